From an optimization exercise on the open Yosys and OpenROAD flow, aimed at small area and a short achievable clock period; shortcuts taken in it are not production practice.
At most, simulation tests tie the RTL to the original design; equivalence was not proved.
Order is by start time. A run may have started before the one above it ended, and the first run may already hold edits.
Some runs may be left out. An edit can pass the tests and still lose a function that they never use.
No functional check of the RTL was part of runs 5 to 9, 27 and 28.

**design/flow/config.mk**
```make
export PLATFORM = sky130hd
export DESIGN_NAME = proc
export DESIGN_NICKNAME = proc
export VERILOG_FILES = /design/flow/design.v
export SDC_FILE = /design/flow/constraint.sdc
export NUM_CORES = 4
export LEC_CHECK = 0
export CAP_MARGIN = 20
export CORE_MARGIN = 2
export CORE_UTILIZATION = 40
export SLEW_MARGIN = 20
```
**design/flow/constraint.sdc**
```tcl
create_clock -name core_clock -period 9.0 [get_ports {clk}]
set_input_delay 1.8000 -clock core_clock [delete_from_list [all_inputs] [get_ports {clk}]]
set_output_delay 1.8000 -clock core_clock [all_outputs]
set_load 0.01 [all_outputs]
```
**design/flow/design.v**
```verilog
module adder16 (A, B, Cin, sign, Out, Ofl);
  input [15:0] A;
  input [15:0] B;
  input Cin;
  input sign;
  output [15:0] Out;
  output Ofl;
  wire [15:0] cout, G, P;
  wire [3:0] outP, outG;
  wire top_outP, top_outG;
  wire [3:0] top_cout;
  wire signed_overflow;
  adder1b ZERO  (.A(A[0]),  .B(B[0]),  .Cin(Cin),        .Sum(Out[0]),  .P(P[0]),  .G(G[0]));
  adder1b ONE   (.A(A[1]),  .B(B[1]),  .Cin(cout[0]),    .Sum(Out[1]),  .P(P[1]),  .G(G[1]));
  adder1b TWO   (.A(A[2]),  .B(B[2]),  .Cin(cout[1]),    .Sum(Out[2]),  .P(P[2]),  .G(G[2]));
  adder1b THREE (.A(A[3]),  .B(B[3]),  .Cin(cout[2]),    .Sum(Out[3]),  .P(P[3]),  .G(G[3]));
  cla4    CLA1  (.G(G[3:0]), .P(P[3:0]), .Cin(Cin), .Cout(cout[3:0]), .outP(outP[0]), .outG(outG[0]));  
  adder1b FOUR  (.A(A[4]),  .B(B[4]),  .Cin(top_cout[0]),.Sum(Out[4]),  .P(P[4]),  .G(G[4]));
  adder1b FIVE  (.A(A[5]),  .B(B[5]),  .Cin(cout[4]),    .Sum(Out[5]),  .P(P[5]),  .G(G[5]));
  adder1b SIX   (.A(A[6]),  .B(B[6]),  .Cin(cout[5]),    .Sum(Out[6]),  .P(P[6]),  .G(G[6]));
  adder1b SEVEN (.A(A[7]),  .B(B[7]),  .Cin(cout[6]),    .Sum(Out[7]),  .P(P[7]),  .G(G[7]));
  cla4    CLA2  (.G(G[7:4]), .P(P[7:4]), .Cin(cout[3]),.Cout(cout[7:4]), .outP(outP[1]), .outG(outG[1])); 
  adder1b EIGHT (.A(A[8]),  .B(B[8]),  .Cin(top_cout[1]),.Sum(Out[8]),  .P(P[8]),  .G(G[8]));
  adder1b NINE  (.A(A[9]),  .B(B[9]),  .Cin(cout[8]),    .Sum(Out[9]),  .P(P[9]),  .G(G[9]));
  adder1b TEN   (.A(A[10]), .B(B[10]), .Cin(cout[9]),    .Sum(Out[10]), .P(P[10]), .G(G[10]));
  adder1b ELEVE (.A(A[11]), .B(B[11]), .Cin(cout[10]),   .Sum(Out[11]), .P(P[11]), .G(G[11]));
  cla4    CLA3  (.G(G[11:8]), .P(P[11:8]), .Cin(cout[7]), .Cout(cout[11:8]), .outP(outP[2]), .outG(outG[2])); 
  adder1b TWELV (.A(A[12]), .B(B[12]), .Cin(top_cout[2]),.Sum(Out[12]), .P(P[12]), .G(G[12]));
  adder1b THIRT (.A(A[13]), .B(B[13]), .Cin(cout[12]),   .Sum(Out[13]), .P(P[13]), .G(G[13]));
  adder1b FOURT (.A(A[14]), .B(B[14]), .Cin(cout[13]),   .Sum(Out[14]), .P(P[14]), .G(G[14]));
  adder1b FIFTE (.A(A[15]), .B(B[15]), .Cin(cout[14]),   .Sum(Out[15]), .P(P[15]), .G(G[15]));
  cla4    CLA4  (.G(G[15:12]), .P(P[15:12]), .Cin(cout[11]), .Cout(cout[15:12]), .outP(outP[3]), .outG(outG[3])); 
  cla4    CLATOP(.G(outG[3:0]), .P(outP[3:0]), .Cin(Cin), .Cout(top_cout[3:0]), .outP(top_outP), .outG(top_outG));
  assign signed_overflow = (((A[15] & B[15]) & (~Out[15])) | (((~A[15]) & (~B[15])) & Out[15]));
  mux2_1 OFL (.InB(signed_overflow), .InA(cout[15]), .S(sign), .Out(Ofl ));      
endmodule
module adder1b(A, B, Cin, P, G, Sum);
	input A, B, Cin;
	output P, G, Sum;
	assign G = A & B;
	assign P = A | B;
	assign Sum = ((A ^ B) ^ Cin);
endmodule
module alu(A, B, Cin, Op, invA, invB, sign, Out, Ofl, Z, ltz);
  input [15:0] A;
  input [15:0] B;
  input Cin;
  input [2:0] Op;
  input invA;
  input invB;
  input sign;
  output [15:0] Out;
  output Ofl;
  output Z;
  output ltz;
  wire [15:0] a_inv, b_inv, muxed_A, muxed_B;
  wire [15:0] add_out, or_out, xor_out, and_out, logical_out, shift_out;
  wire add_Ofl, Ofl_temp, ltz_temp;
  inverter A_INV(.In(A[15:0]), .sign(sign), .Out(a_inv[15:0]));
  inverter B_INV(.In(B[15:0]), .sign(sign), .Out(b_inv[15:0]));
  mux2_1_16bit A_OR_AINV (.InB(a_inv[15:0]), .InA(A[15:0]), .S(invA), .Out(muxed_A[15:0]));
  mux2_1_16bit B_OR_BINV (.InB(b_inv[15:0]), .InA(B[15:0]), .S(invB), .Out(muxed_B[15:0]));
  adder16 A0(.Out(add_out[15:0]), .Ofl(add_Ofl),
    .A(muxed_A[15:0]), .B(muxed_B[15:0]), .Cin(Cin), .sign(sign));
  or16          OR0   (.A(muxed_A[15:0]), .B(muxed_B[15:0]), .Out(or_out[15:0]));
  xor16         XOR0  (.A(muxed_A[15:0]), .B(muxed_B[15:0]), .Out(xor_out[15:0]));
  and16         AND0  (.A(muxed_A[15:0]), .B(muxed_B[15:0]), .Out(and_out[15:0]));
  shifter SHIFT0(.In(muxed_A[15:0]), .Cnt(muxed_B[3:0]), .Op(Op[1:0]), .Out(shift_out[15:0]));
  mux4_1_16bit LOGICAL_MUX (.InD(and_out[15:0]), .InC(xor_out[15:0]), .InB(or_out[15:0]), .InA(add_out[15:0]), .S(Op[1:0]), .Out(logical_out[15:0]));
  mux2_1_16bit SHIFT_OR_ALU(.InB(logical_out[15:0]), .InA(shift_out[15:0]), .S(Op[2]), .Out(Out[15:0])); 
  mux2_1 OFLMUX1(.InB(add_Ofl), .InA(1'b0), .S(Op[2]), .Out(Ofl_temp));
  mux4_1 OFLMUX2(.InD(1'b0), .InC(1'b0), .InB(1'b0), .InA(Ofl_temp), .S(Op[1:0]), .Out(Ofl));
  zero_detector ZERO(.In(Out[15:0]), .Z(Z), .ltz(ltz_temp));
  assign ltz = ((Ofl & (Out[15] ^ muxed_A[15])) == 1'b1)  ? ~ltz_temp : ltz_temp;
endmodule
module alu_control(ALU_op, ALU_funct, invA, invB, sign, op_to_alu, cin, passA, passB);
  input [4:0] ALU_op;
  input [1:0] ALU_funct;
  output reg invA;
  output reg invB;
  output reg sign;
  output reg [2:0] op_to_alu; 
  output reg cin;
  output reg passA, passB;
  always @(*)
  begin
    invA = 1'b0;
    invB = 1'b0;
    sign = 1'b0;
    op_to_alu = 3'b000;
    cin = 1'b0;
    passA = 1'b0;
    passB = 1'b0;
    casex({ALU_op, ALU_funct})
      7'b00000_xx:  
        begin
        end
      7'b11000_xx:  
        begin
          op_to_alu = 3'b000;
          passB = 1'b1;
        end
      7'b11011_00:  
        begin
          op_to_alu = 3'b100;
        end
      7'b11011_11:  
        begin
          invB = 1'b1;
          op_to_alu = 3'b111;
         end
      7'b11011_01:  
        begin
          invA = 1'b1;
          cin = 1'b1;
          op_to_alu = 3'b100;
         end
      7'b11011_10:  
        begin
          op_to_alu = 3'b110;
         end
      7'b11100_xx:  
        begin
          invA = 1'b1;
          cin = 1'b1;
          op_to_alu = 3'b100;
         end
      7'b11101_xx:  
        begin
          sign = 1'b1;
          invB = 1'b1;
          cin = 1'b1;
          op_to_alu = 3'b100;
         end
      7'b11110_xx:  
        begin
          sign = 1'b1;
          invB = 1'b1;
          cin = 1'b1;
          op_to_alu = 3'b100;
         end
      7'b11111_xx:  
        begin
          op_to_alu = 3'b100;
         end
      7'b10010_xx:  
        begin
          op_to_alu = 3'b101;  
         end
      7'b01000_xx:  
        begin
          sign = 1'b1;
          op_to_alu = 3'b100;
        end
      7'b01001_xx:  
        begin
          invA = 1'b1;
          cin = 1'b1;
          op_to_alu = 3'b100;
         end
      7'b01010_xx:  
        begin
          op_to_alu = 3'b110;
         end
      7'b01011_xx:  
        begin
          invB = 1'b1;
          op_to_alu = 3'b111;
         end
      7'b11010_00:  
        begin
          op_to_alu = 3'b000;
         end
      7'b10100_xx:  
        begin
          op_to_alu = 3'b000;
         end
      7'b11010_01:  
        begin
          op_to_alu = 3'b001;
         end
      7'b10101_xx:  
        begin
          op_to_alu = 3'b001;
         end
      7'b11010_10:  
        begin
          op_to_alu = 3'b010;
         end
      7'b10110_xx:  
        begin
          op_to_alu = 3'b010;
         end
      7'b11010_11:  
        begin
          op_to_alu = 3'b011;
         end
      7'b10111_xx:  
        begin
          op_to_alu = 3'b011;
         end
      7'b10000_xx:  
        begin
          op_to_alu = 3'b100;
         end
      7'b10001_xx:  
        begin
          op_to_alu = 3'b100;
         end
      7'b10011_xx:  
        begin
          op_to_alu = 3'b100;
         end
      7'b11001_xx:  
        begin
          op_to_alu = 3'b100;
        end
      7'b01110_xx:  
        begin
          sign = 1'b1;
          invB = 1'b1;
          cin = 1'b1;
          op_to_alu = 3'b100;
        end
      7'b01111_xx:  
        begin
          sign = 1'b1;
          invB = 1'b1;
          cin = 1'b1;
          op_to_alu = 3'b100;
        end
      default:
        begin
        end
    endcase
  end
endmodule
module and16(A,B,Out);
	input [15:0] A;
	input [15:0] B;
	output [15:0] Out;
	assign Out[15] = A[15] & B[15];
	assign Out[14] = A[14] & B[14];
	assign Out[13] = A[13] & B[13];
	assign Out[12] = A[12] & B[12];
	assign Out[11] = A[11] & B[11];
	assign Out[10] = A[10] & B[10];
	assign Out[9]  = A[9]  & B[9];
	assign Out[8]  = A[8]  & B[8];
	assign Out[7]  = A[7]  & B[7];
	assign Out[6]  = A[6]  & B[6];
	assign Out[5]  = A[5]  & B[5];
	assign Out[4]  = A[4]  & B[4];
	assign Out[3]  = A[3]  & B[3];
	assign Out[2]  = A[2]  & B[2];
	assign Out[1]  = A[1]  & B[1];
	assign Out[0]  = A[0]  & B[0];
endmodule
module cla4(G, P, Cin, Cout, outP, outG);
  input [3:0] G, P;
  input Cin;
  output [3:0] Cout;
  output outP, outG;
  assign Cout[0] = G[0] | (P[0] & Cin);
  assign Cout[1] = G[1] | (P[1] & G[0]) | (P[1] & P[0] & Cin);
  assign Cout[2] = G[2] | (G[1] & P[2]) | (G[0] & P[1] & P[2]) | (Cin & P[0] & P[1] & P[2]);  
  assign Cout[3] = G[3] | (G[2] & P[3]) | (G[1] & P[3] & P[2]) | (G[0] & P[3] & P[2] & P[1] & P[0]) | (P[3] & P[2] & P[1] & P[0] & Cin); 
  assign outP = P[3] & P[2] & P[1] & P[0];
  assign outG = G[3] | (P[3] & G[2]) | (P[3] & P[2] & G[1]) | (P[3] & P[2] & P[1] & G[0]);
endmodule
module control(instruction_op, instr_valid, five_bit_imm,
               RegDst, Jump, Branch, MemRead, MemToReg, ALU_op, MemWrite,
               ALUSrc, RegWrite, err, halt, ZeroExtend);
  input [4:0] instruction_op;     
  input instr_valid;
  output reg halt;
  output reg err;
  output reg RegDst;           
  output reg Jump;             
  output reg Branch;           
  output reg MemRead;          
  output reg MemToReg;         
  output [4:0] ALU_op;     
  output reg MemWrite;         
  output reg ALUSrc;          
  output reg RegWrite;         
  output reg five_bit_imm;
  output reg ZeroExtend;
  wire [4:0] instr;
  mux2_1 INSTR [4:0] (.InB(instruction_op), .InA(5'b00001), .S(instr_valid), .Out(instr));
  assign ALU_op = instr;
  always @(instr, instruction_op, instr_valid)
  begin
    RegDst   = 1'b0;
    Jump     = 1'b0;
    Branch   = 1'b0;
    MemRead  = 1'b0;
    MemToReg = 1'b0;
    MemWrite = 1'b0;
    ALUSrc   = 1'b0;
    RegWrite = 1'b0;
    halt     = 1'b0;
    err      = 1'b0;
    five_bit_imm = 1'b0;
    ZeroExtend = 1'b0;
    casex(instr)
      5'b0_0000:  
        begin
          halt = 1'b1;
        end
      5'b0_0001:  
        begin
        end
      5'b0_1000:  
        begin
          five_bit_imm = 1'b1;
          ALUSrc = 1'b1;
          RegWrite = 1'b1;
        end
      5'b0_1001:  
        begin
          five_bit_imm = 1'b1;
          ALUSrc = 1'b1;
          RegWrite = 1'b1;
        end
      5'b0_1010:  
        begin
          five_bit_imm = 1'b1;
          ALUSrc = 1'b1;
          RegWrite = 1'b1;
          ZeroExtend = 1'b1;
        end
      5'b0_1011:  
        begin
          five_bit_imm = 1'b1;
          ALUSrc = 1'b1;
          RegWrite = 1'b1;
          ZeroExtend = 1'b1;
        end
      5'b1_0100:  
        begin
          ALUSrc = 1'b1;
          five_bit_imm = 1'b1;
          RegWrite = 1'b1;
        end
      5'b1_0101:  
        begin
          five_bit_imm = 1'b1;
          ALUSrc = 1'b1;
          RegWrite = 1'b1;
        end
      5'b1_0110:  
        begin
          five_bit_imm = 1'b1;
          RegWrite = 1'b1;
        end
      5'b1_0111:  
        begin
          five_bit_imm = 1'b1;
          ALUSrc = 1'b1;
          RegWrite = 1'b1;
        end
      5'b1_0000:  
        begin
          ALUSrc = 1'b1;
          five_bit_imm = 1'b1;
          MemWrite = 1'b1;
          MemRead = 1'b1;
          MemToReg = 1'b1;
        end
      5'b1_0001:  
        begin
          MemRead = 1'b1;
          MemToReg = 1'b1;
          five_bit_imm = 1'b1;
          ALUSrc = 1'b1;
          RegWrite = 1'b1;
        end
      5'b1_0011:  
        begin
          RegWrite = 1'b1;
          five_bit_imm = 1'b1;
          MemWrite = 1'b1;
          MemRead = 1'b1;
          ALUSrc = 1'b1;
        end
      5'b1_1001:  
        begin
          RegWrite = 1'b1;
          RegDst = 1'b1;
        end
      5'b1_1011:  
        begin
          RegDst = 1'b1;
          RegWrite = 1'b1;
        end
      5'b1_1010:  
        begin
          RegDst = 1'b1;
          RegWrite = 1'b1;
        end
      5'b1_1100:  
        begin
          RegDst = 1'b1;
          RegWrite = 1'b1;
        end
      5'b1_1101:  
        begin
          RegDst = 1'b1;
          RegWrite = 1'b1;
        end
      5'b1_1110:  
        begin
          RegDst = 1'b1;
          RegWrite = 1'b1;
        end
      5'b1_1111:  
        begin
          RegDst = 1'b1;
          RegWrite = 1'b1;
        end
      5'b0_1100:  
        begin
          ALUSrc = 1'b1;
          Branch = 1'b1;
        end
      5'b0_1101:  
        begin
          ALUSrc = 1'b1;
          Branch = 1'b1;
        end
      5'b0_1110:  
        begin
          ALUSrc = 1'b1;
          Branch = 1'b1;
        end
      5'b0_1111:  
        begin
          ALUSrc = 1'b1;
          Branch = 1'b1;
        end
      5'b1_1000:  
        begin
          RegWrite = 1'b1;
          ALUSrc = 1'b1;
        end
      5'b1_0010:  
        begin
          RegWrite = 1'b1;
          ALUSrc = 1'b1;
          ZeroExtend = 1'b1;
        end
      5'b0_0100:  
        begin
          Jump = 1'b1;
        end
      5'b0_0101:  
        begin
          Jump = 1'b1;
          ALUSrc = 1'b1;
        end
      5'b0_0110:  
        begin
          Jump = 1'b1;
          RegWrite = 1'b1;
        end
      5'b0_0111:  
        begin
          Jump = 1'b1;
          RegWrite = 1'b1;
          ALUSrc = 1'b1;
        end
      5'b0_0010:  
        begin
        end
      5'b0_0011:  
        begin
        end
      default:
        begin
          err = 1'b1;  
        end
    endcase
  end
endmodule
module data_forward_unit(
                        WriteReg_ex_mem,  WriteReg_mem_wb,
                        MemRead_ex_mem,
                        Rs_id_ex, Rs_valid_id_ex, 
                        Rt_id_ex, Rt_valid_id_ex, 
                        Rd_ex_mem, Rd_valid_ex_mem, 
                        Rd_mem_wb, Rd_valid_mem_wb,
                        Rs_ex_mem, Rs_valid_ex_mem,
                        forwardA, forwardB 
                        );
  input [2:0] Rd_ex_mem, Rd_mem_wb, Rs_id_ex, Rt_id_ex, Rs_ex_mem;
  input WriteReg_ex_mem, WriteReg_mem_wb, MemRead_ex_mem;
  input Rs_valid_id_ex, Rt_valid_id_ex, Rd_valid_ex_mem, Rd_valid_mem_wb, Rs_valid_ex_mem; 
  output [1:0] forwardA, forwardB;
  wire Rs_ex_hazard, Rt_ex_hazard;
  assign Rs_ex_hazard = (WriteReg_ex_mem & (Rs_id_ex == Rd_ex_mem) & Rs_valid_id_ex & Rd_valid_ex_mem) ? 1 : 0;
  assign Rt_ex_hazard = (WriteReg_ex_mem & (Rt_id_ex == Rd_ex_mem) & Rt_valid_id_ex & Rd_valid_ex_mem) ? 1 : 0;
  wire Rs_mem_hazard, Rt_mem_hazard;
  assign Rs_mem_hazard = (WriteReg_mem_wb & (Rs_id_ex == Rd_mem_wb) & Rs_valid_id_ex & Rd_valid_mem_wb) ? 1 : 0;
  assign Rt_mem_hazard = (WriteReg_mem_wb & (Rt_id_ex == Rd_mem_wb) & Rt_valid_id_ex & Rd_valid_mem_wb) ? 1 : 0;
  assign load_ex_mem = (MemRead_ex_mem & WriteReg_ex_mem & Rs_valid_ex_mem & (Rs_id_ex == Rs_ex_mem)) ? 1 : 0;
  assign forwardA = (load_ex_mem)? 2'b11 : (Rs_ex_hazard) ? 2'b10 : (Rs_mem_hazard) ? 2'b01 : 2'b00;
  assign forwardB = (Rt_ex_hazard) ? 2'b10 : (Rt_mem_hazard) ? 2'b01 : 2'b00;
endmodule
module data_mem(zero, Branch, branchAddr, MemWrite, MemRead, ALU_result, writedata, clk, rst, halt,
           jumpaddr, branch_or_jump, readData, ltz, branch_op,
           dmem_addr, dmem_wdata, dmem_re, dmem_we, dmem_rdata);
  input zero;              
  input Branch;            
  input [15:0] branchAddr; 
  input MemWrite;          
  input [15:0] ALU_result; 
  input [15:0] writedata;  
  input MemRead;           
  input clk, rst;
  input halt;
  input ltz;
  input [1:0] branch_op;
  input [15:0] jumpaddr;
  output [15:0] branch_or_jump; 
  output [15:0] readData;     
  output [15:0] dmem_addr, dmem_wdata;
  output dmem_re, dmem_we;
  input [15:0] dmem_rdata;
  wire nZero;
  wire enable;
  wire isThereABranch, toBranch;
  wire lessThan_or_greatOrEqual, equalZ_or_notEqualZ;
  wire gez;  
  wire [15:0] addr, in;
  assign nZero = ~zero;
  assign enable = (~halt) & MemRead;
  assign gez = ~ltz; 
  mux2_1 LOW1(.InB(nZero), .InA(zero), .S(branch_op[0]), .Out(equalZ_or_notEqualZ));
  mux2_1 LOW2(.InB(gez), .InA(ltz), .S(branch_op[0]), .Out(lessThan_or_greatOrEqual));
  mux2_1 HIGH(.InB(lessThan_or_greatOrEqual), .InA(equalZ_or_notEqualZ), .S(branch_op[1]), .Out(isThereABranch));
  assign toBranch = Branch & isThereABranch;
  mux2_1_16bit BMUX(.InB(branchAddr), .InA(jumpaddr), .S(toBranch), .Out(branch_or_jump));
  mux2_1_16bit STADDR(.InA(writedata), .InB(ALU_result), .S(MemRead), .Out(addr));
  mux2_1_16bit STIN(.InA(ALU_result), .InB(writedata), .S(MemRead), .Out(in));
  assign dmem_addr = addr;
  assign dmem_wdata = in;
  assign dmem_re = enable & (~MemWrite);
  assign dmem_we = enable & MemWrite & (~rst);
  assign readData = dmem_re ? dmem_rdata : 16'h0000;
endmodule
module decode3_8(in, out);
	input [2:0] in;
	output [7:0] out;
	wire[2:0] not_in;
	assign not_in[0] = ~in[0];
	assign not_in[1] = ~in[1];
	assign not_in[2] = ~in[2];
	assign out[0] = not_in[2] & not_in[1] & not_in[0];
	assign out[1] = not_in[2] & not_in[1] & in[0];
	assign out[2] = not_in[2] & in[1] 		& not_in[0];
	assign out[3] = not_in[2] & in[1] 		& in[0];
	assign out[4] = in[2]			& not_in[1] & not_in[0];
	assign out[5] = in[2] 		& not_in[1] & in[0];
	assign out[6] = in[2]			& in[1] 		& not_in[0];
	assign out[7] = in[2] 		& in[1] 		& in[0];
endmodule
module dff (q, d, clk, rst);
    output         q;
    input          d;
    input          clk;
    input          rst;
    reg            state;
    assign q = state;
    always @(posedge clk) begin
      state <= rst? 0 : d;
    end
endmodule
module eight_registers(clk, rst, write, writedata, read0, read1, read2, read3, read4, read5, read6, read7);
  input clk;
  input rst;
  input [7:0] write;
  input [15:0] writedata;
  output[15:0] read0, read1, read2, read3, read4, read5, read6, read7;
  wire [7:0] write_reg;
  reg16bit ZERO (.clk(clk), .rst(rst), .write(write[0]),  .writedata(writedata[15:0]), .readdata(read0[15:0]));
  reg16bit ONE  (.clk(clk), .rst(rst), .write(write[1]),  .writedata(writedata[15:0]), .readdata(read1[15:0]));
  reg16bit TWO  (.clk(clk), .rst(rst), .write(write[2]),  .writedata(writedata[15:0]), .readdata(read2[15:0]));
  reg16bit THREE(.clk(clk), .rst(rst), .write(write[3]),  .writedata(writedata[15:0]), .readdata(read3[15:0]));
  reg16bit FOUR (.clk(clk), .rst(rst), .write(write[4]),  .writedata(writedata[15:0]), .readdata(read4[15:0]));
  reg16bit FIVE (.clk(clk), .rst(rst), .write(write[5]),  .writedata(writedata[15:0]), .readdata(read5[15:0]));
  reg16bit SIX  (.clk(clk), .rst(rst), .write(write[6]),  .writedata(writedata[15:0]), .readdata(read6[15:0]));
  reg16bit SEVEN(.clk(clk), .rst(rst), .write(write[7]),  .writedata(writedata[15:0]), .readdata(read7[15:0]));
endmodule
module ex_mem_ff (clk, rst, alu_result_in, branch_result_in, zero_in, ltz_in,
                  jumpaddr_in, next_pc_in, read2data_in, alu_op_in, write_reg_in,
                  branch_in, mem_read_in, mem_write_in, halt_in, mem_to_reg_in, 
                  reg_write_in, jump_in, 
                  Rs_in, Rd_in, Rt_in, Rs_valid_in, Rt_valid_in, Rd_valid_in,
                  alu_result_out, branch_result_out, zero_out, ltz_out, 
                  jumpaddr_out, next_pc_out, read2data_out, alu_op_out,
                  write_reg_out, branch_out, mem_read_out, mem_write_out, halt_out,
                  mem_to_reg_out, reg_write_out, jump_out,
                  Rs_out, Rd_out, Rt_out, Rs_valid_out, Rt_valid_out, Rd_valid_out);
  input clk, rst;
  input [15:0] alu_result_in, branch_result_in, jumpaddr_in, next_pc_in, read2data_in;
  input zero_in, ltz_in, branch_in, mem_read_in, mem_write_in, halt_in, mem_to_reg_in, reg_write_in, jump_in;
  input [4:0] alu_op_in;
  input [2:0] write_reg_in;
  input [2:0] Rs_in, Rd_in, Rt_in;
  input Rs_valid_in, Rt_valid_in, Rd_valid_in;
  output [15:0] alu_result_out, branch_result_out, jumpaddr_out, next_pc_out, read2data_out;
  output zero_out, ltz_out, branch_out, mem_read_out, mem_write_out, halt_out, mem_to_reg_out, reg_write_out, jump_out;
  output [4:0] alu_op_out;
  output [2:0] write_reg_out;
  output [2:0] Rs_out, Rd_out, Rt_out;
  output Rs_valid_out, Rt_valid_out, Rd_valid_out;
  dff ALU  [15:0] (.q(alu_result_out),    .d(alu_result_in),    .clk(clk), .rst(rst));
  dff BR   [15:0] (.q(branch_result_out), .d(branch_result_in), .clk(clk), .rst(rst));
  dff JUMPA[15:0] (.q(jumpaddr_out),      .d(jumpaddr_in),      .clk(clk), .rst(rst));
  dff PC   [15:0] (.q(next_pc_out),       .d(next_pc_in),       .clk(clk), .rst(rst));
  dff READ2[15:0] (.q(read2data_out),     .d(read2data_in),     .clk(clk), .rst(rst));
  dff ALU_OP [4:0] (.q(alu_op_out), .d(alu_op_in), .clk(clk), .rst(rst));
  dff WRITE_REG [2:0] (.q(write_reg_out), .d(write_reg_in), .clk(clk), .rst(rst));
  dff ZERO (.q(zero_out),       .d(zero_in),       .clk(clk), .rst(rst));
  dff LTZ  (.q(ltz_out),        .d(ltz_in),        .clk(clk), .rst(rst));
  dff BRO  (.q(branch_out),     .d(branch_in),     .clk(clk), .rst(rst));
  dff MEMR (.q(mem_read_out),   .d(mem_read_in),   .clk(clk), .rst(rst));
  dff MEMW (.q(mem_write_out),  .d(mem_write_in),  .clk(clk), .rst(rst));
  dff HALT (.q(halt_out),       .d(halt_in),       .clk(clk), .rst(rst));
  dff MTR  (.q(mem_to_reg_out), .d(mem_to_reg_in), .clk(clk), .rst(rst));
  dff RWO  (.q(reg_write_out),  .d(reg_write_in),  .clk(clk), .rst(rst));
  dff JUMP (.q(jump_out),       .d(jump_in),       .clk(clk), .rst(rst));
  dff RS [2:0] (.q(Rs_out),       .d(Rs_in),       .clk(clk), .rst(rst));
  dff RT [2:0] (.q(Rt_out),       .d(Rt_in),       .clk(clk), .rst(rst));
  dff RD [2:0] (.q(Rd_out),       .d(Rd_in),       .clk(clk), .rst(rst));
  dff RS_V     (.q(Rs_valid_out), .d(Rs_valid_in), .clk(clk), .rst(rst));
  dff RT_V     (.q(Rt_valid_out), .d(Rt_valid_in), .clk(clk), .rst(rst));
  dff RD_V     (.q(Rd_valid_out), .d(Rd_valid_in), .clk(clk), .rst(rst));
endmodule
module execute(alu_op, ALUSrc, read1data, read2data, immediate, pc, invA, invB, cin, sign,
    passThroughA, passThroughB, instr_op, MemWrite, jump_in, jump_out,
    ALU_result, branch_result, zero, ltz, err,
    forwardA, forwardB, data_mem_from_mem_wb, ALU_result_from_ex_mem,
    read2out);
  input [1:0] forwardA, forwardB;
  input [15:0] data_mem_from_mem_wb, ALU_result_from_ex_mem;
  input [2:0] alu_op;    
  input ALUSrc;          
  input [15:0] read1data;
  input [15:0] read2data;
  input [15:0] immediate;
  input [15:0] pc;        
  input invA, invB;       
  input cin;
  input sign;
  input passThroughA;
  input passThroughB;
  input [4:0] instr_op;
  input MemWrite;
  input [15:0] jump_in;
  output [15:0] jump_out;
  output [15:0] ALU_result;  
  output [15:0] branch_result;  
  output zero;
  output err;
  output ltz;
  output [15:0] read2out;
  wire [15:0] alu_in1, alu_in2;
  wire [1:0] sll;          
  wire toShift;            
  wire cin_for_branch;
  wire sign_branch;
  wire branch_ofl;         
  wire alu_ofl, jump_ofl;
  wire [15:0] result, temp_result;
  wire isSetOP;            
  wire seq, slt, sle, sco;
  wire [15:0] set_condition_result; 
  assign sll = 2'b01;
  assign toShift = 1'b1;
  assign cin_for_branch = 1'b0;  
  assign sign_branch = 1'b0;  
  wire isSLBI;
  wire [15:0] shiftBits_SLBI;
  wire isBTR;
  wire [15:0] btr_result, ALU_result_temp;
  wire [15:0] nRead1data, newRead1data;
  wire isRotateRight;
  wire [2:0] ror_or_alu_op;
  wire [15:0] nRead1, rotateVal;
  wire isRORI;
  wire [15:0] fwd_alu_in1, fwd_alu_in2;
  mux4_1 FWDA [15:0] (.InD(read2data), .InC(ALU_result_from_ex_mem), .InB(data_mem_from_mem_wb), .InA(read1data), .S(forwardB), .Out(fwd_alu_in1));
  mux4_1 FWDB [15:0] (.InD(read1data), .InC(ALU_result_from_ex_mem), .InB(data_mem_from_mem_wb), .InA(read2data), .S(forwardA), .Out(fwd_alu_in2));
  assign isRORI = ((~instr_op[0]) & instr_op[1] & instr_op[2] & (~instr_op[3]) & instr_op[4]);
  mux2_1_16bit RORI(.InB(immediate), .InA(fwd_alu_in1), .S(isRORI), .Out(rotateVal));
  inverter NREAD1(.In(rotateVal), .sign(1'b1), .Out(nRead1data));
  assign nRead1 = nRead1data + 1;
  assign isRotateRight = ((~alu_op[0]) & alu_op[1] & (~alu_op[2]));    
  assign ror_or_alu_op = (isRotateRight) ? 3'b000 : alu_op;  
  mux2_1_16bit ROTATERIGHT(.InB(nRead1), .InA(fwd_alu_in1), .S(isRotateRight), .Out(newRead1data));
  assign isBTR = (instr_op[0] & (~instr_op[1]) & (~instr_op[2]) & instr_op[3] & instr_op[4]);
  assign btr_result = {fwd_alu_in2[0],fwd_alu_in2[1],fwd_alu_in2[2],fwd_alu_in2[3],fwd_alu_in2[4],fwd_alu_in2[5],fwd_alu_in2[6],
  fwd_alu_in2[7], fwd_alu_in2[8],fwd_alu_in2[9],fwd_alu_in2[10],fwd_alu_in2[11],fwd_alu_in2[12],
  fwd_alu_in2[13],fwd_alu_in2[14],fwd_alu_in2[15]}; 
  assign isSLBI = ((~instr_op[0]) & instr_op[1] & (~instr_op[2]) & (~instr_op[3]) & instr_op[4]);
  assign shiftBits_SLBI = fwd_alu_in2 << 8;
  mux4_1_16bit ALU_IN1(.InD(fwd_alu_in2), .InC(shiftBits_SLBI), .InB(fwd_alu_in1), .InA(fwd_alu_in2), .S({isSLBI, MemWrite}), .Out(alu_in1));
  wire [15:0] alu_in2_temp;
  mux4_1_16bit ALU_IN2(.InD(immediate), .InC(immediate), .InB(fwd_alu_in2), .InA(newRead1data), .S({ALUSrc,MemWrite}), .Out(alu_in2_temp));
  wire isBranch;
  assign isBranch = ((~instr_op[4]) & instr_op[3] & instr_op[2]);
  mux2_1_16bit ALU2_BRANCH (.InB(16'h0000), .InA(alu_in2_temp), .S(isBranch), .Out(alu_in2));
  alu ALU( 
    .A(alu_in1), .B(alu_in2), .Cin(cin), .Op(ror_or_alu_op), .invA(invA), .invB(invB), .sign(sign), 
    .Out(result), .Ofl(alu_ofl), .Z(zero), .ltz(ltz));
  mux4_1_16bit RESULT(.InD(result), .InC(alu_in2), .InB(read1data), .InA(result), .S({passThroughB, passThroughA}), .Out(temp_result));
  assign seq = ((~instr_op[1]) & (~instr_op[0])) & zero;
  assign slt = ((~instr_op[1]) & instr_op[0]) & ltz;
  assign sle = (instr_op[1] & (~instr_op[0])) & (zero | ltz);
  assign sco = (instr_op[1] & instr_op[0]) & alu_ofl;
  assign isSetOP = ((instr_op[2] & instr_op[3]) & instr_op[4]);
  assign set_condition_result = (seq | slt | sle | sco) ? 16'h0001 : 16'h0000;
  mux2_1_16bit SETRESULT(.InB(set_condition_result), .InA(temp_result), .S(isSetOP), .Out(ALU_result_temp));
  mux2_1_16bit BTRresult(.InB(btr_result), .InA(ALU_result_temp), .S(isBTR), .Out(ALU_result));
    assign read2out = fwd_alu_in1;
  adder16 ADD( 
      .A(pc), .B(immediate), .Cin(cin_for_branch), .sign(sign_branch), 
              .Out(branch_result), .Ofl(branch_ofl));
  wire [15:0] a_in;
  wire jalr, jr, any_jump;
  assign jalr = (~instr_op[4]) & (~instr_op[3]) & instr_op[2] & instr_op[1] & instr_op[0];
  assign jr = (~instr_op[4]) & (~instr_op[3]) & instr_op[2] & (~instr_op[1]) & (instr_op[0]);
  assign any_jump = jalr | jr;
  mux2_1_16bit AIN(.InB(read2data), .InA(pc), .S(jr|jalr), .Out(a_in));
  adder16 JUMP(.A(a_in), .B(jump_in), .Cin(1'b0), .sign(1'b1), .Out(jump_out), .Ofl(jump_ofl));
  assign err = (branch_ofl | alu_ofl) & (~(passThroughA | passThroughB));  
endmodule
module hazard_detection_unit(
                            MemRead_id_ex, 
                            Rt_id_ex, Rs_if_id, Rt_if_id,
                            Rt_valid_id_ex, Rs_valid_if_id, Rt_valid_if_id,
                            PCWrite, IF_ID_Write, zero_control_signals
                            );
  input MemRead_id_ex;
  input [2:0] Rt_id_ex, Rs_if_id, Rt_if_id;
  input Rt_valid_id_ex, Rs_valid_if_id, Rt_valid_if_id;
  output PCWrite;  
  output IF_ID_Write;  
  output zero_control_signals;  
  assign loadUse = MemRead_id_ex && 
                   (((Rt_id_ex == Rs_if_id) & Rt_valid_id_ex & Rs_valid_if_id) || 
                    ((Rt_id_ex == Rt_if_id) & Rt_valid_id_ex & Rt_valid_if_id));
  assign PCWrite              = (loadUse) ? 1'b0 : 1'b1;
  assign IF_ID_Write          = (loadUse) ? 1'b0 : 1'b1;
  assign zero_control_signals = (loadUse) ? 1'b1 : 1'b0;
endmodule
module id_ex_ff(clk, rst, pc_in, read1_in, read2_in, imm_in, jumpaddr_in,
                instr_in, write_reg_in,
                alu_op_in, alu_src_in, branch_in, mem_read_in, mem_write_in,
                mem_to_reg_in, reg_write_in, jump_in, halt_in,
                Rs_in, Rd_in, Rt_in, Rs_valid_in, Rt_valid_in, Rd_valid_in,
                zero_control_signals,
                read1_out, read2_out, pc_out, imm_out, jumpaddr_out, instr_out,
                write_reg_out,
                alu_op_out, alu_src_out, branch_out, mem_read_out, mem_write_out,
                mem_to_reg_out, reg_write_out, jump_out, halt_out,
                Rs_out, Rd_out, Rt_out, Rs_valid_out, Rt_valid_out, Rd_valid_out);
  input clk, rst;
  input [15:0] pc_in, read1_in, read2_in, imm_in, jumpaddr_in;
  input [4:0] alu_op_in;
  input [2:0] write_reg_in;
  input [1:0] instr_in;
  input alu_src_in, branch_in, mem_read_in, mem_write_in, mem_to_reg_in;
  input reg_write_in, jump_in, halt_in;
  input [2:0] Rs_in, Rd_in, Rt_in;
  input Rs_valid_in, Rt_valid_in, Rd_valid_in;
  input zero_control_signals;
  output [4:0] alu_op_out;
  output [2:0] write_reg_out;
  output [1:0] instr_out;
  output alu_src_out, branch_out, mem_read_out, mem_write_out, mem_to_reg_out;
  output reg_write_out, jump_out, halt_out;
  output [15:0] read1_out, read2_out, pc_out, imm_out, jumpaddr_out;
  output [2:0] Rs_out, Rd_out, Rt_out;
  output Rs_valid_out, Rt_valid_out, Rd_valid_out;
  wire mem_write_in_actual, reg_write_in_actual;
  dff PC_FF    [15:0] (.q(pc_out),        .d(pc_in),        .clk(clk), .rst(rst));
  dff READ1_FF [15:0] (.q(read1_out),     .d(read1_in),     .clk(clk), .rst(rst));
  dff READ2_FF [15:0] (.q(read2_out),     .d(read2_in),     .clk(clk), .rst(rst));
  dff IMM_FF   [15:0] (.q(imm_out),       .d(imm_in),       .clk(clk), .rst(rst));
  dff JUMPA_FF [15:0] (.q(jumpaddr_out),  .d(jumpaddr_in),  .clk(clk), .rst(rst));
  dff OP_FF [4:0] (.q(alu_op_out),     .d(alu_op_in),     .clk(clk), .rst(rst));
  dff WRITE_REG [2:0] (.q(write_reg_out), .d(write_reg_in), .clk(clk), .rst(rst));
  dff INSTR [1:0] (.q(instr_out), .d(instr_in), .clk(clk), .rst(rst));
  dff SRC_FF      (.q(alu_src_out),    .d(alu_src_in),    .clk(clk), .rst(rst));
  dff BR_FF       (.q(branch_out),     .d(branch_in),     .clk(clk), .rst(rst));
  dff MEMR_FF     (.q(mem_read_out),   .d(mem_read_in),   .clk(clk), .rst(rst));
  assign mem_write_in_actual = (zero_control_signals) ? 1'b0 : mem_write_in;
  assign reg_write_in_actual = (zero_control_signals) ? 1'b0 : reg_write_in;
  dff MEMW_FF     (.q(mem_write_out),  .d(mem_write_in_actual),  .clk(clk), .rst(rst));
  dff RW_FF       (.q(reg_write_out),  .d(reg_write_in_actual),  .clk(clk), .rst(rst));
  dff MEMTR_FF    (.q(mem_to_reg_out), .d(mem_to_reg_in), .clk(clk), .rst(rst));
  dff JUMP_FF     (.q(jump_out),       .d(jump_in),       .clk(clk), .rst(rst));
  dff HALT_FF     (.q(halt_out),       .d(halt_in),       .clk(clk), .rst(rst));
  dff RS [2:0] (.q(Rs_out),       .d(Rs_in),       .clk(clk), .rst(rst));
  dff RT [2:0] (.q(Rt_out),       .d(Rt_in),       .clk(clk), .rst(rst));
  dff RD [2:0] (.q(Rd_out),       .d(Rd_in),       .clk(clk), .rst(rst));
  dff RS_V     (.q(Rs_valid_out), .d(Rs_valid_in), .clk(clk), .rst(rst));
  dff RT_V     (.q(Rt_valid_out), .d(Rt_valid_in), .clk(clk), .rst(rst));
  dff RD_V     (.q(Rd_valid_out), .d(Rd_valid_in), .clk(clk), .rst(rst));
endmodule
module if_id_ff(pc_in, instr_in, clk, rst, instr_valid, IF_ID_Write,
                pc_out, instr_out, instr_valid_out);
  input clk, rst;
  input instr_valid;
  input [15:0] pc_in;
  input [15:0] instr_in;
  input IF_ID_Write;
  output instr_valid_out;
  output [15:0] pc_out;
  output [15:0] instr_out;
  wire [15:0] instr;
  dff VALID          (.q(instr_valid_out), .d(instr_valid), .clk(clk), .rst(rst));
  dff PC_FF [15:0]   (.q(pc_out),          .d(pc_in),       .clk(clk), .rst(rst));
  dff INSTR_FF [15:0](.q(instr_out),       .d(instr_in),    .clk(clk), .rst(rst));
endmodule
module instr_decode(instruction, writeData, RegWrite, RegDst, clk, rst, pc,
                    jumpAddr, read1data, read2data, immediate, err, five_bit_imm,
                    ZeroExtend, MemWrite, write_reg, write_reg_in);
  input [15:0] instruction;  
  input RegWrite;            
  input RegDst;              
  input [15:0] writeData;    
  input clk, rst;
  input [15:0] pc;            
  input five_bit_imm;
  input ZeroExtend;
  input MemWrite;
  input [2:0] write_reg_in;
  output err;
  output [15:0] jumpAddr;    
  output [15:0] read1data;
  output [15:0] read2data;
  output [15:0] immediate;
  output [2:0] write_reg;
  wire [15:0] imm1, imm2, temp_immediate, zero_imm1, zero_imm2, temp_zero_imm;
  wire [2:0] write_reg_temp;
  wire [2:0] read1reg, read2reg, write1_reg;
  wire [1:0] sll;            
  wire toShift;              
  wire [15:0] read1data_temp, read2data_temp;
  wire [2:0] stuReg, write_regtemp, write_regtemp2;
  wire isSTU;
  wire jal, jalr, jal_or_jalr;
  wire [15:0]writeData1;
  assign read2reg = instruction[7:5];
  assign read1reg = instruction[10:8];
  assign write1_reg = instruction[4:2];
  assign sll = 2'b01;
  assign toShift = 1'b1;
  assign isSTU = instruction[15] & (~instruction[14]) & (~instruction[13]) & instruction[12] & instruction[11]; 
  assign stuReg = read1reg;
  assign jal = (~instruction[15]) & (~instruction[14]) & instruction[13] & instruction[12] & (~instruction[11]);
  assign jalr = (~instruction[15]) & (~instruction[14]) & instruction[13] & instruction[12] & (instruction[11]);
  assign jal_or_jalr = jal | jalr;
  assign write_reg_temp = (RegDst == 1'b0) ? read1reg : write1_reg;
  assign write_regtemp = (five_bit_imm) ? read2reg : write_reg_temp;
  assign write_regtemp2 = (isSTU) ? stuReg : write_regtemp;
  assign write_reg = (jal_or_jalr) ? 3'b111 : write_regtemp2;  
  assign writeData1 = (jal_or_jalr) ? pc : writeData;
  rf_bypass REGS( 
          .read1data(read1data_temp), .read2data(read2data_temp), .err(err),
          .clk(clk), .rst(rst), .read1regsel(read2reg), .read2regsel(read1reg), 
          .writeregsel(write_reg_in), .writedata(writeData1), .write(RegWrite));
  mux2_1_16bit MEM1(.InB(read2data_temp), .InA(read1data_temp), .S(MemWrite), .Out(read1data));
  mux2_1_16bit MEM2(.InB(read1data_temp), .InA(read2data_temp), .S(MemWrite), .Out(read2data));
  wire jr;
  wire [15:0] jumpAddr1, jumpAddr2;
  sign_extend11bit SJUMP(.in(instruction[10:0]), .out(jumpAddr1));
  sign_extend8bit SJUMP8(.in(instruction[7:0]), .out(jumpAddr2));
  assign jr = (~instruction[15]) & (~instruction[14]) & instruction[13] & (~instruction[12]) & instruction[11];
  mux2_1_16bit JADDR(.InB(jumpAddr2), .InA(jumpAddr1), .S(jr|jalr), .Out(jumpAddr));
  sign_extend8bit EXT8 (.in(instruction[7:0]), .out(imm1));
  sign_extend5bit EXT5   (.in(instruction[4:0]), .out(imm2));
  zero_extend8bit Z8EXT(.in(instruction[7:0]), .out(zero_imm1));
  zero_extend5bit Z5EXT(.in(instruction[4:0]), .out(zero_imm2));
  mux2_1_16bit  IMM(.InB(imm2), .InA(imm1), .S(five_bit_imm), .Out(temp_immediate));
  mux2_1_16bit Z5IM(.InB(zero_imm2), .InA(zero_imm1), .S(five_bit_imm), .Out(temp_zero_imm));
  mux2_1_16bit ZIMM(.InB(temp_zero_imm), .InA(temp_immediate), .S(ZeroExtend), .Out(immediate));
endmodule
module instr_fetch(pc, clk, rst, branch_or_jump, toJump, toBranch, PCWrite,
                   instruction, next_pc, instr_valid, err, imem_addr, imem_data);
  input [15:0] pc, branch_or_jump; 
  input clk, rst;
  input toBranch, toJump;
  input PCWrite;
  output [15:0] next_pc;
  output [15:0] instruction;
  output instr_valid;
  output err;
  output [15:0] imem_addr;
  input [15:0] imem_data;
  wire [15:0] next, next_pc_temp;  
  wire cin;
  wire [15:0] increment_pc;
  wire sign;
  wire dump, wr, enable;
  wire [15:0] data_in;
  wire [15:0] jump_or_pc_or_branch;
  assign increment_pc = 16'b0000_0000_0000_0010;
  assign sign = 1'b0;  
  assign cin = 1'b0;   
  assign data_in = 16'b0000_0000_0000_0000;
  assign dump = 1'b0;
  assign wr = 1'b0;
  assign enable = ~rst;   
  assign instr_valid = 1'b1;
  mux4_1_16bit NEXTPC (.InD(branch_or_jump), .InC(pc), .InB(pc), .InA(pc), .S({PCWrite,(toJump | toBranch)}), .Out(jump_or_pc_or_branch));
  dff PC [15:0] (.q(next),  .d(jump_or_pc_or_branch),  .clk(clk), .rst(rst));
  adder16 ADD(.A(next), .B(increment_pc), .Cin(cin), .sign(sign), .Out(next_pc_temp), .Ofl(err));
  assign next_pc = (PCWrite) ? next_pc_temp : next;
  assign imem_addr = next;
  assign instruction = (enable & (~wr)) ? imem_data : 16'h0000;
endmodule
module inverter(In, sign, Out);
	input [15:0] In;
	input sign;
	output [15:0] Out;
	wire sign, Ofl, Z;
	assign Out[15] = ~In[15];	
	assign Out[14] = ~In[14];	
	assign Out[13] = ~In[13];	
	assign Out[12] = ~In[12];	
	assign Out[11] = ~In[11];	
	assign Out[10] = ~In[10];	
	assign Out[9]  = ~In[9];	
	assign Out[8]  = ~In[8];	
	assign Out[7]  = ~In[7];	
	assign Out[6]  = ~In[6];	
	assign Out[5]  = ~In[5];	
	assign Out[4]  = ~In[4];	
	assign Out[3]  = ~In[3];	
	assign Out[2]  = ~In[2];	
	assign Out[1]  = ~In[1];	
	assign Out[0]  = ~In[0];
endmodule
module mem_wb_ff(clk, rst, data_mem_in,  
                 alu_result_in, write_reg_in, mem_to_reg_in, reg_write_in,
                 Rs_in, Rd_in, Rt_in, Rs_valid_in, Rt_valid_in, Rd_valid_in,
                 data_mem_out, alu_result_out, 
                 write_reg_out, mem_to_reg_out, reg_write_out,
                 Rs_out, Rd_out, Rt_out, Rs_valid_out, Rt_valid_out, Rd_valid_out);
  input clk, rst;
  input [15:0]data_mem_in, alu_result_in;
  input [2:0] write_reg_in;
  input mem_to_reg_in, reg_write_in;
  input [2:0] Rs_in, Rd_in, Rt_in;
  input Rs_valid_in, Rt_valid_in, Rd_valid_in;
  output [15:0] data_mem_out, alu_result_out;
  output [2:0] write_reg_out;
  output mem_to_reg_out, reg_write_out;
  output [2:0] Rs_out, Rd_out, Rt_out;
  output Rs_valid_out, Rt_valid_out, Rd_valid_out;
  dff DMEM [15:0](.q(data_mem_out),     .d(data_mem_in),     .clk(clk), .rst(rst));
  dff ALUR [15:0](.q(alu_result_out),   .d(alu_result_in),   .clk(clk), .rst(rst));
  dff WREG [2:0] (.q(write_reg_out), .d(write_reg_in), .clk(clk), .rst(rst));
  dff MTR  (.q(mem_to_reg_out), .d(mem_to_reg_in), .clk(clk), .rst(rst));
  dff REGW (.q(reg_write_out),  .d(reg_write_in),  .clk(clk), .rst(rst));
  dff RS [2:0] (.q(Rs_out),       .d(Rs_in),       .clk(clk), .rst(rst));
  dff RT [2:0] (.q(Rt_out),       .d(Rt_in),       .clk(clk), .rst(rst));
  dff RD [2:0] (.q(Rd_out),       .d(Rd_in),       .clk(clk), .rst(rst));
  dff RS_V     (.q(Rs_valid_out), .d(Rs_valid_in), .clk(clk), .rst(rst));
  dff RT_V     (.q(Rt_valid_out), .d(Rt_valid_in), .clk(clk), .rst(rst));
  dff RD_V     (.q(Rd_valid_out), .d(Rd_valid_in), .clk(clk), .rst(rst));
endmodule
module mux2_1(InA, InB, S, Out);
	input InA;
	input InB;
	input S;
	output Out;
	wire notS;
	wire nandAS, nandBS;
	not1 N1(.in1(S), .out(notS));
	nand2 NA1(.in1(InB), .in2(S), .out(nandBS));
	nand2 NA2(.in1(InA), .in2(notS), .out(nandAS));
	nand2 NA3(.in1(nandBS), .in2(nandAS), .out(Out));
endmodule
module mux2_1_16bit(InB, InA, S, Out);
	input [15:0] InA, InB;
	input S;
	output [15:0] Out;
	mux2_1_4bit FIRST (.InB(InB[3:0]),   .InA(InA[3:0]),   .S(S), .Out(Out[3:0]));
	mux2_1_4bit SECOND(.InB(InB[7:4]),   .InA(InA[7:4]),   .S(S), .Out(Out[7:4]));
	mux2_1_4bit THIRD (.InB(InB[11:8]),  .InA(InA[11:8]),  .S(S), .Out(Out[11:8]));
	mux2_1_4bit LAST  (.InB(InB[15:12]), .InA(InA[15:12]), .S(S), .Out(Out[15:12]));
endmodule
module mux2_1_4bit(InB, InA, S, Out);
	input [3:0] InA, InB;
	input S;
	output [3:0] Out;
	mux2_1 FIRST (.InB(InB[0]), .InA(InA[0]), .S(S), .Out(Out[0]));
	mux2_1 SECOND(.InB(InB[1]), .InA(InA[1]), .S(S), .Out(Out[1]));
	mux2_1 THIRD (.InB(InB[2]), .InA(InA[2]), .S(S), .Out(Out[2]));
	mux2_1 LAST  (.InB(InB[3]), .InA(InA[3]), .S(S), .Out(Out[3]));
endmodule
module mux4_1(InA, InB, InC, InD, S, Out);
	input InA;
	input InB;
	input InC;
	input InD;
	input [1:0] S;
	output Out;
	wire low, high;
	mux2_1 LOW(.InA(InA), .InB(InB), .S(S[0]), .Out(low));
	mux2_1 HIGH(.InA(InC), .InB(InD), .S(S[0]), .Out(high));
	mux2_1 TOP(.InA(low), .InB(high), .S(S[1]), .Out(Out));
endmodule
module mux4_1_16bit(InD, InC, InB, InA, S, Out);
	input [15:0] InD, InC, InB, InA;
	input [1:0] S;
	output [15:0] Out;
	wire [15:0] low, high;
	mux2_1_16bit LOW (.InB(InB[15:0]), .InA(InA[15:0]), .S(S[0]), .Out(low[15:0]));
	mux2_1_16bit HIGH(.InB(InD[15:0]), .InA(InC[15:0]), .S(S[0]), .Out(high[15:0]));
	mux2_1_16bit TOP (.InB(high[15:0]), .InA(low[15:0]), .S(S[1]), .Out(Out[15:0]));
endmodule
module mux8_1_16bit(InH, InG, InF, InE, InD, InC, InB, InA, S, Out);
	input  [15:0] InH, InG, InF, InE, InD, InC, InB, InA;
	input  [2:0] S;
	output [15:0] Out;
	wire [15:0] low, high;
	mux4_1_16bit LOW (.InD(InD[15:0]), .InC(InC[15:0]), .InB(InB[15:0]), .InA(InA[15:0]), .S(S[1:0]), .Out(low[15:0]));
	mux4_1_16bit HIGH(.InD(InH[15:0]), .InC(InG[15:0]), .InB(InF[15:0]), .InA(InE[15:0]), .S(S[1:0]), .Out(high[15:0]));
	mux2_1_16bit TOP (.InB(high[15:0]), .InA(low[15:0]), .S(S[2]), .Out(Out[15:0]));
endmodule
module nand2 (in1,in2,out);
input in1,in2;
output out;
assign out = ~(in1 & in2);
endmodule
module not1 (in1,out);
input in1;
output out;
assign out = ~in1;
endmodule
module or16(A, B, Out);
	input [15:0] A;
	input [15:0] B;
	output [15:0] Out;
	assign Out[15] = A[15] | B[15];
	assign Out[14] = A[14] | B[14];
	assign Out[13] = A[13] | B[13];
	assign Out[12] = A[12] | B[12];
	assign Out[11] = A[11] | B[11];
	assign Out[10] = A[10] | B[10];
	assign Out[9]  = A[9]  | B[9];
	assign Out[8]  = A[8]  | B[8];
	assign Out[7]  = A[7]  | B[7];
	assign Out[6]  = A[6]  | B[6];
	assign Out[5]  = A[5]  | B[5];
	assign Out[4]  = A[4]  | B[4];
	assign Out[3]  = A[3]  | B[3];
  assign Out[2]  = A[2]  | B[2];
	assign Out[1]  = A[1]  | B[1];
	assign Out[0]  = A[0]  | B[0];
endmodule
module reg16bit(clk, rst, write, writedata, readdata);
  input clk;
  input rst;
  input write;
  input [15:0] writedata;
  output [15:0] readdata;
  wire [15:0] read;
  assign read = write ? writedata : readdata;   
  dff REGS[15:0](.q(readdata),  .d(read),  .clk(clk), .rst(rst));
endmodule
module register_control(instruction, Rs, Rt, Rd, Rs_valid, Rt_valid, Rd_valid);
  input [15:0] instruction;
  output reg [2:0] Rs, Rt, Rd;
  output reg Rs_valid, Rt_valid, Rd_valid;
  always @(instruction)
  begin
    Rs = 3'b000;
    Rs_valid = 1'b0;
    Rt = 3'b000;
    Rt_valid = 1'b0;
    Rd = 3'b000;
    Rd_valid = 1'b0;
    casex(instruction[15:11])
      5'b0_00xx:  
        begin
        end
      5'b0_10xx:  
        begin
          Rs = instruction[10:8];
          Rs_valid = 1'b1;
          Rd = instruction[7:5]; 
          Rd_valid = 1'b1;
        end
      5'b1_01xx:  
        begin
          Rs = instruction[10:8];
          Rs_valid = 1'b1;
          Rd = instruction[7:5];
          Rd_valid = 1'b1;
        end
      5'b1_101x:  
        begin
          Rs = instruction[10:8];
          Rs_valid = 1'b1;
          Rt = instruction[7:5];
          Rt_valid = 1'b1;
          Rd = instruction[4:2];
          Rd_valid = 1'b1;
        end
      5'b1_11xx:  
        begin
          Rs = instruction[10:8];
          Rs_valid = 1'b1;
          Rt = instruction[7:5];
          Rt_valid = 1'b1;
          Rd = instruction[4:2];
          Rd_valid = 1'b1;
        end
      5'b1_1001:  
        begin
          Rs = instruction[10:8];
          Rd = instruction[4:2];
          Rs_valid = 1'b1;
          Rd_valid = 1'b1;
        end
      5'b0_1100:  
        begin
          Rs = instruction[10:8];
          Rs_valid = 1'b1;
        end
      5'b1_1000:  
        begin
          Rd = instruction[10:8];
          Rd_valid = 1'b1;
        end
      5'b1_0010:  
        begin
          Rs = instruction[10:8];
          Rs_valid = 1'b1;
          Rd = instruction[10:8];
          Rd_valid = 1'b1;
        end
      5'b1_0000:  
        begin
          Rs = instruction[10:8];
          Rs_valid = 1'b1;
          Rt = instruction[7:5];
          Rt_valid = 1'b1;
          Rd = instruction[7:5];
          Rd_valid = 1'b1;
        end
      5'b1_0001:  
        begin
          Rs = instruction[10:8];
          Rs_valid = 1'b1;
          Rt = instruction[7:5];
          Rt_valid = 1'b1;
          Rd = instruction[7:5];
          Rd_valid = 1'b1;
        end
      5'b1_0011:  
        begin
          Rs = instruction[10:8];
          Rs_valid = 1'b1;
          Rt = instruction[7:5];
          Rt_valid = 1'b1;
          Rd = instruction[10:8];
          Rd_valid = 1'b1;
        end
      5'b0_0100:  
        begin
        end
      5'b0_0101:  
        begin
          Rs = instruction[10:8];
          Rs_valid = 1'b1;
        end
      5'b0_0110:  
        begin
          Rd = 3'b111;
          Rd_valid = 1'b1;
          Rt = 3'b111;
          Rt_valid = 1'b1;
        end
      5'b0_0111:  
        begin
          Rs = instruction[10:8];
          Rs_valid = 1'b1;
          Rd = 3'b111;
          Rd_valid = 1'b1;
          Rt = 3'b111;
          Rt_valid = 1'b1;
        end
      default:
        begin
        end
    endcase
  end
endmodule
module rf (read1data, read2data, err, clk, rst, read1regsel, read2regsel, writeregsel, writedata, write);
  input 			 clk;
	input 			 rst;
  input [2:0]  read1regsel;
  input [2:0]  read2regsel;
  input [2:0]  writeregsel;
  input [15:0] writedata;
  input        write;
	output [15:0] read1data;
  output [15:0] read2data;
  output        err;
	wire [15:0] read0, read1, read2, read3, read4, read5, read6, read7;
	wire [7:0] write_sel, write_logic;
	decode3_8 WRITE(.in(writeregsel[2:0]), .out(write_sel[7:0]));	
	assign write_logic[0] = write_sel[0] & write;
	assign write_logic[1] = write_sel[1] & write;
	assign write_logic[2] = write_sel[2] & write;
	assign write_logic[3] = write_sel[3] & write;
	assign write_logic[4] = write_sel[4] & write;
	assign write_logic[5] = write_sel[5] & write;
	assign write_logic[6] = write_sel[6] & write;
	assign write_logic[7] = write_sel[7] & write;
	eight_registers REGS(	.clk(clk), .rst(rst), .write(write_logic[7:0]), .writedata(writedata[15:0]),
												.read0(read0), .read1(read1), .read2(read2), .read3(read3), .read4(read4), .read5(read5), .read6(read6), .read7(read7));	
	mux8_1_16bit READ1(.InH(read7), .InG(read6), .InF(read5), .InE(read4), .InD(read3), .InC(read2), .InB(read1), .InA(read0), .S(read1regsel[2:0]), .Out(read1data[15:0]));
	mux8_1_16bit READ2(.InH(read7), .InG(read6), .InF(read5), .InE(read4), .InD(read3), .InC(read2), .InB(read1), .InA(read0), .S(read2regsel[2:0]), .Out(read2data[15:0]));
	assign err = 0;
endmodule
module rf_bypass (
           read1data, read2data, err,
           clk, rst, read1regsel, read2regsel, writeregsel, writedata, write
           );
  input clk, rst;
  input [2:0] read1regsel;
  input [2:0] read2regsel;
  input [2:0] writeregsel;
  input [15:0] writedata;
  input        write;
  output [15:0] read1data;
  output [15:0] read2data;
  output        err;
	wire [15:0] read1datainit, read2datainit;
	assign read1data = write && (read1regsel == writeregsel) ? writedata : read1datainit;
	assign read2data = write && (read2regsel == writeregsel) ? writedata : read2datainit;
	rf REG(.read1data(read1datainit), .read2data(read2datainit), .err(err), .clk(clk), .rst(rst), .read1regsel(read1regsel), .read2regsel(read2regsel), .writeregsel(writeregsel), .writedata(writedata), .write(write));
endmodule
module shifter(In, Cnt, Op, Out);
   input [15:0] In;
   input [3:0]  Cnt;
   input [1:0]  Op;
   output [15:0] Out;
  wire [15:0] eight_to_four;
  wire [15:0] four_to_two;
  wire [15:0] two_to_one;
  shifter_eight_bit s3(.Out(eight_to_four),.In(In),           .Cnt(Cnt[3]), .Op(Op));
  shifter_four_bit s2 (.Out(four_to_two),  .In(eight_to_four),.Cnt(Cnt[2]), .Op(Op));
  shifter_two_bit s1  (.Out(two_to_one),   .In(four_to_two),  .Cnt(Cnt[1]), .Op(Op));
  shifter_one_bit s0  (.Out(Out),          .In(two_to_one),   .Cnt(Cnt[0]), .Op(Op));
endmodule  
module shifter_eight_bit (In, Cnt, Op, Out);
  input [15:0] In;
  input Cnt;
  input [1:0]  Op;
  output [15:0] Out;
	wire [15:0] cmdLogic;
	mux4_1 CMD15(.InD(1'b0), .InC(In[15]), .InB(In[7]), .InA(In[7]), .S(Op), .Out(cmdLogic[15]));
	mux2_1 BIT15(.InB(cmdLogic[15]), .InA(In[15]), .S(Cnt), .Out(Out[15]));
	mux4_1 CMD14(.InD(1'b0), .InC(In[15]), .InB(In[6]), .InA(In[6]), .S(Op), .Out(cmdLogic[14]));
	mux2_1 BIT14(.InB(cmdLogic[14]), .InA(In[14]), .S(Cnt), .Out(Out[14]));
	mux4_1 CMD13(.InD(1'b0), .InC(In[15]), .InB(In[5]), .InA(In[5]), .S(Op), .Out(cmdLogic[13]));
	mux2_1 BIT13(.InB(cmdLogic[13]), .InA(In[13]), .S(Cnt), .Out(Out[13]));
	mux4_1 CMD12(.InD(1'b0), .InC(In[15]), .InB(In[4]), .InA(In[4]), .S(Op), .Out(cmdLogic[12]));
	mux2_1 BIT12(.InB(cmdLogic[12]), .InA(In[12]), .S(Cnt), .Out(Out[12]));
	mux4_1 CMD11(.InD(1'b0), .InC(In[15]), .InB(In[3]), .InA(In[3]), .S(Op), .Out(cmdLogic[11]));
	mux2_1 BIT11(.InB(cmdLogic[11]), .InA(In[11]), .S(Cnt), .Out(Out[11]));
	mux4_1 CMD10(.InD(1'b0), .InC(In[15]), .InB(In[2]), .InA(In[2]), .S(Op), .Out(cmdLogic[10]));
	mux2_1 BIT10(.InB(cmdLogic[10]), .InA(In[10]), .S(Cnt), .Out(Out[10]));
	mux4_1 CMD9 (.InD(1'b0), .InC(In[15]), .InB(In[1]), .InA(In[1]), .S(Op), .Out(cmdLogic[9]));
	mux2_1 BIT9 (.InB(cmdLogic[9]), .InA(In[9]),  .S(Cnt), .Out(Out[9]));
	mux4_1 CMD8 (.InD(1'b0), .InC(In[15]), .InB(In[0]), .InA(In[0]), .S(Op), .Out(cmdLogic[8]));
	mux2_1 BIT8 (.InB(cmdLogic[8]), .InA(In[8]),  .S(Cnt), .Out(Out[8]));
	mux4_1 CMD7 (.InD(In[15]), .InC(In[15]), .InB(1'b0), .InA(In[15]), .S(Op), .Out(cmdLogic[7]));
	mux2_1 BIT7 (.InB(cmdLogic[7]), .InA(In[7]),  .S(Cnt), .Out(Out[7]));
	mux4_1 CMD6 (.InD(In[14]), .InC(In[14]), .InB(1'b0), .InA(In[14]), .S(Op), .Out(cmdLogic[6]));
	mux2_1 BIT6 (.InB(cmdLogic[6]), .InA(In[6]),  .S(Cnt), .Out(Out[6]));
	mux4_1 CMD5 (.InD(In[13]), .InC(In[13]), .InB(1'b0), .InA(In[13]), .S(Op), .Out(cmdLogic[5]));
	mux2_1 BIT5 (.InB(cmdLogic[5]), .InA(In[5]),  .S(Cnt), .Out(Out[5]));
	mux4_1 CMD4 (.InD(In[12]), .InC(In[12]), .InB(1'b0), .InA(In[12]), .S(Op), .Out(cmdLogic[4]));
	mux2_1 BIT4 (.InB(cmdLogic[4]), .InA(In[4]),  .S(Cnt), .Out(Out[4]));
	mux4_1 CMD3 (.InD(In[11]), .InC(In[11]), .InB(1'b0), .InA(In[11]), .S(Op), .Out(cmdLogic[3]));
	mux2_1 BIT3 (.InB(cmdLogic[3]), .InA(In[3]),  .S(Cnt), .Out(Out[3]));
	mux4_1 CMD2 (.InD(In[10]), .InC(In[10]), .InB(1'b0), .InA(In[10]), .S(Op), .Out(cmdLogic[2]));
	mux2_1 BIT2 (.InB(cmdLogic[2]), .InA(In[2]),  .S(Cnt), .Out(Out[2]));
	mux4_1 CMD1 (.InD(In[9]), .InC(In[9]), .InB(1'b0), .InA(In[9]), .S(Op), .Out(cmdLogic[1]));
	mux2_1 BIT1 (.InB(cmdLogic[1]),  .InA(In[1]),  .S(Cnt), .Out(Out[1]));
	mux4_1 CMD0 (.InD(In[8]), .InC(In[8]), .InB(1'b0), .InA(In[8]), .S(Op), .Out(cmdLogic[0]));
	mux2_1 BIT0 (.InB(cmdLogic[0]),  .InA(In[0]),  .S(Cnt), .Out(Out[0]));
endmodule
module shifter_four_bit (In, Cnt, Op, Out);
  input [15:0] In;
  input Cnt;
  input [1:0]  Op;
  output [15:0] Out;
	wire [15:0]  cmdLogic;
	mux4_1 CMD15(.InD(1'b0), .InC(In[15]), .InB(In[11]), .InA(In[11]), .S(Op), .Out(cmdLogic[15]));
	mux2_1 BIT15(.InB(cmdLogic[15]), .InA(In[15]), .S(Cnt), .Out(Out[15]));
	mux4_1 CMD14(.InD(1'b0), .InC(In[15]), .InB(In[10]), .InA(In[10]), .S(Op), .Out(cmdLogic[14]));
	mux2_1 BIT14(.InB(cmdLogic[14]), .InA(In[14]), .S(Cnt), .Out(Out[14]));
	mux4_1 CMD13(.InD(1'b0), .InC(In[15]), .InB(In[9]), .InA(In[9]), .S(Op), .Out(cmdLogic[13]));
	mux2_1 BIT13(.InB(cmdLogic[13]), .InA(In[13]), .S(Cnt), .Out(Out[13]));
	mux4_1 CMD12(.InD(1'b0), .InC(In[15]), .InB(In[8]), .InA(In[8]), .S(Op), .Out(cmdLogic[12]));
	mux2_1 BIT12(.InB(cmdLogic[12]), .InA(In[12]), .S(Cnt), .Out(Out[12]));
	mux2_1 CMD11(.InB(In[15]), .InA(In[7]), .S(Op[1]), .Out(cmdLogic[11]));
	mux2_1 BIT11(.InB(cmdLogic[11]), .InA(In[11]), .S(Cnt), .Out(Out[11]));
	mux2_1 CMD10(.InB(In[14]), .InA(In[6]), .S(Op[1]), .Out(cmdLogic[10]));
	mux2_1 BIT10(.InB(cmdLogic[10]), .InA(In[10]), .S(Cnt), .Out(Out[10]));
	mux2_1 CMD9 (.InB(In[13]), .InA(In[5]), .S(Op[1]), .Out(cmdLogic[9]));
	mux2_1 BIT9 (.InB(cmdLogic[9]), .InA(In[9]),  .S(Cnt), .Out(Out[9]));
	mux2_1 CMD8 (.InB(In[12]), .InA(In[4]), .S(Op[1]), .Out(cmdLogic[8]));
	mux2_1 BIT8 (.InB(cmdLogic[8]), .InA(In[8]),  .S(Cnt), .Out(Out[8]));
	mux2_1 CMD7 (.InB(In[11]), .InA(In[3]), .S(Op[1]), .Out(cmdLogic[7]));
	mux2_1 BIT7 (.InB(cmdLogic[7]), .InA(In[7]),  .S(Cnt), .Out(Out[7]));
	mux2_1 CMD6 (.InB(In[10]), .InA(In[2]), .S(Op[1]), .Out(cmdLogic[6]));
	mux2_1 BIT6 (.InB(cmdLogic[6]), .InA(In[6]),  .S(Cnt), .Out(Out[6]));
	mux2_1 CMD5 (.InB(In[9]), .InA(In[1]), .S(Op[1]), .Out(cmdLogic[5]));
	mux2_1 BIT5 (.InB(cmdLogic[5]), .InA(In[5]),  .S(Cnt), .Out(Out[5]));
	mux2_1 CMD4 (.InB(In[8]), .InA(In[0]), .S(Op[1]), .Out(cmdLogic[4]));
	mux2_1 BIT4 (.InB(cmdLogic[4]), .InA(In[4]),  .S(Cnt), .Out(Out[4]));
	mux4_1 CMD3 (.InD(In[7]), .InC(In[7]), .InB(1'b0), .InA(In[15]), .S(Op), .Out(cmdLogic[3]));
	mux2_1 BIT3 (.InB(cmdLogic[3]), .InA(In[3]),  .S(Cnt), .Out(Out[3]));
	mux4_1 CMD2 (.InD(In[6]), .InC(In[6]), .InB(1'b0), .InA(In[14]), .S(Op), .Out(cmdLogic[2]));
	mux2_1 BIT2 (.InB(cmdLogic[2]), .InA(In[2]),  .S(Cnt), .Out(Out[2]));
	mux4_1 CMD1 (.InD(In[5]), .InC(In[5]), .InB(1'b0), .InA(In[13]), .S(Op), .Out(cmdLogic[1]));
	mux2_1 BIT1 (.InB(cmdLogic[1]), .InA(In[1]),  .S(Cnt), .Out(Out[1]));
	mux4_1 CMD0 (.InD(In[4]), .InC(In[4]), .InB(1'b0), .InA(In[12]), .S(Op), .Out(cmdLogic[0]));
	mux2_1 BIT0 (.InB(cmdLogic[0]), .InA(In[0]), .S(Cnt), .Out(Out[0]));
endmodule
module shifter_one_bit (In, Cnt, Op, Out);
  input [15:0] In;
  input Cnt;
  input [1:0]  Op;
  output [15:0] Out;
	wire [15:0] cmdLogic;
	mux4_1 CMD15(.InD(1'b0), .InC(In[15]), .InB(In[14]), .InA(In[14]), .S(Op), .Out(cmdLogic[15]));
	mux2_1 BIT15(.InB(cmdLogic[15]),  .InA(In[15]), .S(Cnt), .Out(Out[15]));
	mux2_1 CMD14(.InB(In[15]), .InA(In[13]), .S(Op[1]), .Out(cmdLogic[14]));
	mux2_1 BIT14(.InB(cmdLogic[14]), .InA(In[14]), .S(Cnt), .Out(Out[14]));
	mux2_1 CMD13(.InB(In[14]), .InA(In[12]), .S(Op[1]), .Out(cmdLogic[13]));
	mux2_1 BIT13(.InB(cmdLogic[13]), .InA(In[13]), .S(Cnt), .Out(Out[13]));
	mux2_1 CMD12(.InB(In[13]), .InA(In[11]), .S(Op[1]), .Out(cmdLogic[12]));
	mux2_1 BIT12(.InB(cmdLogic[12]), .InA(In[12]), .S(Cnt), .Out(Out[12]));
	mux2_1 CMD11(.InB(In[12]), .InA(In[10]), .S(Op[1]), .Out(cmdLogic[11]));
	mux2_1 BIT11(.InB(cmdLogic[11]), .InA(In[11]), .S(Cnt), .Out(Out[11]));
	mux2_1 CMD10(.InB(In[11]), .InA(In[9]), .S(Op[1]), .Out(cmdLogic[10]));
	mux2_1 BIT10(.InB(cmdLogic[10]), .InA(In[10]), .S(Cnt), .Out(Out[10]));
	mux2_1 CMD9 (.InB(In[10]), .InA(In[8]), .S(Op[1]), .Out(cmdLogic[9]));
	mux2_1 BIT9 (.InB(cmdLogic[9]), .InA(In[9]),  .S(Cnt), .Out(Out[9]));
	mux2_1 CMD8 (.InB(In[9]), .InA(In[7]), .S(Op[1]), .Out(cmdLogic[8]));
	mux2_1 BIT8 (.InB(cmdLogic[8]),  .InA(In[8]),  .S(Cnt), .Out(Out[8]));
	mux2_1 CMD7 (.InB(In[8]), .InA(In[6]), .S(Op[1]), .Out(cmdLogic[7]));
	mux2_1 BIT7 (.InB(cmdLogic[7]),  .InA(In[7]),  .S(Cnt), .Out(Out[7]));
	mux2_1 CMD6 (.InB(In[7]), .InA(In[5]), .S(Op[1]), .Out(cmdLogic[6]));
	mux2_1 BIT6 (.InB(cmdLogic[6]),  .InA(In[6]),  .S(Cnt), .Out(Out[6]));
	mux2_1 CMD5 (.InB(In[6]), .InA(In[4]), .S(Op[1]), .Out(cmdLogic[5]));
	mux2_1 BIT5 (.InB(cmdLogic[5]),  .InA(In[5]),  .S(Cnt), .Out(Out[5]));
	mux2_1 CMD4 (.InB(In[5]), .InA(In[3]), .S(Op[1]), .Out(cmdLogic[4]));
	mux2_1 BIT4 (.InB(cmdLogic[4]),  .InA(In[4]),  .S(Cnt), .Out(Out[4]));
	mux2_1 CMD3 (.InB(In[4]), .InA(In[2]), .S(Op[1]), .Out(cmdLogic[3]));
	mux2_1 BIT3 (.InB(cmdLogic[3]),  .InA(In[3]),  .S(Cnt), .Out(Out[3]));
	mux2_1 CMD2 (.InB(In[3]), .InA(In[1]), .S(Op[1]), .Out(cmdLogic[2]));
	mux2_1 BIT2 (.InB(cmdLogic[2]),  .InA(In[2]),  .S(Cnt), .Out(Out[2]));
	mux2_1 CMD1 (.InB(In[2]), .InA(In[0]), .S(Op[1]), .Out(cmdLogic[1]));
	mux2_1 BIT1 (.InB(cmdLogic[1]),  .InA(In[1]),  .S(Cnt), .Out(Out[1]));
	mux4_1 CMD0 (.InD(In[1]), .InC(In[1]), .InB(1'b0), .InA(In[15]), .S(Op), .Out(cmdLogic[0]));
	mux2_1 BIT0 (.InB(cmdLogic[0]),  .InA(In[0]),  .S(Cnt), .Out(Out[0]));
endmodule
module shifter_two_bit (In, Cnt, Op, Out);
  input [15:0] In;
  input Cnt;
  input [1:0]  Op;
  output [15:0] Out;
	wire [15:0] cmdLogic;
	mux4_1 CMD15(.InD(1'b0), .InC(In[15]), .InB(In[13]), .InA(In[13]), .S(Op), .Out(cmdLogic[15]));
	mux2_1 BIT15(.InB(cmdLogic[15]),      .InA(In[15]), .S(Cnt), .Out(Out[15]));
	mux4_1 CMD14(.InD(1'b0), .InC(In[15]), .InB(In[12]), .InA(In[12]), .S(Op), .Out(cmdLogic[14]));
	mux2_1 BIT14(.InB(cmdLogic[14]),      .InA(In[14]), .S(Cnt), .Out(Out[14]));
	mux2_1 CMD13(.InB(In[15]), .InA(In[11]), .S(Op[1]), .Out(cmdLogic[13]));
	mux2_1 BIT13(.InB(cmdLogic[13]), .InA(In[13]), .S(Cnt), .Out(Out[13]));
	mux2_1 CMD12(.InB(In[14]), .InA(In[10]), .S(Op[1]), .Out(cmdLogic[12]));
	mux2_1 BIT12(.InB(cmdLogic[12]), .InA(In[12]), .S(Cnt), .Out(Out[12]));
	mux2_1 CMD11(.InB(In[13]), .InA(In[9]), .S(Op[1]), .Out(cmdLogic[11]));
	mux2_1 BIT11(.InB(cmdLogic[11]), .InA(In[11]), .S(Cnt), .Out(Out[11]));
	mux2_1 CMD10(.InB(In[12]), .InA(In[8]), .S(Op[1]), .Out(cmdLogic[10]));
	mux2_1 BIT10(.InB(cmdLogic[10]), .InA(In[10]), .S(Cnt), .Out(Out[10]));
	mux2_1 CMD9 (.InB(In[11]), .InA(In[7]), .S(Op[1]), .Out(cmdLogic[9]));
	mux2_1 BIT9 (.InB(cmdLogic[9]), .InA(In[9]),  .S(Cnt), .Out(Out[9]));
	mux2_1 CMD8 (.InB(In[10]), .InA(In[6]), .S(Op[1]), .Out(cmdLogic[8]));
	mux2_1 BIT8 (.InB(cmdLogic[8]), .InA(In[8]),  .S(Cnt), .Out(Out[8]));
	mux2_1 CMD7 (.InB(In[9]), .InA(In[5]), .S(Op[1]), .Out(cmdLogic[7]));
	mux2_1 BIT7 (.InB(cmdLogic[7]),  .InA(In[7]),  .S(Cnt), .Out(Out[7]));
	mux2_1 CMD6 (.InB(In[8]), .InA(In[4]), .S(Op[1]), .Out(cmdLogic[6]));
	mux2_1 BIT6 (.InB(cmdLogic[6]),  .InA(In[6]),  .S(Cnt), .Out(Out[6]));
	mux2_1 CMD5(.InB(In[7]), .InA(In[3]), .S(Op[1]), .Out(cmdLogic[5]));
	mux2_1 BIT5 (.InB(cmdLogic[5]),  .InA(In[5]),  .S(Cnt), .Out(Out[5]));
	mux2_1 CMD4 (.InB(In[6]), .InA(In[2]), .S(Op[1]), .Out(cmdLogic[4]));
	mux2_1 BIT4 (.InB(cmdLogic[4]),  .InA(In[4]),  .S(Cnt), .Out(Out[4]));
	mux2_1 CMD3 (.InB(In[5]), .InA(In[1]), .S(Op[1]), .Out(cmdLogic[3]));
	mux2_1 BIT3 (.InB(cmdLogic[3]),  .InA(In[3]),  .S(Cnt), .Out(Out[3]));
	mux2_1 CMD2 (.InB(In[4]), .InA(In[0]), .S(Op[1]), .Out(cmdLogic[2]));
	mux2_1 BIT2 (.InB(cmdLogic[2]),  .InA(In[2]),  .S(Cnt), .Out(Out[2]));
	mux4_1 CMD1 (.InD(In[3]), .InC(In[3]), .InB(1'b0), .InA(In[15]), .S(Op), .Out(cmdLogic[1]));
	mux2_1 BIT1 (.InB(cmdLogic[1]),  .InA(In[1]),  .S(Cnt), .Out(Out[1]));
	mux4_1 CMD0 (.InD(In[2]), .InC(In[2]), .InB(1'b0), .InA(In[14]), .S(Op), .Out(cmdLogic[0]));
	mux2_1 BIT0 (.InB(cmdLogic[0]),  .InA(In[0]),  .S(Cnt), .Out(Out[0]));
endmodule
module sign_extend11bit(in, out);
  input [10:0] in;
  output [15:0] out;
  assign out = {{5{in[10]}},in};
endmodule
module sign_extend5bit(in, out);
  input [4:0] in;
  output [15:0] out;
  assign out = {{11{in[4]}},in};
endmodule
module sign_extend8bit(in, out);
  input [7:0] in;
  output [15:0] out;
  assign out = {{8{in[7]}},in};
endmodule
module write_back(mem_data, ALU_result, MemToReg, 
                  out_data);
  input [15:0] mem_data;
  input [15:0] ALU_result;
  input MemToReg;             
  output [15:0] out_data;     
  mux2_1_16bit DATA_MUX(.InB(mem_data), .InA(ALU_result), .S(MemToReg), .Out(out_data));
endmodule
module xor16(A,B,Out);
	input [15:0] A;
	input [15:0] B;
	output [15:0] Out;
	assign Out[15] = A[15] ^ B[15];
	assign Out[14] = A[14] ^ B[14];
	assign Out[13] = A[13] ^ B[13];
	assign Out[12] = A[12] ^ B[12];
	assign Out[11] = A[11] ^ B[11];
	assign Out[10] = A[10] ^ B[10];
	assign Out[9]  = A[9]  ^ B[9];
	assign Out[8]  = A[8]  ^ B[8];
	assign Out[7]  = A[7]  ^ B[7];
	assign Out[6]  = A[6]  ^ B[6];
	assign Out[5]  = A[5]  ^ B[5];
	assign Out[4]  = A[4]  ^ B[4];
	assign Out[3]  = A[3]  ^ B[3];
	assign Out[2]  = A[2]  ^ B[2];
	assign Out[1]  = A[1]  ^ B[1];
	assign Out[0]  = A[0]  ^ B[0];
endmodule
module zero_detector(In, Z, ltz);
	input [15:0] In;
  output ltz;  
	output Z;
	assign Z = ~|In; 
  assign ltz = (In[15] == 1) ? 1'b1 : 1'b0;
endmodule
module zero_extend5bit(in, out);
  input [4:0] in;
  output [15:0] out;
  wire zero;
  assign zero = 1'b0;
  assign out = {{11{zero}},in};
endmodule
module zero_extend8bit(in, out);
  input [7:0] in;
  output [15:0] out;
  wire zero;
  assign zero = 1'b0;
  assign out = {{8{zero}},in};
endmodule
module proc ( 
  imem_addr, dmem_addr, dmem_wdata, dmem_re, dmem_we, halt_out,
  clk, rst, imem_data, dmem_rdata
  );
  input clk;
  input rst;
  output [15:0] imem_addr;
  input  [15:0] imem_data;
  output [15:0] dmem_addr;
  output [15:0] dmem_wdata;
  output        dmem_re;
  output        dmem_we;
  input  [15:0] dmem_rdata;
  output        halt_out;
  wire RegDst, Jump, Branch, MemRead, MemToReg, MemWrite, ALU_Src, RegWrite; 
  wire [4:0] ALU_op;
  wire control_err;
  wire halt;
  wire five_bit_imm;
  wire ZeroExtend;
  wire alu_ofl;
  wire [15:0] wb_out; 
  wire [15:0] data_mem_from_mem_wb, ALU_result_from_mem_wb;
  wire [2:0] write_reg_from_mem_wb;
  wire MemToReg_from_mem_wb, RegWrite_from_mem_wb;
  wire [2:0] Rs_mem_wb, Rt_mem_wb, Rd_mem_wb;
  wire Rs_valid_mem_wb, Rt_valid_mem_wb, Rd_valid_mem_wb;
  wire [15:0] branch_or_jump;
  wire [15:0] data_mem_out;
  wire [15:0] ALU_result_from_ex_mem, branch_result_from_ex_mem, jumpaddr_from_ex_mem, read2_from_ex_mem, next_pc_from_ex_mem;
  wire [4:0] ALU_op_from_ex_mem;
  wire [2:0] write_reg_from_ex_mem;
  wire zero_from_ex_mem, ltz_from_ex_mem, Branch_from_ex_mem, MemRead_from_ex_mem, MemWrite_from_ex_mem, halt_from_ex_mem, MemToReg_from_ex_mem, RegWrite_from_ex_mem, Jump_from_ex_mem;
  wire [2:0] Rs_ex_mem, Rt_ex_mem, Rd_ex_mem;
  wire Rs_valid_ex_mem, Rt_valid_ex_mem, Rd_valid_ex_mem;
  wire [15:0] read2out_ex;
  wire [15:0] ALU_result;
  wire zero;
  wire [15:0] branch_result;
  wire alu_err;
  wire ltz;
  wire [15:0] jump_out;
  wire [15:0] read1_from_id_ex, read2_from_id_ex, imm_from_id_ex, jumpAddr_from_id_ex, next_pc_from_id_ex;
  wire [4:0] ALU_op_from_id_ex;
  wire [2:0] write_reg_from_id_ex;
  wire [1:0] instruction_from_id_ex;
  wire ALU_Src_from_id_ex, Branch_from_id_ex, MemRead_from_id_ex, MemWrite_from_id_ex, MemToReg_from_id_ex, RegWrite_from_id_ex, Jump_from_id_ex, halt_from_id_ex;
  wire [2:0] Rs_id_ex, Rt_id_ex, Rd_id_ex;
  wire Rs_valid_id_ex, Rt_valid_id_ex, Rd_valid_id_ex;
  wire [15:0] jumpAddr;
  wire [15:0] read1data;
  wire [15:0] read2data;
  wire [15:0] immediate;
  wire decode_err;
  wire [2:0] write_reg;
  wire [15:0] next_pc_from_if_id;
  wire[15:0] instruction_from_if_id;
  wire instr_valid_out;
  wire [15:0] next_pc;
  wire [15:0] instruction;
  wire fetch_err;
  wire instr_valid;
  wire [2:0] op_to_alu;
  wire invA, invB;
  wire sign;
  wire cin;
  wire passA;
  wire passB;
  wire [2:0] Rs, Rt, Rd;
  wire Rs_valid, Rt_valid, Rd_valid;
  wire [1:0] forwardA,forwardB;
  wire PCWrite, IF_ID_Write, zero_control_signals;
  instr_fetch FETCH( 
                    .pc(next_pc), .branch_or_jump(branch_or_jump), .toJump(Jump_from_ex_mem), .toBranch(Branch_from_ex_mem), .clk(clk), .rst(rst),
                    .PCWrite(PCWrite),
                    .next_pc(next_pc), .instruction(instruction), .err(fetch_err), .instr_valid(instr_valid),
                    .imem_addr(imem_addr), .imem_data(imem_data));
  if_id_ff IF_ID(.clk(clk), .rst(rst), .pc_in(next_pc), .instr_in(instruction), .instr_valid(instr_valid), .IF_ID_Write(IF_ID_Write),
                 .pc_out(next_pc_from_if_id), .instr_out(instruction_from_if_id), .instr_valid_out(instr_valid_out));
  instr_decode DECODE( 
                      .instruction(instruction_from_if_id), .RegWrite(RegWrite_from_mem_wb), .RegDst(RegDst), .writeData(wb_out),
                      .clk(clk), .rst(rst), .pc(next_pc_from_if_id), .five_bit_imm(five_bit_imm), .ZeroExtend(ZeroExtend),
                      .MemWrite(MemWrite), .write_reg_in(write_reg_from_mem_wb),
                      .jumpAddr(jumpAddr), .read1data(read1data), .read2data(read2data), .immediate(immediate),
                      .err(decode_err), .write_reg(write_reg));  
 id_ex_ff ID_EX ( 
                 .clk(clk), .rst(rst), .pc_in(next_pc_from_if_id), .read1_in(read1data), .read2_in(read2data), 
                 .imm_in(immediate), .jumpaddr_in(jumpAddr), .instr_in(instruction_from_if_id[1:0]), 
                 .write_reg_in(write_reg),
                 .alu_op_in(ALU_op), .alu_src_in(ALU_Src),
                 .branch_in(Branch), .mem_read_in(MemRead), .mem_write_in(MemWrite), .halt_in(halt), 
                 .mem_to_reg_in(MemToReg), .reg_write_in(RegWrite), .jump_in(Jump),
                 .Rs_in(Rs), .Rs_valid_in(Rs_valid), .Rt_in(Rt), .Rt_valid_in(Rt_valid), .Rd_in(Rd), .Rd_valid_in(Rd_valid),
                 .zero_control_signals(zero_control_signals),
                 .pc_out(next_pc_from_id_ex), .read1_out(read1_from_id_ex), .read2_out(read2_from_id_ex), 
                 .imm_out(imm_from_id_ex), .jumpaddr_out(jumpAddr_from_id_ex), .instr_out(instruction_from_id_ex[1:0]), 
                 .write_reg_out(write_reg_from_id_ex),
                 .alu_op_out(ALU_op_from_id_ex), .alu_src_out(ALU_Src_from_id_ex), 
                 .branch_out(Branch_from_id_ex), .mem_read_out(MemRead_from_id_ex), .mem_write_out(MemWrite_from_id_ex),
                 .halt_out(halt_from_id_ex),
                 .mem_to_reg_out(MemToReg_from_id_ex), .reg_write_out(RegWrite_from_id_ex), .jump_out(Jump_from_id_ex),
                 .Rs_out(Rs_id_ex), .Rs_valid_out(Rs_valid_id_ex), .Rt_out(Rt_id_ex), .Rt_valid_out(Rt_valid_id_ex), 
                 .Rd_out(Rd_id_ex), .Rd_valid_out(Rd_valid_id_ex)
                 ); 
  execute EXECUTE (  
                    .alu_op(op_to_alu), .ALUSrc(ALU_Src_from_id_ex), .read1data(read1_from_id_ex), .read2data(read2_from_id_ex), 
                    .immediate(imm_from_id_ex), .pc(next_pc_from_id_ex), .invA(invA), .invB(invB), .cin(cin), .sign(sign),  
                    .passThroughA(passA), .passThroughB(passB), .instr_op(ALU_op_from_id_ex), .MemWrite(MemWrite_from_id_ex),
                    .jump_in(jumpAddr_from_id_ex),
                    .ALU_result_from_ex_mem(ALU_result_from_ex_mem), .data_mem_from_mem_wb(wb_out),
                    .forwardA(forwardA), .forwardB(forwardB),
                    .ALU_result(ALU_result), .branch_result(branch_result), .zero(zero), .err(alu_err),
                    .ltz(ltz), .jump_out(jump_out), .read2out(read2out_ex));  
  ex_mem_ff EX_MEM ( 
                    .clk(clk), .rst(rst), .alu_result_in(ALU_result), .branch_result_in(branch_result), 
                    .zero_in(zero), .ltz_in(ltz), .jumpaddr_in(jump_out), .next_pc_in(next_pc_from_id_ex),
                    .read2data_in(read2out_ex), .alu_op_in(ALU_op_from_id_ex), .write_reg_in(write_reg_from_id_ex),
                    .branch_in(Branch_from_id_ex), .mem_read_in(MemRead_from_id_ex), .mem_write_in(MemWrite_from_id_ex),
                    .halt_in(halt_from_id_ex),
                    .mem_to_reg_in(MemToReg_from_id_ex), .reg_write_in(RegWrite_from_id_ex), .jump_in(Jump_from_id_ex),
                    .Rs_in(Rs_id_ex), .Rs_valid_in(Rs_valid_id_ex), .Rt_in(Rt_id_ex), .Rt_valid_in(Rt_valid_id_ex), 
                    .Rd_in(Rd_id_ex), .Rd_valid_in(Rd_valid_id_ex),
                    .alu_result_out(ALU_result_from_ex_mem), .branch_result_out(branch_result_from_ex_mem), .zero_out(zero_from_ex_mem),
                    .ltz_out(ltz_from_ex_mem), .jumpaddr_out(jumpaddr_from_ex_mem), .next_pc_out(next_pc_from_ex_mem),
                    .read2data_out(read2_from_ex_mem), .alu_op_out(ALU_op_from_ex_mem), .write_reg_out(write_reg_from_ex_mem),
                    .branch_out(Branch_from_ex_mem), .mem_read_out(MemRead_from_ex_mem), .mem_write_out(MemWrite_from_ex_mem),
                    .halt_out(halt_from_ex_mem),
                    .mem_to_reg_out(MemToReg_from_ex_mem), .reg_write_out(RegWrite_from_ex_mem), .jump_out(Jump_from_ex_mem),
                    .Rs_out(Rs_ex_mem), .Rs_valid_out(Rs_valid_ex_mem), .Rt_out(Rt_ex_mem), .Rt_valid_out(Rt_valid_ex_mem), 
                    .Rd_out(Rd_ex_mem), .Rd_valid_out(Rd_valid_ex_mem)
                   );
  data_mem MEM    (  
                    .zero(zero_from_ex_mem), .Branch(Branch_from_ex_mem), .branchAddr(branch_result_from_ex_mem),  
                    .MemWrite(MemWrite_from_ex_mem), .MemRead(MemRead_from_ex_mem), .ALU_result(ALU_result_from_ex_mem), 
                    .writedata(read2_from_ex_mem), .clk(clk), .rst(rst), .halt(halt_from_ex_mem), .ltz(ltz_from_ex_mem), 
                    .branch_op(ALU_op_from_ex_mem[1:0]), .jumpaddr(jumpaddr_from_ex_mem), 
                    .branch_or_jump(branch_or_jump), .readData(data_mem_out),
                    .dmem_addr(dmem_addr), .dmem_wdata(dmem_wdata), .dmem_re(dmem_re), .dmem_we(dmem_we),
                    .dmem_rdata(dmem_rdata));
  assign halt_out = halt_from_ex_mem;  
  mem_wb_ff MEM_WB( 
                   .data_mem_in(data_mem_out), .alu_result_in(ALU_result_from_ex_mem), .write_reg_in(write_reg_from_ex_mem),
                   .mem_to_reg_in(MemToReg_from_ex_mem), .reg_write_in(RegWrite_from_ex_mem), 
                   .clk(clk), .rst(rst),
                   .Rs_in(Rs_ex_mem), .Rs_valid_in(Rs_valid_ex_mem), .Rt_in(Rt_ex_mem), .Rt_valid_in(Rt_valid_ex_mem), 
                   .Rd_in(Rd_ex_mem), .Rd_valid_in(Rd_valid_ex_mem),
                   .data_mem_out(data_mem_from_mem_wb), .alu_result_out(ALU_result_from_mem_wb), .write_reg_out(write_reg_from_mem_wb),
                   .mem_to_reg_out(MemToReg_from_mem_wb), .reg_write_out(RegWrite_from_mem_wb),
                   .Rs_out(Rs_mem_wb), .Rs_valid_out(Rs_valid_mem_wb), .Rt_out(Rt_mem_wb), .Rt_valid_out(Rt_valid_mem_wb), 
                   .Rd_out(Rd_mem_wb), .Rd_valid_out(Rd_valid_mem_wb)
                  );
  write_back WB   (  
                    .mem_data(data_mem_from_mem_wb), .ALU_result(ALU_result_from_mem_wb), .MemToReg(MemToReg_from_mem_wb), 
                    .out_data(wb_out)); 
  control CONTROL (  
                    .instruction_op(instruction_from_if_id[15:11]), .instr_valid(instr_valid_out),
                    .RegDst(RegDst), .Jump(Jump), .Branch(Branch), .MemRead(MemRead), .MemToReg(MemToReg), .halt(halt),
                    .ALU_op(ALU_op), .MemWrite(MemWrite), .ALUSrc(ALU_Src), .RegWrite(RegWrite), .err(control_err),
                    .five_bit_imm(five_bit_imm), .ZeroExtend(ZeroExtend));
  alu_control ALU_CTL( 
                      .ALU_op(ALU_op_from_id_ex), .ALU_funct(instruction_from_id_ex[1:0]),
                      .invA(invA), .invB(invB), .op_to_alu(op_to_alu), .cin(cin), .sign(sign), .passA(passA), .passB(passB));
  register_control REG_CTL(.instruction(instruction_from_if_id), 
                           .Rs(Rs), .Rt(Rt), .Rd(Rd), 
                           .Rs_valid(Rs_valid), .Rt_valid(Rt_valid), .Rd_valid(Rd_valid));
  data_forward_unit FWD(
                    .Rs_id_ex(Rs_id_ex), .Rs_valid_id_ex(Rs_valid_id_ex), .Rt_id_ex(Rt_id_ex), .Rt_valid_id_ex(Rt_valid_id_ex), 
                    .Rs_ex_mem(Rs_ex_mem), .Rs_valid_ex_mem(Rs_valid_ex_mem),  
                    .Rd_ex_mem(Rd_ex_mem), .Rd_valid_ex_mem(Rd_valid_ex_mem), .Rd_mem_wb(Rd_mem_wb), .Rd_valid_mem_wb(Rd_valid_mem_wb),
                    .WriteReg_ex_mem(RegWrite_from_ex_mem), .WriteReg_mem_wb(RegWrite_from_mem_wb),
                    .MemRead_ex_mem(MemRead_from_ex_mem),
                    .forwardA(forwardA), .forwardB(forwardB));
  hazard_detection_unit HZD( 
                            .MemRead_id_ex(MemRead_from_id_ex), 
                            .Rt_id_ex(Rt_id_ex), .Rs_if_id(Rs), .Rt_if_id(Rt),
                            .Rt_valid_id_ex(Rt_valid_id_ex), .Rs_valid_if_id(Rs_valid), .Rt_valid_if_id(Rt_valid),
                            .PCWrite(PCWrite), .IF_ID_Write(IF_ID_Write), .zero_control_signals(zero_control_signals)
                           );
endmodule 
```
**design/flow/run.sh**
```bash
#!/bin/bash
# synth_recipe.tcl (not shown) runs the flow's synth.tcl, then flattens the netlist and writes it again
# the make line also repeats each setting of config.mk as NAME=value (left out here)
make -C /OpenROAD-flow-scripts/flow DESIGN_CONFIG=/design/flow/config.mk WORK_HOME=/design/flow/orfs CLKGATE_MAP_FILE= SYNTH_SCRIPT=/design/flow/synth_recipe.tcl finish
```
==> results of run 1 <==
worst max-delay path: cells and delay by family (launching register included):
family / cells / cell delay (ns)
mux: 1 / 0.31
flops: 1 / 0.57
fa+ha+maj: 3 / 0.87
xor+xnor: 3 / 0.54
compound gates: 18 / 3.51
simple gates: 7 / 1.79
buf+inv: 3 / 0.47
layer usage:
metal	global-route usage	routed length, µm	vias to the layer above
li1	-	-	11300
met1	0.365	39700	11500
met2	0.464	45200	1202
met3	0.0490	8460	253
met4	0.125	4570	0
met5	0	0	-
cell type report:
class                           instances  share of cell area
Timing Repair Buffer                  154              0.0473
Antenna cell                            4            0.000345
Multi-Input combinational cell       2497               0.566
Clock buffer                           65              0.0449
Sequential cell                       402               0.278
Inverter                              123              0.0160
Tap cell                              855              0.0369
Clock inverter                         20              0.0110
stage by stage:
| step | area, µm² | utilization | worst slack [ns] | instances |
|---|---|---|---|---|
| CTS | 29000 | 0.449 | 1.07 | 4116 |
| global route | 29000 | 0.450 | 0.105 | 4116 |
| detailed placement | 27400 | 0.424 | 1.16 | 4031 |
| floorplan | 26100 | - | 2.27 | 3293 |
| finish | 29000 | 0.450 | 0.874 | 4120 |
| global placement | 27400 | 0.424 | 1.24 | 4031 |
logic make-up (layout without fill, tap and decap cells):
kind of cell | count (synthesis) | in the layout | share of synthesized area
xor gates and xnor gates | 127 | 127 | 0.0437
muxes | 222 | 222 | 0.120
adders and majority gates | 106 | 106 | 0.0516
buffers and inverters | 394 | 362 | 0.0660
and+or+nand+nor | 1240 | 1240 | 0.213
other | 0 | 4 | 0
AOI/OAI and AO/OA | 802 | 802 | 0.197
DFF | 402 | 402 | 0.309
cells in the mapped netlist, drive strengths merged (10+ instances only):
| cell | number |
|---|---|
| mux2i | 97 |
| nor3 | 43 |
| ha | 102 |
| o21ai | 100 |
| nand4 | 15 |
| a31oi | 25 |
| dfxtp | 402 |
| mux4 | 66 |
| nand2 | 513 |
| or3 | 10 |
| a21oi | 353 |
| nor2b | 108 |
| a211oi | 53 |
| and2 | 42 |
| a21boi | 10 |
| o211ai | 45 |
| nand2b | 19 |
| buf | 94 |
| o31ai | 22 |
| or2 | 14 |
| nor4 | 15 |
| nand3 | 68 |
| xor2 | 51 |
| o21a | 17 |
| a41oi | 12 |
| xnor2 | 76 |
| inv | 122 |
| o221ai | 11 |
| clkbuf | 177 |
| mux2 | 59 |
| and3 | 13 |
| o22ai | 14 |
| a211o | 17 |
| nor2 | 348 |
final timing paths:
| kind | end | from | cells past startpoint |
|---|---|---|---|
| min | EX_MEM.HALT.state | ID_EX.HALT_FF.state | 1 |
| max | EX_MEM.ALU[0].state | MEM_WB.REGW.state | 35 |
| max reg2reg | EX_MEM.ALU[0].state | MEM_WB.REGW.state | 35 |
| min reg2reg | EX_MEM.HALT.state | ID_EX.HALT_FF.state | 1 |
==> impl_metrics.prom, run 1 <==
# TYPE chip_impl_metric gauge
chip_impl_metric{name="io-pin-count",unit=""} 85
chip_impl_metric{name="drive_above_1_share",unit=""} 0.103
chip_impl_metric{name="yosys.area.top_type_share",unit=""} 0.309
chip_impl_metric{name="clkLatencyLatePin",unit="ns"} 0.61
chip_impl_metric{name="timing.reg2reg.setup_slack",unit="ns"} 0.87
chip_impl_metric{name="fin_crit_sh",unit=""} 0.903
chip_impl_info{name="tritoncts",value="done"} 1
chip_impl_metric{name="routed-via-count",unit=""} 24300
chip_impl_info{name="most_common_cell_after_layout_fill_and_taps_aside",value="sky130_fd_sc_hd__nand2_1"} 1
chip_impl_metric{name="clk_pin_slew_worst_setup_hold_paths",unit="ns"} 0.07
chip_impl_metric{name="fin_setup_tns",unit="ns"} 0
chip_impl_metric{name="tritoncts_num_sinks",unit=""} 402
chip_impl_metric{name="finalWeightedCongestion",unit=""} 1.03
chip_impl_metric{name="fp-row-count",unit=""} 93
chip_impl_metric{name="grt_antenna_before_repair",unit=""} 2
chip_impl_info{name="kind_of_capture_point_of_the_worst_setup_path",value="flop"} 1
chip_impl_metric{name="antenna_left",unit=""} 0
chip_impl_metric{name="cts-hold-fix-buffers",unit=""} 0
chip_impl_metric{name="clockBufferDepth",unit=""} 3
chip_impl_info{name="unrepaired_setup_endpoints_after_global_routing",value="no"} 1
chip_impl_metric{name="finalWorstPathRequiredPeriod",unit="ns"} 8.13
chip_impl_metric{name="grt_start_max_net_pins",unit=""} 98
chip_impl_info{name="mostFrequentLayoutCells",value="sky130_fd_sc_hd__nand2_1 (513), sky130_fd_sc_hd__dfxtp_1 (397), sky130_fd_sc_hd__a21oi_1 (352)"} 1
chip_impl_metric{name="post_cts.repair.setup_buffers",unit=""} 0
chip_impl_metric{name="route.final.wire_length",unit="µm"} 97900
chip_impl_metric{name="synth_seq_area_share",unit=""} 0.309
chip_impl_metric{name="drt_iter0_markers",unit=""} 2761
chip_impl_info{name="tightest_hold_check_type",value="reg -> reg"} 1
chip_impl_metric{name="port-buffer-count",unit=""} 84
chip_impl_metric{name="timing.fmax",unit="GHz"} 0.123
chip_impl_metric{name="initial_core_util",unit=""} 0.404
chip_impl_metric{name="register_area",unit="µm²"} 8050
chip_impl_metric{name="vias_per_cell",unit=""} 5.90
chip_impl_metric{name="finalHoldViolCount",unit=""} 0
chip_impl_info{name="path_class",value="reg -> reg"} 1
chip_impl_metric{name="die-height",unit="µm"} 259
chip_impl_metric{name="design.core.area",unit="µm²"} 64500
chip_impl_metric{name="ys_seq_elements",unit=""} 402
chip_impl_metric{name="final-max-slew-violation-count",unit=""} 0
chip_impl_metric{name="drc_violations",unit=""} 0
chip_impl_info{name="master_of_the_slowest_instance_on_the_critical_path",value="sky130_fd_sc_hd__nor3_1"} 1
chip_impl_metric{name="timing.clock.skew",unit="ns"} 0.0439
chip_impl_info{name="yosys_top_cell_by_area",value="sky130_fd_sc_hd__dfxtp_1"} 1
chip_impl_metric{name="post-dp-hpwl",unit="µm"} 70400
chip_impl_metric{name="design.final.nets",unit=""} 3363
chip_impl_metric{name="synth_area",unit="µm²"} 26100
chip_impl_metric{name="post_synthesis_mean_instance_area",unit="µm²"} 7.92
chip_impl_metric{name="drt_first_pass_iters",unit=""} 7
chip_impl_metric{name="synthDistinctLibCells",unit=""} 98
chip_impl_metric{name="synth_edf_count",unit=""} 0
chip_impl_metric{name="ys_async_sr_fraction",unit=""} 0
chip_impl_info{name="cts-root-buf",value="sky130_fd_sc_hd__clkbuf_16"} 1
chip_impl_info{name="outcome",value="complete, no violations"} 1
chip_impl_metric{name="global_route.usage.total",unit=""} 0.283
chip_impl_info{name="worst_setup_path_start_kind",value="flop"} 1
chip_impl_metric{name="final-setup-viol-count",unit=""} 0
chip_impl_metric{name="synth_warnings",unit=""} 6
chip_impl_metric{name="area_of_the_multi_input_gates",unit="µm²"} 16400
chip_impl_metric{name="timing.critical_path.required",unit="ns"} 9.54
chip_impl_metric{name="die_area",unit="µm²"} 67200
chip_impl_metric{name="grt_first_pass_wirelength",unit="µm"} 145000
chip_impl_metric{name="postCtsResizedCells",unit=""} 0
chip_impl_info{name="synth_ff_type",value="sky130_fd_sc_hd__dfxtp_1"} 1
chip_impl_metric{name="area_growth",unit="%"} 11.2
chip_impl_metric{name="synthCells",unit=""} 3293
chip_impl_metric{name="first_global_vias",unit=""} 22500
chip_impl_info{name="synth.top_cells.by_area",value="sky130_fd_sc_hd__dfxtp_1 (31%), sky130_fd_sc_hd__nand2_1 (7.4%), sky130_fd_sc_hd__a21oi_1 (6.8%), sky130_fd_sc_hd__mux4_2 (5.7%), sky130_fd_sc_hd__nor2_1 (5.0%)"} 1
chip_impl_metric{name="maximum_fanout_along_the_worst_path",unit=""} 14
chip_impl_metric{name="timing.hold.ws",unit="ns"} 0.439
chip_impl_metric{name="wire_per_inst",unit="µm"} 23.8
chip_impl_metric{name="filler_cell_count",unit=""} 6499
chip_impl_metric{name="total_number_of_h_tree_levels",unit=""} 2
chip_impl_metric{name="max_slew_margin",unit=""} 0.227
chip_impl_metric{name="fp.dieW",unit="µm"} 259
chip_impl_metric{name="cp_slowest_stage_delay",unit="ns"} 0.67
chip_impl_metric{name="grt-ovfl-total",unit=""} 0
chip_impl_metric{name="worstPathArrival",unit="ns"} 8.66
chip_impl_metric{name="worstMarginPinSlew",unit="ns"} 1.14
chip_impl_metric{name="number_of_max_capacitance_violations_reported",unit=""} 0
chip_impl_metric{name="cts_buffers",unit=""} 46
Power of run 1 is not shown: the default activity estimate is doubtful for this run.
==> inputs of run 2 (changes only) <==
==> design/flow/design.v (replaced) <==
module proc (
  imem_addr, dmem_addr, dmem_wdata, dmem_re, dmem_we, halt_out,
  clk, rst, imem_data, dmem_rdata
  );
  input clk;
  input rst;
  output [15:0] imem_addr;
  input  [15:0] imem_data;
  output [15:0] dmem_addr;
  output [15:0] dmem_wdata;
  output        dmem_re;
  output        dmem_we;
  input  [15:0] dmem_rdata;
  output        halt_out;
  reg [15:0] pc;                   
  reg [15:0] ir_d, pc_d;           
  reg [15:0] pc_e, r1_e, r2_e;     
  reg [10:0] ir_e;
  reg [4:0]  op_e;
  reg        five_e, zx_e;
  reg [2:0]  wreg_e;
  reg        regw_e, memr_e, memw_e, br_e, jmp_e, halt_e;
  reg        fa_ld, fa_ex, fa_mem, fb_ex, fb_mem;
  reg [15:0] alu_m, wdata_m, tgt_m;  
  reg [2:0]  wreg_m;
  reg        regw_m, re_m, we_m, redir_m, halt_m;
  reg [15:0] wb_w;                 
  reg [2:0]  wreg_w;
  reg        regw_w;
  reg [15:0] rf [0:7];
  wire [4:0] op = ir_d[15:11];
  wire [2:0] fs = ir_d[10:8];
  wire [2:0] ft = ir_d[7:5];
  wire d_st    = (op == 5'b10000);
  wire d_ld    = (op == 5'b10001);
  wire d_stu   = (op == 5'b10011);
  wire d_jl    = (op[4:1] == 4'b0011);           
  wire d_memw  = d_st | d_stu;
  wire d_memr  = d_st | d_ld | d_stu;
  wire d_five  = (op[4:2] == 3'b010) | (op[4:2] == 3'b101) | d_memr;
  wire d_zx    = (op == 5'b01010) | (op == 5'b01011) | (op == 5'b10010);
  wire d_regdst = (op[4:2] == 3'b111) | (op[4:1] == 4'b1101) | (op == 5'b11001);
  wire d_regw  = (op[4:2] == 3'b010) | (op[4:2] == 3'b101) | d_ld | d_stu |
                 (op[4:3] == 2'b11) | (op == 5'b10010) | d_jl;
  wire d_rsv = (op[4:2] == 3'b010) | (op[4:2] == 3'b101) | (op[4:3] == 2'b11 && op != 5'b11000) |
               (op == 5'b01100) | (op == 5'b10010) | d_memr | (op == 5'b00101) | (op == 5'b00111);
  wire d_rtv = (op[4:2] == 3'b111) | (op[4:1] == 4'b1101) | d_memr | d_jl;
  wire [2:0] d_rt  = d_jl ? 3'b111 : ft;
  wire [2:0] d_rsf = d_rsv ? fs : 3'b000;
  wire [2:0] d_wreg = d_jl ? 3'b111 : d_stu ? fs : d_five ? ft : d_regdst ? ir_d[4:2] : fs;
  wire stall = memr_e & ((ir_e[7:5] == fs) & d_rsv | (ir_e[7:5] == d_rt) & d_rtv);
  wire [15:0] wd = d_jl ? pc_d : wb_w;
  wire [15:0] rd_t = (regw_w && ft == wreg_w) ? wd : rf[ft];
  wire [15:0] rd_s = (regw_w && fs == wreg_w) ? wd : rf[fs];
  integer i;
  always @(posedge clk) begin
    for (i = 0; i < 8; i = i + 1)
      if (rst | (regw_w & (wreg_w == i)))
        rf[i] <= rst ? 16'h0000 : wd;
  end
  wire [15:0] pc2 = pc + 16'd2;
  assign imem_addr = pc;
  always @(posedge clk) begin
    if (rst) pc <= 16'h0000;
    else if (!stall) pc <= redir_m ? tgt_m : pc2;
    ir_d <= rst ? 16'h0800 : imem_data;
    pc_d <= stall ? pc : pc2;
  end
  always @(posedge clk) begin
    pc_e   <= pc_d;
    r1_e   <= d_memw ? rd_s : rd_t;
    r2_e   <= d_memw ? rd_t : rd_s;
    ir_e   <= ir_d[10:0];
    op_e   <= op;
    five_e <= d_five;
    zx_e   <= d_zx;
    wreg_e <= d_wreg;
    fa_ld  <= memr_e & regw_e & (d_rsf == ir_e[10:8]);
    fa_ex  <= regw_e & d_rsv & (fs == wreg_e);
    fa_mem <= regw_m & d_rsv & (fs == wreg_m);
    fb_ex  <= regw_e & d_rtv & (d_rt == wreg_e);
    fb_mem <= regw_m & d_rtv & (d_rt == wreg_m);
    if (rst) begin
      regw_e <= 1'b0; memr_e <= 1'b0; memw_e <= 1'b0;
      br_e <= 1'b0; jmp_e <= 1'b0; halt_e <= 1'b0;
    end else begin
      regw_e <= d_regw & ~stall;
      memr_e <= d_memr;
      memw_e <= d_memw & ~stall;
      br_e   <= (op[4:2] == 3'b011);
      jmp_e  <= (op[4:2] == 3'b001);
      halt_e <= (op == 5'b00000);
    end
  end
  wire [15:0] x = fb_ex ? alu_m : fb_mem ? wb_w : r1_e;
  wire [15:0] y = fa_ld ? r1_e : fa_ex ? alu_m : fa_mem ? wb_w : r2_e;
  wire [15:0] imm = five_e ? (zx_e ? {11'b0, ir_e[4:0]} : {{11{ir_e[4]}}, ir_e[4:0]})
                           : (zx_e ? {8'b0, ir_e[7:0]}  : {{8{ir_e[7]}}, ir_e[7:0]});
  wire [1:0] fn = ir_e[1:0];
  wire e_rtype = (op_e == 5'b11011);
  wire e_sub   = (e_rtype & fn == 2'b01) | (op_e == 5'b01001);
  wire e_imm   = (op_e[4:2] == 3'b010) | (op_e[4:2] == 3'b100) | (op_e[4:2] == 3'b101) | (op_e == 5'b00111);
  wire [15:0] add_a0 = memw_e ? x : y;
  wire [15:0] add_a  = e_sub ? ~add_a0 : add_a0;
  wire [15:0] add_b  = e_imm ? imm : x;
  wire [16:0] sum    = {1'b0, add_a} + {1'b0, add_b} + {16'b0, e_sub};
  wire [3:0] sh_src = e_imm ? ir_e[3:0] : x[3:0];
  wire [1:0] sh_op  = (op_e[4:2] == 3'b101) ? op_e[1:0] : (op_e == 5'b11010) ? fn : 2'b00;
  wire [3:0] sh_rot = sh_op[1] ? (4'd0 - sh_src) : sh_src;
  wire [31:0] sh_dbl = {y, y} << sh_rot;
  wire [15:0] rot = sh_dbl[31:16];
  wire [15:0] sh_res = (sh_op == 2'b01) ? (y << sh_src) :
                       (sh_op == 2'b11) ? (y >> sh_src) : rot;
  wire eq  = (x == y);
  wire lt  = ({~y[15], y[14:0]} < {~x[15], x[14:0]});
  wire set_bit = (op_e[1:0] == 2'b00) ? eq : (op_e[1:0] == 2'b01) ? lt : (op_e[1:0] == 2'b10) ? (lt | eq) : sum[16];
  wire [15:0] btr;
  genvar g;
  generate for (g = 0; g < 16; g = g + 1) begin : BTRG
    assign btr[g] = y[15 - g];
  end endgenerate
  reg [15:0] res;
  always @(*) begin
    case (op_e)
      5'b01000, 5'b01001, 5'b10000, 5'b10001, 5'b10011: res = sum[15:0];
      5'b01010: res = y ^ imm;
      5'b01011: res = y & ~imm;
      5'b10010: res = {y[7:0], 8'h00} | imm;
      5'b11000: res = imm;
      5'b11001: res = btr;
      5'b11011: case (fn)
                  2'b00, 2'b01: res = sum[15:0];
                  2'b10: res = y ^ x;
                  default: res = y & ~x;
                endcase
      5'b11100, 5'b11101, 5'b11110, 5'b11111: res = {15'b0, set_bit};
      default: res = sh_res;    
    endcase
  end
  wire yz = (y == 16'h0000);
  wire cond = op_e[1] ? (op_e[0] ? ~y[15] : y[15]) : (op_e[0] ? ~yz : yz);
  wire e_jr = (op_e == 5'b00101) | (op_e == 5'b00111);
  wire [15:0] sext8  = {{8{ir_e[7]}}, ir_e[7:0]};
  wire [15:0] sext11 = {{5{ir_e[10]}}, ir_e[10:0]};
  wire [15:0] t_br = pc_e + sext8;
  wire [15:0] t_j  = (e_jr ? r2_e : pc_e) + (e_jr ? sext8 : sext11);
  always @(posedge clk) begin
    alu_m   <= res;
    wdata_m <= x;
    tgt_m   <= (br_e & cond) ? t_br : t_j;
    wreg_m  <= wreg_e;
    if (rst) begin
      regw_m <= 1'b0; re_m <= 1'b0; we_m <= 1'b0; redir_m <= 1'b0; halt_m <= 1'b0;
    end else begin
      regw_m  <= regw_e;
      re_m    <= memr_e & ~memw_e;
      we_m    <= memw_e;
      redir_m <= br_e | jmp_e;
      halt_m  <= halt_e;
    end
  end
  assign dmem_addr  = alu_m;
  assign dmem_wdata = wdata_m;
  assign dmem_re    = re_m;
  assign dmem_we    = we_m & ~rst;
  assign halt_out   = halt_m;
  always @(posedge clk) begin
    wb_w   <= re_m ? dmem_rdata : alu_m;
    wreg_w <= wreg_m;
    regw_w <= rst ? 1'b0 : regw_m;
  end
endmodule
==> run 2 against run 1 <==
- routed wire length down 22%
- register-to-register slack better by 2.9 ns
- count of clock-buffer cells in the layout shrank 9
- worst setup slack better by 2.9 ns
- clock skew fell by 0.020 ns
- design area down 20%
- sequential cell count is 70 lower
- synthesized cell count fell by 31%
- worst hold slack lost 0.12 ns
- critical path depth is 18 lower
- area after synthesis is 21% lower
- via count is 26% lower
- critical path type unchanged
- largest cell class unchanged
==> impl_metrics.prom, run 2 <==
# TYPE chip_impl_metric gauge
chip_impl_info{name="critical_path_launch_point",value="op_e[3]"} 1
chip_impl_info{name="kind_of_capture_point_of_the_worst_setup_path",value="flop"} 1
chip_impl_metric{name="cts-hold-fix-buffers",unit=""} 0
chip_impl_metric{name="timing.reg2reg.setup_slack",unit="ns"} 3.78
chip_impl_info{name="yosys_top_cell_by_area",value="sky130_fd_sc_hd__dfxtp_1"} 1
chip_impl_info{name="hold_path.startpoint",value="ir_d[1]"} 1
chip_impl_metric{name="total_number_of_h_tree_levels",unit=""} 2
chip_impl_info{name="registers.top_by_ff_count",value="rf"} 1
chip_impl_metric{name="drt_iter0_markers",unit=""} 1755
chip_impl_metric{name="clk_pin_slew_worst_setup_hold_paths",unit="ns"} 0.06
chip_impl_metric{name="area_of_the_multi_input_gates",unit="µm²"} 11800
chip_impl_info{name="tritoncts",value="done"} 1
chip_impl_info{name="most_common_cell_after_layout_fill_and_taps_aside",value="sky130_fd_sc_hd__nor2_1"} 1
chip_impl_metric{name="port-buffer-count",unit=""} 84
chip_impl_metric{name="timing.critical_path.required",unit="ns"} 9.43
chip_impl_metric{name="antenna_left",unit=""} 0
chip_impl_metric{name="ys_async_sr_fraction",unit=""} 0
chip_impl_metric{name="die-height",unit="µm"} 231
chip_impl_metric{name="finalWeightedCongestion",unit=""} 1.03
chip_impl_info{name="outcome",value="complete, no violations"} 1
chip_impl_metric{name="postLayoutCoreUtil",unit=""} 0.455
chip_impl_metric{name="timing.fmax",unit="GHz"} 0.192
chip_impl_metric{name="io-pin-count",unit=""} 85
chip_impl_metric{name="filler_cell_count",unit=""} 4970
chip_impl_metric{name="worstPathArrival",unit="ns"} 5.64
chip_impl_metric{name="final-max-slew-violation-count",unit=""} 0
chip_impl_metric{name="global_route.usage.total",unit=""} 0.280
chip_impl_metric{name="ys_seq_elements",unit=""} 332
chip_impl_metric{name="postCtsResizedCells",unit=""} 0
chip_impl_metric{name="cts_buffers",unit=""} 39
chip_impl_metric{name="drive_above_1_share",unit=""} 0.0962
chip_impl_metric{name="vias_per_cell",unit=""} 6.07
chip_impl_metric{name="finalHoldViolCount",unit=""} 0
chip_impl_info{name="yosys-top-cells-count",value="sky130_fd_sc_hd__nor2_1 (229), sky130_fd_sc_hd__a21oi_1 (208), sky130_fd_sc_hd__dfxtp_1 (204)"} 1
chip_impl_metric{name="reg2regPathDepth",unit=""} 17
chip_impl_info{name="synth_most_common_cell",value="sky130_fd_sc_hd__nor2_1"} 1
chip_impl_metric{name="drc_violations",unit=""} 0
chip_impl_metric{name="area_growth",unit="%"} 13.1
chip_impl_metric{name="fin_setup_tns",unit="ns"} 0
chip_impl_metric{name="num_antenna_cells",unit=""} 0
chip_impl_metric{name="register_area",unit="µm²"} 7930
chip_impl_metric{name="flip_flop_count_of_the_largest_register_all_copies_and_words_added",unit=""} 128
chip_impl_metric{name="maximum_fanout_along_the_worst_path",unit=""} 26
chip_impl_info{name="synth_ff_type",value="sky130_fd_sc_hd__dfxtp_1"} 1
chip_impl_metric{name="first_global_vias",unit=""} 17400
chip_impl_info{name="rr_endpoint",value="alu_m[14]"} 1
chip_impl_metric{name="number_of_max_capacitance_violations_reported",unit=""} 0
chip_impl_metric{name="final-setup-viol-count",unit=""} 0
chip_impl_metric{name="design.final.nets",unit=""} 2402
chip_impl_info{name="worst_hold_path.endpoint",value="ir_e[1]"} 1
chip_impl_metric{name="synth_warnings",unit=""} 2
chip_impl_metric{name="worstMarginPinSlew",unit="ns"} 1.10
chip_impl_metric{name="routed-via-count",unit=""} 18100
chip_impl_metric{name="wire_per_inst",unit="µm"} 25.5
chip_impl_metric{name="die_area",unit="µm²"} 53300
chip_impl_info{name="worst_setup_path_start_kind",value="flop"} 1
chip_impl_metric{name="post_cts.repair.setup_buffers",unit=""} 0
chip_impl_metric{name="post_synthesis_mean_instance_area",unit="µm²"} 9.11
chip_impl_metric{name="grt-ovfl-total",unit=""} 0
chip_impl_metric{name="design.core.area",unit="µm²"} 51100
chip_impl_info{name="mostFrequentLayoutCells",value="sky130_fd_sc_hd__nor2_1 (229), sky130_fd_sc_hd__a21oi_1 (208), sky130_fd_sc_hd__dfxtp_1 (199)"} 1
chip_impl_metric{name="synth_edf_count",unit=""} 128
chip_impl_metric{name="synthCells",unit=""} 2258
chip_impl_info{name="path_class",value="reg -> reg"} 1
chip_impl_metric{name="grt_antenna_before_repair",unit=""} 2
chip_impl_info{name="cts-root-buf",value="sky130_fd_sc_hd__clkbuf_16"} 1
chip_impl_info{name="unrepaired_setup_endpoints_after_global_routing",value="no"} 1
chip_impl_metric{name="timing.hold.ws",unit="ns"} 0.324
chip_impl_metric{name="synth_seq_area_share",unit=""} 0.385
chip_impl_metric{name="grt_first_pass_wirelength",unit="µm"} 112000
chip_impl_info{name="tightest_hold_check_type",value="reg -> reg"} 1
chip_impl_metric{name="synthDistinctLibCells",unit=""} 90
chip_impl_metric{name="route.final.wire_length",unit="µm"} 76000
chip_impl_metric{name="fp.dieW",unit="µm"} 231
chip_impl_info{name="timing.rr.start",value="op_e[3]"} 1
chip_impl_metric{name="tritoncts_num_sinks",unit=""} 332
chip_impl_metric{name="clockBufferDepth",unit=""} 3
chip_impl_metric{name="synth_area",unit="µm²"} 20600
chip_impl_metric{name="yosys.area.top_type_share",unit=""} 0.198
chip_impl_metric{name="min_path_cells",unit=""} 0
chip_impl_metric{name="post-dp-hpwl",unit="µm"} 55700
chip_impl_metric{name="grt_start_max_net_pins",unit=""} 70
chip_impl_metric{name="fin_crit_sh",unit=""} 0.579
chip_impl_metric{name="initial_core_util",unit=""} 0.403
chip_impl_metric{name="finalWorstPathRequiredPeriod",unit="ns"} 5.22
chip_impl_metric{name="clkLatencyLatePin",unit="ns"} 0.57
chip_impl_metric{name="fp-row-count",unit=""} 83
chip_impl_metric{name="timing.clock.skew",unit="ns"} 0.0235
chip_impl_metric{name="drt_first_pass_iters",unit=""} 6
chip_impl_info{name="synth.top_cells.by_area",value="sky130_fd_sc_hd__dfxtp_1 (20%), sky130_fd_sc_hd__edfxtp_1 (19%), sky130_fd_sc_hd__mux2i_1 (7.3%), sky130_fd_sc_hd__ha_1 (5.2%), sky130_fd_sc_hd__a21oi_1 (5.1%)"} 1
chip_impl_metric{name="max_slew_margin",unit=""} 0.267
[run 2: cell count changes after synthesis, moves of 47 or more]
cell / delta
sky130_fd_sc_hd__o21ai_0: +68
sky130_fd_sc_hd__edfxtp_1: +128
sky130_fd_sc_hd__a21oi_1: -145
sky130_fd_sc_hd__nor2_1: -119
sky130_fd_sc_hd__buf_4: -47
sky130_fd_sc_hd__nor2b_1: -56
sky130_fd_sc_hd__dfxtp_1: -198
sky130_fd_sc_hd__mux2i_1: +54
sky130_fd_sc_hd__clkbuf_1: -77
sky130_fd_sc_hd__inv_1: -47
sky130_fd_sc_hd__nand2_1: -334
[run 2: cell type report]
class	instances	share of cell area
sequential	332	0.341
multi-input combinational	1703	0.506
clock buffer	56	0.0487
timing repair buffer	122	0.0485
inverter	82	0.0133
tap	680	0.0366
clock inverter	12	0.00635
[run 2: cell families (layout without fill, tap and decap cells)]
| group | Yosys count | after routing | synth area share |
|---|---|---|---|
| compound gates | 646 | 646 | 0.195 |
| simple gates | 629 | 629 | 0.140 |
| flops | 332 | 332 | 0.385 |
| mux | 245 | 245 | 0.140 |
| buf+inv | 223 | 272 | 0.0437 |
| xor+xnor | 95 | 95 | 0.0418 |
| fa+ha+maj | 88 | 88 | 0.0546 |
[run 2: worst max path at each step]
stage                      endpoint  cells after the start
final                     alu_m[14]                     17
after global placement    alu_m[14]                     17
after CTS                 alu_m[14]                     17
after floorplan           alu_m[14]                     16
after detailed placement  alu_m[14]                     17
after global routing      alu_m[14]                     17
[run 2: layer usage]
layer  global-route usage  routed length [µm]  share of wire
met1                0.352               31200           0.41
met5                    0                   0              0
met4                0.138                3900          0.051
met3               0.0459                4860          0.064
met2                0.467               36100           0.47
[run 2: critical path: stages, from the launching register on]
cell                        delay [ns]
sky130_fd_sc_hd__dfxtp_1          0.66
sky130_fd_sc_hd__nand2b_1         0.23
sky130_fd_sc_hd__o22ai_2          0.19
sky130_fd_sc_hd__buf_4            0.31
sky130_fd_sc_hd__mux2_4           0.48
sky130_fd_sc_hd__inv_4            0.30
sky130_fd_sc_hd__a21oi_1          0.18
sky130_fd_sc_hd__fa_1             0.48
sky130_fd_sc_hd__a21o_1           0.20
sky130_fd_sc_hd__a211oi_1         0.24
sky130_fd_sc_hd__nor2_1           0.10
sky130_fd_sc_hd__or4b_1           0.50
sky130_fd_sc_hd__nand3_1          0.16
sky130_fd_sc_hd__a21oi_1          0.10
sky130_fd_sc_hd__or2_2            0.30
sky130_fd_sc_hd__mux2i_1          0.12
sky130_fd_sc_hd__a2111oi_0        0.40
sky130_fd_sc_hd__nor3_1           0.11
[run 2: stage by stage]
step	cell area (µm²)	instances	worst slack [ns]
finish	23300	2987	3.78
global route	23300	2987	3.40
CTS	23300	2987	3.87
detailed placement	22000	2919	3.90
global placement	22000	2918	3.92
floorplan	20600	2258	4.46
Power of run 2 is not shown: the default activity estimate is doubtful for this run.
==> inputs of run 3 (changes only) <==
--- a/design/flow/config.mk
+++ b/design/flow/config.mk
@@ -8,4 +8,5 @@
 export CAP_MARGIN = 20
 export CORE_MARGIN = 2
 export CORE_UTILIZATION = 40
+export SETUP_SLACK_MARGIN = 5
 export SLEW_MARGIN = 20
==> run 3 against run 2 <==
- still clean
- via count grew 2.7%
- routed wire length grew 5.1%
- utilization grew 2.7 points
- count of clock-buffer cells in the layout shrank 5
- sequential share of layout area shrank 1.8 points
- design area grew 5.9%
- non-clock buffer count grew 68
- die area is the same
- maximum frequency grew 30%
- worst hold slack gained 0.00097 ns
- highest routed layer unchanged
==> impl_metrics.prom, run 3 <==
# TYPE chip_impl_metric gauge
chip_impl_info{name="yosys-top-cells-count",value="sky130_fd_sc_hd__nor2_1 (229), sky130_fd_sc_hd__a21oi_1 (208), sky130_fd_sc_hd__dfxtp_1 (204)"} 1
chip_impl_info{name="outcome",value="complete, no violations"} 1
chip_impl_info{name="worst_setup_path_start_kind",value="input pin"} 1
chip_impl_metric{name="clockBufferDepth",unit=""} 3
chip_impl_metric{name="post-dp-hpwl",unit="µm"} 55200
chip_impl_info{name="master_of_the_slowest_instance_on_the_critical_path",value="sky130_fd_sc_hd__buf_12"} 1
chip_impl_metric{name="grt_first_pass_wirelength",unit="µm"} 117000
chip_impl_metric{name="fp-row-count",unit=""} 83
chip_impl_info{name="tightest_hold_check_type",value="reg -> reg"} 1
chip_impl_metric{name="final-max-slew-violation-count",unit=""} 0
chip_impl_metric{name="finalHoldViolCount",unit=""} 0
chip_impl_metric{name="route.final.wire_length",unit="µm"} 79900
chip_impl_metric{name="finalWorstPathRequiredPeriod",unit="ns"} 4.01
chip_impl_metric{name="synth_edf_count",unit=""} 128
chip_impl_metric{name="yosys.area.top_type_share",unit=""} 0.198
chip_impl_metric{name="die-height",unit="µm"} 231
chip_impl_metric{name="worstPathArrival",unit="ns"} 2.21
chip_impl_metric{name="number_of_max_capacitance_violations_reported",unit=""} 0
chip_impl_metric{name="clk_pin_slew_worst_setup_hold_paths",unit="ns"} 0.06
chip_impl_metric{name="grt_start_max_net_pins",unit=""} 58
chip_impl_metric{name="wire_per_inst",unit="µm"} 26.1
chip_impl_metric{name="drive_above_1_share",unit=""} 0.154
chip_impl_metric{name="initial_core_util",unit=""} 0.403
chip_impl_metric{name="global_route.usage.total",unit=""} 0.294
chip_impl_info{name="tritoncts",value="done"} 1
chip_impl_metric{name="synth_area",unit="µm²"} 20600
chip_impl_metric{name="routed-via-count",unit=""} 18600
chip_impl_info{name="cell_breakdown_of_the_critical_path",value="buf_12, buf_12, nor2b_4, buf_6"} 1
chip_impl_info{name="synth.top_cells.by_area",value="sky130_fd_sc_hd__dfxtp_1 (20%), sky130_fd_sc_hd__edfxtp_1 (19%), sky130_fd_sc_hd__mux2i_1 (7.3%), sky130_fd_sc_hd__ha_1 (5.2%), sky130_fd_sc_hd__a21oi_1 (5.1%)"} 1
chip_impl_info{name="unrepaired_setup_endpoints_after_global_routing",value="yes"} 1
chip_impl_metric{name="crit_buf_inv",unit=""} 3
chip_impl_metric{name="final-setup-viol-count",unit=""} 0
chip_impl_info{name="synth_most_common_cell",value="sky130_fd_sc_hd__nor2_1"} 1
chip_impl_metric{name="timing.clock.skew",unit="ns"} 0.0331
chip_impl_metric{name="first_global_vias",unit=""} 18100
chip_impl_metric{name="post_synthesis_mean_instance_area",unit="µm²"} 9.11
chip_impl_metric{name="ys_async_sr_fraction",unit=""} 0
chip_impl_info{name="yosys_top_cell_by_area",value="sky130_fd_sc_hd__dfxtp_1"} 1
chip_impl_metric{name="total_number_of_h_tree_levels",unit=""} 2
chip_impl_metric{name="cts_buffers",unit=""} 39
chip_impl_metric{name="timing.critical_path.required",unit="ns"} 7.20
chip_impl_info{name="most_common_cell_after_layout_fill_and_taps_aside",value="sky130_fd_sc_hd__nor2_1"} 1
chip_impl_metric{name="synthCells",unit=""} 2258
chip_impl_info{name="registers.top_by_ff_count",value="rf"} 1
chip_impl_info{name="path_class",value="in -> out"} 1
chip_impl_info{name="critical_path.most_common_cell",value="sky130_fd_sc_hd__buf_12"} 1
chip_impl_metric{name="area_growth",unit="%"} 19.8
chip_impl_metric{name="vias_per_cell",unit=""} 6.09
chip_impl_metric{name="max_slew_margin",unit=""} 0.272
chip_impl_info{name="mostFrequentLayoutCells",value="sky130_fd_sc_hd__nor2_1 (225), sky130_fd_sc_hd__a21oi_1 (198), sky130_fd_sc_hd__dfxtp_1 (188)"} 1
chip_impl_metric{name="tritoncts_num_sinks",unit=""} 332
chip_impl_metric{name="grt_antenna_before_repair",unit=""} 1
chip_impl_metric{name="port-buffer-count",unit=""} 84
chip_impl_metric{name="drt_iter0_markers",unit=""} 1836
chip_impl_metric{name="timing.fmax",unit="GHz"} 0.249
chip_impl_info{name="kind_of_capture_point_of_the_worst_setup_path",value="output port"} 1
chip_impl_metric{name="die_area",unit="µm²"} 53300
chip_impl_metric{name="synthDistinctLibCells",unit=""} 90
chip_impl_metric{name="worstMarginPinSlew",unit="ns"} 1.09
chip_impl_metric{name="clkLatencyLatePin",unit="ns"} 0.57
chip_impl_info{name="crit_path_leading_delay_family",value="buffers and inverters"} 1
chip_impl_info{name="synth_ff_type",value="sky130_fd_sc_hd__dfxtp_1"} 1
chip_impl_metric{name="drt_first_pass_iters",unit=""} 6
chip_impl_metric{name="synth_seq_area_share",unit=""} 0.385
chip_impl_metric{name="cts-hold-fix-buffers",unit=""} 0
chip_impl_metric{name="drc_violations",unit=""} 0
chip_impl_metric{name="design.core.area",unit="µm²"} 51100
chip_impl_metric{name="design.final.nets",unit=""} 2473
chip_impl_metric{name="io-pin-count",unit=""} 85
chip_impl_metric{name="synth_warnings",unit=""} 2
chip_impl_metric{name="grt-ovfl-total",unit=""} 0
chip_impl_metric{name="fp.dieW",unit="µm"} 231
chip_impl_info{name="cts-root-buf",value="sky130_fd_sc_hd__clkbuf_16"} 1
chip_impl_metric{name="finalWeightedCongestion",unit=""} 1.01
chip_impl_metric{name="cp_slowest_stage_delay",unit="ns"} 0.11
chip_impl_metric{name="antenna_left",unit=""} 0
chip_impl_metric{name="ys_seq_elements",unit=""} 332
chip_impl_metric{name="flip_flop_count_of_the_largest_register_all_copies_and_words_added",unit=""} 128
chip_impl_metric{name="fin_crit_sh",unit=""} 0.446
chip_impl_metric{name="maximum_fanout_along_the_worst_path",unit=""} 2
chip_impl_metric{name="fin_setup_tns",unit="ns"} 0
## run 3: cell count changes in the layout (fill, tap and decap cells not counted), moves of 7 or more
cell | previous run | this run
sky130_fd_sc_hd__dfxtp_1 | 199 | 188
sky130_fd_sc_hd__buf_12 | 0 | 13
sky130_fd_sc_hd__buf_4 | 37 | 80
sky130_fd_sc_hd__a21oi_1 | 208 | 198
sky130_fd_sc_hd__bufbuf_16 | 0 | 7
sky130_fd_sc_hd__dfxtp_4 | 0 | 7
sky130_fd_sc_hd__o21ai_0 | 164 | 156
sky130_fd_sc_hd__a21oi_2 | 1 | 9
## run 3: kinds of logic (layout without fill, tap and decap cells)
kind of cell,count (synthesis),after routing,synth area share
other,0,1,0
AOI/OAI and AO/OA,646,647,0.195
and+or+nand+nor,629,629,0.140
xor gates and xnor gates,95,95,0.0418
DFF,332,332,0.385
muxes,245,246,0.140
adders and majority gates,88,88,0.0546
buffers and inverters,223,341,0.0437
## run 3: layout make-up
| cell class | count | area, µm² |
|---|---|---|
| antenna | 1 | 2.50 |
| multi-input combinational | 1705 | 12200 |
| timing repair inverter | 1 | 8.76 |
| fill | 4934 | 26500 |
| timing repair buffer | 190 | 1990 |
| tap | 680 | 851 |
| clock inverter | 17 | 195 |
| sequential | 332 | 7970 |
| inverter | 82 | 335 |
| clock buffer | 51 | 1090 |
## run 3: what timing repair did
item                       4_1_cts  5_1_grt
gates cloned                    12        0
setup buffers                   44       15
gates resized for setup        116       39
pin swaps                       20       12
setup endpoints to repair       24       12
## run 3: worst paths after layout
path | from | end | slack [ns] | cells after the start
setup / recovery | rst | dmem_we | 4.99 | 4
setup reg to reg | r2_e[1] | alu_m[14] | 5.09 | 17
hold / removal | ir_d[1] | ir_e[1] | 0.32 | 0
hold reg to reg | ir_d[1] | ir_e[1] | 0.32 | 0
## run 3: layer usage
metal	vias up	global-route usage	share of wire
li1	8487	-	-
met1	9104	0.361	0.40
met2	806	0.486	0.47
met3	221	0.0552	0.072
met4	0	0.164	0.059
met5	-	0	0
## run 3: per-stage QoR
stage	util	worst slack (ns)	instance area, µm²	cells	hold WS [ns]
floorplan	-	4.92	20700	2258	0.310
global placement	0.431	3.66	22000	2919	0.313
detailed placement	0.431	3.63	22000	2919	0.315
CTS	0.477	4.99	24400	3043	0.326
global route	0.482	4.88	24600	3058	0.329
finish	0.482	4.99	24600	3059	0.325
Power of run 3 is not shown: the default activity estimate is doubtful for this run.
==> inputs of run 4 (changes only) <==
--- a/design/flow/config.mk
+++ b/design/flow/config.mk
@@ -5,6 +5,7 @@
 export SDC_FILE = /design/flow/constraint.sdc
 export NUM_CORES = 4
 export LEC_CHECK = 0
+export ABC_CLOCK_PERIOD_IN_PS = 3500
 export CAP_MARGIN = 20
 export CORE_MARGIN = 2
 export CORE_UTILIZATION = 40
==> run 4 against run 3 <==
- via count is the same
- critical endpoint unchanged
- worst setup slack is the same
- first-iteration DRC count is the same
- sequential share of layout area is the same
- largest cell class unchanged
- still clean
- worst hold slack is the same
- sequential cell count is the same
- maximum frequency is the same
==> impl_metrics.prom, run 4 <==
# TYPE chip_impl_metric gauge
chip_impl_info{name="outcome",value="complete, no violations"} 1
chip_impl_metric{name="filler_cell_count",unit=""} 4934
chip_impl_metric{name="drt_first_pass_iters",unit=""} 6
chip_impl_metric{name="ys_async_sr_fraction",unit=""} 0
chip_impl_metric{name="final-max-slew-violation-count",unit=""} 0
chip_impl_info{name="path_class",value="in -> out"} 1
chip_impl_info{name="unrepaired_setup_endpoints_after_global_routing",value="yes"} 1
chip_impl_metric{name="critical_path_depth",unit=""} 4
chip_impl_metric{name="fp-row-count",unit=""} 83
chip_impl_info{name="synth_ff_type",value="sky130_fd_sc_hd__dfxtp_1"} 1
chip_impl_metric{name="timing.clock.skew",unit="ns"} 0.0331
chip_impl_metric{name="timing.reg2reg.setup_slack",unit="ns"} 5.09
chip_impl_metric{name="fin_setup_tns",unit="ns"} 0
chip_impl_info{name="tritoncts",value="done"} 1
chip_impl_metric{name="crit_buf_inv",unit=""} 3
chip_impl_metric{name="maximum_fanout_along_the_worst_path",unit=""} 2
chip_impl_metric{name="design.final.nets",unit=""} 2473
chip_impl_info{name="cts-root-buf",value="sky130_fd_sc_hd__clkbuf_16"} 1
chip_impl_info{name="registers.top_by_ff_count",value="rf"} 1
chip_impl_metric{name="routed-via-count",unit=""} 18600
chip_impl_metric{name="route.final.wire_length",unit="µm"} 79900
chip_impl_metric{name="final-setup-viol-count",unit=""} 0
chip_impl_metric{name="worstPathArrival",unit="ns"} 2.21
chip_impl_metric{name="grt_first_pass_wirelength",unit="µm"} 117000
chip_impl_info{name="rr_endpoint",value="alu_m[14]"} 1
chip_impl_metric{name="post-place-ws",unit="ns"} 3.63
chip_impl_metric{name="synth_area",unit="µm²"} 20600
chip_impl_info{name="worst_setup_path_start_kind",value="input pin"} 1
chip_impl_info{name="worst_setup_path_endpoint",value="dmem_we"} 1
chip_impl_info{name="master_of_the_slowest_instance_on_the_critical_path",value="sky130_fd_sc_hd__buf_12"} 1
chip_impl_info{name="yosys_top_cell_by_area",value="sky130_fd_sc_hd__dfxtp_1"} 1
chip_impl_metric{name="wire_per_inst",unit="µm"} 26.1
chip_impl_metric{name="vias_per_cell",unit=""} 6.09
chip_impl_metric{name="cts-hold-fix-buffers",unit=""} 0
chip_impl_metric{name="flip_flop_count_of_the_largest_register_all_copies_and_words_added",unit=""} 128
chip_impl_info{name="hold_path.startpoint",value="ir_d[1]"} 1
chip_impl_metric{name="design.core.area",unit="µm²"} 51100
chip_impl_info{name="yosys-top-cells-count",value="sky130_fd_sc_hd__nor2_1 (229), sky130_fd_sc_hd__a21oi_1 (208), sky130_fd_sc_hd__dfxtp_1 (204)"} 1
chip_impl_metric{name="drt_iter0_markers",unit=""} 1836
chip_impl_metric{name="fin_crit_sh",unit=""} 0.446
chip_impl_metric{name="ys_seq_elements",unit=""} 332
chip_impl_metric{name="clockBufferDepth",unit=""} 3
chip_impl_info{name="mostFrequentLayoutCells",value="sky130_fd_sc_hd__nor2_1 (225), sky130_fd_sc_hd__a21oi_1 (198), sky130_fd_sc_hd__dfxtp_1 (188)"} 1
chip_impl_metric{name="tritoncts_num_sinks",unit=""} 332
chip_impl_metric{name="global_route.usage.total",unit=""} 0.294
chip_impl_metric{name="fp.dieW",unit="µm"} 231
chip_impl_metric{name="worstMarginPinSlew",unit="ns"} 1.09
chip_impl_metric{name="number_of_max_capacitance_violations_reported",unit=""} 0
chip_impl_info{name="tightest_hold_check_type",value="reg -> reg"} 1
chip_impl_metric{name="yosys.area_share.adder",unit=""} 0.0546
chip_impl_metric{name="first_global_vias",unit=""} 18100
chip_impl_metric{name="max_slew_margin",unit=""} 0.272
chip_impl_metric{name="io-pin-count",unit=""} 85
chip_impl_metric{name="drive_above_1_share",unit=""} 0.154
chip_impl_metric{name="grt-ovfl-total",unit=""} 0
chip_impl_metric{name="clk_pin_slew_worst_setup_hold_paths",unit="ns"} 0.06
chip_impl_info{name="synth_most_common_cell",value="sky130_fd_sc_hd__nor2_1"} 1
chip_impl_metric{name="grt_antenna_before_repair",unit=""} 1
chip_impl_metric{name="antenna_left",unit=""} 0
chip_impl_metric{name="yosys.area.top_type_share",unit=""} 0.198
chip_impl_metric{name="drc_violations",unit=""} 0
chip_impl_metric{name="synth_simple_gate_area_frac",unit=""} 0.140
chip_impl_metric{name="finalHoldViolCount",unit=""} 0
chip_impl_metric{name="cp_slowest_stage_delay",unit="ns"} 0.11
chip_impl_info{name="timing.rr.start",value="r2_e[1]"} 1
chip_impl_info{name="crit_path_leading_delay_family",value="buffers and inverters"} 1
chip_impl_metric{name="final.setup.worst_slack",unit="ns"} 4.99
chip_impl_metric{name="post-dp-hpwl",unit="µm"} 55200
chip_impl_metric{name="cts_buffers",unit=""} 39
chip_impl_metric{name="clkLatencyLatePin",unit="ns"} 0.57
chip_impl_metric{name="post_synthesis_mean_instance_area",unit="µm²"} 9.11
chip_impl_metric{name="finalWorstPathRequiredPeriod",unit="ns"} 4.01
chip_impl_info{name="critical_path_launch_point",value="rst"} 1
chip_impl_metric{name="synth_warnings",unit=""} 2
chip_impl_metric{name="grt_start_max_net_pins",unit=""} 58
chip_impl_info{name="critical_path.most_common_cell",value="sky130_fd_sc_hd__buf_12"} 1
chip_impl_info{name="cell_breakdown_of_the_critical_path",value="buf_12, buf_12, nor2b_4, buf_6"} 1
chip_impl_metric{name="finalWeightedCongestion",unit=""} 1.01
chip_impl_info{name="most_common_cell_after_layout_fill_and_taps_aside",value="sky130_fd_sc_hd__nor2_1"} 1
chip_impl_metric{name="port-buffer-count",unit=""} 84
chip_impl_info{name="kind_of_capture_point_of_the_worst_setup_path",value="output port"} 1
chip_impl_metric{name="synth_seq_area_share",unit=""} 0.385
chip_impl_metric{name="area_growth",unit="%"} 19.8
chip_impl_metric{name="reg2regPathDepth",unit=""} 17
chip_impl_metric{name="die-height",unit="µm"} 231
chip_impl_metric{name="total_number_of_h_tree_levels",unit=""} 2
chip_impl_metric{name="yosys-mux-area-fraction",unit=""} 0.140
chip_impl_info{name="synth.top_cells.by_area",value="sky130_fd_sc_hd__dfxtp_1 (20%), sky130_fd_sc_hd__edfxtp_1 (19%), sky130_fd_sc_hd__mux2i_1 (7.3%), sky130_fd_sc_hd__ha_1 (5.2%), sky130_fd_sc_hd__a21oi_1 (5.1%)"} 1
chip_impl_info{name="largest_family_of_logic_cells_by_synthesized_area",value="compound AO/OA/AOI/OAI gates"} 1
chip_impl_metric{name="die_area",unit="µm²"} 53300
chip_impl_metric{name="timing.fmax",unit="GHz"} 0.249
chip_impl_metric{name="timing.critical_path.required",unit="ns"} 7.20
chip_impl_metric{name="synthCells",unit=""} 2258
chip_impl_metric{name="synth_compound_area_frac",unit=""} 0.195
chip_impl_metric{name="yosys.area_share.xor_xnor",unit=""} 0.0418
chip_impl_metric{name="initial_core_util",unit=""} 0.403
chip_impl_metric{name="synthDistinctLibCells",unit=""} 90
chip_impl_metric{name="synth_edf_count",unit=""} 128
## run 4: cell type report
class | instances | area (µm²) | share of cell area
Antenna cell | 1 | 2.50 | 0.000102
Clock buffer | 51 | 1090 | 0.0444
Clock inverter | 17 | 195 | 0.00792
Inverter | 82 | 335 | 0.0136
Multi-Input combinational cell | 1705 | 12200 | 0.495
Sequential cell | 332 | 7970 | 0.323
Tap cell | 680 | 851 | 0.0345
Timing Repair Buffer | 190 | 1990 | 0.0807
Timing Repair inverter | 1 | 8.76 | 0.000355
## run 4: worst min path at each step
stage	cells past startpoint	end
2_1_floorplan	0	ir_e[0]
3_3_place_gp	0	ir_e[0]
3_5_place_dp	0	ir_e[1]
4_1_cts	0	ir_e[1]
5_1_grt	0	ir_e[1]
6_report	0	ir_e[1]
## run 4: through the flow
step,hold slack (ns),util,std cells,area (µm²)
after floorplan,0.310,-,2258,20700
after CTS,0.326,0.477,3043,24400
after global placement,0.313,0.431,2919,22000
after detailed placement,0.315,0.431,2919,22000
final,0.325,0.482,3059,24600
after global routing,0.329,0.482,3058,24600
## run 4: what timing repair did
item                       4_1_cts  5_1_grt
setup endpoints to repair       24       12
gates resized for setup        116       39
buffers inserted                44       15
gates cloned                    12        0
pin swaps                       20       12
## run 4: cell families after synthesis
family	after synthesis
AO/OA/AOI/OAI	646
AND/OR/NAND/NOR	629
flip-flops	332
multiplexers	245
buffers and inverters	223
XOR/XNOR	95
adder cells (fa/ha/maj)	88
## run 4: layer usage
| metal | track usage | wire length [µm] | vias to the layer above |
|---|---|---|---|
| li1 | - | - | 8487 |
| met1 | 0.361 | 31800 | 9104 |
| met2 | 0.486 | 37700 | 806 |
| met3 | 0.0552 | 5720 | 221 |
| met4 | 0.164 | 4730 | 0 |
| met5 | 0 | 0 | - |
Power of run 4 is not shown: the default activity estimate is doubtful for this run.
==> inputs of run 5 (changes only) <==
==> design/flow/design.v (replaced) <==
module proc (
  imem_addr, dmem_addr, dmem_wdata, dmem_re, dmem_we, halt_out,
  clk, rst, imem_data, dmem_rdata
  );
  input clk;
  input rst;
  output [15:0] imem_addr;
  input  [15:0] imem_data;
  output [15:0] dmem_addr;
  output [15:0] dmem_wdata;
  output        dmem_re;
  output        dmem_we;
  input  [15:0] dmem_rdata;
  output        halt_out;
  reg [15:0] pc;                   
  reg [15:0] ir_d, pc_d;           
  reg [15:0] pc_e, r1_e, r2_e;     
  reg [15:0] imm_e;
  reg [10:0] ir_e;
  reg [1:0]  opl_e;                
  reg        sub_e, bimm_e, jr_e;
  reg        r_add_e, r_xor_e, r_andn_e, r_slbi_e, r_imm_e, r_btr_e, r_set_e, r_sh_e;
  reg [1:0]  shop_e;               
  reg        shx_e;                
  reg [3:0]  shamt_e, shrot_e;     
  reg [2:0]  wreg_e;
  reg        regw_e, memr_e, memw_e, br_e, jmp_e, halt_e;
  reg        fa_ld, fa_ex, fa_mem, fb_ex, fb_mem;
  reg [15:0] alu_m, wdata_m, tgt_m;  
  reg [2:0]  wreg_m;
  reg        regw_m, re_m, we_m, redir_m, halt_m;
  reg [15:0] wb_w;                 
  reg [15:0] rf [0:7];
  wire [15:0] wd;
  wire [4:0] op = ir_d[15:11];
  wire [2:0] fs = ir_d[10:8];
  wire [2:0] ft = ir_d[7:5];
  wire d_st    = (op == 5'b10000);
  wire d_ld    = (op == 5'b10001);
  wire d_stu   = (op == 5'b10011);
  wire d_jl    = (op[4:1] == 4'b0011);           
  wire d_memw  = d_st | d_stu;
  wire d_memr  = d_st | d_ld | d_stu;
  wire d_five  = (op[4:2] == 3'b010) | (op[4:2] == 3'b101) | d_memr;
  wire d_zx    = (op == 5'b01010) | (op == 5'b01011) | (op == 5'b10010);
  wire d_regdst = (op[4:2] == 3'b111) | (op[4:1] == 4'b1101) | (op == 5'b11001);
  wire d_regw  = (op[4:2] == 3'b010) | (op[4:2] == 3'b101) | d_ld | d_stu |
                 (op[4:3] == 2'b11) | (op == 5'b10010) | d_jl;
  wire d_rsv = (op[4:2] == 3'b010) | (op[4:2] == 3'b101) | (op[4:3] == 2'b11 && op != 5'b11000) |
               (op == 5'b01100) | (op == 5'b10010) | d_memr | (op == 5'b00101) | (op == 5'b00111);
  wire d_rtv = (op[4:2] == 3'b111) | (op[4:1] == 4'b1101) | d_memr | d_jl;
  wire [2:0] d_rt  = d_jl ? 3'b111 : ft;
  wire [2:0] d_rsf = d_rsv ? fs : 3'b000;
  wire [2:0] d_wreg = d_jl ? 3'b111 : d_stu ? fs : d_five ? ft : d_regdst ? ir_d[4:2] : fs;
  wire [1:0] d_fn = ir_d[1:0];
  wire d_rr   = (op == 5'b11011);
  wire d_sub  = (d_rr & d_fn == 2'b01) | (op == 5'b01001);
  wire d_bimm = (op[4:2] == 3'b010) | (op[4:2] == 3'b100) | (op[4:2] == 3'b101) | (op == 5'b00111);
  wire [15:0] d_imm = d_five ? (d_zx ? {11'b0, ir_d[4:0]} : {{11{ir_d[4]}}, ir_d[4:0]})
                             : (d_zx ? {8'b0, ir_d[7:0]}  : {{8{ir_d[7]}}, ir_d[7:0]});
  wire d_r_add  = (op == 5'b01000) | (op == 5'b01001) | d_memr | (d_rr & ~d_fn[1]);
  wire d_r_xor  = (op == 5'b01010) | (d_rr & d_fn == 2'b10);
  wire d_r_andn = (op == 5'b01011) | (d_rr & d_fn == 2'b11);
  wire d_r_slbi = (op == 5'b10010);
  wire d_r_lbi  = (op == 5'b11000);
  wire d_r_btr  = (op == 5'b11001);
  wire d_r_set  = (op[4:2] == 3'b111);
  wire d_r_sh   = ~(d_r_add | d_r_xor | d_r_andn | d_r_slbi | d_r_lbi | d_r_btr | d_r_set);
  wire [1:0] d_shop = (op[4:2] == 3'b101) ? op[1:0] : (op == 5'b11010) ? d_fn : 2'b00;
  wire [3:0] d_shamt = ir_d[3:0];
  wire [3:0] d_shrot = d_shop[1] ? (4'd0 - ir_d[3:0]) : ir_d[3:0];
  wire stall = memr_e & ((ir_e[7:5] == fs) & d_rsv | (ir_e[7:5] == d_rt) & d_rtv);
  wire [2:0] sel1 = d_memw ? fs : ft;
  wire [2:0] sel2 = d_memw ? ft : fs;
  wire [7:0] oh1 = 8'b1 << sel1;
  wire [7:0] oh2 = 8'b1 << sel2;
  reg [15:0] rf_1, rf_2;
  integer j;
  always @(*) begin
    rf_1 = 16'h0; rf_2 = 16'h0;
    for (j = 0; j < 8; j = j + 1) begin
      rf_1 = rf_1 | ({16{oh1[j]}} & rf[j]);
      rf_2 = rf_2 | ({16{oh2[j]}} & rf[j]);
    end
  end
  wire [15:0] rd_1 = rf_1;
  wire [15:0] rd_2 = rf_2;
  integer i;
  always @(posedge clk) begin
    for (i = 0; i < 8; i = i + 1)
      if (rst | (regw_m & (wreg_m == i)))
        rf[i] <= rst ? 16'h0000 : wd;
  end
  wire [15:0] pc2 = pc + 16'd2;
  assign imem_addr = pc;
  wire [15:0] pc_d_nx = stall ? pc : pc2;
  always @(posedge clk) begin
    if (rst) pc <= 16'h0000;
    else if (!stall) pc <= redir_m ? tgt_m : pc2;
    ir_d <= rst ? 16'h0800 : imem_data;
    pc_d <= pc_d_nx;
  end
  always @(posedge clk) begin
    pc_e   <= pc_d;
    r1_e   <= rd_1;
    r2_e   <= rd_2;
    ir_e   <= ir_d[10:0];
    imm_e  <= d_imm;
    opl_e  <= op[1:0];
    sub_e  <= d_sub;
    bimm_e <= d_bimm;
    jr_e   <= (op == 5'b00101) | (op == 5'b00111);
    r_add_e <= d_r_add; r_xor_e <= d_r_xor; r_andn_e <= d_r_andn; r_slbi_e <= d_r_slbi;
    r_imm_e <= d_r_slbi | d_r_lbi; r_btr_e <= d_r_btr; r_set_e <= d_r_set; r_sh_e <= d_r_sh;
    shop_e  <= d_shop;
    shx_e   <= ~d_bimm;
    shamt_e <= d_shamt;
    shrot_e <= d_shrot;
    wreg_e <= d_wreg;
    fa_ld  <= memr_e & regw_e & (d_rsf == ir_e[10:8]);
    fa_ex  <= regw_e & d_rsv & (fs == wreg_e);
    fa_mem <= regw_m & d_rsv & (fs == wreg_m);
    fb_ex  <= regw_e & d_rtv & (d_rt == wreg_e);
    fb_mem <= regw_m & d_rtv & (d_rt == wreg_m);
    if (rst) begin
      regw_e <= 1'b0; memr_e <= 1'b0; memw_e <= 1'b0;
      br_e <= 1'b0; jmp_e <= 1'b0; halt_e <= 1'b0;
    end else begin
      regw_e <= d_regw & ~stall;
      memr_e <= d_memr;
      memw_e <= d_memw & ~stall;
      br_e   <= (op[4:2] == 3'b011);
      jmp_e  <= (op[4:2] == 3'b001);
      halt_e <= (op == 5'b00000);
    end
  end
  wire [15:0] x = fb_ex ? alu_m : fb_mem ? wb_w : r1_e;
  wire [15:0] y = fa_ld ? r1_e : fa_ex ? alu_m : fa_mem ? wb_w : r2_e;
  wire [15:0] imm = imm_e;
  wire [15:0] opb    = bimm_e ? imm : x;
  wire [15:0] add_a0 = memw_e ? x : y;
  wire [15:0] add_a  = sub_e ? ~add_a0 : add_a0;
  wire [16:0] sum    = {1'b0, add_a} + {1'b0, opb} + {16'b0, sub_e};
  wire [3:0] sh_amt = shx_e ? x[3:0] : shamt_e;
  wire [3:0] sh_rot = shx_e ? (shop_e[1] ? (4'd0 - x[3:0]) : x[3:0]) : shrot_e;
  wire [15:0] rt1 = sh_rot[0] ? {y[14:0],   y[15]}      : y;
  wire [15:0] rt2 = sh_rot[1] ? {rt1[13:0], rt1[15:14]} : rt1;
  wire [15:0] rt4 = sh_rot[2] ? {rt2[11:0], rt2[15:12]} : rt2;
  wire [15:0] rot = sh_rot[3] ? {rt4[7:0],  rt4[15:8]}  : rt4;
  reg  [15:0] sh_mask;
  integer k;
  always @(*) begin
    for (k = 0; k < 16; k = k + 1)
      case (shop_e)
        2'b01:   sh_mask[k] = (k >= sh_amt);         
        2'b11:   sh_mask[k] = ((15 - k) >= sh_amt);  
        default: sh_mask[k] = 1'b1;                  
      endcase
  end
  wire [15:0] sh_res = rot & sh_mask;
  wire eq  = (x == y);
  wire lt  = ({~y[15], y[14:0]} < {~x[15], x[14:0]});
  wire set_bit = (opl_e == 2'b00) ? eq : (opl_e == 2'b01) ? lt : (opl_e == 2'b10) ? (lt | eq) : sum[16];
  wire [15:0] btr;
  genvar g;
  generate for (g = 0; g < 16; g = g + 1) begin : BTRG
    assign btr[g] = y[15 - g];
  end endgenerate
  wire [15:0] res = ({16{r_add_e}}  & sum[15:0]) |
                    ({16{r_xor_e}}  & (y ^ opb)) |
                    ({16{r_andn_e}} & (y & ~opb)) |
                    ({16{r_slbi_e}} & {y[7:0], 8'h00}) |
                    ({16{r_imm_e}}  & imm) |
                    ({16{r_btr_e}}  & btr) |
                    ({16{r_set_e}}  & {15'b0, set_bit}) |
                    ({16{r_sh_e}}   & sh_res);
  wire yz = (y == 16'h0000);
  wire cond = opl_e[1] ? (opl_e[0] ? ~y[15] : y[15]) : (opl_e[0] ? ~yz : yz);
  wire [15:0] t_base = jr_e ? r2_e : pc_e;
  wire [8:0]  t_lo   = {1'b0, t_base[7:0]} + {1'b0, ir_e[7:0]};
  wire [7:0]  t_hi8  = t_base[15:8] + {8{ir_e[7]}} + {7'b0, t_lo[8]};
  wire [7:0]  t_hi11 = t_base[15:8] + {{5{ir_e[10]}}, ir_e[10:8]} + {7'b0, t_lo[8]};
  wire [7:0]  t_hi   = (jr_e | (br_e & cond)) ? t_hi8 : t_hi11;
  always @(posedge clk) begin
    alu_m   <= res;
    wdata_m <= x;
    tgt_m   <= {t_hi, t_lo[7:0]};
    wreg_m  <= wreg_e;
    if (rst) begin
      regw_m <= 1'b0; re_m <= 1'b0; we_m <= 1'b0; redir_m <= 1'b0; halt_m <= 1'b0;
    end else begin
      regw_m  <= regw_e;
      re_m    <= memr_e & ~memw_e;
      we_m    <= memw_e;
      redir_m <= br_e | jmp_e;
      halt_m  <= halt_e;
    end
  end
  assign dmem_addr  = alu_m;
  assign dmem_wdata = wdata_m;
  assign dmem_re    = re_m;
  assign dmem_we    = we_m & ~rst;
  assign halt_out   = halt_m;
  wire [15:0] wbv = re_m ? dmem_rdata : alu_m;
  wire jl_next = (imem_data[15:12] == 4'b0011);
  assign wd = jl_next ? pc_d_nx : wbv;
  always @(posedge clk) begin
    wb_w <= wbv;
  end
endmodule
--- a/design/flow/config.mk
+++ b/design/flow/config.mk
@@ -5,7 +5,6 @@
 export SDC_FILE = /design/flow/constraint.sdc
 export NUM_CORES = 4
 export LEC_CHECK = 0
-export ABC_CLOCK_PERIOD_IN_PS = 3500
 export CAP_MARGIN = 20
 export CORE_MARGIN = 2
 export CORE_UTILIZATION = 40
==> run 5 against run 4 <==
- still clean on timing, DRC and antenna
- first-iteration DRC count decreased by 20%
- routed wire length is 23% lower
- global-route usage fell by 3.9 points
- via count decreased by 20%
==> impl_metrics.prom, run 5 <==
# TYPE chip_impl_metric gauge
chip_impl_info{name="outcome",value="complete, no violations"} 1
chip_impl_metric{name="route.final.wire_length",unit="µm"} 61300
chip_impl_metric{name="area_growth",unit="%"} 17.5
chip_impl_metric{name="worstPathArrival",unit="ns"} 2.22
chip_impl_metric{name="maximum_fanout_along_the_worst_path",unit=""} 2
chip_impl_metric{name="worstMarginPinSlew",unit="ns"} 1.14
chip_impl_metric{name="post-dp-hpwl",unit="µm"} 43200
chip_impl_info{name="mostFrequentLayoutCells",value="sky130_fd_sc_hd__dfxtp_1 (210), sky130_fd_sc_hd__edfxtp_1 (128), sky130_fd_sc_hd__nor2_1 (116)"} 1
chip_impl_metric{name="timing.clock.skew",unit="ns"} 0.0138
chip_impl_metric{name="drt_first_pass_iters",unit=""} 5
chip_impl_info{name="synth_ff_type",value="sky130_fd_sc_hd__dfxtp_1"} 1
chip_impl_metric{name="drt_iter0_markers",unit=""} 1477
chip_impl_info{name="most_common_cell_after_layout_fill_and_taps_aside",value="sky130_fd_sc_hd__dfxtp_1"} 1
chip_impl_metric{name="clockBufferDepth",unit=""} 3
chip_impl_metric{name="design.final.nets",unit=""} 1999
chip_impl_metric{name="io-pin-count",unit=""} 85
chip_impl_metric{name="number_of_max_capacitance_violations_reported",unit=""} 0
chip_impl_metric{name="grt_start_max_net_pins",unit=""} 44
chip_impl_metric{name="ys_seq_elements",unit=""} 344
chip_impl_metric{name="fp.dieW",unit="µm"} 218
chip_impl_metric{name="finalWorstPathRequiredPeriod",unit="ns"} 4.02
chip_impl_metric{name="drc_violations",unit=""} 0
chip_impl_metric{name="clkLatencyLatePin",unit="ns"} 0.57
chip_impl_metric{name="synthDistinctLibCells",unit=""} 86
chip_impl_metric{name="synth_warnings",unit=""} 2
chip_impl_metric{name="synth_seq_area_share",unit=""} 0.447
chip_impl_metric{name="timing.reg2reg.setup_slack",unit="ns"} 5.00
chip_impl_metric{name="initial_core_util",unit=""} 0.404
chip_impl_metric{name="synth_area",unit="µm²"} 18300
chip_impl_info{name="synth_most_common_cell",value="sky130_fd_sc_hd__dfxtp_1"} 1
chip_impl_info{name="tightest_hold_check_type",value="reg -> reg"} 1
chip_impl_metric{name="finalWeightedCongestion",unit=""} 0.981
chip_impl_metric{name="timing.fmax",unit="GHz"} 0.249
chip_impl_metric{name="finalHoldViolCount",unit=""} 0
chip_impl_metric{name="wire_per_inst",unit="µm"} 24.4
chip_impl_metric{name="drive_above_1_share",unit=""} 0.128
chip_impl_metric{name="grt-ovfl-total",unit=""} 0
chip_impl_metric{name="max_slew_margin",unit=""} 0.237
chip_impl_metric{name="timing.critical_path.required",unit="ns"} 7.20
chip_impl_metric{name="flip_flop_count_of_the_largest_register_all_copies_and_words_added",unit=""} 128
chip_impl_info{name="tritoncts",value="done"} 1
chip_impl_info{name="registers.top_by_ff_count",value="rf"} 1
chip_impl_metric{name="final-max-slew-violation-count",unit=""} 0
chip_impl_info{name="path_class",value="in -> out"} 1
chip_impl_info{name="kind_of_capture_point_of_the_worst_setup_path",value="output port"} 1
chip_impl_metric{name="routed-via-count",unit=""} 15000
chip_impl_info{name="yosys_top_cell_by_area",value="sky130_fd_sc_hd__dfxtp_1"} 1
chip_impl_metric{name="num_antenna_cells",unit=""} 0
chip_impl_metric{name="port-buffer-count",unit=""} 84
chip_impl_metric{name="clk_pin_slew_worst_setup_hold_paths",unit="ns"} 0.06
chip_impl_metric{name="yosys.area.top_type_share",unit=""} 0.236
chip_impl_metric{name="fin_crit_sh",unit=""} 0.447
chip_impl_metric{name="synthCells",unit=""} 1819
chip_impl_metric{name="synth_edf_count",unit=""} 128
chip_impl_metric{name="die_area",unit="µm²"} 47400
chip_impl_metric{name="ys_async_sr_fraction",unit=""} 0
chip_impl_info{name="unrepaired_setup_endpoints_after_global_routing",value="yes"} 1
chip_impl_metric{name="global_route.usage.total",unit=""} 0.255
chip_impl_info{name="worst_setup_path_start_kind",value="input pin"} 1
chip_impl_metric{name="cts_buffers",unit=""} 40
chip_impl_info{name="yosys-top-cells-count",value="sky130_fd_sc_hd__dfxtp_1 (216), sky130_fd_sc_hd__edfxtp_1 (128), sky130_fd_sc_hd__nor2_1 (123)"} 1
chip_impl_metric{name="final-setup-viol-count",unit=""} 0
chip_impl_metric{name="die-height",unit="µm"} 218
chip_impl_info{name="synth.top_cells.by_area",value="sky130_fd_sc_hd__dfxtp_1 (24%), sky130_fd_sc_hd__edfxtp_1 (21%), sky130_fd_sc_hd__mux2i_1 (6.1%), sky130_fd_sc_hd__ha_1 (5.1%), sky130_fd_sc_hd__a22oi_1 (3.2%)"} 1
chip_impl_metric{name="antenna_left",unit=""} 0
chip_impl_metric{name="post_synthesis_mean_instance_area",unit="µm²"} 10.1
chip_impl_metric{name="vias_per_cell",unit=""} 5.96
chip_impl_metric{name="fin_setup_tns",unit="ns"} 0
chip_impl_metric{name="tritoncts_num_sinks",unit=""} 344
chip_impl_metric{name="fp-row-count",unit=""} 78
chip_impl_metric{name="filler_cell_count",unit=""} 4187
chip_impl_metric{name="grt_antenna_before_repair",unit=""} 0
chip_impl_info{name="cts-root-buf",value="sky130_fd_sc_hd__clkbuf_16"} 1
chip_impl_metric{name="design.core.area",unit="µm²"} 45300
chip_impl_metric{name="total_number_of_h_tree_levels",unit=""} 2
chip_impl_metric{name="grt_first_pass_wirelength",unit="µm"} 90800
chip_impl_metric{name="first_global_vias",unit=""} 14500
## run 5: cell count changes after synthesis, moves of 20 or more
cell,previous run,this run
sky130_fd_sc_hd__o21ai_0,164,66
sky130_fd_sc_hd__a21oi_1,208,99
sky130_fd_sc_hd__mux2i_1,151,111
sky130_fd_sc_hd__mux4_2,27,0
sky130_fd_sc_hd__xor2_1,30,54
sky130_fd_sc_hd__a211oi_1,40,20
sky130_fd_sc_hd__nor2_1,229,123
sky130_fd_sc_hd__inv_1,73,94
sky130_fd_sc_hd__nand2_1,179,106
sky130_fd_sc_hd__a22oi_1,16,79
sky130_fd_sc_hd__a221oi_1,17,39
sky130_fd_sc_hd__clkbuf_1,98,72
sky130_fd_sc_hd__xnor2_1,62,24
## run 5: final cells by class
cell class,count,area [µm²],area share
inverter,95,357,0.0166
sequential,344,8180,0.381
clock inverter,12,133,0.00617
clock buffer,57,1220,0.0568
timing repair buffer,137,1340,0.0624
multi-input combinational,1266,9500,0.442
tap,600,751,0.0349
## run 5: layer usage
metal | vias up | GRT usage | share of wire
met1 | 7303 | 0.319 | 0.41
met3 | 159 | 0.0377 | 0.061
met4 | 0 | 0.131 | 0.055
li1 | 6898 | - | -
met5 | - | 0 | 0
met2 | 605 | 0.429 | 0.47
## run 5: kinds of logic (layout without fill, tap and decap cells)
family                     Yosys count  in the layout  synth area share
buffers and inverters              209            301            0.0476
xor gates and xnor gates            78             78            0.0374
and+or+nand+nor                    441            441             0.119
DFF                                344            344             0.447
muxes                              163            163            0.0936
AOI/OAI and AO/OA                  503            503             0.198
adders and majority gates           81             81            0.0579
## run 5: path summary, 6_finish.rpt
kind | startpoint | end | depth (start not counted)
max | rst | dmem_we | 4
min | pc_d[7] | pc_e[7] | 0
max reg2reg | fa_ld | alu_m[0] | 16
min reg2reg | pc_d[7] | pc_e[7] | 0
## run 5: through the flow
stage               worst slack [ns]  cell area (µm²)  hold WS (ns)   util  instances
finish                          4.98            21500         0.322  0.475       2511
detailed placement              4.08            19700         0.312  0.434       2424
global route                    4.76            21500         0.330  0.475       2511
floorplan                       5.02            18300         0.310      -       1819
global placement                4.12            19700         0.311  0.434       2423
CTS                             4.81            21200         0.323  0.469       2500
## run 5: timing repair
action / in CTS / in global routing
gates cloned: 2 / 0
resized for setup: 33 / 37
endpoints found under the setup margin: 112 / 114
setup buffers: 5 / 11
hold buffers: 0 / 0
pin swaps: 1 / 15
## run 5: worst max-delay path, cell delays in order
cell and delay (ns):
sky130_fd_sc_hd__buf_12 0.10, sky130_fd_sc_hd__buf_12 0.11, sky130_fd_sc_hd__nor2b_4 0.10, sky130_fd_sc_hd__buf_6 0.10
Power of run 5 is not shown: the default activity estimate is doubtful for this run.
==> inputs of run 6 (changes only) <==
--- a/design/flow/config.mk
+++ b/design/flow/config.mk
@@ -8,5 +8,4 @@
 export CAP_MARGIN = 20
 export CORE_MARGIN = 2
 export CORE_UTILIZATION = 40
-export SETUP_SLACK_MARGIN = 5
 export SLEW_MARGIN = 20
==> run 6 against run 5 <==
- still clean on timing, DRC and antenna
- global-route usage shrank 0.59 points
- worst setup slack lost 1.1 ns
- utilization shrank 1.2 points
- first-iteration DRC count shrank 0.74%
- maximum frequency shrank 22%
- register-to-register slack lost 1.2 ns
- design area shrank 2.5%
- clock skew grew 0.019 ns
- sequential cell count is the same
- critical path depth grew 10
- die area is the same
- highest routed layer unchanged
==> impl_metrics.prom, run 6 <==
# TYPE chip_impl_metric gauge
chip_impl_info{name="outcome",value="complete, no violations"} 1
chip_impl_info{name="yosys_top_cell_by_area",value="sky130_fd_sc_hd__dfxtp_1"} 1
chip_impl_metric{name="port-buffer-count",unit=""} 84
chip_impl_metric{name="final-max-slew-violation-count",unit=""} 0
chip_impl_metric{name="first_global_vias",unit=""} 14300
chip_impl_info{name="synth_ff_type",value="sky130_fd_sc_hd__dfxtp_1"} 1
chip_impl_metric{name="timing.clock.skew",unit="ns"} 0.0332
chip_impl_metric{name="clkLatencyLatePin",unit="ns"} 0.58
chip_impl_info{name="kind_of_capture_point_of_the_worst_setup_path",value="flop"} 1
chip_impl_metric{name="post_cts.repair.setup_buffers",unit=""} 0
chip_impl_metric{name="postLayoutCoreUtil",unit=""} 0.463
chip_impl_metric{name="finalWeightedCongestion",unit=""} 0.958
chip_impl_metric{name="synth_edf_count",unit=""} 128
chip_impl_metric{name="flip_flop_count_of_the_largest_register_all_copies_and_words_added",unit=""} 128
chip_impl_metric{name="grt_antenna_before_repair",unit=""} 1
chip_impl_metric{name="max_slew_margin",unit=""} 0.179
chip_impl_metric{name="yosys.area.top_type_share",unit=""} 0.236
chip_impl_info{name="unrepaired_setup_endpoints_after_global_routing",value="no"} 1
chip_impl_metric{name="vias_per_cell",unit=""} 5.91
chip_impl_metric{name="number_of_max_capacitance_violations_reported",unit=""} 0
chip_impl_metric{name="io-pin-count",unit=""} 85
chip_impl_metric{name="timing.reg2reg.setup_slack",unit="ns"} 3.84
chip_impl_metric{name="design.final.nets",unit=""} 1982
chip_impl_metric{name="routedLengthMet1",unit="µm"} 24600
chip_impl_metric{name="finalHoldViolCount",unit=""} 0
chip_impl_metric{name="clockBufferDepth",unit=""} 3
chip_impl_metric{name="drt_iter0_markers",unit=""} 1466
chip_impl_metric{name="ys_seq_elements",unit=""} 344
chip_impl_info{name="worst_setup_path_start_kind",value="flop"} 1
chip_impl_metric{name="global_route.usage.total",unit=""} 0.249
chip_impl_metric{name="design.core.area",unit="µm²"} 45300
chip_impl_metric{name="worstMarginPinSlew",unit="ns"} 1.23
chip_impl_metric{name="worstPathArrival",unit="ns"} 5.58
chip_impl_info{name="registers.top_by_ff_count",value="rf"} 1
chip_impl_metric{name="fp.dieW",unit="µm"} 218
chip_impl_metric{name="synth_area",unit="µm²"} 18300
chip_impl_metric{name="tritoncts_num_sinks",unit=""} 344
chip_impl_metric{name="die_area",unit="µm²"} 47400
chip_impl_info{name="rr_endpoint",value="alu_m[0]"} 1
chip_impl_metric{name="ys_async_sr_fraction",unit=""} 0
chip_impl_info{name="tightest_hold_check_type",value="reg -> reg"} 1
chip_impl_metric{name="fp-row-count",unit=""} 78
chip_impl_metric{name="route.met3.wl",unit="µm"} 3800
chip_impl_metric{name="synthDistinctLibCells",unit=""} 86
chip_impl_metric{name="filler_cell_count",unit=""} 4187
chip_impl_info{name="synth_most_common_cell",value="sky130_fd_sc_hd__dfxtp_1"} 1
chip_impl_info{name="path_class",value="reg -> reg"} 1
chip_impl_metric{name="total_number_of_h_tree_levels",unit=""} 2
chip_impl_metric{name="cts-hold-fix-buffers",unit=""} 0
chip_impl_metric{name="reg2regPathDepth",unit=""} 14
chip_impl_info{name="timing.rr.start",value="fa_ex"} 1
chip_impl_metric{name="post_synthesis_mean_instance_area",unit="µm²"} 10.1
chip_impl_info{name="synth.top_cells.by_area",value="sky130_fd_sc_hd__dfxtp_1 (24%), sky130_fd_sc_hd__edfxtp_1 (21%), sky130_fd_sc_hd__mux2i_1 (6.1%), sky130_fd_sc_hd__ha_1 (5.1%), sky130_fd_sc_hd__a22oi_1 (3.2%)"} 1
chip_impl_metric{name="clk_pin_slew_worst_setup_hold_paths",unit="ns"} 0.06
chip_impl_metric{name="antenna_left",unit=""} 0
chip_impl_metric{name="routed-via-count",unit=""} 14800
chip_impl_metric{name="detailroute.wirelength.met2",unit="µm"} 28100
chip_impl_info{name="highest_layer",value="met4"} 1
chip_impl_metric{name="postCtsResizedCells",unit=""} 0
chip_impl_info{name="yosys-top-cells-count",value="sky130_fd_sc_hd__dfxtp_1 (216), sky130_fd_sc_hd__edfxtp_1 (128), sky130_fd_sc_hd__nor2_1 (123)"} 1
chip_impl_metric{name="synthCells",unit=""} 1819
chip_impl_metric{name="timing.critical_path.required",unit="ns"} 9.41
chip_impl_metric{name="synth_seq_area_share",unit=""} 0.447
chip_impl_metric{name="timing.fmax",unit="GHz"} 0.194
chip_impl_metric{name="grt-ovfl-total",unit=""} 0
chip_impl_info{name="worst_hold_path.endpoint",value="pc_e[7]"} 1
chip_impl_metric{name="wire_per_inst",unit="µm"} 23.8
chip_impl_info{name="tritoncts",value="done"} 1
chip_impl_metric{name="fin_setup_tns",unit="ns"} 0
chip_impl_metric{name="finalWorstPathRequiredPeriod",unit="ns"} 5.16
chip_impl_metric{name="drc_violations",unit=""} 0
chip_impl_metric{name="initial_core_util",unit=""} 0.404
chip_impl_metric{name="fin_crit_sh",unit=""} 0.574
chip_impl_metric{name="cts_buffers",unit=""} 39
chip_impl_metric{name="drt_first_pass_iters",unit=""} 5
chip_impl_info{name="most_common_cell_after_layout_fill_and_taps_aside",value="sky130_fd_sc_hd__dfxtp_1"} 1
chip_impl_metric{name="synth_warnings",unit=""} 2
chip_impl_metric{name="maximum_fanout_along_the_worst_path",unit=""} 27
chip_impl_info{name="hold_path.startpoint",value="pc_d[7]"} 1
chip_impl_metric{name="post-dp-hpwl",unit="µm"} 43300
chip_impl_metric{name="min_path_cells",unit=""} 0
chip_impl_metric{name="grt_start_max_net_pins",unit=""} 68
chip_impl_metric{name="route.final.wire_length",unit="µm"} 59500
chip_impl_metric{name="final-setup-viol-count",unit=""} 0
chip_impl_info{name="mostFrequentLayoutCells",value="sky130_fd_sc_hd__dfxtp_1 (216), sky130_fd_sc_hd__edfxtp_1 (128), sky130_fd_sc_hd__nor2_1 (119)"} 1
chip_impl_metric{name="die-height",unit="µm"} 218
chip_impl_metric{name="num_antenna_cells",unit=""} 0
chip_impl_metric{name="drive_above_1_share",unit=""} 0.0980
chip_impl_info{name="cts-root-buf",value="sky130_fd_sc_hd__clkbuf_16"} 1
chip_impl_metric{name="area_growth",unit="%"} 14.6
chip_impl_metric{name="grt_first_pass_wirelength",unit="µm"} 89400
-- run 6: cell counts after synthesis --
No cell type changed its count.
-- run 6: layout make-up --
class | count | area (µm²) | area share
multi-input cells | 1266 | 9310 | 0.444
repair buffers | 121 | 1110 | 0.0531
well taps | 600 | 751 | 0.0358
flip-flops and latches | 344 | 8170 | 0.390
clock buffers | 58 | 1120 | 0.0535
clock inverters | 13 | 134 | 0.00639
inverters | 95 | 357 | 0.0170
-- run 6: cell families after synthesis --
group / share of synthesized area
compound gates: 0.198
xor+xnor: 0.0374
fa+ha+maj: 0.0579
buf+inv: 0.0476
flops: 0.447
mux: 0.0936
simple gates: 0.119
-- run 6: how the worst max path moves through the flow --
stage          slack (ns)   from  cells after the start   endpoint
2_1_floorplan        4.98   jr_e                     20  tgt_m[15]
3_3_place_gp         4.13    rst                      4    dmem_we
3_5_place_dp         3.94  fa_ex                     14   alu_m[0]
4_1_cts              3.93  fa_ex                     14   alu_m[0]
5_1_grt              3.59  fa_ex                     14   alu_m[0]
6_report             3.84  fa_ex                     14   alu_m[0]
-- run 6: worst max-delay path, stage by stage, from the launching register on --
cell	delay (ns)
sky130_fd_sc_hd__dfxtp_1	0.84
sky130_fd_sc_hd__nor2_2	0.34
sky130_fd_sc_hd__a221oi_2	0.80
sky130_fd_sc_hd__nor2_1	0.08
sky130_fd_sc_hd__a21oi_1	0.17
sky130_fd_sc_hd__xor2_1	0.13
sky130_fd_sc_hd__fa_1	0.49
sky130_fd_sc_hd__a21o_1	0.19
sky130_fd_sc_hd__a21oi_1	0.24
sky130_fd_sc_hd__o21ai_0	0.22
sky130_fd_sc_hd__a31oi_1	0.37
sky130_fd_sc_hd__o221ai_1	0.27
sky130_fd_sc_hd__a221o_1	0.40
sky130_fd_sc_hd__a211oi_1	0.33
sky130_fd_sc_hd__o41ai_1	0.13
-- run 6: per-stage QoR --
stage | setup WS, ns | instance area [µm²] | hold slack [ns] | std cells
after floorplan | 4.98 | 18300 | 0.310 | 1819
after global placement | 4.13 | 19700 | 0.311 | 2426
after detailed placement | 3.94 | 19700 | 0.312 | 2426
after CTS | 3.93 | 20900 | 0.311 | 2497
after global routing | 3.59 | 21000 | 0.320 | 2497
final | 3.84 | 21000 | 0.314 | 2497
-- run 6: metal layers --
| metal | vias up | track usage |
|---|---|---|
| met3 | 157 | 0.0339 |
| met2 | 626 | 0.417 |
| met1 | 7112 | 0.315 |
| met5 | - | 0 |
| li1 | 6858 | - |
| met4 | 0 | 0.126 |
Power of run 6 is not shown: the default activity estimate is doubtful for this run.
==> inputs of run 7 (changes only) <==
==> design/flow/design.v (replaced) <==
module proc (
  imem_addr, dmem_addr, dmem_wdata, dmem_re, dmem_we, halt_out,
  clk, rst, imem_data, dmem_rdata
  );
  input clk;
  input rst;
  output [15:0] imem_addr;
  input  [15:0] imem_data;
  output [15:0] dmem_addr;
  output [15:0] dmem_wdata;
  output        dmem_re;
  output        dmem_we;
  input  [15:0] dmem_rdata;
  output        halt_out;
  reg [15:0] pc;                   
  reg [15:0] ir_d, pc_d;           
  reg [15:0] x_e, y_e;             
  reg [15:0] imm_e;
  reg [2:0]  rs_e, rt_e;           
  reg [1:0]  opl_e;                
  reg        sub_e, jr_e;
  reg        r_add_e, r_xor_e, r_andn_e, r_slbi_e, r_imm_e, r_btr_e, r_set_e, r_sh_e;
  reg [1:0]  shop_e;               
  reg [3:0]  shamt_e;              
  reg [2:0]  wreg_e;
  reg        regw_e, memr_e, memw_e, br_e, jmp_e, halt_e;
  reg [15:0] alu_m, wdata_m, tgt_m;  
  reg [2:0]  wreg_m;
  reg        regw_m, re_m, we_m, redir_m, halt_m;
  reg [15:0] rf [0:7];
  wire [4:0] op = ir_d[15:11];
  wire [2:0] fs = ir_d[10:8];
  wire [2:0] ft = ir_d[7:5];
  wire [1:0] d_fn = ir_d[1:0];
  wire d_st    = (op == 5'b10000);
  wire d_ld    = (op == 5'b10001);
  wire d_stu   = (op == 5'b10011);
  wire d_jl    = (op[4:1] == 4'b0011);           
  wire d_jr    = (op == 5'b00101) | (op == 5'b00111);
  wire d_br    = (op[4:2] == 3'b011);
  wire d_jmp   = (op[4:2] == 3'b001);
  wire d_memw  = d_st | d_stu;
  wire d_memr  = d_st | d_ld | d_stu;
  wire d_five  = (op[4:2] == 3'b010) | (op[4:2] == 3'b101) | d_memr;
  wire d_zx    = (op == 5'b01010) | (op == 5'b01011) | (op == 5'b10010);
  wire d_regdst = (op[4:2] == 3'b111) | (op[4:1] == 4'b1101) | (op == 5'b11001);
  wire d_regw  = (op[4:2] == 3'b010) | (op[4:2] == 3'b101) | d_ld | d_stu |
                 (op[4:3] == 2'b11) | (op == 5'b10010) | d_jl;
  wire d_rsv = (op[4:2] == 3'b010) | (op[4:2] == 3'b101) | (op[4:3] == 2'b11 && op != 5'b11000) |
               (op == 5'b01100) | (op == 5'b10010) | d_memr | d_jr;
  wire d_rtv = (op[4:2] == 3'b111) | (op[4:1] == 4'b1101) | d_memr | d_jl;
  wire [2:0] d_rt  = d_jl ? 3'b111 : ft;
  wire [2:0] d_rsf = d_rsv ? fs : 3'b000;
  wire [2:0] d_wreg = d_jl ? 3'b111 : d_stu ? fs : d_five ? ft : d_regdst ? ir_d[4:2] : fs;
  wire d_rr   = (op == 5'b11011);
  wire d_sub  = (d_rr & d_fn == 2'b01) | (op == 5'b01001);
  wire d_bimm = (op[4:2] == 3'b010) | (op[4:2] == 3'b100) | (op[4:2] == 3'b101) | (op == 5'b00111);
  wire [15:0] d_imm = d_five ? (d_zx ? {11'b0, ir_d[4:0]} : {{11{ir_d[4]}}, ir_d[4:0]})
                             : (d_zx ? {8'b0, ir_d[7:0]}  : {{8{ir_d[7]}}, ir_d[7:0]});
  wire d_r_add  = (op == 5'b01000) | (op == 5'b01001) | d_memr | (d_rr & ~d_fn[1]);
  wire d_r_xor  = (op == 5'b01010) | (d_rr & d_fn == 2'b10);
  wire d_r_andn = (op == 5'b01011) | (d_rr & d_fn == 2'b11);
  wire d_r_slbi = (op == 5'b10010);
  wire d_r_lbi  = (op == 5'b11000);
  wire d_r_btr  = (op == 5'b11001);
  wire d_r_set  = (op[4:2] == 3'b111);
  wire d_r_sh   = ~(d_r_add | d_r_xor | d_r_andn | d_r_slbi | d_r_lbi | d_r_btr | d_r_set);
  wire [1:0] d_shop = (op[4:2] == 3'b101) ? op[1:0] : (op == 5'b11010) ? d_fn : 2'b00;
  wire stall = memr_e & ((rt_e == fs) & d_rsv | (rt_e == d_rt) & d_rtv);
  wire [15:0] wd;
  integer i;
  always @(posedge clk) begin
    for (i = 0; i < 8; i = i + 1)
      if (rst | (regw_m & (wreg_m == i)))
        rf[i] <= rst ? 16'h0000 : wd;
  end
  wire [2:0] sel1 = d_memw ? fs : ft;
  wire [2:0] sel2 = d_memw ? ft : fs;
  wire [7:0] oh1 = 8'b1 << sel1;
  wire [7:0] oh2 = 8'b1 << sel2;
  reg [15:0] rd_1, rd_2;
  integer j;
  always @(*) begin
    rd_1 = 16'h0; rd_2 = 16'h0;
    for (j = 0; j < 8; j = j + 1) begin
      rd_1 = rd_1 | ({16{oh1[j]}} & rf[j]);
      rd_2 = rd_2 | ({16{oh2[j]}} & rf[j]);
    end
  end
  wire [15:0] res, wbv;
  wire fa_ld  = memr_e & regw_e & (d_rsf == rs_e);
  wire fa_ex  = regw_e & d_rsv & (fs == wreg_e);
  wire fa_mem = regw_m & d_rsv & (fs == wreg_m);
  wire fb_ex  = regw_e & d_rtv & (d_rt == wreg_e);
  wire fb_mem = regw_m & d_rtv & (d_rt == wreg_m);
  wire [15:0] x_n = fb_ex ? res : fb_mem ? wbv : rd_1;
  wire [15:0] y_n = fa_ld ? rd_1 : fa_ex ? res : fa_mem ? wbv : rd_2;
  wire [15:0] pc2 = pc + 16'd2;
  wire [15:0] pc_d_nx = stall ? pc : pc2;
  assign imem_addr = pc;
  always @(posedge clk) begin
    if (rst) pc <= 16'h0000;
    else if (!stall) pc <= redir_m ? tgt_m : pc2;
    ir_d[15:11] <= rst ? 5'b00001 : imem_data[15:11];    
    ir_d[10:0]  <= imem_data[10:0];
    pc_d <= pc_d_nx;
  end
  always @(posedge clk) begin
    x_e    <= d_jr ? rd_2 : (d_br | op == 5'b00100 | op == 5'b00110) ? pc_d :
              (d_bimm | d_r_lbi) ? d_imm : x_n;
    y_e    <= (d_memw & ~stall) ? x_n : y_n;
    imm_e  <= d_imm;
    rs_e   <= fs;
    rt_e   <= ft;
    opl_e  <= op[1:0];
    sub_e  <= d_sub;
    jr_e   <= d_jr;
    r_add_e <= d_r_add; r_xor_e <= d_r_xor; r_andn_e <= d_r_andn; r_slbi_e <= d_r_slbi;
    r_imm_e <= d_r_slbi | d_r_lbi; r_btr_e <= d_r_btr; r_set_e <= d_r_set; r_sh_e <= d_r_sh;
    shop_e  <= d_shop;
    shamt_e <= d_bimm ? ir_d[3:0] : x_n[3:0];
    wreg_e <= d_wreg;
    if (rst) begin
      regw_e <= 1'b0; memr_e <= 1'b0; memw_e <= 1'b0;
      br_e <= 1'b0; jmp_e <= 1'b0; halt_e <= 1'b0;
    end else begin
      regw_e <= d_regw & ~stall;
      memr_e <= d_memr;
      memw_e <= d_memw & ~stall;
      br_e   <= d_br;
      jmp_e  <= d_jmp;
      halt_e <= (op == 5'b00000);
    end
  end
  wire [15:0] x = x_e;
  wire [15:0] y = y_e;
  wire [15:0] imm = imm_e;
  wire [15:0] opb    = x;
  wire [15:0] add_a  = sub_e ? ~y : y;
  wire [16:0] sum    = {1'b0, add_a} + {1'b0, opb} + {16'b0, sub_e};
  wire [3:0] sh_rot = shop_e[1] ? (4'd0 - shamt_e) : shamt_e;
  wire [15:0] rt1 = sh_rot[0] ? {y[14:0],   y[15]}      : y;
  wire [15:0] rt2 = sh_rot[1] ? {rt1[13:0], rt1[15:14]} : rt1;
  wire [15:0] rt4 = sh_rot[2] ? {rt2[11:0], rt2[15:12]} : rt2;
  wire [15:0] rot = sh_rot[3] ? {rt4[7:0],  rt4[15:8]}  : rt4;
  reg  [15:0] sh_mask;
  integer k;
  always @(*) begin
    for (k = 0; k < 16; k = k + 1)
      case (shop_e)
        2'b01:   sh_mask[k] = (k >= shamt_e);         
        2'b11:   sh_mask[k] = ((15 - k) >= shamt_e);  
        default: sh_mask[k] = 1'b1;                   
      endcase
  end
  wire [15:0] sh_res = rot & sh_mask;
  wire eq  = (x == y);
  wire lt  = ({~y[15], y[14:0]} < {~x[15], x[14:0]});
  wire set_bit = (opl_e == 2'b00) ? eq : (opl_e == 2'b01) ? lt : (opl_e == 2'b10) ? (lt | eq) : sum[16];
  wire [15:0] btr;
  genvar g;
  generate for (g = 0; g < 16; g = g + 1) begin : BTRG
    assign btr[g] = y[15 - g];
  end endgenerate
  assign res = ({16{r_add_e}}  & sum[15:0]) |
               ({16{r_xor_e}}  & (y ^ opb)) |
               ({16{r_andn_e}} & (y & ~opb)) |
               ({16{r_slbi_e}} & {y[7:0], 8'h00}) |
               ({16{r_imm_e}}  & x) |
               ({16{r_btr_e}}  & btr) |
               ({16{r_set_e}}  & {15'b0, set_bit}) |
               ({16{r_sh_e}}   & sh_res);
  wire yz = (y == 16'h0000);
  wire cond = opl_e[1] ? (opl_e[0] ? ~y[15] : y[15]) : (opl_e[0] ? ~yz : yz);
  wire [8:0]  t_lo   = {1'b0, x[7:0]} + {1'b0, imm[7:0]};
  wire [7:0]  t_hi8  = x[15:8] + {8{imm[7]}} + {7'b0, t_lo[8]};
  wire [7:0]  t_hi11 = x[15:8] + {{5{rs_e[2]}}, rs_e} + {7'b0, t_lo[8]};
  wire [7:0]  t_hi   = (jr_e | (br_e & cond)) ? t_hi8 : t_hi11;
  always @(posedge clk) begin
    alu_m   <= res;
    wdata_m <= y;
    tgt_m   <= {t_hi, t_lo[7:0]};
    wreg_m  <= wreg_e;
    if (rst) begin
      regw_m <= 1'b0; re_m <= 1'b0; we_m <= 1'b0; redir_m <= 1'b0; halt_m <= 1'b0;
    end else begin
      regw_m  <= regw_e;
      re_m    <= memr_e & ~memw_e;
      we_m    <= memw_e;
      redir_m <= br_e | jmp_e;
      halt_m  <= halt_e;
    end
  end
  assign dmem_addr  = alu_m;
  assign dmem_wdata = wdata_m;
  assign dmem_re    = re_m;
  assign dmem_we    = we_m & ~rst;
  assign halt_out   = halt_m;
  assign wbv = re_m ? dmem_rdata : alu_m;
  wire jl_next = (imem_data[15:12] == 4'b0011);
  assign wd = jl_next ? pc_d_nx : wbv;
endmodule
--- a/design/flow/config.mk
+++ b/design/flow/config.mk
@@ -7,5 +7,6 @@
 export LEC_CHECK = 0
 export CAP_MARGIN = 20
 export CORE_MARGIN = 2
-export CORE_UTILIZATION = 40
+export CORE_UTILIZATION = 70
+export SETUP_SLACK_MARGIN = 5
 export SLEW_MARGIN = 20
==> run 7 against run 6 <==
- clock skew shrank 0.0057 ns
- routed wire length up 15%
- non-clock buffer count grew 4
- global-route usage is 24 points higher
- utilization grew 34 points
- sequential share of layout area down 2.6 points
- die area shrank 43%
- maximum frequency grew 28%
- critical path depth is 10 lower
- critical path type is now in -> out
- critical endpoint is now dmem_we
==> impl_metrics.prom, run 7 <==
# TYPE chip_impl_metric gauge
chip_impl_info{name="yosys-top-cells-count",value="sky130_fd_sc_hd__dfxtp_1 (177), sky130_fd_sc_hd__o21ai_0 (129), sky130_fd_sc_hd__edfxtp_1 (128)"} 1
chip_impl_metric{name="die-height",unit="µm"} 165
chip_impl_metric{name="synthDistinctLibCells",unit=""} 98
chip_impl_metric{name="finalHoldViolCount",unit=""} 0
chip_impl_metric{name="register_area",unit="µm²"} 7400
chip_impl_metric{name="fp-row-count",unit=""} 58
chip_impl_info{name="tritoncts",value="done"} 1
chip_impl_metric{name="finalWorstPathRequiredPeriod",unit="ns"} 4.02
chip_impl_metric{name="port-buffer-count",unit=""} 84
chip_impl_metric{name="cp_slowest_stage_delay",unit="ns"} 0.12
chip_impl_metric{name="clkLatencyLatePin",unit="ns"} 0.59
chip_impl_metric{name="vias_per_cell",unit=""} 7.69
chip_impl_metric{name="max_slew_margin",unit=""} 0.210
chip_impl_info{name="worst_setup_path_start_kind",value="input pin"} 1
chip_impl_metric{name="synth_compound_area_frac",unit=""} 0.234
chip_impl_metric{name="flip_flop_count_of_the_largest_register_all_copies_and_words_added",unit=""} 128
chip_impl_metric{name="worstMarginPinSlew",unit="ns"} 1.18
chip_impl_metric{name="initial_core_util",unit=""} 0.716
chip_impl_metric{name="timing.critical_path.required",unit="ns"} 7.20
chip_impl_metric{name="grt_first_pass_wirelength",unit="µm"} 99300
chip_impl_metric{name="routed-via-count",unit=""} 17500
chip_impl_metric{name="design.final.nets",unit=""} 2024
chip_impl_metric{name="synth_edf_count",unit=""} 128
chip_impl_metric{name="global_route.usage.total",unit=""} 0.492
chip_impl_metric{name="ys_async_sr_fraction",unit=""} 0
chip_impl_metric{name="yosys.area_share.xor_xnor",unit=""} 0.0401
chip_impl_metric{name="drt_iter0_markers",unit=""} 3296
chip_impl_metric{name="route.final.wire_length",unit="µm"} 68200
chip_impl_metric{name="final.setup.worst_slack",unit="ns"} 4.98
chip_impl_info{name="synth_ff_type",value="sky130_fd_sc_hd__dfxtp_1"} 1
chip_impl_metric{name="fp.dieW",unit="µm"} 165
chip_impl_metric{name="antenna_left",unit=""} 0
chip_impl_metric{name="first_global_vias",unit=""} 16600
chip_impl_metric{name="crit_buf_inv",unit=""} 3
chip_impl_metric{name="filler_cell_count",unit=""} 1553
chip_impl_metric{name="post-dp-hpwl",unit="µm"} 46000
chip_impl_info{name="master_of_the_slowest_instance_on_the_critical_path",value="sky130_fd_sc_hd__buf_12"} 1
chip_impl_metric{name="synthCells",unit=""} 1900
chip_impl_info{name="mostFrequentLayoutCells",value="sky130_fd_sc_hd__dfxtp_1 (169), sky130_fd_sc_hd__edfxtp_1 (128), sky130_fd_sc_hd__o21ai_0 (124)"} 1
chip_impl_metric{name="yosys-mux-area-fraction",unit=""} 0.0736
chip_impl_info{name="outcome",value="complete, no violations"} 1
chip_impl_metric{name="ys_seq_elements",unit=""} 305
chip_impl_metric{name="clockBufferDepth",unit=""} 3
chip_impl_metric{name="timing.fmax",unit="GHz"} 0.249
chip_impl_metric{name="design.core.area",unit="µm²"} 25300
chip_impl_metric{name="drc_violations",unit=""} 0
chip_impl_metric{name="final-setup-viol-count",unit=""} 0
chip_impl_info{name="path_class",value="in -> out"} 1
chip_impl_info{name="unrepaired_setup_endpoints_after_global_routing",value="yes"} 1
chip_impl_metric{name="finalWeightedCongestion",unit=""} 1.06
chip_impl_metric{name="fin_crit_sh",unit=""} 0.446
chip_impl_info{name="critical_path.most_common_cell",value="sky130_fd_sc_hd__buf_12"} 1
chip_impl_metric{name="fin_setup_tns",unit="ns"} 0
chip_impl_metric{name="wire_per_inst",unit="µm"} 29.9
chip_impl_info{name="registers.top_by_ff_count",value="rf"} 1
chip_impl_metric{name="final-max-slew-violation-count",unit=""} 0
chip_impl_metric{name="total_number_of_h_tree_levels",unit=""} 1
chip_impl_metric{name="area_growth",unit="%"} 12.5
chip_impl_info{name="synth_most_common_cell",value="sky130_fd_sc_hd__dfxtp_1"} 1
chip_impl_metric{name="grt_start_max_net_pins",unit=""} 43
chip_impl_metric{name="die_area",unit="µm²"} 27100
chip_impl_metric{name="number_of_max_capacitance_violations_reported",unit=""} 0
chip_impl_metric{name="drive_above_1_share",unit=""} 0.118
chip_impl_metric{name="cts_buffers",unit=""} 30
chip_impl_metric{name="synth_warnings",unit=""} 2
chip_impl_metric{name="synth_seq_area_share",unit=""} 0.409
chip_impl_info{name="yosys_top_cell_by_area",value="sky130_fd_sc_hd__edfxtp_1"} 1
chip_impl_metric{name="post-place-ws",unit="ns"} 4.20
chip_impl_info{name="cell_breakdown_of_the_critical_path",value="buf_12, buf_12, nor2b_4, buf_6"} 1
chip_impl_info{name="tightest_hold_check_type",value="reg -> reg"} 1
chip_impl_metric{name="grt_antenna_before_repair",unit=""} 3
chip_impl_metric{name="tritoncts_num_sinks",unit=""} 305
chip_impl_info{name="kind_of_capture_point_of_the_worst_setup_path",value="output port"} 1
chip_impl_metric{name="worstPathArrival",unit="ns"} 2.22
chip_impl_metric{name="synth_simple_gate_area_frac",unit=""} 0.144
chip_impl_metric{name="yosys.area.top_type_share",unit=""} 0.213
chip_impl_info{name="largest_family_of_logic_cells_by_synthesized_area",value="compound AO/OA/AOI/OAI gates"} 1
chip_impl_metric{name="area_of_the_multi_input_gates",unit="µm²"} 9930
chip_impl_metric{name="synth_area",unit="µm²"} 18100
chip_impl_info{name="cts-root-buf",value="sky130_fd_sc_hd__clkbuf_16"} 1
chip_impl_metric{name="grt-ovfl-total",unit=""} 0
chip_impl_info{name="crit_path_leading_delay_family",value="buffers and inverters"} 1
chip_impl_metric{name="maximum_fanout_along_the_worst_path",unit=""} 3
chip_impl_info{name="most_common_cell_after_layout_fill_and_taps_aside",value="sky130_fd_sc_hd__dfxtp_1"} 1
chip_impl_metric{name="yosys.area_share.adder",unit=""} 0.0482
chip_impl_metric{name="io-pin-count",unit=""} 85
chip_impl_metric{name="post_synthesis_mean_instance_area",unit="µm²"} 9.52
chip_impl_info{name="synth.top_cells.by_area",value="sky130_fd_sc_hd__edfxtp_1 (21%), sky130_fd_sc_hd__dfxtp_1 (20%), sky130_fd_sc_hd__ha_1 (4.2%), sky130_fd_sc_hd__o21ai_0 (3.6%), sky130_fd_sc_hd__mux2i_1 (3.2%)"} 1
chip_impl_metric{name="clk_pin_slew_worst_setup_hold_paths",unit="ns"} 0.07
chip_impl_metric{name="timing.clock.skew",unit="ns"} 0.0275
chip_impl_metric{name="drt_first_pass_iters",unit=""} 9
-- run 7: cell types whose count changed in the layout (fill, tap and decap cells not counted), sizes merged, moves of 21 or more --
| cell | delta |
|---|---|
| o21ai | +72 |
| a22oi | -23 |
| mux2i | -53 |
| nor4 | +21 |
| dfxtp | -39 |
| a221oi | -31 |
-- run 7: logic make-up after synthesis --
family	count (synthesis)
AO/OA/AOI/OAI	607
XOR/XNOR	78
adder cells (fa/ha/maj)	66
buffers and inverters	218
flip-flops	305
multiplexers	109
AND/OR/NAND/NOR	517
-- run 7: worst paths after layout --
| check | startpoint | end | slack (ns) | cells past startpoint |
|---|---|---|---|---|
| setup / recovery | rst | dmem_we | 4.98 | 4 |
| hold / removal | wreg_e[2] | wreg_m[2] | 0.40 | 0 |
| setup reg to reg | ir_d[15] | rf[2][1] | 4.99 | 8 |
| hold reg to reg | wreg_e[2] | wreg_m[2] | 0.40 | 0 |
-- run 7: cell type report --
| type | count | share of cell area |
|---|---|---|
| diodes | 3 | 0.000369 |
| clock buffers | 40 | 0.0402 |
| clock inverters | 16 | 0.0112 |
| inverters | 85 | 0.0157 |
| multi-input cells | 1377 | 0.488 |
| flip-flops and latches | 305 | 0.364 |
| well taps | 330 | 0.0203 |
| repair buffers | 125 | 0.0601 |
-- run 7: layer usage --
metal  up-vias  GRT usage  routed length, µm
met5         -          0                 13
met4         2      0.363               6630
met3       509      0.149              10200
met2      1750      0.745              28900
met1      8026      0.594              22500
li1       7248          -                  -
-- run 7: what timing repair did --
item / 4_1_cts / 5_1_grt
gates resized for setup: 11 / 47
cloned: 1 / 1
buffers inserted: 0 / 9
hold buffers: 0 / 0
endpoints found under the setup margin: 126 / 144
pin swaps: 0 / 5
-- run 7: metrics by stage --
step / util / instances / area, µm² / hold slack (ns)
after floorplan: - / 1900 / 18100 / 0.326
after global placement: 0.750 / 2209 / 18900 / 0.392
after CTS: 0.794 / 2266 / 20100 / 0.400
after detailed placement: 0.750 / 2209 / 18900 / 0.394
after global routing: 0.805 / 2278 / 20300 / 0.406
final: 0.805 / 2281 / 20300 / 0.402
Power of run 7 is not shown: the default activity estimate is doubtful for this run.
==> inputs of run 8 (changes only) <==
--- a/design/flow/design.v
+++ b/design/flow/design.v
@@ -15,7 +15,7 @@
   reg [15:0] pc;                   
   reg [15:0] ir_d, pc_d;           
   reg [15:0] x_e, y_e;             
-  reg [15:0] imm_e;
+  reg [7:0]  imm_e;                 
   reg [2:0]  rs_e, rt_e;           
   reg [1:0]  opl_e;                
   reg        sub_e, jr_e;
@@ -109,7 +109,7 @@
     x_e    <= d_jr ? rd_2 : (d_br | op == 5'b00100 | op == 5'b00110) ? pc_d :
               (d_bimm | d_r_lbi) ? d_imm : x_n;
     y_e    <= (d_memw & ~stall) ? x_n : y_n;
-    imm_e  <= d_imm;
+    imm_e  <= ir_d[7:0];
     rs_e   <= fs;
     rt_e   <= ft;
     opl_e  <= op[1:0];
@@ -134,7 +134,7 @@
   end
   wire [15:0] x = x_e;
   wire [15:0] y = y_e;
-  wire [15:0] imm = imm_e;
+  wire [7:0]  imm = imm_e;
   wire [15:0] opb    = x;
   wire [15:0] add_a  = sub_e ? ~y : y;
   wire [16:0] sum    = {1'b0, add_a} + {1'b0, opb} + {16'b0, sub_e};
==> design/flow/flow/run.sh (new file) <==
#!/bin/bash
# The standard ORFS layout (standard.sh), with two changes to how it
# sizes cells: port buffers use the smallest buffer (buf_1) instead of the
# resizer's default pick, and gates off the critical paths are downsized after
# global routing (RECOVER_POWER). Everything else is the standard flow.
set -euo pipefail
export BUFFER_PORTS_ARGS="-buffer_cell sky130_fd_sc_hd__buf_1"
export RECOVER_POWER=100
bash standard.sh > standard_flow.log 2>&1
==> design/flow/standard.sh (new file) <==
#!/bin/bash
# synth_recipe.tcl (not shown) runs the flow's synth.tcl, then flattens the netlist and writes it again
# the make line also repeats each setting of config.mk as NAME=value (left out here)
make -C /OpenROAD-flow-scripts/flow DESIGN_CONFIG=/design/flow/config.mk WORK_HOME=/design/flow/orfs CLKGATE_MAP_FILE= SYNTH_SCRIPT=/design/flow/synth_recipe.tcl "${@:-finish}"
--- a/design/flow/config.mk
+++ b/design/flow/config.mk
@@ -7,6 +7,6 @@
 export LEC_CHECK = 0
 export CAP_MARGIN = 20
 export CORE_MARGIN = 2
-export CORE_UTILIZATION = 70
+export CORE_UTILIZATION = 55
 export SETUP_SLACK_MARGIN = 5
 export SLEW_MARGIN = 20
removed: design/flow/run.sh
==> run 8 against run 7 <==
- the layout now fails its checks (capacitance limit, slew limit)
- sequential cell count fell by 3
- sequential share of layout area rose by 1.2 points
- non-clock buffer count rose by 1
- final cell count rose by 2.3%
- routed wire length fell by 2.7%
- worst setup slack got worse by 1.9 ns
- synthesized cell count fell by 1.9%
- global-route usage fell by 11 points
- design area fell by 4.2%
- first-iteration DRC count fell by 27%
- area after synthesis fell by 1.3%
- critical path depth rose by 7
- critical path type is now reg -> reg
==> impl_metrics.prom, run 8 <==
# TYPE chip_impl_metric gauge
chip_impl_metric{name="filler_cell_count",unit=""} 2746
chip_impl_metric{name="synthCells",unit=""} 1864
chip_impl_metric{name="timing.fmax",unit="GHz"} 0.170
chip_impl_metric{name="finalWorstPathRequiredPeriod",unit="ns"} 5.89
chip_impl_info{name="synth.top_cells.by_area",value="sky130_fd_sc_hd__edfxtp_1 (22%), sky130_fd_sc_hd__dfxtp_1 (20%), sky130_fd_sc_hd__ha_1 (4.2%), sky130_fd_sc_hd__o21ai_0 (3.3%), sky130_fd_sc_hd__a21oi_1 (3.1%)"} 1
chip_impl_info{name="yosys_top_cell_by_area",value="sky130_fd_sc_hd__edfxtp_1"} 1
chip_impl_metric{name="drive_above_1_share",unit=""} 0.0906
chip_impl_info{name="synth_most_common_cell",value="sky130_fd_sc_hd__dfxtp_1"} 1
chip_impl_metric{name="synth_seq_area_share",unit=""} 0.411
chip_impl_metric{name="antenna_left",unit=""} 0
chip_impl_metric{name="design.final.nets",unit=""} 2005
chip_impl_metric{name="grt.met2_usage",unit=""} 0.622
chip_impl_info{name="tritoncts",value="done"} 1
chip_impl_metric{name="fp.dieW",unit="µm"} 184
chip_impl_metric{name="globalRouteMet3Util",unit=""} 0.0686
chip_impl_metric{name="final-max-slew-violation-count",unit=""} 20
chip_impl_metric{name="grt_start_max_net_pins",unit=""} 39
chip_impl_info{name="most_common_cell_after_layout_fill_and_taps_aside",value="sky130_fd_sc_hd__dfxtp_1"} 1
chip_impl_info{name="mostFrequentLayoutCells",value="sky130_fd_sc_hd__dfxtp_1 (173), sky130_fd_sc_hd__edfxtp_1 (128), sky130_fd_sc_hd__nor2_1 (126)"} 1
chip_impl_metric{name="initial_core_util",unit=""} 0.563
chip_impl_metric{name="ys_seq_elements",unit=""} 302
chip_impl_metric{name="post-place-ws",unit="ns"} 4.55
chip_impl_metric{name="fin_setup_tns",unit="ns"} 0
chip_impl_metric{name="area_growth",unit="%"} 9.21
chip_impl_metric{name="routed-via-count",unit=""} 16300
chip_impl_metric{name="flip_flop_count_of_the_largest_register_all_copies_and_words_added",unit=""} 128
chip_impl_metric{name="first_global_vias",unit=""} 15300
chip_impl_metric{name="worstMarginPinSlew",unit="ns"} 1.75
chip_impl_metric{name="drt_iter0_markers",unit=""} 2422
chip_impl_metric{name="cts_buffers",unit=""} 35
chip_impl_info{name="yosys-top-cells-count",value="sky130_fd_sc_hd__dfxtp_1 (174), sky130_fd_sc_hd__edfxtp_1 (128), sky130_fd_sc_hd__nand2_1 (124), sky130_fd_sc_hd__nor2_1 (124), sky130_fd_sc_hd__o21ai_0 (118)"} 1
chip_impl_metric{name="fin_area",unit="µm²"} 19500
chip_impl_info{name="tightest_hold_check_type",value="reg -> reg"} 1
chip_impl_metric{name="post-dp-hpwl",unit="µm"} 46600
chip_impl_metric{name="grtUsageMet1",unit=""} 0.499
chip_impl_info{name="outcome",value="complete, but fails checks"} 1
chip_impl_metric{name="design.core.area",unit="µm²"} 31700
chip_impl_metric{name="detailed_place.area",unit="µm²"} 18300
chip_impl_metric{name="drt_first_pass_iters",unit=""} 7
chip_impl_metric{name="fin_crit_sh",unit=""} 0.654
chip_impl_metric{name="synth_area",unit="µm²"} 17800
chip_impl_metric{name="yosys.area.top_type_share",unit=""} 0.215
chip_impl_metric{name="die_area",unit="µm²"} 33900
chip_impl_metric{name="total_number_of_h_tree_levels",unit=""} 2
chip_impl_metric{name="global_route.usage.total",unit=""} 0.387
chip_impl_metric{name="clkLatencyLatePin",unit="ns"} 0.55
chip_impl_metric{name="port-buffer-count",unit=""} 84
chip_impl_metric{name="register_area",unit="µm²"} 7330
chip_impl_metric{name="drc_violations",unit=""} 0
chip_impl_metric{name="synth_edf_count",unit=""} 128
chip_impl_metric{name="max_slew_margin",unit=""} -0.202
chip_impl_metric{name="vias_per_cell",unit=""} 6.98
chip_impl_metric{name="finalHoldViolCount",unit=""} 0
chip_impl_metric{name="clk_pin_slew_worst_setup_hold_paths",unit="ns"} 0.06
chip_impl_metric{name="number_of_max_capacitance_violations_reported",unit=""} 2
chip_impl_metric{name="synth_warnings",unit=""} 2
chip_impl_metric{name="worstPathArrival",unit="ns"} 6.29
chip_impl_info{name="grt.busiest_layer",value="met2"} 1
chip_impl_metric{name="clockBufferDepth",unit=""} 3
chip_impl_info{name="violatedChecks",value="capacitance limit, slew limit"} 1
chip_impl_metric{name="area_of_the_multi_input_gates",unit="µm²"} 9680
chip_impl_metric{name="synthDistinctLibCells",unit=""} 98
chip_impl_metric{name="maximum_fanout_along_the_worst_path",unit=""} 37
chip_impl_metric{name="tritoncts_num_sinks",unit=""} 302
chip_impl_metric{name="grt_antenna_before_repair",unit=""} 0
chip_impl_metric{name="route.final.wire_length",unit="µm"} 66300
chip_impl_metric{name="wire_per_inst",unit="µm"} 28.4
chip_impl_info{name="path_class",value="reg -> reg"} 1
chip_impl_metric{name="grt_first_pass_wirelength",unit="µm"} 97200
chip_impl_metric{name="die-height",unit="µm"} 184
chip_impl_metric{name="grt-ovfl-total",unit=""} 0
chip_impl_info{name="synth_ff_type",value="sky130_fd_sc_hd__dfxtp_1"} 1
chip_impl_metric{name="final.setup.worst_slack",unit="ns"} 3.11
chip_impl_metric{name="finalWeightedCongestion",unit=""} 0.979
chip_impl_metric{name="num_antenna_cells",unit=""} 0
chip_impl_metric{name="post_synthesis_mean_instance_area",unit="µm²"} 9.57
chip_impl_metric{name="timing.critical_path.required",unit="ns"} 9.40
chip_impl_info{name="registers.top_by_ff_count",value="rf"} 1
chip_impl_info{name="unrepaired_setup_endpoints_after_global_routing",value="yes"} 1
chip_impl_metric{name="final-setup-viol-count",unit=""} 0
chip_impl_metric{name="fp-row-count",unit=""} 65
chip_impl_metric{name="ys_async_sr_fraction",unit=""} 0
chip_impl_info{name="kind_of_capture_point_of_the_worst_setup_path",value="flop"} 1
chip_impl_info{name="cts-root-buf",value="sky130_fd_sc_hd__clkbuf_16"} 1
chip_impl_metric{name="timing.clock.skew",unit="ns"} 0.0244
chip_impl_metric{name="io-pin-count",unit=""} 85
chip_impl_metric{name="cts-hold-fix-buffers",unit=""} 0
chip_impl_info{name="worst_setup_path_start_kind",value="flop"} 1
## run 8: changes by cell type in the layout (fill, tap and decap cells not counted), sizes merged, moves of 9 or more
cell           before  now
a22oi              56   70
a31oi              13   26
buf                41  103
clkbuf             41   66
clkdlybuf4s50      82    0
inv                85   69
mux2i              59   50
nor4               28   19
o21ai             139  126
xnor2              31   43
xor2               47   37
## run 8: worst paths after layout
check,start,slack [ns],to,cells past startpoint
worst max-delay path,ir_d[15],3.11,y_e[8],11
worst min-delay path,memw_e,0.41,re_m,1
worst max register to register,ir_d[15],3.11,y_e[8],11
worst min register to register,memw_e,0.41,re_m,1
## run 8: worst max-delay path, stage by stage, from the launching register on
cell	delay, ns
sky130_fd_sc_hd__dfxtp_1	0.31
sky130_fd_sc_hd__clkbuf_1	1.05
sky130_fd_sc_hd__or3b_1	0.87
sky130_fd_sc_hd__nor2_1	0.56
sky130_fd_sc_hd__clkbuf_4	0.25
sky130_fd_sc_hd__mux2i_1	0.17
sky130_fd_sc_hd__clkbuf_1	0.42
sky130_fd_sc_hd__a22o_1	0.35
sky130_fd_sc_hd__a2111oi_0	1.26
sky130_fd_sc_hd__a211oi_1	0.19
sky130_fd_sc_hd__a21oi_1	0.17
sky130_fd_sc_hd__o221ai_1	0.12
## run 8: logic make-up after synthesis
logic type,share of synthesized area
AND/OR/NAND/NOR,0.147
AO/OA/AOI/OAI,0.238
adder cells (fa/ha/maj),0.0488
buffers and inverters,0.0469
multiplexers,0.0679
XOR/XNOR,0.0407
flip-flops,0.411
## run 8: layout make-up
class,instances,area share
clock buffers,44,0.0488
flip-flops and latches,302,0.376
clock inverters,20,0.0106
inverters,67,0.0129
repair buffers,126,0.0288
multi-input cells,1373,0.497
well taps,402,0.0258
## run 8: through the flow
| step | util | instances | hold WS, ns |
|---|---|---|---|
| final | 0.614 | 2334 | 0.411 |
| after global routing | 0.614 | 2334 | 0.427 |
| after CTS | 0.620 | 2332 | 0.408 |
| after detailed placement | 0.578 | 2260 | 0.400 |
| after global placement | 0.578 | 2260 | 0.396 |
| after floorplan | - | 1864 | 0.326 |
## run 8: metal layers
metal	routed length (µm)	vias up	share of wire
li1	-	7171	-
met1	25800	7849	0.39
met2	29900	1018	0.45
met3	6300	246	0.095
met4	4270	0	0.064
met5	0	-	0
## run 8: timing repair
| action | in CTS | in global routing |
|---|---|---|
| pin swaps | 1 | 2 |
| cloned | 2 | 1 |
| setup endpoints to repair | 57 | 100 |
| resized for setup | 14 | 24 |
| buffers inserted | 6 | 1 |
Power of run 8 is not shown: the default activity estimate is doubtful for this run.
==> inputs of run 9 (changes only) <==
==> design/flow/flow/run.sh (replaced) <==
#!/bin/bash
# The standard ORFS layout (standard.sh) with one change to how it
# sizes cells: the port buffers that the standard flow inserts use the
# smallest buffer (buf_1) instead of the resizer's default pick.
set -euo pipefail
export BUFFER_PORTS_ARGS="-buffer_cell sky130_fd_sc_hd__buf_1"
bash standard.sh > standard_flow.log 2>&1
==> run 9 against run 8 <==
- the run now finishes clean
- area after synthesis unchanged
- utilization grew 0.89 points
- first-iteration DRC count fell by 3.4%
- die area did not move
- non-clock buffer count did not move
- critical path depth fell by 7
- global-route usage stayed put
- design area increased by 1.5%
- worst setup slack improved by 1.9 ns
- synthesized cell count stayed put
- final cell count did not move
- critical endpoint is now dmem_we
- largest cell class unchanged
- highest routed layer unchanged
==> impl_metrics.prom, run 9 <==
# TYPE chip_impl_metric gauge
chip_impl_metric{name="final-max-slew-violation-count",unit=""} 0
chip_impl_metric{name="drc_violations",unit=""} 0
chip_impl_metric{name="synth_warnings",unit=""} 2
chip_impl_metric{name="finalWeightedCongestion",unit=""} 0.979
chip_impl_metric{name="synth_seq_area_share",unit=""} 0.411
chip_impl_metric{name="clockBufferDepth",unit=""} 3
chip_impl_metric{name="cts_buffers",unit=""} 35
chip_impl_metric{name="ys_seq_elements",unit=""} 302
chip_impl_metric{name="clk_pin_slew_worst_setup_hold_paths",unit="ns"} 0.06
chip_impl_metric{name="cp_slowest_stage_delay",unit="ns"} 0.13
chip_impl_metric{name="num_antenna_cells",unit=""} 0
chip_impl_metric{name="finalHoldViolCount",unit=""} 0
chip_impl_metric{name="fin_setup_tns",unit="ns"} 0
chip_impl_metric{name="worstPathArrival",unit="ns"} 2.24
chip_impl_metric{name="drive_above_1_share",unit=""} 0.121
chip_impl_metric{name="timing.reg2reg.setup_slack",unit="ns"} 5.19
chip_impl_metric{name="synthCells",unit=""} 1864
chip_impl_metric{name="grt_antenna_before_repair",unit=""} 0
chip_impl_metric{name="register_area",unit="µm²"} 7330
chip_impl_info{name="tritoncts",value="done"} 1
chip_impl_metric{name="total_number_of_h_tree_levels",unit=""} 2
chip_impl_info{name="worst_setup_path_start_kind",value="input pin"} 1
chip_impl_info{name="critical_path.most_common_cell",value="sky130_fd_sc_hd__buf_12"} 1
chip_impl_metric{name="route.final.wire_length",unit="µm"} 66300
chip_impl_metric{name="cts-hold-fix-buffers",unit=""} 0
chip_impl_metric{name="drt_first_pass_iters",unit=""} 8
chip_impl_info{name="outcome",value="complete, no violations"} 1
chip_impl_metric{name="initial_core_util",unit=""} 0.563
chip_impl_metric{name="area_of_the_multi_input_gates",unit="µm²"} 9810
chip_impl_info{name="cts-root-buf",value="sky130_fd_sc_hd__clkbuf_16"} 1
chip_impl_metric{name="grt_first_pass_wirelength",unit="µm"} 97200
chip_impl_metric{name="filler_cell_count",unit=""} 2703
chip_impl_metric{name="fp.dieW",unit="µm"} 184
chip_impl_info{name="yosys_top_cell_by_area",value="sky130_fd_sc_hd__edfxtp_1"} 1
chip_impl_metric{name="antenna_left",unit=""} 0
chip_impl_metric{name="post-dp-hpwl",unit="µm"} 46600
chip_impl_metric{name="routed-via-count",unit=""} 16200
chip_impl_metric{name="die-height",unit="µm"} 184
chip_impl_metric{name="wire_per_inst",unit="µm"} 28.4
chip_impl_metric{name="grt-ovfl-total",unit=""} 0
chip_impl_info{name="unrepaired_setup_endpoints_after_global_routing",value="yes"} 1
chip_impl_metric{name="timing.hold.ws",unit="ns"} 0.410
chip_impl_metric{name="synth_area",unit="µm²"} 17800
chip_impl_info{name="path_class",value="in -> out"} 1
chip_impl_metric{name="fin_crit_sh",unit=""} 0.448
chip_impl_metric{name="yosys.area.top_type_share",unit=""} 0.215
chip_impl_metric{name="synthDistinctLibCells",unit=""} 98
chip_impl_metric{name="port-buffer-count",unit=""} 84
chip_impl_info{name="kind_of_capture_point_of_the_worst_setup_path",value="output port"} 1
chip_impl_metric{name="final-setup-viol-count",unit=""} 0
chip_impl_metric{name="design.core.area",unit="µm²"} 31700
chip_impl_info{name="master_of_the_slowest_instance_on_the_critical_path",value="sky130_fd_sc_hd__buf_2"} 1
chip_impl_metric{name="design.final.nets",unit=""} 2005
chip_impl_metric{name="clkLatencyLatePin",unit="ns"} 0.55
chip_impl_metric{name="fp-row-count",unit=""} 65
chip_impl_metric{name="tritoncts_num_sinks",unit=""} 302
chip_impl_info{name="synth.top_cells.by_area",value="sky130_fd_sc_hd__edfxtp_1 (22%), sky130_fd_sc_hd__dfxtp_1 (20%), sky130_fd_sc_hd__ha_1 (4.2%), sky130_fd_sc_hd__o21ai_0 (3.3%), sky130_fd_sc_hd__a21oi_1 (3.1%)"} 1
chip_impl_metric{name="worstMarginPinSlew",unit="ns"} 1.14
chip_impl_metric{name="place_inst",unit=""} 2260
chip_impl_metric{name="max_slew_margin",unit=""} 0.242
chip_impl_metric{name="timing.critical_path.required",unit="ns"} 7.20
chip_impl_metric{name="flip_flop_count_of_the_largest_register_all_copies_and_words_added",unit=""} 128
chip_impl_metric{name="ys_async_sr_fraction",unit=""} 0
chip_impl_metric{name="area_growth",unit="%"} 10.8
chip_impl_metric{name="timing.clock.skew",unit="ns"} 0.0210
chip_impl_metric{name="vias_per_cell",unit=""} 6.95
chip_impl_metric{name="global_route.usage.total",unit=""} 0.387
chip_impl_metric{name="post_synthesis_mean_instance_area",unit="µm²"} 9.57
chip_impl_info{name="synth_most_common_cell",value="sky130_fd_sc_hd__dfxtp_1"} 1
chip_impl_metric{name="number_of_max_capacitance_violations_reported",unit=""} 0
chip_impl_metric{name="io-pin-count",unit=""} 85
chip_impl_metric{name="maximum_fanout_along_the_worst_path",unit=""} 2
chip_impl_info{name="mostFrequentLayoutCells",value="sky130_fd_sc_hd__dfxtp_1 (168), sky130_fd_sc_hd__edfxtp_1 (128), sky130_fd_sc_hd__nand2_1 (124)"} 1
chip_impl_info{name="yosys-top-cells-count",value="sky130_fd_sc_hd__dfxtp_1 (174), sky130_fd_sc_hd__edfxtp_1 (128), sky130_fd_sc_hd__nand2_1 (124), sky130_fd_sc_hd__nor2_1 (124), sky130_fd_sc_hd__o21ai_0 (118)"} 1
chip_impl_metric{name="drt_iter0_markers",unit=""} 2339
chip_impl_metric{name="post_layout_nonfiller_instances",unit=""} 2334
chip_impl_info{name="cell_breakdown_of_the_critical_path",value="buf_12, buf_12, nor2b_1, buf_2"} 1
chip_impl_info{name="registers.top_by_ff_count",value="rf"} 1
chip_impl_metric{name="synth_edf_count",unit=""} 128
chip_impl_metric{name="timing.fmax",unit="GHz"} 0.248
chip_impl_metric{name="detailed_place.area",unit="µm²"} 18300
chip_impl_info{name="tightest_hold_check_type",value="reg -> reg"} 1
chip_impl_metric{name="grt_start_max_net_pins",unit=""} 39
chip_impl_info{name="most_common_cell_after_layout_fill_and_taps_aside",value="sky130_fd_sc_hd__dfxtp_1"} 1
chip_impl_info{name="synth_ff_type",value="sky130_fd_sc_hd__dfxtp_1"} 1
chip_impl_metric{name="finalWorstPathRequiredPeriod",unit="ns"} 4.04
chip_impl_metric{name="fin_area",unit="µm²"} 19800
chip_impl_metric{name="first_global_vias",unit=""} 15300
chip_impl_metric{name="die_area",unit="µm²"} 33900
## run 9: cell counts after synthesis
Identical to the previous run, type by type.
## run 9: final cells by class
| class | instances | share of cell area |
|---|---|---|
| clock inverter | 20 | 0.0104 |
| tap | 402 | 0.0254 |
| clock buffer | 44 | 0.0481 |
| multi-input combinational | 1373 | 0.496 |
| timing repair buffer | 126 | 0.0360 |
| inverter | 67 | 0.0127 |
| sequential | 302 | 0.371 |
## run 9: logic make-up (layout without fill, tap and decap cells)
kind of cell / after synthesis / in the layout / synth area share
AO/OA/AOI/OAI: 612 / 612 / 0.238
XOR/XNOR: 79 / 80 / 0.0407
adder cells (fa/ha/maj): 66 / 66 / 0.0488
buffers and inverters: 190 / 257 / 0.0469
flip-flops: 302 / 302 / 0.411
multiplexers: 101 / 101 / 0.0679
AND/OR/NAND/NOR: 514 / 514 / 0.147
## run 9: path summary, 6_finish.rpt
path / from / endpoint / cells past startpoint
max: rst / dmem_we / 4
min: memw_e / re_m / 1
max reg2reg: shamt_e[0] / x_e[5] / 10
min reg2reg: memw_e / re_m / 1
## run 9: worst max-delay path: cells and delay by family
family	cells	cell delay [ns]
buf+inv	3	0.34
simple gates	1	0.09
## run 9: layer usage
| metal | wire length (µm) | vias to the layer above | GRT usage |
|---|---|---|---|
| li1 | - | 7169 | - |
| met1 | 26000 | 7812 | 0.499 |
| met2 | 29900 | 989 | 0.622 |
| met3 | 6170 | 255 | 0.0686 |
| met4 | 4280 | 0 | 0.206 |
| met5 | 0 | - | 0 |
## run 9: repair_timing
item                       4_1_cts  5_1_grt
gates resized for setup         14       24
buffers inserted                 6        1
pin swaps                        1        2
cloned                           2        1
setup endpoints to repair       57      100
## run 9: metrics by stage
stage	setup slack, ns	utilization
floorplan	5.02	-
finish	4.96	0.623
global placement	4.55	0.578
detailed placement	4.55	0.578
global route	4.93	0.623
CTS	4.86	0.620
Power of run 9 is not shown: the default activity estimate is doubtful for this run.
==> inputs of run 10 (changes only) <==
--- a/design/flow/design.v
+++ b/design/flow/design.v
@@ -19,7 +19,7 @@
   reg [2:0]  rs_e, rt_e;           
   reg [1:0]  opl_e;                
   reg        sub_e, jr_e;
-  reg        r_add_e, r_xor_e, r_andn_e, r_slbi_e, r_imm_e, r_btr_e, r_set_e, r_sh_e;
+  reg        r_add_e, r_xor_e, r_andn_e, r_imm_e, r_btr_e, r_set_e, r_sh_e;
   reg [1:0]  shop_e;               
   reg [3:0]  shamt_e;              
   reg [2:0]  wreg_e;
@@ -53,7 +53,7 @@
   wire [2:0] d_rsf = d_rsv ? fs : 3'b000;
   wire [2:0] d_wreg = d_jl ? 3'b111 : d_stu ? fs : d_five ? ft : d_regdst ? ir_d[4:2] : fs;
   wire d_rr   = (op == 5'b11011);
-  wire d_sub  = (d_rr & d_fn == 2'b01) | (op == 5'b01001);
+  wire d_sub  = (d_rr & d_fn == 2'b01) | (op == 5'b01001) | (op[4:2] == 3'b111 && op[1:0] != 2'b11);
   wire d_bimm = (op[4:2] == 3'b010) | (op[4:2] == 3'b100) | (op[4:2] == 3'b101) | (op == 5'b00111);
   wire [15:0] d_imm = d_five ? (d_zx ? {11'b0, ir_d[4:0]} : {{11{ir_d[4]}}, ir_d[4:0]})
                              : (d_zx ? {8'b0, ir_d[7:0]}  : {{8{ir_d[7]}}, ir_d[7:0]});
@@ -64,8 +64,8 @@
   wire d_r_lbi  = (op == 5'b11000);
   wire d_r_btr  = (op == 5'b11001);
   wire d_r_set  = (op[4:2] == 3'b111);
-  wire d_r_sh   = ~(d_r_add | d_r_xor | d_r_andn | d_r_slbi | d_r_lbi | d_r_btr | d_r_set);
-  wire [1:0] d_shop = (op[4:2] == 3'b101) ? op[1:0] : (op == 5'b11010) ? d_fn : 2'b00;
+  wire d_r_sh   = ~(d_r_add | d_r_xor | d_r_andn | d_r_lbi | d_r_btr | d_r_set);    
+  wire [1:0] d_shop = (op[4:2] == 3'b101) ? op[1:0] : (op == 5'b11010) ? d_fn : d_r_slbi ? 2'b01 : 2'b00;
   wire stall = memr_e & ((rt_e == fs) & d_rsv | (rt_e == d_rt) & d_rtv);
   wire [15:0] wd;
   integer i;
@@ -115,10 +115,10 @@
     opl_e  <= op[1:0];
     sub_e  <= d_sub;
     jr_e   <= d_jr;
-    r_add_e <= d_r_add; r_xor_e <= d_r_xor; r_andn_e <= d_r_andn; r_slbi_e <= d_r_slbi;
+    r_add_e <= d_r_add; r_xor_e <= d_r_xor; r_andn_e <= d_r_andn;
     r_imm_e <= d_r_slbi | d_r_lbi; r_btr_e <= d_r_btr; r_set_e <= d_r_set; r_sh_e <= d_r_sh;
     shop_e  <= d_shop;
-    shamt_e <= d_bimm ? ir_d[3:0] : x_n[3:0];
+    shamt_e <= d_r_slbi ? 4'd8 : d_bimm ? ir_d[3:0] : x_n[3:0];
     wreg_e <= d_wreg;
     if (rst) begin
       regw_e <= 1'b0; memr_e <= 1'b0; memw_e <= 1'b0;
@@ -154,9 +154,10 @@
       endcase
   end
   wire [15:0] sh_res = rot & sh_mask;
-  wire eq  = (x == y);
-  wire lt  = ({~y[15], y[14:0]} < {~x[15], x[14:0]});
-  wire set_bit = (opl_e == 2'b00) ? eq : (opl_e == 2'b01) ? lt : (opl_e == 2'b10) ? (lt | eq) : sum[16];
+  wire eq  = (sum[15:0] == 16'h0000);
+  wire c15 = sum[15] ^ ~y[15] ^ x[15];
+  wire le  = (~x[15] & y[15]) | (~x[15] & c15) | (y[15] & c15);    
+  wire set_bit = (opl_e == 2'b00) ? eq : (opl_e == 2'b01) ? (le & ~eq) : (opl_e == 2'b10) ? le : sum[16];
   wire [15:0] btr;
   genvar g;
   generate for (g = 0; g < 16; g = g + 1) begin : BTRG
@@ -165,7 +166,6 @@
   assign res = ({16{r_add_e}}  & sum[15:0]) |
                ({16{r_xor_e}}  & (y ^ opb)) |
                ({16{r_andn_e}} & (y & ~opb)) |
-               ({16{r_slbi_e}} & {y[7:0], 8'h00}) |
                ({16{r_imm_e}}  & x) |
                ({16{r_btr_e}}  & btr) |
                ({16{r_set_e}}  & {15'b0, set_bit}) |
==> run 10 against run 9 <==
- clock skew is essentially flat
- worst setup slack worse by 0.018 ns
- utilization decreased by 0.91 points
- area after synthesis shrank 2.4%
- via count down 6.4%
- die area fell by 2.4%
- synthesized cell count fell by 2.6%
- critical path depth unchanged
- highest routed layer unchanged
==> impl_metrics.prom, run 10 <==
# TYPE chip_impl_metric gauge
chip_impl_info{name="outcome",value="complete, no violations"} 1
chip_impl_metric{name="finalHoldViolCount",unit=""} 0
chip_impl_metric{name="synth_edf_count",unit=""} 128
chip_impl_metric{name="worstPathArrival",unit="ns"} 2.25
chip_impl_metric{name="place_inst",unit=""} 2196
chip_impl_info{name="path_class",value="in -> out"} 1
chip_impl_metric{name="reg2regPathDepth",unit=""} 11
chip_impl_metric{name="max_slew_margin",unit=""} 0.264
chip_impl_metric{name="fin_setup_tns",unit="ns"} 0
chip_impl_metric{name="routed-via-count",unit=""} 15200
chip_impl_metric{name="design.final.nets",unit=""} 1936
chip_impl_metric{name="initial_core_util",unit=""} 0.555
chip_impl_metric{name="synth_seq_area_share",unit=""} 0.420
chip_impl_metric{name="global_route.usage.total",unit=""} 0.358
chip_impl_info{name="cts-root-buf",value="sky130_fd_sc_hd__clkbuf_16"} 1
chip_impl_metric{name="tritoncts_num_sinks",unit=""} 301
chip_impl_metric{name="flip_flop_count_of_the_largest_register_all_copies_and_words_added",unit=""} 128
chip_impl_metric{name="grt-ovfl-total",unit=""} 0
chip_impl_metric{name="drt_iter0_markers",unit=""} 1827
chip_impl_info{name="yosys_top_cell_by_area",value="sky130_fd_sc_hd__edfxtp_1"} 1
chip_impl_metric{name="final-max-slew-violation-count",unit=""} 0
chip_impl_metric{name="timing.clock.skew",unit="ns"} 0.0213
chip_impl_metric{name="clk_pin_slew_worst_setup_hold_paths",unit="ns"} 0.06
chip_impl_metric{name="postLayoutCoreUtil",unit=""} 0.614
chip_impl_metric{name="die_area",unit="µm²"} 33100
chip_impl_metric{name="finalWorstPathRequiredPeriod",unit="ns"} 4.05
chip_impl_metric{name="ys_seq_elements",unit=""} 301
chip_impl_metric{name="timing.fmax",unit="GHz"} 0.247
chip_impl_metric{name="finalWeightedCongestion",unit=""} 0.959
chip_impl_info{name="most_common_cell_after_layout_fill_and_taps_aside",value="sky130_fd_sc_hd__dfxtp_1"} 1
chip_impl_metric{name="yosys.area.top_type_share",unit=""} 0.221
chip_impl_metric{name="timing.critical_path.required",unit="ns"} 7.20
chip_impl_metric{name="post_layout_nonfiller_instances",unit=""} 2266
chip_impl_metric{name="timing.hold.ws",unit="ns"} 0.399
chip_impl_metric{name="post_synthesis_mean_instance_area",unit="µm²"} 9.59
chip_impl_metric{name="port-buffer-count",unit=""} 84
chip_impl_info{name="unrepaired_setup_endpoints_after_global_routing",value="yes"} 1
chip_impl_metric{name="drt_first_pass_iters",unit=""} 5
chip_impl_metric{name="clockBufferDepth",unit=""} 3
chip_impl_info{name="mostFrequentLayoutCells",value="sky130_fd_sc_hd__dfxtp_1 (169), sky130_fd_sc_hd__nand2_1 (153), sky130_fd_sc_hd__edfxtp_1 (128)"} 1
chip_impl_info{name="kind_of_capture_point_of_the_worst_setup_path",value="output port"} 1
chip_impl_metric{name="worstMarginPinSlew",unit="ns"} 1.10
chip_impl_metric{name="fp.dieW",unit="µm"} 182
chip_impl_info{name="synth_ff_type",value="sky130_fd_sc_hd__dfxtp_1"} 1
chip_impl_metric{name="synth_warnings",unit=""} 2
chip_impl_info{name="yosys-top-cells-count",value="sky130_fd_sc_hd__dfxtp_1 (173), sky130_fd_sc_hd__nand2_1 (153), sky130_fd_sc_hd__edfxtp_1 (128)"} 1
chip_impl_metric{name="clkLatencyLatePin",unit="ns"} 0.53
chip_impl_metric{name="synth_area",unit="µm²"} 17400
chip_impl_info{name="synth.top_cells.by_area",value="sky130_fd_sc_hd__edfxtp_1 (22%), sky130_fd_sc_hd__dfxtp_1 (20%), sky130_fd_sc_hd__mux2i_1 (5.0%), sky130_fd_sc_hd__ha_1 (4.0%), sky130_fd_sc_hd__a22oi_1 (3.4%)"} 1
chip_impl_metric{name="fp-row-count",unit=""} 65
chip_impl_metric{name="register_area",unit="µm²"} 7310
chip_impl_metric{name="area_growth",unit="%"} 10.7
chip_impl_metric{name="cts_buffers",unit=""} 34
chip_impl_metric{name="grt_antenna_before_repair",unit=""} 0
chip_impl_info{name="worst_setup_path_start_kind",value="input pin"} 1
chip_impl_metric{name="filler_cell_count",unit=""} 2705
chip_impl_metric{name="area_of_the_multi_input_gates",unit="µm²"} 9480
chip_impl_metric{name="num_antenna_cells",unit=""} 0
chip_impl_metric{name="io-pin-count",unit=""} 85
chip_impl_metric{name="final-setup-viol-count",unit=""} 0
chip_impl_metric{name="antenna_left",unit=""} 0
chip_impl_metric{name="die-height",unit="µm"} 182
chip_impl_metric{name="drc_violations",unit=""} 0
chip_impl_metric{name="grt_first_pass_wirelength",unit="µm"} 89100
chip_impl_metric{name="number_of_max_capacitance_violations_reported",unit=""} 0
chip_impl_metric{name="grt_start_max_net_pins",unit=""} 47
chip_impl_metric{name="total_number_of_h_tree_levels",unit=""} 2
chip_impl_info{name="tritoncts",value="done"} 1
chip_impl_info{name="registers.top_by_ff_count",value="rf"} 1
chip_impl_info{name="tightest_hold_check_type",value="reg -> reg"} 1
chip_impl_metric{name="post-dp-hpwl",unit="µm"} 42200
chip_impl_metric{name="drive_above_1_share",unit=""} 0.101
chip_impl_metric{name="route.final.wire_length",unit="µm"} 60600
chip_impl_metric{name="wire_per_inst",unit="µm"} 26.7
chip_impl_metric{name="maximum_fanout_along_the_worst_path",unit=""} 2
chip_impl_metric{name="ys_async_sr_fraction",unit=""} 0
chip_impl_metric{name="min_path_cells",unit=""} 0
chip_impl_metric{name="first_global_vias",unit=""} 14200
chip_impl_metric{name="vias_per_cell",unit=""} 6.70
chip_impl_metric{name="fin_crit_sh",unit=""} 0.450
chip_impl_info{name="synth_most_common_cell",value="sky130_fd_sc_hd__dfxtp_1"} 1
chip_impl_metric{name="synthCells",unit=""} 1815
chip_impl_metric{name="design.core.area",unit="µm²"} 31400
chip_impl_metric{name="synthDistinctLibCells",unit=""} 99
## run 10: cell count changes after synthesis, sizes merged, moves of 10 or more
cell    before  now
a22o        35   10
a22oi       70   81
nand2      124  154
mux2        41   22
o211ai      14   26
a21oi      112   96
inv         67   57
a222oi      15    1
o21ai      126   96
mux2i       50   89
## run 10: stage by stage
stage	cell area, µm²	setup slack (ns)
final	19300	4.95
after floorplan	17400	5.02
after global placement	17900	4.49
after detailed placement	17900	4.49
after CTS	19100	4.95
after global routing	19300	4.94
## run 10: worst max-delay path, stage by stage
cell                        delay, ns
sky130_fd_sc_hd__clkbuf_16       0.12
sky130_fd_sc_hd__buf_12          0.11
sky130_fd_sc_hd__nor2b_1         0.09
sky130_fd_sc_hd__buf_2           0.13
## run 10: cells by family (layout without fill, tap and decap cells)
logic type,count (synthesis),after routing,synth area share
compound gates,542,542,0.217
xor+xnor,82,82,0.0425
fa+ha+maj,62,62,0.0471
buf+inv,188,236,0.0464
flops,301,301,0.420
mux,123,123,0.0818
simple gates,517,518,0.145
## run 10: worst paths after layout
| path | startpoint | to | slack [ns] |
|---|---|---|---|
| worst min register to register | wreg_e[2] | wreg_m[2] | 0.40 |
| worst min-delay path | wreg_e[2] | wreg_m[2] | 0.40 |
| worst max register to register | ir_d[13] | rf[1][4] | 5.17 |
| worst max-delay path | rst | dmem_we | 4.95 |
## run 10: final cells by class
type	instances	share of cell area
flip-flops and latches	301	0.379
inverters	59	0.0117
clock inverters	19	0.00798
multi-input cells	1327	0.492
well taps	402	0.0261
repair buffers	117	0.0349
clock buffers	41	0.0482
## run 10: metal layers
layer / part of all wire / GRT usage
met1: 0.40 / 0.460
met2: 0.47 / 0.589
met3: 0.082 / 0.0634
met4: 0.052 / 0.169
met5: 0 / 0
## run 10: repair_timing
item                                    in CTS  in global routing
endpoints found under the setup margin      66                143
pin swaps                                    0                  3
buffers inserted                             5                  2
gates cloned                                 2                  1
hold buffers                                 0                  0
gates resized for setup                     15                 25
Power of run 10 is not shown: the default activity estimate is doubtful for this run.
==> inputs of run 11 (changes only) <==
--- a/design/flow/config.mk
+++ b/design/flow/config.mk
@@ -8,5 +8,8 @@
 export CAP_MARGIN = 20
 export CORE_MARGIN = 2
 export CORE_UTILIZATION = 55
+export CTS_BUF_LIST = sky130_fd_sc_hd__clkbuf_8
+export CTS_CLUSTER_DIAMETER = 50
+export CTS_CLUSTER_SIZE = 20
 export SETUP_SLACK_MARGIN = 5
 export SLEW_MARGIN = 20
==> run 11 against run 10 <==
- clock skew increased by 0.0083 ns
- first-iteration DRC count decreased by 15%
- final cell count increased by 0.22%
- design area decreased by 2.0%
- worst setup slack improved by 0.0014 ns
- register-to-register slack improved by 0.02 ns
- still clean on timing, DRC and antenna
==> impl_metrics.prom, run 11 <==
# TYPE chip_impl_metric gauge
chip_impl_metric{name="timing.clock.skew",unit="ns"} 0.0296
chip_impl_info{name="unrepaired_setup_endpoints_after_global_routing",value="yes"} 1
chip_impl_metric{name="min_path_cells",unit=""} 0
chip_impl_info{name="kind_of_capture_point_of_the_worst_setup_path",value="output port"} 1
chip_impl_info{name="synth_most_common_cell",value="sky130_fd_sc_hd__dfxtp_1"} 1
chip_impl_metric{name="wire_per_inst",unit="µm"} 26.5
chip_impl_info{name="registers.top_by_ff_count",value="rf"} 1
chip_impl_metric{name="synth_seq_area_share",unit=""} 0.420
chip_impl_metric{name="global_route.usage.total",unit=""} 0.355
chip_impl_metric{name="synth_edf_count",unit=""} 128
chip_impl_metric{name="vias_per_cell",unit=""} 6.69
chip_impl_metric{name="routed-via-count",unit=""} 15200
chip_impl_metric{name="final-max-slew-violation-count",unit=""} 0
chip_impl_metric{name="die-height",unit="µm"} 182
chip_impl_metric{name="post_synthesis_mean_instance_area",unit="µm²"} 9.59
chip_impl_metric{name="grt_antenna_before_repair",unit=""} 0
chip_impl_metric{name="design.core.area",unit="µm²"} 31400
chip_impl_metric{name="flip_flop_count_of_the_largest_register_all_copies_and_words_added",unit=""} 128
chip_impl_metric{name="clockBufferDepth",unit=""} 3
chip_impl_info{name="tritoncts",value="done"} 1
chip_impl_metric{name="die_area",unit="µm²"} 33100
chip_impl_metric{name="grt-ovfl-total",unit=""} 0
chip_impl_metric{name="maximum_fanout_along_the_worst_path",unit=""} 2
chip_impl_metric{name="total_number_of_h_tree_levels",unit=""} 2
chip_impl_info{name="mostFrequentLayoutCells",value="sky130_fd_sc_hd__dfxtp_1 (168), sky130_fd_sc_hd__nand2_1 (153), sky130_fd_sc_hd__edfxtp_1 (128)"} 1
chip_impl_metric{name="drt_first_pass_iters",unit=""} 6
chip_impl_metric{name="synthDistinctLibCells",unit=""} 99
chip_impl_metric{name="drc_violations",unit=""} 0
chip_impl_metric{name="clk_pin_slew_worst_setup_hold_paths",unit="ns"} 0.09
chip_impl_metric{name="reg2regPathDepth",unit=""} 11
chip_impl_metric{name="worstPathArrival",unit="ns"} 2.25
chip_impl_metric{name="finalWeightedCongestion",unit=""} 0.959
chip_impl_metric{name="tritoncts_num_sinks",unit=""} 301
chip_impl_metric{name="io-pin-count",unit=""} 85
chip_impl_metric{name="cts_buffers",unit=""} 35
chip_impl_info{name="cell_breakdown_of_the_critical_path",value="clkbuf_16, buf_12, nor2b_1, buf_2"} 1
chip_impl_metric{name="drt_iter0_markers",unit=""} 1554
chip_impl_metric{name="cp_slowest_stage_delay",unit="ns"} 0.13
chip_impl_metric{name="fp-row-count",unit=""} 65
chip_impl_metric{name="finalWorstPathRequiredPeriod",unit="ns"} 4.05
chip_impl_info{name="path_class",value="in -> out"} 1
chip_impl_metric{name="drive_above_1_share",unit=""} 0.105
chip_impl_metric{name="area_growth",unit="%"} 8.54
chip_impl_metric{name="timing.fmax",unit="GHz"} 0.247
chip_impl_metric{name="finalHoldViolCount",unit=""} 0
chip_impl_metric{name="timing.hold.ws",unit="ns"} 0.410
chip_impl_metric{name="ys_seq_elements",unit=""} 301
chip_impl_metric{name="number_of_max_capacitance_violations_reported",unit=""} 0
chip_impl_metric{name="ys_async_sr_fraction",unit=""} 0
chip_impl_info{name="synth.top_cells.by_area",value="sky130_fd_sc_hd__edfxtp_1 (22%), sky130_fd_sc_hd__dfxtp_1 (20%), sky130_fd_sc_hd__mux2i_1 (5.0%), sky130_fd_sc_hd__ha_1 (4.0%), sky130_fd_sc_hd__a22oi_1 (3.4%)"} 1
chip_impl_metric{name="post-dp-hpwl",unit="µm"} 42200
chip_impl_metric{name="crit_buf_inv",unit=""} 3
chip_impl_metric{name="critical_path_depth",unit=""} 4
chip_impl_info{name="crit_path_leading_delay_family",value="buffers and inverters"} 1
chip_impl_info{name="yosys_top_cell_by_area",value="sky130_fd_sc_hd__edfxtp_1"} 1
chip_impl_metric{name="yosys.area.top_type_share",unit=""} 0.221
chip_impl_metric{name="num_antenna_cells",unit=""} 0
chip_impl_info{name="tightest_hold_check_type",value="reg -> reg"} 1
chip_impl_metric{name="first_global_vias",unit=""} 14200
chip_impl_metric{name="port-buffer-count",unit=""} 84
chip_impl_metric{name="fp.dieW",unit="µm"} 182
chip_impl_metric{name="filler_cell_count",unit=""} 2755
chip_impl_metric{name="synthCells",unit=""} 1815
chip_impl_info{name="cts-root-buf",value="sky130_fd_sc_hd__clkbuf_8"} 1
chip_impl_metric{name="antenna_left",unit=""} 0
chip_impl_metric{name="synth_area",unit="µm²"} 17400
chip_impl_info{name="yosys-top-cells-count",value="sky130_fd_sc_hd__dfxtp_1 (173), sky130_fd_sc_hd__nand2_1 (153), sky130_fd_sc_hd__edfxtp_1 (128)"} 1
chip_impl_metric{name="clkLatencyLatePin",unit="ns"} 0.59
chip_impl_metric{name="grt_first_pass_wirelength",unit="µm"} 88600
chip_impl_metric{name="max_slew_margin",unit=""} 0.253
chip_impl_metric{name="worstMarginPinSlew",unit="ns"} 1.11
chip_impl_metric{name="timing.critical_path.required",unit="ns"} 7.20
chip_impl_metric{name="synth_warnings",unit=""} 2
chip_impl_metric{name="design.final.nets",unit=""} 1938
chip_impl_metric{name="route.final.wire_length",unit="µm"} 60200
chip_impl_info{name="master_of_the_slowest_instance_on_the_critical_path",value="sky130_fd_sc_hd__buf_2"} 1
chip_impl_metric{name="grt_start_max_net_pins",unit=""} 47
chip_impl_info{name="worst_setup_path_start_kind",value="input pin"} 1
chip_impl_metric{name="fin_setup_tns",unit="ns"} 0
chip_impl_info{name="outcome",value="complete, no violations"} 1
chip_impl_metric{name="initial_core_util",unit=""} 0.555
chip_impl_info{name="synth_ff_type",value="sky130_fd_sc_hd__dfxtp_1"} 1
chip_impl_metric{name="final-setup-viol-count",unit=""} 0
chip_impl_info{name="most_common_cell_after_layout_fill_and_taps_aside",value="sky130_fd_sc_hd__dfxtp_1"} 1
chip_impl_metric{name="fin_crit_sh",unit=""} 0.450
[run 11: worst reg2reg max path, cell delays in order, from the launching register on]
cell                       delay, ns
sky130_fd_sc_hd__dfxtp_2        0.68
sky130_fd_sc_hd__xor2_1         0.21
sky130_fd_sc_hd__fa_1           0.47
sky130_fd_sc_hd__a21oi_1        0.23
sky130_fd_sc_hd__o21bai_1       0.11
sky130_fd_sc_hd__xor2_1         0.19
sky130_fd_sc_hd__or4b_2         0.66
sky130_fd_sc_hd__nor4_1         0.29
sky130_fd_sc_hd__and4b_1        0.32
sky130_fd_sc_hd__a21oi_1        0.12
sky130_fd_sc_hd__o21a_1         0.23
sky130_fd_sc_hd__o221a_1        0.22
[run 11: area by class of cell]
| type | count | area, µm² | area share |
|---|---|---|---|
| clock buffer | 35 | 482 | 0.0255 |
| clock inverter | 29 | 243 | 0.0128 |
| inverter | 59 | 225 | 0.0119 |
| multi-input combinational | 1327 | 9460 | 0.501 |
| sequential | 301 | 7320 | 0.387 |
| tap | 402 | 503 | 0.0266 |
| timing repair buffer | 118 | 668 | 0.0354 |
[run 11: cell families (layout without fill, tap and decap cells)]
group           Yosys count  count (layout)  synth area share
compound gates          542             542             0.217
buf+inv                 188             241            0.0464
simple gates            517             518             0.145
mux                     123             123            0.0818
flops                   301             301             0.420
xor+xnor                 82              82            0.0425
fa+ha+maj                62              62            0.0471
[run 11: timing repair]
action / 4_1_cts / 5_1_grt
gates cloned: 2 / 1
resized for setup: 16 / 24
setup buffers: 7 / 1
hold buffers: 0 / 0
pin swaps: 1 / 1
setup endpoints to repair: 75 / 139
[run 11: final timing paths]
kind / startpoint / endpoint / slack (ns)
worst max-delay path: rst / dmem_we / 4.95
worst min-delay path: wreg_e[2] / wreg_m[2] / 0.41
worst max register to register: sub_e / y_e[0] / 5.19
worst min register to register: wreg_e[2] / wreg_m[2] / 0.41
[run 11: per-stage QoR]
step	cell area [µm²]	setup WS, ns	util	std cells
after floorplan	17400	5.02	-	1815
after global placement	17900	4.49	0.569	2196
after detailed placement	17900	4.49	0.569	2196
after CTS	18800	4.95	0.599	2269
after global routing	18900	4.94	0.602	2271
final	18900	4.95	0.602	2271
[run 11: layer usage]
layer | vias to the layer above | GRT usage | share of wire
met5 | - | 0 | 0
li1 | 6875 | - | -
met4 | 0 | 0.173 | 0.053
met3 | 179 | 0.0622 | 0.079
met2 | 786 | 0.586 | 0.47
met1 | 7353 | 0.455 | 0.40
Power of run 11 is not shown: the default activity estimate is doubtful for this run.
==> inputs of run 12 (changes only) <==
--- a/design/flow/config.mk
+++ b/design/flow/config.mk
@@ -8,8 +8,8 @@
 export CAP_MARGIN = 20
 export CORE_MARGIN = 2
 export CORE_UTILIZATION = 55
-export CTS_BUF_LIST = sky130_fd_sc_hd__clkbuf_8
-export CTS_CLUSTER_DIAMETER = 50
-export CTS_CLUSTER_SIZE = 20
+export CTS_BUF_LIST = sky130_fd_sc_hd__clkbuf_4 sky130_fd_sc_hd__clkbuf_8
+export CTS_CLUSTER_DIAMETER = 40
+export CTS_CLUSTER_SIZE = 16
 export SETUP_SLACK_MARGIN = 5
 export SLEW_MARGIN = 20
==> run 12 against run 11 <==
- first-iteration DRC count is 1.4% higher
- still clean
- area after synthesis is the same
- sequential share of layout area is 0.53 points lower
- count of clock-buffer cells in the layout is 9 higher
- largest cell class unchanged
- global-route usage up 0.42 points
- critical path type unchanged
==> impl_metrics.prom, run 12 <==
# TYPE chip_impl_metric gauge
chip_impl_metric{name="synth_warnings",unit=""} 2
chip_impl_metric{name="final-setup-viol-count",unit=""} 0
chip_impl_metric{name="ys_async_sr_fraction",unit=""} 0
chip_impl_info{name="master_of_the_slowest_instance_on_the_critical_path",value="sky130_fd_sc_hd__buf_2"} 1
chip_impl_info{name="unrepaired_setup_endpoints_after_global_routing",value="yes"} 1
chip_impl_metric{name="max_slew_margin",unit=""} 0.275
chip_impl_metric{name="finalHoldViolCount",unit=""} 0
chip_impl_metric{name="cts-hold-fix-buffers",unit=""} 0
chip_impl_metric{name="yosys-mux-area-fraction",unit=""} 0.0818
chip_impl_metric{name="fp.dieW",unit="µm"} 182
chip_impl_metric{name="die-height",unit="µm"} 182
chip_impl_metric{name="critical_path_depth",unit=""} 4
chip_impl_metric{name="antenna_left",unit=""} 0
chip_impl_metric{name="design.core.area",unit="µm²"} 31400
chip_impl_metric{name="initial_core_util",unit=""} 0.555
chip_impl_metric{name="reg2regPathDepth",unit=""} 11
chip_impl_metric{name="yosys.area_share.adder",unit=""} 0.0471
chip_impl_info{name="crit_path_leading_delay_family",value="buffers and inverters"} 1
chip_impl_metric{name="route.final.wire_length",unit="µm"} 59900
chip_impl_info{name="worst_setup_path_start_kind",value="input pin"} 1
chip_impl_metric{name="drt_iter0_markers",unit=""} 1575
chip_impl_info{name="tightest_hold_check_type",value="reg -> reg"} 1
chip_impl_info{name="cell_breakdown_of_the_critical_path",value="clkbuf_16, buf_12, nor2b_1, buf_2"} 1
chip_impl_metric{name="post_synthesis_mean_instance_area",unit="µm²"} 9.59
chip_impl_metric{name="synth_compound_area_frac",unit=""} 0.217
chip_impl_metric{name="maximum_fanout_along_the_worst_path",unit=""} 2
chip_impl_metric{name="clockBufferDepth",unit=""} 3
chip_impl_metric{name="grt_antenna_before_repair",unit=""} 1
chip_impl_info{name="kind_of_capture_point_of_the_worst_setup_path",value="output port"} 1
chip_impl_info{name="synth.top_cells.by_area",value="sky130_fd_sc_hd__edfxtp_1 (22%), sky130_fd_sc_hd__dfxtp_1 (20%), sky130_fd_sc_hd__mux2i_1 (5.0%), sky130_fd_sc_hd__ha_1 (4.0%), sky130_fd_sc_hd__a22oi_1 (3.4%)"} 1
chip_impl_metric{name="number_of_max_capacitance_violations_reported",unit=""} 0
chip_impl_metric{name="flip_flop_count_of_the_largest_register_all_copies_and_words_added",unit=""} 128
chip_impl_metric{name="total_number_of_h_tree_levels",unit=""} 2
chip_impl_metric{name="grt_start_max_net_pins",unit=""} 47
chip_impl_metric{name="finalWorstPathRequiredPeriod",unit="ns"} 4.06
chip_impl_info{name="synth_most_common_cell",value="sky130_fd_sc_hd__dfxtp_1"} 1
chip_impl_metric{name="crit_buf_inv",unit=""} 3
chip_impl_info{name="most_common_cell_after_layout_fill_and_taps_aside",value="sky130_fd_sc_hd__dfxtp_1"} 1
chip_impl_metric{name="filler_cell_count",unit=""} 2748
chip_impl_info{name="registers.top_by_ff_count",value="rf"} 1
chip_impl_info{name="path_class",value="in -> out"} 1
chip_impl_info{name="mostFrequentLayoutCells",value="sky130_fd_sc_hd__dfxtp_1 (168), sky130_fd_sc_hd__nand2_1 (153), sky130_fd_sc_hd__edfxtp_1 (128)"} 1
chip_impl_metric{name="tritoncts_num_sinks",unit=""} 301
chip_impl_metric{name="clkLatencyLatePin",unit="ns"} 0.65
chip_impl_metric{name="timing.fmax",unit="GHz"} 0.246
chip_impl_metric{name="timing.critical_path.required",unit="ns"} 7.20
chip_impl_metric{name="vias_per_cell",unit=""} 6.65
chip_impl_metric{name="yosys.area_share.xor_xnor",unit=""} 0.0425
chip_impl_info{name="yosys-top-cells-count",value="sky130_fd_sc_hd__dfxtp_1 (173), sky130_fd_sc_hd__nand2_1 (153), sky130_fd_sc_hd__edfxtp_1 (128)"} 1
chip_impl_metric{name="port-buffer-count",unit=""} 84
chip_impl_metric{name="drt_first_pass_iters",unit=""} 5
chip_impl_metric{name="drc_violations",unit=""} 0
chip_impl_metric{name="global_route.usage.total",unit=""} 0.360
chip_impl_metric{name="fp-row-count",unit=""} 65
chip_impl_metric{name="timing.clock.skew",unit="ns"} 0.0252
chip_impl_metric{name="grt_first_pass_wirelength",unit="µm"} 89000
chip_impl_metric{name="design.final.nets",unit=""} 1946
chip_impl_metric{name="yosys.area.top_type_share",unit=""} 0.221
chip_impl_metric{name="ys_seq_elements",unit=""} 301
chip_impl_metric{name="synth_simple_gate_area_frac",unit=""} 0.145
chip_impl_metric{name="synthCells",unit=""} 1815
chip_impl_metric{name="wire_per_inst",unit="µm"} 26.2
chip_impl_metric{name="worstPathArrival",unit="ns"} 2.26
chip_impl_metric{name="num_antenna_cells",unit=""} 0
chip_impl_metric{name="synth_seq_area_share",unit=""} 0.420
chip_impl_metric{name="synthDistinctLibCells",unit=""} 99
chip_impl_info{name="largest_family_of_logic_cells_by_synthesized_area",value="compound AO/OA/AOI/OAI gates"} 1
chip_impl_metric{name="post-dp-hpwl",unit="µm"} 42200
chip_impl_metric{name="cp_slowest_stage_delay",unit="ns"} 0.13
chip_impl_info{name="cts-root-buf",value="sky130_fd_sc_hd__clkbuf_8"} 1
chip_impl_metric{name="fin_setup_tns",unit="ns"} 0
chip_impl_info{name="outcome",value="complete, no violations"} 1
chip_impl_metric{name="first_global_vias",unit=""} 14300
chip_impl_metric{name="drive_above_1_share",unit=""} 0.114
chip_impl_metric{name="worstMarginPinSlew",unit="ns"} 1.09
chip_impl_metric{name="synth_edf_count",unit=""} 128
chip_impl_info{name="synth_ff_type",value="sky130_fd_sc_hd__dfxtp_1"} 1
chip_impl_metric{name="finalWeightedCongestion",unit=""} 0.959
chip_impl_metric{name="synth_area",unit="µm²"} 17400
chip_impl_metric{name="die_area",unit="µm²"} 33100
chip_impl_metric{name="area_growth",unit="%"} 10.0
chip_impl_info{name="tritoncts",value="done"} 1
chip_impl_metric{name="fin_crit_sh",unit=""} 0.451
chip_impl_info{name="yosys_top_cell_by_area",value="sky130_fd_sc_hd__edfxtp_1"} 1
chip_impl_metric{name="cts_buffers",unit=""} 43
chip_impl_metric{name="clk_pin_slew_worst_setup_hold_paths",unit="ns"} 0.09
chip_impl_metric{name="routed-via-count",unit=""} 15200
chip_impl_metric{name="final-max-slew-violation-count",unit=""} 0
chip_impl_metric{name="grt-ovfl-total",unit=""} 0
chip_impl_metric{name="io-pin-count",unit=""} 85
chip_impl_metric{name="min_path_cells",unit=""} 1
==> run 12: changes by cell type in the layout (fill, tap and decap cells not counted), sizes merged <==
cell,change
clkbuf,+9
clkinv,+6
inv,-1
bufinv,+2
nor2,-1
clkinvlp,-1
buf,+1
==> run 12: layout make-up <==
cell class / count / area, µm² / share of cell area
Sequential cell: 301 / 7310 / 0.382
Tap cell: 402 / 503 / 0.0263
Clock inverter: 35 / 363 / 0.0189
Timing Repair Buffer: 119 / 676 / 0.0353
Inverter: 59 / 225 / 0.0118
Clock buffer: 44 / 599 / 0.0313
Multi-Input combinational cell: 1326 / 9480 / 0.495
==> run 12: layer usage <==
| metal | up-vias | GRT usage | part of all wire |
|---|---|---|---|
| met5 | - | 0 | 0.00027 |
| met4 | 2 | 0.172 | 0.052 |
| met3 | 188 | 0.0644 | 0.079 |
| met2 | 757 | 0.594 | 0.47 |
| met1 | 7354 | 0.459 | 0.40 |
| li1 | 6899 | - | - |
==> run 12: repair_timing <==
item / 4_1_cts / 5_1_grt
endpoints found under the hold margin: 0 / 0
setup buffers: 9 / 0
cloned: 2 / 0
pin swaps: 1 / 0
endpoints found under the setup margin: 75 / 139
gates resized for setup: 17 / 24
==> run 12: cells by family after synthesis <==
| family | count (synthesis) |
|---|---|
| mux | 123 |
| xor+xnor | 82 |
| flops | 301 |
| compound gates | 542 |
| simple gates | 517 |
| fa+ha+maj | 62 |
| buf+inv | 188 |
==> run 12: final timing paths <==
kind | start | slack (ns) | endpoint
worst min-delay path | memw_e | 0.41 | re_m
worst min register to register | memw_e | 0.41 | re_m
worst max register to register | sub_e | 5.17 | y_e[0]
worst max-delay path | rst | 4.94 | dmem_we
==> run 12: through the flow <==
step	utilization	setup WS [ns]	instance area [µm²]	instances	hold WS, ns
after detailed placement	0.569	4.49	17900	2196	0.389
after CTS	0.607	4.95	19000	2286	0.415
final	0.610	4.94	19200	2286	0.413
after global routing	0.610	4.93	19200	2286	0.434
after global placement	0.569	4.49	17900	2196	0.392
after floorplan	-	5.02	17400	1815	0.326
==> run 12: worst reg2reg max path, cell delays in order (launching register included) <==
cell                       delay [ns]
sky130_fd_sc_hd__dfxtp_2         0.67
sky130_fd_sc_hd__xor2_1          0.21
sky130_fd_sc_hd__fa_1            0.47
sky130_fd_sc_hd__a21oi_1         0.23
sky130_fd_sc_hd__o21bai_1        0.10
sky130_fd_sc_hd__xor2_1          0.19
sky130_fd_sc_hd__or4b_2          0.66
sky130_fd_sc_hd__nor4_1          0.28
sky130_fd_sc_hd__and4b_1         0.33
sky130_fd_sc_hd__a21oi_1         0.13
sky130_fd_sc_hd__o21a_1          0.24
sky130_fd_sc_hd__o221a_1         0.22
Power of run 12 is not shown: the default activity estimate is doubtful for this run.
==> inputs of run 13 (changes only) <==
==> design/flow/flow/run.sh (replaced) <==
#!/bin/bash
# The standard ORFS layout (standard.sh) with changes to how it sizes
# cells only: the port buffers that the standard flow inserts use the smallest
# buffer (buf_1), and clock tree synthesis uses clkbuf_8 clusters of at most
# 20 sinks and no dummy loads. Everything else is the standard flow.
set -euo pipefail
export BUFFER_PORTS_ARGS="-buffer_cell sky130_fd_sc_hd__buf_1"
export CTS_ARGS="-sink_clustering_enable -repair_clock_nets -sink_clustering_size 20 -sink_clustering_max_diameter 50 -buf_list sky130_fd_sc_hd__clkbuf_8 -dont_use_dummy_load"
bash standard.sh > standard_flow.log 2>&1
==> design/flow/config.mk (replaced) <==
export PLATFORM = sky130hd
export DESIGN_NAME = proc
export DESIGN_NICKNAME = proc
export VERILOG_FILES = /design/flow/design.v
export SDC_FILE = /design/flow/constraint.sdc
export NUM_CORES = 4
export LEC_CHECK = 0
export CAP_MARGIN = 20
export CORE_MARGIN = 2
export CORE_UTILIZATION = 55
export CTS_BUF_LIST = sky130_fd_sc_hd__clkbuf_8
export CTS_CLUSTER_DIAMETER = 50
export CTS_CLUSTER_SIZE = 20
export SETUP_SLACK_MARGIN = 5
export SLEW_MARGIN = 20
==> run 13 against run 12 <==
- still clean
- design area down 2.6%
- global-route usage down 0.44 points
- maximum frequency up 0.16%
- critical path type unchanged
- critical endpoint unchanged
==> impl_metrics.prom, run 13 <==
# TYPE chip_impl_metric gauge
chip_impl_info{name="worst_setup_path_start_kind",value="input pin"} 1
chip_impl_info{name="tritoncts",value="done"} 1
chip_impl_metric{name="drt_first_pass_iters",unit=""} 6
chip_impl_metric{name="port-buffer-count",unit=""} 84
chip_impl_metric{name="finalHoldViolCount",unit=""} 0
chip_impl_metric{name="route.final.wire_length",unit="µm"} 59800
chip_impl_metric{name="synth_seq_area_share",unit=""} 0.420
chip_impl_metric{name="maximum_fanout_along_the_worst_path",unit=""} 2
chip_impl_metric{name="die_area",unit="µm²"} 33100
chip_impl_metric{name="antenna_left",unit=""} 0
chip_impl_metric{name="number_of_max_capacitance_violations_reported",unit=""} 0
chip_impl_metric{name="design.final.nets",unit=""} 1939
chip_impl_info{name="yosys_top_cell_by_area",value="sky130_fd_sc_hd__edfxtp_1"} 1
chip_impl_info{name="cts-root-buf",value="sky130_fd_sc_hd__clkbuf_8"} 1
chip_impl_metric{name="grt-ovfl-total",unit=""} 0
chip_impl_info{name="mostFrequentLayoutCells",value="sky130_fd_sc_hd__dfxtp_1 (170), sky130_fd_sc_hd__nand2_1 (153), sky130_fd_sc_hd__edfxtp_1 (128)"} 1
chip_impl_metric{name="post-dp-hpwl",unit="µm"} 42200
chip_impl_info{name="path_class",value="in -> out"} 1
chip_impl_metric{name="synthCells",unit=""} 1815
chip_impl_info{name="synth.top_cells.by_area",value="sky130_fd_sc_hd__edfxtp_1 (22%), sky130_fd_sc_hd__dfxtp_1 (20%), sky130_fd_sc_hd__mux2i_1 (5.0%), sky130_fd_sc_hd__ha_1 (4.0%), sky130_fd_sc_hd__a22oi_1 (3.4%)"} 1
chip_impl_metric{name="grt_antenna_before_repair",unit=""} 0
chip_impl_metric{name="cts_buffers",unit=""} 35
chip_impl_info{name="critical_path_launch_point",value="rst"} 1
chip_impl_metric{name="yosys.area_share.xor_xnor",unit=""} 0.0425
chip_impl_metric{name="synth_warnings",unit=""} 2
chip_impl_metric{name="global_route.usage.total",unit=""} 0.355
chip_impl_metric{name="total_number_of_h_tree_levels",unit=""} 2
chip_impl_metric{name="fin_crit_sh",unit=""} 0.450
chip_impl_metric{name="final-setup-viol-count",unit=""} 0
chip_impl_info{name="largest_family_of_logic_cells_by_synthesized_area",value="compound AO/OA/AOI/OAI gates"} 1
chip_impl_info{name="rr_endpoint",value="y_e[0]"} 1
chip_impl_metric{name="drc_violations",unit=""} 0
chip_impl_info{name="unrepaired_setup_endpoints_after_global_routing",value="yes"} 1
chip_impl_metric{name="clk_pin_slew_worst_setup_hold_paths",unit="ns"} 0.08
chip_impl_metric{name="final-max-slew-violation-count",unit=""} 0
chip_impl_metric{name="clockBufferDepth",unit=""} 3
chip_impl_metric{name="die-height",unit="µm"} 182
chip_impl_metric{name="timing.critical_path.required",unit="ns"} 7.20
chip_impl_info{name="timing.rr.start",value="y_e[0]"} 1
chip_impl_metric{name="yosys.area.top_type_share",unit=""} 0.221
chip_impl_metric{name="fp.dieW",unit="µm"} 182
chip_impl_info{name="worst_setup_path_endpoint",value="dmem_we"} 1
chip_impl_metric{name="ys_seq_elements",unit=""} 301
chip_impl_metric{name="wire_per_inst",unit="µm"} 26.7
chip_impl_metric{name="synth_simple_gate_area_frac",unit=""} 0.145
chip_impl_metric{name="finalWorstPathRequiredPeriod",unit="ns"} 4.05
chip_impl_metric{name="yosys-mux-area-fraction",unit=""} 0.0818
chip_impl_info{name="yosys-top-cells-count",value="sky130_fd_sc_hd__dfxtp_1 (173), sky130_fd_sc_hd__nand2_1 (153), sky130_fd_sc_hd__edfxtp_1 (128)"} 1
chip_impl_metric{name="grt_first_pass_wirelength",unit="µm"} 88500
chip_impl_metric{name="finalWeightedCongestion",unit=""} 0.959
chip_impl_info{name="hold_path.startpoint",value="wreg_e[2]"} 1
chip_impl_info{name="most_common_cell_after_layout_fill_and_taps_aside",value="sky130_fd_sc_hd__dfxtp_1"} 1
chip_impl_metric{name="drt_iter0_markers",unit=""} 1751
chip_impl_metric{name="flip_flop_count_of_the_largest_register_all_copies_and_words_added",unit=""} 128
chip_impl_metric{name="reg2regPathDepth",unit=""} 12
chip_impl_metric{name="fp-row-count",unit=""} 65
chip_impl_metric{name="num_antenna_cells",unit=""} 0
chip_impl_metric{name="max_slew_margin",unit=""} 0.259
chip_impl_metric{name="ys_async_sr_fraction",unit=""} 0
chip_impl_metric{name="timing.fmax",unit="GHz"} 0.247
chip_impl_metric{name="area_growth",unit="%"} 7.16
chip_impl_metric{name="io-pin-count",unit=""} 85
chip_impl_info{name="outcome",value="complete, no violations"} 1
chip_impl_info{name="synth_most_common_cell",value="sky130_fd_sc_hd__dfxtp_1"} 1
chip_impl_metric{name="yosys.area_share.adder",unit=""} 0.0471
chip_impl_metric{name="tritoncts_num_sinks",unit=""} 301
chip_impl_info{name="registers.top_by_ff_count",value="rf"} 1
chip_impl_metric{name="synth_edf_count",unit=""} 128
chip_impl_info{name="kind_of_capture_point_of_the_worst_setup_path",value="output port"} 1
chip_impl_metric{name="timing.reg2reg.setup_slack",unit="ns"} 5.06
chip_impl_metric{name="grt_start_max_net_pins",unit=""} 47
chip_impl_metric{name="vias_per_cell",unit=""} 6.68
chip_impl_metric{name="post_synthesis_mean_instance_area",unit="µm²"} 9.59
chip_impl_metric{name="synth_compound_area_frac",unit=""} 0.217
chip_impl_metric{name="clkLatencyLatePin",unit="ns"} 0.58
chip_impl_metric{name="fin_setup_tns",unit="ns"} 0
chip_impl_info{name="synth_ff_type",value="sky130_fd_sc_hd__dfxtp_1"} 1
chip_impl_metric{name="synthDistinctLibCells",unit=""} 99
chip_impl_metric{name="worstPathArrival",unit="ns"} 2.25
chip_impl_info{name="tightest_hold_check_type",value="reg -> reg"} 1
chip_impl_metric{name="first_global_vias",unit=""} 14100
chip_impl_metric{name="drive_above_1_share",unit=""} 0.0929
chip_impl_metric{name="synth_area",unit="µm²"} 17400
chip_impl_metric{name="design.core.area",unit="µm²"} 31400
chip_impl_metric{name="worstMarginPinSlew",unit="ns"} 1.10
chip_impl_metric{name="routed-via-count",unit=""} 15000
chip_impl_metric{name="timing.clock.skew",unit="ns"} 0.0601
chip_impl_metric{name="initial_core_util",unit=""} 0.555
[run 13: worst min path at each step]
stage / to / slack, ns / cells after the start
3_5_place_dp: wreg_m[2] / 0.39 / 0
6_report: wreg_m[2] / 0.41 / 0
5_1_grt: wreg_m[2] / 0.41 / 0
3_3_place_gp: re_m / 0.39 / 1
4_1_cts: wreg_m[2] / 0.41 / 0
2_1_floorplan: opl_e[1] / 0.33 / 0
[run 13: worst max-delay path, cell delays in order]
cell and delay [ns]:
sky130_fd_sc_hd__clkbuf_16 0.12, sky130_fd_sc_hd__buf_12 0.11, sky130_fd_sc_hd__nor2b_1 0.09, sky130_fd_sc_hd__buf_2 0.13
[run 13: cells by family (layout without fill, tap and decap cells)]
| family | after synthesis | after routing |
|---|---|---|
| xor+xnor | 82 | 82 |
| buf+inv | 188 | 213 |
| fa+ha+maj | 62 | 62 |
| compound gates | 542 | 542 |
| simple gates | 517 | 518 |
| flops | 301 | 301 |
| mux | 123 | 123 |
[run 13: metal layers]
metal  wire [µm]  vias to the layer above  GRT usage
met5           0                        -          0
met1       24200                     7272      0.460
li1            -                     6848          -
met4        2880                        0      0.152
met2       28300                      716      0.594
met3        4520                      154     0.0552
[run 13: timing repair]
item | 4_1_cts | 5_1_grt
resized for setup | 16 | 21
setup endpoints to repair | 68 | 139
hold buffers | 0 | 0
pin swaps | 1 | 2
cloned | 2 | 1
setup buffers | 8 | 1
[run 13: cell type report]
type	count	area, µm²
Fill cell	2774	12700
Multi-Input combinational cell	1327	9460
Sequential cell	301	7310
Timing Repair Buffer	119	676
Tap cell	402	503
Clock buffer	35	482
Inverter	59	225
[run 13: stage by stage]
stage | setup slack (ns) | hold slack [ns] | area [µm²] | cells | util
6_report | 4.95 | 0.408 | 18700 | 2243 | 0.594
4_1_cts | 4.95 | 0.405 | 18600 | 2241 | 0.591
2_1_floorplan | 5.02 | 0.326 | 17400 | 1815 | -
5_1_grt | 4.81 | 0.410 | 18700 | 2243 | 0.594
3_3_place_gp | 4.49 | 0.392 | 17900 | 2196 | 0.569
3_5_place_dp | 4.49 | 0.389 | 17900 | 2196 | 0.569
Power of run 13 is not shown: the default activity estimate is doubtful for this run.
==> inputs of run 14 (changes only) <==
--- a/design/flow/design.v
+++ b/design/flow/design.v
@@ -24,7 +24,7 @@
   reg [3:0]  shamt_e;              
   reg [2:0]  wreg_e;
   reg        regw_e, memr_e, memw_e, br_e, jmp_e, halt_e;
-  reg [15:0] alu_m, wdata_m, tgt_m;  
+  reg [15:0] alu_m, wdata_m;       
   reg [2:0]  wreg_m;
   reg        regw_m, re_m, we_m, redir_m, halt_m;
   reg [15:0] rf [0:7];
@@ -72,7 +72,7 @@
   always @(posedge clk) begin
     for (i = 0; i < 8; i = i + 1)
       if (rst | (regw_m & (wreg_m == i)))
-        rf[i] <= rst ? 16'h0000 : wd;
+        rf[i] <= wd;
   end
   wire [2:0] sel1 = d_memw ? fs : ft;
   wire [2:0] sel2 = d_memw ? ft : fs;
@@ -99,8 +99,9 @@
   wire [15:0] pc_d_nx = stall ? pc : pc2;
   assign imem_addr = pc;
   always @(posedge clk) begin
-    if (rst) pc <= 16'h0000;
-    else if (!stall) pc <= redir_m ? tgt_m : pc2;
+    pc <= ({16{~rst & ~stall &  redir_m}} & wdata_m) |
+          ({16{~rst & ~stall & ~redir_m}} & pc2) |
+          ({16{~rst &  stall}} & pc);
     ir_d[15:11] <= rst ? 5'b00001 : imem_data[15:11];    
     ir_d[10:0]  <= imem_data[10:0];
     pc_d <= pc_d_nx;
@@ -178,8 +179,7 @@
   wire [7:0]  t_hi   = (jr_e | (br_e & cond)) ? t_hi8 : t_hi11;
   always @(posedge clk) begin
     alu_m   <= res;
-    wdata_m <= y;
-    tgt_m   <= {t_hi, t_lo[7:0]};
+    wdata_m <= (br_e | jmp_e) ? {t_hi, t_lo[7:0]} : y;
     wreg_m  <= wreg_e;
     if (rst) begin
       regw_m <= 1'b0; re_m <= 1'b0; we_m <= 1'b0; redir_m <= 1'b0; halt_m <= 1'b0;
@@ -198,5 +198,8 @@
   assign halt_out   = halt_m;
   assign wbv = re_m ? dmem_rdata : alu_m;
   wire jl_next = (imem_data[15:12] == 4'b0011);
-  assign wd = jl_next ? pc_d_nx : wbv;
+  wire w_pc  = ~rst & jl_next;
+  wire w_rd  = ~rst & ~jl_next & re_m;
+  wire w_alu = ~rst & ~jl_next & ~re_m;
+  assign wd = ({16{w_pc}} & pc_d_nx) | ({16{w_rd}} & dmem_rdata) | ({16{w_alu}} & alu_m);
 endmodule
==> design/flow/flow/run.sh (replaced) <==
#!/bin/bash
# The standard ORFS layout (standard.sh) with one change to how it
# sizes cells: the port buffers that the standard flow inserts use the
# smallest buffer (buf_1) instead of the resizer's default pick.
set -euo pipefail
export BUFFER_PORTS_ARGS="-buffer_cell sky130_fd_sc_hd__buf_1"
bash standard.sh > standard_flow.log 2>&1
==> run 14 against run 13 <==
- routed wire length rose by 2.8%
- design area rose by 0.35%
- count of clock-buffer cells in the layout fell by 6
- critical path depth did not move
- non-clock buffer count rose by 10
- worst setup slack got worse by 0.00089 ns
- still clean
- synthesized cell count rose by 1.2%
- highest routed layer unchanged
==> impl_metrics.prom, run 14 <==
# TYPE chip_impl_metric gauge
chip_impl_metric{name="port-buffer-count",unit=""} 84
chip_impl_metric{name="drive_above_1_share",unit=""} 0.120
chip_impl_metric{name="timing.fmax",unit="GHz"} 0.247
chip_impl_metric{name="post_layout_nonfiller_instances",unit=""} 2281
chip_impl_metric{name="yosys.area_share.adder",unit=""} 0.0480
chip_impl_info{name="largest_family_of_logic_cells_by_synthesized_area",value="compound AO/OA/AOI/OAI gates"} 1
chip_impl_metric{name="total_number_of_h_tree_levels",unit=""} 1
chip_impl_metric{name="fin_area",unit="µm²"} 18700
chip_impl_metric{name="final-setup-viol-count",unit=""} 0
chip_impl_metric{name="worstMarginPinSlew",unit="ns"} 1.22
chip_impl_metric{name="synth_seq_area_share",unit=""} 0.409
chip_impl_metric{name="timing.critical_path.required",unit="ns"} 7.20
chip_impl_metric{name="clkLatencyLatePin",unit="ns"} 0.63
chip_impl_metric{name="grt.met2_usage",unit=""} 0.575
chip_impl_metric{name="fp.dieW",unit="µm"} 180
chip_impl_info{name="path_class",value="in -> out"} 1
chip_impl_metric{name="timing.clock.skew",unit="ns"} 0.0195
chip_impl_metric{name="antenna_left",unit=""} 0
chip_impl_info{name="most_common_cell_after_layout_fill_and_taps_aside",value="sky130_fd_sc_hd__nand2_1"} 1
chip_impl_metric{name="max_slew_margin",unit=""} 0.179
chip_impl_metric{name="io-pin-count",unit=""} 85
chip_impl_metric{name="timing.reg2reg.setup_slack",unit="ns"} 5.08
chip_impl_info{name="synth_ff_type",value="sky130_fd_sc_hd__dfxtp_1"} 1
chip_impl_info{name="mostFrequentLayoutCells",value="sky130_fd_sc_hd__nand2_1 (156), sky130_fd_sc_hd__nor2_1 (148), sky130_fd_sc_hd__dfxtp_1 (143)"} 1
chip_impl_metric{name="num_antenna_cells",unit=""} 0
chip_impl_metric{name="clk_pin_slew_worst_setup_hold_paths",unit="ns"} 0.09
chip_impl_metric{name="first_global_vias",unit=""} 14600
chip_impl_metric{name="maximum_fanout_along_the_worst_path",unit=""} 2
chip_impl_metric{name="synthDistinctLibCells",unit=""} 94
chip_impl_metric{name="grtUsageMet1",unit=""} 0.478
chip_impl_metric{name="wire_per_inst",unit="µm"} 27.0
chip_impl_metric{name="synth_edf_count",unit=""} 128
chip_impl_info{name="worst_hold_path.endpoint",value="re_m"} 1
chip_impl_metric{name="global_route.usage.total",unit=""} 0.363
chip_impl_metric{name="grt-ovfl-total",unit=""} 0
chip_impl_metric{name="route.final.wire_length",unit="µm"} 61500
chip_impl_metric{name="place_inst",unit=""} 2206
chip_impl_metric{name="drc_violations",unit=""} 0
chip_impl_metric{name="yosys-mux-area-fraction",unit=""} 0.0762
chip_impl_metric{name="die_area",unit="µm²"} 32500
chip_impl_metric{name="detailed_place.area",unit="µm²"} 17600
chip_impl_info{name="yosys_top_cell_by_area",value="sky130_fd_sc_hd__edfxtp_1"} 1
chip_impl_metric{name="synthCells",unit=""} 1836
chip_impl_info{name="cts-root-buf",value="sky130_fd_sc_hd__clkbuf_8"} 1
chip_impl_metric{name="flip_flop_count_of_the_largest_register_all_copies_and_words_added",unit=""} 128
chip_impl_metric{name="area_growth",unit="%"} 9.58
chip_impl_info{name="grt.busiest_layer",value="met2"} 1
chip_impl_metric{name="min_path_cells",unit=""} 1
chip_impl_metric{name="grt_start_max_net_pins",unit=""} 44
chip_impl_metric{name="post_synthesis_mean_instance_area",unit="µm²"} 9.31
chip_impl_metric{name="area_of_the_multi_input_gates",unit="µm²"} 9570
chip_impl_info{name="kind_of_capture_point_of_the_worst_setup_path",value="output port"} 1
chip_impl_info{name="timing.rr.start",value="x_e[0]"} 1
chip_impl_metric{name="fp-row-count",unit=""} 64
chip_impl_metric{name="initial_core_util",unit=""} 0.559
chip_impl_metric{name="worstPathArrival",unit="ns"} 2.25
chip_impl_info{name="unrepaired_setup_endpoints_after_global_routing",value="yes"} 1
chip_impl_metric{name="tritoncts_num_sinks",unit=""} 285
chip_impl_metric{name="filler_cell_count",unit=""} 2680
chip_impl_metric{name="grt_first_pass_wirelength",unit="µm"} 90700
chip_impl_info{name="outcome",value="complete, no violations"} 1
chip_impl_metric{name="register_area",unit="µm²"} 7010
chip_impl_metric{name="drt_iter0_markers",unit=""} 2076
chip_impl_metric{name="synth_area",unit="µm²"} 17100
chip_impl_info{name="tritoncts",value="done"} 1
chip_impl_metric{name="yosys.area.top_type_share",unit=""} 0.225
chip_impl_metric{name="fin_crit_sh",unit=""} 0.450
chip_impl_metric{name="vias_per_cell",unit=""} 6.86
chip_impl_metric{name="routed-via-count",unit=""} 15700
chip_impl_metric{name="ys_seq_elements",unit=""} 285
chip_impl_metric{name="fin_setup_tns",unit="ns"} 0
chip_impl_metric{name="grt_antenna_before_repair",unit=""} 0
chip_impl_metric{name="die-height",unit="µm"} 180
chip_impl_metric{name="clockBufferDepth",unit=""} 3
chip_impl_metric{name="design.core.area",unit="µm²"} 30600
chip_impl_info{name="hold_path.startpoint",value="memw_e"} 1
chip_impl_metric{name="number_of_max_capacitance_violations_reported",unit=""} 0
chip_impl_metric{name="reg2regPathDepth",unit=""} 12
chip_impl_metric{name="synth_compound_area_frac",unit=""} 0.234
chip_impl_info{name="tightest_hold_check_type",value="reg -> reg"} 1
chip_impl_metric{name="post-dp-hpwl",unit="µm"} 43300
chip_impl_metric{name="synth_warnings",unit=""} 2
chip_impl_metric{name="finalWeightedCongestion",unit=""} 0.980
chip_impl_metric{name="cts_buffers",unit=""} 29
chip_impl_metric{name="synth_simple_gate_area_frac",unit=""} 0.150
chip_impl_metric{name="finalHoldViolCount",unit=""} 0
chip_impl_info{name="synth.top_cells.by_area",value="sky130_fd_sc_hd__edfxtp_1 (22%), sky130_fd_sc_hd__dfxtp_1 (18%), sky130_fd_sc_hd__a22oi_1 (4.6%), sky130_fd_sc_hd__ha_1 (4.1%), sky130_fd_sc_hd__a21oi_1 (3.9%)"} 1
chip_impl_metric{name="final-max-slew-violation-count",unit=""} 0
chip_impl_info{name="rr_endpoint",value="y_e[0]"} 1
chip_impl_metric{name="globalRouteMet3Util",unit=""} 0.0467
chip_impl_metric{name="drt_first_pass_iters",unit=""} 9
chip_impl_metric{name="yosys.area_share.xor_xnor",unit=""} 0.0399
chip_impl_metric{name="ys_async_sr_fraction",unit=""} 0
chip_impl_info{name="worst_setup_path_start_kind",value="input pin"} 1
chip_impl_metric{name="finalWorstPathRequiredPeriod",unit="ns"} 4.05
chip_impl_info{name="registers.top_by_ff_count",value="rf"} 1
chip_impl_info{name="yosys-top-cells-count",value="sky130_fd_sc_hd__dfxtp_1 (157), sky130_fd_sc_hd__nand2_1 (157), sky130_fd_sc_hd__nor2_1 (150)"} 1
chip_impl_metric{name="design.final.nets",unit=""} 1959
-- run 14: cell count changes in the layout (fill, tap and decap cells not counted), moves of 10 or more --
cell / delta
sky130_fd_sc_hd__a21oi_1: +37
sky130_fd_sc_hd__a22oi_1: +24
sky130_fd_sc_hd__dfxtp_1: -27
sky130_fd_sc_hd__o21ai_0: +33
sky130_fd_sc_hd__a221oi_1: -10
sky130_fd_sc_hd__mux2i_1: -28
sky130_fd_sc_hd__nor2_1: +22
sky130_fd_sc_hd__buf_4: +10
sky130_fd_sc_hd__o21ai_1: -12
-- run 14: worst max-delay path by stage --
stage	from	endpoint	slack, ns	depth (start not counted)
3_5_place_dp	sub_e	y_e[0]	4.50	10
6_report	rst	dmem_we	4.95	4
2_1_floorplan	rst	dmem_we	5.02	2
3_3_place_gp	rst	dmem_we	4.53	4
5_1_grt	x_e[0]	wdata_m[14]	4.88	21
4_1_cts	rst	dmem_we	4.95	4
-- run 14: kinds of logic (layout without fill, tap and decap cells) --
kind of cell / after synthesis / after routing
flops: 285 / 285
simple gates: 531 / 531
buf+inv: 184 / 233
compound gates: 591 / 591
mux: 106 / 106
xor+xnor: 77 / 77
fa+ha+maj: 62 / 62
-- run 14: repair_timing --
action | 4_1_cts | 5_1_grt
setup endpoints to repair | 89 | 116
gates cloned | 2 | 0
hold buffers | 0 | 0
pin swaps | 2 | 15
resized for setup | 29 | 37
setup buffers | 2 | 18
-- run 14: worst max-delay path: stages --
cell	delay (ns)
sky130_fd_sc_hd__clkbuf_16	0.12
sky130_fd_sc_hd__buf_12	0.12
sky130_fd_sc_hd__nor2b_4	0.10
sky130_fd_sc_hd__buf_6	0.11
-- run 14: through the flow --
step | worst slack, ns | util | hold slack, ns
finish | 4.95 | 0.612 | 0.423
global route | 4.88 | 0.612 | 0.440
CTS | 4.95 | 0.603 | 0.424
detailed placement | 4.50 | 0.574 | 0.400
global placement | 4.53 | 0.574 | 0.399
floorplan | 5.02 | - | 0.326
-- run 14: routing by layer --
| metal | share of wire | vias to the layer above |
|---|---|---|
| li1 | - | 6979 |
| met1 | 0.39 | 7528 |
| met2 | 0.45 | 917 |
| met3 | 0.087 | 235 |
| met4 | 0.069 | 0 |
| met5 | 0 | - |
-- run 14: area by class of cell --
type / instances / area share
multi-input combinational: 1367 / 0.511
sequential: 285 / 0.375
timing repair buffer: 129 / 0.0404
tap: 396 / 0.0265
clock buffer: 29 / 0.0213
clock inverter: 24 / 0.0160
inverter: 51 / 0.0102
Power of run 14 is not shown: the default activity estimate is doubtful for this run.
==> inputs of run 15 (changes only) <==
==> design/flow/flow/run.sh (replaced) <==
#!/bin/bash
# The standard ORFS layout (standard.sh) with changes to how it sizes
# cells only: the port buffers that the standard flow inserts use the smallest
# buffer (buf_1), and clock tree synthesis uses clkbuf_8 clusters of at most
# 20 sinks and no dummy loads; the buffers that ABC inserted are removed at
# floorplan and the resizer buffers again where needed. Everything else is
# the standard flow.
set -euo pipefail
export BUFFER_PORTS_ARGS="-buffer_cell sky130_fd_sc_hd__buf_1"
export CTS_ARGS="-sink_clustering_enable -repair_clock_nets -sink_clustering_size 20 -sink_clustering_max_diameter 50 -buf_list sky130_fd_sc_hd__clkbuf_8 -dont_use_dummy_load"
export REMOVE_ABC_BUFFERS=1
bash standard.sh > standard_flow.log 2>&1
==> run 15 against run 14 <==
- register-to-register slack about the same
- first-iteration DRC count decreased by 10%
- synthesized cell count did not move
- area after synthesis is the same
- die area is the same
- still clean
- maximum frequency is essentially flat
- critical path depth stayed put
- clock skew grew 0.11 ns
- sequential share of layout area rose by 0.64 points
- utilization fell by 0.92 points
- final cell count decreased by 1.3%
==> impl_metrics.prom, run 15 <==
# TYPE chip_impl_metric gauge
chip_impl_info{name="outcome",value="complete, no violations"} 1
chip_impl_info{name="unrepaired_setup_endpoints_after_global_routing",value="yes"} 1
chip_impl_info{name="tritoncts",value="done"} 1
chip_impl_metric{name="post-dp-hpwl",unit="µm"} 42300
chip_impl_metric{name="finalWeightedCongestion",unit=""} 0.997
chip_impl_metric{name="fp-row-count",unit=""} 64
chip_impl_metric{name="grt_antenna_before_repair",unit=""} 0
chip_impl_info{name="tightest_hold_check_type",value="reg -> reg"} 1
chip_impl_metric{name="route.final.wire_length",unit="µm"} 59500
chip_impl_metric{name="synthCells",unit=""} 1836
chip_impl_metric{name="wire_per_inst",unit="µm"} 26.4
chip_impl_metric{name="synth_warnings",unit=""} 2
chip_impl_metric{name="fp.dieW",unit="µm"} 180
chip_impl_metric{name="maximum_fanout_along_the_worst_path",unit=""} 2
chip_impl_info{name="registers.top_by_ff_count",value="rf"} 1
chip_impl_metric{name="total_number_of_h_tree_levels",unit=""} 1
chip_impl_info{name="kind_of_capture_point_of_the_worst_setup_path",value="output port"} 1
chip_impl_metric{name="final-setup-viol-count",unit=""} 0
chip_impl_metric{name="grt_first_pass_wirelength",unit="µm"} 88700
chip_impl_metric{name="grt-ovfl-total",unit=""} 0
chip_impl_metric{name="die_area",unit="µm²"} 32500
chip_impl_metric{name="grt_start_max_net_pins",unit=""} 44
chip_impl_metric{name="ys_seq_elements",unit=""} 285
chip_impl_info{name="synth.top_cells.by_area",value="sky130_fd_sc_hd__edfxtp_1 (22%), sky130_fd_sc_hd__dfxtp_1 (18%), sky130_fd_sc_hd__a22oi_1 (4.6%), sky130_fd_sc_hd__ha_1 (4.1%), sky130_fd_sc_hd__a21oi_1 (3.9%)"} 1
chip_impl_metric{name="drive_above_1_share",unit=""} 0.115
chip_impl_info{name="most_common_cell_after_layout_fill_and_taps_aside",value="sky130_fd_sc_hd__nand2_1"} 1
chip_impl_metric{name="final-max-slew-violation-count",unit=""} 0
chip_impl_info{name="yosys_top_cell_by_area",value="sky130_fd_sc_hd__edfxtp_1"} 1
chip_impl_metric{name="io-pin-count",unit=""} 85
chip_impl_metric{name="die-height",unit="µm"} 180
chip_impl_metric{name="routed-via-count",unit=""} 15300
chip_impl_metric{name="global_route.usage.total",unit=""} 0.354
chip_impl_metric{name="synth_area",unit="µm²"} 17100
chip_impl_info{name="synth_ff_type",value="sky130_fd_sc_hd__dfxtp_1"} 1
chip_impl_metric{name="ys_async_sr_fraction",unit=""} 0
chip_impl_metric{name="clockBufferDepth",unit=""} 3
chip_impl_metric{name="number_of_max_capacitance_violations_reported",unit=""} 0
chip_impl_info{name="path_class",value="in -> out"} 1
chip_impl_metric{name="max_slew_margin",unit=""} 0.233
chip_impl_metric{name="synth_seq_area_share",unit=""} 0.409
chip_impl_metric{name="design.core.area",unit="µm²"} 30600
chip_impl_metric{name="num_antenna_cells",unit=""} 0
chip_impl_metric{name="yosys.area.top_type_share",unit=""} 0.225
chip_impl_metric{name="synthDistinctLibCells",unit=""} 94
chip_impl_metric{name="vias_per_cell",unit=""} 6.78
chip_impl_metric{name="drt_first_pass_iters",unit=""} 5
chip_impl_metric{name="clk_pin_slew_worst_setup_hold_paths",unit="ns"} 0.06
chip_impl_metric{name="timing.critical_path.required",unit="ns"} 7.20
chip_impl_metric{name="fin_crit_sh",unit=""} 0.450
chip_impl_metric{name="worstPathArrival",unit="ns"} 2.25
chip_impl_metric{name="fin_setup_tns",unit="ns"} 0
chip_impl_metric{name="worstMarginPinSlew",unit="ns"} 1.13
chip_impl_metric{name="initial_core_util",unit=""} 0.559
chip_impl_metric{name="first_global_vias",unit=""} 14200
chip_impl_metric{name="design.final.nets",unit=""} 1954
chip_impl_metric{name="timing.fmax",unit="GHz"} 0.247
chip_impl_metric{name="area_growth",unit="%"} 7.93
chip_impl_info{name="mostFrequentLayoutCells",value="sky130_fd_sc_hd__nand2_1 (154), sky130_fd_sc_hd__nor2_1 (146), sky130_fd_sc_hd__dfxtp_1 (135)"} 1
chip_impl_info{name="yosys-top-cells-count",value="sky130_fd_sc_hd__dfxtp_1 (157), sky130_fd_sc_hd__nand2_1 (157), sky130_fd_sc_hd__nor2_1 (150)"} 1
chip_impl_metric{name="port-buffer-count",unit=""} 84
chip_impl_metric{name="drt_iter0_markers",unit=""} 1861
chip_impl_metric{name="tritoncts_num_sinks",unit=""} 285
chip_impl_metric{name="filler_cell_count",unit=""} 2710
chip_impl_metric{name="synth_edf_count",unit=""} 128
chip_impl_metric{name="flip_flop_count_of_the_largest_register_all_copies_and_words_added",unit=""} 128
chip_impl_metric{name="antenna_left",unit=""} 0
chip_impl_metric{name="cts_buffers",unit=""} 31
chip_impl_info{name="cts-root-buf",value="sky130_fd_sc_hd__clkbuf_8"} 1
chip_impl_metric{name="clkLatencyLatePin",unit="ns"} 0.66
chip_impl_info{name="worst_setup_path_start_kind",value="input pin"} 1
chip_impl_metric{name="finalHoldViolCount",unit=""} 0
chip_impl_metric{name="drc_violations",unit=""} 0
chip_impl_metric{name="post_synthesis_mean_instance_area",unit="µm²"} 9.31
chip_impl_metric{name="finalWorstPathRequiredPeriod",unit="ns"} 4.05
chip_impl_metric{name="timing.clock.skew",unit="ns"} 0.132
## run 15: changes by cell type in the layout (fill, tap and decap cells not counted), sizes merged
cell	change
clkbuf	+2
bufinv	-2
clkinv	-6
inv	-12
clkinvlp	-4
buf	-7
## run 15: routing by layer
metal | wire length (µm) | part of all wire | vias up | track usage
met1 | 23900 | 0.40 | 7330 | 0.472
met3 | 5140 | 0.086 | 167 | 0.0525
li1 | - | - | 6923 | -
met2 | 27600 | 0.46 | 852 | 0.574
met4 | 2870 | 0.048 | 0 | 0.157
met5 | 0 | 0 | - | 0
## run 15: final cells by class
class	instances	area [µm²]	share of cell area
multi-input combinational	1367	9600	0.521
sequential	285	7030	0.381
timing repair buffer	122	698	0.0379
tap	396	495	0.0269
clock buffer	31	427	0.0231
inverter	51	191	0.0104
## run 15: final timing paths
kind / from / endpoint / slack [ns] / cells after the start
worst max register to register: x_e[0] / wdata_m[14] / 5.08 / 22
worst min-delay path: pc[0] / pc_d[0] / 0.38 / 0
worst min register to register: pc[0] / pc_d[0] / 0.38 / 0
worst max-delay path: rst / dmem_we / 4.95 / 4
## run 15: kinds of logic after synthesis
| kind of cell | share of synthesized area |
|---|---|
| AO/OA/AOI/OAI | 0.234 |
| XOR/XNOR | 0.0399 |
| adder cells (fa/ha/maj) | 0.0480 |
| buffers and inverters | 0.0432 |
| flip-flops | 0.409 |
| multiplexers | 0.0762 |
| AND/OR/NAND/NOR | 0.150 |
## run 15: per-stage QoR
stage                     area, µm²  setup slack (ns)  instances   util  hold WS [ns]
final                         18400              4.95       2252  0.603         0.376
after global routing          18400              4.85       2252  0.603         0.391
after CTS                     18200              4.95       2243  0.595         0.379
after detailed placement      17600              4.46       2207  0.575         0.394
after global placement        17600              4.53       2207  0.575         0.403
after floorplan               16500              4.82       1703      -         0.361
## run 15: timing repair
item	4_1_cts	5_1_grt
pin swaps	1	11
hold buffers	0	0
buffers inserted	3	9
gates resized for setup	28	50
gates cloned	2	0
endpoints found under the setup margin	55	95
## run 15: worst max-delay path, stage by stage
cell and delay, ns:
sky130_fd_sc_hd__clkbuf_16 0.12, sky130_fd_sc_hd__buf_12 0.12, sky130_fd_sc_hd__nor2b_1 0.08, sky130_fd_sc_hd__buf_2 0.13
Power of run 15 is not shown: the default activity estimate is doubtful for this run.
==> inputs of run 16 (changes only) <==
==> design/flow/flow/run.sh (replaced) <==
#!/bin/bash
# The standard ORFS layout (standard.sh) with changes to how it sizes
# cells only: the port buffers that the standard flow inserts use the smallest
# buffer (buf_1), and clock tree synthesis uses clkbuf_8 clusters of at most
# 20 sinks and no dummy loads. Everything else is the standard flow.
set -euo pipefail
export BUFFER_PORTS_ARGS="-buffer_cell sky130_fd_sc_hd__buf_1"
export CTS_ARGS="-sink_clustering_enable -repair_clock_nets -sink_clustering_size 20 -sink_clustering_max_diameter 50 -buf_list sky130_fd_sc_hd__clkbuf_8 -dont_use_dummy_load"
bash standard.sh > standard_flow.log 2>&1
==> run 16 against run 15 <==
- die area unchanged
- synthesized cell count unchanged
- non-clock buffer count up 5
- register-to-register slack better by 0.04 ns
- maximum frequency about the same
- worst setup slack about the same
- design area down 0.18%
- critical path type unchanged
- still clean
- final cell count up 0.13%
- largest cell class unchanged
- first-iteration DRC count up 4.1%
==> impl_metrics.prom, run 16 <==
# TYPE chip_impl_metric gauge
chip_impl_info{name="outcome",value="complete, no violations"} 1
chip_impl_info{name="kind_of_capture_point_of_the_worst_setup_path",value="output port"} 1
chip_impl_metric{name="clkLatencyLatePin",unit="ns"} 0.62
chip_impl_metric{name="total_number_of_h_tree_levels",unit=""} 1
chip_impl_metric{name="cts-hold-fix-buffers",unit=""} 0
chip_impl_metric{name="synth_area",unit="µm²"} 17100
chip_impl_metric{name="finalHoldViolCount",unit=""} 0
chip_impl_metric{name="maximum_fanout_along_the_worst_path",unit=""} 2
chip_impl_metric{name="timing.fmax",unit="GHz"} 0.247
chip_impl_metric{name="cts_buffers",unit=""} 29
chip_impl_info{name="mostFrequentLayoutCells",value="sky130_fd_sc_hd__nand2_1 (155), sky130_fd_sc_hd__nor2_1 (148), sky130_fd_sc_hd__dfxtp_1 (143)"} 1
chip_impl_metric{name="flip_flop_count_of_the_largest_register_all_copies_and_words_added",unit=""} 128
chip_impl_metric{name="number_of_max_capacitance_violations_reported",unit=""} 0
chip_impl_info{name="master_of_the_slowest_instance_on_the_critical_path",value="sky130_fd_sc_hd__clkbuf_16"} 1
chip_impl_metric{name="drt_iter0_markers",unit=""} 1937
chip_impl_metric{name="num_antenna_cells",unit=""} 0
chip_impl_metric{name="die_area",unit="µm²"} 32500
chip_impl_metric{name="synth_warnings",unit=""} 2
chip_impl_metric{name="global_route.usage.total",unit=""} 0.363
chip_impl_metric{name="antenna_left",unit=""} 0
chip_impl_metric{name="wire_per_inst",unit="µm"} 27.1
chip_impl_metric{name="finalWeightedCongestion",unit=""} 0.980
chip_impl_metric{name="fp.dieW",unit="µm"} 180
chip_impl_info{name="tritoncts",value="done"} 1
chip_impl_metric{name="drive_above_1_share",unit=""} 0.107
chip_impl_metric{name="port-buffer-count",unit=""} 84
chip_impl_metric{name="filler_cell_count",unit=""} 2709
chip_impl_metric{name="max_slew_margin",unit=""} 0.202
chip_impl_metric{name="vias_per_cell",unit=""} 6.87
chip_impl_metric{name="initial_core_util",unit=""} 0.559
chip_impl_metric{name="cp_slowest_stage_delay",unit="ns"} 0.12
chip_impl_info{name="most_common_cell_after_layout_fill_and_taps_aside",value="sky130_fd_sc_hd__nand2_1"} 1
chip_impl_metric{name="route.final.wire_length",unit="µm"} 61200
chip_impl_metric{name="die-height",unit="µm"} 180
chip_impl_metric{name="design.core.area",unit="µm²"} 30600
chip_impl_metric{name="register_area",unit="µm²"} 7010
chip_impl_metric{name="fp-row-count",unit=""} 64
chip_impl_info{name="cts-root-buf",value="sky130_fd_sc_hd__clkbuf_8"} 1
chip_impl_metric{name="post_synthesis_mean_instance_area",unit="µm²"} 9.31
chip_impl_metric{name="synth_seq_area_share",unit=""} 0.409
chip_impl_metric{name="clockBufferDepth",unit=""} 3
chip_impl_info{name="registers.top_by_ff_count",value="rf"} 1
chip_impl_metric{name="grt_start_max_net_pins",unit=""} 44
chip_impl_metric{name="timing.clock.skew",unit="ns"} 0.0645
chip_impl_info{name="cell_breakdown_of_the_critical_path",value="clkbuf_16, buf_12, nor2b_4, buf_6"} 1
chip_impl_metric{name="grt-ovfl-total",unit=""} 0
chip_impl_metric{name="area_of_the_multi_input_gates",unit="µm²"} 9560
chip_impl_metric{name="final-max-slew-violation-count",unit=""} 0
chip_impl_info{name="synth.top_cells.by_area",value="sky130_fd_sc_hd__edfxtp_1 (22%), sky130_fd_sc_hd__dfxtp_1 (18%), sky130_fd_sc_hd__a22oi_1 (4.6%), sky130_fd_sc_hd__ha_1 (4.1%), sky130_fd_sc_hd__a21oi_1 (3.9%)"} 1
chip_impl_info{name="synth_ff_type",value="sky130_fd_sc_hd__dfxtp_1"} 1
chip_impl_metric{name="final-setup-viol-count",unit=""} 0
chip_impl_metric{name="first_global_vias",unit=""} 14500
chip_impl_metric{name="synthDistinctLibCells",unit=""} 94
chip_impl_info{name="tightest_hold_check_type",value="reg -> reg"} 1
chip_impl_info{name="worst_setup_path_start_kind",value="input pin"} 1
chip_impl_metric{name="io-pin-count",unit=""} 85
chip_impl_info{name="path_class",value="in -> out"} 1
chip_impl_metric{name="post-dp-hpwl",unit="µm"} 43300
chip_impl_metric{name="design.final.nets",unit=""} 1957
chip_impl_metric{name="routed-via-count",unit=""} 15500
chip_impl_metric{name="area_growth",unit="%"} 7.74
chip_impl_metric{name="worstMarginPinSlew",unit="ns"} 1.19
chip_impl_info{name="unrepaired_setup_endpoints_after_global_routing",value="yes"} 1
chip_impl_metric{name="synthCells",unit=""} 1836
chip_impl_metric{name="drt_first_pass_iters",unit=""} 8
chip_impl_metric{name="clk_pin_slew_worst_setup_hold_paths",unit="ns"} 0.05
chip_impl_info{name="highest_layer",value="met4"} 1
chip_impl_metric{name="fin_crit_sh",unit=""} 0.450
chip_impl_info{name="yosys-top-cells-count",value="sky130_fd_sc_hd__dfxtp_1 (157), sky130_fd_sc_hd__nand2_1 (157), sky130_fd_sc_hd__nor2_1 (150)"} 1
chip_impl_info{name="yosys_top_cell_by_area",value="sky130_fd_sc_hd__edfxtp_1"} 1
chip_impl_metric{name="yosys.area.top_type_share",unit=""} 0.225
chip_impl_metric{name="ys_seq_elements",unit=""} 285
chip_impl_metric{name="finalWorstPathRequiredPeriod",unit="ns"} 4.05
chip_impl_metric{name="tritoncts_num_sinks",unit=""} 285
chip_impl_metric{name="synth_edf_count",unit=""} 128
chip_impl_metric{name="crit_buf_inv",unit=""} 3
chip_impl_metric{name="worstPathArrival",unit="ns"} 2.25
chip_impl_metric{name="routedLengthMet1",unit="µm"} 24000
chip_impl_metric{name="ys_async_sr_fraction",unit=""} 0
chip_impl_metric{name="timing.critical_path.required",unit="ns"} 7.20
chip_impl_metric{name="fin_setup_tns",unit="ns"} 0
chip_impl_metric{name="route.met3.wl",unit="µm"} 5400
chip_impl_metric{name="detailroute.wirelength.met2",unit="µm"} 27700
chip_impl_metric{name="drc_violations",unit=""} 0
chip_impl_metric{name="grt_antenna_before_repair",unit=""} 0
chip_impl_info{name="crit_path_leading_delay_family",value="buffers and inverters"} 1
chip_impl_metric{name="grt_first_pass_wirelength",unit="µm"} 90400
==> run 16: cell types whose count changed in the layout (fill, tap and decap cells not counted), sizes merged <==
cell | before | now
clkbuf | 32 | 30
buf | 119 | 124
==> run 16: kinds of logic (layout without fill, tap and decap cells) <==
group | Yosys count | in the layout | share of synthesized area
compound gates | 591 | 591 | 0.234
simple gates | 531 | 531 | 0.150
flops | 285 | 285 | 0.409
buf+inv | 184 | 207 | 0.0432
mux | 106 | 106 | 0.0762
xor+xnor | 77 | 77 | 0.0399
fa+ha+maj | 62 | 62 | 0.0480
==> run 16: area by class of cell <==
| cell class | count | share of cell area |
|---|---|---|
| timing repair buffer | 127 | 0.0410 |
| tap | 396 | 0.0269 |
| clock buffer | 29 | 0.0217 |
| sequential | 285 | 0.381 |
| inverter | 51 | 0.0104 |
| multi-input combinational | 1367 | 0.519 |
==> run 16: worst paths after layout <==
kind	endpoint	slack [ns]	startpoint	cells after the start
max	dmem_we	4.95	rst	4
min	re_m	0.42	memw_e	1
max reg2reg	y_e[0]	5.12	y_e[0]	11
min reg2reg	re_m	0.42	memw_e	1
==> run 16: worst reg2reg max path: cells and delay by family, from the launching register on <==
kind | cells | cell delay (ns)
flip-flops | 1 | 0.38
XOR/XNOR | 1 | 0.19
adder cells (fa/ha/maj) | 1 | 0.42
AO/OA/AOI/OAI | 3 | 0.92
AND/OR/NAND/NOR | 4 | 1.50
multiplexers | 1 | 0.27
buffers and inverters | 1 | 0.08
==> run 16: what timing repair did <==
action / 4_1_cts / 5_1_grt
gates resized for setup: 27 / 39
setup endpoints to repair: 89 / 108
setup buffers: 2 / 16
gates cloned: 2 / 0
pin swaps: 1 / 15
==> run 16: per-layer routing <==
layer	up-vias	track usage
li1	6934	-
met1	7430	0.478
met2	917	0.572
met3	212	0.0495
met4	0	0.214
met5	-	0
==> run 16: per-stage QoR <==
step | instances | util | setup WS, ns | cell area, µm² | hold WS [ns]
after floorplan | 1836 | - | 5.02 | 17100 | 0.326
after global placement | 2206 | 0.574 | 4.53 | 17600 | 0.399
after detailed placement | 2206 | 0.574 | 4.50 | 17600 | 0.400
after CTS | 2239 | 0.593 | 4.95 | 18100 | 0.418
after global routing | 2255 | 0.602 | 4.91 | 18400 | 0.421
final | 2255 | 0.602 | 4.95 | 18400 | 0.417
Power of run 16 is not shown: the default activity estimate is doubtful for this run.
==> inputs of run 17 (changes only) <==
==> design/flow/config.mk (replaced) <==
export PLATFORM = sky130hd
export DESIGN_NAME = proc
export DESIGN_NICKNAME = proc
export VERILOG_FILES = /design/flow/design.v
export SDC_FILE = /design/flow/constraint.sdc
export NUM_CORES = 4
export LEC_CHECK = 0
export CAP_MARGIN = 20
export CORE_MARGIN = 2
export CORE_UTILIZATION = 65
export SETUP_SLACK_MARGIN = 5
export SLEW_MARGIN = 20
==> run 17 against run 16 <==
- still clean
- synthesized cell count stayed put
- register-to-register slack about the same
- routed wire length fell by 6.0%
- final cell count is 3.2% lower
- utilization grew 10 points
- worst hold slack gained 0.011 ns
- clock skew decreased by 0.0063 ns
- count of clock-buffer cells in the layout decreased by 4
==> impl_metrics.prom, run 17 <==
# TYPE chip_impl_metric gauge
chip_impl_info{name="outcome",value="complete, no violations"} 1
chip_impl_metric{name="first_global_vias",unit=""} 14700
chip_impl_info{name="cell_breakdown_of_the_critical_path",value="buf_12, buf_12, nor2b_4, buf_6"} 1
chip_impl_metric{name="worstPathArrival",unit="ns"} 2.26
chip_impl_info{name="master_of_the_slowest_instance_on_the_critical_path",value="sky130_fd_sc_hd__buf_12"} 1
chip_impl_metric{name="drc_violations",unit=""} 0
chip_impl_metric{name="global_route.usage.total",unit=""} 0.401
chip_impl_metric{name="grt_first_pass_wirelength",unit="µm"} 85800
chip_impl_metric{name="clk_pin_slew_worst_setup_hold_paths",unit="ns"} 0.08
chip_impl_metric{name="final-setup-viol-count",unit=""} 0
chip_impl_metric{name="area_growth",unit="%"} 6.46
chip_impl_metric{name="fp-row-count",unit=""} 59
chip_impl_info{name="yosys_top_cell_by_area",value="sky130_fd_sc_hd__edfxtp_1"} 1
chip_impl_metric{name="finalWorstPathRequiredPeriod",unit="ns"} 4.06
chip_impl_metric{name="timing.reg2reg.setup_slack",unit="ns"} 5.13
chip_impl_metric{name="synth_edf_count",unit=""} 128
chip_impl_metric{name="clkLatencyLatePin",unit="ns"} 0.61
chip_impl_metric{name="grt_start_max_net_pins",unit=""} 57
chip_impl_metric{name="initial_core_util",unit=""} 0.659
chip_impl_info{name="most_common_cell_after_layout_fill_and_taps_aside",value="sky130_fd_sc_hd__nand2_1"} 1
chip_impl_metric{name="io-pin-count",unit=""} 85
chip_impl_metric{name="timing.fmax",unit="GHz"} 0.247
chip_impl_info{name="registers.top_by_ff_count",value="rf"} 1
chip_impl_metric{name="yosys.area.top_type_share",unit=""} 0.225
chip_impl_info{name="cts-root-buf",value="sky130_fd_sc_hd__clkbuf_8"} 1
chip_impl_metric{name="worstMarginPinSlew",unit="ns"} 1.09
chip_impl_metric{name="drive_above_1_share",unit=""} 0.0979
chip_impl_info{name="unrepaired_setup_endpoints_after_global_routing",value="yes"} 1
chip_impl_metric{name="fp.dieW",unit="µm"} 166
chip_impl_metric{name="reg2regPathDepth",unit=""} 11
chip_impl_metric{name="timing.critical_path.required",unit="ns"} 7.20
chip_impl_metric{name="cts_buffers",unit=""} 25
chip_impl_metric{name="synth_warnings",unit=""} 2
chip_impl_info{name="mostFrequentLayoutCells",value="sky130_fd_sc_hd__nand2_1 (153), sky130_fd_sc_hd__nor2_1 (148), sky130_fd_sc_hd__dfxtp_1 (142)"} 1
chip_impl_metric{name="max_slew_margin",unit=""} 0.272
chip_impl_metric{name="num_antenna_cells",unit=""} 0
chip_impl_metric{name="wire_per_inst",unit="µm"} 26.4
chip_impl_metric{name="filler_cell_count",unit=""} 2057
chip_impl_info{name="hold_path.startpoint",value="wreg_e[0]"} 1
chip_impl_info{name="critical_path.most_common_cell",value="sky130_fd_sc_hd__buf_12"} 1
chip_impl_info{name="synth.top_cells.by_area",value="sky130_fd_sc_hd__edfxtp_1 (22%), sky130_fd_sc_hd__dfxtp_1 (18%), sky130_fd_sc_hd__a22oi_1 (4.6%), sky130_fd_sc_hd__ha_1 (4.1%), sky130_fd_sc_hd__a21oi_1 (3.9%)"} 1
chip_impl_metric{name="cp_slowest_stage_delay",unit="ns"} 0.12
chip_impl_metric{name="vias_per_cell",unit=""} 7.17
chip_impl_metric{name="drt_first_pass_iters",unit=""} 6
chip_impl_metric{name="routed-via-count",unit=""} 15600
chip_impl_metric{name="finalHoldViolCount",unit=""} 0
chip_impl_metric{name="min_path_cells",unit=""} 0
chip_impl_metric{name="die-height",unit="µm"} 166
chip_impl_metric{name="grt_antenna_before_repair",unit=""} 0
chip_impl_metric{name="synth_area",unit="µm²"} 17100
chip_impl_info{name="yosys-top-cells-count",value="sky130_fd_sc_hd__dfxtp_1 (157), sky130_fd_sc_hd__nand2_1 (157), sky130_fd_sc_hd__nor2_1 (150)"} 1
chip_impl_metric{name="design.final.nets",unit=""} 1946
chip_impl_metric{name="timing.clock.skew",unit="ns"} 0.0582
chip_impl_metric{name="maximum_fanout_along_the_worst_path",unit=""} 3
chip_impl_metric{name="antenna_left",unit=""} 0
chip_impl_metric{name="final-max-slew-violation-count",unit=""} 0
chip_impl_metric{name="route.final.wire_length",unit="µm"} 57500
chip_impl_metric{name="total_number_of_h_tree_levels",unit=""} 1
chip_impl_info{name="synth_ff_type",value="sky130_fd_sc_hd__dfxtp_1"} 1
chip_impl_metric{name="fin_area",unit="µm²"} 18200
chip_impl_metric{name="synthCells",unit=""} 1836
chip_impl_metric{name="finalWeightedCongestion",unit=""} 1.00
chip_impl_metric{name="grt-ovfl-total",unit=""} 0
chip_impl_metric{name="ys_seq_elements",unit=""} 285
chip_impl_info{name="critical_path_launch_point",value="rst"} 1
chip_impl_metric{name="port-buffer-count",unit=""} 84
chip_impl_metric{name="post-dp-hpwl",unit="µm"} 40300
chip_impl_metric{name="ys_async_sr_fraction",unit=""} 0
chip_impl_info{name="kind_of_capture_point_of_the_worst_setup_path",value="output port"} 1
chip_impl_info{name="worst_setup_path_start_kind",value="input pin"} 1
chip_impl_metric{name="design.core.area",unit="µm²"} 25900
chip_impl_metric{name="post_synthesis_mean_instance_area",unit="µm²"} 9.31
chip_impl_metric{name="fin_crit_sh",unit=""} 0.451
chip_impl_metric{name="clockBufferDepth",unit=""} 3
chip_impl_metric{name="tritoncts_num_sinks",unit=""} 285
chip_impl_metric{name="die_area",unit="µm²"} 27600
chip_impl_info{name="worst_hold_path.endpoint",value="wreg_m[0]"} 1
chip_impl_metric{name="synthDistinctLibCells",unit=""} 94
chip_impl_info{name="rr_endpoint",value="y_e[0]"} 1
chip_impl_info{name="tightest_hold_check_type",value="reg -> reg"} 1
chip_impl_metric{name="number_of_max_capacitance_violations_reported",unit=""} 0
chip_impl_info{name="timing.rr.start",value="y_e[0]"} 1
chip_impl_metric{name="postLayoutCoreUtil",unit=""} 0.702
chip_impl_metric{name="detailed_place.area",unit="µm²"} 17500
chip_impl_metric{name="synth_seq_area_share",unit=""} 0.409
chip_impl_metric{name="fin_setup_tns",unit="ns"} 0
chip_impl_info{name="tritoncts",value="done"} 1
chip_impl_info{name="path_class",value="in -> out"} 1
chip_impl_metric{name="flip_flop_count_of_the_largest_register_all_copies_and_words_added",unit=""} 128
chip_impl_metric{name="drt_iter0_markers",unit=""} 2398
run 17: layout make-up:
| type | count | area, µm² | area share |
|---|---|---|---|
| repair buffers | 120 | 673 | 0.0370 |
| inverters | 51 | 191 | 0.0105 |
| well taps | 335 | 419 | 0.0230 |
| flip-flops and latches | 285 | 7010 | 0.385 |
| multi-input cells | 1367 | 9550 | 0.525 |
| clock buffers | 25 | 344 | 0.0189 |
run 17: worst max path at each step:
| stage | to | slack, ns | depth (start not counted) |
|---|---|---|---|
| after floorplan | dmem_we | 5.02 | 2 |
| after global placement | dmem_we | 4.55 | 4 |
| after detailed placement | y_e[0] | 4.53 | 10 |
| after CTS | dmem_we | 4.80 | 4 |
| after global routing | wdata_m[14] | 4.82 | 22 |
| final | dmem_we | 4.94 | 4 |
run 17: repair_timing:
action | in CTS | in global routing
hold buffers | 0 | 0
buffers inserted | 0 | 12
pin swaps | 1 | 6
setup endpoints to repair | 36 | 80
resized for setup | 21 | 40
cloned | 0 | 2
run 17: layer usage:
layer | GRT usage | part of all wire | vias up
li1 | - | - | 6910
met3 | 0.0589 | 0.11 | 259
met5 | 0 | 0 | -
met2 | 0.637 | 0.45 | 1137
met4 | 0.242 | 0.073 | 0
met1 | 0.524 | 0.37 | 7342
run 17: through the flow:
step                hold WS, ns  instances  worst slack, ns
finish                    0.428       2183             4.94
global route              0.437       2183             4.82
CTS                       0.422       2168             4.80
detailed placement        0.398       2143             4.53
global placement          0.397       2143             4.55
floorplan                 0.326       1836             5.02
run 17: worst max-delay path, delay by kind of cell:
family | cells | cell delay [ns]
AND/OR/NAND/NOR | 1 | 0.12
buffers and inverters | 3 | 0.33
run 17: cells by family after synthesis:
logic type | after synthesis | synth area share
DFF | 285 | 0.409
buffers and inverters | 184 | 0.0432
AOI/OAI and AO/OA | 591 | 0.234
adders and majority gates | 62 | 0.0480
xor gates and xnor gates | 77 | 0.0399
and+or+nand+nor | 531 | 0.150
muxes | 106 | 0.0762
Power of run 17 is not shown: the default activity estimate is doubtful for this run.
==> inputs of run 18 (changes only) <==
--- a/design/flow/design.v
+++ b/design/flow/design.v
@@ -78,15 +78,11 @@
   wire [2:0] sel2 = d_memw ? ft : fs;
   wire [7:0] oh1 = 8'b1 << sel1;
   wire [7:0] oh2 = 8'b1 << sel2;
-  reg [15:0] rd_1, rd_2;
-  integer j;
-  always @(*) begin
-    rd_1 = 16'h0; rd_2 = 16'h0;
-    for (j = 0; j < 8; j = j + 1) begin
-      rd_1 = rd_1 | ({16{oh1[j]}} & rf[j]);
-      rd_2 = rd_2 | ({16{oh2[j]}} & rf[j]);
-    end
-  end
+  wire [15:0] rd_1, rd_2;
+  sel8 RD1(.s(oh1), .d0(rf[0]), .d1(rf[1]), .d2(rf[2]), .d3(rf[3]),
+           .d4(rf[4]), .d5(rf[5]), .d6(rf[6]), .d7(rf[7]), .q(rd_1));
+  sel8 RD2(.s(oh2), .d0(rf[0]), .d1(rf[1]), .d2(rf[2]), .d3(rf[3]),
+           .d4(rf[4]), .d5(rf[5]), .d6(rf[6]), .d7(rf[7]), .q(rd_2));
   wire [15:0] res, wbv;
   wire fa_ld  = memr_e & regw_e & (d_rsf == rs_e);
   wire fa_ex  = regw_e & d_rsv & (fs == wreg_e);
@@ -94,7 +90,25 @@
   wire fb_ex  = regw_e & d_rtv & (d_rt == wreg_e);
   wire fb_mem = regw_m & d_rtv & (d_rt == wreg_m);
   wire [15:0] x_n = fb_ex ? res : fb_mem ? wbv : rd_1;
-  wire [15:0] y_n = fa_ld ? rd_1 : fa_ex ? res : fa_mem ? wbv : rd_2;
+  wire d_pcb = d_br | (op == 5'b00100) | (op == 5'b00110);    
+  wire d_ximm = d_bimm | d_r_lbi;
+  wire xs_rd2 = d_jr;
+  wire xs_pc  = ~d_jr & d_pcb;
+  wire xs_imm = ~d_jr & ~d_pcb & d_ximm;
+  wire xs_fwd = ~d_jr & ~d_pcb & ~d_ximm;
+  wire xs_res = xs_fwd & fb_ex;
+  wire xs_wbv = xs_fwd & ~fb_ex & fb_mem;
+  wire xs_rd1 = xs_fwd & ~fb_ex & ~fb_mem;
+  wire st_go  = d_memw & ~stall;
+  wire ys_rd1 = st_go ? (~fb_ex & ~fb_mem) : fa_ld;
+  wire ys_res = st_go ? fb_ex : (~fa_ld & fa_ex);
+  wire ys_wbv = st_go ? (~fb_ex & fb_mem) : (~fa_ld & ~fa_ex & fa_mem);
+  wire ys_rd2 = ~st_go & ~fa_ld & ~fa_ex & ~fa_mem;
+  wire [15:0] x_sel, y_sel;
+  sel6 XS(.s({xs_res, xs_wbv, xs_rd1, xs_rd2, xs_pc, xs_imm}),
+          .d0(d_imm), .d1(pc_d), .d2(rd_2), .d3(rd_1), .d4(wbv), .d5(res), .q(x_sel));
+  sel4 YS(.s({ys_res, ys_wbv, ys_rd1, ys_rd2}),
+          .d0(rd_2), .d1(rd_1), .d2(wbv), .d3(res), .q(y_sel));
   wire [15:0] pc2 = pc + 16'd2;
   wire [15:0] pc_d_nx = stall ? pc : pc2;
   assign imem_addr = pc;
@@ -107,9 +121,8 @@
     pc_d <= pc_d_nx;
   end
   always @(posedge clk) begin
-    x_e    <= d_jr ? rd_2 : (d_br | op == 5'b00100 | op == 5'b00110) ? pc_d :
-              (d_bimm | d_r_lbi) ? d_imm : x_n;
-    y_e    <= (d_memw & ~stall) ? x_n : y_n;
+    x_e    <= x_sel;
+    y_e    <= y_sel;
     imm_e  <= ir_d[7:0];
     rs_e   <= fs;
     rt_e   <= ft;
@@ -203,3 +216,23 @@
   wire w_alu = ~rst & ~jl_next & ~re_m;
   assign wd = ({16{w_pc}} & pc_d_nx) | ({16{w_rd}} & dmem_rdata) | ({16{w_alu}} & alu_m);
 endmodule
+module sel8(s, d0, d1, d2, d3, d4, d5, d6, d7, q);
+  input  [7:0]  s;
+  input  [15:0] d0, d1, d2, d3, d4, d5, d6, d7;
+  output [15:0] q;
+  assign q = ({16{s[0]}} & d0) | ({16{s[1]}} & d1) | ({16{s[2]}} & d2) | ({16{s[3]}} & d3) |
+             ({16{s[4]}} & d4) | ({16{s[5]}} & d5) | ({16{s[6]}} & d6) | ({16{s[7]}} & d7);
+endmodule
+module sel6(s, d0, d1, d2, d3, d4, d5, q);
+  input  [5:0]  s;
+  input  [15:0] d0, d1, d2, d3, d4, d5;
+  output [15:0] q;
+  assign q = ({16{s[0]}} & d0) | ({16{s[1]}} & d1) | ({16{s[2]}} & d2) | ({16{s[3]}} & d3) |
+             ({16{s[4]}} & d4) | ({16{s[5]}} & d5);
+endmodule
+module sel4(s, d0, d1, d2, d3, q);
+  input  [3:0]  s;
+  input  [15:0] d0, d1, d2, d3;
+  output [15:0] q;
+  assign q = ({16{s[0]}} & d0) | ({16{s[1]}} & d1) | ({16{s[2]}} & d2) | ({16{s[3]}} & d3);
+endmodule
--- a/design/flow/config.mk
+++ b/design/flow/config.mk
@@ -7,6 +7,7 @@
 export LEC_CHECK = 0
 export CAP_MARGIN = 20
 export CORE_MARGIN = 2
-export CORE_UTILIZATION = 65
+export CORE_UTILIZATION = 55
 export SETUP_SLACK_MARGIN = 5
 export SLEW_MARGIN = 20
+export SYNTH_HIERARCHICAL = 1
==> run 18 against run 17 <==
- still clean
- synthesized cell count down 8.5%
- global-route usage fell by 6.3 points
- die area up 14%
- largest cell class unchanged
- highest routed layer unchanged
==> impl_metrics.prom, run 18 <==
# TYPE chip_impl_metric gauge
chip_impl_metric{name="first_global_vias",unit=""} 12900
chip_impl_metric{name="worstPathArrival",unit="ns"} 2.26
chip_impl_metric{name="final-max-slew-violation-count",unit=""} 0
chip_impl_metric{name="routedLengthMet1",unit="µm"} 22500
chip_impl_metric{name="timing.clock.skew",unit="ns"} 0.115
chip_impl_metric{name="area_growth",unit="%"} 4.83
chip_impl_metric{name="post_synthesis_mean_instance_area",unit="µm²"} 9.88
chip_impl_metric{name="drive_above_1_share",unit=""} 0.110
chip_impl_metric{name="worstMarginPinSlew",unit="ns"} 1.04
chip_impl_info{name="yosys_top_cell_by_area",value="sky130_fd_sc_hd__edfxtp_1"} 1
chip_impl_info{name="cts-root-buf",value="sky130_fd_sc_hd__clkbuf_8"} 1
chip_impl_info{name="most_common_cell_after_layout_fill_and_taps_aside",value="sky130_fd_sc_hd__a22oi_1"} 1
chip_impl_metric{name="finalWorstPathRequiredPeriod",unit="ns"} 4.06
chip_impl_metric{name="reg2regPathDepth",unit=""} 21
chip_impl_info{name="synth_most_common_cell",value="sky130_fd_sc_hd__a22oi_1"} 1
chip_impl_metric{name="wire_per_inst",unit="µm"} 25.7
chip_impl_metric{name="route.met3.wl",unit="µm"} 4100
chip_impl_info{name="tightest_hold_check_type",value="reg -> reg"} 1
chip_impl_metric{name="max_slew_margin",unit=""} 0.302
chip_impl_metric{name="post-dp-hpwl",unit="µm"} 38400
chip_impl_info{name="yosys-top-cells-count",value="sky130_fd_sc_hd__a22oi_1 (202), sky130_fd_sc_hd__nand2_1 (164), sky130_fd_sc_hd__dfxtp_1 (157)"} 1
chip_impl_metric{name="grt_start_max_net_pins",unit=""} 44
chip_impl_metric{name="synth_edf_count",unit=""} 128
chip_impl_metric{name="die-height",unit="µm"} 178
chip_impl_metric{name="clk_pin_slew_worst_setup_hold_paths",unit="ns"} 0.08
chip_impl_metric{name="total_number_of_h_tree_levels",unit=""} 1
chip_impl_metric{name="clockBufferDepth",unit=""} 3
chip_impl_info{name="registers.top_by_ff_count",value="rf"} 1
chip_impl_metric{name="timing.hold.ws",unit="ns"} 0.428
chip_impl_metric{name="cts-hold-fix-buffers",unit=""} 0
chip_impl_info{name="highest_layer",value="met4"} 1
chip_impl_metric{name="timing.reg2reg.setup_slack",unit="ns"} 5.11
chip_impl_info{name="path_class",value="in -> out"} 1
chip_impl_metric{name="drt_first_pass_iters",unit=""} 6
chip_impl_metric{name="synthCells",unit=""} 1680
chip_impl_metric{name="port-buffer-count",unit=""} 84
chip_impl_info{name="unrepaired_setup_endpoints_after_global_routing",value="yes"} 1
chip_impl_metric{name="detailroute.wirelength.met2",unit="µm"} 25200
chip_impl_info{name="tritoncts",value="done"} 1
chip_impl_metric{name="fp.dieW",unit="µm"} 178
chip_impl_metric{name="min_path_cells",unit=""} 1
chip_impl_info{name="cell_breakdown_of_the_critical_path",value="clkbuf_16, buf_12, nor2b_1, buf_2"} 1
chip_impl_metric{name="synth_seq_area_share",unit=""} 0.421
chip_impl_info{name="worst_hold_path.endpoint",value="re_m"} 1
chip_impl_metric{name="ys_seq_elements",unit=""} 285
chip_impl_metric{name="number_of_max_capacitance_violations_reported",unit=""} 0
chip_impl_metric{name="cts_buffers",unit=""} 29
chip_impl_metric{name="finalHoldViolCount",unit=""} 0
chip_impl_metric{name="tritoncts_num_sinks",unit=""} 285
chip_impl_metric{name="routed-via-count",unit=""} 13900
chip_impl_metric{name="area_of_the_multi_input_gates",unit="µm²"} 8650
chip_impl_metric{name="route.final.wire_length",unit="µm"} 53800
chip_impl_metric{name="grt-ovfl-total",unit=""} 0
chip_impl_metric{name="grt_first_pass_wirelength",unit="µm"} 79900
chip_impl_metric{name="num_antenna_cells",unit=""} 0
chip_impl_metric{name="design.final.nets",unit=""} 1797
chip_impl_metric{name="design.core.area",unit="µm²"} 29600
chip_impl_metric{name="register_area",unit="µm²"} 7000
chip_impl_metric{name="fin_setup_tns",unit="ns"} 0
chip_impl_metric{name="timing.fmax",unit="GHz"} 0.246
chip_impl_info{name="synth_ff_type",value="sky130_fd_sc_hd__dfxtp_1"} 1
chip_impl_info{name="outcome",value="complete, no violations"} 1
chip_impl_metric{name="synthDistinctLibCells",unit=""} 78
chip_impl_metric{name="antenna_left",unit=""} 0
chip_impl_info{name="rr_endpoint",value="wdata_m[15]"} 1
chip_impl_info{name="kind_of_capture_point_of_the_worst_setup_path",value="output port"} 1
chip_impl_metric{name="drc_violations",unit=""} 0
chip_impl_metric{name="global_route.usage.total",unit=""} 0.338
chip_impl_info{name="timing.rr.start",value="x_e[0]"} 1
chip_impl_metric{name="io-pin-count",unit=""} 85
chip_impl_metric{name="flip_flop_count_of_the_largest_register_all_copies_and_words_added",unit=""} 128
chip_impl_metric{name="cp_slowest_stage_delay",unit="ns"} 0.13
chip_impl_metric{name="fin_crit_sh",unit=""} 0.451
chip_impl_metric{name="finalWeightedCongestion",unit=""} 0.967
chip_impl_metric{name="synth_warnings",unit=""} 9
chip_impl_metric{name="filler_cell_count",unit=""} 2659
chip_impl_metric{name="initial_core_util",unit=""} 0.560
chip_impl_metric{name="yosys.area.top_type_share",unit=""} 0.232
chip_impl_info{name="master_of_the_slowest_instance_on_the_critical_path",value="sky130_fd_sc_hd__buf_2"} 1
chip_impl_metric{name="synth_area",unit="µm²"} 16600
chip_impl_metric{name="grt_antenna_before_repair",unit=""} 0
chip_impl_info{name="hold_path.startpoint",value="memw_e"} 1
chip_impl_metric{name="maximum_fanout_along_the_worst_path",unit=""} 2
chip_impl_metric{name="final-setup-viol-count",unit=""} 0
chip_impl_metric{name="timing.critical_path.required",unit="ns"} 7.20
chip_impl_metric{name="vias_per_cell",unit=""} 6.64
chip_impl_metric{name="drt_iter0_markers",unit=""} 1533
chip_impl_metric{name="ys_async_sr_fraction",unit=""} 0
chip_impl_info{name="worst_setup_path_start_kind",value="input pin"} 1
chip_impl_metric{name="clkLatencyLatePin",unit="ns"} 0.63
chip_impl_info{name="critical_path_launch_point",value="rst"} 1
chip_impl_metric{name="die_area",unit="µm²"} 31600
chip_impl_info{name="mostFrequentLayoutCells",value="sky130_fd_sc_hd__a22oi_1 (202), sky130_fd_sc_hd__nand2_1 (164), sky130_fd_sc_hd__dfxtp_1 (147)"} 1
chip_impl_info{name="synth.top_cells.by_area",value="sky130_fd_sc_hd__edfxtp_1 (23%), sky130_fd_sc_hd__dfxtp_1 (19%), sky130_fd_sc_hd__a22oi_1 (9.1%), sky130_fd_sc_hd__ha_1 (4.2%), sky130_fd_sc_hd__nand2_1 (3.7%)"} 1
chip_impl_metric{name="fp-row-count",unit=""} 63
run 18: repair_timing:
item / 4_1_cts / 5_1_grt
pin swaps: 1 / 6
gates resized for setup: 17 / 24
gates cloned: 2 / 0
buffers inserted: 2 / 2
endpoints found under the setup margin: 8 / 18
run 18: through the flow:
| stage | utilization | area, µm² | instances | setup slack, ns |
|---|---|---|---|---|
| 2_1_floorplan | - | 16600 | 1680 | 5.02 |
| 3_3_place_gp | 0.565 | 16800 | 2053 | 4.50 |
| 3_5_place_dp | 0.565 | 16800 | 2054 | 4.50 |
| 4_1_cts | 0.584 | 17300 | 2087 | 4.94 |
| 5_1_grt | 0.587 | 17400 | 2089 | 4.88 |
| 6_report | 0.587 | 17400 | 2089 | 4.94 |
run 18: worst max path at each step:
| stage | slack [ns] | end | depth (start not counted) |
|---|---|---|---|
| finish | 4.94 | dmem_we | 4 |
| global route | 4.88 | wdata_m[15] | 21 |
| CTS | 4.94 | dmem_we | 4 |
| detailed placement | 4.50 | dmem_we | 4 |
| global placement | 4.50 | dmem_we | 4 |
| floorplan | 5.02 | dmem_we | 2 |
run 18: layout make-up:
class | instances | share of cell area
Clock buffer | 29 | 0.0229
Inverter | 43 | 0.00928
Multi-Input combinational cell | 1219 | 0.497
Sequential cell | 285 | 0.403
Tap cell | 390 | 0.0281
Timing Repair Buffer | 123 | 0.0399
run 18: worst max-delay path, delay by kind of cell:
kind | cells | cell delay [ns]
simple gates | 1 | 0.09
buf+inv | 3 | 0.36
run 18: logic make-up (layout without fill, tap and decap cells):
family	Yosys count	count (layout)	share of synthesized area
and+or+nand+nor	483	483	0.139
DFF	285	285	0.421
buffers and inverters	176	195	0.0655
adders and majority gates	62	62	0.0495
AOI/OAI and AO/OA	526	526	0.227
muxes	72	72	0.0575
xor gates and xnor gates	76	76	0.0401
run 18: metal layers:
| layer | up-vias | track usage |
|---|---|---|
| li1 | 6360 | - |
| met1 | 6744 | 0.461 |
| met2 | 664 | 0.552 |
| met3 | 111 | 0.0467 |
| met4 | 0 | 0.120 |
| met5 | - | 0 |
run 18: per-module statistics from Yosys (local to each module, per instance):
| module | area [µm²] | times used | flops+latches | cells |
|---|---|---|---|---|
| sel4 | 464 | 1 | 0 | 56 |
| sel8 | 779 | 2 | 0 | 96 |
| sel6 | 589 | 1 | 0 | 76 |
| proc | 14000 | 1 | 285 | 1356 |
Power of run 18 is not shown: the default activity estimate is doubtful for this run.
==> inputs of run 19 (changes only) <==
==> design/flow/flow/run.sh (replaced) <==
#!/bin/bash
# The standard ORFS layout (standard.sh) with changes to how it sizes
# cells only: the port buffers that the standard flow inserts use the smallest
# buffer (buf_1), and clock tree synthesis uses clkbuf_8 clusters of at most
# 20 sinks and no dummy loads; synthesis maps adders with yosys's default
# (Brent-Kung) carry logic instead of the Kogge-Stone extra map. Everything
# else is the standard flow.
set -euo pipefail
export BUFFER_PORTS_ARGS="-buffer_cell sky130_fd_sc_hd__buf_1"
export CTS_ARGS="-sink_clustering_enable -repair_clock_nets -sink_clustering_size 20 -sink_clustering_max_diameter 50 -buf_list sky130_fd_sc_hd__clkbuf_8 -dont_use_dummy_load"
export SYNTH_OPERATIONS_ARGS="-nofsm"
bash standard.sh > standard_flow.log 2>&1
==> run 19 against run 18 <==
- utilization rose by 0.55 points
- design area grew 0.68%
- sequential cell count stayed put
- routed wire length fell by 0.86%
- maximum frequency fell by 3.6%
- global-route usage down 0.14 points
- non-clock buffer count increased by 5
- worst hold slack lost 0.0066 ns
- largest cell class unchanged
==> impl_metrics.prom, run 19 <==
# TYPE chip_impl_metric gauge
chip_impl_info{name="outcome",value="complete, no violations"} 1
chip_impl_metric{name="num_antenna_cells",unit=""} 0
chip_impl_metric{name="vias_per_cell",unit=""} 6.74
chip_impl_info{name="registers.top_by_ff_count",value="rf"} 1
chip_impl_metric{name="synthCells",unit=""} 1556
chip_impl_metric{name="finalWorstPathRequiredPeriod",unit="ns"} 4.21
chip_impl_metric{name="yosys.area.top_type_share",unit=""} 0.234
chip_impl_metric{name="postLayoutCoreUtil",unit=""} 0.592
chip_impl_info{name="synth.top_cells.by_area",value="sky130_fd_sc_hd__edfxtp_1 (23%), sky130_fd_sc_hd__dfxtp_1 (19%), sky130_fd_sc_hd__a22oi_1 (9.0%), sky130_fd_sc_hd__ha_1 (4.3%), sky130_fd_sc_hd__buf_6 (3.6%)"} 1
chip_impl_metric{name="cts_buffers",unit=""} 34
chip_impl_info{name="mostFrequentLayoutCells",value="sky130_fd_sc_hd__a22oi_1 (197), sky130_fd_sc_hd__dfxtp_1 (146), sky130_fd_sc_hd__nand2_1 (144)"} 1
chip_impl_metric{name="drive_above_1_share",unit=""} 0.154
chip_impl_metric{name="place_inst",unit=""} 1921
chip_impl_metric{name="antenna_left",unit=""} 0
chip_impl_metric{name="drt_iter0_markers",unit=""} 1691
chip_impl_metric{name="first_global_vias",unit=""} 12400
chip_impl_metric{name="synth_warnings",unit=""} 9
chip_impl_metric{name="final-setup-viol-count",unit=""} 0
chip_impl_metric{name="clockBufferDepth",unit=""} 3
chip_impl_metric{name="yosys-mux-area-fraction",unit=""} 0.0779
chip_impl_metric{name="ys_async_sr_fraction",unit=""} 0
chip_impl_metric{name="clkLatencyLatePin",unit="ns"} 0.58
chip_impl_metric{name="synth_area",unit="µm²"} 16400
chip_impl_metric{name="clk_pin_slew_worst_setup_hold_paths",unit="ns"} 0.10
chip_impl_metric{name="die-height",unit="µm"} 177
chip_impl_info{name="most_common_cell_after_layout_fill_and_taps_aside",value="sky130_fd_sc_hd__a22oi_1"} 1
chip_impl_metric{name="timing.fmax",unit="GHz"} 0.237
chip_impl_metric{name="synth_compound_area_frac",unit=""} 0.196
chip_impl_metric{name="global_route.usage.total",unit=""} 0.337
chip_impl_metric{name="yosys.area_share.adder",unit=""} 0.0700
chip_impl_metric{name="post_layout_nonfiller_instances",unit=""} 1982
chip_impl_metric{name="route.final.wire_length",unit="µm"} 53300
chip_impl_metric{name="ys_seq_elements",unit=""} 285
chip_impl_metric{name="synth_seq_area_share",unit=""} 0.425
chip_impl_metric{name="post-dp-hpwl",unit="µm"} 37600
chip_impl_metric{name="final-max-slew-violation-count",unit=""} 0
chip_impl_metric{name="cts-hold-fix-buffers",unit=""} 0
chip_impl_metric{name="total_number_of_h_tree_levels",unit=""} 2
chip_impl_metric{name="timing.clock.skew",unit="ns"} 0.104
chip_impl_info{name="yosys_top_cell_by_area",value="sky130_fd_sc_hd__edfxtp_1"} 1
chip_impl_metric{name="drt_first_pass_iters",unit=""} 6
chip_impl_metric{name="synth_edf_count",unit=""} 128
chip_impl_metric{name="port-buffer-count",unit=""} 84
chip_impl_metric{name="finalWeightedCongestion",unit=""} 0.925
chip_impl_metric{name="design.final.nets",unit=""} 1706
chip_impl_metric{name="flip_flop_count_of_the_largest_register_all_copies_and_words_added",unit=""} 128
chip_impl_metric{name="fp-row-count",unit=""} 63
chip_impl_metric{name="yosys.area_share.xor_xnor",unit=""} 0.0309
chip_impl_info{name="cts-root-buf",value="sky130_fd_sc_hd__clkbuf_8"} 1
chip_impl_metric{name="fin_crit_sh",unit=""} 0.468
chip_impl_metric{name="fin_setup_tns",unit="ns"} 0
chip_impl_metric{name="timing.critical_path.required",unit="ns"} 9.44
chip_impl_metric{name="synthDistinctLibCells",unit=""} 79
chip_impl_info{name="largest_family_of_logic_cells_by_synthesized_area",value="compound AO/OA/AOI/OAI gates"} 1
chip_impl_info{name="kind_of_capture_point_of_the_worst_setup_path",value="flop"} 1
chip_impl_metric{name="tritoncts_num_sinks",unit=""} 285
chip_impl_info{name="worst_setup_path_start_kind",value="flop"} 1
chip_impl_info{name="path_class",value="reg -> reg"} 1
chip_impl_metric{name="synth_simple_gate_area_frac",unit=""} 0.133
chip_impl_metric{name="worstPathArrival",unit="ns"} 4.66
chip_impl_metric{name="grt_first_pass_wirelength",unit="µm"} 78000
chip_impl_info{name="tritoncts",value="done"} 1
chip_impl_metric{name="routed-via-count",unit=""} 13400
chip_impl_metric{name="max_slew_margin",unit=""} 0.252
chip_impl_info{name="synth_ff_type",value="sky130_fd_sc_hd__dfxtp_1"} 1
chip_impl_metric{name="fp.dieW",unit="µm"} 177
chip_impl_metric{name="worstMarginPinSlew",unit="ns"} 1.12
chip_impl_metric{name="number_of_max_capacitance_violations_reported",unit=""} 0
chip_impl_metric{name="drc_violations",unit=""} 0
chip_impl_metric{name="initial_core_util",unit=""} 0.556
chip_impl_metric{name="grt_antenna_before_repair",unit=""} 0
chip_impl_metric{name="maximum_fanout_along_the_worst_path",unit=""} 2
chip_impl_info{name="yosys-top-cells-count",value="sky130_fd_sc_hd__a22oi_1 (198), sky130_fd_sc_hd__dfxtp_1 (157), sky130_fd_sc_hd__nand2_1 (145)"} 1
chip_impl_metric{name="io-pin-count",unit=""} 85
chip_impl_metric{name="finalHoldViolCount",unit=""} 0
chip_impl_metric{name="design.core.area",unit="µm²"} 29600
chip_impl_metric{name="area_growth",unit="%"} 6.56
chip_impl_info{name="tightest_hold_check_type",value="reg -> reg"} 1
chip_impl_metric{name="die_area",unit="µm²"} 31300
chip_impl_info{name="synth_most_common_cell",value="sky130_fd_sc_hd__a22oi_1"} 1
chip_impl_metric{name="grt_start_max_net_pins",unit=""} 49
chip_impl_info{name="unrepaired_setup_endpoints_after_global_routing",value="yes"} 1
chip_impl_metric{name="wire_per_inst",unit="µm"} 26.9
chip_impl_metric{name="grt-ovfl-total",unit=""} 0
chip_impl_metric{name="post_synthesis_mean_instance_area",unit="µm²"} 10.6
[run 19: cell types whose count changed after synthesis, moves of 8 or more]
cell and change:
sky130_fd_sc_hd__nor2b_1 -8, sky130_fd_sc_hd__nand2_1 -19, sky130_fd_sc_hd__nand2b_1 -11, sky130_fd_sc_hd__o21ai_0 -12, sky130_fd_sc_hd__a21oi_1 -48, sky130_fd_sc_hd__xnor2_1 -15, sky130_fd_sc_hd__nor2_1 -28, sky130_fd_sc_hd__clkbuf_1 -16
sky130_fd_sc_hd__fa_1 +16
[run 19: logic make-up (layout without fill, tap and decap cells)]
logic type / Yosys count / count (layout)
buffers and inverters: 167 / 203
flip-flops: 285 / 285
XOR/XNOR: 58 / 58
AND/OR/NAND/NOR: 438 / 438
AO/OA/AOI/OAI: 435 / 435
multiplexers: 94 / 94
adder cells (fa/ha/maj): 79 / 79
[run 19: per-stage QoR]
| step | hold WS (ns) | area (µm²) | setup WS [ns] |
|---|---|---|---|
| after floorplan | 0.326 | 16500 | 4.88 |
| after global placement | 0.416 | 16500 | 4.45 |
| after detailed placement | 0.411 | 16500 | 4.38 |
| after CTS | 0.421 | 17300 | 4.72 |
| after global routing | 0.440 | 17500 | 4.57 |
| final | 0.421 | 17500 | 4.79 |
[run 19: Yosys stat by module (local to each module, per instance)]
module / cells / times used / cell area [µm²]
sel6: 76 / 1 / 589
sel8: 96 / 2 / 779
proc: 1232 / 1 / 13800
sel4: 56 / 1 / 464
[run 19: per-layer routing]
metal	GRT usage	vias to the layer above	part of all wire
met1	0.480	6588	0.43
li1	-	5957	-
met2	0.514	696	0.44
met5	0	-	0
met4	0.117	0	0.038
met3	0.0666	123	0.092
[run 19: final timing paths]
path,from,to,slack (ns),cells after the start
setup / recovery,x_e[0],wdata_m[15],4.79,21
setup reg to reg,x_e[0],wdata_m[15],4.79,21
hold reg to reg,memw_e,re_m,0.42,1
hold / removal,memw_e,re_m,0.42,1
[run 19: timing repair]
action / CTS / global route
cloned: 2 / 0
resized for setup: 28 / 28
setup buffers: 11 / 14
setup endpoints to repair: 30 / 21
pin swaps: 17 / 18
[run 19: final cells by class]
class	count	area (µm²)
Inverter	41	154
Timing Repair Buffer	128	773
Fill cell	2606	12000
Sequential cell	285	7010
Tap cell	390	488
Multi-Input combinational cell	1104	8620
Clock buffer	34	468
[run 19: critical path: stages (launching register included)]
cell                      delay, ns
sky130_fd_sc_hd__dfxtp_4       0.36
sky130_fd_sc_hd__ha_4          0.15
sky130_fd_sc_hd__inv_2         0.05
sky130_fd_sc_hd__fa_2          0.18
sky130_fd_sc_hd__inv_2         0.04
sky130_fd_sc_hd__a21o_1        0.14
sky130_fd_sc_hd__a21o_1        0.18
sky130_fd_sc_hd__a21o_1        0.16
sky130_fd_sc_hd__a21o_1        0.19
sky130_fd_sc_hd__a21o_1        0.16
sky130_fd_sc_hd__a21o_1        0.19
sky130_fd_sc_hd__fa_2          0.34
sky130_fd_sc_hd__fa_2          0.34
sky130_fd_sc_hd__a21o_1        0.16
sky130_fd_sc_hd__a21o_1        0.18
sky130_fd_sc_hd__a21o_1        0.17
sky130_fd_sc_hd__a21o_1        0.18
sky130_fd_sc_hd__fa_2          0.33
sky130_fd_sc_hd__xor2_1        0.16
sky130_fd_sc_hd__mux2i_1       0.21
sky130_fd_sc_hd__xnor2_1       0.15
sky130_fd_sc_hd__a21oi_1       0.09
Power of run 19 is not shown: the default activity estimate is doubtful for this run.
==> inputs of run 20 (changes only) <==
==> design/flow/flow/run.sh (replaced) <==
#!/bin/bash
# The standard ORFS layout (standard.sh) with changes to how it sizes
# cells only: the port buffers that the standard flow inserts use the smallest
# buffer (buf_1), and clock tree synthesis uses clkbuf_8 clusters of at most
# 20 sinks and no dummy loads. Everything else is the standard flow.
set -euo pipefail
export BUFFER_PORTS_ARGS="-buffer_cell sky130_fd_sc_hd__buf_1"
export CTS_ARGS="-sink_clustering_enable -repair_clock_nets -sink_clustering_size 20 -sink_clustering_max_diameter 50 -buf_list sky130_fd_sc_hd__clkbuf_8 -dont_use_dummy_load"
bash standard.sh > standard_flow.log 2>&1
--- a/design/flow/config.mk
+++ b/design/flow/config.mk
@@ -7,7 +7,7 @@
 export LEC_CHECK = 0
 export CAP_MARGIN = 20
 export CORE_MARGIN = 2
-export CORE_UTILIZATION = 55
-export SETUP_SLACK_MARGIN = 5
+export CORE_UTILIZATION = 62
+export SETUP_SLACK_MARGIN = 4.9
 export SLEW_MARGIN = 20
 export SYNTH_HIERARCHICAL = 1
==> run 20 against run 19 <==
- final cell count increased by 2.0%
- sequential share of layout area increased by 0.65 points
- global-route usage increased by 2.8 points
- highest routed layer unchanged
- via count increased by 5.2%
- routed wire length decreased by 1.9%
==> impl_metrics.prom, run 20 <==
# TYPE chip_impl_metric gauge
chip_impl_metric{name="drc_violations",unit=""} 0
chip_impl_metric{name="synth_edf_count",unit=""} 128
chip_impl_metric{name="timing.hold.ws",unit="ns"} 0.372
chip_impl_metric{name="max_slew_margin",unit=""} 0.216
chip_impl_metric{name="area_growth",unit="%"} 3.75
chip_impl_metric{name="number_of_max_capacitance_violations_reported",unit=""} 0
chip_impl_metric{name="num_antenna_cells",unit=""} 0
chip_impl_info{name="unrepaired_setup_endpoints_after_global_routing",value="no"} 1
chip_impl_metric{name="final-setup-viol-count",unit=""} 0
chip_impl_metric{name="clockBufferDepth",unit=""} 3
chip_impl_metric{name="yosys.area.top_type_share",unit=""} 0.232
chip_impl_metric{name="global_route.usage.total",unit=""} 0.365
chip_impl_metric{name="clkLatencyLatePin",unit="ns"} 0.63
chip_impl_info{name="outcome",value="complete, no violations"} 1
chip_impl_info{name="cell_breakdown_of_the_critical_path",value="buf_12, buf_12, nor2b_1, buf_2"} 1
chip_impl_metric{name="synth_area",unit="µm²"} 16600
chip_impl_metric{name="drt_first_pass_iters",unit=""} 6
chip_impl_metric{name="design.core.area",unit="µm²"} 26100
chip_impl_metric{name="route.final.wire_length",unit="µm"} 52300
chip_impl_metric{name="finalHoldViolCount",unit=""} 0
chip_impl_metric{name="io-pin-count",unit=""} 85
chip_impl_metric{name="grt-ovfl-total",unit=""} 0
chip_impl_info{name="tritoncts",value="done"} 1
chip_impl_metric{name="final-max-slew-violation-count",unit=""} 0
chip_impl_metric{name="synth_warnings",unit=""} 9
chip_impl_info{name="yosys-top-cells-count",value="sky130_fd_sc_hd__a22oi_1 (202), sky130_fd_sc_hd__nand2_1 (164), sky130_fd_sc_hd__dfxtp_1 (157)"} 1
chip_impl_metric{name="fin_area",unit="µm²"} 17200
chip_impl_metric{name="synth_seq_area_share",unit=""} 0.421
chip_impl_metric{name="synthDistinctLibCells",unit=""} 78
chip_impl_metric{name="finalWorstPathRequiredPeriod",unit="ns"} 4.05
chip_impl_metric{name="drive_above_1_share",unit=""} 0.106
chip_impl_metric{name="worstMarginPinSlew",unit="ns"} 1.18
chip_impl_metric{name="finalWeightedCongestion",unit=""} 1.00
chip_impl_metric{name="flip_flop_count_of_the_largest_register_all_copies_and_words_added",unit=""} 128
chip_impl_metric{name="cp_slowest_stage_delay",unit="ns"} 0.13
chip_impl_info{name="crit_path_leading_delay_family",value="buffers and inverters"} 1
chip_impl_metric{name="die-height",unit="µm"} 168
chip_impl_info{name="synth.top_cells.by_area",value="sky130_fd_sc_hd__edfxtp_1 (23%), sky130_fd_sc_hd__dfxtp_1 (19%), sky130_fd_sc_hd__a22oi_1 (9.1%), sky130_fd_sc_hd__ha_1 (4.2%), sky130_fd_sc_hd__nand2_1 (3.7%)"} 1
chip_impl_info{name="path_class",value="in -> out"} 1
chip_impl_metric{name="cts_buffers",unit=""} 28
chip_impl_metric{name="tritoncts_num_sinks",unit=""} 285
chip_impl_metric{name="maximum_fanout_along_the_worst_path",unit=""} 3
chip_impl_metric{name="first_global_vias",unit=""} 12900
chip_impl_info{name="cts-root-buf",value="sky130_fd_sc_hd__clkbuf_8"} 1
chip_impl_metric{name="post_synthesis_mean_instance_area",unit="µm²"} 9.88
chip_impl_metric{name="timing.reg2reg.setup_slack",unit="ns"} 5.10
chip_impl_metric{name="post-place-ws",unit="ns"} 4.50
chip_impl_metric{name="antenna_left",unit=""} 0
chip_impl_metric{name="final.setup.worst_slack",unit="ns"} 4.95
chip_impl_info{name="master_of_the_slowest_instance_on_the_critical_path",value="sky130_fd_sc_hd__buf_2"} 1
chip_impl_info{name="registers.top_by_ff_count",value="rf"} 1
chip_impl_metric{name="synthCells",unit=""} 1680
chip_impl_metric{name="fp-row-count",unit=""} 59
chip_impl_metric{name="vias_per_cell",unit=""} 6.96
chip_impl_metric{name="fin_setup_tns",unit="ns"} 0
chip_impl_info{name="tightest_hold_check_type",value="reg -> reg"} 1
chip_impl_info{name="synth_ff_type",value="sky130_fd_sc_hd__dfxtp_1"} 1
chip_impl_metric{name="routed-via-count",unit=""} 14100
chip_impl_metric{name="design.final.nets",unit=""} 1784
chip_impl_metric{name="ys_async_sr_fraction",unit=""} 0
chip_impl_metric{name="timing.clock.skew",unit="ns"} 0.133
chip_impl_metric{name="fp.dieW",unit="µm"} 168
chip_impl_metric{name="crit_buf_inv",unit=""} 3
chip_impl_metric{name="drt_iter0_markers",unit=""} 2002
chip_impl_metric{name="worstPathArrival",unit="ns"} 2.25
chip_impl_info{name="kind_of_capture_point_of_the_worst_setup_path",value="output port"} 1
chip_impl_metric{name="timing.fmax",unit="GHz"} 0.247
chip_impl_metric{name="grt_start_max_net_pins",unit=""} 58
chip_impl_metric{name="port-buffer-count",unit=""} 84
chip_impl_info{name="critical_path.most_common_cell",value="sky130_fd_sc_hd__buf_12"} 1
chip_impl_info{name="mostFrequentLayoutCells",value="sky130_fd_sc_hd__a22oi_1 (202), sky130_fd_sc_hd__nand2_1 (164), sky130_fd_sc_hd__dfxtp_1 (150)"} 1
chip_impl_info{name="most_common_cell_after_layout_fill_and_taps_aside",value="sky130_fd_sc_hd__a22oi_1"} 1
chip_impl_metric{name="grt_antenna_before_repair",unit=""} 0
chip_impl_metric{name="wire_per_inst",unit="µm"} 25.9
chip_impl_metric{name="total_number_of_h_tree_levels",unit=""} 1
chip_impl_metric{name="die_area",unit="µm²"} 28100
chip_impl_metric{name="fin_crit_sh",unit=""} 0.450
chip_impl_info{name="yosys_top_cell_by_area",value="sky130_fd_sc_hd__edfxtp_1"} 1
chip_impl_info{name="synth_most_common_cell",value="sky130_fd_sc_hd__a22oi_1"} 1
chip_impl_metric{name="grt_first_pass_wirelength",unit="µm"} 78400
chip_impl_metric{name="ys_seq_elements",unit=""} 285
chip_impl_metric{name="clk_pin_slew_worst_setup_hold_paths",unit="ns"} 0.07
chip_impl_metric{name="timing.critical_path.required",unit="ns"} 7.20
chip_impl_metric{name="initial_core_util",unit=""} 0.635
chip_impl_metric{name="post-dp-hpwl",unit="µm"} 37200
chip_impl_metric{name="detailed_place.area",unit="µm²"} 16600
chip_impl_info{name="worst_setup_path_start_kind",value="input pin"} 1
-- run 20: cell count changes in the layout (fill, tap and decap cells not counted), sizes merged, moves of 8 or more --
cell / change
o21ai: +14
nand2b: +10
mux2: -10
nand2: +19
fa: -16
buf: -16
xnor2: +15
nor2b: +8
a21oi: +47
nor2: +26
-- run 20: cell families (layout without fill, tap and decap cells) --
logic type / after synthesis / in the layout / share of synthesized area
DFF: 285 / 285 / 0.421
adders and majority gates: 62 / 62 / 0.0495
buffers and inverters: 176 / 182 / 0.0655
xor gates and xnor gates: 76 / 76 / 0.0401
muxes: 72 / 72 / 0.0575
and+or+nand+nor: 483 / 483 / 0.139
AOI/OAI and AO/OA: 526 / 526 / 0.227
-- run 20: worst paths after layout --
kind / startpoint / endpoint / cells after the start
setup / recovery: rst / dmem_we / 4
hold / removal: pc[0] / pc_d[0] / 0
setup reg to reg: x_e[0] / wdata_m[15] / 21
hold reg to reg: pc[0] / pc_d[0] / 0
-- run 20: stage by stage --
stage                      util  std cells
after detailed placement  0.637       1988
after global routing      0.659       2021
final                     0.659       2021
after floorplan               -       1680
after CTS                 0.652       2016
after global placement    0.637       1988
-- run 20: cell type report --
cell class	count	area (µm²)
clock buffers	28	385
multi-input cells	1219	8660
repair buffers	111	583
inverters	43	161
fillers	2129	8920
flip-flops and latches	285	7000
well taps	335	419
-- run 20: worst register-to-register path, stage by stage, from the launching register on --
cell and delay (ns):
sky130_fd_sc_hd__dfxtp_4 0.35, sky130_fd_sc_hd__ha_1 0.20, sky130_fd_sc_hd__inv_2 0.07, sky130_fd_sc_hd__fa_2 0.21, sky130_fd_sc_hd__inv_1 0.05, sky130_fd_sc_hd__a21oi_2 0.13
sky130_fd_sc_hd__o21ai_2 0.07, sky130_fd_sc_hd__and2_1 0.17, sky130_fd_sc_hd__o21ai_1 0.12, sky130_fd_sc_hd__nand2b_1 0.08, sky130_fd_sc_hd__a21o_1 0.20, sky130_fd_sc_hd__a21o_4 0.23
sky130_fd_sc_hd__fa_2 0.39, sky130_fd_sc_hd__a21o_1 0.19, sky130_fd_sc_hd__a21oi_2 0.13, sky130_fd_sc_hd__nor2b_1 0.07, sky130_fd_sc_hd__o21a_1 0.19, sky130_fd_sc_hd__o41a_1 0.32
sky130_fd_sc_hd__xor2_1 0.16, sky130_fd_sc_hd__mux2i_1 0.19, sky130_fd_sc_hd__xnor2_1 0.13, sky130_fd_sc_hd__o21ai_0 0.08
-- run 20: modules after synthesis (local to each module, per instance) --
module	cells inside	copies in the design	cell area (µm²)	flops+latches
proc	1356	1	14000	285
sel4	56	1	464	0
sel6	76	1	589	0
sel8	96	2	779	0
-- run 20: routing by layer --
metal / GRT usage / share of wire / up-vias / wire length [µm]
li1: - / - / 6337 / -
met1: 0.497 / 0.39 / 6792 / 20600
met2: 0.599 / 0.47 / 795 / 24600
met3: 0.0520 / 0.094 / 134 / 4940
met4: 0.132 / 0.041 / 0 / 2160
met5: 0 / 0 / - / 0
-- run 20: timing repair --
item                                    4_1_cts  5_1_grt
hold buffers                                  0        0
endpoints found under the setup margin        4       16
pin swaps                                     0        6
buffers inserted                              0        3
gates resized for setup                       5       32
gates cloned                                  0        2
Power of run 20 is not shown: the default activity estimate is doubtful for this run.
==> inputs of run 21 (changes only) <==
--- a/design/flow/config.mk
+++ b/design/flow/config.mk
@@ -8,6 +8,6 @@
 export CAP_MARGIN = 20
 export CORE_MARGIN = 2
 export CORE_UTILIZATION = 62
-export SETUP_SLACK_MARGIN = 4.9
+export SETUP_SLACK_MARGIN = 5
 export SLEW_MARGIN = 20
 export SYNTH_HIERARCHICAL = 1
==> run 21 against run 20 <==
- utilization is 0.29 points higher
- critical path type unchanged
- routed wire length up 0.72%
- worst setup slack better by 0.023 ns
- maximum frequency grew 0.58%
- sequential cell count did not move
- critical path depth unchanged
- synthesized cell count stayed put
- worst hold slack better by 0.00073 ns
- non-clock buffer count is 4 higher
==> impl_metrics.prom, run 21 <==
# TYPE chip_impl_metric gauge
chip_impl_metric{name="drt_iter0_markers",unit=""} 2003
chip_impl_metric{name="postLayoutCoreUtil",unit=""} 0.662
chip_impl_metric{name="vias_per_cell",unit=""} 6.96
chip_impl_metric{name="grtUsageMet1",unit=""} 0.497
chip_impl_info{name="worst_setup_path_start_kind",value="input pin"} 1
chip_impl_metric{name="finalWeightedCongestion",unit=""} 1.00
chip_impl_metric{name="synth_area",unit="µm²"} 16600
chip_impl_metric{name="filler_cell_count",unit=""} 2122
chip_impl_metric{name="grt-ovfl-total",unit=""} 0
chip_impl_metric{name="synth_simple_gate_area_frac",unit=""} 0.139
chip_impl_metric{name="final.setup.worst_slack",unit="ns"} 4.97
chip_impl_metric{name="synthDistinctLibCells",unit=""} 78
chip_impl_metric{name="timing.critical_path.required",unit="ns"} 7.20
chip_impl_info{name="rr_endpoint",value="y_e[0]"} 1
chip_impl_metric{name="synth_seq_area_share",unit=""} 0.421
chip_impl_info{name="synth_ff_type",value="sky130_fd_sc_hd__dfxtp_1"} 1
chip_impl_metric{name="area_growth",unit="%"} 4.20
chip_impl_metric{name="maximum_fanout_along_the_worst_path",unit=""} 2
chip_impl_metric{name="number_of_max_capacitance_violations_reported",unit=""} 0
chip_impl_metric{name="drc_violations",unit=""} 0
chip_impl_metric{name="grt_start_max_net_pins",unit=""} 58
chip_impl_metric{name="timing.clock.skew",unit="ns"} 0.135
chip_impl_metric{name="total_number_of_h_tree_levels",unit=""} 1
chip_impl_metric{name="initial_core_util",unit=""} 0.635
chip_impl_metric{name="grt_antenna_before_repair",unit=""} 1
chip_impl_info{name="registers.top_by_ff_count",value="rf"} 1
chip_impl_metric{name="flip_flop_count_of_the_largest_register_all_copies_and_words_added",unit=""} 128
chip_impl_metric{name="post-place-ws",unit="ns"} 4.50
chip_impl_info{name="yosys_top_cell_by_area",value="sky130_fd_sc_hd__edfxtp_1"} 1
chip_impl_metric{name="fp-row-count",unit=""} 59
chip_impl_info{name="hold_path.startpoint",value="pc[0]"} 1
chip_impl_metric{name="finalWorstPathRequiredPeriod",unit="ns"} 4.03
chip_impl_metric{name="clk_pin_slew_worst_setup_hold_paths",unit="ns"} 0.07
chip_impl_metric{name="die_area",unit="µm²"} 28100
chip_impl_info{name="tritoncts",value="done"} 1
chip_impl_metric{name="ys_async_sr_fraction",unit=""} 0
chip_impl_metric{name="die-height",unit="µm"} 168
chip_impl_metric{name="fp.dieW",unit="µm"} 168
chip_impl_metric{name="clkLatencyLatePin",unit="ns"} 0.63
chip_impl_info{name="grt.busiest_layer",value="met2"} 1
chip_impl_metric{name="worstMarginPinSlew",unit="ns"} 1.22
chip_impl_info{name="path_class",value="in -> out"} 1
chip_impl_metric{name="design.core.area",unit="µm²"} 26100
chip_impl_metric{name="cts-hold-fix-buffers",unit=""} 0
chip_impl_info{name="kind_of_capture_point_of_the_worst_setup_path",value="output port"} 1
chip_impl_metric{name="cts_buffers",unit=""} 28
chip_impl_metric{name="yosys.area.top_type_share",unit=""} 0.232
chip_impl_metric{name="final-max-slew-violation-count",unit=""} 0
chip_impl_metric{name="grt_first_pass_wirelength",unit="µm"} 78600
chip_impl_metric{name="worstPathArrival",unit="ns"} 2.23
chip_impl_info{name="yosys-top-cells-count",value="sky130_fd_sc_hd__a22oi_1 (202), sky130_fd_sc_hd__nand2_1 (164), sky130_fd_sc_hd__dfxtp_1 (157)"} 1
chip_impl_metric{name="synth_warnings",unit=""} 9
chip_impl_metric{name="antenna_left",unit=""} 0
chip_impl_metric{name="global_route.usage.total",unit=""} 0.366
chip_impl_metric{name="ys_seq_elements",unit=""} 285
chip_impl_metric{name="routed-via-count",unit=""} 14100
chip_impl_info{name="synth_most_common_cell",value="sky130_fd_sc_hd__a22oi_1"} 1
chip_impl_metric{name="synthCells",unit=""} 1680
chip_impl_info{name="synth.top_cells.by_area",value="sky130_fd_sc_hd__edfxtp_1 (23%), sky130_fd_sc_hd__dfxtp_1 (19%), sky130_fd_sc_hd__a22oi_1 (9.1%), sky130_fd_sc_hd__ha_1 (4.2%), sky130_fd_sc_hd__nand2_1 (3.7%)"} 1
chip_impl_metric{name="post-dp-hpwl",unit="µm"} 37200
chip_impl_metric{name="final-setup-viol-count",unit=""} 0
chip_impl_metric{name="yosys-mux-area-fraction",unit=""} 0.0575
chip_impl_metric{name="finalHoldViolCount",unit=""} 0
chip_impl_metric{name="min_path_cells",unit=""} 0
chip_impl_metric{name="clockBufferDepth",unit=""} 3
chip_impl_metric{name="synth_edf_count",unit=""} 128
chip_impl_metric{name="tritoncts_num_sinks",unit=""} 285
chip_impl_metric{name="grt.met2_usage",unit=""} 0.602
chip_impl_info{name="worst_hold_path.endpoint",value="pc_d[0]"} 1
chip_impl_metric{name="globalRouteMet3Util",unit=""} 0.0522
chip_impl_info{name="most_common_cell_after_layout_fill_and_taps_aside",value="sky130_fd_sc_hd__a22oi_1"} 1
chip_impl_metric{name="post_synthesis_mean_instance_area",unit="µm²"} 9.88
chip_impl_metric{name="timing.fmax",unit="GHz"} 0.248
chip_impl_metric{name="yosys.area_share.xor_xnor",unit=""} 0.0401
chip_impl_metric{name="fin_crit_sh",unit=""} 0.448
chip_impl_metric{name="max_slew_margin",unit=""} 0.187
chip_impl_metric{name="design.final.nets",unit=""} 1788
chip_impl_metric{name="drt_first_pass_iters",unit=""} 9
chip_impl_metric{name="timing.reg2reg.setup_slack",unit="ns"} 5.16
chip_impl_metric{name="port-buffer-count",unit=""} 84
chip_impl_metric{name="io-pin-count",unit=""} 85
chip_impl_info{name="largest_family_of_logic_cells_by_synthesized_area",value="compound AO/OA/AOI/OAI gates"} 1
chip_impl_info{name="mostFrequentLayoutCells",value="sky130_fd_sc_hd__a22oi_1 (202), sky130_fd_sc_hd__nand2_1 (164), sky130_fd_sc_hd__dfxtp_1 (148)"} 1
chip_impl_info{name="unrepaired_setup_endpoints_after_global_routing",value="yes"} 1
chip_impl_metric{name="first_global_vias",unit=""} 12900
chip_impl_metric{name="wire_per_inst",unit="µm"} 26.0
chip_impl_info{name="tightest_hold_check_type",value="reg -> reg"} 1
chip_impl_metric{name="num_antenna_cells",unit=""} 0
chip_impl_metric{name="yosys.area_share.adder",unit=""} 0.0495
chip_impl_metric{name="drive_above_1_share",unit=""} 0.115
chip_impl_metric{name="fin_setup_tns",unit="ns"} 0
chip_impl_metric{name="route.final.wire_length",unit="µm"} 52700
chip_impl_info{name="outcome",value="complete, no violations"} 1
chip_impl_info{name="timing.rr.start",value="ir_d[13]"} 1
chip_impl_metric{name="synth_compound_area_frac",unit=""} 0.227
chip_impl_info{name="cts-root-buf",value="sky130_fd_sc_hd__clkbuf_8"} 1
chip_impl_metric{name="reg2regPathDepth",unit=""} 11
-- run 21: repair_timing --
item / 4_1_cts / 5_1_grt
pin swaps: 2 / 20
gates resized for setup: 12 / 39
buffers inserted: 2 / 5
endpoints found under the setup margin: 6 / 23
gates cloned: 0 / 2
-- run 21: per-stage QoR --
stage	cell area, µm²	std cells	hold slack, ns
after floorplan	16600	1680	0.329
after global placement	16600	1988	0.389
after detailed placement	16600	1988	0.393
after CTS	17100	2018	0.341
after global routing	17300	2025	0.349
final	17300	2025	0.373
-- run 21: worst max-delay path by stage --
stage	from	end	slack [ns]	cells after the start
6_report	rst	dmem_we	4.97	4
3_3_place_gp	rst	dmem_we	4.50	4
2_1_floorplan	rst	dmem_we	5.02	2
4_1_cts	rst	dmem_we	4.80	4
5_1_grt	rst	dmem_we	4.92	4
3_5_place_dp	rst	dmem_we	4.50	4
-- run 21: kinds of logic (layout without fill, tap and decap cells) --
kind of cell,count (synthesis),in the layout
AOI/OAI and AO/OA,526,526
xor gates and xnor gates,76,76
adders and majority gates,62,62
buffers and inverters,176,186
DFF,285,285
muxes,72,72
and+or+nand+nor,483,483
-- run 21: cell type report --
| type | count | area [µm²] | area share |
|---|---|---|---|
| multi-input combinational | 1219 | 8710 | 0.504 |
| clock buffer | 28 | 385 | 0.0223 |
| inverter | 43 | 161 | 0.00934 |
| tap | 335 | 419 | 0.0242 |
| sequential | 285 | 7000 | 0.405 |
| timing repair buffer | 115 | 613 | 0.0355 |
-- run 21: modules after synthesis, one instance, submodules excluded --
module / flip-flops and latches / cells / times used / area [µm²]
sel6: 0 / 76 / 1 / 589
proc: 285 / 1356 / 1 / 14000
sel4: 0 / 56 / 1 / 464
sel8: 0 / 96 / 2 / 779
-- run 21: worst max-delay path, cell delays in order --
cell and delay [ns]:
sky130_fd_sc_hd__buf_12 0.10, sky130_fd_sc_hd__buf_12 0.11, sky130_fd_sc_hd__nor2b_1 0.09, sky130_fd_sc_hd__buf_2 0.13
-- run 21: per-layer routing --
| metal | part of all wire | up-vias | wire length [µm] |
|---|---|---|---|
| met4 | 0.043 | 2 | 2280 |
| met3 | 0.096 | 151 | 5080 |
| met1 | 0.39 | 6804 | 20700 |
| met5 | 0.00021 | - | 11 |
| met2 | 0.47 | 793 | 24600 |
| li1 | - | 6349 | - |
Power of run 21 is not shown: the default activity estimate is doubtful for this run.
==> inputs of run 22 (changes only) <==
--- a/design/flow/design.v
+++ b/design/flow/design.v
@@ -109,13 +109,24 @@
           .d0(d_imm), .d1(pc_d), .d2(rd_2), .d3(rd_1), .d4(wbv), .d5(res), .q(x_sel));
   sel4 YS(.s({ys_res, ys_wbv, ys_rd1, ys_rd2}),
           .d0(rd_2), .d1(rd_1), .d2(wbv), .d3(res), .q(y_sel));
-  wire [15:0] pc2 = pc + 16'd2;
+  wire [15:0] pc2;
+  wire [15:1] pc_c;
+  assign pc_c[1] = 1'b1;
+  genvar q;
+  generate for (q = 1; q < 16; q = q + 1) begin : PCINC
+    assign pc2[q] = pc[q] ^ pc_c[q];
+    if (q < 15) begin : C
+      assign pc_c[q + 1] = pc[q] & pc_c[q];
+    end
+  end endgenerate
+  assign pc2[0] = pc[0];
   wire [15:0] pc_d_nx = stall ? pc : pc2;
+  wire [15:0] pc_nx;
+  sel3 PCN(.s({~rst & ~stall & redir_m, ~rst & ~stall & ~redir_m, ~rst & stall}),
+           .d0(pc), .d1(pc2), .d2(wdata_m), .q(pc_nx));
   assign imem_addr = pc;
   always @(posedge clk) begin
-    pc <= ({16{~rst & ~stall &  redir_m}} & wdata_m) |
-          ({16{~rst & ~stall & ~redir_m}} & pc2) |
-          ({16{~rst &  stall}} & pc);
+    pc <= pc_nx;
     ir_d[15:11] <= rst ? 5'b00001 : imem_data[15:11];    
     ir_d[10:0]  <= imem_data[10:0];
     pc_d <= pc_d_nx;
@@ -186,13 +197,11 @@
                ({16{r_sh_e}}   & sh_res);
   wire yz = (y == 16'h0000);
   wire cond = opl_e[1] ? (opl_e[0] ? ~y[15] : y[15]) : (opl_e[0] ? ~yz : yz);
-  wire [8:0]  t_lo   = {1'b0, x[7:0]} + {1'b0, imm[7:0]};
-  wire [7:0]  t_hi8  = x[15:8] + {8{imm[7]}} + {7'b0, t_lo[8]};
-  wire [7:0]  t_hi11 = x[15:8] + {{5{rs_e[2]}}, rs_e} + {7'b0, t_lo[8]};
-  wire [7:0]  t_hi   = (jr_e | (br_e & cond)) ? t_hi8 : t_hi11;
+  wire [7:0]  t_offh = (jr_e | (br_e & cond)) ? {8{imm[7]}} : {{5{rs_e[2]}}, rs_e};
+  wire [15:0] t_sum  = x + {t_offh, imm[7:0]};
   always @(posedge clk) begin
     alu_m   <= res;
-    wdata_m <= (br_e | jmp_e) ? {t_hi, t_lo[7:0]} : y;
+    wdata_m <= (br_e | jmp_e) ? t_sum : y;
     wreg_m  <= wreg_e;
     if (rst) begin
       regw_m <= 1'b0; re_m <= 1'b0; we_m <= 1'b0; redir_m <= 1'b0; halt_m <= 1'b0;
@@ -214,7 +223,7 @@
   wire w_pc  = ~rst & jl_next;
   wire w_rd  = ~rst & ~jl_next & re_m;
   wire w_alu = ~rst & ~jl_next & ~re_m;
-  assign wd = ({16{w_pc}} & pc_d_nx) | ({16{w_rd}} & dmem_rdata) | ({16{w_alu}} & alu_m);
+  sel3 WD(.s({w_pc, w_rd, w_alu}), .d0(alu_m), .d1(dmem_rdata), .d2(pc_d_nx), .q(wd));
 endmodule
 module sel8(s, d0, d1, d2, d3, d4, d5, d6, d7, q);
   input  [7:0]  s;
@@ -236,3 +245,9 @@
   output [15:0] q;
   assign q = ({16{s[0]}} & d0) | ({16{s[1]}} & d1) | ({16{s[2]}} & d2) | ({16{s[3]}} & d3);
 endmodule
+module sel3(s, d0, d1, d2, q);
+  input  [2:0]  s;
+  input  [15:0] d0, d1, d2;
+  output [15:0] q;
+  assign q = ({16{s[0]}} & d0) | ({16{s[1]}} & d1) | ({16{s[2]}} & d2);
+endmodule
--- a/design/flow/config.mk
+++ b/design/flow/config.mk
@@ -7,7 +7,7 @@
 export LEC_CHECK = 0
 export CAP_MARGIN = 20
 export CORE_MARGIN = 2
-export CORE_UTILIZATION = 62
+export CORE_UTILIZATION = 55
 export SETUP_SLACK_MARGIN = 5
 export SLEW_MARGIN = 20
 export SYNTH_HIERARCHICAL = 1
==> run 22 against run 21 <==
- first-iteration DRC count decreased by 6.0%
- utilization decreased by 7.8 points
- sequential share of layout area increased by 1.3 points
==> impl_metrics.prom, run 22 <==
# TYPE chip_impl_metric gauge
chip_impl_info{name="outcome",value="complete, no violations"} 1
chip_impl_metric{name="io-pin-count",unit=""} 85
chip_impl_metric{name="area_growth",unit="%"} 4.47
chip_impl_info{name="critical_path.most_common_cell",value="sky130_fd_sc_hd__buf_8"} 1
chip_impl_info{name="tritoncts",value="done"} 1
chip_impl_metric{name="design.final.nets",unit=""} 1697
chip_impl_metric{name="cts-hold-fix-buffers",unit=""} 0
chip_impl_metric{name="fin_crit_sh",unit=""} 0.449
chip_impl_metric{name="global_route.usage.total",unit=""} 0.332
chip_impl_metric{name="crit_buf_inv",unit=""} 3
chip_impl_metric{name="die_area",unit="µm²"} 30500
chip_impl_metric{name="clockBufferDepth",unit=""} 3
chip_impl_metric{name="clkLatencyLatePin",unit="ns"} 0.59
chip_impl_metric{name="yosys.area.top_type_share",unit=""} 0.240
chip_impl_info{name="kind_of_capture_point_of_the_worst_setup_path",value="output port"} 1
chip_impl_metric{name="drt_first_pass_iters",unit=""} 9
chip_impl_metric{name="synthCells",unit=""} 1579
chip_impl_info{name="crit_path_leading_delay_family",value="buffers and inverters"} 1
chip_impl_info{name="cell_breakdown_of_the_critical_path",value="buf_8, buf_8, nor2b_1, buf_2"} 1
chip_impl_metric{name="min_path_cells",unit=""} 0
chip_impl_info{name="registers.top_by_ff_count",value="rf"} 1
chip_impl_metric{name="number_of_max_capacitance_violations_reported",unit=""} 0
chip_impl_metric{name="maximum_fanout_along_the_worst_path",unit=""} 2
chip_impl_metric{name="synth_seq_area_share",unit=""} 0.436
chip_impl_metric{name="ys_async_sr_fraction",unit=""} 0
chip_impl_info{name="mostFrequentLayoutCells",value="sky130_fd_sc_hd__a22oi_1 (214), sky130_fd_sc_hd__dfxtp_1 (146), sky130_fd_sc_hd__nand2_1 (133)"} 1
chip_impl_metric{name="fp-row-count",unit=""} 62
chip_impl_metric{name="timing.clock.skew",unit="ns"} 0.0825
chip_impl_metric{name="synth_area",unit="µm²"} 16000
chip_impl_metric{name="final-max-slew-violation-count",unit=""} 0
chip_impl_metric{name="drt_iter0_markers",unit=""} 1883
chip_impl_metric{name="final-setup-viol-count",unit=""} 0
chip_impl_metric{name="vias_per_cell",unit=""} 6.80
chip_impl_info{name="unrepaired_setup_endpoints_after_global_routing",value="yes"} 1
chip_impl_info{name="cts-root-buf",value="sky130_fd_sc_hd__clkbuf_8"} 1
chip_impl_metric{name="timing.fmax",unit="GHz"} 0.248
chip_impl_metric{name="synth_warnings",unit=""} 9
chip_impl_metric{name="antenna_left",unit=""} 0
chip_impl_metric{name="first_global_vias",unit=""} 12300
chip_impl_metric{name="timing.critical_path.required",unit="ns"} 7.20
chip_impl_metric{name="max_slew_margin",unit=""} 0.289
chip_impl_info{name="tightest_hold_check_type",value="reg -> reg"} 1
chip_impl_metric{name="total_number_of_h_tree_levels",unit=""} 1
chip_impl_metric{name="post_synthesis_mean_instance_area",unit="µm²"} 10.2
chip_impl_info{name="yosys_top_cell_by_area",value="sky130_fd_sc_hd__edfxtp_1"} 1
chip_impl_metric{name="design.core.area",unit="µm²"} 28700
chip_impl_metric{name="cts_buffers",unit=""} 26
chip_impl_metric{name="cp_slowest_stage_delay",unit="ns"} 0.13
chip_impl_metric{name="port-buffer-count",unit=""} 84
chip_impl_metric{name="synthDistinctLibCells",unit=""} 72
chip_impl_metric{name="worstPathArrival",unit="ns"} 2.24
chip_impl_metric{name="post-dp-hpwl",unit="µm"} 37600
chip_impl_info{name="yosys-top-cells-count",value="sky130_fd_sc_hd__a22oi_1 (214), sky130_fd_sc_hd__dfxtp_1 (157), sky130_fd_sc_hd__nand2_1 (133)"} 1
chip_impl_info{name="synth.top_cells.by_area",value="sky130_fd_sc_hd__edfxtp_1 (24%), sky130_fd_sc_hd__dfxtp_1 (20%), sky130_fd_sc_hd__a22oi_1 (10%), sky130_fd_sc_hd__ha_1 (4.9%), sky130_fd_sc_hd__buf_6 (3.7%)"} 1
chip_impl_metric{name="reg2regPathDepth",unit=""} 16
chip_impl_metric{name="tritoncts_num_sinks",unit=""} 285
chip_impl_info{name="worst_setup_path_start_kind",value="input pin"} 1
chip_impl_metric{name="wire_per_inst",unit="µm"} 26.5
chip_impl_info{name="most_common_cell_after_layout_fill_and_taps_aside",value="sky130_fd_sc_hd__a22oi_1"} 1
chip_impl_metric{name="finalHoldViolCount",unit=""} 0
chip_impl_metric{name="route.final.wire_length",unit="µm"} 52400
chip_impl_metric{name="synth_edf_count",unit=""} 128
chip_impl_metric{name="flip_flop_count_of_the_largest_register_all_copies_and_words_added",unit=""} 128
chip_impl_metric{name="drc_violations",unit=""} 0
chip_impl_metric{name="clk_pin_slew_worst_setup_hold_paths",unit="ns"} 0.09
chip_impl_metric{name="drive_above_1_share",unit=""} 0.112
chip_impl_metric{name="critical_path_depth",unit=""} 4
chip_impl_info{name="path_class",value="in -> out"} 1
chip_impl_metric{name="grt_start_max_net_pins",unit=""} 31
chip_impl_metric{name="num_antenna_cells",unit=""} 0
chip_impl_metric{name="initial_core_util",unit=""} 0.559
chip_impl_info{name="synth_ff_type",value="sky130_fd_sc_hd__dfxtp_1"} 1
chip_impl_metric{name="grt-ovfl-total",unit=""} 0
chip_impl_metric{name="timing.hold.ws",unit="ns"} 0.411
chip_impl_metric{name="die-height",unit="µm"} 175
chip_impl_metric{name="fin_setup_tns",unit="ns"} 0
chip_impl_metric{name="worstMarginPinSlew",unit="ns"} 1.07
chip_impl_metric{name="grt_antenna_before_repair",unit=""} 1
chip_impl_info{name="synth_most_common_cell",value="sky130_fd_sc_hd__a22oi_1"} 1
chip_impl_metric{name="finalWorstPathRequiredPeriod",unit="ns"} 4.04
chip_impl_metric{name="ys_seq_elements",unit=""} 285
chip_impl_info{name="master_of_the_slowest_instance_on_the_critical_path",value="sky130_fd_sc_hd__buf_2"} 1
chip_impl_metric{name="grt_first_pass_wirelength",unit="µm"} 77100
chip_impl_metric{name="routed-via-count",unit=""} 13500
chip_impl_metric{name="fp.dieW",unit="µm"} 175
chip_impl_metric{name="finalWeightedCongestion",unit=""} 0.951
## run 22: cell types whose count changed in the layout (fill, tap and decap cells not counted), moves of 12 or more
cell	change
sky130_fd_sc_hd__mux2i_1	+22
sky130_fd_sc_hd__o21ai_1	+20
sky130_fd_sc_hd__a222oi_1	+32
sky130_fd_sc_hd__mux4_2	-16
sky130_fd_sc_hd__a21oi_1	-39
sky130_fd_sc_hd__o21ai_0	-36
sky130_fd_sc_hd__inv_1	+40
sky130_fd_sc_hd__nand2_1	-31
sky130_fd_sc_hd__xnor2_1	-20
sky130_fd_sc_hd__o211ai_1	-12
sky130_fd_sc_hd__a22oi_1	+12
sky130_fd_sc_hd__nor2_1	-32
## run 22: routing by layer
metal / GRT usage / vias up / share of wire
li1: - / 6026 / -
met1: 0.463 / 6493 / 0.41
met2: 0.525 / 800 / 0.46
met3: 0.0463 / 136 / 0.089
met4: 0.134 / 2 / 0.047
met5: 0 / - / 0.00025
## run 22: logic make-up (layout without fill, tap and decap cells)
logic type      after synthesis  in the layout  share of synthesized area
compound gates              464            464                      0.216
xor+xnor                     62             62                     0.0347
fa+ha+maj                    65             65                     0.0517
buf+inv                     203            220                     0.0757
flops                       285            285                      0.436
mux                          96             96                     0.0631
simple gates                404            404                      0.123
## run 22: timing repair
item	4_1_cts	5_1_grt
gates cloned	1	0
buffers inserted	3	0
resized for setup	19	30
pin swaps	1	5
endpoints found under the setup margin	44	170
## run 22: worst register-to-register path: stages (launching register included)
cell	delay, ns
sky130_fd_sc_hd__dfxtp_2	0.33
sky130_fd_sc_hd__ha_1	0.20
sky130_fd_sc_hd__ha_2	0.17
sky130_fd_sc_hd__ha_2	0.17
sky130_fd_sc_hd__ha_2	0.17
sky130_fd_sc_hd__ha_1	0.18
sky130_fd_sc_hd__ha_2	0.17
sky130_fd_sc_hd__ha_1	0.17
sky130_fd_sc_hd__ha_1	0.18
sky130_fd_sc_hd__ha_1	0.18
sky130_fd_sc_hd__ha_2	0.18
sky130_fd_sc_hd__ha_4	0.16
sky130_fd_sc_hd__ha_4	0.17
sky130_fd_sc_hd__ha_4	0.21
sky130_fd_sc_hd__mux2_4	0.27
sky130_fd_sc_hd__a222oi_1	0.47
sky130_fd_sc_hd__inv_1	0.23
## run 22: metrics by stage
stage	setup slack (ns)	cells	instance area, µm²	utilization
2_1_floorplan	5.02	1579	16000	-
3_3_place_gp	4.82	1950	16100	0.562
3_5_place_dp	4.76	1950	16100	0.562
4_1_cts	4.97	1980	16600	0.579
5_1_grt	4.92	1980	16700	0.584
6_report	4.96	1980	16700	0.584
## run 22: final timing paths
path / startpoint / to / slack (ns)
hold / removal: wreg_e[0] / wreg_m[0] / 0.41
hold reg to reg: wreg_e[0] / wreg_m[0] / 0.41
setup / recovery: rst / dmem_we / 4.96
setup reg to reg: pc[1] / rf[3][14] / 5.11
## run 22: area by class of cell
| type | count | area, µm² |
|---|---|---|
| fill | 2518 | 12000 |
| multi-input combinational | 1091 | 8050 |
| sequential | 285 | 7010 |
| timing repair buffer | 106 | 526 |
| tap | 384 | 480 |
| clock buffer | 26 | 358 |
| inverter | 88 | 330 |
## run 22: Yosys stat by module, one instance, submodules excluded
| module | flip-flops and latches | area (µm²) | cells |
|---|---|---|---|
| sel3 | 0 | 248 | 35 |
| proc | 285 | 12900 | 1185 |
| sel6 | 0 | 589 | 76 |
| sel4 | 0 | 464 | 56 |
| sel8 | 0 | 779 | 96 |
Power of run 22 is not shown: the default activity estimate is doubtful for this run.
==> inputs of run 23 (changes only) <==
--- a/design/flow/config.mk
+++ b/design/flow/config.mk
@@ -7,7 +7,7 @@
 export LEC_CHECK = 0
 export CAP_MARGIN = 20
 export CORE_MARGIN = 2
-export CORE_UTILIZATION = 55
+export CORE_UTILIZATION = 62
 export SETUP_SLACK_MARGIN = 5
 export SLEW_MARGIN = 20
 export SYNTH_HIERARCHICAL = 1
==> run 23 against run 22 <==
- still clean on timing, DRC and antenna
- maximum frequency up 0.29%
- clock skew rose by 0.015 ns
- synthesized cell count stayed put
- design area is 1.1% lower
- first-iteration DRC count rose by 7.1%
- sequential cell count did not move
- routed wire length fell by 4.3%
- highest routed layer unchanged
==> impl_metrics.prom, run 23 <==
# TYPE chip_impl_metric gauge
chip_impl_info{name="hold_path.startpoint",value="memw_e"} 1
chip_impl_metric{name="clockBufferDepth",unit=""} 3
chip_impl_metric{name="post-dp-hpwl",unit="µm"} 36000
chip_impl_metric{name="number_of_max_capacitance_violations_reported",unit=""} 0
chip_impl_metric{name="ys_seq_elements",unit=""} 285
chip_impl_info{name="cts-root-buf",value="sky130_fd_sc_hd__clkbuf_8"} 1
chip_impl_info{name="master_of_the_slowest_instance_on_the_critical_path",value="sky130_fd_sc_hd__buf_2"} 1
chip_impl_metric{name="grt_start_max_net_pins",unit=""} 28
chip_impl_metric{name="wire_per_inst",unit="µm"} 26.1
chip_impl_metric{name="timing.clock.skew",unit="ns"} 0.0977
chip_impl_info{name="mostFrequentLayoutCells",value="sky130_fd_sc_hd__a22oi_1 (214), sky130_fd_sc_hd__dfxtp_1 (145), sky130_fd_sc_hd__nand2_1 (133)"} 1
chip_impl_info{name="critical_path.most_common_cell",value="sky130_fd_sc_hd__buf_6"} 1
chip_impl_metric{name="post_synthesis_mean_instance_area",unit="µm²"} 10.2
chip_impl_info{name="rr_endpoint",value="x_e[9]"} 1
chip_impl_metric{name="tritoncts_num_sinks",unit=""} 285
chip_impl_metric{name="drt_iter0_markers",unit=""} 2016
chip_impl_metric{name="flip_flop_count_of_the_largest_register_all_copies_and_words_added",unit=""} 128
chip_impl_metric{name="die_area",unit="µm²"} 27200
chip_impl_metric{name="max_slew_margin",unit=""} 0.260
chip_impl_info{name="registers.top_by_ff_count",value="rf"} 1
chip_impl_metric{name="worstMarginPinSlew",unit="ns"} 1.10
chip_impl_metric{name="initial_core_util",unit=""} 0.635
chip_impl_metric{name="clkLatencyLatePin",unit="ns"} 0.60
chip_impl_info{name="worst_setup_path_start_kind",value="input pin"} 1
chip_impl_metric{name="maximum_fanout_along_the_worst_path",unit=""} 2
chip_impl_metric{name="final-setup-viol-count",unit=""} 0
chip_impl_metric{name="timing.critical_path.required",unit="ns"} 7.20
chip_impl_info{name="tritoncts",value="done"} 1
chip_impl_metric{name="place_inst",unit=""} 1895
chip_impl_info{name="crit_path_leading_delay_family",value="buffers and inverters"} 1
chip_impl_metric{name="worstPathArrival",unit="ns"} 2.22
chip_impl_metric{name="area_growth",unit="%"} 3.31
chip_impl_metric{name="cts-hold-fix-buffers",unit=""} 0
chip_impl_metric{name="final-max-slew-violation-count",unit=""} 0
chip_impl_info{name="worst_hold_path.endpoint",value="re_m"} 1
chip_impl_info{name="yosys-top-cells-count",value="sky130_fd_sc_hd__a22oi_1 (214), sky130_fd_sc_hd__dfxtp_1 (157), sky130_fd_sc_hd__nand2_1 (133)"} 1
chip_impl_metric{name="grt_first_pass_wirelength",unit="µm"} 73800
chip_impl_metric{name="design.final.nets",unit=""} 1698
chip_impl_metric{name="ys_async_sr_fraction",unit=""} 0
chip_impl_metric{name="vias_per_cell",unit=""} 6.99
chip_impl_metric{name="io-pin-count",unit=""} 85
chip_impl_metric{name="min_path_cells",unit=""} 1
chip_impl_info{name="timing.rr.start",value="shamt_e[0]"} 1
chip_impl_info{name="tightest_hold_check_type",value="reg -> reg"} 1
chip_impl_metric{name="crit_buf_inv",unit=""} 3
chip_impl_info{name="outcome",value="complete, no violations"} 1
chip_impl_metric{name="synthCells",unit=""} 1579
chip_impl_metric{name="grt_antenna_before_repair",unit=""} 2
chip_impl_info{name="synth_ff_type",value="sky130_fd_sc_hd__dfxtp_1"} 1
chip_impl_metric{name="clk_pin_slew_worst_setup_hold_paths",unit="ns"} 0.09
chip_impl_metric{name="finalHoldViolCount",unit=""} 0
chip_impl_metric{name="fin_setup_tns",unit="ns"} 0
chip_impl_info{name="unrepaired_setup_endpoints_after_global_routing",value="yes"} 1
chip_impl_metric{name="synth_area",unit="µm²"} 16000
chip_impl_metric{name="cp_slowest_stage_delay",unit="ns"} 0.13
chip_impl_metric{name="timing.fmax",unit="GHz"} 0.248
chip_impl_metric{name="timing.hold.ws",unit="ns"} 0.415
chip_impl_metric{name="synthDistinctLibCells",unit=""} 72
chip_impl_metric{name="global_route.usage.total",unit=""} 0.362
chip_impl_metric{name="reg2regPathDepth",unit=""} 12
chip_impl_metric{name="drt_first_pass_iters",unit=""} 8
chip_impl_metric{name="total_number_of_h_tree_levels",unit=""} 1
chip_impl_metric{name="design.core.area",unit="µm²"} 25300
chip_impl_metric{name="synth_warnings",unit=""} 9
chip_impl_metric{name="post_layout_nonfiller_instances",unit=""} 1927
chip_impl_metric{name="timing.reg2reg.setup_slack",unit="ns"} 5.11
chip_impl_metric{name="cts_buffers",unit=""} 27
chip_impl_metric{name="antenna_left",unit=""} 0
chip_impl_info{name="cell_breakdown_of_the_critical_path",value="buf_6, buf_6, nor2b_1, buf_2"} 1
chip_impl_info{name="synth.top_cells.by_area",value="sky130_fd_sc_hd__edfxtp_1 (24%), sky130_fd_sc_hd__dfxtp_1 (20%), sky130_fd_sc_hd__a22oi_1 (10%), sky130_fd_sc_hd__ha_1 (4.9%), sky130_fd_sc_hd__buf_6 (3.7%)"} 1
chip_impl_metric{name="drc_violations",unit=""} 0
chip_impl_info{name="kind_of_capture_point_of_the_worst_setup_path",value="output port"} 1
chip_impl_info{name="path_class",value="in -> out"} 1
chip_impl_metric{name="synth_edf_count",unit=""} 128
chip_impl_metric{name="fp-row-count",unit=""} 58
chip_impl_metric{name="port-buffer-count",unit=""} 84
chip_impl_metric{name="finalWorstPathRequiredPeriod",unit="ns"} 4.02
chip_impl_metric{name="num_antenna_cells",unit=""} 0
chip_impl_metric{name="synth_seq_area_share",unit=""} 0.436
chip_impl_info{name="most_common_cell_after_layout_fill_and_taps_aside",value="sky130_fd_sc_hd__a22oi_1"} 1
chip_impl_info{name="yosys_top_cell_by_area",value="sky130_fd_sc_hd__edfxtp_1"} 1
chip_impl_metric{name="die-height",unit="µm"} 165
chip_impl_metric{name="grt-ovfl-total",unit=""} 0
chip_impl_metric{name="finalWeightedCongestion",unit=""} 0.982
chip_impl_metric{name="yosys.area.top_type_share",unit=""} 0.240
chip_impl_metric{name="fp.dieW",unit="µm"} 165
chip_impl_metric{name="fin_crit_sh",unit=""} 0.447
chip_impl_metric{name="first_global_vias",unit=""} 12300
chip_impl_metric{name="routed-via-count",unit=""} 13500
chip_impl_metric{name="route.final.wire_length",unit="µm"} 50200
chip_impl_info{name="synth_most_common_cell",value="sky130_fd_sc_hd__a22oi_1"} 1
chip_impl_metric{name="drive_above_1_share",unit=""} 0.106
==> run 23: cell types whose count changed in the layout (fill, tap and decap cells not counted), sizes merged <==
| cell | change |
|---|---|
| clkbuf | +1 |
| bufbuf | -1 |
| buf | +1 |
==> run 23: cell families (layout without fill, tap and decap cells) <==
kind of cell               after synthesis  count (layout)  share of synthesized area
AOI/OAI and AO/OA                      464             464                      0.216
adders and majority gates               65              65                     0.0517
muxes                                   96              96                     0.0631
buffers and inverters                  203             221                     0.0757
DFF                                    285             285                      0.436
xor gates and xnor gates                62              62                     0.0347
and+or+nand+nor                        404             404                      0.123
==> run 23: through the flow <==
stage	instance area, µm²	setup WS (ns)	util
floorplan	16000	5.02	-
global placement	16100	4.83	0.636
detailed placement	16100	4.75	0.636
CTS	16500	4.98	0.652
global route	16600	4.94	0.656
finish	16600	4.98	0.656
==> run 23: metal layers <==
| layer | GRT usage | vias to the layer above | routed length, µm |
|---|---|---|---|
| met3 | 0.0600 | 163 | 4720 |
| li1 | - | 6040 | - |
| met5 | 0 | - | 15 |
| met4 | 0.181 | 2 | 2760 |
| met2 | 0.573 | 832 | 23000 |
| met1 | 0.483 | 6433 | 19700 |
==> run 23: worst max-delay path by stage <==
stage / startpoint / slack (ns) / endpoint / cells past startpoint
after floorplan: rst / 5.02 / dmem_we / 2
after global placement: rst / 4.83 / dmem_we / 4
after detailed placement: sub_e / 4.75 / shamt_e[0] / 13
after CTS: rst / 4.98 / dmem_we / 4
after global routing: rst / 4.94 / dmem_we / 4
final: rst / 4.98 / dmem_we / 4
==> run 23: cell type report <==
class                   count  area, µm²
well taps                 330        413
fillers                  2079       8690
flip-flops and latches    285       7010
clock buffers              27        372
repair buffers            106        490
multi-input cells        1091       7950
inverters                  88        330
==> run 23: Yosys stat by module (local to each module, per instance) <==
module  area, µm²  flops+latches
proc        12900            285
sel3          248              0
sel4          464              0
sel6          589              0
sel8          779              0
==> run 23: what timing repair did <==
action | 4_1_cts | 5_1_grt
buffers inserted | 2 | 2
resized for setup | 9 | 24
cloned | 1 | 0
endpoints found under the setup margin | 28 | 92
pin swaps | 1 | 4
Power of run 23 is not shown: the default activity estimate is doubtful for this run.
==> inputs of run 24 (changes only) <==
==> design/flow/flow/run.sh (replaced) <==
#!/bin/bash
# The standard ORFS layout (standard.sh) with changes to how it sizes
# cells only: the port buffers that the standard flow inserts use the smallest
# buffer (buf_1), and clock tree synthesis uses clkbuf_8 clusters of at most
# 20 sinks and no dummy loads; the buffers that ABC inserted are removed at
# floorplan and the resizer buffers again where needed. Everything else is
# the standard flow.
set -euo pipefail
export BUFFER_PORTS_ARGS="-buffer_cell sky130_fd_sc_hd__buf_1"
export CTS_ARGS="-sink_clustering_enable -repair_clock_nets -sink_clustering_size 20 -sink_clustering_max_diameter 50 -buf_list sky130_fd_sc_hd__clkbuf_8 -dont_use_dummy_load"
export REMOVE_ABC_BUFFERS=1
bash standard.sh > standard_flow.log 2>&1
==> run 24 against run 23 <==
- worst setup slack worse by 0.0035 ns
- critical path depth unchanged
- clock skew up 0.0035 ns
- still clean on timing, DRC and antenna
- critical path type unchanged
- non-clock buffer count up 15
- sequential share of layout area down 0.76 points
- final cell count up 0.99%
- maximum frequency about the same
- design area up 1.7%
- register-to-register slack better by 0.03 ns
- largest cell class unchanged
==> impl_metrics.prom, run 24 <==
# TYPE chip_impl_metric gauge
chip_impl_metric{name="grt-ovfl-total",unit=""} 0
chip_impl_metric{name="final-max-slew-violation-count",unit=""} 0
chip_impl_info{name="unrepaired_setup_endpoints_after_global_routing",value="yes"} 1
chip_impl_metric{name="wire_per_inst",unit="µm"} 26.4
chip_impl_metric{name="synth_seq_area_share",unit=""} 0.436
chip_impl_info{name="tightest_hold_check_type",value="reg -> reg"} 1
chip_impl_metric{name="tritoncts_num_sinks",unit=""} 285
chip_impl_metric{name="global_route.usage.total",unit=""} 0.372
chip_impl_metric{name="cts-hold-fix-buffers",unit=""} 0
chip_impl_info{name="path_class",value="in -> out"} 1
chip_impl_metric{name="grt_antenna_before_repair",unit=""} 1
chip_impl_metric{name="synth_area",unit="µm²"} 16000
chip_impl_metric{name="total_number_of_h_tree_levels",unit=""} 1
chip_impl_metric{name="worstPathArrival",unit="ns"} 2.23
chip_impl_metric{name="routed-via-count",unit=""} 13700
chip_impl_metric{name="timing.fmax",unit="GHz"} 0.248
chip_impl_info{name="tritoncts",value="done"} 1
chip_impl_info{name="synth.top_cells.by_area",value="sky130_fd_sc_hd__edfxtp_1 (24%), sky130_fd_sc_hd__dfxtp_1 (20%), sky130_fd_sc_hd__a22oi_1 (10%), sky130_fd_sc_hd__ha_1 (4.9%), sky130_fd_sc_hd__buf_6 (3.7%)"} 1
chip_impl_info{name="mostFrequentLayoutCells",value="sky130_fd_sc_hd__a22oi_1 (214), sky130_fd_sc_hd__dfxtp_1 (150), sky130_fd_sc_hd__nand2_1 (133)"} 1
chip_impl_metric{name="worstMarginPinSlew",unit="ns"} 1.08
chip_impl_metric{name="die_area",unit="µm²"} 27200
chip_impl_metric{name="ys_seq_elements",unit=""} 285
chip_impl_metric{name="drive_above_1_share",unit=""} 0.111
chip_impl_metric{name="clockBufferDepth",unit=""} 3
chip_impl_metric{name="fp-row-count",unit=""} 58
chip_impl_metric{name="drc_violations",unit=""} 0
chip_impl_metric{name="maximum_fanout_along_the_worst_path",unit=""} 2
chip_impl_metric{name="filler_cell_count",unit=""} 2046
chip_impl_metric{name="die-height",unit="µm"} 165
chip_impl_metric{name="clk_pin_slew_worst_setup_hold_paths",unit="ns"} 0.10
chip_impl_metric{name="post_synthesis_mean_instance_area",unit="µm²"} 10.2
chip_impl_metric{name="timing.hold.ws",unit="ns"} 0.375
chip_impl_metric{name="vias_per_cell",unit=""} 7.04
chip_impl_info{name="highest_layer",value="met4"} 1
chip_impl_metric{name="ys_async_sr_fraction",unit=""} 0
chip_impl_metric{name="post-place-ws",unit="ns"} 4.69
chip_impl_metric{name="antenna_left",unit=""} 0
chip_impl_info{name="registers.top_by_ff_count",value="rf"} 1
chip_impl_metric{name="detailroute.wirelength.met2",unit="µm"} 22500
chip_impl_metric{name="fin_setup_tns",unit="ns"} 0
chip_impl_metric{name="max_slew_margin",unit=""} 0.278
chip_impl_metric{name="cts_buffers",unit=""} 30
chip_impl_metric{name="fin_crit_sh",unit=""} 0.448
chip_impl_metric{name="routedLengthMet1",unit="µm"} 20600
chip_impl_metric{name="route.final.wire_length",unit="µm"} 51400
chip_impl_metric{name="design.final.nets",unit=""} 1716
chip_impl_info{name="outcome",value="complete, no violations"} 1
chip_impl_metric{name="synth_warnings",unit=""} 9
chip_impl_metric{name="grt_first_pass_wirelength",unit="µm"} 75600
chip_impl_info{name="worst_setup_path_start_kind",value="input pin"} 1
chip_impl_metric{name="finalHoldViolCount",unit=""} 0
chip_impl_metric{name="timing.reg2reg.setup_slack",unit="ns"} 5.14
chip_impl_info{name="synth_most_common_cell",value="sky130_fd_sc_hd__a22oi_1"} 1
chip_impl_metric{name="synth_edf_count",unit=""} 128
chip_impl_metric{name="first_global_vias",unit=""} 12500
chip_impl_metric{name="area_growth",unit="%"} 5.03
chip_impl_metric{name="route.met3.wl",unit="µm"} 6030
chip_impl_metric{name="timing.clock.skew",unit="ns"} 0.101
chip_impl_metric{name="finalWeightedCongestion",unit=""} 1.03
chip_impl_metric{name="design.core.area",unit="µm²"} 25300
chip_impl_metric{name="initial_core_util",unit=""} 0.635
chip_impl_info{name="yosys_top_cell_by_area",value="sky130_fd_sc_hd__edfxtp_1"} 1
chip_impl_metric{name="synthCells",unit=""} 1579
chip_impl_metric{name="grt_start_max_net_pins",unit=""} 31
chip_impl_metric{name="drt_iter0_markers",unit=""} 2066
chip_impl_info{name="most_common_cell_after_layout_fill_and_taps_aside",value="sky130_fd_sc_hd__a22oi_1"} 1
chip_impl_info{name="kind_of_capture_point_of_the_worst_setup_path",value="output port"} 1
chip_impl_metric{name="io-pin-count",unit=""} 85
chip_impl_metric{name="yosys.area.top_type_share",unit=""} 0.240
chip_impl_metric{name="port-buffer-count",unit=""} 84
chip_impl_metric{name="finalWorstPathRequiredPeriod",unit="ns"} 4.03
chip_impl_metric{name="post-dp-hpwl",unit="µm"} 37200
chip_impl_metric{name="fp.dieW",unit="µm"} 165
chip_impl_metric{name="clkLatencyLatePin",unit="ns"} 0.65
chip_impl_info{name="cts-root-buf",value="sky130_fd_sc_hd__clkbuf_8"} 1
chip_impl_info{name="synth_ff_type",value="sky130_fd_sc_hd__dfxtp_1"} 1
chip_impl_info{name="yosys-top-cells-count",value="sky130_fd_sc_hd__a22oi_1 (214), sky130_fd_sc_hd__dfxtp_1 (157), sky130_fd_sc_hd__nand2_1 (133)"} 1
chip_impl_metric{name="synthDistinctLibCells",unit=""} 72
chip_impl_metric{name="timing.critical_path.required",unit="ns"} 7.20
chip_impl_metric{name="drt_first_pass_iters",unit=""} 6
chip_impl_metric{name="number_of_max_capacitance_violations_reported",unit=""} 0
chip_impl_metric{name="final-setup-viol-count",unit=""} 0
chip_impl_metric{name="final.setup.worst_slack",unit="ns"} 4.97
chip_impl_metric{name="flip_flop_count_of_the_largest_register_all_copies_and_words_added",unit=""} 128
## run 24: cell counts after synthesis
No cell type changed its count.
## run 24: critical path, stage by stage
cell and delay [ns]:
sky130_fd_sc_hd__buf_8 0.10, sky130_fd_sc_hd__buf_12 0.11, sky130_fd_sc_hd__nor2b_1 0.08, sky130_fd_sc_hd__buf_2 0.13
## run 24: per-layer routing
layer	global-route usage	vias up
li1	-	6060
met1	0.518	6577
met2	0.565	906
met3	0.0801	150
met4	0.150	0
met5	0	-
## run 24: logic make-up (layout without fill, tap and decap cells)
group                    Yosys count  count (layout)  share of synthesized area
AO/OA/AOI/OAI                    464             464                      0.216
XOR/XNOR                          62              62                     0.0347
adder cells (fa/ha/maj)           65              65                     0.0517
buffers and inverters            203             239                     0.0757
flip-flops                       285             285                      0.436
multiplexers                      96              96                     0.0631
other                              0               1                          0
AND/OR/NAND/NOR                  404             404                      0.123
## run 24: layout make-up
class                           instances  area, µm²  share of cell area
Timing Repair Buffer                  121        659              0.0392
Sequential cell                       285       7000               0.415
Inverter                               88        330              0.0196
Clock buffer                           30        413              0.0245
Multi-Input combinational cell       1091       8030               0.477
Tap cell                              330        413              0.0245
Antenna cell                            1       2.50            0.000149
## run 24: path summary, 6_finish.rpt
kind | startpoint | cells past startpoint | to
min | ir_d[0] | 0 | imm_e[0]
max | rst | 4 | dmem_we
min reg2reg | ir_d[0] | 0 | imm_e[0]
max reg2reg | ir_d[12] | 10 | shamt_e[0]
## run 24: Yosys stat by module (local to each module, per instance)
module / area [µm²] / flops+latches
proc: 12900 / 285
sel8: 779 / 0
sel6: 589 / 0
sel4: 464 / 0
sel3: 248 / 0
## run 24: timing repair
action / 4_1_cts / 5_1_grt
resized for setup: 26 / 15
endpoints found under the setup margin: 61 / 112
pin swaps: 2 / 2
gates cloned: 1 / 0
setup buffers: 5 / 3
hold endpoints to repair: 0 / 0
## run 24: metrics by stage
stage	util	cells	instance area [µm²]
floorplan	-	1464	15100
global placement	0.638	1905	16100
detailed placement	0.639	1906	16100
CTS	0.661	1942	16700
global route	0.667	1945	16800
finish	0.667	1946	16800
Power of run 24 is not shown: the default activity estimate is doubtful for this run.
==> inputs of run 25 (changes only) <==
==> design/flow/flow/run.sh (replaced) <==
#!/bin/bash
# The standard ORFS layout (standard.sh) with changes to how it sizes
# cells only: the port buffers that the standard flow inserts use the smallest
# buffer (buf_1), and clock tree synthesis uses clkbuf_8 clusters of at most
# 20 sinks and no dummy loads. Everything else is the standard flow.
set -euo pipefail
export BUFFER_PORTS_ARGS="-buffer_cell sky130_fd_sc_hd__buf_1"
export CTS_ARGS="-sink_clustering_enable -repair_clock_nets -sink_clustering_size 20 -sink_clustering_max_diameter 50 -buf_list sky130_fd_sc_hd__clkbuf_8 -dont_use_dummy_load"
bash standard.sh > standard_flow.log 2>&1
--- a/design/flow/config.mk
+++ b/design/flow/config.mk
@@ -8,6 +8,7 @@
 export CAP_MARGIN = 20
 export CORE_MARGIN = 2
 export CORE_UTILIZATION = 62
+export PLACE_DENSITY = 0.75
 export SETUP_SLACK_MARGIN = 5
 export SLEW_MARGIN = 20
 export SYNTH_HIERARCHICAL = 1
==> run 25 against run 24 <==
- design area shrank 1.3%
- highest routed layer unchanged
- global-route usage shrank 1.2 points
- register-to-register slack lost 0.04 ns
- count of clock-buffer cells in the layout shrank 3
- die area is the same
- critical path type unchanged
- non-clock buffer count shrank 2
- worst hold slack gained 0.038 ns
- final cell count shrank 0.26%
==> impl_metrics.prom, run 25 <==
# TYPE chip_impl_metric gauge
chip_impl_metric{name="synth_edf_count",unit=""} 128
chip_impl_metric{name="drt_first_pass_iters",unit=""} 9
chip_impl_info{name="synth_most_common_cell",value="sky130_fd_sc_hd__a22oi_1"} 1
chip_impl_info{name="cts-root-buf",value="sky130_fd_sc_hd__clkbuf_8"} 1
chip_impl_metric{name="port-buffer-count",unit=""} 84
chip_impl_metric{name="fp.dieW",unit="µm"} 165
chip_impl_info{name="outcome",value="complete, no violations"} 1
chip_impl_info{name="synth_ff_type",value="sky130_fd_sc_hd__dfxtp_1"} 1
chip_impl_metric{name="grt_first_pass_wirelength",unit="µm"} 74000
chip_impl_metric{name="finalWeightedCongestion",unit=""} 1.02
chip_impl_info{name="unrepaired_setup_endpoints_after_global_routing",value="yes"} 1
chip_impl_metric{name="cts_buffers",unit=""} 27
chip_impl_info{name="tritoncts",value="done"} 1
chip_impl_metric{name="timing.critical_path.required",unit="ns"} 7.20
chip_impl_metric{name="final.setup.worst_slack",unit="ns"} 4.96
chip_impl_metric{name="wire_per_inst",unit="µm"} 25.6
chip_impl_metric{name="maximum_fanout_along_the_worst_path",unit=""} 2
chip_impl_metric{name="global_route.usage.total",unit=""} 0.360
chip_impl_metric{name="cts-hold-fix-buffers",unit=""} 0
chip_impl_metric{name="ys_seq_elements",unit=""} 285
chip_impl_info{name="tightest_hold_check_type",value="reg -> reg"} 1
chip_impl_info{name="most_common_cell_after_layout_fill_and_taps_aside",value="sky130_fd_sc_hd__a22oi_1"} 1
chip_impl_metric{name="first_global_vias",unit=""} 12600
chip_impl_metric{name="final-setup-viol-count",unit=""} 0
chip_impl_metric{name="ys_async_sr_fraction",unit=""} 0
chip_impl_metric{name="grt-ovfl-total",unit=""} 0
chip_impl_metric{name="post-dp-hpwl",unit="µm"} 35500
chip_impl_metric{name="worstMarginPinSlew",unit="ns"} 1.02
chip_impl_metric{name="post-place-ws",unit="ns"} 4.70
chip_impl_metric{name="drive_above_1_share",unit=""} 0.100
chip_impl_metric{name="yosys.area.top_type_share",unit=""} 0.240
chip_impl_info{name="critical_path.most_common_cell",value="sky130_fd_sc_hd__buf_6"} 1
chip_impl_metric{name="timing.fmax",unit="GHz"} 0.248
chip_impl_metric{name="initial_core_util",unit=""} 0.635
chip_impl_metric{name="number_of_max_capacitance_violations_reported",unit=""} 0
chip_impl_info{name="cell_breakdown_of_the_critical_path",value="buf_6, buf_6, nor2b_1, buf_2"} 1
chip_impl_metric{name="fp-row-count",unit=""} 58
chip_impl_metric{name="clk_pin_slew_worst_setup_hold_paths",unit="ns"} 0.08
chip_impl_metric{name="timing.hold.ws",unit="ns"} 0.413
chip_impl_metric{name="area_growth",unit="%"} 3.65
chip_impl_metric{name="flip_flop_count_of_the_largest_register_all_copies_and_words_added",unit=""} 128
chip_impl_metric{name="routed-via-count",unit=""} 13600
chip_impl_metric{name="final-max-slew-violation-count",unit=""} 0
chip_impl_metric{name="fin_crit_sh",unit=""} 0.449
chip_impl_metric{name="post_synthesis_mean_instance_area",unit="µm²"} 10.2
chip_impl_metric{name="clockBufferDepth",unit=""} 3
chip_impl_metric{name="design.final.nets",unit=""} 1711
chip_impl_metric{name="crit_buf_inv",unit=""} 3
chip_impl_info{name="kind_of_capture_point_of_the_worst_setup_path",value="output port"} 1
chip_impl_metric{name="cp_slowest_stage_delay",unit="ns"} 0.14
chip_impl_info{name="path_class",value="in -> out"} 1
chip_impl_metric{name="finalHoldViolCount",unit=""} 0
chip_impl_metric{name="max_slew_margin",unit=""} 0.318
chip_impl_metric{name="synthDistinctLibCells",unit=""} 72
chip_impl_metric{name="clkLatencyLatePin",unit="ns"} 0.61
chip_impl_metric{name="die-height",unit="µm"} 165
chip_impl_metric{name="fin_setup_tns",unit="ns"} 0
chip_impl_metric{name="antenna_left",unit=""} 0
chip_impl_info{name="registers.top_by_ff_count",value="rf"} 1
chip_impl_metric{name="drt_iter0_markers",unit=""} 1917
chip_impl_metric{name="worstPathArrival",unit="ns"} 2.24
chip_impl_metric{name="grt_antenna_before_repair",unit=""} 2
chip_impl_metric{name="die_area",unit="µm²"} 27200
chip_impl_metric{name="design.core.area",unit="µm²"} 25300
chip_impl_metric{name="synth_seq_area_share",unit=""} 0.436
chip_impl_metric{name="vias_per_cell",unit=""} 7.00
chip_impl_metric{name="finalWorstPathRequiredPeriod",unit="ns"} 4.04
chip_impl_metric{name="drc_violations",unit=""} 0
chip_impl_info{name="mostFrequentLayoutCells",value="sky130_fd_sc_hd__a22oi_1 (214), sky130_fd_sc_hd__dfxtp_1 (150), sky130_fd_sc_hd__nand2_1 (133)"} 1
chip_impl_info{name="yosys_top_cell_by_area",value="sky130_fd_sc_hd__edfxtp_1"} 1
chip_impl_metric{name="post_layout_nonfiller_instances",unit=""} 1941
chip_impl_info{name="yosys-top-cells-count",value="sky130_fd_sc_hd__a22oi_1 (214), sky130_fd_sc_hd__dfxtp_1 (157), sky130_fd_sc_hd__nand2_1 (133)"} 1
chip_impl_metric{name="tritoncts_num_sinks",unit=""} 285
chip_impl_metric{name="timing.clock.skew",unit="ns"} 0.0615
chip_impl_metric{name="grt_start_max_net_pins",unit=""} 28
chip_impl_metric{name="route.final.wire_length",unit="µm"} 49800
chip_impl_info{name="worst_setup_path_start_kind",value="input pin"} 1
chip_impl_metric{name="synthCells",unit=""} 1579
chip_impl_metric{name="place_inst",unit=""} 1908
chip_impl_metric{name="total_number_of_h_tree_levels",unit=""} 1
chip_impl_info{name="crit_path_leading_delay_family",value="buffers and inverters"} 1
chip_impl_metric{name="io-pin-count",unit=""} 85
chip_impl_metric{name="synth_warnings",unit=""} 9
chip_impl_info{name="master_of_the_slowest_instance_on_the_critical_path",value="sky130_fd_sc_hd__buf_2"} 1
chip_impl_metric{name="synth_area",unit="µm²"} 16000
chip_impl_info{name="synth.top_cells.by_area",value="sky130_fd_sc_hd__edfxtp_1 (24%), sky130_fd_sc_hd__dfxtp_1 (20%), sky130_fd_sc_hd__a22oi_1 (10%), sky130_fd_sc_hd__ha_1 (4.9%), sky130_fd_sc_hd__buf_6 (3.7%)"} 1
## run 25: changes by cell type in the layout (fill, tap and decap cells not counted), moves of 2 or more
cell,previous run,this run
sky130_fd_sc_hd__ha_1,52,60
sky130_fd_sc_hd__ha_4,6,1
sky130_fd_sc_hd__nor2_1,77,82
sky130_fd_sc_hd__nor2_2,9,4
sky130_fd_sc_hd__clkbuf_8,30,27
sky130_fd_sc_hd__ha_2,5,2
sky130_fd_sc_hd__buf_12,2,0
sky130_fd_sc_hd__buf_6,1,3
## run 25: timing repair
item	4_1_cts	5_1_grt
setup endpoints to repair	33	59
gates cloned	1	0
pin swaps	0	1
setup buffers	2	0
resized for setup	7	15
## run 25: worst register-to-register path: cells and delay by family, from the launching register on
family                 cells  cell delay, ns
and+or+nand+nor            2            0.47
muxes                      1            0.47
AOI/OAI and AO/OA          4            1.35
buffers and inverters      2            0.58
DFF                        1            0.73
## run 25: final cells by class
class,count,area [µm²]
antenna,1,2.50
tap,330,413
fill,2003,8640
inverter,88,330
multi-input combinational,1091,7910
clock buffer,27,372
timing repair buffer,119,592
sequential,285,7000
## run 25: final timing paths
kind | startpoint | endpoint | slack, ns | depth (start not counted)
worst max-delay path | rst | dmem_we | 4.96 | 4
worst min-delay path | memw_e | re_m | 0.41 | 1
worst max register to register | ir_d[12] | rf[2][3] | 5.10 | 9
worst min register to register | memw_e | re_m | 0.41 | 1
## run 25: cells by family (layout without fill, tap and decap cells)
family | count (synthesis) | after routing | synth area share
xor gates and xnor gates | 62 | 62 | 0.0347
buffers and inverters | 203 | 234 | 0.0757
adders and majority gates | 65 | 65 | 0.0517
muxes | 96 | 96 | 0.0631
and+or+nand+nor | 404 | 404 | 0.123
AOI/OAI and AO/OA | 464 | 464 | 0.216
DFF | 285 | 285 | 0.436
other | 0 | 1 | 0
## run 25: through the flow
step,utilization,cell area [µm²]
final,0.658,16600
after global routing,0.658,16600
after CTS,0.655,16500
after detailed placement,0.639,16100
after global placement,0.639,16100
after floorplan,-,16000
## run 25: layer usage
layer | GRT usage | part of all wire
met5 | 0 | 0
met4 | 0.180 | 0.052
met3 | 0.0711 | 0.11
met2 | 0.580 | 0.46
met1 | 0.464 | 0.38
## run 25: modules after synthesis, one instance, submodules excluded
module  flops+latches  cell area (µm²)  times used
sel8                0              779           2
sel3                0              248           2
sel4                0              464           1
sel6                0              589           1
proc              285            12900           1
Power of run 25 is not shown: the default activity estimate is doubtful for this run.
==> inputs of run 26 (changes only) <==
==> design/flow/flow/run.sh (replaced) <==
#!/bin/bash
# The standard ORFS layout (standard.sh) with changes to how it sizes
# cells only: the port buffers that the standard flow inserts use the smallest
# buffer (buf_1), and clock tree synthesis uses clkbuf_8 clusters of at most
# 26 sinks and no dummy loads. Everything else is the standard flow.
set -euo pipefail
export BUFFER_PORTS_ARGS="-buffer_cell sky130_fd_sc_hd__buf_1"
export CTS_ARGS="-sink_clustering_enable -repair_clock_nets -sink_clustering_size 26 -sink_clustering_max_diameter 60 -buf_list sky130_fd_sc_hd__clkbuf_8 -dont_use_dummy_load"
bash standard.sh > standard_flow.log 2>&1
--- a/design/flow/config.mk
+++ b/design/flow/config.mk
@@ -8,7 +8,6 @@
 export CAP_MARGIN = 20
 export CORE_MARGIN = 2
 export CORE_UTILIZATION = 62
-export PLACE_DENSITY = 0.75
 export SETUP_SLACK_MARGIN = 5
 export SLEW_MARGIN = 20
 export SYNTH_HIERARCHICAL = 1
==> run 26 against run 25 <==
- utilization is 0.31 points lower
- first-iteration DRC count rose by 4.6%
- register-to-register slack about the same
- area after synthesis did not move
- routed wire length is 0.60% higher
- die area unchanged
- sequential cell count stayed put
- critical path type unchanged
- critical endpoint unchanged
- largest cell class unchanged
- highest routed layer unchanged
==> impl_metrics.prom, run 26 <==
# TYPE chip_impl_metric gauge
chip_impl_info{name="yosys_top_cell_by_area",value="sky130_fd_sc_hd__edfxtp_1"} 1
chip_impl_info{name="registers.top_by_ff_count",value="rf"} 1
chip_impl_metric{name="drc_violations",unit=""} 0
chip_impl_metric{name="tritoncts_num_sinks",unit=""} 285
chip_impl_info{name="synth_most_common_cell",value="sky130_fd_sc_hd__a22oi_1"} 1
chip_impl_metric{name="finalHoldViolCount",unit=""} 0
chip_impl_metric{name="synth_seq_area_share",unit=""} 0.436
chip_impl_metric{name="wire_per_inst",unit="µm"} 26.0
chip_impl_metric{name="number_of_max_capacitance_violations_reported",unit=""} 0
chip_impl_info{name="synth.top_cells.by_area",value="sky130_fd_sc_hd__edfxtp_1 (24%), sky130_fd_sc_hd__dfxtp_1 (20%), sky130_fd_sc_hd__a22oi_1 (10%), sky130_fd_sc_hd__ha_1 (4.9%), sky130_fd_sc_hd__buf_6 (3.7%)"} 1
chip_impl_metric{name="synth_edf_count",unit=""} 128
chip_impl_metric{name="synth_simple_gate_area_frac",unit=""} 0.123
chip_impl_info{name="most_common_cell_after_layout_fill_and_taps_aside",value="sky130_fd_sc_hd__a22oi_1"} 1
chip_impl_metric{name="vias_per_cell",unit=""} 7.01
chip_impl_info{name="tritoncts",value="done"} 1
chip_impl_metric{name="fin_crit_sh",unit=""} 0.447
chip_impl_metric{name="timing.critical_path.required",unit="ns"} 7.20
chip_impl_metric{name="global_route.usage.total",unit=""} 0.363
chip_impl_metric{name="first_global_vias",unit=""} 12300
chip_impl_metric{name="detailed_place.area",unit="µm²"} 16100
chip_impl_metric{name="grt-ovfl-total",unit=""} 0
chip_impl_info{name="cts-root-buf",value="sky130_fd_sc_hd__clkbuf_8"} 1
chip_impl_metric{name="fp-row-count",unit=""} 58
chip_impl_metric{name="num_antenna_cells",unit=""} 0
chip_impl_metric{name="yosys-mux-area-fraction",unit=""} 0.0631
chip_impl_metric{name="fin_setup_tns",unit="ns"} 0
chip_impl_info{name="critical_path_launch_point",value="rst"} 1
chip_impl_metric{name="io-pin-count",unit=""} 85
chip_impl_metric{name="drive_above_1_share",unit=""} 0.108
chip_impl_info{name="yosys-top-cells-count",value="sky130_fd_sc_hd__a22oi_1 (214), sky130_fd_sc_hd__dfxtp_1 (157), sky130_fd_sc_hd__nand2_1 (133)"} 1
chip_impl_metric{name="reg2regPathDepth",unit=""} 12
chip_impl_metric{name="clk_pin_slew_worst_setup_hold_paths",unit="ns"} 0.10
chip_impl_info{name="synth_ff_type",value="sky130_fd_sc_hd__dfxtp_1"} 1
chip_impl_info{name="worst_setup_path_start_kind",value="input pin"} 1
chip_impl_info{name="kind_of_capture_point_of_the_worst_setup_path",value="output port"} 1
chip_impl_info{name="timing.rr.start",value="shamt_e[0]"} 1
chip_impl_metric{name="post-dp-hpwl",unit="µm"} 36000
chip_impl_info{name="outcome",value="complete, no violations"} 1
chip_impl_metric{name="synthDistinctLibCells",unit=""} 72
chip_impl_metric{name="max_slew_margin",unit=""} 0.255
chip_impl_metric{name="clkLatencyLatePin",unit="ns"} 0.59
chip_impl_metric{name="initial_core_util",unit=""} 0.635
chip_impl_metric{name="grt_start_max_net_pins",unit=""} 28
chip_impl_metric{name="yosys.area_share.adder",unit=""} 0.0517
chip_impl_metric{name="worstPathArrival",unit="ns"} 2.22
chip_impl_metric{name="ys_seq_elements",unit=""} 285
chip_impl_metric{name="finalWeightedCongestion",unit=""} 0.982
chip_impl_metric{name="maximum_fanout_along_the_worst_path",unit=""} 2
chip_impl_metric{name="drt_first_pass_iters",unit=""} 10
chip_impl_metric{name="clockBufferDepth",unit=""} 3
chip_impl_info{name="rr_endpoint",value="x_e[9]"} 1
chip_impl_metric{name="grt_first_pass_wirelength",unit="µm"} 74000
chip_impl_metric{name="synth_compound_area_frac",unit=""} 0.216
chip_impl_info{name="mostFrequentLayoutCells",value="sky130_fd_sc_hd__a22oi_1 (214), sky130_fd_sc_hd__dfxtp_1 (144), sky130_fd_sc_hd__nand2_1 (133)"} 1
chip_impl_metric{name="drt_iter0_markers",unit=""} 2006
chip_impl_metric{name="synth_warnings",unit=""} 9
chip_impl_metric{name="route.final.wire_length",unit="µm"} 50100
chip_impl_metric{name="area_growth",unit="%"} 3.17
chip_impl_metric{name="die-height",unit="µm"} 165
chip_impl_metric{name="die_area",unit="µm²"} 27200
chip_impl_metric{name="design.core.area",unit="µm²"} 25300
chip_impl_info{name="largest_family_of_logic_cells_by_synthesized_area",value="compound AO/OA/AOI/OAI gates"} 1
chip_impl_metric{name="yosys.area_share.xor_xnor",unit=""} 0.0347
chip_impl_metric{name="antenna_left",unit=""} 0
chip_impl_metric{name="min_path_cells",unit=""} 1
chip_impl_info{name="hold_path.startpoint",value="memw_e"} 1
chip_impl_metric{name="timing.fmax",unit="GHz"} 0.249
chip_impl_info{name="path_class",value="in -> out"} 1
chip_impl_metric{name="worstMarginPinSlew",unit="ns"} 1.11
chip_impl_metric{name="fin_area",unit="µm²"} 16500
chip_impl_metric{name="final-setup-viol-count",unit=""} 0
chip_impl_metric{name="cts_buffers",unit=""} 25
chip_impl_metric{name="flip_flop_count_of_the_largest_register_all_copies_and_words_added",unit=""} 128
chip_impl_metric{name="synthCells",unit=""} 1579
chip_impl_metric{name="yosys.area.top_type_share",unit=""} 0.240
chip_impl_metric{name="grt_antenna_before_repair",unit=""} 0
chip_impl_metric{name="timing.reg2reg.setup_slack",unit="ns"} 5.09
chip_impl_metric{name="total_number_of_h_tree_levels",unit=""} 1
chip_impl_info{name="unrepaired_setup_endpoints_after_global_routing",value="yes"} 1
chip_impl_metric{name="post_synthesis_mean_instance_area",unit="µm²"} 10.2
chip_impl_metric{name="port-buffer-count",unit=""} 84
chip_impl_info{name="worst_hold_path.endpoint",value="re_m"} 1
chip_impl_metric{name="timing.clock.skew",unit="ns"} 0.0754
chip_impl_metric{name="synth_area",unit="µm²"} 16000
chip_impl_metric{name="final-max-slew-violation-count",unit=""} 0
chip_impl_metric{name="finalWorstPathRequiredPeriod",unit="ns"} 4.02
chip_impl_metric{name="design.final.nets",unit=""} 1696
chip_impl_metric{name="routed-via-count",unit=""} 13500
chip_impl_info{name="tightest_hold_check_type",value="reg -> reg"} 1
chip_impl_metric{name="ys_async_sr_fraction",unit=""} 0
chip_impl_metric{name="fp.dieW",unit="µm"} 165
run 26: layer usage:
layer / vias to the layer above / global-route usage / wire length [µm]
met4: 0 / 0.182 / 2730
met1: 6425 / 0.481 / 19400
met5: - / 0 / 0
met3: 164 / 0.0655 / 5040
li1: 6032 / - / -
met2: 865 / 0.575 / 22900
run 26: worst max path at each step:
stage                       to  slack, ns  depth (start not counted)
floorplan              dmem_we       5.02                          2
global placement       dmem_we       4.83                          4
detailed placement  shamt_e[0]       4.75                         13
CTS                    dmem_we       4.98                          4
global route           dmem_we       4.94                          4
finish                 dmem_we       4.98                          4
run 26: layout make-up:
class	instances	area, µm²
fillers	2077	8710
multi-input cells	1091	7950
flip-flops and latches	285	7010
repair buffers	106	490
well taps	330	413
clock buffers	25	344
inverters	88	330
run 26: cell families after synthesis:
| group | after synthesis |
|---|---|
| AOI/OAI and AO/OA | 464 |
| xor gates and xnor gates | 62 |
| adders and majority gates | 65 |
| buffers and inverters | 203 |
| DFF | 285 |
| muxes | 96 |
| and+or+nand+nor | 404 |
run 26: through the flow:
step | std cells | hold slack (ns) | util | setup slack (ns)
floorplan | 1579 | 0.329 | - | 5.02
global placement | 1895 | 0.396 | 0.636 | 4.83
detailed placement | 1895 | 0.393 | 0.636 | 4.75
CTS | 1923 | 0.416 | 0.652 | 4.98
global route | 1925 | 0.426 | 0.655 | 4.94
finish | 1925 | 0.417 | 0.655 | 4.98
run 26: per-module statistics from Yosys (local to each module, per instance):
module,cells,cell area [µm²]
sel3,35,248
proc,1185,12900
sel8,96,779
sel4,56,464
sel6,76,589
run 26: critical path, stage by stage:
cell and delay [ns]:
sky130_fd_sc_hd__buf_6 0.09, sky130_fd_sc_hd__buf_6 0.11, sky130_fd_sc_hd__nor2b_1 0.09, sky130_fd_sc_hd__buf_2 0.13
run 26: repair_timing:
| item | in CTS | in global routing |
|---|---|---|
| resized for setup | 15 | 22 |
| setup endpoints to repair | 49 | 75 |
| pin swaps | 2 | 4 |
| hold buffers | 0 | 0 |
| gates cloned | 1 | 0 |
| setup buffers | 2 | 2 |
Power of run 26 is not shown: the default activity estimate is doubtful for this run.
==> inputs of run 27 (changes only) <==
--- a/design/flow/design.v
+++ b/design/flow/design.v
@@ -83,13 +83,12 @@
            .d4(rf[4]), .d5(rf[5]), .d6(rf[6]), .d7(rf[7]), .q(rd_1));
   sel8 RD2(.s(oh2), .d0(rf[0]), .d1(rf[1]), .d2(rf[2]), .d3(rf[3]),
            .d4(rf[4]), .d5(rf[5]), .d6(rf[6]), .d7(rf[7]), .q(rd_2));
-  wire [15:0] res, wbv;
+  wire [15:0] res;
   wire fa_ld  = memr_e & regw_e & (d_rsf == rs_e);
   wire fa_ex  = regw_e & d_rsv & (fs == wreg_e);
   wire fa_mem = regw_m & d_rsv & (fs == wreg_m);
   wire fb_ex  = regw_e & d_rtv & (d_rt == wreg_e);
   wire fb_mem = regw_m & d_rtv & (d_rt == wreg_m);
-  wire [15:0] x_n = fb_ex ? res : fb_mem ? wbv : rd_1;
   wire d_pcb = d_br | (op == 5'b00100) | (op == 5'b00110);    
   wire d_ximm = d_bimm | d_r_lbi;
   wire xs_rd2 = d_jr;
@@ -105,10 +104,12 @@
   wire ys_wbv = st_go ? (~fb_ex & fb_mem) : (~fa_ld & ~fa_ex & fa_mem);
   wire ys_rd2 = ~st_go & ~fa_ld & ~fa_ex & ~fa_mem;
   wire [15:0] x_sel, y_sel;
-  sel6 XS(.s({xs_res, xs_wbv, xs_rd1, xs_rd2, xs_pc, xs_imm}),
-          .d0(d_imm), .d1(pc_d), .d2(rd_2), .d3(rd_1), .d4(wbv), .d5(res), .q(x_sel));
-  sel4 YS(.s({ys_res, ys_wbv, ys_rd1, ys_rd2}),
-          .d0(rd_2), .d1(rd_1), .d2(wbv), .d3(res), .q(y_sel));
+  wire [3:0] wbv4 = re_m ? dmem_rdata[3:0] : alu_m[3:0];
+  wire [3:0] x_n4 = fb_ex ? res[3:0] : fb_mem ? wbv4 : rd_1[3:0];
+  sel7 XS(.s({xs_res, xs_wbv & re_m, xs_wbv & ~re_m, xs_rd1, xs_rd2, xs_pc, xs_imm}),
+          .d0(d_imm), .d1(pc_d), .d2(rd_2), .d3(rd_1), .d4(alu_m), .d5(dmem_rdata), .d6(res), .q(x_sel));
+  sel5 YS(.s({ys_res, ys_wbv & re_m, ys_wbv & ~re_m, ys_rd1, ys_rd2}),
+          .d0(rd_2), .d1(rd_1), .d2(alu_m), .d3(dmem_rdata), .d4(res), .q(y_sel));
   wire [15:0] pc2;
   wire [15:1] pc_c;
   assign pc_c[1] = 1'b1;
@@ -143,7 +144,7 @@
     r_add_e <= d_r_add; r_xor_e <= d_r_xor; r_andn_e <= d_r_andn;
     r_imm_e <= d_r_slbi | d_r_lbi; r_btr_e <= d_r_btr; r_set_e <= d_r_set; r_sh_e <= d_r_sh;
     shop_e  <= d_shop;
-    shamt_e <= d_r_slbi ? 4'd8 : d_bimm ? ir_d[3:0] : x_n[3:0];
+    shamt_e <= d_r_slbi ? 4'd8 : d_bimm ? ir_d[3:0] : x_n4;
     wreg_e <= d_wreg;
     if (rst) begin
       regw_e <= 1'b0; memr_e <= 1'b0; memw_e <= 1'b0;
@@ -218,7 +219,6 @@
   assign dmem_re    = re_m;
   assign dmem_we    = we_m & ~rst;
   assign halt_out   = halt_m;
-  assign wbv = re_m ? dmem_rdata : alu_m;
   wire jl_next = (imem_data[15:12] == 4'b0011);
   wire w_pc  = ~rst & jl_next;
   wire w_rd  = ~rst & ~jl_next & re_m;
@@ -232,6 +232,20 @@
   assign q = ({16{s[0]}} & d0) | ({16{s[1]}} & d1) | ({16{s[2]}} & d2) | ({16{s[3]}} & d3) |
              ({16{s[4]}} & d4) | ({16{s[5]}} & d5) | ({16{s[6]}} & d6) | ({16{s[7]}} & d7);
 endmodule
+module sel7(s, d0, d1, d2, d3, d4, d5, d6, q);
+  input  [6:0]  s;
+  input  [15:0] d0, d1, d2, d3, d4, d5, d6;
+  output [15:0] q;
+  assign q = ({16{s[0]}} & d0) | ({16{s[1]}} & d1) | ({16{s[2]}} & d2) | ({16{s[3]}} & d3) |
+             ({16{s[4]}} & d4) | ({16{s[5]}} & d5) | ({16{s[6]}} & d6);
+endmodule
+module sel5(s, d0, d1, d2, d3, d4, q);
+  input  [4:0]  s;
+  input  [15:0] d0, d1, d2, d3, d4;
+  output [15:0] q;
+  assign q = ({16{s[0]}} & d0) | ({16{s[1]}} & d1) | ({16{s[2]}} & d2) | ({16{s[3]}} & d3) |
+             ({16{s[4]}} & d4);
+endmodule
 module sel6(s, d0, d1, d2, d3, d4, d5, q);
   input  [5:0]  s;
   input  [15:0] d0, d1, d2, d3, d4, d5;
==> design/flow/flow/run.sh (replaced) <==
#!/bin/bash
# The standard ORFS layout (standard.sh) with changes to how it sizes
# cells only: the port buffers that the standard flow inserts use the smallest
# buffer (buf_1), and clock tree synthesis uses clkbuf_8 clusters of at most
# 20 sinks and no dummy loads. Everything else is the standard flow.
set -euo pipefail
export BUFFER_PORTS_ARGS="-buffer_cell sky130_fd_sc_hd__buf_1"
export CTS_ARGS="-sink_clustering_enable -repair_clock_nets -sink_clustering_size 20 -sink_clustering_max_diameter 50 -buf_list sky130_fd_sc_hd__clkbuf_8 -dont_use_dummy_load"
bash standard.sh > standard_flow.log 2>&1
==> run 27 against run 26 <==
- sequential share of layout area down 0.80 points
- register-to-register slack improved by 0.03 ns
- highest routed layer unchanged
- worst setup slack got worse by 0.0031 ns
- still clean on timing, DRC and antenna
- sequential cell count is the same
==> impl_metrics.prom, run 27 <==
# TYPE chip_impl_metric gauge
chip_impl_info{name="outcome",value="complete, no violations"} 1
chip_impl_info{name="yosys_top_cell_by_area",value="sky130_fd_sc_hd__edfxtp_1"} 1
chip_impl_info{name="cts-root-buf",value="sky130_fd_sc_hd__clkbuf_8"} 1
chip_impl_metric{name="die-height",unit="µm"} 165
chip_impl_info{name="cell_breakdown_of_the_critical_path",value="buf_8, buf_12, nor2b_1, buf_2"} 1
chip_impl_info{name="master_of_the_slowest_instance_on_the_critical_path",value="sky130_fd_sc_hd__buf_2"} 1
chip_impl_metric{name="timing.clock.skew",unit="ns"} 0.0799
chip_impl_metric{name="worstPathArrival",unit="ns"} 2.23
chip_impl_metric{name="ys_seq_elements",unit=""} 285
chip_impl_info{name="kind_of_capture_point_of_the_worst_setup_path",value="output port"} 1
chip_impl_metric{name="maximum_fanout_along_the_worst_path",unit=""} 2
chip_impl_metric{name="cts-hold-fix-buffers",unit=""} 0
chip_impl_metric{name="grt_first_pass_wirelength",unit="µm"} 76500
chip_impl_metric{name="drive_above_1_share",unit=""} 0.0906
chip_impl_info{name="yosys-top-cells-count",value="sky130_fd_sc_hd__a22oi_1 (187), sky130_fd_sc_hd__dfxtp_1 (157), sky130_fd_sc_hd__nand2_1 (139)"} 1
chip_impl_info{name="mostFrequentLayoutCells",value="sky130_fd_sc_hd__a22oi_1 (187), sky130_fd_sc_hd__dfxtp_1 (144), sky130_fd_sc_hd__nand2_1 (139)"} 1
chip_impl_metric{name="area_growth",unit="%"} 4.96
chip_impl_metric{name="final-max-slew-violation-count",unit=""} 0
chip_impl_metric{name="flip_flop_count_of_the_largest_register_all_copies_and_words_added",unit=""} 128
chip_impl_metric{name="initial_core_util",unit=""} 0.634
chip_impl_metric{name="route.final.wire_length",unit="µm"} 52500
chip_impl_metric{name="timing.critical_path.required",unit="ns"} 7.20
chip_impl_metric{name="grt_start_max_net_pins",unit=""} 32
chip_impl_metric{name="worstMarginPinSlew",unit="ns"} 1.09
chip_impl_metric{name="fin_setup_tns",unit="ns"} 0
chip_impl_metric{name="wire_per_inst",unit="µm"} 26.6
chip_impl_metric{name="postLayoutCoreUtil",unit=""} 0.665
chip_impl_metric{name="tritoncts_num_sinks",unit=""} 285
chip_impl_metric{name="antenna_left",unit=""} 0
chip_impl_metric{name="drt_first_pass_iters",unit=""} 12
chip_impl_metric{name="synth_warnings",unit=""} 9
chip_impl_info{name="synth.top_cells.by_area",value="sky130_fd_sc_hd__edfxtp_1 (24%), sky130_fd_sc_hd__dfxtp_1 (20%), sky130_fd_sc_hd__a22oi_1 (8.7%), sky130_fd_sc_hd__ha_1 (4.9%), sky130_fd_sc_hd__a222oi_1 (4.1%)"} 1
chip_impl_metric{name="first_global_vias",unit=""} 12700
chip_impl_metric{name="filler_cell_count",unit=""} 2015
chip_impl_metric{name="final-setup-viol-count",unit=""} 0
chip_impl_metric{name="grt_antenna_before_repair",unit=""} 0
chip_impl_info{name="registers.top_by_ff_count",value="rf"} 1
chip_impl_metric{name="post_synthesis_mean_instance_area",unit="µm²"} 9.94
chip_impl_metric{name="num_antenna_cells",unit=""} 0
chip_impl_metric{name="number_of_max_capacitance_violations_reported",unit=""} 0
chip_impl_metric{name="drt_iter0_markers",unit=""} 2537
chip_impl_info{name="tightest_hold_check_type",value="reg -> reg"} 1
chip_impl_metric{name="synth_area",unit="µm²"} 16100
chip_impl_metric{name="synthDistinctLibCells",unit=""} 87
chip_impl_metric{name="design.final.nets",unit=""} 1745
chip_impl_metric{name="finalHoldViolCount",unit=""} 0
chip_impl_info{name="worst_setup_path_start_kind",value="input pin"} 1
chip_impl_metric{name="clk_pin_slew_worst_setup_hold_paths",unit="ns"} 0.07
chip_impl_metric{name="vias_per_cell",unit=""} 7.23
chip_impl_info{name="synth_most_common_cell",value="sky130_fd_sc_hd__a22oi_1"} 1
chip_impl_metric{name="finalWeightedCongestion",unit=""} 0.979
chip_impl_metric{name="cts_buffers",unit=""} 29
chip_impl_metric{name="fin_crit_sh",unit=""} 0.447
chip_impl_metric{name="ys_async_sr_fraction",unit=""} 0
chip_impl_metric{name="clkLatencyLatePin",unit="ns"} 0.61
chip_impl_metric{name="fp-row-count",unit=""} 58
chip_impl_metric{name="die_area",unit="µm²"} 27200
chip_impl_metric{name="synth_edf_count",unit=""} 128
chip_impl_metric{name="design.core.area",unit="µm²"} 25300
chip_impl_metric{name="timing.fmax",unit="GHz"} 0.248
chip_impl_info{name="path_class",value="in -> out"} 1
chip_impl_info{name="most_common_cell_after_layout_fill_and_taps_aside",value="sky130_fd_sc_hd__a22oi_1"} 1
chip_impl_metric{name="synth_seq_area_share",unit=""} 0.435
chip_impl_metric{name="grt-ovfl-total",unit=""} 0
chip_impl_info{name="unrepaired_setup_endpoints_after_global_routing",value="yes"} 1
chip_impl_metric{name="cp_slowest_stage_delay",unit="ns"} 0.13
chip_impl_metric{name="synthCells",unit=""} 1615
chip_impl_metric{name="post_layout_nonfiller_instances",unit=""} 1974
chip_impl_metric{name="global_route.usage.total",unit=""} 0.376
chip_impl_metric{name="place_inst",unit=""} 1935
chip_impl_metric{name="drc_violations",unit=""} 0
chip_impl_info{name="tritoncts",value="done"} 1
chip_impl_metric{name="post-dp-hpwl",unit="µm"} 37500
chip_impl_metric{name="max_slew_margin",unit=""} 0.266
chip_impl_metric{name="clockBufferDepth",unit=""} 3
chip_impl_info{name="crit_path_leading_delay_family",value="buffers and inverters"} 1
chip_impl_info{name="synth_ff_type",value="sky130_fd_sc_hd__dfxtp_1"} 1
chip_impl_metric{name="io-pin-count",unit=""} 85
chip_impl_metric{name="port-buffer-count",unit=""} 84
chip_impl_metric{name="crit_buf_inv",unit=""} 3
chip_impl_metric{name="yosys.area.top_type_share",unit=""} 0.239
chip_impl_metric{name="finalWorstPathRequiredPeriod",unit="ns"} 4.03
chip_impl_metric{name="fp.dieW",unit="µm"} 165
chip_impl_metric{name="total_number_of_h_tree_levels",unit=""} 1
chip_impl_metric{name="routed-via-count",unit=""} 14300
[run 27: cell count changes after synthesis, moves of 10 or more]
| cell | previous run | this run |
|---|---|---|
| sky130_fd_sc_hd__buf_2 | 4 | 19 |
| sky130_fd_sc_hd__a22oi_2 | 22 | 6 |
| sky130_fd_sc_hd__a22oi_1 | 214 | 187 |
| sky130_fd_sc_hd__o21ai_0 | 24 | 61 |
| sky130_fd_sc_hd__o21ai_1 | 25 | 2 |
| sky130_fd_sc_hd__mux2_2 | 32 | 21 |
| sky130_fd_sc_hd__buf_6 | 53 | 39 |
| sky130_fd_sc_hd__a21oi_1 | 48 | 63 |
| sky130_fd_sc_hd__nand3_1 | 29 | 39 |
| sky130_fd_sc_hd__a222oi_1 | 34 | 66 |
[run 27: cells by family after synthesis]
| logic type | synth area share |
|---|---|
| AND/OR/NAND/NOR | 0.128 |
| AO/OA/AOI/OAI | 0.231 |
| multiplexers | 0.0539 |
| adder cells (fa/ha/maj) | 0.0516 |
| flip-flops | 0.435 |
| buffers and inverters | 0.0699 |
| XOR/XNOR | 0.0309 |
[run 27: modules after synthesis (local to each module, per instance)]
module,copies in the design,flops+latches,cells inside
proc,1,285,1223
sel7,1,0,75
sel5,1,0,55
sel8,2,0,96
sel3,2,0,35
[run 27: cell type report]
| class | count | area, µm² | area share |
|---|---|---|---|
| multi-input cells | 1125 | 8080 | 0.480 |
| clock buffers | 29 | 399 | 0.0237 |
| inverters | 88 | 330 | 0.0196 |
| repair buffers | 117 | 621 | 0.0368 |
| flip-flops and latches | 285 | 7010 | 0.416 |
| well taps | 330 | 413 | 0.0245 |
[run 27: worst reg2reg max path, delay by kind of cell, from the launching register on]
family	cells	cell delay (ns)
buffers and inverters	1	0.19
AO/OA/AOI/OAI	1	0.31
multiplexers	1	0.30
adder cells (fa/ha/maj)	13	2.45
flip-flops	1	0.34
[run 27: path summary, 6_finish.rpt]
| check | slack [ns] | startpoint | endpoint | cells past startpoint |
|---|---|---|---|---|
| worst max-delay path | 4.97 | rst | dmem_we | 4 |
| worst min-delay path | 0.41 | wreg_e[0] | wreg_m[0] | 0 |
| worst max register to register | 5.12 | pc[1] | rf[2][14] | 16 |
| worst min register to register | 0.41 | wreg_e[0] | wreg_m[0] | 0 |
[run 27: layer usage]
metal / wire (µm) / GRT usage / vias to the layer above
met1: 20700 / 0.541 / 6750
met2: 22800 / 0.572 / 1072
li1: - / - / 6279
met3: 6810 / 0.0721 / 180
met4: 2060 / 0.123 / 0
met5: 0 / 0 / -
[run 27: per-stage QoR]
stage	hold WS (ns)	worst slack (ns)	instance area, µm²
floorplan	0.326	5.02	16100
global placement	0.395	4.58	16200
detailed placement	0.396	4.51	16200
CTS	0.406	4.97	16700
global route	0.422	4.96	16900
finish	0.408	4.97	16900
[run 27: timing repair]
item / CTS / global route
cloned: 1 / 0
endpoints found under the setup margin: 79 / 45
gates resized for setup: 12 / 26
pin swaps: 0 / 2
setup buffers: 2 / 6
Power of run 27 is not shown: the default activity estimate is doubtful for this run.
==> inputs of run 28 (changes only) <==
--- a/design/flow/config.mk
+++ b/design/flow/config.mk
@@ -7,7 +7,7 @@
 export LEC_CHECK = 0
 export CAP_MARGIN = 20
 export CORE_MARGIN = 2
-export CORE_UTILIZATION = 62
+export CORE_UTILIZATION = 66
 export SETUP_SLACK_MARGIN = 5
 export SLEW_MARGIN = 20
 export SYNTH_HIERARCHICAL = 1
==> run 28 against run 27 <==
- still clean on timing, DRC and antenna
- sequential share of layout area about the same
- first-iteration DRC count decreased by 6.8%
- non-clock buffer count up 9
- synthesized cell count stayed put
- final cell count rose by 0.20%
- register-to-register slack improved by 0.02 ns
- design area barely moved
- worst hold slack better by 0.0019 ns
- area after synthesis stayed put
- routed wire length is 0.29% higher
- maximum frequency down 0.14%
- sequential cell count stayed put
- critical endpoint unchanged
- largest cell class unchanged
- highest routed layer is now met5
==> impl_metrics.prom, run 28 <==
# TYPE chip_impl_metric gauge
chip_impl_metric{name="post_layout_nonfiller_instances",unit=""} 1978
chip_impl_info{name="most_common_cell_after_layout_fill_and_taps_aside",value="sky130_fd_sc_hd__a22oi_1"} 1
chip_impl_metric{name="die_area",unit="µm²"} 25600
chip_impl_metric{name="drc_violations",unit=""} 0
chip_impl_metric{name="fin_area",unit="µm²"} 16900
chip_impl_metric{name="route.final.wire_length",unit="µm"} 52600
chip_impl_metric{name="final-setup-viol-count",unit=""} 0
chip_impl_metric{name="finalHoldViolCount",unit=""} 0
chip_impl_info{name="cts-root-buf",value="sky130_fd_sc_hd__clkbuf_8"} 1
chip_impl_metric{name="design.core.area",unit="µm²"} 24100
chip_impl_metric{name="drive_above_1_share",unit=""} 0.0967
chip_impl_metric{name="final.setup.worst_slack",unit="ns"} 4.97
chip_impl_metric{name="synth_simple_gate_area_frac",unit=""} 0.128
chip_impl_metric{name="post_synthesis_mean_instance_area",unit="µm²"} 9.94
chip_impl_info{name="crit_path_leading_delay_family",value="buffers and inverters"} 1
chip_impl_metric{name="worstPathArrival",unit="ns"} 2.23
chip_impl_metric{name="first_global_vias",unit=""} 13100
chip_impl_metric{name="detailed_place.area",unit="µm²"} 16300
chip_impl_info{name="synth_most_common_cell",value="sky130_fd_sc_hd__a22oi_1"} 1
chip_impl_metric{name="drt_iter0_markers",unit=""} 2365
chip_impl_metric{name="number_of_max_capacitance_violations_reported",unit=""} 0
chip_impl_metric{name="yosys.area_share.adder",unit=""} 0.0516
chip_impl_metric{name="synth_edf_count",unit=""} 128
chip_impl_info{name="worst_setup_path_start_kind",value="input pin"} 1
chip_impl_metric{name="wire_per_inst",unit="µm"} 26.6
chip_impl_metric{name="synth_seq_area_share",unit=""} 0.435
chip_impl_metric{name="clockBufferDepth",unit=""} 3
chip_impl_metric{name="max_slew_margin",unit=""} 0.286
chip_impl_info{name="outcome",value="complete, no violations"} 1
chip_impl_info{name="tritoncts",value="done"} 1
chip_impl_metric{name="synthDistinctLibCells",unit=""} 87
chip_impl_metric{name="vias_per_cell",unit=""} 7.20
chip_impl_info{name="path_class",value="in -> out"} 1
chip_impl_metric{name="crit_buf_inv",unit=""} 3
chip_impl_metric{name="finalWorstPathRequiredPeriod",unit="ns"} 4.03
chip_impl_info{name="synth.top_cells.by_area",value="sky130_fd_sc_hd__edfxtp_1 (24%), sky130_fd_sc_hd__dfxtp_1 (20%), sky130_fd_sc_hd__a22oi_1 (8.7%), sky130_fd_sc_hd__ha_1 (4.9%), sky130_fd_sc_hd__a222oi_1 (4.1%)"} 1
chip_impl_metric{name="io-pin-count",unit=""} 85
chip_impl_metric{name="yosys-mux-area-fraction",unit=""} 0.0538
chip_impl_metric{name="grt-ovfl-total",unit=""} 0
chip_impl_metric{name="num_antenna_cells",unit=""} 0
chip_impl_metric{name="timing.critical_path.required",unit="ns"} 7.20
chip_impl_metric{name="synthCells",unit=""} 1615
chip_impl_metric{name="antenna_left",unit=""} 0
chip_impl_metric{name="routed-via-count",unit=""} 14200
chip_impl_metric{name="place_inst",unit=""} 1940
chip_impl_metric{name="cp_slowest_stage_delay",unit="ns"} 0.13
chip_impl_metric{name="ys_seq_elements",unit=""} 285
chip_impl_info{name="largest_family_of_logic_cells_by_synthesized_area",value="compound AO/OA/AOI/OAI gates"} 1
chip_impl_metric{name="flip_flop_count_of_the_largest_register_all_copies_and_words_added",unit=""} 128
chip_impl_metric{name="finalWeightedCongestion",unit=""} 1.02
chip_impl_metric{name="grt_start_max_net_pins",unit=""} 32
chip_impl_info{name="unrepaired_setup_endpoints_after_global_routing",value="yes"} 1
chip_impl_metric{name="ys_async_sr_fraction",unit=""} 0
chip_impl_info{name="kind_of_capture_point_of_the_worst_setup_path",value="output port"} 1
chip_impl_metric{name="yosys.area_share.xor_xnor",unit=""} 0.0309
chip_impl_metric{name="fin_crit_sh",unit=""} 0.448
chip_impl_metric{name="total_number_of_h_tree_levels",unit=""} 1
chip_impl_metric{name="yosys.area.top_type_share",unit=""} 0.239
chip_impl_info{name="yosys-top-cells-count",value="sky130_fd_sc_hd__a22oi_1 (187), sky130_fd_sc_hd__dfxtp_1 (157), sky130_fd_sc_hd__nand2_1 (139)"} 1
chip_impl_metric{name="timing.fmax",unit="GHz"} 0.248
chip_impl_metric{name="port-buffer-count",unit=""} 84
chip_impl_metric{name="post-place-ws",unit="ns"} 4.83
chip_impl_info{name="cell_breakdown_of_the_critical_path",value="buf_6, buf_6, nor2b_1, buf_2"} 1
chip_impl_info{name="master_of_the_slowest_instance_on_the_critical_path",value="sky130_fd_sc_hd__buf_2"} 1
chip_impl_metric{name="maximum_fanout_along_the_worst_path",unit=""} 2
chip_impl_metric{name="synth_compound_area_frac",unit=""} 0.231
chip_impl_metric{name="clkLatencyLatePin",unit="ns"} 0.66
chip_impl_info{name="mostFrequentLayoutCells",value="sky130_fd_sc_hd__a22oi_1 (187), sky130_fd_sc_hd__dfxtp_1 (144), sky130_fd_sc_hd__nand2_1 (139)"} 1
chip_impl_metric{name="global_route.usage.total",unit=""} 0.400
chip_impl_metric{name="design.final.nets",unit=""} 1755
chip_impl_metric{name="initial_core_util",unit=""} 0.666
chip_impl_metric{name="timing.clock.skew",unit="ns"} 0.138
chip_impl_metric{name="drt_first_pass_iters",unit=""} 10
chip_impl_metric{name="fp.dieW",unit="µm"} 160
chip_impl_metric{name="synth_warnings",unit=""} 9
chip_impl_metric{name="cts-hold-fix-buffers",unit=""} 0
chip_impl_metric{name="fp-row-count",unit=""} 57
chip_impl_info{name="yosys_top_cell_by_area",value="sky130_fd_sc_hd__edfxtp_1"} 1
chip_impl_metric{name="clk_pin_slew_worst_setup_hold_paths",unit="ns"} 0.08
chip_impl_info{name="tightest_hold_check_type",value="reg -> reg"} 1
chip_impl_metric{name="worstMarginPinSlew",unit="ns"} 1.07
chip_impl_metric{name="area_growth",unit="%"} 4.98
chip_impl_metric{name="post-dp-hpwl",unit="µm"} 37500
chip_impl_info{name="synth_ff_type",value="sky130_fd_sc_hd__dfxtp_1"} 1
chip_impl_info{name="critical_path.most_common_cell",value="sky130_fd_sc_hd__buf_6"} 1
chip_impl_metric{name="cts_buffers",unit=""} 30
chip_impl_metric{name="synth_area",unit="µm²"} 16100
chip_impl_metric{name="area_of_the_multi_input_gates",unit="µm²"} 8060
chip_impl_metric{name="grt_antenna_before_repair",unit=""} 1
chip_impl_info{name="registers.top_by_ff_count",value="rf"} 1
chip_impl_metric{name="tritoncts_num_sinks",unit=""} 285
chip_impl_metric{name="final-max-slew-violation-count",unit=""} 0
chip_impl_metric{name="fin_setup_tns",unit="ns"} 0
chip_impl_metric{name="filler_cell_count",unit=""} 1896
chip_impl_metric{name="die-height",unit="µm"} 160
chip_impl_metric{name="grt_first_pass_wirelength",unit="µm"} 79100
chip_impl_metric{name="register_area",unit="µm²"} 7010
==> run 28: cell counts after synthesis <==
No cell type changed its count.
==> run 28: what timing repair did <==
item | CTS | global route
pin swaps | 2 | 2
endpoints found under the setup margin | 10 | 54
cloned | 1 | 0
buffers inserted | 5 | 1
gates resized for setup | 15 | 20
==> run 28: logic make-up after synthesis <==
group	count (synthesis)
muxes	83
buffers and inverters	205
adders and majority gates	65
AOI/OAI and AO/OA	498
and+or+nand+nor	424
xor gates and xnor gates	55
DFF	285
==> run 28: per-layer routing <==
layer	wire, µm	vias to the layer above	GRT usage	part of all wire
met3	7050	203	0.0979	0.13
met5	9	-	0	0.00017
li1	-	6289	-	-
met2	23000	1013	0.613	0.44
met1	19600	6729	0.541	0.37
met4	2930	2	0.181	0.056
==> run 28: final timing paths <==
kind / startpoint / endpoint / slack [ns] / cells past startpoint
worst max-delay path: rst / dmem_we / 4.97 / 4
worst min-delay path: memw_e / re_m / 0.41 / 1
worst max register to register: y_e[11] / wdata_m[15] / 5.14 / 17
worst min register to register: memw_e / re_m / 0.41 / 1
==> run 28: worst register-to-register path, stage by stage, from the launching register on <==
cell	delay, ns
sky130_fd_sc_hd__dfxtp_1	0.31
sky130_fd_sc_hd__buf_4	0.19
sky130_fd_sc_hd__nor4_1	0.28
sky130_fd_sc_hd__nand4_1	0.12
sky130_fd_sc_hd__nor4_1	0.21
sky130_fd_sc_hd__a21oi_1	0.08
sky130_fd_sc_hd__xnor2_1	0.21
sky130_fd_sc_hd__a21oi_2	0.23
sky130_fd_sc_hd__mux2_2	0.44
sky130_fd_sc_hd__ha_1	0.38
sky130_fd_sc_hd__or2_2	0.30
sky130_fd_sc_hd__a21oi_1	0.18
sky130_fd_sc_hd__a31oi_2	0.09
sky130_fd_sc_hd__nand4_1	0.14
sky130_fd_sc_hd__nand4b_1	0.10
sky130_fd_sc_hd__a21oi_1	0.17
sky130_fd_sc_hd__xnor3_1	0.22
sky130_fd_sc_hd__o21ai_0	0.14
==> run 28: cell type report <==
class,instances,share of cell area
Clock buffer,30,0.0245
Inverter,88,0.0196
Multi-Input combinational cell,1125,0.478
Sequential cell,285,0.416
Tap cell,324,0.0241
Timing Repair Buffer,126,0.0382
==> run 28: stage by stage <==
step | hold WS, ns | util
6_report | 0.410 | 0.699
5_1_grt | 0.410 | 0.699
4_1_cts | 0.403 | 0.696
3_5_place_dp | 0.401 | 0.675
3_3_place_gp | 0.392 | 0.675
2_1_floorplan | 0.326 | -
==> run 28: per-module statistics from Yosys (local to each module, per instance) <==
module  times used  area, µm²  flops+latches
sel3             2        248              0
sel8             2        779              0
sel7             1        546              0
proc             1      13100            285
sel5             1        388              0
Power of run 28 is not shown: the default activity estimate is doubtful for this run.
==> inputs of run 29 (changes only) <==
==> design/flow/design.v: back to that of run 22 <==
--- a/design/flow/config.mk
+++ b/design/flow/config.mk
@@ -7,7 +7,8 @@
 export LEC_CHECK = 0
 export CAP_MARGIN = 20
 export CORE_MARGIN = 2
-export CORE_UTILIZATION = 66
+export CORE_UTILIZATION = 62
+export GPL_TIMING_DRIVEN = 0
 export SETUP_SLACK_MARGIN = 5
 export SLEW_MARGIN = 20
 export SYNTH_HIERARCHICAL = 1
==> run 29 against run 28 <==
- worst hold slack worse by 0.057 ns
- area after synthesis decreased by 0.15%
- utilization down 0.81 points
- via count down 1.7%
- still clean on timing, DRC and antenna
- design area up 3.6%
- maximum frequency about the same
- critical endpoint unchanged
==> impl_metrics.prom, run 29 <==
# TYPE chip_impl_metric gauge
chip_impl_info{name="outcome",value="complete, no violations"} 1
chip_impl_metric{name="drc_violations",unit=""} 0
chip_impl_metric{name="port-buffer-count",unit=""} 84
chip_impl_metric{name="timing.reg2reg.setup_slack",unit="ns"} 5.12
chip_impl_metric{name="timing.hold.ws",unit="ns"} 0.353
chip_impl_metric{name="final-max-slew-violation-count",unit=""} 0
chip_impl_metric{name="fp-row-count",unit=""} 58
chip_impl_info{name="cts-root-buf",value="sky130_fd_sc_hd__clkbuf_8"} 1
chip_impl_metric{name="design.final.nets",unit=""} 1804
chip_impl_metric{name="synthCells",unit=""} 1579
chip_impl_metric{name="total_number_of_h_tree_levels",unit=""} 1
chip_impl_metric{name="final-setup-viol-count",unit=""} 0
chip_impl_info{name="cell_breakdown_of_the_critical_path",value="buf_12, buf_8, nor2b_4, buf_6"} 1
chip_impl_metric{name="die_area",unit="µm²"} 27200
chip_impl_metric{name="clkLatencyLatePin",unit="ns"} 0.64
chip_impl_metric{name="drive_above_1_share",unit=""} 0.125
chip_impl_metric{name="grt_start_max_net_pins",unit=""} 21
chip_impl_metric{name="max_slew_margin",unit=""} 0.314
chip_impl_metric{name="yosys.area_share.xor_xnor",unit=""} 0.0347
chip_impl_metric{name="grt_antenna_before_repair",unit=""} 0
chip_impl_metric{name="drt_iter0_markers",unit=""} 1931
chip_impl_metric{name="cts_buffers",unit=""} 28
chip_impl_metric{name="clockBufferDepth",unit=""} 3
chip_impl_metric{name="vias_per_cell",unit=""} 6.88
chip_impl_metric{name="global_route.usage.total",unit=""} 0.376
chip_impl_info{name="tightest_hold_check_type",value="reg -> reg"} 1
chip_impl_metric{name="timing.critical_path.required",unit="ns"} 7.20
chip_impl_metric{name="synth_simple_gate_area_frac",unit=""} 0.123
chip_impl_metric{name="worstPathArrival",unit="ns"} 2.24
chip_impl_metric{name="synth_seq_area_share",unit=""} 0.436
chip_impl_metric{name="grt_first_pass_wirelength",unit="µm"} 76500
chip_impl_metric{name="post-dp-hpwl",unit="µm"} 38600
chip_impl_metric{name="route.final.wire_length",unit="µm"} 52500
chip_impl_info{name="mostFrequentLayoutCells",value="sky130_fd_sc_hd__a22oi_1 (214), sky130_fd_sc_hd__dfxtp_1 (152), sky130_fd_sc_hd__nand2_1 (133)"} 1
chip_impl_metric{name="timing.clock.skew",unit="ns"} 0.157
chip_impl_info{name="largest_family_of_logic_cells_by_synthesized_area",value="compound AO/OA/AOI/OAI gates"} 1
chip_impl_metric{name="io-pin-count",unit=""} 85
chip_impl_metric{name="timing.fmax",unit="GHz"} 0.248
chip_impl_metric{name="synth_edf_count",unit=""} 128
chip_impl_metric{name="yosys.area.top_type_share",unit=""} 0.240
chip_impl_metric{name="area_growth",unit="%"} 8.87
chip_impl_metric{name="finalWorstPathRequiredPeriod",unit="ns"} 4.04
chip_impl_info{name="synth_most_common_cell",value="sky130_fd_sc_hd__a22oi_1"} 1
chip_impl_metric{name="yosys.area_share.adder",unit=""} 0.0517
chip_impl_metric{name="wire_per_inst",unit="µm"} 25.8
chip_impl_metric{name="post_synthesis_mean_instance_area",unit="µm²"} 10.2
chip_impl_metric{name="first_global_vias",unit=""} 13000
chip_impl_metric{name="number_of_max_capacitance_violations_reported",unit=""} 0
chip_impl_metric{name="initial_core_util",unit=""} 0.635
chip_impl_metric{name="synthDistinctLibCells",unit=""} 72
chip_impl_metric{name="min_path_cells",unit=""} 0
chip_impl_metric{name="crit_buf_inv",unit=""} 3
chip_impl_metric{name="ys_seq_elements",unit=""} 285
chip_impl_info{name="crit_path_leading_delay_family",value="buffers and inverters"} 1
chip_impl_metric{name="synth_area",unit="µm²"} 16000
chip_impl_metric{name="fp.dieW",unit="µm"} 165
chip_impl_metric{name="routed-via-count",unit=""} 14000
chip_impl_info{name="registers.top_by_ff_count",value="rf"} 1
chip_impl_metric{name="worstMarginPinSlew",unit="ns"} 1.03
chip_impl_metric{name="antenna_left",unit=""} 0
chip_impl_metric{name="yosys-mux-area-fraction",unit=""} 0.0631
chip_impl_metric{name="cts-hold-fix-buffers",unit=""} 0
chip_impl_info{name="synth_ff_type",value="sky130_fd_sc_hd__dfxtp_1"} 1
chip_impl_metric{name="cp_slowest_stage_delay",unit="ns"} 0.11
chip_impl_info{name="unrepaired_setup_endpoints_after_global_routing",value="yes"} 1
chip_impl_metric{name="clk_pin_slew_worst_setup_hold_paths",unit="ns"} 0.10
chip_impl_info{name="most_common_cell_after_layout_fill_and_taps_aside",value="sky130_fd_sc_hd__a22oi_1"} 1
chip_impl_metric{name="design.core.area",unit="µm²"} 25300
chip_impl_metric{name="maximum_fanout_along_the_worst_path",unit=""} 2
chip_impl_metric{name="finalHoldViolCount",unit=""} 0
chip_impl_info{name="yosys_top_cell_by_area",value="sky130_fd_sc_hd__edfxtp_1"} 1
chip_impl_metric{name="die-height",unit="µm"} 165
chip_impl_info{name="synth.top_cells.by_area",value="sky130_fd_sc_hd__edfxtp_1 (24%), sky130_fd_sc_hd__dfxtp_1 (20%), sky130_fd_sc_hd__a22oi_1 (10%), sky130_fd_sc_hd__ha_1 (4.9%), sky130_fd_sc_hd__buf_6 (3.7%)"} 1
chip_impl_metric{name="grt-ovfl-total",unit=""} 0
chip_impl_metric{name="drt_first_pass_iters",unit=""} 8
chip_impl_metric{name="ys_async_sr_fraction",unit=""} 0
chip_impl_info{name="master_of_the_slowest_instance_on_the_critical_path",value="sky130_fd_sc_hd__buf_8"} 1
chip_impl_metric{name="synth_warnings",unit=""} 9
chip_impl_info{name="tritoncts",value="done"} 1
chip_impl_metric{name="reg2regPathDepth",unit=""} 14
chip_impl_metric{name="fin_crit_sh",unit=""} 0.448
chip_impl_metric{name="finalWeightedCongestion",unit=""} 1.02
chip_impl_info{name="kind_of_capture_point_of_the_worst_setup_path",value="output port"} 1
chip_impl_info{name="worst_setup_path_start_kind",value="input pin"} 1
chip_impl_metric{name="synth_compound_area_frac",unit=""} 0.216
chip_impl_metric{name="tritoncts_num_sinks",unit=""} 285
chip_impl_metric{name="flip_flop_count_of_the_largest_register_all_copies_and_words_added",unit=""} 128
chip_impl_info{name="path_class",value="in -> out"} 1
chip_impl_info{name="yosys-top-cells-count",value="sky130_fd_sc_hd__a22oi_1 (214), sky130_fd_sc_hd__dfxtp_1 (157), sky130_fd_sc_hd__nand2_1 (133)"} 1
chip_impl_metric{name="fin_setup_tns",unit="ns"} 0
chip_impl_metric{name="critical_path_depth",unit=""} 4
run 29: changes by cell type after synthesis, sizes merged, moves of 9 or more:
cell	delta
a21oi	-17
a222oi	-32
a22oi	+43
mux2	+20
nand3	-9
o21ai	-15
run 29: area by class of cell:
| class | count | area, µm² |
|---|---|---|
| repair buffers | 96 | 442 |
| clock buffers | 28 | 385 |
| well taps | 330 | 413 |
| inverters | 88 | 330 |
| diodes | 1 | 2.50 |
| plain buffers | 115 | 907 |
| multi-input cells | 1091 | 7980 |
| flip-flops and latches | 285 | 7000 |
| fillers | 1930 | 7800 |
run 29: logic make-up after synthesis:
logic type | Yosys count
AO/OA/AOI/OAI | 464
AND/OR/NAND/NOR | 404
flip-flops | 285
buffers and inverters | 203
multiplexers | 96
adder cells (fa/ha/maj) | 65
XOR/XNOR | 62
run 29: repair_timing:
| item | 4_1_cts | 5_1_grt |
|---|---|---|
| setup buffers | 4 | 8 |
| resized for setup | 25 | 31 |
| pin swaps | 3 | 7 |
| endpoints found under the setup margin | 92 | 82 |
run 29: per-stage QoR:
stage               utilization  cells  worst slack (ns)  cell area (µm²)
floorplan                     -   1579              5.02            16000
detailed placement        0.664   1993              4.38            16800
global route              0.691   2033              4.95            17500
CTS                       0.684   2025              4.94            17300
global placement          0.664   1993              4.42            16800
finish                    0.691   2034              4.96            17500
run 29: routing by layer:
| metal | share of wire | GRT usage | up-vias | wire length [µm] |
|---|---|---|---|---|
| met5 | 0 | 0 | - | 0 |
| met4 | 0.054 | 0.181 | 0 | 2830 |
| met3 | 0.10 | 0.0703 | 195 | 5420 |
| met2 | 0.47 | 0.614 | 902 | 24500 |
| met1 | 0.38 | 0.484 | 6655 | 19800 |
| li1 | - | - | 6247 | - |
run 29: worst paths after layout:
check | end | start
setup / recovery | dmem_we | rst
hold / removal | rt_e[1] | ir_d[6]
setup reg to reg | y_e[0] | y_e[1]
hold reg to reg | rt_e[1] | ir_d[6]
run 29: Yosys stat by module (local to each module, per instance):
module	cells	flops+latches	copies in the design	cell area, µm²
sel6	76	0	1	589
sel8	96	0	2	779
sel4	56	0	1	464
sel3	35	0	2	248
proc	1185	285	1	12900
Power of run 29 is not shown: the default activity estimate is doubtful for this run.
==> inputs of run 30 (changes only) <==
==> design/flow/flow/run.sh (replaced) <==
#!/bin/bash
# The standard ORFS layout (standard.sh) with changes to how it sizes
# cells only: the port buffers that the standard flow inserts use the smallest
# buffer (buf_1), and clock tree synthesis uses clkbuf_8 clusters of at most
# 26 sinks and no dummy loads. Everything else is the standard flow.
set -euo pipefail
export BUFFER_PORTS_ARGS="-buffer_cell sky130_fd_sc_hd__buf_1"
export CTS_ARGS="-sink_clustering_enable -repair_clock_nets -sink_clustering_size 26 -sink_clustering_max_diameter 60 -buf_list sky130_fd_sc_hd__clkbuf_8 -dont_use_dummy_load"
bash standard.sh > standard_flow.log 2>&1
--- a/design/flow/config.mk
+++ b/design/flow/config.mk
@@ -8,7 +8,6 @@
 export CAP_MARGIN = 20
 export CORE_MARGIN = 2
 export CORE_UTILIZATION = 62
-export GPL_TIMING_DRIVEN = 0
-export SETUP_SLACK_MARGIN = 5
+export SETUP_SLACK_MARGIN = 4.95
 export SLEW_MARGIN = 20
 export SYNTH_HIERARCHICAL = 1
==> run 30 against run 29 <==
- still clean on timing, DRC and antenna
- via count down 3.9%
- first-iteration DRC count is 6.2% lower
- register-to-register slack is essentially flat
- synthesized cell count did not move
- worst hold slack gained 0.063 ns
- critical path depth stayed put
- maximum frequency is 0.26% higher
- sequential share of layout area increased by 2.3 points
- clock skew decreased by 0.089 ns
- area after synthesis unchanged
- utilization down 3.7 points
- critical path type unchanged
- highest routed layer unchanged
==> impl_metrics.prom, run 30 <==
# TYPE chip_impl_metric gauge
chip_impl_metric{name="first_global_vias",unit=""} 12300
chip_impl_metric{name="finalHoldViolCount",unit=""} 0
chip_impl_metric{name="drt_first_pass_iters",unit=""} 7
chip_impl_info{name="unrepaired_setup_endpoints_after_global_routing",value="yes"} 1
chip_impl_metric{name="area_growth",unit="%"} 2.99
chip_impl_metric{name="cp_slowest_stage_delay",unit="ns"} 0.13
chip_impl_metric{name="die_area",unit="µm²"} 27200
chip_impl_metric{name="drc_violations",unit=""} 0
chip_impl_info{name="mostFrequentLayoutCells",value="sky130_fd_sc_hd__a22oi_1 (214), sky130_fd_sc_hd__dfxtp_1 (145), sky130_fd_sc_hd__nand2_1 (133)"} 1
chip_impl_metric{name="ys_async_sr_fraction",unit=""} 0
chip_impl_metric{name="synth_area",unit="µm²"} 16000
chip_impl_info{name="yosys-top-cells-count",value="sky130_fd_sc_hd__a22oi_1 (214), sky130_fd_sc_hd__dfxtp_1 (157), sky130_fd_sc_hd__nand2_1 (133)"} 1
chip_impl_info{name="synth_ff_type",value="sky130_fd_sc_hd__dfxtp_1"} 1
chip_impl_metric{name="yosys-mux-area-fraction",unit=""} 0.0631
chip_impl_metric{name="number_of_max_capacitance_violations_reported",unit=""} 0
chip_impl_metric{name="total_number_of_h_tree_levels",unit=""} 1
chip_impl_metric{name="yosys.area_share.xor_xnor",unit=""} 0.0347
chip_impl_info{name="cell_breakdown_of_the_critical_path",value="buf_8, buf_6, nor2b_1, buf_2"} 1
chip_impl_metric{name="clkLatencyLatePin",unit="ns"} 0.58
chip_impl_metric{name="routed-via-count",unit=""} 13500
chip_impl_metric{name="drive_above_1_share",unit=""} 0.104
chip_impl_metric{name="grt_first_pass_wirelength",unit="µm"} 74000
chip_impl_info{name="most_common_cell_after_layout_fill_and_taps_aside",value="sky130_fd_sc_hd__a22oi_1"} 1
chip_impl_info{name="yosys_top_cell_by_area",value="sky130_fd_sc_hd__edfxtp_1"} 1
chip_impl_metric{name="finalWorstPathRequiredPeriod",unit="ns"} 4.03
chip_impl_metric{name="worstMarginPinSlew",unit="ns"} 1.12
chip_impl_metric{name="filler_cell_count",unit=""} 2076
chip_impl_info{name="worst_setup_path_start_kind",value="input pin"} 1
chip_impl_info{name="rr_endpoint",value="x_e[9]"} 1
chip_impl_metric{name="vias_per_cell",unit=""} 6.99
chip_impl_metric{name="num_antenna_cells",unit=""} 0
chip_impl_info{name="path_class",value="in -> out"} 1
chip_impl_metric{name="post_synthesis_mean_instance_area",unit="µm²"} 10.2
chip_impl_metric{name="fin_area",unit="µm²"} 16500
chip_impl_info{name="cts-root-buf",value="sky130_fd_sc_hd__clkbuf_8"} 1
chip_impl_info{name="master_of_the_slowest_instance_on_the_critical_path",value="sky130_fd_sc_hd__buf_2"} 1
chip_impl_metric{name="synth_compound_area_frac",unit=""} 0.216
chip_impl_metric{name="clockBufferDepth",unit=""} 3
chip_impl_info{name="largest_family_of_logic_cells_by_synthesized_area",value="compound AO/OA/AOI/OAI gates"} 1
chip_impl_metric{name="initial_core_util",unit=""} 0.635
chip_impl_metric{name="final-max-slew-violation-count",unit=""} 0
chip_impl_metric{name="synth_seq_area_share",unit=""} 0.436
chip_impl_metric{name="fp-row-count",unit=""} 58
chip_impl_metric{name="flip_flop_count_of_the_largest_register_all_copies_and_words_added",unit=""} 128
chip_impl_info{name="synth_most_common_cell",value="sky130_fd_sc_hd__a22oi_1"} 1
chip_impl_metric{name="timing.fmax",unit="GHz"} 0.248
chip_impl_metric{name="post-place-ws",unit="ns"} 4.75
chip_impl_metric{name="fp.dieW",unit="µm"} 165
chip_impl_metric{name="design.core.area",unit="µm²"} 25300
chip_impl_metric{name="yosys.area.top_type_share",unit=""} 0.240
chip_impl_metric{name="synth_edf_count",unit=""} 128
chip_impl_info{name="timing.rr.start",value="shamt_e[0]"} 1
chip_impl_metric{name="postLayoutCoreUtil",unit=""} 0.654
chip_impl_metric{name="drt_iter0_markers",unit=""} 1812
chip_impl_metric{name="reg2regPathDepth",unit=""} 12
chip_impl_info{name="kind_of_capture_point_of_the_worst_setup_path",value="output port"} 1
chip_impl_metric{name="global_route.usage.total",unit=""} 0.363
chip_impl_metric{name="max_slew_margin",unit=""} 0.250
chip_impl_metric{name="timing.reg2reg.setup_slack",unit="ns"} 5.12
chip_impl_info{name="critical_path_launch_point",value="rst"} 1
chip_impl_metric{name="design.final.nets",unit=""} 1694
chip_impl_metric{name="grt_start_max_net_pins",unit=""} 28
chip_impl_metric{name="grt-ovfl-total",unit=""} 0
chip_impl_metric{name="route.final.wire_length",unit="µm"} 50000
chip_impl_metric{name="cts_buffers",unit=""} 25
chip_impl_metric{name="die-height",unit="µm"} 165
chip_impl_metric{name="ys_seq_elements",unit=""} 285
chip_impl_metric{name="io-pin-count",unit=""} 85
chip_impl_info{name="tritoncts",value="done"} 1
chip_impl_metric{name="synthCells",unit=""} 1579
chip_impl_metric{name="wire_per_inst",unit="µm"} 26.0
chip_impl_metric{name="detailed_place.area",unit="µm²"} 16100
chip_impl_info{name="tightest_hold_check_type",value="reg -> reg"} 1
chip_impl_info{name="worst_setup_path_endpoint",value="dmem_we"} 1
chip_impl_metric{name="maximum_fanout_along_the_worst_path",unit=""} 2
chip_impl_metric{name="fin_crit_sh",unit=""} 0.447
chip_impl_metric{name="grt_antenna_before_repair",unit=""} 0
chip_impl_metric{name="tritoncts_num_sinks",unit=""} 285
chip_impl_info{name="synth.top_cells.by_area",value="sky130_fd_sc_hd__edfxtp_1 (24%), sky130_fd_sc_hd__dfxtp_1 (20%), sky130_fd_sc_hd__a22oi_1 (10%), sky130_fd_sc_hd__ha_1 (4.9%), sky130_fd_sc_hd__buf_6 (3.7%)"} 1
chip_impl_metric{name="antenna_left",unit=""} 0
chip_impl_metric{name="synth_warnings",unit=""} 9
chip_impl_info{name="registers.top_by_ff_count",value="rf"} 1
chip_impl_metric{name="fin_setup_tns",unit="ns"} 0
chip_impl_metric{name="timing.clock.skew",unit="ns"} 0.0683
chip_impl_metric{name="worstPathArrival",unit="ns"} 2.23
chip_impl_info{name="hold_path.startpoint",value="memw_e"} 1
chip_impl_metric{name="final.setup.worst_slack",unit="ns"} 4.97
chip_impl_metric{name="post-dp-hpwl",unit="µm"} 36000
chip_impl_metric{name="clk_pin_slew_worst_setup_hold_paths",unit="ns"} 0.10
chip_impl_metric{name="cts-hold-fix-buffers",unit=""} 0
chip_impl_metric{name="port-buffer-count",unit=""} 84
chip_impl_metric{name="timing.critical_path.required",unit="ns"} 7.20
chip_impl_metric{name="synthDistinctLibCells",unit=""} 72
chip_impl_metric{name="finalWeightedCongestion",unit=""} 0.982
chip_impl_metric{name="yosys.area_share.adder",unit=""} 0.0517
chip_impl_info{name="outcome",value="complete, no violations"} 1
chip_impl_metric{name="synth_simple_gate_area_frac",unit=""} 0.123
chip_impl_metric{name="final-setup-viol-count",unit=""} 0
-- run 30: layer usage --
layer / track usage / part of all wire
met1: 0.482 / 0.38
met3: 0.0655 / 0.11
met5: 0 / 0
met4: 0.182 / 0.055
met2: 0.574 / 0.46
-- run 30: stage by stage --
stage | instances | hold slack [ns]
6_report | 1923 | 0.416
5_1_grt | 1923 | 0.426
4_1_cts | 1922 | 0.416
3_5_place_dp | 1895 | 0.393
3_3_place_gp | 1895 | 0.396
2_1_floorplan | 1579 | 0.329
-- run 30: how the worst min path moves through the flow --
stage                end  slack, ns  depth (start not counted)
2_1_floorplan   opl_e[1]       0.33                          0
3_3_place_gp        re_m       0.40                          1
3_5_place_dp   wreg_m[0]       0.39                          0
4_1_cts             re_m       0.42                          1
5_1_grt        wreg_m[0]       0.43                          0
6_report            re_m       0.42                          1
-- run 30: modules after synthesis (local to each module, per instance) --
module	area, µm²	cells inside	flip-flops and latches	copies in the design
proc	12900	1185	285	1
sel8	779	96	0	2
sel4	464	56	0	1
sel3	248	35	0	2
sel6	589	76	0	1
-- run 30: cells by family after synthesis --
family	Yosys count
simple gates	404
flops	285
xor+xnor	62
mux	96
compound gates	464
fa+ha+maj	65
buf+inv	203
-- run 30: timing repair --
action                                  in CTS  in global routing
gates cloned                                 1                  0
resized for setup                           12                 20
setup buffers                                1                  1
pin swaps                                    2                  3
endpoints found under the setup margin      28                147
-- run 30: critical path, delay by kind of cell --
| family | cells | cell delay (ns) |
|---|---|---|
| buffers and inverters | 3 | 0.34 |
| and+or+nand+nor | 1 | 0.09 |
-- run 30: area by class of cell --
type                            count  area [µm²]  area share
Timing Repair Buffer              104         479      0.0290
Sequential cell                   285        7000       0.424
Multi-Input combinational cell   1091        7940       0.481
Clock buffer                       25         344      0.0208
Tap cell                          330         413      0.0250
Inverter                           88         330      0.0200
Power of run 30 is not shown: the default activity estimate is doubtful for this run.
==> inputs of run 31 (changes only) <==
--- a/design/flow/config.mk
+++ b/design/flow/config.mk
@@ -11,3 +11,4 @@
 export SETUP_SLACK_MARGIN = 4.95
 export SLEW_MARGIN = 20
 export SYNTH_HIERARCHICAL = 1
+export TNS_END_PERCENT = 0
==> run 31 against run 30 <==
- critical path depth stayed put
- count of clock-buffer cells in the layout stayed put
- worst setup slack worse by 0.13 ns
- sequential cell count stayed put
- routed wire length is 0.15% lower
- worst hold slack hardly changed
==> impl_metrics.prom, run 31 <==
# TYPE chip_impl_metric gauge
chip_impl_metric{name="routed-via-count",unit=""} 13400
chip_impl_metric{name="maximum_fanout_along_the_worst_path",unit=""} 26
chip_impl_metric{name="timing.fmax",unit="GHz"} 0.241
chip_impl_info{name="cts-root-buf",value="sky130_fd_sc_hd__clkbuf_8"} 1
chip_impl_info{name="most_common_cell_after_layout_fill_and_taps_aside",value="sky130_fd_sc_hd__a22oi_1"} 1
chip_impl_metric{name="design.final.nets",unit=""} 1691
chip_impl_metric{name="timing.clock.skew",unit="ns"} 0.0741
chip_impl_info{name="tightest_hold_check_type",value="reg -> reg"} 1
chip_impl_metric{name="grt-ovfl-total",unit=""} 0
chip_impl_metric{name="finalWorstPathRequiredPeriod",unit="ns"} 4.16
chip_impl_metric{name="clockBufferDepth",unit=""} 3
chip_impl_metric{name="synth_seq_area_share",unit=""} 0.436
chip_impl_metric{name="post-dp-hpwl",unit="µm"} 36000
chip_impl_metric{name="detailed_place.area",unit="µm²"} 16100
chip_impl_metric{name="cts_buffers",unit=""} 25
chip_impl_metric{name="post_synthesis_mean_instance_area",unit="µm²"} 10.2
chip_impl_metric{name="yosys.area.top_type_share",unit=""} 0.240
chip_impl_metric{name="timing.reg2reg.setup_slack",unit="ns"} 4.98
chip_impl_metric{name="num_antenna_cells",unit=""} 0
chip_impl_info{name="outcome",value="complete, no violations"} 1
chip_impl_metric{name="die_area",unit="µm²"} 27200
chip_impl_metric{name="grt_antenna_before_repair",unit=""} 0
chip_impl_metric{name="die-height",unit="µm"} 165
chip_impl_metric{name="finalHoldViolCount",unit=""} 0
chip_impl_metric{name="register_area",unit="µm²"} 6990
chip_impl_metric{name="finalWeightedCongestion",unit=""} 0.982
chip_impl_metric{name="clkLatencyLatePin",unit="ns"} 0.58
chip_impl_metric{name="ys_async_sr_fraction",unit=""} 0
chip_impl_metric{name="fp.dieW",unit="µm"} 165
chip_impl_metric{name="port-buffer-count",unit=""} 84
chip_impl_metric{name="number_of_max_capacitance_violations_reported",unit=""} 0
chip_impl_metric{name="min_path_cells",unit=""} 1
chip_impl_metric{name="cts-hold-fix-buffers",unit=""} 0
chip_impl_metric{name="clk_pin_slew_worst_setup_hold_paths",unit="ns"} 0.10
chip_impl_info{name="rr_endpoint",value="rf[5][14]"} 1
chip_impl_info{name="unrepaired_setup_endpoints_after_global_routing",value="yes"} 1
chip_impl_info{name="cell_breakdown_of_the_critical_path",value="buf_1, buf_4, nor2b_1, clkbuf_2"} 1
chip_impl_metric{name="global_route.usage.total",unit=""} 0.362
chip_impl_metric{name="drt_iter0_markers",unit=""} 2165
chip_impl_metric{name="wire_per_inst",unit="µm"} 26.0
chip_impl_metric{name="cp_slowest_stage_delay",unit="ns"} 0.27
chip_impl_metric{name="post_cts.repair.setup_buffers",unit=""} 0
chip_impl_metric{name="post-place-ws",unit="ns"} 4.75
chip_impl_metric{name="synthDistinctLibCells",unit=""} 72
chip_impl_metric{name="post_layout_nonfiller_instances",unit=""} 1920
chip_impl_metric{name="antenna_left",unit=""} 0
chip_impl_info{name="yosys_top_cell_by_area",value="sky130_fd_sc_hd__edfxtp_1"} 1
chip_impl_info{name="tritoncts",value="done"} 1
chip_impl_metric{name="flip_flop_count_of_the_largest_register_all_copies_and_words_added",unit=""} 128
chip_impl_metric{name="synthCells",unit=""} 1579
chip_impl_metric{name="timing.critical_path.required",unit="ns"} 7.20
chip_impl_metric{name="tritoncts_num_sinks",unit=""} 285
chip_impl_info{name="synth.top_cells.by_area",value="sky130_fd_sc_hd__edfxtp_1 (24%), sky130_fd_sc_hd__dfxtp_1 (20%), sky130_fd_sc_hd__a22oi_1 (10%), sky130_fd_sc_hd__ha_1 (4.9%), sky130_fd_sc_hd__buf_6 (3.7%)"} 1
chip_impl_metric{name="ys_seq_elements",unit=""} 285
chip_impl_metric{name="fin_crit_sh",unit=""} 0.462
chip_impl_metric{name="first_global_vias",unit=""} 12300
chip_impl_metric{name="final.setup.worst_slack",unit="ns"} 4.84
chip_impl_metric{name="final-max-slew-violation-count",unit=""} 0
chip_impl_metric{name="synth_edf_count",unit=""} 128
chip_impl_metric{name="area_of_the_multi_input_gates",unit="µm²"} 7910
chip_impl_metric{name="worstMarginPinSlew",unit="ns"} 1.11
chip_impl_metric{name="drive_above_1_share",unit=""} 0.0931
chip_impl_metric{name="drt_first_pass_iters",unit=""} 9
chip_impl_info{name="synth_most_common_cell",value="sky130_fd_sc_hd__a22oi_1"} 1
chip_impl_metric{name="drc_violations",unit=""} 0
chip_impl_metric{name="grt_start_max_net_pins",unit=""} 28
chip_impl_info{name="kind_of_capture_point_of_the_worst_setup_path",value="output port"} 1
chip_impl_info{name="synth_ff_type",value="sky130_fd_sc_hd__dfxtp_1"} 1
chip_impl_metric{name="io-pin-count",unit=""} 85
chip_impl_metric{name="route.final.wire_length",unit="µm"} 49900
chip_impl_info{name="hold_path.startpoint",value="memw_e"} 1
chip_impl_metric{name="area_growth",unit="%"} 2.49
chip_impl_metric{name="vias_per_cell",unit=""} 6.99
chip_impl_info{name="registers.top_by_ff_count",value="rf"} 1
chip_impl_metric{name="initial_core_util",unit=""} 0.635
chip_impl_metric{name="reg2regPathDepth",unit=""} 16
chip_impl_metric{name="final-setup-viol-count",unit=""} 0
chip_impl_info{name="worst_hold_path.endpoint",value="re_m"} 1
chip_impl_info{name="worst_setup_path_start_kind",value="input pin"} 1
chip_impl_metric{name="place_inst",unit=""} 1895
chip_impl_info{name="path_class",value="in -> out"} 1
chip_impl_info{name="timing.rr.start",value="pc[1]"} 1
chip_impl_info{name="mostFrequentLayoutCells",value="sky130_fd_sc_hd__a22oi_1 (214), sky130_fd_sc_hd__dfxtp_1 (152), sky130_fd_sc_hd__nand2_1 (133)"} 1
chip_impl_metric{name="synth_area",unit="µm²"} 16000
chip_impl_metric{name="fin_setup_tns",unit="ns"} 0
chip_impl_metric{name="fin_area",unit="µm²"} 16400
chip_impl_metric{name="synth_warnings",unit=""} 9
chip_impl_metric{name="fp-row-count",unit=""} 58
chip_impl_metric{name="max_slew_margin",unit=""} 0.257
chip_impl_metric{name="worstPathArrival",unit="ns"} 2.36
chip_impl_info{name="yosys-top-cells-count",value="sky130_fd_sc_hd__a22oi_1 (214), sky130_fd_sc_hd__dfxtp_1 (157), sky130_fd_sc_hd__nand2_1 (133)"} 1
chip_impl_metric{name="total_number_of_h_tree_levels",unit=""} 1
chip_impl_info{name="master_of_the_slowest_instance_on_the_critical_path",value="sky130_fd_sc_hd__buf_4"} 1
chip_impl_metric{name="filler_cell_count",unit=""} 2088
chip_impl_metric{name="design.core.area",unit="µm²"} 25300
chip_impl_metric{name="grt_first_pass_wirelength",unit="µm"} 73700
run 31: cell count changes in the layout (fill, tap and decap cells not counted), moves of 2 or more:
cell,change
sky130_fd_sc_hd__ha_2,-3
sky130_fd_sc_hd__dfxtp_2,-6
sky130_fd_sc_hd__ha_1,+4
sky130_fd_sc_hd__dfxtp_1,+7
sky130_fd_sc_hd__buf_2,-2
run 31: cell type report:
type	instances	area share
multi-input cells	1091	0.481
flip-flops and latches	285	0.426
repair buffers	101	0.0270
well taps	330	0.0251
clock buffers	25	0.0209
inverters	88	0.0201
run 31: Yosys stat by module (local to each module, per instance):
module	cells inside	flops+latches	times used
sel8	96	0	2
sel6	76	0	1
sel3	35	0	2
proc	1185	285	1
sel4	56	0	1
run 31: worst max path at each step:
stage                     startpoint         end  slack (ns)  cells past startpoint
after CTS                        rst     dmem_we        4.83                      4
final                            rst     dmem_we        4.84                      4
after floorplan                  rst     dmem_we        5.02                      2
after global placement           rst     dmem_we        4.83                      4
after global routing             rst     dmem_we        4.78                      4
after detailed placement       sub_e  shamt_e[0]        4.75                     13
run 31: cell families (layout without fill, tap and decap cells):
kind of cell | after synthesis | count (layout) | share of synthesized area
AOI/OAI and AO/OA | 464 | 464 | 0.216
xor gates and xnor gates | 62 | 62 | 0.0347
adders and majority gates | 65 | 65 | 0.0517
buffers and inverters | 203 | 214 | 0.0757
DFF | 285 | 285 | 0.436
muxes | 96 | 96 | 0.0631
and+or+nand+nor | 404 | 404 | 0.123
run 31: metal layers:
layer  vias to the layer above  track usage  wire length, µm
met2                       797        0.576            22800
met5                         -            0                0
met3                       163       0.0650             4830
met1                      6435        0.479            19500
li1                       6025            -                -
met4                         0        0.175             2740
run 31: per-stage QoR:
stage	hold slack, ns	util
6_report	0.416	0.651
5_1_grt	0.426	0.651
4_1_cts	0.416	0.650
3_5_place_dp	0.393	0.636
3_3_place_gp	0.396	0.636
2_1_floorplan	0.329	-
run 31: timing repair:
item,in CTS,in global routing
setup endpoints to repair,28,144
gates resized for setup,1,10
pin swaps,0,1
run 31: worst max-delay path: cells and delay by family:
family                 cells  cell delay [ns]
and+or+nand+nor            1             0.08
buffers and inverters      3             0.47
Power of run 31 is not shown: the default activity estimate is doubtful for this run.
==> inputs of run 32 (changes only) <==
==> design/flow/config.mk (replaced) <==
export PLATFORM = sky130hd
export DESIGN_NAME = proc
export DESIGN_NICKNAME = proc
export VERILOG_FILES = /design/flow/design.v
export SDC_FILE = /design/flow/constraint.sdc
export NUM_CORES = 4
export LEC_CHECK = 0
export CAP_MARGIN = 5
export CORE_MARGIN = 2
export CORE_UTILIZATION = 62
export SETUP_SLACK_MARGIN = 4.95
export SLEW_MARGIN = 5
export SYNTH_HIERARCHICAL = 1
==> run 32 against run 31 <==
- non-clock buffer count up 3
- clock skew is 0.0058 ns lower
- routed wire length rose by 0.15%
- sequential cell count unchanged
- register-to-register slack gained 0.14 ns
- final cell count up 0.16%
- sequential share of layout area decreased by 0.14 points
- highest routed layer unchanged
==> impl_metrics.prom, run 32 <==
# TYPE chip_impl_metric gauge
chip_impl_metric{name="initial_core_util",unit=""} 0.635
chip_impl_metric{name="finalHoldViolCount",unit=""} 0
chip_impl_metric{name="timing.critical_path.required",unit="ns"} 7.20
chip_impl_metric{name="design.final.nets",unit=""} 1694
chip_impl_metric{name="drt_iter0_markers",unit=""} 1812
chip_impl_metric{name="design.core.area",unit="µm²"} 25300
chip_impl_metric{name="antenna_left",unit=""} 0
chip_impl_info{name="cts-root-buf",value="sky130_fd_sc_hd__clkbuf_8"} 1
chip_impl_metric{name="synth_area",unit="µm²"} 16000
chip_impl_info{name="path_class",value="in -> out"} 1
chip_impl_info{name="largest_family_of_logic_cells_by_synthesized_area",value="compound AO/OA/AOI/OAI gates"} 1
chip_impl_info{name="synth_most_common_cell",value="sky130_fd_sc_hd__a22oi_1"} 1
chip_impl_metric{name="yosys-mux-area-fraction",unit=""} 0.0631
chip_impl_info{name="synth.top_cells.by_area",value="sky130_fd_sc_hd__edfxtp_1 (24%), sky130_fd_sc_hd__dfxtp_1 (20%), sky130_fd_sc_hd__a22oi_1 (10%), sky130_fd_sc_hd__ha_1 (4.9%), sky130_fd_sc_hd__buf_6 (3.7%)"} 1
chip_impl_metric{name="route.final.wire_length",unit="µm"} 50000
chip_impl_metric{name="grt_start_max_net_pins",unit=""} 28
chip_impl_metric{name="finalWorstPathRequiredPeriod",unit="ns"} 4.03
chip_impl_info{name="registers.top_by_ff_count",value="rf"} 1
chip_impl_metric{name="final-setup-viol-count",unit=""} 0
chip_impl_metric{name="finalWeightedCongestion",unit=""} 0.982
chip_impl_metric{name="synth_seq_area_share",unit=""} 0.436
chip_impl_metric{name="timing.fmax",unit="GHz"} 0.248
chip_impl_metric{name="yosys.area.top_type_share",unit=""} 0.240
chip_impl_metric{name="drt_first_pass_iters",unit=""} 7
chip_impl_metric{name="fin_crit_sh",unit=""} 0.447
chip_impl_info{name="unrepaired_setup_endpoints_after_global_routing",value="yes"} 1
chip_impl_metric{name="post_layout_nonfiller_instances",unit=""} 1923
chip_impl_metric{name="io-pin-count",unit=""} 85
chip_impl_metric{name="synth_warnings",unit=""} 9
chip_impl_metric{name="vias_per_cell",unit=""} 6.99
chip_impl_metric{name="synth_compound_area_frac",unit=""} 0.216
chip_impl_info{name="outcome",value="complete, no violations"} 1
chip_impl_metric{name="final.setup.worst_slack",unit="ns"} 4.97
chip_impl_metric{name="die-height",unit="µm"} 165
chip_impl_metric{name="cts-hold-fix-buffers",unit=""} 0
chip_impl_metric{name="total_number_of_h_tree_levels",unit=""} 1
chip_impl_metric{name="drc_violations",unit=""} 0
chip_impl_info{name="yosys_top_cell_by_area",value="sky130_fd_sc_hd__edfxtp_1"} 1
chip_impl_metric{name="fin_setup_tns",unit="ns"} 0
chip_impl_metric{name="synthCells",unit=""} 1579
chip_impl_metric{name="area_growth",unit="%"} 2.99
chip_impl_metric{name="max_slew_margin",unit=""} 0.250
chip_impl_metric{name="fp.dieW",unit="µm"} 165
chip_impl_metric{name="clockBufferDepth",unit=""} 3
chip_impl_metric{name="post_synthesis_mean_instance_area",unit="µm²"} 10.2
chip_impl_metric{name="number_of_max_capacitance_violations_reported",unit=""} 0
chip_impl_metric{name="synth_edf_count",unit=""} 128
chip_impl_info{name="mostFrequentLayoutCells",value="sky130_fd_sc_hd__a22oi_1 (214), sky130_fd_sc_hd__dfxtp_1 (145), sky130_fd_sc_hd__nand2_1 (133)"} 1
chip_impl_metric{name="timing.clock.skew",unit="ns"} 0.0683
chip_impl_metric{name="synth_simple_gate_area_frac",unit=""} 0.123
chip_impl_metric{name="ys_async_sr_fraction",unit=""} 0
chip_impl_metric{name="yosys.area_share.adder",unit=""} 0.0517
chip_impl_metric{name="clk_pin_slew_worst_setup_hold_paths",unit="ns"} 0.10
chip_impl_info{name="most_common_cell_after_layout_fill_and_taps_aside",value="sky130_fd_sc_hd__a22oi_1"} 1
chip_impl_metric{name="port-buffer-count",unit=""} 84
chip_impl_metric{name="first_global_vias",unit=""} 12300
chip_impl_metric{name="fp-row-count",unit=""} 58
chip_impl_metric{name="global_route.usage.total",unit=""} 0.363
chip_impl_metric{name="post-place-ws",unit="ns"} 4.75
chip_impl_metric{name="num_antenna_cells",unit=""} 0
chip_impl_info{name="tritoncts",value="done"} 1
chip_impl_info{name="worst_setup_path_start_kind",value="input pin"} 1
chip_impl_metric{name="worstMarginPinSlew",unit="ns"} 1.12
chip_impl_metric{name="cts_buffers",unit=""} 25
chip_impl_metric{name="worstPathArrival",unit="ns"} 2.23
chip_impl_metric{name="drive_above_1_share",unit=""} 0.104
chip_impl_metric{name="place_inst",unit=""} 1895
chip_impl_metric{name="wire_per_inst",unit="µm"} 26.0
chip_impl_metric{name="grt_first_pass_wirelength",unit="µm"} 74000
chip_impl_metric{name="final-max-slew-violation-count",unit=""} 0
chip_impl_info{name="yosys-top-cells-count",value="sky130_fd_sc_hd__a22oi_1 (214), sky130_fd_sc_hd__dfxtp_1 (157), sky130_fd_sc_hd__nand2_1 (133)"} 1
chip_impl_metric{name="die_area",unit="µm²"} 27200
chip_impl_metric{name="routed-via-count",unit=""} 13500
chip_impl_metric{name="grt-ovfl-total",unit=""} 0
chip_impl_metric{name="post-dp-hpwl",unit="µm"} 36000
chip_impl_metric{name="yosys.area_share.xor_xnor",unit=""} 0.0347
chip_impl_metric{name="tritoncts_num_sinks",unit=""} 285
chip_impl_metric{name="flip_flop_count_of_the_largest_register_all_copies_and_words_added",unit=""} 128
chip_impl_metric{name="maximum_fanout_along_the_worst_path",unit=""} 2
chip_impl_metric{name="ys_seq_elements",unit=""} 285
chip_impl_metric{name="clkLatencyLatePin",unit="ns"} 0.58
chip_impl_metric{name="synthDistinctLibCells",unit=""} 72
chip_impl_info{name="kind_of_capture_point_of_the_worst_setup_path",value="output port"} 1
chip_impl_metric{name="grt_antenna_before_repair",unit=""} 0
chip_impl_info{name="synth_ff_type",value="sky130_fd_sc_hd__dfxtp_1"} 1
chip_impl_info{name="tightest_hold_check_type",value="reg -> reg"} 1
-- run 32: cell count changes in the layout (fill, tap and decap cells not counted), sizes merged --
cell    delta
buf        +4
clkbuf     -1
-- run 32: per-module statistics from Yosys (local to each module, per instance) --
module	cells	flip-flops and latches	area (µm²)
sel3	35	0	248
sel8	96	0	779
sel4	56	0	464
proc	1185	285	12900
sel6	76	0	589
-- run 32: path summary, 6_finish.rpt --
kind                   start      end  slack, ns  cells after the start
setup / recovery         rst  dmem_we       4.97                      4
hold reg to reg       memw_e     re_m       0.42                      1
setup reg to reg  shamt_e[0]   x_e[9]       5.12                     12
hold / removal        memw_e     re_m       0.42                      1
-- run 32: worst max-delay path, stage by stage --
cell	delay (ns)
sky130_fd_sc_hd__buf_8	0.10
sky130_fd_sc_hd__buf_6	0.11
sky130_fd_sc_hd__nor2b_1	0.09
sky130_fd_sc_hd__buf_2	0.13
-- run 32: cell families (layout without fill, tap and decap cells) --
logic type,Yosys count,after routing
AOI/OAI and AO/OA,464,464
xor gates and xnor gates,62,62
adders and majority gates,65,65
buffers and inverters,203,217
DFF,285,285
muxes,96,96
and+or+nand+nor,404,404
-- run 32: final cells by class --
class	count	area [µm²]
sequential	285	7000
multi-input combinational	1091	7940
fill	2076	8740
inverter	88	330
tap	330	413
timing repair buffer	104	479
clock buffer	25	344
-- run 32: metrics by stage --
stage	hold slack (ns)	utilization	instance area [µm²]
after floorplan	0.329	-	16000
after global placement	0.396	0.636	16100
after detailed placement	0.393	0.636	16100
after CTS	0.416	0.651	16400
after global routing	0.426	0.654	16500
final	0.416	0.654	16500
-- run 32: layer usage --
layer / GRT usage / vias up / routed length (µm)
li1: - / 6026 / -
met1: 0.482 / 6365 / 19000
met2: 0.574 / 896 / 22900
met3: 0.0655 / 164 / 5310
met4: 0.182 / 0 / 2770
met5: 0 / - / 0
-- run 32: timing repair --
item	in CTS	in global routing
gates cloned	1	0
endpoints found under the setup margin	28	147
setup buffers	1	1
gates resized for setup	12	20
pin swaps	2	3
Power of run 32 is not shown: the default activity estimate is doubtful for this run.

## re-timing with driven ports
The results above use ideal ports. As a check the final layouts listed here were re-extracted and re-timed, cells and wires unchanged.
Step 1: set_driving_cell puts a clkbuf_16 on clk and a buf_2 on each other input, an assumption about the parent block.
Step 2 moves the port delays by t, midway between the first and last clock arrival at a register: inputs arrive t later, outputs are due t later. That takes back most of the time a late clock gives input paths.
Slacks: ideal ports / drivers / drivers and shift; pairs: ideal ports / drivers.
run	t, ns	setup WS [ns]	worst setup path after step 2
run 1	0.649	0.874 / 0.874 / 0.874	register to register
run 2	0.619	3.785 / 3.785 / 3.785	register to register
run 3	0.615	4.986 / 4.934 / 4.934	input to output
run 4	0.615	4.986 / 4.934 / 4.934	input to output
run 5	0.613	4.978 / 4.930 / 4.930	input to output
run 6	0.623	3.838 / 3.838 / 3.838	register to register
run 7	0.622	4.982 / 4.934 / 4.719	input to register
run 8	0.599	3.112 / 3.112 / 3.112	register to register
run 9	0.595	4.964 / 4.909 / 4.909	input to output
run 10	0.573	4.946 / 4.896 / 4.896	input to output
run 11	0.623	4.947 / 4.898 / 4.898	input to output
run 12	0.677	4.942 / 4.892 / 4.892	input to output
run 13	0.595	4.948 / 4.898 / 4.898	input to output
run 14	0.666	4.947 / 4.904 / 4.904	input to output
run 15	0.642	4.947 / 4.904 / 4.904	input to output
run 16	0.638	4.947 / 4.904 / 4.904	input to output
run 17	0.633	4.945 / 4.888 / 4.888	input to output
run 18	0.627	4.940 / 4.890 / 4.890	input to output
run 19	0.572	4.788 / 4.788 / 4.788	register to register
run 20	0.616	4.946 / 4.899 / 4.899	input to output
run 21	0.615	4.969 / 4.922 / 4.922	input to output
run 22	0.601	4.963 / 4.924 / 4.924	input to output
run 23	0.607	4.975 / 4.943 / 4.943	input to output
run 24	0.647	4.972 / 4.924 / 4.924	input to output
run 25	0.619	4.963 / 4.930 / 4.924	input to register
run 26	0.597	4.976 / 4.944 / 4.944	input to output
run 27	0.623	4.973 / 4.935 / 4.873	input to register
run 28	0.633	4.967 / 4.935 / 4.925	input to register
run 29	0.613	4.964 / 4.918 / 4.918	input to output
run 30	0.597	4.975 / 4.933 / 4.933	input to output
run 31	0.587	4.844 / 4.817 / 4.817	input to output
run 32	0.597	4.975 / 4.933 / 4.933	input to output
For run 7, which loses most, drivers alone change the setup slack by -0.048 ns; drivers and shift together by -0.263 ns.
